Background: an optimization exercise with open tools, aiming at small area, a short achievable clock period and few clock cycles. Do not read the settings as production practice. Where RTL was checked, it was by simulation tests only, not by an equivalence proof against the original. Order is by start time. A run may have started before the one above it ended, and the first run may already hold edits. Not every run is shown, and edits may drop behaviour that the tests do not exercise. No functional check of the RTL was part of runs 1 to 9, 18, 24 to 26 and 35.

`flow/design.v`:
```
module SORT_IP #(parameter IP_WIDTH = 8) (
    IN_character, IN_weight,
    OUT_character
);
input [IP_WIDTH*4-1:0]  IN_character;
input [IP_WIDTH*5-1:0]  IN_weight;
output [IP_WIDTH*4-1:0] OUT_character;
generate
    if(IP_WIDTH == 3) 
    begin
        wire [3:0] index[0:2];
        wire [4:0] weight[0:2];
        wire [4:0] w[0:5];
        wire [3:0] i[0:5];
        assign index[0] = IN_character[3:0];
        assign index[1] = IN_character[7:4];
        assign index[2] = IN_character[11:8];
        assign weight[0] = IN_weight[4:0];
        assign weight[1] = IN_weight[9:5];
        assign weight[2] = IN_weight[14:10];   
        compare c0(.index_1(index[0]) ,.index_2(index[2]),.weight_1(weight[0]),.weight_2(weight[2]),.index_b(i[0]),.index_s(i[1]),.weight_b(w[0]), .weight_s(w[1]));
        compare c1(.index_1(i[0]) ,.index_2(index[1]),.weight_1(w[0]),.weight_2(weight[1]),.index_b(i[2]),.index_s(i[3]),.weight_b(w[2]), .weight_s(w[3]));
        compare c2(.index_1(i[3]) ,.index_2(i[1]),.weight_1(w[3]),.weight_2(w[1]),.index_b(i[4]),.index_s(i[5]),.weight_b(w[4]), .weight_s(w[5]));
        assign OUT_character = {i[2],i[4],i[5]};
    end
    else if(IP_WIDTH == 4)
    begin
        wire [3:0] index[0:3];
        wire [4:0] weight[0:3];
        wire [3:0] i[0:9];
        wire [4:0] w[0:9];
        assign index[0] = IN_character[3:0];
        assign index[1] = IN_character[7:4];
        assign index[2] = IN_character[11:8];
        assign index[3] = IN_character[15:12];
        assign weight[0] = IN_weight[4:0];
        assign weight[1] = IN_weight[9:5];
        assign weight[2] = IN_weight[14:10];
        assign weight[3] = IN_weight[19:15];
        compare c0(.index_1(index[0]) ,.index_2(index[2]),.weight_1(weight[0]),.weight_2(weight[2]),.index_b(i[0]),.index_s(i[2]),.weight_b(w[0]), .weight_s(w[2]));
        compare c1(.index_1(index[1]) ,.index_2(index[3]),.weight_1(weight[1]),.weight_2(weight[3]),.index_b(i[1]),.index_s(i[3]),.weight_b(w[1]), .weight_s(w[3]));
        compare c2(.index_1(i[0]) ,.index_2(i[1]),.weight_1(w[0]),.weight_2(w[1]),.index_b(i[4]),.index_s(i[5]),.weight_b(w[4]), .weight_s(w[5]));
        compare c3(.index_1(i[2]) ,.index_2(i[3]),.weight_1(w[2]),.weight_2(w[3]),.index_b(i[6]),.index_s(i[7]),.weight_b(w[6]), .weight_s(w[7]));
        compare c4(.index_1(i[5]) ,.index_2(i[6]),.weight_1(w[5]),.weight_2(w[6]),.index_b(i[8]),.index_s(i[9]),.weight_b(w[8]), .weight_s(w[9]));
        assign OUT_character = {i[4],i[8],i[9],i[7]};
    end
    else if(IP_WIDTH == 5)
    begin
        wire [3:0] index[0:4];
        wire [4:0] weight[0:4];
        wire [3:0] i[0:17];
        wire [4:0] w[0:17];
        assign index[0] = IN_character[3:0];
        assign index[1] = IN_character[7:4];
        assign index[2] = IN_character[11:8];
        assign index[3] = IN_character[15:12];
        assign index[4] = IN_character[19:16];
        assign weight[0] = IN_weight[4:0];
        assign weight[1] = IN_weight[9:5];
        assign weight[2] = IN_weight[14:10];
        assign weight[3] = IN_weight[19:15];
        assign weight[4] = IN_weight[24:20];
        compare c0(.index_1(index[0]) ,.index_2(index[3]),.weight_1(weight[0]),.weight_2(weight[3]),.index_b(i[0]),.index_s(i[2]),.weight_b(w[0]), .weight_s(w[2]));
        compare c1(.index_1(index[1]) ,.index_2(index[4]),.weight_1(weight[1]),.weight_2(weight[4]),.index_b(i[1]),.index_s(i[3]),.weight_b(w[1]), .weight_s(w[3]));
        compare c2(.index_1(i[0]) ,.index_2(index[2]),.weight_1(w[0]),.weight_2(weight[2]),.index_b(i[4]),.index_s(i[6]),.weight_b(w[4]), .weight_s(w[6]));
        compare c3(.index_1(i[1]) ,.index_2(i[2]),.weight_1(w[1]),.weight_2(w[2]),.index_b(i[5]),.index_s(i[7]),.weight_b(w[5]), .weight_s(w[7]));
        compare c4(.index_1(i[4]) ,.index_2(i[5]),.weight_1(w[4]),.weight_2(w[5]),.index_b(i[8]),.index_s(i[9]),.weight_b(w[8]), .weight_s(w[9]));
        compare c5(.index_1(i[6]) ,.index_2(i[3]),.weight_1(w[6]),.weight_2(w[3]),.index_b(i[10]),.index_s(i[11]),.weight_b(w[10]), .weight_s(w[11])); 
        compare c6(.index_1(i[9]) ,.index_2(i[10]),.weight_1(w[9]),.weight_2(w[10]),.index_b(i[12]),.index_s(i[13]),.weight_b(w[12]), .weight_s(w[13]));
        compare c7(.index_1(i[7]) ,.index_2(i[11]),.weight_1(w[7]),.weight_2(w[11]),.index_b(i[14]),.index_s(i[15]),.weight_b(w[14]), .weight_s(w[15])); 
        compare c8(.index_1(i[13]) ,.index_2(i[14]),.weight_1(w[13]),.weight_2(w[14]),.index_b(i[16]),.index_s(i[17]),.weight_b(w[16]), .weight_s(w[17]));    
        assign OUT_character = {i[8],i[12],i[16],i[17],i[15]};       
    end
    else if(IP_WIDTH == 6)
    begin
        wire [3:0] index[0:5];
        wire [4:0] weight[0:5];
        wire [3:0] i[0:23];
        wire [4:0] w[0:23];
        assign index[0] = IN_character[3:0];
        assign index[1] = IN_character[7:4];
        assign index[2] = IN_character[11:8];
        assign index[3] = IN_character[15:12];
        assign index[4] = IN_character[19:16];
        assign index[5] = IN_character[23:20];
        assign weight[0] = IN_weight[4:0];
        assign weight[1] = IN_weight[9:5];
        assign weight[2] = IN_weight[14:10];
        assign weight[3] = IN_weight[19:15];
        assign weight[4] = IN_weight[24:20];
        assign weight[5] = IN_weight[29:25];
        compare c0(.index_1(index[0]) ,.index_2(index[5]),.weight_1(weight[0]),.weight_2(weight[5]),.index_b(i[0]),.index_s(i[5]),.weight_b(w[0]), .weight_s(w[5]));
        compare c1(.index_1(index[1]) ,.index_2(index[3]),.weight_1(weight[1]),.weight_2(weight[3]),.index_b(i[1]),.index_s(i[3]),.weight_b(w[1]), .weight_s(w[3]));
        compare c2(.index_1(index[2]) ,.index_2(index[4]),.weight_1(weight[2]),.weight_2(weight[4]),.index_b(i[2]),.index_s(i[4]),.weight_b(w[2]), .weight_s(w[4]));
        compare c3(.index_1(i[1]) ,.index_2(i[2]),.weight_1(w[1]),.weight_2(w[2]),.index_b(i[6]),.index_s(i[7]),.weight_b(w[6]), .weight_s(w[7]));
        compare c4(.index_1(i[3]) ,.index_2(i[4]),.weight_1(w[3]),.weight_2(w[4]),.index_b(i[8]),.index_s(i[9]),.weight_b(w[8]), .weight_s(w[9]));
        compare c5(.index_1(i[0]) ,.index_2(i[8]),.weight_1(w[0]),.weight_2(w[8]),.index_b(i[10]),.index_s(i[12]),.weight_b(w[10]), .weight_s(w[12]));
        compare c6(.index_1(i[7]) ,.index_2(i[5]),.weight_1(w[7]),.weight_2(w[5]),.index_b(i[11]),.index_s(i[13]),.weight_b(w[11]), .weight_s(w[13]));
        compare c7(.index_1(i[10]) ,.index_2(i[6]),.weight_1(w[10]),.weight_2(w[6]),.index_b(i[14]),.index_s(i[15]),.weight_b(w[14]), .weight_s(w[15]));
        compare c8(.index_1(i[11]) ,.index_2(i[12]),.weight_1(w[11]),.weight_2(w[12]),.index_b(i[16]),.index_s(i[17]),.weight_b(w[16]), .weight_s(w[17]));
        compare c9(.index_1(i[9]) ,.index_2(i[13]),.weight_1(w[9]),.weight_2(w[13]),.index_b(i[18]),.index_s(i[19]),.weight_b(w[18]), .weight_s(w[19]));
        compare c10(.index_1(i[15]) ,.index_2(i[16]),.weight_1(w[15]),.weight_2(w[16]),.index_b(i[20]),.index_s(i[21]),.weight_b(w[20]), .weight_s(w[21]));
        compare c11(.index_1(i[17]) ,.index_2(i[18]),.weight_1(w[17]),.weight_2(w[18]),.index_b(i[22]),.index_s(i[23]),.weight_b(w[22]), .weight_s(w[23]));
        assign OUT_character = {i[14],i[20],i[21],i[22],i[23],i[19]};
    end
    else if(IP_WIDTH == 7)
    begin
        wire [3:0] index[0:6];
        wire [4:0] weight[0:6];
        wire [3:0] i[0:31];
        wire [4:0] w[0:31];
        assign index[0] = IN_character[3:0];
        assign index[1] = IN_character[7:4];
        assign index[2] = IN_character[11:8];
        assign index[3] = IN_character[15:12];
        assign index[4] = IN_character[19:16];
        assign index[5] = IN_character[23:20];
        assign index[6] = IN_character[27:24];
        assign weight[0] = IN_weight[4:0];
        assign weight[1] = IN_weight[9:5];
        assign weight[2] = IN_weight[14:10];
        assign weight[3] = IN_weight[19:15];
        assign weight[4] = IN_weight[24:20];
        assign weight[5] = IN_weight[29:25];
        assign weight[6] = IN_weight[34:30];
        compare c0(.index_1(index[0]) ,.index_2(index[6]),.weight_1(weight[0]),.weight_2(weight[6]),.index_b(i[0]),.index_s(i[1]),.weight_b(w[0]), .weight_s(w[1]));
        compare c1(.index_1(index[2]) ,.index_2(index[3]),.weight_1(weight[2]),.weight_2(weight[3]),.index_b(i[2]),.index_s(i[3]),.weight_b(w[2]), .weight_s(w[3]));
        compare c2(.index_1(index[4]) ,.index_2(index[5]),.weight_1(weight[4]),.weight_2(weight[5]),.index_b(i[4]),.index_s(i[5]),.weight_b(w[4]), .weight_s(w[5]));
        compare c3(.index_1(index[1]) ,.index_2(i[4]),.weight_1(weight[1]),.weight_2(w[4]),.index_b(i[6]),.index_s(i[7]),.weight_b(w[6]), .weight_s(w[7]));
        compare c4(.index_1(i[0]) ,.index_2(i[2]),.weight_1(w[0]),.weight_2(w[2]),.index_b(i[8]),.index_s(i[9]),.weight_b(w[8]), .weight_s(w[9]));
        compare c5(.index_1(i[3]) ,.index_2(i[1]),.weight_1(w[3]),.weight_2(w[1]),.index_b(i[10]),.index_s(i[11]),.weight_b(w[10]), .weight_s(w[11]));
        compare c6(.index_1(i[8]) ,.index_2(i[6]),.weight_1(w[8]),.weight_2(w[6]),.index_b(i[12]),.index_s(i[13]),.weight_b(w[12]), .weight_s(w[13]));
        compare c7(.index_1(i[10]) ,.index_2(i[7]),.weight_1(w[10]),.weight_2(w[7]),.index_b(i[14]),.index_s(i[15]),.weight_b(w[14]), .weight_s(w[15]));
        compare c8(.index_1(i[9]) ,.index_2(i[5]),.weight_1(w[9]),.weight_2(w[5]),.index_b(i[16]),.index_s(i[17]),.weight_b(w[16]), .weight_s(w[17]));
        compare c9(.index_1(i[13]) ,.index_2(i[16]),.weight_1(w[13]),.weight_2(w[16]),.index_b(i[18]),.index_s(i[19]),.weight_b(w[18]), .weight_s(w[19]));
        compare c10(.index_1(i[15]) ,.index_2(i[11]),.weight_1(w[15]),.weight_2(w[11]),.index_b(i[20]),.index_s(i[21]),.weight_b(w[20]), .weight_s(w[21]));
        compare c11(.index_1(i[19]) ,.index_2(i[14]),.weight_1(w[19]),.weight_2(w[14]),.index_b(i[22]),.index_s(i[23]),.weight_b(w[22]), .weight_s(w[23]));
        compare c12(.index_1(i[20]) ,.index_2(i[17]),.weight_1(w[20]),.weight_2(w[17]),.index_b(i[24]),.index_s(i[25]),.weight_b(w[24]), .weight_s(w[25]));
        compare c13(.index_1(i[18]) ,.index_2(i[22]),.weight_1(w[18]),.weight_2(w[22]),.index_b(i[26]),.index_s(i[27]),.weight_b(w[26]), .weight_s(w[27]));
        compare c14(.index_1(i[23]) ,.index_2(i[24]),.weight_1(w[23]),.weight_2(w[24]),.index_b(i[28]),.index_s(i[29]),.weight_b(w[28]), .weight_s(w[29]));
        compare c15(.index_1(i[25]) ,.index_2(i[21]),.weight_1(w[25]),.weight_2(w[21]),.index_b(i[30]),.index_s(i[31]),.weight_b(w[30]), .weight_s(w[31]));
        assign OUT_character = {i[12],i[26],i[27],i[28],i[29],i[30],i[31]};
    end
    else if(IP_WIDTH == 8)
    begin
        wire [3:0] index[7:0];
        wire [4:0] weight[7:0];
        wire [3:0] i[0:37];
        wire [4:0] w[0:37];
        assign index[0] = IN_character[3:0];
        assign index[1] = IN_character[7:4];
        assign index[2] = IN_character[11:8];
        assign index[3] = IN_character[15:12];
        assign index[4] = IN_character[19:16];
        assign index[5] = IN_character[23:20];
        assign index[6] = IN_character[27:24];
        assign index[7] = IN_character[31:28];
        assign weight[0] = IN_weight[4:0];
        assign weight[1] = IN_weight[9:5];
        assign weight[2] = IN_weight[14:10];
        assign weight[3] = IN_weight[19:15];
        assign weight[4] = IN_weight[24:20];
        assign weight[5] = IN_weight[29:25];
        assign weight[6] = IN_weight[34:30];
        assign weight[7] = IN_weight[39:35];
        compare c0(.index_1(index[1]) ,.index_2(index[3]),.weight_1(weight[1]),.weight_2(weight[3]),.index_b(i[0]),.index_s(i[1]),.weight_b(w[0]), .weight_s(w[1]));
        compare c1(.index_1(index[4]) ,.index_2(index[6]),.weight_1(weight[4]),.weight_2(weight[6]),.index_b(i[2]),.index_s(i[3]),.weight_b(w[2]), .weight_s(w[3]));
        compare c2(.index_1(index[0]) ,.index_2(index[2]),.weight_1(weight[0]),.weight_2(weight[2]),.index_b(i[4]),.index_s(i[5]),.weight_b(w[4]), .weight_s(w[5]));
        compare c3(.index_1(index[5]) ,.index_2(index[7]),.weight_1(weight[5]),.weight_2(weight[7]),.index_b(i[6]),.index_s(i[7]),.weight_b(w[6]), .weight_s(w[7]));
        compare c4(.index_1(i[4]) ,.index_2(i[2]),.weight_1(w[4]),.weight_2(w[2]),.index_b(i[8]),.index_s(i[9]),.weight_b(w[8]), .weight_s(w[9]));
        compare c5(.index_1(i[0]) ,.index_2(i[6]),.weight_1(w[0]),.weight_2(w[6]),.index_b(i[10]),.index_s(i[11]),.weight_b(w[10]), .weight_s(w[11]));     
        compare c6(.index_1(i[5]) ,.index_2(i[3]),.weight_1(w[5]),.weight_2(w[3]),.index_b(i[12]),.index_s(i[13]),.weight_b(w[12]), .weight_s(w[13]));
        compare c7(.index_1(i[1]) ,.index_2(i[7]),.weight_1(w[1]),.weight_2(w[7]),.index_b(i[14]),.index_s(i[15]),.weight_b(w[14]), .weight_s(w[15]));
        compare c8(.index_1(i[8]) ,.index_2(i[10]),.weight_1(w[8]),.weight_2(w[10]),.index_b(i[16]),.index_s(i[17]),.weight_b(w[16]), .weight_s(w[17]));
        compare c9(.index_1(i[12]) ,.index_2(i[14]),.weight_1(w[12]),.weight_2(w[14]),.index_b(i[18]),.index_s(i[19]),.weight_b(w[18]), .weight_s(w[19]));
        compare c10(.index_1(i[9]) ,.index_2(i[11]),.weight_1(w[9]),.weight_2(w[11]),.index_b(i[20]),.index_s(i[21]),.weight_b(w[20]), .weight_s(w[21]));
        compare c11(.index_1(i[13]) ,.index_2(i[15]),.weight_1(w[13]),.weight_2(w[15]),.index_b(i[22]),.index_s(i[23]),.weight_b(w[22]), .weight_s(w[23]));
        compare c12(.index_1(i[18]) ,.index_2(i[20]),.weight_1(w[18]),.weight_2(w[20]),.index_b(i[24]),.index_s(i[25]),.weight_b(w[24]), .weight_s(w[25]));
        compare c13(.index_1(i[19]) ,.index_2(i[21]),.weight_1(w[19]),.weight_2(w[21]),.index_b(i[26]),.index_s(i[27]),.weight_b(w[26]), .weight_s(w[27]));
        compare c14(.index_1(i[17]) ,.index_2(i[25]),.weight_1(w[17]),.weight_2(w[25]),.index_b(i[28]),.index_s(i[29]),.weight_b(w[28]), .weight_s(w[29]));
        compare c15(.index_1(i[26]) ,.index_2(i[22]),.weight_1(w[26]),.weight_2(w[22]),.index_b(i[30]),.index_s(i[31]),.weight_b(w[30]), .weight_s(w[31]));
        compare c16(.index_1(i[28]) ,.index_2(i[24]),.weight_1(w[28]),.weight_2(w[24]),.index_b(i[32]),.index_s(i[33]),.weight_b(w[32]), .weight_s(w[33]));
        compare c17(.index_1(i[30]) ,.index_2(i[29]),.weight_1(w[30]),.weight_2(w[29]),.index_b(i[34]),.index_s(i[35]),.weight_b(w[34]), .weight_s(w[35]));
        compare c18(.index_1(i[27]) ,.index_2(i[31]),.weight_1(w[27]),.weight_2(w[31]),.index_b(i[36]),.index_s(i[37]),.weight_b(w[36]), .weight_s(w[37]));
        assign OUT_character = {i[16],i[32],i[33],i[34],i[35],i[36],i[37],i[23]};
    end
    else
    begin
        wire [3:0] index[0:2];
        wire [4:0] weight[0:2];
        wire [4:0] w[0:5];
        wire [3:0] i[0:5];
        assign index[0] = IN_character[3:0];
        assign index[1] = IN_character[7:4];
        assign index[2] = IN_character[11:8];
        assign weight[0] = IN_weight[4:0];
        assign weight[1] = IN_weight[9:5];
        assign weight[2] = IN_weight[14:10];   
        compare c0(.index_1(index[0]) ,.index_2(index[2]),.weight_1(weight[0]),.weight_2(weight[2]),.index_b(i[0]),.index_s(i[1]),.weight_b(w[0]), .weight_s(w[1]));
        compare c1(.index_1(i[0]) ,.index_2(index[1]),.weight_1(w[0]),.weight_2(weight[1]),.index_b(i[2]),.index_s(i[3]),.weight_b(w[2]), .weight_s(w[3]));
        compare c2(.index_1(i[3]) ,.index_2(i[1]),.weight_1(w[3]),.weight_2(w[1]),.index_b(i[4]),.index_s(i[5]),.weight_b(w[4]), .weight_s(w[5]));
        assign OUT_character = {i[2],i[4],i[5]};
    end
endgenerate
endmodule
module compare(
   index_1, 
   index_2,
   weight_1,
   weight_2,
   index_b,
   index_s,
   weight_b,
   weight_s
);
input [3:0] index_1;
input [3:0] index_2;
input [4:0] weight_1;
input [4:0] weight_2;
output reg [3:0] index_b;
output reg [3:0] index_s;
output reg [4:0] weight_b;
output reg [4:0] weight_s;
always @ (*)
begin
    if(weight_1 > weight_2 || (weight_1 == weight_2 && index_1 > index_2))
    begin
        index_b = index_1;
        index_s = index_2;
        weight_b = weight_1;
        weight_s = weight_2;
    end
    else
    begin
        index_b = index_2;
        index_s = index_1;
        weight_b = weight_2;
        weight_s = weight_1;
    end
end
endmodule
module HT_TOP(
    clk,
	rst_n,
	in_valid,
    in_weight, 
	out_mode,
    out_valid, 
	out_code
);
input clk, rst_n, in_valid, out_mode;
input [2:0] in_weight;
output reg out_valid, out_code;
reg [31:0] IN_character, OUT_character;
reg [39:0] IN_weight;
reg [4:0] weight_reg [0:15];
reg [3:0] current_state, next_state;
reg [3:0] input_cnt;
reg out_mode_reg;
reg mask_add[1:6][14:7];
reg [31:0] temp_out;
reg [2:0] build_cnt;
reg [2:0] out_len [14:7];
reg [6:0] huffman_out [14:7];
reg [2:0] out_cnt;
integer i;
integer j;
parameter IDLE = 0;
parameter INPUT = 1;
parameter BUILD = 2;
parameter A = 3;
parameter B = 4;
parameter C = 5;
parameter E = 6;
parameter I = 7;
parameter L = 8;
parameter O = 9;
parameter V = 10;
parameter shift = 11;
SORT_IP #(8) s0(.IN_character(IN_character),.IN_weight(IN_weight),.OUT_character(OUT_character));
always @ (*)
begin
    next_state = current_state;
    case(current_state)
        IDLE:
        begin
            if(in_valid == 1'b1) next_state = INPUT;
            else next_state = IDLE;
        end
        INPUT:
        begin
            if(input_cnt == 6) next_state = BUILD;
            else next_state = INPUT;
        end
        BUILD:
        begin
            if(build_cnt == 0) next_state = I;
            else next_state = BUILD;
        end
        I:
        begin
            if(out_cnt == out_len[10] - 1) 
            begin
                if(out_mode_reg == 1) next_state = C;
                else next_state = L;
            end
            else next_state = I;
        end
        C:
        begin
            if(out_cnt == out_len[12] - 1) next_state = L;
            else next_state = C;
        end
        L:
        begin
            if(out_cnt == out_len[9] - 1) 
            begin
                if(out_mode_reg == 1) next_state = A;
                else next_state = O;
            end
            else next_state = L;
        end
        A:
        begin
            if(out_cnt == out_len[14]-1) next_state = B;
            else next_state = A;
        end
        B:
        begin
            if(out_cnt == out_len[13]-1) next_state = IDLE;
            else next_state = B;
        end
        O:
        begin
            if(out_cnt == out_len[8]-1) next_state = V;
            else next_state = O;
        end
        V:
        begin
            if(out_cnt == out_len[7]-1) next_state = E;
            else next_state = V;
        end
        E:
        begin
            if(out_cnt == out_len[11]-1) next_state = IDLE;
            else next_state = E;
        end
    endcase
end
always @ (posedge clk or negedge rst_n)
begin
    if(!rst_n) out_code <= 0;
    else
    begin
        if(current_state == IDLE) out_code <= 0;
        else if(current_state == I) out_code <= huffman_out[10][out_cnt];
        else if(current_state == C) out_code <= huffman_out[12][out_cnt];
        else if(current_state == L) out_code <= huffman_out[9][out_cnt];
        else if(current_state == A) out_code <= huffman_out[14][out_cnt];
        else if(current_state == B) out_code <= huffman_out[13][out_cnt];
        else if(current_state == O) out_code <= huffman_out[8][out_cnt];
        else if(current_state == V) out_code <= huffman_out[7][out_cnt];
        else if(current_state == E) out_code <= huffman_out[11][out_cnt];
    end
end
always @ (posedge clk or negedge rst_n)
begin
    if(!rst_n) out_valid <= 0;
    else
    begin
        if(current_state == IDLE) out_valid <= 0;
        else if(current_state == I) out_valid <= 1;
    end
end
always @ (posedge clk or negedge rst_n)
begin
    if(!rst_n) out_cnt <= 0;
    else
    begin
        if(current_state == IDLE) out_cnt <= 0;
        else if(current_state == I)
        begin
         if(out_cnt ==  out_len[10] -1) out_cnt <= 0;
         else out_cnt <= out_cnt + 1;
        end
        else if(current_state == C)
        begin
         if(out_cnt ==  out_len[12] -1) out_cnt <= 0;
         else out_cnt <= out_cnt + 1;
        end
        else if(current_state == L)
        begin
         if(out_cnt ==  out_len[9] -1) out_cnt <= 0;
         else out_cnt <= out_cnt + 1;
        end
        else if(current_state == A)
        begin
         if(out_cnt ==  out_len[14] -1) out_cnt <= 0;
         else out_cnt <= out_cnt + 1;
        end
        else if(current_state == B)
        begin
         if(out_cnt ==  out_len[13] -1) out_cnt <= 0;
         else out_cnt <= out_cnt + 1;
        end
        else if(current_state == O)
        begin
         if(out_cnt ==  out_len[8] -1) out_cnt <= 0;
         else out_cnt <= out_cnt + 1;
        end
        else if(current_state == V)
        begin
         if(out_cnt ==  out_len[7] -1) out_cnt <= 0;
         else out_cnt <= out_cnt + 1;
        end
        else if(current_state == E)
        begin
         if(out_cnt ==  out_len[11] -1) out_cnt <= 0;
         else out_cnt <= out_cnt + 1;
        end
    end
end
always @ (*)
begin
    IN_weight = 0;
    if(build_cnt == 6) IN_weight = {weight_reg[14],weight_reg[13],weight_reg[12],weight_reg[11],weight_reg[10],weight_reg[9],weight_reg[8],weight_reg[7]};
    else IN_weight = {weight_reg[temp_out[31:28]],weight_reg[temp_out[27:24]], weight_reg[temp_out[23:20]], weight_reg[temp_out[19:16]], weight_reg[temp_out[15:12]], weight_reg[temp_out[11:8]], weight_reg[temp_out[7:4]], weight_reg[temp_out[3:0]]};
end
always @ (*)
begin
    IN_character = 0;
        case(build_cnt)
            6: IN_character = {4'd14,4'd13,4'd12,4'd11,4'd10,4'd9,4'd8,4'd7};
            5: IN_character = temp_out;
            4: IN_character = temp_out;
            3: IN_character = temp_out;
            2: IN_character = temp_out;
            1: IN_character = temp_out;
            0: IN_character = temp_out;  
        endcase 
end
always @ (posedge clk or negedge rst_n)
begin
    if(!rst_n) temp_out <= 0;
    else
    begin
        if(next_state == IDLE) temp_out <= 0;
        else if(next_state == BUILD || current_state == BUILD)
        begin
            case(build_cnt)
            6: temp_out <= {OUT_character[31:8],4'd6,4'd15};
            5: temp_out <= {OUT_character[27:8],4'd5,4'd15,4'd15};
            4: temp_out <= {OUT_character[23:8],4'd4,4'd15,4'd15,4'd15};
            3: temp_out <= {OUT_character[19:8],4'd3,4'd15,4'd15,4'd15,4'd15};
            2: temp_out <= {OUT_character[15:8],4'd2,4'd15,4'd15,4'd15,4'd15,4'd15};
            1: temp_out <= {OUT_character[11:8],4'd1,4'd15,4'd15,4'd15,4'd15,4'd15,4'd15};
            endcase
        end
    end
end
always @ (posedge clk or negedge rst_n)
begin
    if(!rst_n)
    begin
        for(i=0;i<7;i=i+1)
            for(j=7;j<15;j=j+1)
                mask_add[i][j] <= 0;
    end
    else
    begin
        if(next_state == IDLE)
        begin
            for(i=0;i<7;i=i+1)
                for(j=7;j<15;j=j+1)
                    mask_add[i][j] <= 0;
        end
        else if(next_state == BUILD || current_state == BUILD)
        begin
            if(build_cnt >= 1)
            begin
            if(OUT_character[3:0] >= 7 && OUT_character[7:4] >= 7)
            begin
                mask_add[build_cnt][OUT_character[3:0]] <= 1;
                mask_add[build_cnt][OUT_character[7:4]] <= 1; 
            end
            else if(OUT_character[3:0] < 7 && OUT_character[7:4] < 7)
            begin
                for(i=7;i<15;i=i+1)
                begin
                    mask_add[build_cnt][i] <= mask_add[OUT_character[3:0]][i] | mask_add[OUT_character[7:4]][i];
                end
            end
            else if(OUT_character[3:0] < 7 && OUT_character[7:4]>=7)
            begin
                case(OUT_character[7:4])
                    7:
                    begin
                        mask_add[build_cnt][7] <= 1;
                        mask_add[build_cnt][8] <= mask_add[OUT_character[3:0]][8];   
                        mask_add[build_cnt][9] <= mask_add[OUT_character[3:0]][9];    
                        mask_add[build_cnt][10] <= mask_add[OUT_character[3:0]][10]; 
                        mask_add[build_cnt][11] <= mask_add[OUT_character[3:0]][11];   
                        mask_add[build_cnt][12] <= mask_add[OUT_character[3:0]][12];    
                        mask_add[build_cnt][13] <= mask_add[OUT_character[3:0]][13];    
                        mask_add[build_cnt][14] <= mask_add[OUT_character[3:0]][14];                     
                    end
                    8:
                    begin
                        mask_add[build_cnt][8] <= 1;
                        mask_add[build_cnt][7] <= mask_add[OUT_character[3:0]][7];   
                        mask_add[build_cnt][9] <= mask_add[OUT_character[3:0]][9];    
                        mask_add[build_cnt][10] <= mask_add[OUT_character[3:0]][10]; 
                        mask_add[build_cnt][11] <= mask_add[OUT_character[3:0]][11];   
                        mask_add[build_cnt][12] <= mask_add[OUT_character[3:0]][12];    
                        mask_add[build_cnt][13] <= mask_add[OUT_character[3:0]][13];    
                        mask_add[build_cnt][14] <= mask_add[OUT_character[3:0]][14];   
                    end
                    9:
                    begin
                        mask_add[build_cnt][9] <= 1;
                        mask_add[build_cnt][7] <= mask_add[OUT_character[3:0]][7];   
                        mask_add[build_cnt][8] <= mask_add[OUT_character[3:0]][8];    
                        mask_add[build_cnt][10] <= mask_add[OUT_character[3:0]][10]; 
                        mask_add[build_cnt][11] <= mask_add[OUT_character[3:0]][11];   
                        mask_add[build_cnt][12] <= mask_add[OUT_character[3:0]][12];    
                        mask_add[build_cnt][13] <= mask_add[OUT_character[3:0]][13];    
                        mask_add[build_cnt][14] <= mask_add[OUT_character[3:0]][14];   
                    end
                    10:
                    begin
                        mask_add[build_cnt][10] <= 1;
                        mask_add[build_cnt][7] <= mask_add[OUT_character[3:0]][7];   
                        mask_add[build_cnt][8] <= mask_add[OUT_character[3:0]][8];    
                        mask_add[build_cnt][9] <= mask_add[OUT_character[3:0]][9]; 
                        mask_add[build_cnt][11] <= mask_add[OUT_character[3:0]][11];   
                        mask_add[build_cnt][12] <= mask_add[OUT_character[3:0]][12];    
                        mask_add[build_cnt][13] <= mask_add[OUT_character[3:0]][13];    
                        mask_add[build_cnt][14] <= mask_add[OUT_character[3:0]][14];   
                    end
                    11:
                    begin
                        mask_add[build_cnt][11] <= 1;
                        mask_add[build_cnt][7] <= mask_add[OUT_character[3:0]][7];   
                        mask_add[build_cnt][8] <= mask_add[OUT_character[3:0]][8];    
                        mask_add[build_cnt][9] <= mask_add[OUT_character[3:0]][9]; 
                        mask_add[build_cnt][10] <= mask_add[OUT_character[3:0]][10];   
                        mask_add[build_cnt][12] <= mask_add[OUT_character[3:0]][12];    
                        mask_add[build_cnt][13] <= mask_add[OUT_character[3:0]][13];    
                        mask_add[build_cnt][14] <= mask_add[OUT_character[3:0]][14];   
                    end
                    12:
                    begin
                        mask_add[build_cnt][12] <= 1;
                        mask_add[build_cnt][7] <= mask_add[OUT_character[3:0]][7];   
                        mask_add[build_cnt][8] <= mask_add[OUT_character[3:0]][8];    
                        mask_add[build_cnt][9] <= mask_add[OUT_character[3:0]][9]; 
                        mask_add[build_cnt][10] <= mask_add[OUT_character[3:0]][10];   
                        mask_add[build_cnt][11] <= mask_add[OUT_character[3:0]][11];    
                        mask_add[build_cnt][13] <= mask_add[OUT_character[3:0]][13];    
                        mask_add[build_cnt][14] <= mask_add[OUT_character[3:0]][14];   
                    end
                    13:
                    begin
                        mask_add[build_cnt][13] <= 1;
                        mask_add[build_cnt][7] <= mask_add[OUT_character[3:0]][7];   
                        mask_add[build_cnt][8] <= mask_add[OUT_character[3:0]][8];    
                        mask_add[build_cnt][9] <= mask_add[OUT_character[3:0]][9]; 
                        mask_add[build_cnt][10] <= mask_add[OUT_character[3:0]][10];   
                        mask_add[build_cnt][11] <= mask_add[OUT_character[3:0]][11];    
                        mask_add[build_cnt][12] <= mask_add[OUT_character[3:0]][12];    
                        mask_add[build_cnt][14] <= mask_add[OUT_character[3:0]][14];   
                    end
                    14:
                    begin
                        mask_add[build_cnt][14] <= 1;
                        mask_add[build_cnt][7] <= mask_add[OUT_character[3:0]][7];   
                        mask_add[build_cnt][8] <= mask_add[OUT_character[3:0]][8];    
                        mask_add[build_cnt][9] <= mask_add[OUT_character[3:0]][9]; 
                        mask_add[build_cnt][10] <= mask_add[OUT_character[3:0]][10];   
                        mask_add[build_cnt][11] <= mask_add[OUT_character[3:0]][11];    
                        mask_add[build_cnt][12] <= mask_add[OUT_character[3:0]][12];    
                        mask_add[build_cnt][13] <= mask_add[OUT_character[3:0]][13];   
                    end
                endcase 
            end
            else if(OUT_character[3:0] >= 7 && OUT_character[7:4]<7)
            begin
                case(OUT_character[3:0])
                    7:
                    begin
                        mask_add[build_cnt][7] <= 1;
                        mask_add[build_cnt][8] <= mask_add[OUT_character[7:4]][8];
                        mask_add[build_cnt][9] <= mask_add[OUT_character[7:4]][9];
                        mask_add[build_cnt][10] <= mask_add[OUT_character[7:4]][10];
                        mask_add[build_cnt][11] <= mask_add[OUT_character[7:4]][11];
                        mask_add[build_cnt][12] <= mask_add[OUT_character[7:4]][12];
                        mask_add[build_cnt][13] <= mask_add[OUT_character[7:4]][13];
                        mask_add[build_cnt][14] <= mask_add[OUT_character[7:4]][14];
                    end
                    8:
                    begin
                        mask_add[build_cnt][8] <= 1;
                        mask_add[build_cnt][7] <= mask_add[OUT_character[7:4]][7];
                        mask_add[build_cnt][9] <= mask_add[OUT_character[7:4]][9];
                        mask_add[build_cnt][10] <= mask_add[OUT_character[7:4]][10];
                        mask_add[build_cnt][11] <= mask_add[OUT_character[7:4]][11];
                        mask_add[build_cnt][12] <= mask_add[OUT_character[7:4]][12];
                        mask_add[build_cnt][13] <= mask_add[OUT_character[7:4]][13];
                        mask_add[build_cnt][14] <= mask_add[OUT_character[7:4]][14];
                    end
                    9:
                    begin
                        mask_add[build_cnt][9] <= 1;
                        mask_add[build_cnt][7] <= mask_add[OUT_character[7:4]][7];
                        mask_add[build_cnt][8] <= mask_add[OUT_character[7:4]][8];
                        mask_add[build_cnt][10] <= mask_add[OUT_character[7:4]][10];
                        mask_add[build_cnt][11] <= mask_add[OUT_character[7:4]][11];
                        mask_add[build_cnt][12] <= mask_add[OUT_character[7:4]][12];
                        mask_add[build_cnt][13] <= mask_add[OUT_character[7:4]][13];
                        mask_add[build_cnt][14] <= mask_add[OUT_character[7:4]][14];
                    end
                    10:
                    begin
                        mask_add[build_cnt][10] <= 1;
                        mask_add[build_cnt][7] <= mask_add[OUT_character[7:4]][7];
                        mask_add[build_cnt][8] <= mask_add[OUT_character[7:4]][8];
                        mask_add[build_cnt][9] <= mask_add[OUT_character[7:4]][9];
                        mask_add[build_cnt][11] <= mask_add[OUT_character[7:4]][11];
                        mask_add[build_cnt][12] <= mask_add[OUT_character[7:4]][12];
                        mask_add[build_cnt][13] <= mask_add[OUT_character[7:4]][13];
                        mask_add[build_cnt][14] <= mask_add[OUT_character[7:4]][14];
                    end
                    11:
                    begin
                        mask_add[build_cnt][11] <= 1;
                        mask_add[build_cnt][7] <= mask_add[OUT_character[7:4]][7];
                        mask_add[build_cnt][8] <= mask_add[OUT_character[7:4]][8];
                        mask_add[build_cnt][9] <= mask_add[OUT_character[7:4]][9];
                        mask_add[build_cnt][10] <= mask_add[OUT_character[7:4]][10];
                        mask_add[build_cnt][12] <= mask_add[OUT_character[7:4]][12];
                        mask_add[build_cnt][13] <= mask_add[OUT_character[7:4]][13];
                        mask_add[build_cnt][14] <= mask_add[OUT_character[7:4]][14];
                    end
                    12:
                    begin
                        mask_add[build_cnt][12] <= 1;
                        mask_add[build_cnt][7] <= mask_add[OUT_character[7:4]][7];
                        mask_add[build_cnt][8] <= mask_add[OUT_character[7:4]][8];
                        mask_add[build_cnt][9] <= mask_add[OUT_character[7:4]][9];
                        mask_add[build_cnt][10] <= mask_add[OUT_character[7:4]][10];
                        mask_add[build_cnt][11] <= mask_add[OUT_character[7:4]][11];
                        mask_add[build_cnt][13] <= mask_add[OUT_character[7:4]][13];
                        mask_add[build_cnt][14] <= mask_add[OUT_character[7:4]][14];
                    end
                    13:
                    begin
                        mask_add[build_cnt][13] <= 1;
                        mask_add[build_cnt][7] <= mask_add[OUT_character[7:4]][7];
                        mask_add[build_cnt][8] <= mask_add[OUT_character[7:4]][8];
                        mask_add[build_cnt][9] <= mask_add[OUT_character[7:4]][9];
                        mask_add[build_cnt][10] <= mask_add[OUT_character[7:4]][10];
                        mask_add[build_cnt][11] <= mask_add[OUT_character[7:4]][11];
                        mask_add[build_cnt][12] <= mask_add[OUT_character[7:4]][12];
                        mask_add[build_cnt][14] <= mask_add[OUT_character[7:4]][14];
                    end
                    14:
                    begin
                        mask_add[build_cnt][14] <= 1;
                        mask_add[build_cnt][7] <= mask_add[OUT_character[7:4]][7];
                        mask_add[build_cnt][8] <= mask_add[OUT_character[7:4]][8];
                        mask_add[build_cnt][9] <= mask_add[OUT_character[7:4]][9];
                        mask_add[build_cnt][10] <= mask_add[OUT_character[7:4]][10];
                        mask_add[build_cnt][11] <= mask_add[OUT_character[7:4]][11];
                        mask_add[build_cnt][12] <= mask_add[OUT_character[7:4]][12];
                        mask_add[build_cnt][13] <= mask_add[OUT_character[7:4]][13];
                    end
                endcase
            end
            end
        end
    end
end
always @ (posedge clk or negedge rst_n)
begin
    if(!rst_n)
    begin
        for(i=7;i<15;i=i+1)
            huffman_out[i] <= 0;
    end
    else
    begin
        if(current_state == IDLE) 
        begin
            for(i=7;i<15;i=i+1)
                huffman_out[i] <= 0;
        end
        else if (next_state == BUILD || current_state == BUILD)
        begin
            if(OUT_character[7:4] >= 7 && OUT_character[3:0] >= 7)
            begin
                huffman_out[OUT_character[7:4]] <= {huffman_out[OUT_character[7:4]][5:0],1'b0};
                huffman_out[OUT_character[3:0]] <= {huffman_out[OUT_character[3:0]][5:0],1'b1};
            end
            else if(OUT_character[7:4] >= 7 && OUT_character[3:0] < 7)
            begin
                if(OUT_character[7:4] == 7) huffman_out[7] <= {huffman_out[7][5:0],1'b0};
                else
                begin
                    if(mask_add[OUT_character[3:0]][7] == 1) huffman_out[7] <= {huffman_out[7][5:0] , 1'b1};
                end
                if(OUT_character[7:4] == 8) huffman_out[8] <= {huffman_out[8][5:0],1'b0};
                else
                begin
                    if(mask_add[OUT_character[3:0]][8] == 1) huffman_out[8] <= {huffman_out[8][5:0] , 1'b1};
                end
                if(OUT_character[7:4] == 9) huffman_out[9] <= {huffman_out[9][5:0],1'b0};
                else
                begin
                    if(mask_add[OUT_character[3:0]][9] == 1) huffman_out[9] <= {huffman_out[9][5:0] , 1'b1};
                end
                if(OUT_character[7:4] == 10) huffman_out[10] <= {huffman_out[10][5:0],1'b0};
                else
                begin
                    if(mask_add[OUT_character[3:0]][10] == 1) huffman_out[10] <= {huffman_out[10][5:0] , 1'b1};
                end
                if(OUT_character[7:4] == 11) huffman_out[11] <= {huffman_out[11][5:0],1'b0};
                else
                begin
                    if(mask_add[OUT_character[3:0]][11] == 1) huffman_out[11] <= {huffman_out[11][5:0] , 1'b1};
                end
                if(OUT_character[7:4] == 12) huffman_out[12] <= {huffman_out[12][5:0],1'b0};
                else
                begin
                    if(mask_add[OUT_character[3:0]][12] == 1) huffman_out[12] <= {huffman_out[12][5:0] , 1'b1};
                end
                if(OUT_character[7:4] == 13) huffman_out[13] <= {huffman_out[13][5:0],1'b0};
                else
                begin
                    if(mask_add[OUT_character[3:0]][13] == 1) huffman_out[13] <= {huffman_out[13][5:0] , 1'b1};
                end
                if(OUT_character[7:4] == 14) huffman_out[14] <= {huffman_out[14][5:0],1'b0};
                else
                begin
                    if(mask_add[OUT_character[3:0]][14] == 1) huffman_out[14] <= {huffman_out[14][5:0] , 1'b1};
                end
            end
            else if(OUT_character[7:4] <7 && OUT_character[3:0] >= 7)
            begin
                if(OUT_character[3:0] == 7) huffman_out[7] <= {huffman_out[7][5:0],1'b1};
                else
                begin
                    if(mask_add[OUT_character[7:4]][7] == 1) huffman_out[7] <= {huffman_out[7][5:0],1'b0}; 
                end
                if(OUT_character[3:0] == 8) huffman_out[8] <= {huffman_out[8][5:0],1'b1};
                else
                begin
                    if(mask_add[OUT_character[7:4]][8] == 1) huffman_out[8] <= {huffman_out[8][5:0],1'b0}; 
                end
                if(OUT_character[3:0] == 9) huffman_out[9] <= {huffman_out[9][5:0],1'b1};
                else
                begin
                    if(mask_add[OUT_character[7:4]][9] == 1) huffman_out[9] <= {huffman_out[9][5:0],1'b0}; 
                end
                if(OUT_character[3:0] == 10) huffman_out[10] <= {huffman_out[10][5:0],1'b1};
                else
                begin
                    if(mask_add[OUT_character[7:4]][10] == 1) huffman_out[10] <= {huffman_out[10][5:0],1'b0}; 
                end
                if(OUT_character[3:0] == 11) huffman_out[11] <= {huffman_out[11][5:0],1'b1};
                else
                begin
                    if(mask_add[OUT_character[7:4]][11] == 1) huffman_out[11] <= {huffman_out[11][5:0],1'b0}; 
                end
                if(OUT_character[3:0] == 12) huffman_out[12] <= {huffman_out[12][5:0],1'b1};
                else
                begin
                    if(mask_add[OUT_character[7:4]][12] == 1) huffman_out[12] <= {huffman_out[12][5:0],1'b0}; 
                end
                if(OUT_character[3:0] == 13) huffman_out[13] <= {huffman_out[13][5:0],1'b1};
                else
                begin
                    if(mask_add[OUT_character[7:4]][13] == 1) huffman_out[13] <= {huffman_out[13][5:0],1'b0}; 
                end
                if(OUT_character[3:0] == 14) huffman_out[14] <= {huffman_out[14][5:0],1'b1};
                else
                begin
                    if(mask_add[OUT_character[7:4]][14] == 1) huffman_out[14] <= {huffman_out[14][5:0],1'b0}; 
                end
            end
            else
            begin
                if(mask_add[OUT_character[7:4]][7] == 1 && mask_add[OUT_character[3:0]][7] == 0) huffman_out[7] <= {huffman_out[7][5:0],1'b0};
                else if(mask_add[OUT_character[7:4]][7] == 0 && mask_add[OUT_character[3:0]][7] == 1) huffman_out[7] <= {huffman_out[7][5:0],1'b1};
                if(mask_add[OUT_character[7:4]][8] == 1 && mask_add[OUT_character[3:0]][8] == 0) huffman_out[8] <= {huffman_out[8][5:0],1'b0};
                else if(mask_add[OUT_character[7:4]][8] == 0 && mask_add[OUT_character[3:0]][8] == 1) huffman_out[8] <= {huffman_out[8][5:0],1'b1};
                if(mask_add[OUT_character[7:4]][9] == 1 && mask_add[OUT_character[3:0]][9] == 0) huffman_out[9] <= {huffman_out[9][5:0],1'b0};
                else if(mask_add[OUT_character[7:4]][9] == 0 && mask_add[OUT_character[3:0]][9] == 1) huffman_out[9] <= {huffman_out[9][5:0],1'b1};
                if(mask_add[OUT_character[7:4]][10] == 1 && mask_add[OUT_character[3:0]][10] == 0) huffman_out[10] <= {huffman_out[10][5:0],1'b0};
                else if(mask_add[OUT_character[7:4]][10] == 0 && mask_add[OUT_character[3:0]][10] == 1) huffman_out[10] <= {huffman_out[10][5:0],1'b1};
                if(mask_add[OUT_character[7:4]][11] == 1 && mask_add[OUT_character[3:0]][11] == 0) huffman_out[11] <= {huffman_out[11][5:0],1'b0};
                else if(mask_add[OUT_character[7:4]][11] == 0 && mask_add[OUT_character[3:0]][11] == 1) huffman_out[11] <= {huffman_out[11][5:0],1'b1};
                if(mask_add[OUT_character[7:4]][12] == 1 && mask_add[OUT_character[3:0]][12] == 0) huffman_out[12] <= {huffman_out[12][5:0],1'b0};
                else if(mask_add[OUT_character[7:4]][12] == 0 && mask_add[OUT_character[3:0]][12] == 1) huffman_out[12] <= {huffman_out[12][5:0],1'b1};
                if(mask_add[OUT_character[7:4]][13] == 1 && mask_add[OUT_character[3:0]][13] == 0) huffman_out[13] <= {huffman_out[13][5:0],1'b0};
                else if(mask_add[OUT_character[7:4]][13] == 0 && mask_add[OUT_character[3:0]][13] == 1) huffman_out[13] <= {huffman_out[13][5:0],1'b1};
                if(mask_add[OUT_character[7:4]][14] == 1 && mask_add[OUT_character[3:0]][14] == 0) huffman_out[14] <= {huffman_out[14][5:0],1'b0};
                else if(mask_add[OUT_character[7:4]][14] == 0 && mask_add[OUT_character[3:0]][14] == 1) huffman_out[14] <= {huffman_out[14][5:0],1'b1};
            end
        end
    end
end
always @ (posedge clk or negedge rst_n)
begin
    if(!rst_n)
    begin
        for(i=7;i<15;i=i+1)
        begin
            out_len[i] <= 0;
        end
    end
    else
    begin
        if(current_state == IDLE)
        begin
            for(i=7; i<15;i=i+1)
                out_len[i] <= 0;
        end
        else if (next_state == BUILD || current_state == BUILD)
        begin
            if(OUT_character[7:4]>=7 && OUT_character[3:0] >= 7)
            begin
                out_len[OUT_character[7:4]] <= out_len[OUT_character[7:4]] + 1;
                out_len[OUT_character[3:0]] <= out_len[OUT_character[3:0]] + 1;
            end 
            else if(OUT_character[7:4] >= 7 && OUT_character[3:0] <7)
            begin
                if(OUT_character[7:4] == 7) out_len[7] <= out_len[7] + 1;
                else
                begin
                    if(mask_add[OUT_character[3:0]][7] == 1) out_len[7] <= out_len[7] + 1;
                end
                if(OUT_character[7:4] == 8) out_len[8] <= out_len[8] +1;
                else
                begin
                    if(mask_add[OUT_character[3:0]][8] == 1) out_len[8] <= out_len[8] + 1;
                end
                if(OUT_character[7:4] == 9) out_len[9] <= out_len[9] + 1;
                else
                begin
                    if(mask_add[OUT_character[3:0]][9] == 1) out_len[9] <= out_len[9] + 1;
                end
                if(OUT_character[7:4] == 10) out_len[10] <= out_len[10] + 1;
                else
                begin
                    if(mask_add[OUT_character[3:0]][10] == 1) out_len[10] <= out_len[10] + 1;
                end
                if(OUT_character[7:4] == 11) out_len[11] <= out_len[11] + 1;
                else
                begin
                    if(mask_add[OUT_character[3:0]][11] == 1) out_len[11] <= out_len[11] + 1;
                end
                if(OUT_character[7:4] == 12) out_len[12] <= out_len[12] + 1;
                else
                begin
                    if(mask_add[OUT_character[3:0]][12] == 1) out_len[12] <= out_len[12] + 1;
                end
                if(OUT_character[7:4] == 13) out_len[13] <= out_len[13] + 1;
                else
                begin
                    if(mask_add[OUT_character[3:0]][13] == 1) out_len[13] <= out_len[13] + 1;
                end
                if(OUT_character[7:4] == 14) out_len[14] <= out_len[14] + 1;
                else
                begin
                    if(mask_add[OUT_character[3:0]][14] == 1) out_len[14] <= out_len[14] + 1;
                end
            end
            else if(OUT_character[7:4] < 7 && OUT_character[3:0] >= 7)
            begin
                if(OUT_character[3:0] == 7) out_len[7] <= out_len[7] + 1;
                else
                begin
                    if(mask_add[OUT_character[7:4]][7] == 1) out_len[7] <= out_len[7] + 1;
                end
                if(OUT_character[3:0] == 8) out_len[8] <= out_len[8] + 1;
                else
                begin
                    if(mask_add[OUT_character[7:4]][8] == 1) out_len[8] <= out_len[8] + 1;
                end
                if(OUT_character[3:0] == 9) out_len[9] <= out_len[9] + 1;
                else
                begin
                    if(mask_add[OUT_character[7:4]][9] == 1) out_len[9] <= out_len[9] + 1;
                end
                if(OUT_character[3:0] == 10) out_len[10] <= out_len[10] + 1;
                else
                begin
                    if(mask_add[OUT_character[7:4]][10] == 1) out_len[10] <= out_len[10] + 1;
                end
                if(OUT_character[3:0] == 11) out_len[11] <= out_len[11] + 1;
                else
                begin
                    if(mask_add[OUT_character[7:4]][11] == 1) out_len[11] <= out_len[11] + 1;
                end
                if(OUT_character[3:0] == 12) out_len[12] <= out_len[12] + 1;
                else
                begin
                    if(mask_add[OUT_character[7:4]][12] == 1) out_len[12] <= out_len[12] + 1;
                end
                if(OUT_character[3:0] == 13) out_len[13] <= out_len[13] + 1;
                else
                begin
                    if(mask_add[OUT_character[7:4]][13] == 1) out_len[13] <= out_len[13] + 1;
                end
                if(OUT_character[3:0] == 14) out_len[14] <= out_len[14] + 1;
                else
                begin
                    if(mask_add[OUT_character[7:4]][14] == 1) out_len[14] <= out_len[14] + 1;
                end
            end
            else
            begin
                if(mask_add[OUT_character[3:0]][7] == 1) out_len[7] <= out_len[7] + 1;
                else
                begin
                    if(mask_add[OUT_character[7:4]][7] == 1) out_len[7] <= out_len[7] + 1;
                end   
                if(mask_add[OUT_character[3:0]][8] == 1) out_len[8] <= out_len[8] + 1;
                else
                begin
                    if(mask_add[OUT_character[7:4]][8] == 1) out_len[8] <= out_len[8] + 1;
                end    
                if(mask_add[OUT_character[3:0]][9] == 1) out_len[9] <= out_len[9] + 1;
                else
                begin
                    if(mask_add[OUT_character[7:4]][9] == 1) out_len[9] <= out_len[9] + 1;
                end       
                if(mask_add[OUT_character[3:0]][10] == 1) out_len[10] <= out_len[10] + 1;
                else
                begin
                    if(mask_add[OUT_character[7:4]][10] == 1) out_len[10] <= out_len[10] + 1;
                end               
                if(mask_add[OUT_character[3:0]][11] == 1) out_len[11] <= out_len[11] + 1;
                else
                begin
                    if(mask_add[OUT_character[7:4]][11] == 1) out_len[11] <= out_len[11] + 1;
                end    
                if(mask_add[OUT_character[3:0]][12] == 1) out_len[12] <= out_len[12] + 1;
                else
                begin
                    if(mask_add[OUT_character[7:4]][12] == 1) out_len[12] <= out_len[12] + 1;
                end     
                if(mask_add[OUT_character[3:0]][13] == 1) out_len[13] <= out_len[13] + 1;
                else
                begin
                    if(mask_add[OUT_character[7:4]][13] == 1) out_len[13] <= out_len[13] + 1;
                end   
                if(mask_add[OUT_character[3:0]][14] == 1) out_len[14] <= out_len[14] + 1;
                else
                begin
                    if(mask_add[OUT_character[7:4]][14] == 1) out_len[14] <= out_len[14] + 1;
                end        
            end
        end
    end
end
always @ (posedge clk or negedge rst_n)
begin
    if(!rst_n) build_cnt <= 6;
    else
    begin
        if(current_state == IDLE) build_cnt <= 6;
        else if(next_state == BUILD) 
        begin
            if(build_cnt == 0) build_cnt <= 0;
            else build_cnt <= build_cnt - 1;
        end
    end
end
always @ (posedge clk or negedge rst_n)
begin
    if(!rst_n)
    begin
        for(i=0;i<16;i=i+1)
        begin
            weight_reg[i] <= 0;
        end
    end
    else
    begin
        if(next_state == IDLE)
        begin
            for(i=0;i<15;i=i+1)
            begin
                weight_reg[i] <= 0;
            end
            weight_reg[15] <= 5'd31;
        end
        else if(next_state == INPUT)
        begin
            weight_reg[input_cnt] <= in_weight;
        end
        else if (next_state == BUILD || current_state == BUILD)
        begin
            weight_reg[build_cnt] <= weight_reg[OUT_character[7:4]] + weight_reg[OUT_character[3:0]];
        end
    end
end
always @ (posedge clk or negedge rst_n)
begin
    if(!rst_n) input_cnt <= 4'd14;
    else
    begin
        if(next_state == IDLE)
        begin
            input_cnt <= 4'd14;
        end
        else if(next_state == INPUT)
        begin
            input_cnt <= input_cnt - 1;
        end
    end
end
always @ (posedge clk or negedge rst_n)
begin
    if(!rst_n) out_mode_reg <= 0;
    else
    begin
        if(current_state == IDLE && next_state == INPUT)
        begin
            out_mode_reg <= out_mode;
        end
    end
end
always @ (posedge clk or negedge rst_n)
begin
    if(!rst_n) current_state <= IDLE;
    else current_state <= next_state;
end
endmodule
```
`flow/run.sh`:
```
#!/bin/bash
# synth_recipe.tcl (not shown) runs the flow's synth.tcl, then flattens the netlist and writes it again
# the make line also repeats each setting of config.mk as NAME=value (left out here)
make -C /OpenROAD-flow-scripts/flow DESIGN_CONFIG=/design/flow/config.mk WORK_HOME=/design/flow/orfs CLKGATE_MAP_FILE= SYNTH_SCRIPT=/design/flow/synth_recipe.tcl finish
```
`flow/config.mk`:
```
export PLATFORM = sky130hd
export DESIGN_NAME = HT_TOP
export DESIGN_NICKNAME = HT_TOP
export VERILOG_FILES = /design/flow/design.v
export SDC_FILE = /design/flow/constraint.sdc
export NUM_CORES = 4
export LEC_CHECK = 0
export CAP_MARGIN = 20
export CORE_MARGIN = 2
export CORE_UTILIZATION = 40
export SLEW_MARGIN = 20
```
`flow/constraint.sdc`:
```
create_clock -name core_clock -period 17.0 [get_ports {clk}]
set_input_delay 3.4000 -clock core_clock [delete_from_list [all_inputs] [get_ports {clk}]]
set_output_delay 3.4000 -clock core_clock [all_outputs]
set_load 0.01 [all_outputs]
```
==> run notes, run 1 <==
HP Class=reg -> reg; vias per inst=6.99; M1 wire length=70.2 mm; Mapped Area=0.0367 mm²; max-cap violation count=0; Cell Count, Final, Fillers Out=6,127; Tcrit/Tclk final=95.3%; leading cell type in the layout, fill and taps excluded=nand2_1; Initial Util=40.2%; num rows=111; worst hold slack=0.482 ns; core area=0.0912 mm²; Mapped Avg Cell Area=7.39 µm²; Die W=307 µm; CTS buffer count=39; crit path launch type=flip-flop; nets@finish=5,124; f_max=61.7 MHz; # fillers=9,334; routed via count=42,800; GRT overflow=0; die area=0.0942 mm²; synth-to-layout area growth=10.0%; Final WS setup=0.799 ns; clk slew on worst S/H paths=0.06 ns; largest net degree at the start of global routing=98; initial antenna violation count=5; # DRC=0; max reg flops=98; GPL Wtd Cong=1.08; FF+latch count, synth=299; Yosys top cell by area=dfrtp_1; Sink Count=299; share of cells above drive strength 1=12.8%; Top cell by count, worst path=ha_1; root buf cell=clkbuf_16; Setup violations, final=0; Synth top area share=15.7%; synth unique cells=125; io pins=9; kind of critical path=reg -> reg; CTS tree=yes; Routed Antenna Nets=0; Final Hold Vio Count=0; number of global-route vias before repair=39,600; relative max-transition margin=17.9%; CP endpoint kind=flip-flop; Area contributors post-synth=dfrtp_1 16%, ha_1 7.1%, a21oi_1 6.7%; Clock Latency Late Sink=0.61 ns; crit-path max FO=20; commonest non-fill, non-tap cells in the layout=564 x nand2_1, 484 x nor2_1, 477 x a21oi_1, 356 x o21ai_0, 241 x buf_4; Avg WL per Cell=31.0 µm; CP max-delay cell=dfrtp_1; Placed Cells=6,044; ys flop type=dfrtp_1; CP required=17.49 ns; clk_skew=0.0369 ns; register area share after synthesis=21.3%; Final Max Tran Viols=0; met3 wire length=25.6 mm; DR top layer=met5; post-layout minimum cycle time=16.20 ns; setup TNS=0 ns; Crit path largest cell delay=0.86 ns; die height=307 µm; Longest Clk Path Bufs=3; CP arrival=16.69 ns; 1st-pass router iterations=8; DP Worst Slack=-0.0329 ns; DP HPWL=139 mm; first-pass GRT wire length=273 mm; Async S/R FF share, synth=78.9%; H-tree Lvls=2; synth warn=7; count of flip-flops with a built-in enable after synthesis=63; worst slew pin tran=1.22 ns; met2 WL post-DR=78.5 mm; Total Wirelength=190 mm; gr usage total=38.8%; status=timing/DRC/antenna clean; cell count after synthesis=4,964; # port buffers=8; hold path depth=1; Detailed Route Iter0 Violations=7,213; R2R depth=61
worst max-delay path, delay by kind of cell (launching register included):
family          cells  cell delay, ns
buf+inv             5            0.80
flops               1            0.86
fa+ha+maj           8            2.26
xor+xnor            3            0.59
simple gates       16            3.98
compound gates     26            6.35
mux                 3            1.24
area by class of cell:
class                      instances  area [µm²]  share of cell area, %
inverter                         190         717                   1.78
sequential                       299        7830                   19.4
tap                             1186        1480                   3.67
clock buffer                      55        1130                   2.79
multi-input combinational       4124       27100                   67.0
antenna                            3        7.51                 0.0186
clock inverter                    17         186                  0.462
timing repair buffer             253        1960                   4.86
what timing repair did:
action,CTS,global route
resized for setup,2,85
setup endpoints to repair,7,223
hold buffers,0,0
buffers inserted,0,7
pin swaps,0,5
synth_stat cells (37+ instances only):
master	instances
a211oi_1	86
a21oi_1	489
a221oi_1	67
a22oi_1	86
a31oi_1	78
and2_1	38
buf_1	37
buf_2	62
clkbuf_1	291
dfrtp_1	231
edfxtp_1	63
ha_1	209
inv_1	183
mux2_2	84
mux2i_1	219
nand2_1	567
nand2b_1	37
nand3_1	167
nor2_1	492
nor2b_1	52
nor3_1	106
o211ai_1	61
o21ai_0	369
o21ai_1	59
o22ai_1	42
worst paths after layout:
| path | from | endpoint | slack [ns] |
|---|---|---|---|
| worst max-delay path | weight_reg[10][1] | mask_add[20] | 0.80 |
| worst min-delay path | out_valid | out_valid | 0.48 |
| worst max register to register | weight_reg[10][1] | mask_add[20] | 0.80 |
| worst min register to register | out_valid | out_valid | 0.48 |
| max in group asynchronous | rst_n | temp_out[28] | 12.04 |
| min in group asynchronous | rst_n | huffman_out[12][5] | 2.80 |
kinds of logic (layout without fill, tap and decap cells):
family,after synthesis,after routing,synth area share [%]
AND/OR/NAND/NOR,1688,1688,21.5
adder cells (fa/ha/maj),210,210,7.18
other,1,66,0.0102
flip-flops,299,299,21.3
AO/OA/AOI/OAI,1791,1791,32.4
multiplexers,331,331,10.1
XOR/XNOR,41,41,0.978
buffers and inverters,603,515,6.66
per-stage QoR:
stage,util (%),instance area [µm²]
5_1_grt,44.3,40400
3_5_place_dp,42.4,38700
4_1_cts,43.9,40000
6_report,44.3,40400
3_3_place_gp,42.4,38700
2_1_floorplan,-,36900
per-layer routing:
| metal | vias up | track usage [%] |
|---|---|---|
| met5 | - | 0 |
| met4 | 4 | 25.0 |
| met3 | 965 | 11.2 |
| met2 | 3314 | 57.7 |
| met1 | 20100 | 49.0 |
| li1 | 18400 | - |
Power of run 1 is left out: the tool's default activity adds up to more than one toggle a clock period on the data nets, which glitch-free logic cannot reach.
==> run 2, diff against run 1 <==
==> flow/design.v (replaced) <==
module SORT_IP #(parameter IP_WIDTH = 8) (
    IN_character, IN_weight,
    OUT_character
);
input [IP_WIDTH*4-1:0]  IN_character;
input [IP_WIDTH*5-1:0]  IN_weight;
output [IP_WIDTH*4-1:0] OUT_character;
generate
    if(IP_WIDTH == 3) 
    begin
        wire [3:0] index[0:2];
        wire [4:0] weight[0:2];
        wire [4:0] w[0:5];
        wire [3:0] i[0:5];
        assign index[0] = IN_character[3:0];
        assign index[1] = IN_character[7:4];
        assign index[2] = IN_character[11:8];
        assign weight[0] = IN_weight[4:0];
        assign weight[1] = IN_weight[9:5];
        assign weight[2] = IN_weight[14:10];   
        compare c0(.index_1(index[0]) ,.index_2(index[2]),.weight_1(weight[0]),.weight_2(weight[2]),.index_b(i[0]),.index_s(i[1]),.weight_b(w[0]), .weight_s(w[1]));
        compare c1(.index_1(i[0]) ,.index_2(index[1]),.weight_1(w[0]),.weight_2(weight[1]),.index_b(i[2]),.index_s(i[3]),.weight_b(w[2]), .weight_s(w[3]));
        compare c2(.index_1(i[3]) ,.index_2(i[1]),.weight_1(w[3]),.weight_2(w[1]),.index_b(i[4]),.index_s(i[5]),.weight_b(w[4]), .weight_s(w[5]));
        assign OUT_character = {i[2],i[4],i[5]};
    end
    else if(IP_WIDTH == 4)
    begin
        wire [3:0] index[0:3];
        wire [4:0] weight[0:3];
        wire [3:0] i[0:9];
        wire [4:0] w[0:9];
        assign index[0] = IN_character[3:0];
        assign index[1] = IN_character[7:4];
        assign index[2] = IN_character[11:8];
        assign index[3] = IN_character[15:12];
        assign weight[0] = IN_weight[4:0];
        assign weight[1] = IN_weight[9:5];
        assign weight[2] = IN_weight[14:10];
        assign weight[3] = IN_weight[19:15];
        compare c0(.index_1(index[0]) ,.index_2(index[2]),.weight_1(weight[0]),.weight_2(weight[2]),.index_b(i[0]),.index_s(i[2]),.weight_b(w[0]), .weight_s(w[2]));
        compare c1(.index_1(index[1]) ,.index_2(index[3]),.weight_1(weight[1]),.weight_2(weight[3]),.index_b(i[1]),.index_s(i[3]),.weight_b(w[1]), .weight_s(w[3]));
        compare c2(.index_1(i[0]) ,.index_2(i[1]),.weight_1(w[0]),.weight_2(w[1]),.index_b(i[4]),.index_s(i[5]),.weight_b(w[4]), .weight_s(w[5]));
        compare c3(.index_1(i[2]) ,.index_2(i[3]),.weight_1(w[2]),.weight_2(w[3]),.index_b(i[6]),.index_s(i[7]),.weight_b(w[6]), .weight_s(w[7]));
        compare c4(.index_1(i[5]) ,.index_2(i[6]),.weight_1(w[5]),.weight_2(w[6]),.index_b(i[8]),.index_s(i[9]),.weight_b(w[8]), .weight_s(w[9]));
        assign OUT_character = {i[4],i[8],i[9],i[7]};
    end
    else if(IP_WIDTH == 5)
    begin
        wire [3:0] index[0:4];
        wire [4:0] weight[0:4];
        wire [3:0] i[0:17];
        wire [4:0] w[0:17];
        assign index[0] = IN_character[3:0];
        assign index[1] = IN_character[7:4];
        assign index[2] = IN_character[11:8];
        assign index[3] = IN_character[15:12];
        assign index[4] = IN_character[19:16];
        assign weight[0] = IN_weight[4:0];
        assign weight[1] = IN_weight[9:5];
        assign weight[2] = IN_weight[14:10];
        assign weight[3] = IN_weight[19:15];
        assign weight[4] = IN_weight[24:20];
        compare c0(.index_1(index[0]) ,.index_2(index[3]),.weight_1(weight[0]),.weight_2(weight[3]),.index_b(i[0]),.index_s(i[2]),.weight_b(w[0]), .weight_s(w[2]));
        compare c1(.index_1(index[1]) ,.index_2(index[4]),.weight_1(weight[1]),.weight_2(weight[4]),.index_b(i[1]),.index_s(i[3]),.weight_b(w[1]), .weight_s(w[3]));
        compare c2(.index_1(i[0]) ,.index_2(index[2]),.weight_1(w[0]),.weight_2(weight[2]),.index_b(i[4]),.index_s(i[6]),.weight_b(w[4]), .weight_s(w[6]));
        compare c3(.index_1(i[1]) ,.index_2(i[2]),.weight_1(w[1]),.weight_2(w[2]),.index_b(i[5]),.index_s(i[7]),.weight_b(w[5]), .weight_s(w[7]));
        compare c4(.index_1(i[4]) ,.index_2(i[5]),.weight_1(w[4]),.weight_2(w[5]),.index_b(i[8]),.index_s(i[9]),.weight_b(w[8]), .weight_s(w[9]));
        compare c5(.index_1(i[6]) ,.index_2(i[3]),.weight_1(w[6]),.weight_2(w[3]),.index_b(i[10]),.index_s(i[11]),.weight_b(w[10]), .weight_s(w[11])); 
        compare c6(.index_1(i[9]) ,.index_2(i[10]),.weight_1(w[9]),.weight_2(w[10]),.index_b(i[12]),.index_s(i[13]),.weight_b(w[12]), .weight_s(w[13]));
        compare c7(.index_1(i[7]) ,.index_2(i[11]),.weight_1(w[7]),.weight_2(w[11]),.index_b(i[14]),.index_s(i[15]),.weight_b(w[14]), .weight_s(w[15])); 
        compare c8(.index_1(i[13]) ,.index_2(i[14]),.weight_1(w[13]),.weight_2(w[14]),.index_b(i[16]),.index_s(i[17]),.weight_b(w[16]), .weight_s(w[17]));    
        assign OUT_character = {i[8],i[12],i[16],i[17],i[15]};       
    end
    else if(IP_WIDTH == 6)
    begin
        wire [3:0] index[0:5];
        wire [4:0] weight[0:5];
        wire [3:0] i[0:23];
        wire [4:0] w[0:23];
        assign index[0] = IN_character[3:0];
        assign index[1] = IN_character[7:4];
        assign index[2] = IN_character[11:8];
        assign index[3] = IN_character[15:12];
        assign index[4] = IN_character[19:16];
        assign index[5] = IN_character[23:20];
        assign weight[0] = IN_weight[4:0];
        assign weight[1] = IN_weight[9:5];
        assign weight[2] = IN_weight[14:10];
        assign weight[3] = IN_weight[19:15];
        assign weight[4] = IN_weight[24:20];
        assign weight[5] = IN_weight[29:25];
        compare c0(.index_1(index[0]) ,.index_2(index[5]),.weight_1(weight[0]),.weight_2(weight[5]),.index_b(i[0]),.index_s(i[5]),.weight_b(w[0]), .weight_s(w[5]));
        compare c1(.index_1(index[1]) ,.index_2(index[3]),.weight_1(weight[1]),.weight_2(weight[3]),.index_b(i[1]),.index_s(i[3]),.weight_b(w[1]), .weight_s(w[3]));
        compare c2(.index_1(index[2]) ,.index_2(index[4]),.weight_1(weight[2]),.weight_2(weight[4]),.index_b(i[2]),.index_s(i[4]),.weight_b(w[2]), .weight_s(w[4]));
        compare c3(.index_1(i[1]) ,.index_2(i[2]),.weight_1(w[1]),.weight_2(w[2]),.index_b(i[6]),.index_s(i[7]),.weight_b(w[6]), .weight_s(w[7]));
        compare c4(.index_1(i[3]) ,.index_2(i[4]),.weight_1(w[3]),.weight_2(w[4]),.index_b(i[8]),.index_s(i[9]),.weight_b(w[8]), .weight_s(w[9]));
        compare c5(.index_1(i[0]) ,.index_2(i[8]),.weight_1(w[0]),.weight_2(w[8]),.index_b(i[10]),.index_s(i[12]),.weight_b(w[10]), .weight_s(w[12]));
        compare c6(.index_1(i[7]) ,.index_2(i[5]),.weight_1(w[7]),.weight_2(w[5]),.index_b(i[11]),.index_s(i[13]),.weight_b(w[11]), .weight_s(w[13]));
        compare c7(.index_1(i[10]) ,.index_2(i[6]),.weight_1(w[10]),.weight_2(w[6]),.index_b(i[14]),.index_s(i[15]),.weight_b(w[14]), .weight_s(w[15]));
        compare c8(.index_1(i[11]) ,.index_2(i[12]),.weight_1(w[11]),.weight_2(w[12]),.index_b(i[16]),.index_s(i[17]),.weight_b(w[16]), .weight_s(w[17]));
        compare c9(.index_1(i[9]) ,.index_2(i[13]),.weight_1(w[9]),.weight_2(w[13]),.index_b(i[18]),.index_s(i[19]),.weight_b(w[18]), .weight_s(w[19]));
        compare c10(.index_1(i[15]) ,.index_2(i[16]),.weight_1(w[15]),.weight_2(w[16]),.index_b(i[20]),.index_s(i[21]),.weight_b(w[20]), .weight_s(w[21]));
        compare c11(.index_1(i[17]) ,.index_2(i[18]),.weight_1(w[17]),.weight_2(w[18]),.index_b(i[22]),.index_s(i[23]),.weight_b(w[22]), .weight_s(w[23]));
        assign OUT_character = {i[14],i[20],i[21],i[22],i[23],i[19]};
    end
    else if(IP_WIDTH == 7)
    begin
        wire [3:0] index[0:6];
        wire [4:0] weight[0:6];
        wire [3:0] i[0:31];
        wire [4:0] w[0:31];
        assign index[0] = IN_character[3:0];
        assign index[1] = IN_character[7:4];
        assign index[2] = IN_character[11:8];
        assign index[3] = IN_character[15:12];
        assign index[4] = IN_character[19:16];
        assign index[5] = IN_character[23:20];
        assign index[6] = IN_character[27:24];
        assign weight[0] = IN_weight[4:0];
        assign weight[1] = IN_weight[9:5];
        assign weight[2] = IN_weight[14:10];
        assign weight[3] = IN_weight[19:15];
        assign weight[4] = IN_weight[24:20];
        assign weight[5] = IN_weight[29:25];
        assign weight[6] = IN_weight[34:30];
        compare c0(.index_1(index[0]) ,.index_2(index[6]),.weight_1(weight[0]),.weight_2(weight[6]),.index_b(i[0]),.index_s(i[1]),.weight_b(w[0]), .weight_s(w[1]));
        compare c1(.index_1(index[2]) ,.index_2(index[3]),.weight_1(weight[2]),.weight_2(weight[3]),.index_b(i[2]),.index_s(i[3]),.weight_b(w[2]), .weight_s(w[3]));
        compare c2(.index_1(index[4]) ,.index_2(index[5]),.weight_1(weight[4]),.weight_2(weight[5]),.index_b(i[4]),.index_s(i[5]),.weight_b(w[4]), .weight_s(w[5]));
        compare c3(.index_1(index[1]) ,.index_2(i[4]),.weight_1(weight[1]),.weight_2(w[4]),.index_b(i[6]),.index_s(i[7]),.weight_b(w[6]), .weight_s(w[7]));
        compare c4(.index_1(i[0]) ,.index_2(i[2]),.weight_1(w[0]),.weight_2(w[2]),.index_b(i[8]),.index_s(i[9]),.weight_b(w[8]), .weight_s(w[9]));
        compare c5(.index_1(i[3]) ,.index_2(i[1]),.weight_1(w[3]),.weight_2(w[1]),.index_b(i[10]),.index_s(i[11]),.weight_b(w[10]), .weight_s(w[11]));
        compare c6(.index_1(i[8]) ,.index_2(i[6]),.weight_1(w[8]),.weight_2(w[6]),.index_b(i[12]),.index_s(i[13]),.weight_b(w[12]), .weight_s(w[13]));
        compare c7(.index_1(i[10]) ,.index_2(i[7]),.weight_1(w[10]),.weight_2(w[7]),.index_b(i[14]),.index_s(i[15]),.weight_b(w[14]), .weight_s(w[15]));
        compare c8(.index_1(i[9]) ,.index_2(i[5]),.weight_1(w[9]),.weight_2(w[5]),.index_b(i[16]),.index_s(i[17]),.weight_b(w[16]), .weight_s(w[17]));
        compare c9(.index_1(i[13]) ,.index_2(i[16]),.weight_1(w[13]),.weight_2(w[16]),.index_b(i[18]),.index_s(i[19]),.weight_b(w[18]), .weight_s(w[19]));
        compare c10(.index_1(i[15]) ,.index_2(i[11]),.weight_1(w[15]),.weight_2(w[11]),.index_b(i[20]),.index_s(i[21]),.weight_b(w[20]), .weight_s(w[21]));
        compare c11(.index_1(i[19]) ,.index_2(i[14]),.weight_1(w[19]),.weight_2(w[14]),.index_b(i[22]),.index_s(i[23]),.weight_b(w[22]), .weight_s(w[23]));
        compare c12(.index_1(i[20]) ,.index_2(i[17]),.weight_1(w[20]),.weight_2(w[17]),.index_b(i[24]),.index_s(i[25]),.weight_b(w[24]), .weight_s(w[25]));
        compare c13(.index_1(i[18]) ,.index_2(i[22]),.weight_1(w[18]),.weight_2(w[22]),.index_b(i[26]),.index_s(i[27]),.weight_b(w[26]), .weight_s(w[27]));
        compare c14(.index_1(i[23]) ,.index_2(i[24]),.weight_1(w[23]),.weight_2(w[24]),.index_b(i[28]),.index_s(i[29]),.weight_b(w[28]), .weight_s(w[29]));
        compare c15(.index_1(i[25]) ,.index_2(i[21]),.weight_1(w[25]),.weight_2(w[21]),.index_b(i[30]),.index_s(i[31]),.weight_b(w[30]), .weight_s(w[31]));
        assign OUT_character = {i[12],i[26],i[27],i[28],i[29],i[30],i[31]};
    end
    else if(IP_WIDTH == 8)
    begin
        wire [3:0] index[7:0];
        wire [4:0] weight[7:0];
        wire [3:0] i[0:37];
        wire [4:0] w[0:37];
        assign index[0] = IN_character[3:0];
        assign index[1] = IN_character[7:4];
        assign index[2] = IN_character[11:8];
        assign index[3] = IN_character[15:12];
        assign index[4] = IN_character[19:16];
        assign index[5] = IN_character[23:20];
        assign index[6] = IN_character[27:24];
        assign index[7] = IN_character[31:28];
        assign weight[0] = IN_weight[4:0];
        assign weight[1] = IN_weight[9:5];
        assign weight[2] = IN_weight[14:10];
        assign weight[3] = IN_weight[19:15];
        assign weight[4] = IN_weight[24:20];
        assign weight[5] = IN_weight[29:25];
        assign weight[6] = IN_weight[34:30];
        assign weight[7] = IN_weight[39:35];
        compare c0(.index_1(index[1]) ,.index_2(index[3]),.weight_1(weight[1]),.weight_2(weight[3]),.index_b(i[0]),.index_s(i[1]),.weight_b(w[0]), .weight_s(w[1]));
        compare c1(.index_1(index[4]) ,.index_2(index[6]),.weight_1(weight[4]),.weight_2(weight[6]),.index_b(i[2]),.index_s(i[3]),.weight_b(w[2]), .weight_s(w[3]));
        compare c2(.index_1(index[0]) ,.index_2(index[2]),.weight_1(weight[0]),.weight_2(weight[2]),.index_b(i[4]),.index_s(i[5]),.weight_b(w[4]), .weight_s(w[5]));
        compare c3(.index_1(index[5]) ,.index_2(index[7]),.weight_1(weight[5]),.weight_2(weight[7]),.index_b(i[6]),.index_s(i[7]),.weight_b(w[6]), .weight_s(w[7]));
        compare c4(.index_1(i[4]) ,.index_2(i[2]),.weight_1(w[4]),.weight_2(w[2]),.index_b(i[8]),.index_s(i[9]),.weight_b(w[8]), .weight_s(w[9]));
        compare c5(.index_1(i[0]) ,.index_2(i[6]),.weight_1(w[0]),.weight_2(w[6]),.index_b(i[10]),.index_s(i[11]),.weight_b(w[10]), .weight_s(w[11]));     
        compare c6(.index_1(i[5]) ,.index_2(i[3]),.weight_1(w[5]),.weight_2(w[3]),.index_b(i[12]),.index_s(i[13]),.weight_b(w[12]), .weight_s(w[13]));
        compare c7(.index_1(i[1]) ,.index_2(i[7]),.weight_1(w[1]),.weight_2(w[7]),.index_b(i[14]),.index_s(i[15]),.weight_b(w[14]), .weight_s(w[15]));
        compare c8(.index_1(i[8]) ,.index_2(i[10]),.weight_1(w[8]),.weight_2(w[10]),.index_b(i[16]),.index_s(i[17]),.weight_b(w[16]), .weight_s(w[17]));
        compare c9(.index_1(i[12]) ,.index_2(i[14]),.weight_1(w[12]),.weight_2(w[14]),.index_b(i[18]),.index_s(i[19]),.weight_b(w[18]), .weight_s(w[19]));
        compare c10(.index_1(i[9]) ,.index_2(i[11]),.weight_1(w[9]),.weight_2(w[11]),.index_b(i[20]),.index_s(i[21]),.weight_b(w[20]), .weight_s(w[21]));
        compare c11(.index_1(i[13]) ,.index_2(i[15]),.weight_1(w[13]),.weight_2(w[15]),.index_b(i[22]),.index_s(i[23]),.weight_b(w[22]), .weight_s(w[23]));
        compare c12(.index_1(i[18]) ,.index_2(i[20]),.weight_1(w[18]),.weight_2(w[20]),.index_b(i[24]),.index_s(i[25]),.weight_b(w[24]), .weight_s(w[25]));
        compare c13(.index_1(i[19]) ,.index_2(i[21]),.weight_1(w[19]),.weight_2(w[21]),.index_b(i[26]),.index_s(i[27]),.weight_b(w[26]), .weight_s(w[27]));
        compare c14(.index_1(i[17]) ,.index_2(i[25]),.weight_1(w[17]),.weight_2(w[25]),.index_b(i[28]),.index_s(i[29]),.weight_b(w[28]), .weight_s(w[29]));
        compare c15(.index_1(i[26]) ,.index_2(i[22]),.weight_1(w[26]),.weight_2(w[22]),.index_b(i[30]),.index_s(i[31]),.weight_b(w[30]), .weight_s(w[31]));
        compare c16(.index_1(i[28]) ,.index_2(i[24]),.weight_1(w[28]),.weight_2(w[24]),.index_b(i[32]),.index_s(i[33]),.weight_b(w[32]), .weight_s(w[33]));
        compare c17(.index_1(i[30]) ,.index_2(i[29]),.weight_1(w[30]),.weight_2(w[29]),.index_b(i[34]),.index_s(i[35]),.weight_b(w[34]), .weight_s(w[35]));
        compare c18(.index_1(i[27]) ,.index_2(i[31]),.weight_1(w[27]),.weight_2(w[31]),.index_b(i[36]),.index_s(i[37]),.weight_b(w[36]), .weight_s(w[37]));
        assign OUT_character = {i[16],i[32],i[33],i[34],i[35],i[36],i[37],i[23]};
    end
    else
    begin
        wire [3:0] index[0:2];
        wire [4:0] weight[0:2];
        wire [4:0] w[0:5];
        wire [3:0] i[0:5];
        assign index[0] = IN_character[3:0];
        assign index[1] = IN_character[7:4];
        assign index[2] = IN_character[11:8];
        assign weight[0] = IN_weight[4:0];
        assign weight[1] = IN_weight[9:5];
        assign weight[2] = IN_weight[14:10];   
        compare c0(.index_1(index[0]) ,.index_2(index[2]),.weight_1(weight[0]),.weight_2(weight[2]),.index_b(i[0]),.index_s(i[1]),.weight_b(w[0]), .weight_s(w[1]));
        compare c1(.index_1(i[0]) ,.index_2(index[1]),.weight_1(w[0]),.weight_2(weight[1]),.index_b(i[2]),.index_s(i[3]),.weight_b(w[2]), .weight_s(w[3]));
        compare c2(.index_1(i[3]) ,.index_2(i[1]),.weight_1(w[3]),.weight_2(w[1]),.index_b(i[4]),.index_s(i[5]),.weight_b(w[4]), .weight_s(w[5]));
        assign OUT_character = {i[2],i[4],i[5]};
    end
endgenerate
endmodule
module compare(
   index_1, 
   index_2,
   weight_1,
   weight_2,
   index_b,
   index_s,
   weight_b,
   weight_s
);
input [3:0] index_1;
input [3:0] index_2;
input [4:0] weight_1;
input [4:0] weight_2;
output reg [3:0] index_b;
output reg [3:0] index_s;
output reg [4:0] weight_b;
output reg [4:0] weight_s;
always @ (*)
begin
    if(weight_1 > weight_2 || (weight_1 == weight_2 && index_1 > index_2))
    begin
        index_b = index_1;
        index_s = index_2;
        weight_b = weight_1;
        weight_s = weight_2;
    end
    else
    begin
        index_b = index_2;
        index_s = index_1;
        weight_b = weight_2;
        weight_s = weight_1;
    end
end
endmodule
module HT_TOP(
    clk,
    rst_n,
    in_valid,
    in_weight,
    out_mode,
    out_valid,
    out_code
);
input clk, rst_n, in_valid, out_mode;
input [2:0] in_weight;
output reg out_valid, out_code;
reg        merge, sending;
reg  [2:0] cnt;
reg  [2:0] cur;
reg        mode;
reg  [4:0] lw [0:7];
reg  [2:0] ptr [0:4];
reg  [7:0] code [0:4];
integer j, t;
wire       cur_mode = (cnt == 3'd0) ? out_mode : mode;
wire [4:0] sum = lw[0] + lw[1];
wire [4:0] val = merge ? sum : {2'b00, in_weight};
reg  [9:0] lt;
reg  [4:0] lwx [0:9];
always @(*) begin
    for (j = 0; j < 8; j = j + 1) lwx[j] = lw[j];
    lwx[8] = 5'd31;
    lwx[9] = 5'd31;
    lt[8] = 1'b0;
    lt[9] = 1'b0;
    for (j = 0; j < 8; j = j + 1)
        lt[j] = (lw[j] < val) | (!merge & (j + cnt < 8));
    if (merge) lt[1] = 1'b1;
end
reg [2:0] ins;
always @(*) begin
    ins = 3'd0;
    for (j = 0; j < 8; j = j + 1)
        if (merge) begin
            if (lt[j+1] & !lt[j+2]) ins = j;
        end else begin
            if (lt[j] & !lt[j+1]) ins = j;
        end
end
reg [2:0] leaf [0:4];
always @(*) begin
    leaf[0] = 3'd4;                        
    leaf[1] = cur_mode ? 3'd2 : 3'd5;      
    leaf[2] = cur_mode ? 3'd5 : 3'd6;      
    leaf[3] = cur_mode ? 3'd0 : 3'd7;      
    leaf[4] = cur_mode ? 3'd1 : 3'd3;      
end
wire root = merge & (cnt == 3'd6);
wire [7:0] code_cur = code[cur];
wire last_bit = (code_cur[7:1] == 7'd1);
always @(posedge clk) begin
    if (in_valid & (cnt == 3'd0)) mode <= out_mode;
    if (in_valid | (merge & !root)) begin
        for (j = 0; j < 8; j = j + 1)
            if (merge)
                lw[j] <= lt[j+2] ? lwx[j+2] : (lt[j+1] ? sum : lwx[j+1]);
            else
                lw[j] <= lt[j+1] ? lwx[j+1] : (lt[j] ? val : lwx[j]);
    end
    for (t = 0; t < 5; t = t + 1) begin
        if (in_valid) begin
            if (cnt == 3'd0) code[t] <= 8'd1;
            if (leaf[t] == cnt) ptr[t] <= ins;
            else if (lt[ptr[t]]) ptr[t] <= ptr[t] - 3'd1;
        end else if (merge) begin
            if (ptr[t][2:1] == 2'b00) begin
                ptr[t] <= ins;
                if (!(root && t == 0)) code[t] <= {code[t][6:0], ~ptr[t][0]};
            end else if (lt[ptr[t]]) ptr[t] <= ptr[t] - 3'd2;
            else ptr[t] <= ptr[t] - 3'd1;
        end else if (sending && cur == t) begin
            code[t] <= {1'b0, code[t][7:1]};
        end
    end
end
always @(posedge clk or negedge rst_n) begin
    if (!rst_n) begin
        merge <= 1'b0;
        sending <= 1'b0;
        cnt <= 3'd0;
        cur <= 3'd0;
        out_valid <= 1'b0;
        out_code <= 1'b0;
    end else begin
        if (in_valid) begin
            cnt <= cnt + 3'd1;
            if (cnt == 3'd7) merge <= 1'b1;
        end else if (merge) begin
            cnt <= cnt + 3'd1;
            if (root) begin
                merge <= 1'b0;
                sending <= 1'b1;
                out_valid <= 1'b1;
                out_code <= ~ptr[0][0];
                cur <= (code[0] == 8'd1) ? 3'd1 : 3'd0;
                cnt <= 3'd0;
            end
        end else if (sending) begin
            out_code <= code_cur[0];
            if (last_bit) begin
                cur <= cur + 3'd1;
                if (cur == 3'd4) begin
                    sending <= 1'b0;
                end
            end
        end else begin
            out_valid <= 1'b0;
            out_code <= 1'b0;
            cur <= 3'd0;
        end
    end
end
endmodule
==> run 2 against run 1 <==
  * Cell count shrank 81%
  * Worst hold slack gained 0.035 ns
  * Still clean on timing, DRC and antenna
  * Sequential share of layout area grew 16 points
  * Critical path depth shrank 50
  * Synthesized cell count shrank 82%
  * Non-clock buffer count shrank 231
  * Clock skew shrank 0.023 ns
  * Die area shrank 77%
  * Flip-flop and latch count shrank 193
  * Count of clock-buffer cells in the layout shrank 46
  * Largest cell class unchanged
  * Via count shrank 84%
  * Final area shrank 78%
==> run notes, run 2 <==
root buf cell=clkbuf_16 (unchanged); Initial Util=40.6% (was 40.2%); antenna cells=0 (was 3); register area share after synthesis=38.3% (was 21.3%); HP Class=reg -> reg (unchanged); commonest non-fill, non-tap cells in the layout=108 x nand2_1, 103 x nor2_1, 96 x edfxtp_1, 58 x a21oi_1, 57 x mux2i_1 (was 564 x nand2_1, 484 x nor2_1, 477 x a21oi_1, 356 x o21ai_0, 241 x buf_4); # fillers=1,982 (was 9,334); GPL Wtd Cong=0.815 (was 1.08); Longest Clk Path Bufs=2 (was 3); synth unique cells=83 (was 125); Yosys top cell by area=edfxtp_1 (was dfrtp_1); post-layout minimum cycle time=7.05 ns (was 16.20 ns); Avg WL per Cell=18.9 µm (was 31.0 µm); Multi-input gate area=0.00468 mm² (was 0.0271 mm²); share of cells above drive strength 1=7.46% (was 12.8%); f_max=142 MHz (was 61.7 MHz); Tcrit/Tclk final=41.5% (was 95.3%); CP endpoint kind=flip-flop (unchanged); clk_skew=0.0141 ns (was 0.0369 ns); relative max-transition margin=29.6% (was 17.9%); adder-cell area share of the yosys netlist=8.65% (was 7.18%); CTS buffer count=9 (was 39); setup TNS=0 ns (unchanged); num rows=52 (was 111); Clock Latency Late Sink=0.36 ns (was 0.61 ns); Die W=147 µm (was 307 µm); Reg-to-Reg Start=lw[1][0] (was weight_reg[10][1]); Sink Count=106 (was 299); Routed Antenna Nets=0 (unchanged); GRT overflow=0 (unchanged); FF+latch count, synth=106 (was 299); kind of critical path=in -> reg (was reg -> reg); synth warn=6 (was 7); top-count cell post-synth=nand2_1 (unchanged); Top cell by count, worst path=mux2i_1 (was ha_1); io pins=9 (unchanged); leading cell type in the layout, fill and taps excluded=nand2_1 (unchanged); Synth top area share=35.2% (was 15.7%); routed via count=6,782 (was 42,800); CTS tree=yes (unchanged); Total Wirelength=21.5 mm (was 190 mm); # port buffers=8 (unchanged); r2r setup slk=11.90 ns (was 0.80 ns); Area contributors post-synth=edfxtp_1 35%, ha_1 8.4%, mux2i_1 7.0% (was dfrtp_1 16%, ha_1 7.1%, a21oi_1 6.7%); synth-to-layout area growth=7.29% (was 10.0%); crit-path max FO=26 (was 20); CP max-delay cell=mux2i_1 (was dfrtp_1); first-pass GRT wire length=35.4 mm (was 273 mm); XOR/XNOR share of the synthesized area=1.07% (was 0.978%); Mapped Avg Cell Area=9.18 µm² (was 7.39 µm²); cell count after synthesis=892 (was 4,964); reg2reg end=ptr[0][2] (was mask_add[20]); hold path depth=2 (was 1); max-cap violation count=0 (unchanged); core area=0.0202 mm² (was 0.0912 mm²); largest family of logic cells by synthesized area=compound AO/OA/AOI/OAI gates (unchanged); H-tree Lvls=3 (was 2); worst slew pin tran=1.05 ns (was 1.22 ns); synth cell count leaders=108 x nand2_1, 103 x nor2_1, 96 x edfxtp_1 (was 567 x nand2_1, 492 x nor2_1, 489 x a21oi_1); Async S/R FF share, synth=9.43% (was 78.9%); top cell family by delay on the critical path=compound AO/OA/AOI/OAI gates (unchanged); ys flop type=edfxtp_1 (was dfrtp_1); Worst Hold Path EP=out_code (was out_valid); Compound-Gate Fraction of Synth Area=23.1% (was 32.4%); crit path launch type=input port (was flip-flop); Final Max Tran Viols=0 (unchanged); number of global-route vias before repair=6,616 (was 39,600); count of flip-flops with a built-in enable after synthesis=96 (was 63); Final Hold Vio Count=0 (unchanged); Setup violations, final=0 (unchanged); initial antenna violation count=0 (was 5); post_cts resized=0 (was 2); CP arrival=7.17 ns (was 16.69 ns); R2R depth=16 (was 61); Crit path largest cell delay=0.61 ns (was 0.86 ns); RSZ-0062 raised after global routing=false; FF+latch area=0.00314 mm² (was 0.00783 mm²); clk slew on worst S/H paths=0.08 ns (was 0.06 ns); Buf+Inv Stages, Crit Path=1 (was 5); Hold-fix buffers, CTS=0 (unchanged); Detailed Route Iter0 Violations=565 (was 7,213); gr usage total=20.3% (was 38.8%); CP required=17.12 ns (was 17.49 ns); die height=147 µm (was 307 µm); post-synthesis mux area share=9.35% (was 10.1%); Mapped Area=0.00819 mm² (was 0.0367 mm²); die area=0.0216 mm² (was 0.0942 mm²); nets@finish=929 (was 5,124); status=timing/DRC/antenna clean (unchanged); DP HPWL=15.4 mm (was 139 mm); CP Cell Sequence=clkdlybuf4s50_1 > mux2i_1 > ha_1 > a21o_1 > a211oi_1 > a21o_2 > nor2_1 > o32ai_1 > mux2i_1 > mux2_2 > a221o_1; 1st-pass router iterations=5 (was 8); largest net degree at the start of global routing=74 (was 98); hold_sp=out_code (was out_valid); post-CTS setup repair buffer count=0 (unchanged); Synth Area in Simple Gates=14.9% (was 21.5%); # DRC=0 (unchanged); vias per inst=5.94 (was 6.99)
run 2: changes by cell type after synthesis, sizes merged, moves of 106 or more:
cell and change:
nand3 -151, o21ai -370, nor3 -106, mux2i -162, nor2 -399, nand2 -464
dfrtp -221, a21oi -435, inv -152, ha -154, clkbuf -249
run 2: cell families (layout without fill, tap and decap cells):
kind of cell / after synthesis / in the layout
XOR/XNOR: 10 / 10
buffers and inverters: 96 / 75
flip-flops: 106 / 106
adder cells (fa/ha/maj): 56 / 56
AO/OA/AOI/OAI: 274 / 274
AND/OR/NAND/NOR: 282 / 282
multiplexers: 68 / 68
run 2: stage by stage:
stage	instances	hold WS, ns	cell area (µm²)	setup WS, ns	utilization, %
after CTS	1141	0.522	8790	9.96	43.6
after global routing	1141	0.581	8790	9.70	43.6
after global placement	1125	0.498	8470	9.65	42.0
final	1141	0.517	8790	9.95	43.6
after detailed placement	1125	0.503	8470	9.58	42.0
after floorplan	892	0.516	8190	10.61	-
run 2: how the worst max path moves through the flow:
stage	startpoint	slack [ns]	end	cells past startpoint
5_1_grt	in_weight[2]	9.70	ptr[0][1]	11
6_report	in_weight[2]	9.95	ptr[0][1]	11
4_1_cts	in_weight[2]	9.96	ptr[0][1]	11
2_1_floorplan	in_weight[1]	10.61	ptr[0][1]	11
3_5_place_dp	in_weight[2]	9.58	ptr[0][1]	11
3_3_place_gp	in_weight[2]	9.65	ptr[0][1]	11
run 2: worst register-to-register path: stages (launching register included):
cell and delay (ns):
edfxtp_1 0.41, ha_1 0.21, inv_1 0.06, fa_1 0.40, inv_1 0.07, a21o_1 0.10
a21oi_1 0.09, xnor2_1 0.66, or2_2 0.39, ha_1 0.29, nor2_1 0.18, a311o_1 0.70
mux2_2 0.31, o221ai_2 0.14, or2_1 0.41, o21a_1 0.22, a221o_1 0.25
run 2: layer usage:
| layer | track usage [%] | vias to the layer above | part of all wire (%) |
|---|---|---|---|
| met5 | 0 | - | 0 |
| li1 | - | 3295 | - |
| met1 | 28.5 | 3296 | 46 |
| met2 | 33.5 | 173 | 48 |
| met3 | 2.89 | 18 | 5.0 |
| met4 | 4.71 | 0 | 1.1 |
run 2: layout make-up:
type / instances / share of cell area [%]
multi-input cells: 690 / 53.2
flip-flops and latches: 106 / 35.7
well taps: 270 / 3.85
clock buffers: 9 / 2.56
repair buffers: 22 / 2.05
inverters: 37 / 1.58
clock inverters: 7 / 1.01
Power of run 2 is left out for the same reason.
==> run 3, diff against run 2 <==
--- a/flow/design.v
+++ b/flow/design.v
@@ -251,17 +251,28 @@
 input clk, rst_n, in_valid, out_mode;
 input [2:0] in_weight;
 output reg out_valid, out_code;
-reg        merge, sending;
+reg        vr, merge, sending;
 reg  [2:0] cnt;
 reg  [2:0] cur;
 reg        mode;
+reg  [2:0] xr;
 reg  [4:0] lw [0:7];
 reg  [2:0] ptr [0:4];
 reg  [7:0] code [0:4];
 integer j, t;
-wire       cur_mode = (cnt == 3'd0) ? out_mode : mode;
+function lt5;
+    input [4:0] a, b;
+    integer k;
+    reg c;
+    begin
+        c = 1'b0;
+        for (k = 0; k < 5; k = k + 1)
+            c = (~a[k] & b[k]) | (~a[k] & c) | (b[k] & c);
+        lt5 = c;
+    end
+endfunction
 wire [4:0] sum = lw[0] + lw[1];
-wire [4:0] val = merge ? sum : {2'b00, in_weight};
+wire [4:0] val = merge ? sum : {2'b00, xr};
 reg  [9:0] lt;
 reg  [4:0] lwx [0:9];
 always @(*) begin
@@ -271,7 +282,7 @@
     lt[8] = 1'b0;
     lt[9] = 1'b0;
     for (j = 0; j < 8; j = j + 1)
-        lt[j] = (lw[j] < val) | (!merge & (j + cnt < 8));
+        lt[j] = lt5(lw[j], val) | (!merge & (cnt < 8 - j));
     if (merge) lt[1] = 1'b1;
 end
 reg [2:0] ins;
@@ -286,42 +297,51 @@
 end
 reg [2:0] leaf [0:4];
 always @(*) begin
-    leaf[0] = 3'd4;                        
-    leaf[1] = cur_mode ? 3'd2 : 3'd5;      
-    leaf[2] = cur_mode ? 3'd5 : 3'd6;      
-    leaf[3] = cur_mode ? 3'd0 : 3'd7;      
-    leaf[4] = cur_mode ? 3'd1 : 3'd3;      
+    leaf[0] = 3'd4;                    
+    leaf[1] = mode ? 3'd2 : 3'd5;      
+    leaf[2] = mode ? 3'd5 : 3'd6;      
+    leaf[3] = mode ? 3'd0 : 3'd7;      
+    leaf[4] = mode ? 3'd1 : 3'd3;      
 end
 wire root = merge & (cnt == 3'd6);
-wire [7:0] code_cur = code[cur];
-wire last_bit = (code_cur[7:1] == 7'd1);
+wire empty = (code[0] == 8'd1);
+wire [7:0] src = empty ? code[1] : code[0];
+wire fin = (src[7:1] == 7'd1) & ((cur + {2'b00, empty}) == 3'd4);
 always @(posedge clk) begin
-    if (in_valid & (cnt == 3'd0)) mode <= out_mode;
-    if (in_valid | (merge & !root)) begin
-        for (j = 0; j < 8; j = j + 1)
-            if (merge)
-                lw[j] <= lt[j+2] ? lwx[j+2] : (lt[j+1] ? sum : lwx[j+1]);
-            else
-                lw[j] <= lt[j+1] ? lwx[j+1] : (lt[j] ? val : lwx[j]);
-    end
+    if (in_valid & !vr) mode <= out_mode;
+    xr <= in_weight;
+    for (j = 0; j < 8; j = j + 1)
+        if (merge)
+            lw[j] <= lt[j+2] ? lwx[j+2] : (lt[j+1] ? sum : lwx[j+1]);
+        else
+            lw[j] <= lt[j+1] ? lwx[j+1] : (lt[j] ? val : lwx[j]);
     for (t = 0; t < 5; t = t + 1) begin
-        if (in_valid) begin
-            if (cnt == 3'd0) code[t] <= 8'd1;
+        if (!merge) begin
             if (leaf[t] == cnt) ptr[t] <= ins;
             else if (lt[ptr[t]]) ptr[t] <= ptr[t] - 3'd1;
-        end else if (merge) begin
-            if (ptr[t][2:1] == 2'b00) begin
-                ptr[t] <= ins;
-                if (!(root && t == 0)) code[t] <= {code[t][6:0], ~ptr[t][0]};
-            end else if (lt[ptr[t]]) ptr[t] <= ptr[t] - 3'd2;
+        end else begin
+            if (ptr[t][2:1] == 2'b00) ptr[t] <= ins;
+            else if (lt[ptr[t]]) ptr[t] <= ptr[t] - 3'd2;
             else ptr[t] <= ptr[t] - 3'd1;
-        end else if (sending && cur == t) begin
-            code[t] <= {1'b0, code[t][7:1]};
+        end
+    end
+    for (t = 0; t < 5; t = t + 1)
+        if (vr)
+            code[t] <= {code[t][6:0], cnt == 3'd7};
+        else if (merge & (ptr[t][2:1] == 2'b00) & !(root & (t == 0)))
+            code[t] <= {code[t][6:0], ~ptr[t][0]};
+    if (sending) begin
+        code[0] <= {1'b0, src[7:1]};
+        if (empty) begin
+            code[1] <= code[2];
+            code[2] <= code[3];
+            code[3] <= code[4];
         end
     end
 end
 always @(posedge clk or negedge rst_n) begin
     if (!rst_n) begin
+        vr <= 1'b0;
         merge <= 1'b0;
         sending <= 1'b0;
         cnt <= 3'd0;
@@ -329,7 +349,8 @@
         out_valid <= 1'b0;
         out_code <= 1'b0;
     end else begin
-        if (in_valid) begin
+        vr <= in_valid;
+        if (vr) begin
             cnt <= cnt + 3'd1;
             if (cnt == 3'd7) merge <= 1'b1;
         end else if (merge) begin
@@ -339,21 +360,16 @@
                 sending <= 1'b1;
                 out_valid <= 1'b1;
                 out_code <= ~ptr[0][0];
-                cur <= (code[0] == 8'd1) ? 3'd1 : 3'd0;
+                cur <= 3'd0;
                 cnt <= 3'd0;
             end
         end else if (sending) begin
-            out_code <= code_cur[0];
-            if (last_bit) begin
-                cur <= cur + 3'd1;
-                if (cur == 3'd4) begin
-                    sending <= 1'b0;
-                end
-            end
+            out_code <= src[0];
+            cur <= cur + {2'b00, empty};
+            if (fin) sending <= 1'b0;
         end else begin
             out_valid <= 1'b0;
             out_code <= 1'b0;
-            cur <= 3'd0;
         end
     end
 end
==> flow/flow/run.sh (new file) <==
#!/bin/bash
set -euo pipefail
bash standard.sh SETUP_SLACK_MARGIN=12.5 finish > standard_flow.log 2>&1
==> flow/standard.sh (new file) <==
#!/bin/bash
# synth_recipe.tcl (not shown) runs the flow's synth.tcl, then flattens the netlist and writes it again
# the make line also repeats each setting of config.mk as NAME=value (left out here)
make -C /OpenROAD-flow-scripts/flow DESIGN_CONFIG=/design/flow/config.mk WORK_HOME=/design/flow/orfs CLKGATE_MAP_FILE= SYNTH_SCRIPT=/design/flow/synth_recipe.tcl "${@:-finish}"
removed: flow/run.sh
==> run 3 against run 2 <==
  * Count of clock-buffer cells in the layout is 2 higher
  * Clock skew hardly changed
  * Die area is 6.9% lower
  * Synthesized area is 7.0% lower
  * Setup slack better by 2.6 ns
  * Highest routed layer unchanged
  * Utilization is 0.14 points higher
  * Critical path depth is 10 lower
  * Critical path type is now reg -> out
  * Fmax is 58% higher
  * Wire length is 6.0% lower
  * Non-clock buffer count is 9 lower
  * Global-route usage is 0.051 points lower
  * Cell count is 3.5% lower
==> run notes, run 3 <==
status=timing/DRC/antenna clean (unchanged); Detailed Route Iter0 Violations=807 (was 565); synth-to-layout area growth=7.38% (was 7.29%); CP endpoint kind=primary output (was flip-flop); CTS tree=yes (unchanged); count of flip-flops with a built-in enable after synthesis=66 (was 96); largest family of logic cells by synthesized area=compound AO/OA/AOI/OAI gates (unchanged); root buf cell=clkbuf_16 (unchanged); Reg-to-Reg Start=merge (was lw[1][0]); Yosys top cell by area=edfxtp_1 (unchanged); Synth Area in Simple Gates=17.2% (was 14.9%); routed via count=6,678 (was 6,782); CP arrival=1.07 ns (was 7.17 ns); initial antenna violation count=0 (unchanged); H-tree Lvls=3 (unchanged); post-CTS setup repair buffer count=0 (unchanged); Tcrit/Tclk final=26.3% (was 41.5%); leading cell type in the layout, fill and taps excluded=nand2_1 (unchanged); core area=0.0187 mm² (was 0.0202 mm²); CP required=13.60 ns (was 17.12 ns); CP max-delay cell=dfrtp_1 (was mux2i_1); Mapped Area=0.00761 mm² (was 0.00819 mm²); GPL Wtd Cong=0.878 (was 0.815); synth cell count leaders=133 x nand2_1, 77 x o21ai_0, 75 x nor2_1 (was 108 x nand2_1, 103 x nor2_1, 96 x edfxtp_1); FF+latch count, synth=110 (was 106); crit path launch type=flip-flop (was input port); register area share after synthesis=38.3% (about the same); gr usage total=20.3% (about the same); Longest Clk Path Bufs=2 (unchanged); CTS buffer count=9 (unchanged); vias per inst=6.07 (was 5.94); post-layout minimum cycle time=4.47 ns (was 7.05 ns); Worst Hold Path EP=code[4][7] (was out_code); relative max-transition margin=44.0% (was 29.6%); Buf+Inv Stages, Crit Path=1 (unchanged); 1st-pass router iterations=7 (was 5); number of global-route vias before repair=5,972 (was 6,616); fin util=43.7% (was 43.6%); r2r setup slk=12.73 ns (was 11.90 ns); Total Wirelength=20.2 mm (was 21.5 mm); cell count after synthesis=885 (was 892); post-synthesis mux area share=7.22% (was 9.35%); RSZ-0062 raised after global routing=true (was false); share of cells above drive strength 1=7.96% (was 7.46%); Clock Latency Late Sink=0.37 ns (was 0.36 ns); GRT overflow=0 (unchanged); Compound-Gate Fraction of Synth Area=26.0% (was 23.1%); die height=142 µm (was 147 µm); XOR/XNOR share of the synthesized area=2.07% (was 1.07%); Crit path largest cell delay=0.41 ns (was 0.61 ns); max-cap violation count=0 (unchanged); Async S/R FF share, synth=10.0% (was 9.43%); synth warn=6 (unchanged); synth unique cells=88 (was 83); setup TNS=0 ns (unchanged); CP Cell Sequence=dlygate4sd2_1 (was clkdlybuf4s50_1 > mux2i_1 > ha_1 > a21o_1 > a211oi_1 > a21o_2 > nor2_1 > o32ai_1 > mux2i_1 > mux2_2 > a221o_1); f_max=224 MHz (was 142 MHz); Initial Util=40.7% (was 40.6%); Synth top area share=26.0% (was 35.2%); HP Class=reg -> reg (unchanged); clk_skew=0.0138 ns (was 0.0141 ns); reg2reg end=ptr[1][0] (was ptr[0][2]); kind of critical path=reg -> out (was in -> reg); largest net degree at the start of global routing=64 (was 74); antenna cells=0 (unchanged); Sink Count=110 (was 106); Final Max Tran Viols=0 (unchanged); commonest non-fill, non-tap cells in the layout=133 x nand2_1, 77 x o21ai_0, 73 x nor2_1, 66 x edfxtp_1, 58 x a21oi_1 (was 108 x nand2_1, 103 x nor2_1, 96 x edfxtp_1, 58 x a21oi_1, 57 x mux2i_1); Placed Cells=1,085 (was 1,125); crit-path max FO=2 (was 26); Routed Antenna Nets=0 (unchanged); DP HPWL=14.6 mm (was 15.4 mm); top cell family by delay on the critical path=flip-flops (was compound AO/OA/AOI/OAI gates); nets@finish=888 (was 929); io pins=9 (unchanged); adder-cell area share of the yosys netlist=4.50% (was 8.65%); Avg WL per Cell=18.4 µm (was 18.9 µm); die area=0.0201 mm² (was 0.0216 mm²); hold_sp=code[4][6] (was out_code); num rows=50 (was 52); top-count cell post-synth=nand2_1 (unchanged); hold path depth=0 (was 2); R2R depth=12 (was 16); worst hold slack=0.456 ns (was 0.517 ns); ys flop type=edfxtp_1 (unchanged); # DRC=0 (unchanged); clk slew on worst S/H paths=0.08 ns (about the same); worst slew pin tran=0.836 ns (was 1.05 ns); Setup violations, final=0 (unchanged); Final Hold Vio Count=0 (unchanged); # port buffers=8 (unchanged); first-pass GRT wire length=32.6 mm (was 35.4 mm); Die W=142 µm (was 147 µm); Mapped Avg Cell Area=8.60 µm² (was 9.18 µm²); Cell Count, Final, Fillers Out=1,101 (was 1,141); Area contributors post-synth=edfxtp_1 26%, dfxtp_1 8.7%, nand2_1 6.6% (was edfxtp_1 35%, ha_1 8.4%, mux2i_1 7.0%)
run 3: cell count changes in the layout (fill, tap and decap cells not counted), sizes merged, moves of 21 or more:
cell    previous run  this run
ha                55        19
dfxtp              0        33
edfxtp            96        66
nor2             103        75
nand2            108       133
o21ai             60        82
mux2i             59        38
run 3: logic make-up after synthesis:
family / count (synthesis)
AOI/OAI and AO/OA: 293
adders and majority gates: 29
and+or+nand+nor: 298
buffers and inverters: 89
xor gates and xnor gates: 15
muxes: 50
other: 1
DFF: 110
run 3: per-layer routing:
| metal | routed length [µm] | track usage [%] |
|---|---|---|
| met1 | 10100 | 31.6 |
| met3 | 1470 | 4.31 |
| met5 | 0 | 0 |
| met4 | 196 | 4.74 |
| met2 | 8410 | 28.4 |
run 3: stage by stage:
stage	setup WS [ns]	instance area [µm²]
6_report	12.53	8170
5_1_grt	12.45	8170
4_1_cts	12.52	8140
3_5_place_dp	11.82	7830
3_3_place_gp	11.87	7830
2_1_floorplan	13.19	7630
run 3: worst max-delay path by stage:
stage                     cells past startpoint         to  startpoint
after floorplan                               1       mode    in_valid
after global placement                       11  ptr[4][2]       merge
after detailed placement                     11  ptr[1][0]       merge
after CTS                                     1   out_code    out_code
after global routing                         11  ptr[3][2]       merge
final                                         1   out_code    out_code
run 3: area by class of cell:
| type | instances | area, µm² |
|---|---|---|
| Inverter | 38 | 143 |
| Sequential cell | 110 | 2920 |
| Timing Repair Buffer | 13 | 123 |
| Tap cell | 234 | 293 |
| Fill cell | 1834 | 10500 |
| Clock inverter | 5 | 43.8 |
| Multi-Input combinational cell | 690 | 4400 |
| Clock buffer | 11 | 254 |
run 3: what timing repair did:
action / in CTS / in global routing
hold endpoints to repair: 0 / 0
setup endpoints to repair: 39 / 21
hold buffers: 0 / 0
gates resized for setup: 8 / 9
Power of run 3 is not shown: the default activity estimate is doubtful for this run.
==> run 4, diff against run 3 <==
==> flow/run.sh (new file) <==
#!/bin/bash
# synth_recipe.tcl (not shown) runs the flow's synth.tcl, then flattens the netlist and writes it again
# the make line also repeats each setting of config.mk as NAME=value (left out here)
make -C /OpenROAD-flow-scripts/flow DESIGN_CONFIG=/design/flow/config.mk WORK_HOME=/design/flow/orfs CLKGATE_MAP_FILE= SYNTH_SCRIPT=/design/flow/synth_recipe.tcl finish
removed: flow/flow/run.sh
removed: flow/standard.sh
==> run 4 against run 3 <==
  * Wire length is essentially flat
  * Non-clock buffer count is the same
  * Utilization shrank 0.25 points
  * Worst hold slack lost 0.00081 ns
  * Synthesized area is the same
  * First-iteration DRC count shrank 6.7%
  * Critical path type is now reg -> reg
==> run notes, run 4 <==
crit path launch type=flip-flop (unchanged); synth cell count leaders=133 x nand2_1, 77 x o21ai_0, 75 x nor2_1 (unchanged); Avg WL per Cell=18.4 µm (about the same); Async S/R FF share, synth=10.0% (unchanged); Initial Util=40.7% (unchanged); cell count after synthesis=885 (unchanged); post-CTS setup repair buffer count=0 (unchanged); Area contributors post-synth=edfxtp_1 26%, dfxtp_1 8.7%, nand2_1 6.6% (unchanged); Clock Latency Late Sink=0.37 ns (about the same); Final Hold Vio Count=0 (unchanged); count of flip-flops with a built-in enable after synthesis=66 (unchanged); Tcrit/Tclk final=31.1% (was 26.3%); # DRC=0 (unchanged); die height=142 µm (unchanged); post_cts resized=0 (was 8); synth warn=6 (unchanged); post-layout minimum cycle time=5.29 ns (was 4.47 ns); Die W=142 µm (unchanged); CP required=17.13 ns (was 13.60 ns); Mapped Avg Cell Area=8.60 µm² (unchanged); routed via count=6,648 (was 6,678); CTS buffer count=9 (unchanged); Setup violations, final=0 (unchanged); vias per inst=6.04 (was 6.07); initial antenna violation count=0 (unchanged); FF+latch count, synth=110 (unchanged); relative max-transition margin=35.0% (was 44.0%); kind of critical path=reg -> reg (was reg -> out); 1st-pass router iterations=6 (was 7); status=timing/DRC/antenna clean (unchanged); clk slew on worst S/H paths=0.08 ns (about the same); largest net degree at the start of global routing=64 (unchanged); commonest non-fill, non-tap cells in the layout=133 x nand2_1, 77 x o21ai_0, 75 x nor2_1, 66 x edfxtp_1, 58 x a21oi_1 (was 133 x nand2_1, 77 x o21ai_0, 73 x nor2_1, 66 x edfxtp_1, 58 x a21oi_1); number of global-route vias before repair=5,956 (was 5,972); synth unique cells=88 (unchanged); ys flop type=edfxtp_1 (unchanged); CP endpoint kind=flip-flop (was primary output); io pins=9 (unchanged); top-count cell post-synth=nand2_1 (unchanged); die area=0.0201 mm² (unchanged); antenna cells=0 (unchanged); Sink Count=110 (unchanged); CTS tree=yes (unchanged); leading cell type in the layout, fill and taps excluded=nand2_1 (unchanged); f_max=189 MHz (was 224 MHz); share of cells above drive strength 1=6.92% (was 7.96%); Routed Antenna Nets=0 (unchanged); setup TNS=0 ns (unchanged); Longest Clk Path Bufs=2 (unchanged); # fillers=1,831 (was 1,834); HP Class=reg -> reg (unchanged); core area=0.0187 mm² (unchanged); num rows=50 (unchanged); first-pass GRT wire length=32.5 mm (was 32.6 mm); H-tree Lvls=3 (unchanged); Detailed Route Iter0 Violations=753 (was 807); Final Max Tran Viols=0 (unchanged); nets@finish=888 (unchanged); GRT overflow=0 (unchanged); Hold-fix buffers, CTS=0 (unchanged); CP arrival=5.42 ns (was 1.07 ns); register area share after synthesis=38.3% (unchanged); root buf cell=clkbuf_16 (unchanged); max-cap violation count=0 (unchanged); clk_skew=0.0134 ns (was 0.0138 ns); Total Wirelength=20.2 mm (about the same); gr usage total=20.3% (about the same); Yosys top cell by area=edfxtp_1 (unchanged); GPL Wtd Cong=0.878 (unchanged); Synth top area share=26.0% (unchanged); crit-path max FO=52 (was 2); synth-to-layout area growth=6.77% (was 7.38%); # port buffers=8 (unchanged); worst slew pin tran=0.972 ns (was 0.836 ns); RSZ-0062 raised after global routing=false (was true); DP HPWL=14.6 mm (unchanged); Mapped Area=0.00761 mm² (unchanged)
## run 4: through the flow
step                      utilization (%)  cells  setup WS [ns]  hold WS, ns  instance area, µm²
after floorplan                         -    889          13.19        0.418                7630
after global placement               41.9   1085          11.87        0.432                7830
after detailed placement             41.9   1085          11.82        0.435                7830
after CTS                            43.5   1101          11.81        0.460                8130
after global routing                 43.5   1101          11.24        0.470                8130
final                                43.5   1101          11.71        0.455                8130
## run 4: per-layer routing
layer	up-vias	part of all wire [%]	global-route usage, %
met1	3143	50	31.8
met5	-	0	0
met4	0	0.87	4.74
met2	235	41	28.4
li1	3257	-	-
met3	13	7.4	3.94
## run 4: logic make-up (layout without fill, tap and decap cells)
group                      count (synthesis)  after routing  share of synthesized area [%]
xor gates and xnor gates                  15             15                           2.07
adders and majority gates                 29             29                           4.50
other                                      1              5                         0.0493
and+or+nand+nor                          298            298                           17.2
AOI/OAI and AO/OA                        293            293                           26.0
DFF                                      110            110                           38.3
muxes                                     50             50                           7.22
buffers and inverters                     89             67                           4.62
## run 4: critical path, stage by stage (launching register included)
cell and delay, ns:
dfrtp_2 0.79, buf_4 0.58, mux2i_1 0.79, or2_2 0.23, maj3_1 0.16, maj3_1 0.19, a211oi_2 0.07, nor2_1 0.78
o31ai_1 0.26, a221oi_1 0.76, o221ai_1 0.20, a31o_2 0.24
## run 4: worst paths after layout
kind,from,end,slack (ns),depth (start not counted)
worst max-delay path,merge,ptr[1][0],11.71,11
worst max register to register,merge,ptr[1][0],11.71,11
worst min-delay path,code[4][6],code[4][7],0.46,0
max in group asynchronous,rst_n,merge,13.28,1
worst min register to register,code[4][6],code[4][7],0.46,0
min in group asynchronous,rst_n,vr,3.36,1
## run 4: final cells by class
class / instances / area, µm² / area share (%)
clock buffer: 11 / 254 / 3.13
clock inverter: 5 / 43.8 / 0.539
inverter: 38 / 143 / 1.75
multi-input combinational: 690 / 4360 / 53.6
sequential: 110 / 2920 / 35.9
tap: 234 / 293 / 3.60
timing repair buffer: 13 / 118 / 1.45
Power of run 4 is not shown: the default activity estimate is doubtful for this run.
==> run 5, diff against run 4 <==
--- a/flow/design.v
+++ b/flow/design.v
@@ -315,16 +315,11 @@
             lw[j] <= lt[j+2] ? lwx[j+2] : (lt[j+1] ? sum : lwx[j+1]);
         else
             lw[j] <= lt[j+1] ? lwx[j+1] : (lt[j] ? val : lwx[j]);
-    for (t = 0; t < 5; t = t + 1) begin
-        if (!merge) begin
-            if (leaf[t] == cnt) ptr[t] <= ins;
-            else if (lt[ptr[t]]) ptr[t] <= ptr[t] - 3'd1;
-        end else begin
-            if (ptr[t][2:1] == 2'b00) ptr[t] <= ins;
-            else if (lt[ptr[t]]) ptr[t] <= ptr[t] - 3'd2;
-            else ptr[t] <= ptr[t] - 3'd1;
-        end
-    end
+    for (t = 0; t < 5; t = t + 1)
+        if (merge ? (ptr[t][2:1] == 2'b00) : (leaf[t] == cnt))
+            ptr[t] <= ins;
+        else
+            ptr[t] <= ptr[t] - {1'b0, merge & lt[ptr[t]], merge ^ lt[ptr[t]]};
     for (t = 0; t < 5; t = t + 1)
         if (vr)
             code[t] <= {code[t][6:0], cnt == 3'd7};
==> flow/flow/run.sh (new file) <==
#!/bin/bash
set -euo pipefail
MARGIN=${MARGIN:-12.6}
HERE=$(pwd)
printf 'strash\ndch\nmap -a\nstrash\ndch\nmap -a\n' > "$HERE/area.abc"
cat > "$HERE/area_synth.tcl" <<'TCL'
proc abc {args} {
  set i [lsearch -exact $args -script]
  if {$i >= 0} {
    set args [lreplace $args [expr {$i + 1}] [expr {$i + 1}] $::env(AREA_ABC_SCRIPT)]
  }
  yosys abc {*}$args
}
TCL
cat synth_recipe.tcl >> "$HERE/area_synth.tcl"
export AREA_ABC_SCRIPT="$HERE/area.abc"
bash standard.sh SYNTH_SCRIPT="$HERE/area_synth.tcl" SETUP_SLACK_MARGIN="$MARGIN" finish > standard_flow.log 2>&1
==> flow/standard.sh (new file) <==
#!/bin/bash
# synth_recipe.tcl (not shown) runs the flow's synth.tcl, then flattens the netlist and writes it again
# the make line also repeats each setting of config.mk as NAME=value (left out here)
make -C /OpenROAD-flow-scripts/flow DESIGN_CONFIG=/design/flow/config.mk WORK_HOME=/design/flow/orfs CLKGATE_MAP_FILE= SYNTH_SCRIPT=/design/flow/synth_recipe.tcl "${@:-finish}"
removed: flow/run.sh
==> run 5 against run 4 <==
  * Clock skew shrank 0.0068 ns
  * Still clean on timing, DRC and antenna
  * Wire length shrank 6.2%
  * Critical endpoint is now out_valid
  * First-iteration DRC count shrank 8.2%
  * Fmax grew 22%
  * Die area shrank 17%
  * Flip-flop and latch count is the same
  * Sequential share of layout area grew 1.1 points
  * Synthesized cell count shrank 13%
==> run notes, run 5 <==
status=timing/DRC/antenna clean (unchanged); M1 wire length=7.77 mm (was 10.2 mm); met2 WL post-DR=9.26 mm (was 8.36 mm); CP Cell Sequence=buf_2 (was buf_4 > mux2i_1 > or2_2 > maj3_1 > maj3_1 > a211oi_2 > nor2_1 > o31ai_1 > a221oi_1 > o221ai_1 > a31o_2); clk slew on worst S/H paths=0.08 ns (about the same); nets@finish=858 (was 888); core area=0.0153 mm² (was 0.0187 mm²); top-count cell post-synth=o21ai_0 (was nand2_1); vias per inst=5.95 (was 6.04); FF+latch count, synth=110 (unchanged); largest net degree at the start of global routing=62 (was 64); top cell family by delay on the critical path=flip-flops (was compound AO/OA/AOI/OAI gates); gr usage total=23.2% (was 20.3%); worst slew pin tran=0.680 ns (was 0.972 ns); ys flop type=edfxtp_1 (unchanged); Clock Latency Late Sink=0.37 ns (about the same); commonest non-fill, non-tap cells in the layout=104 x o21ai_0, 103 x a21oi_1, 97 x nand2_1, 75 x clkinv_1, 64 x nor2_1 (was 133 x nand2_1, 77 x o21ai_0, 75 x nor2_1, 66 x edfxtp_1, 58 x a21oi_1); relative max-transition margin=54.5% (was 35.0%); die height=129 µm (was 142 µm); CP required=13.60 ns (was 17.13 ns); first-pass GRT wire length=30.3 mm (was 32.5 mm); synth unique cells=34 (was 88); Mapped Area=0.00626 mm² (was 0.00761 mm²); synth cell count leaders=114 x o21ai_0, 113 x a21oi_1, 101 x nand2_1 (was 133 x nand2_1, 77 x o21ai_0, 75 x nor2_1); die area=0.0167 mm² (was 0.0201 mm²); RSZ-0062 raised after global routing=true (was false); Buf+Inv Stages, Crit Path=1 (unchanged); # DRC=0 (unchanged); io pins=9 (unchanged); leading cell type in the layout, fill and taps excluded=o21ai_0 (was nand2_1); CP arrival=0.92 ns (was 5.42 ns); max-cap violation count=0 (unchanged); GPL Wtd Cong=0.910 (was 0.878); synth warn=6 (unchanged); HP Class=reg -> reg (unchanged); Async S/R FF share, synth=10.0% (unchanged); CP endpoint kind=primary output (was flip-flop); met3 wire length=1.13 mm (was 1.49 mm); clk_skew=0.00656 ns (was 0.0134 ns); GRT overflow=0 (unchanged); Placed Cells=999 (was 1,085); initial antenna violation count=0 (unchanged); crit-path max FO=2 (was 52); num rows=45 (was 50); # fillers=1,485 (was 1,831); Detailed Route Iter0 Violations=691 (was 753); Routed Antenna Nets=0 (unchanged); Final Max Tran Viols=0 (unchanged); Initial Util=41.1% (was 40.7%); synth-to-layout area growth=19.7% (was 6.77%); Yosys top cell by area=edfxtp_1 (unchanged); Mapped Avg Cell Area=8.11 µm² (was 8.60 µm²); CTS buffer count=9 (unchanged); CP max-delay cell=dfrtp_1 (was dfrtp_2); number of global-route vias before repair=5,968 (was 5,956); 1st-pass router iterations=5 (was 6); routed via count=6,203 (was 6,648); DR top layer=met4 (unchanged); antenna cells=0 (unchanged); setup TNS=0 ns (unchanged); register area share after synthesis=44.2% (was 38.3%); kind of critical path=reg -> out (was reg -> reg); Tcrit/Tclk final=25.4% (was 31.1%); Total Wirelength=19.0 mm (was 20.2 mm); post-layout minimum cycle time=4.32 ns (was 5.29 ns); Synth top area share=24.4% (was 26.0%); Avg WL per Cell=18.2 µm (was 18.4 µm); f_max=231 MHz (was 189 MHz); Longest Clk Path Bufs=2 (unchanged); count of flip-flops with a built-in enable after synthesis=51 (was 66); CTS tree=yes (unchanged); DP HPWL=12.9 mm (was 14.6 mm); Die W=129 µm (was 142 µm); Area contributors post-synth=edfxtp_1 24%, dfxtp_1 15%, o21ai_0 9.1% (was edfxtp_1 26%, dfxtp_1 8.7%, nand2_1 6.6%); root buf cell=clkbuf_16 (unchanged); Crit path largest cell delay=0.41 ns (was 0.79 ns); Cell Count, Final, Fillers Out=1,043 (was 1,101); # port buffers=8 (unchanged); Setup violations, final=0 (unchanged); crit path launch type=flip-flop (unchanged); cell count after synthesis=772 (was 885); Final Hold Vio Count=0 (unchanged); share of cells above drive strength 1=12.5% (was 6.92%); H-tree Lvls=3 (unchanged); Sink Count=110 (unchanged)
## run 5: cell types whose count changed after synthesis, moves of 10 or more
cell | previous run | this run
clkinv_1 | 1 | 85
a21oi_1 | 58 | 113
clkbuf_1 | 39 | 0
inv_1 | 37 | 0
o21ai_0 | 77 | 114
mux2i_1 | 38 | 6
nand2_1 | 133 | 101
o22ai_1 | 7 | 23
dfxtp_1 | 33 | 48
edfxtp_1 | 66 | 51
a22o_1 | 10 | 0
a31oi_1 | 21 | 11
## run 5: path summary, 6_finish.rpt
kind                                 start    endpoint  slack [ns]  cells after the start
max in group asynchronous            rst_n       merge       13.26                      1
min in group asynchronous            rst_n   out_valid        3.36                      1
worst max-delay path             out_valid   out_valid       12.68                      1
worst min-delay path            code[4][1]  code[4][2]        0.45                      0
worst min register to register  code[4][1]  code[4][2]        0.45                      0
worst max register to register    lw[0][0]   ptr[2][2]       12.77                     24
## run 5: layer usage
metal	up-vias	track usage, %
met3	80	4.34
met4	0	11.6
li1	2925	-
met2	268	38.9
met1	2930	28.5
met5	-	0
## run 5: logic make-up (layout without fill, tap and decap cells)
| kind of cell | after synthesis | after routing | share of synthesized area (%) |
|---|---|---|---|
| flip-flops | 110 | 110 | 44.2 |
| other | 1 | 5 | 0.0599 |
| buffers and inverters | 85 | 140 | 5.09 |
| XOR/XNOR | 7 | 7 | 0.979 |
| AND/OR/NAND/NOR | 221 | 222 | 14.3 |
| adder cells (fa/ha/maj) | 27 | 27 | 5.99 |
| multiplexers | 6 | 6 | 0.959 |
| AO/OA/AOI/OAI | 315 | 315 | 28.4 |
## run 5: what timing repair did
item,in CTS,in global routing
setup buffers,10,17
pin swaps,5,10
endpoints found under the setup margin,73,15
gates cloned,1,0
resized for setup,36,44
hold buffers,0,0
## run 5: stage by stage
stage | setup WS, ns | util, % | area, µm² | hold slack, ns
finish | 12.68 | 49.1 | 7500 | 0.454
floorplan | 12.61 | - | 6320 | 0.422
global route | 12.59 | 49.1 | 7500 | 0.475
detailed placement | 11.23 | 43.9 | 6690 | 0.444
global placement | 11.36 | 43.9 | 6690 | 0.439
CTS | 12.60 | 47.3 | 7220 | 0.456
## run 5: worst register-to-register path, cell delays in order, from the launching register on
cell and delay [ns]:
edfxtp_1 0.36, ha_2 0.19, clkinv_1 0.07, fa_2 0.36, nor2_2 0.13, or2_2 0.12, a21oi_1 0.07, or2_2 0.30
nand2_4 0.14, nor2_4 0.08, buf_4 0.16, o211ai_1 0.17, buf_4 0.16, nand2_4 0.06, buf_6 0.16, a21oi_1 0.18
o21ai_0 0.11, nand3_1 0.08, o31ai_1 0.07, ha_1 0.28, ha_1 0.19, fa_1 0.37, xor2_1 0.15, nand2_1 0.06
o21ai_0 0.08
## run 5: area by class of cell
cell class              instances  area [µm²]  share of cell area [%]
repair buffers                 39         345                    4.61
well taps                     211         264                    3.52
clock inverters                 7        91.3                    1.22
flip-flops and latches        110        2770                    37.0
inverters                      85         365                    4.87
clock buffers                   9         225                    3.00
multi-input cells             582        3430                    45.8
Power of run 5 is not shown: default switching activity piles up to over one toggle a cycle in this logic, so the estimate is an artifact.
==> run 6, diff against run 5 <==
--- a/flow/flow/run.sh
+++ b/flow/flow/run.sh
@@ -1,6 +1,6 @@
 #!/bin/bash
 set -euo pipefail
-MARGIN=${MARGIN:-12.6}
+MARGIN=${MARGIN:-12.85}
 HERE=$(pwd)
 printf 'strash\ndch\nmap -a\nstrash\ndch\nmap -a\n' > "$HERE/area.abc"
 cat > "$HERE/area_synth.tcl" <<'TCL'
==> run 6 against run 5 <==
  * Utilization is 2.4 points higher
  * Synthesized area stayed put
  * Largest cell class unchanged
  * Count of clock-buffer cells in the layout stayed put
==> run notes, run 6 <==
status=timing/DRC/antenna clean (unchanged); num rows=45 (unchanged); Final Max Tran Viols=0 (unchanged); Total Wirelength=18.9 mm (was 19.0 mm); Final Hold Vio Count=0 (unchanged); top cell family by delay on the critical path=flip-flops (unchanged); number of global-route vias before repair=6,030 (was 5,968); r2r setup slk=12.88 ns (was 12.77 ns); routed via count=6,211 (was 6,203); die area=0.0167 mm² (unchanged); die height=129 µm (unchanged); CP arrival=0.90 ns (was 0.92 ns); synth-to-layout area growth=25.4% (was 19.7%); synth unique cells=34 (unchanged); Worst path depth=1 (unchanged); leading cell type in the layout, fill and taps excluded=nand2_1 (was o21ai_0); CTS tree=yes (unchanged); share of cells above drive strength 1=18.9% (was 12.5%); Initial Util=41.1% (unchanged); Routed Antenna Nets=0 (unchanged); clk slew on worst S/H paths=0.08 ns (about the same); Die W=129 µm (unchanged); io pins=9 (unchanged); DP HPWL=12.6 mm (was 12.9 mm); FF+latch count, synth=110 (unchanged); CP Capture Point=out_code (was out_valid); Area contributors post-synth=edfxtp_1 24%, dfxtp_1 15%, o21ai_0 9.1% (unchanged); worst slew pin tran=0.725 ns (was 0.680 ns); Mapped Area=0.00626 mm² (unchanged); Buf+Inv Stages, Crit Path=1 (unchanged); largest net degree at the start of global routing=62 (unchanged); # port buffers=8 (unchanged); Sink Count=110 (unchanged); Synth top area share=24.4% (unchanged); Reg-to-Reg Start=lw[1][0] (was lw[0][0]); nets@finish=879 (was 858); met2 WL post-DR=9.50 mm (was 9.26 mm); commonest non-fill, non-tap cells in the layout=98 x nand2_1, 94 x a21oi_1, 79 x o21ai_0, 72 x clkinv_1, 62 x nor2_1 (was 104 x o21ai_0, 103 x a21oi_1, 97 x nand2_1, 75 x clkinv_1, 64 x nor2_1); register area share after synthesis=44.2% (unchanged); f_max=233 MHz (was 231 MHz); Longest Clk Path Bufs=2 (unchanged); worst hold slack=0.460 ns (was 0.454 ns); met3 wire length=909 µm (was 1.13 mm); reg2reg end=ptr[2][2] (unchanged); DR top layer=met4 (unchanged); synth cell count leaders=114 x o21ai_0, 113 x a21oi_1, 101 x nand2_1 (unchanged); GRT overflow=0 (unchanged); GPL Wtd Cong=0.899 (was 0.910); Avg WL per Cell=17.8 µm (was 18.2 µm); Yosys top cell by area=edfxtp_1 (unchanged); CP max-delay cell=dfrtp_1 (unchanged); crit path launch type=flip-flop (unchanged); Mapped Avg Cell Area=8.11 µm² (unchanged); Setup violations, final=0 (unchanged); crit-path max FO=2 (unchanged); Tcrit/Tclk final=25.3% (was 25.4%); R2R depth=24 (unchanged); H-tree Lvls=3 (unchanged); CP Cell Sequence=buf_2 (unchanged); vias per inst=5.84 (was 5.95); RSZ-0062 raised after global routing=true (unchanged); HP Class=reg -> reg (unchanged); core area=0.0153 mm² (unchanged); ys flop type=edfxtp_1 (unchanged); max-cap violation count=0 (unchanged); Detailed Route Iter0 Violations=501 (was 691); relative max-transition margin=51.5% (was 54.5%); CP required=13.60 ns (about the same); kind of critical path=reg -> out (unchanged); CP endpoint kind=primary output (unchanged); Crit. Startpoint=out_code (was out_valid); first-pass GRT wire length=30.0 mm (was 30.3 mm); setup TNS=0 ns (unchanged); initial antenna violation count=0 (unchanged); clk_skew=0.0102 ns (was 0.00656 ns); post-layout minimum cycle time=4.30 ns (was 4.32 ns); synth warn=6 (unchanged); M1 wire length=7.67 mm (was 7.77 mm); # DRC=0 (unchanged); Async S/R FF share, synth=10.0% (unchanged); gr usage total=22.9% (was 23.2%); antenna cells=0 (unchanged); CTS buffer count=9 (unchanged); Clock Latency Late Sink=0.37 ns (about the same); root buf cell=clkbuf_16 (unchanged); top-count cell post-synth=o21ai_0 (unchanged); count of flip-flops with a built-in enable after synthesis=51 (unchanged); Crit path largest cell delay=0.39 ns (was 0.41 ns); cell count after synthesis=772 (unchanged); 1st-pass router iterations=5 (unchanged)
==> run 6: worst min path at each step <==
stage	from	end	cells after the start
3_5_place_dp	code[4][3]	code[4][4]	0
5_1_grt	code[4][4]	code[4][5]	0
6_report	code[4][6]	code[4][7]	0
2_1_floorplan	code[4][7]	code[3][7]	2
4_1_cts	code[4][3]	code[4][4]	0
3_3_place_gp	code[4][4]	code[4][5]	0
==> run 6: cells by family (layout without fill, tap and decap cells) <==
family / Yosys count / in the layout / synth area share [%]
buffers and inverters: 85 / 161 / 5.09
DFF: 110 / 110 / 44.2
xor gates and xnor gates: 7 / 7 / 0.979
AOI/OAI and AO/OA: 315 / 315 / 28.4
other: 1 / 5 / 0.0599
muxes: 6 / 6 / 0.959
adders and majority gates: 27 / 27 / 5.99
and+or+nand+nor: 221 / 222 / 14.3
==> run 6: layer usage <==
metal	vias to the layer above	global-route usage, %
met5	-	0
met4	0	11.6
met3	67	5.33
met2	205	39.6
met1	2957	26.6
li1	2982	-
==> run 6: layout make-up <==
class | count | area [µm²]
Fill cell | 1367 | 7400
Multi-Input combinational cell | 582 | 3630
Sequential cell | 110 | 2770
Timing Repair Buffer | 59 | 527
Inverter | 85 | 379
Tap cell | 211 | 264
Clock buffer | 9 | 225
Clock inverter | 7 | 57.6
Timing Repair inverter | 1 | 6.26
==> run 6: timing repair <==
| action | CTS | global route |
|---|---|---|
| cloned | 2 | 0 |
| endpoints found under the setup margin | 78 | 17 |
| pin swaps | 19 | 34 |
| hold buffers | 0 | 0 |
| buffers inserted | 33 | 14 |
| gates resized for setup | 46 | 80 |
==> run 6: metrics by stage <==
stage | util [%] | worst slack (ns) | std cells | area, µm²
global route | 51.5 | 12.67 | 1064 | 7860
floorplan | - | 12.85 | 776 | 6390
global placement | 44.3 | 11.79 | 998 | 6760
CTS | 49.0 | 12.69 | 1050 | 7480
detailed placement | 44.4 | 11.61 | 999 | 6770
finish | 51.5 | 12.70 | 1064 | 7860
Power of run 6 is left out for the same reason.
==> run 7, diff against run 6 <==
--- a/flow/design.v
+++ b/flow/design.v
@@ -256,7 +256,9 @@
 reg  [2:0] cur;
 reg        mode;
 reg  [2:0] xr;
-reg  [4:0] lw [0:7];
+reg  [4:0] lw [0:6];
+reg  [2:0] lw7;       
+reg        fill7;     
 reg  [2:0] ptr [0:4];
 reg  [7:0] code [0:4];
 integer j, t;
@@ -276,13 +278,14 @@
 reg  [9:0] lt;
 reg  [4:0] lwx [0:9];
 always @(*) begin
-    for (j = 0; j < 8; j = j + 1) lwx[j] = lw[j];
+    for (j = 0; j < 7; j = j + 1) lwx[j] = lw[j];
+    lwx[7] = {fill7, fill7, lw7 | {3{fill7}}};
     lwx[8] = 5'd31;
     lwx[9] = 5'd31;
     lt[8] = 1'b0;
     lt[9] = 1'b0;
     for (j = 0; j < 8; j = j + 1)
-        lt[j] = lt5(lw[j], val) | (!merge & (cnt < 8 - j));
+        lt[j] = lt5(lwx[j], val) | (!merge & (cnt < 8 - j));
     if (merge) lt[1] = 1'b1;
 end
 reg [2:0] ins;
@@ -309,12 +312,16 @@
 wire fin = (src[7:1] == 7'd1) & ((cur + {2'b00, empty}) == 3'd4);
 always @(posedge clk) begin
     if (in_valid & !vr) mode <= out_mode;
+    if (root) cur <= 3'd0;
+    else if (sending) cur <= cur + {2'b00, empty};
     xr <= in_weight;
-    for (j = 0; j < 8; j = j + 1)
+    for (j = 0; j < 7; j = j + 1)
         if (merge)
             lw[j] <= lt[j+2] ? lwx[j+2] : (lt[j+1] ? sum : lwx[j+1]);
         else
             lw[j] <= lt[j+1] ? lwx[j+1] : (lt[j] ? val : lwx[j]);
+    fill7 <= merge;
+    if (!merge & lt[7]) lw7 <= xr;
     for (t = 0; t < 5; t = t + 1)
         if (merge ? (ptr[t][2:1] == 2'b00) : (leaf[t] == cnt))
             ptr[t] <= ins;
@@ -340,7 +347,6 @@
         merge <= 1'b0;
         sending <= 1'b0;
         cnt <= 3'd0;
-        cur <= 3'd0;
         out_valid <= 1'b0;
         out_code <= 1'b0;
     end else begin
@@ -355,12 +361,10 @@
                 sending <= 1'b1;
                 out_valid <= 1'b1;
                 out_code <= ~ptr[0][0];
-                cur <= 3'd0;
                 cnt <= 3'd0;
             end
         end else if (sending) begin
             out_code <= src[0];
-            cur <= cur + {2'b00, empty};
             if (fin) sending <= 1'b0;
         end else begin
             out_valid <= 1'b0;
--- a/flow/flow/run.sh
+++ b/flow/flow/run.sh
@@ -1,6 +1,6 @@
 #!/bin/bash
 set -euo pipefail
-MARGIN=${MARGIN:-12.85}
+MARGIN=${MARGIN:-12.6}
 HERE=$(pwd)
 printf 'strash\ndch\nmap -a\nstrash\ndch\nmap -a\n' > "$HERE/area.abc"
 cat > "$HERE/area_synth.tcl" <<'TCL'
==> run 7 against run 6 <==
  * Still clean
  * Register-to-register slack worse by 0.09 ns
  * Count of clock-buffer cells in the layout unchanged
  * Flip-flop and latch count down 1
  * Sequential share of layout area up 1.9 points
  * Critical endpoint unchanged
  * Largest cell class unchanged
==> run notes, run 7 <==
leading cell type in the layout, fill and taps excluded=a21oi_1 (was nand2_1); kind of critical path=reg -> out (unchanged); met3 usage=3.91% (was 5.33%); Synth top area share=26.1% (was 24.4%); core area=0.0152 mm² (was 0.0153 mm²); largest net degree at the start of global routing=55 (was 62); Routed Antenna Nets=0 (unchanged); num rows=45 (unchanged); routing usage on met1=32.2% (was 26.6%); clk_skew=0.00832 ns (was 0.0102 ns); Area contributors post-synth=edfxtp_1 26%, dfxtp_1 15%, o21ai_0 8.9% (was edfxtp_1 24%, dfxtp_1 15%, o21ai_0 9.1%); crit path launch type=flip-flop (unchanged); clk slew on worst S/H paths=0.08 ns (about the same); cell count after synthesis=763 (was 772); CP Cell Sequence=buf_2 (unchanged); max-cap violation count=0 (unchanged); CP endpoint kind=primary output (unchanged); r2r setup slk=12.79 ns (was 12.88 ns); Biggest register=code; Final Max Tran Viols=0 (unchanged); Buf+Inv Stages, Crit Path=1 (unchanged); HP Class=reg -> reg (unchanged); Tcrit/Tclk final=25.4% (was 25.3%); Mapped Avg Cell Area=8.13 µm² (was 8.11 µm²); grt peak-use layer=met1 (was met2); status=timing/DRC/antenna clean (unchanged); crit-path max FO=2 (unchanged); count of flip-flops with a built-in enable after synthesis=54 (was 51); max reg flops=40; # fillers=1,455 (was 1,367); gr usage total=21.4% (was 22.9%); nets@finish=863 (was 879); setup TNS=0 ns (unchanged); Mapped Area=0.00620 mm² (was 0.00626 mm²); Placed Cells=967 (was 999); GRT overflow=0 (unchanged); Longest Clk Path Bufs=2 (unchanged); first-pass GRT wire length=28.0 mm (was 30.0 mm); Detailed Route Iter0 Violations=699 (was 501); Setup violations, final=0 (unchanged); met2 GRT Util=32.1% (was 39.6%); Avg WL per Cell=17.7 µm (was 17.8 µm); Initial Util=40.8% (was 41.1%); Final Hold Vio Count=0 (unchanged); FF+latch count, synth=109 (was 110); root buf cell=clkbuf_16 (unchanged); CP required=13.60 ns (about the same); CTS buffer count=9 (unchanged); top cell family by delay on the critical path=flip-flops (unchanged); synth-to-layout area growth=20.1% (was 25.4%); commonest non-fill, non-tap cells in the layout=103 x a21oi_1, 100 x nand2_1, 97 x o21ai_0, 84 x nor2_1, 54 x edfxtp_1 (was 98 x nand2_1, 94 x a21oi_1, 79 x o21ai_0, 72 x clkinv_1, 62 x nor2_1); Yosys top cell by area=edfxtp_1 (unchanged); routed via count=6,102 (was 6,211); die area=0.0165 mm² (was 0.0167 mm²); top-count cell post-synth=o21ai_0 (unchanged); Sink Count=109 (was 110); f_max=232 MHz (was 233 MHz); relative max-transition margin=49.2% (was 51.5%); H-tree Lvls=3 (unchanged); DP HPWL=12.0 mm (was 12.6 mm); CTS tree=yes (unchanged); RSZ-0062 raised after global routing=true (unchanged); antenna cells=0 (unchanged); die height=129 µm (about the same); CP arrival=0.91 ns (was 0.90 ns); GPL Wtd Cong=0.888 (was 0.899); io pins=9 (unchanged); vias per inst=5.95 (was 5.84); # port buffers=8 (unchanged); Die W=129 µm (about the same); worst slew pin tran=0.763 ns (was 0.725 ns); share of cells above drive strength 1=13.3% (was 18.9%); initial antenna violation count=0 (unchanged); Crit path largest cell delay=0.40 ns (was 0.39 ns); synth warn=6 (unchanged); 1st-pass router iterations=5 (unchanged); Total Wirelength=18.1 mm (was 18.9 mm); synth unique cells=31 (was 34); synth cell count leaders=110 x o21ai_0, 108 x a21oi_1, 105 x nand2_1 (was 114 x o21ai_0, 113 x a21oi_1, 101 x nand2_1); # DRC=0 (unchanged); CP max-delay cell=dfrtp_1 (unchanged); Cell Count, Final, Fillers Out=1,025 (was 1,064); Async S/R FF share, synth=7.34% (was 10.0%); number of global-route vias before repair=5,280 (was 6,030); post-layout minimum cycle time=4.31 ns (was 4.30 ns); ys flop type=edfxtp_1 (unchanged); Clock Latency Late Sink=0.37 ns (about the same); register area share after synthesis=44.5% (was 44.2%)
run 7: layer usage:
metal	routed length, µm	vias to the layer above
li1	-	2933
met4	201	0
met3	1480	19
met5	0	-
met2	7830	283
met1	8590	2867
run 7: through the flow:
| step | utilization [%] | worst slack, ns | area [µm²] | hold slack, ns |
|---|---|---|---|---|
| 5_1_grt | 49.0 | 12.53 | 7450 | 0.481 |
| 3_5_place_dp | 43.6 | 11.55 | 6630 | 0.444 |
| 3_3_place_gp | 43.6 | 11.72 | 6630 | 0.434 |
| 2_1_floorplan | - | 12.53 | 6290 | 0.422 |
| 4_1_cts | 46.8 | 12.60 | 7120 | 0.464 |
| 6_report | 49.0 | 12.69 | 7450 | 0.464 |
run 7: final cells by class:
class / count / area [µm²] / area share (%)
clock buffer: 9 / 225 / 3.02
clock inverter: 7 / 78.8 / 1.06
inverter: 64 / 269 / 3.61
multi-input combinational: 597 / 3460 / 46.4
sequential: 109 / 2770 / 37.1
tap: 188 / 235 / 3.16
timing repair buffer: 50 / 409 / 5.49
timing repair inverter: 1 / 6.26 / 0.0840
run 7: worst paths after layout:
| kind | from | to | depth (start not counted) |
|---|---|---|---|
| setup / recovery | out_code | out_code | 1 |
| hold / removal | code[4][1] | code[4][2] | 0 |
| setup reg to reg | merge | ptr[0][2] | 19 |
| hold reg to reg | code[4][1] | code[4][2] | 0 |
| max in group asynchronous | rst_n | merge | 1 |
| min in group asynchronous | rst_n | vr | 1 |
run 7: what timing repair did:
action	4_1_cts	5_1_grt
pin swaps	2	9
cloned	1	3
setup endpoints to repair	74	17
buffers inserted	8	29
resized for setup	34	25
hold buffers	0	0
run 7: cells by family (layout without fill, tap and decap cells):
logic type	after synthesis	count (layout)	synth area share, %
xor gates and xnor gates	9	9	1.27
muxes	10	10	1.61
adders and majority gates	27	27	5.93
AOI/OAI and AO/OA	294	294	26.4
DFF	109	109	44.5
and+or+nand+nor	249	252	16.4
other	1	5	0.0605
buffers and inverters	64	131	3.87
Power of run 7 is left out for the same reason.
==> run 8, diff against run 7 <==
--- a/flow/config.mk
+++ b/flow/config.mk
@@ -7,5 +7,6 @@
 export LEC_CHECK = 0
 export CAP_MARGIN = 20
 export CORE_MARGIN = 2
-export CORE_UTILIZATION = 40
+export CORE_UTILIZATION = 65
+export CTS_BUF_LIST = sky130_fd_sc_hd__clkbuf_4 sky130_fd_sc_hd__clkbuf_8
 export SLEW_MARGIN = 20
==> run 8 against run 7 <==
  * Still clean on timing, DRC and antenna
  * Global-route usage is 13 points higher
  * Critical path depth stayed put
  * Sequential share of layout area is 0.72 points higher
  * Final area is 1.9% lower
  * Worst hold slack better by 0.0018 ns
  * Non-clock buffer count is 2 lower
  * Synthesized cell count stayed put
  * Die area is 37% lower
  * Register-to-register slack worse by 0.06 ns
  * Cell count is 6.0% lower
  * First-iteration DRC count is 29% higher
  * Setup slack worse by 0.0070 ns
  * Largest cell class unchanged
  * Highest routed layer unchanged
==> run notes, run 8 <==
status=timing/DRC/antenna clean (unchanged); 1st-pass router iterations=6 (was 5); antenna cells=0 (unchanged); Biggest register=code (unchanged); core area=0.00924 mm² (was 0.0152 mm²); synth-to-layout area growth=17.8% (was 20.1%); GPL Wtd Cong=0.948 (was 0.888); kind of critical path=reg -> out (unchanged); Longest Clk Path Bufs=2 (unchanged); Async S/R FF share, synth=7.34% (unchanged); synth cell count leaders=110 x o21ai_0, 108 x a21oi_1, 105 x nand2_1 (unchanged); # DRC=0 (unchanged); Crit path largest cell delay=0.40 ns (about the same); HP Class=reg -> reg (unchanged); synth unique cells=31 (unchanged); CP max-delay cell=dfrtp_1 (unchanged); worst hold slack=0.466 ns (was 0.464 ns); Area contributors post-synth=edfxtp_1 26%, dfxtp_1 15%, o21ai_0 8.9% (unchanged); Reg-to-Reg Start=lw[1][1] (was merge); vias per inst=6.56 (was 5.95); number of global-route vias before repair=5,597 (was 5,280); Buf+Inv Stages, Crit Path=1 (unchanged); post-layout minimum cycle time=4.32 ns (was 4.31 ns); Hold-fix buffers, CTS=0 (unchanged); # port buffers=8 (unchanged); leading cell type in the layout, fill and taps excluded=a21oi_1 (unchanged); GRT overflow=0 (unchanged); Die W=102 µm (was 129 µm); setup TNS=0 ns (unchanged); initial antenna violation count=0 (unchanged); Total Wirelength=17.9 mm (was 18.1 mm); Mapped Area=0.00620 mm² (unchanged); RSZ-0062 raised after global routing=true (unchanged); top-count cell post-synth=o21ai_0 (unchanged); register area share after synthesis=44.5% (unchanged); Initial Util=67.1% (was 40.8%); commonest non-fill, non-tap cells in the layout=104 x a21oi_1, 100 x nand2_1, 94 x o21ai_0, 85 x nor2_1, 54 x edfxtp_1 (was 103 x a21oi_1, 100 x nand2_1, 97 x o21ai_0, 84 x nor2_1, 54 x edfxtp_1); max-cap violation count=0 (unchanged); Synth Area in Simple Gates=16.4% (unchanged); CP arrival=0.92 ns (was 0.91 ns); largest net degree at the start of global routing=55 (unchanged); Synth top area share=26.1% (unchanged); XOR/XNOR share of the synthesized area=1.27% (unchanged); clk_skew=0.0142 ns (was 0.00832 ns); count of flip-flops with a built-in enable after synthesis=54 (unchanged); CP endpoint kind=primary output (unchanged); DP HPWL=11.6 mm (was 12.0 mm); Tcrit/Tclk final=25.4% (about the same); die area=0.0103 mm² (was 0.0165 mm²); root buf cell=clkbuf_8 (was clkbuf_16); CP Capture Point=out_code (unchanged); first-pass GRT wire length=27.8 mm (was 28.0 mm); ys flop type=edfxtp_1 (unchanged); adder-cell area share of the yosys netlist=5.93% (unchanged); post-synthesis mux area share=1.61% (unchanged); FF+latch count, synth=109 (unchanged); CTS buffer count=9 (unchanged); die height=102 µm (was 129 µm); CTS tree=yes (unchanged); synth warn=6 (unchanged); crit path launch type=flip-flop (unchanged); io pins=9 (unchanged); r2r setup slk=12.73 ns (was 12.79 ns); Clock Latency Late Sink=0.39 ns (was 0.37 ns); relative max-transition margin=28.7% (was 49.2%); R2R depth=18 (was 19); Sink Count=109 (unchanged); top cell family by delay on the critical path=flip-flops (unchanged); Avg WL per Cell=18.6 µm (was 17.7 µm); Final Hold Vio Count=0 (unchanged); CP required=13.60 ns (about the same); crit-path max FO=2 (unchanged); Mapped Avg Cell Area=8.13 µm² (unchanged); hold path depth=2 (was 0); Detailed Route Iter0 Violations=903 (was 699); share of cells above drive strength 1=13.2% (was 13.3%); routed via count=6,318 (was 6,102); worst slew pin tran=1.06 ns (was 0.763 ns); nets@finish=860 (was 863); Crit. Startpoint=out_code (unchanged); max reg flops=40 (unchanged); clk slew on worst S/H paths=0.10 ns (was 0.08 ns); largest family of logic cells by synthesized area=compound AO/OA/AOI/OAI gates (unchanged); f_max=232 MHz (about the same); Final Max Tran Viols=0 (unchanged); num rows=35 (was 45); Yosys top cell by area=edfxtp_1 (unchanged); Worst path depth=1 (unchanged); Compound-Gate Fraction of Synth Area=26.4% (unchanged); fin util=79.1% (was 49.0%); H-tree Lvls=3 (unchanged); # fillers=639 (was 1,455); cell count after synthesis=763 (unchanged); gr usage total=34.4% (was 21.4%); reg2reg end=ptr[2][1] (was ptr[0][2]); Setup violations, final=0 (unchanged); CP Cell Sequence=buf_2 (unchanged); Routed Antenna Nets=0 (unchanged)
run 8: changes by cell type in the layout (fill, tap and decap cells not counted), moves of 2 or more:
cell       delta
clkbuf_8     +10
buf_2         +2
o21ai_0       -3
inv_6         +3
o21ai_2       +2
clkinv_4      -3
clkbuf_16     -9
buf_4         -6
fa_2          +2
fa_1          -2
nand2_2       -2
run 8: how the worst min path moves through the flow:
stage          startpoint          to
2_1_floorplan  code[4][7]  code[3][7]
3_5_place_dp   code[4][5]  code[4][6]
4_1_cts        code[0][7]  code[0][7]
3_3_place_gp   code[4][1]  code[4][2]
5_1_grt        code[4][2]  code[4][3]
6_report       code[0][7]  code[0][7]
run 8: timing repair:
item | 4_1_cts | 5_1_grt
gates cloned | 1 | 3
setup endpoints to repair | 67 | 26
resized for setup | 36 | 33
pin swaps | 3 | 15
setup buffers | 7 | 28
run 8: layout make-up:
cell class | count | area, µm² | area share [%]
clock buffer | 10 | 138 | 1.88
clock inverter | 6 | 76.3 | 1.04
inverter | 64 | 289 | 3.95
multi-input combinational | 596 | 3460 | 47.3
sequential | 109 | 2770 | 37.9
tap | 129 | 161 | 2.21
timing repair buffer | 48 | 415 | 5.68
timing repair inverter | 1 | 5.00 | 0.0685
run 8: worst min-delay path: stages, from the launching register on:
cell	delay, ns
dfxtp_1	0.34
clkinv_1	0.04
a21oi_1	0.05
run 8: logic make-up (layout without fill, tap and decap cells):
family,count (synthesis),count (layout)
compound gates,294,295
mux,10,10
buf+inv,64,129
xor+xnor,9,9
flops,109,109
other cells,1,5
fa+ha+maj,27,27
simple gates,249,250
run 8: per-layer routing:
metal | wire length [µm] | track usage [%]
met5 | 0 | 0
met4 | 346 | 8.00
met3 | 2090 | 8.42
met2 | 7830 | 50.5
met1 | 7630 | 51.4
run 8: per-stage QoR:
step	setup WS, ns	area (µm²)	std cells
6_report	12.68	7310	963
5_1_grt	12.50	7310	963
4_1_cts	12.62	6940	931
3_5_place_dp	11.66	6550	907
3_3_place_gp	11.76	6550	907
2_1_floorplan	12.53	6290	767
Power of run 8 is left out for the same reason.
==> run 9, diff against run 8 <==
--- a/flow/design.v
+++ b/flow/design.v
@@ -251,11 +251,10 @@
 input clk, rst_n, in_valid, out_mode;
 input [2:0] in_weight;
 output reg out_valid, out_code;
-reg        vr, merge, sending;
+reg        merge, sending;
 reg  [2:0] cnt;
 reg  [2:0] cur;
 reg        mode;
-reg  [2:0] xr;
 reg  [4:0] lw [0:6];
 reg  [2:0] lw7;       
 reg        fill7;     
@@ -274,7 +273,7 @@
     end
 endfunction
 wire [4:0] sum = lw[0] + lw[1];
-wire [4:0] val = merge ? sum : {2'b00, xr};
+wire       cur_mode = (cnt == 3'd0) ? out_mode : mode;
 reg  [9:0] lt;
 reg  [4:0] lwx [0:9];
 always @(*) begin
@@ -285,7 +284,7 @@
     lt[8] = 1'b0;
     lt[9] = 1'b0;
     for (j = 0; j < 8; j = j + 1)
-        lt[j] = lt5(lwx[j], val) | (!merge & (cnt < 8 - j));
+        lt[j] = lt5(lwx[j], merge ? sum : {2'b00, in_weight}) | (!merge & (cnt < 8 - j));
     if (merge) lt[1] = 1'b1;
 end
 reg [2:0] ins;
@@ -301,34 +300,33 @@
 reg [2:0] leaf [0:4];
 always @(*) begin
     leaf[0] = 3'd4;                    
-    leaf[1] = mode ? 3'd2 : 3'd5;      
-    leaf[2] = mode ? 3'd5 : 3'd6;      
-    leaf[3] = mode ? 3'd0 : 3'd7;      
-    leaf[4] = mode ? 3'd1 : 3'd3;      
+    leaf[1] = cur_mode ? 3'd2 : 3'd5;      
+    leaf[2] = cur_mode ? 3'd5 : 3'd6;      
+    leaf[3] = cur_mode ? 3'd0 : 3'd7;      
+    leaf[4] = cur_mode ? 3'd1 : 3'd3;      
 end
 wire root = merge & (cnt == 3'd6);
 wire empty = (code[0] == 8'd1);
 wire [7:0] src = empty ? code[1] : code[0];
 wire fin = (src[7:1] == 7'd1) & ((cur + {2'b00, empty}) == 3'd4);
 always @(posedge clk) begin
-    if (in_valid & !vr) mode <= out_mode;
+    if (in_valid & (cnt == 3'd0)) mode <= out_mode;
     if (root) cur <= 3'd0;
     else if (sending) cur <= cur + {2'b00, empty};
-    xr <= in_weight;
     for (j = 0; j < 7; j = j + 1)
         if (merge)
             lw[j] <= lt[j+2] ? lwx[j+2] : (lt[j+1] ? sum : lwx[j+1]);
         else
-            lw[j] <= lt[j+1] ? lwx[j+1] : (lt[j] ? val : lwx[j]);
+            lw[j] <= lt[j+1] ? lwx[j+1] : (lt[j] ? {2'b00, in_weight} : lwx[j]);
     fill7 <= merge;
-    if (!merge & lt[7]) lw7 <= xr;
+    if (!merge & lt[7]) lw7 <= in_weight;
     for (t = 0; t < 5; t = t + 1)
         if (merge ? (ptr[t][2:1] == 2'b00) : (leaf[t] == cnt))
             ptr[t] <= ins;
         else
             ptr[t] <= ptr[t] - {1'b0, merge & lt[ptr[t]], merge ^ lt[ptr[t]]};
     for (t = 0; t < 5; t = t + 1)
-        if (vr)
+        if (in_valid)
             code[t] <= {code[t][6:0], cnt == 3'd7};
         else if (merge & (ptr[t][2:1] == 2'b00) & !(root & (t == 0)))
             code[t] <= {code[t][6:0], ~ptr[t][0]};
@@ -343,15 +341,13 @@
 end
 always @(posedge clk or negedge rst_n) begin
     if (!rst_n) begin
-        vr <= 1'b0;
         merge <= 1'b0;
         sending <= 1'b0;
         cnt <= 3'd0;
         out_valid <= 1'b0;
         out_code <= 1'b0;
     end else begin
-        vr <= in_valid;
-        if (vr) begin
+        if (in_valid) begin
             cnt <= cnt + 3'd1;
             if (cnt == 3'd7) merge <= 1'b1;
         end else if (merge) begin
--- a/flow/config.mk
+++ b/flow/config.mk
@@ -7,6 +7,5 @@
 export LEC_CHECK = 0
 export CAP_MARGIN = 20
 export CORE_MARGIN = 2
-export CORE_UTILIZATION = 65
-export CTS_BUF_LIST = sky130_fd_sc_hd__clkbuf_4 sky130_fd_sc_hd__clkbuf_8
+export CORE_UTILIZATION = 40
 export SLEW_MARGIN = 20
==> run 9 against run 8 <==
  * Still clean
  * Via count fell by 0.98%
  * Register-to-register slack got worse by 0.86 ns
  * Global-route usage fell by 11 points
  * Final area rose by 6.9%
  * Synthesized cell count rose by 1.6%
  * Clock skew fell by 0.0030 ns
  * Wire length rose by 7.2%
  * First-iteration DRC count fell by 31%
  * Non-clock buffer count rose by 16
  * Synthesized area fell by 0.22%
  * Setup slack got worse by 1.9 ns
  * Largest cell class unchanged
==> run notes, run 9 <==
RSZ-0062 raised after global routing=true (unchanged); Total Wirelength=19.2 mm (was 17.9 mm); Final Hold Vio Count=0 (unchanged); CTS tree=yes (unchanged); die height=128 µm (was 102 µm); Biggest register=code (unchanged); Initial Util=40.9% (was 67.1%); Detailed Route Iter0 Violations=622 (was 903); Tcrit/Tclk final=36.6% (was 25.4%); antenna cells=0 (unchanged); # DRC=0 (unchanged); max reg flops=40 (unchanged); relative max-transition margin=41.1% (was 28.7%); setup TNS=0 ns (unchanged); post-route cell area=0.00781 mm² (was 0.00731 mm²); status=timing/DRC/antenna clean (unchanged); core area=0.0151 mm² (was 0.00924 mm²); placed cell area=0.00674 mm² (was 0.00655 mm²); Final Max Tran Viols=0 (unchanged); first-pass GRT wire length=30.0 mm (was 27.8 mm); 1st-pass router iterations=6 (unchanged); GRT overflow=0 (unchanged); vias per inst=5.96 (was 6.56); root buf cell=clkbuf_16 (was clkbuf_8); Avg WL per Cell=18.3 µm (was 18.6 µm); gr usage total=23.5% (was 34.4%); worst hold slack=0.455 ns (was 0.466 ns); nets@finish=889 (was 860); CP required=17.23 ns (was 13.60 ns); io pins=9 (unchanged); Routed Antenna Nets=0 (unchanged); post-layout minimum cycle time=6.22 ns (was 4.32 ns); HP Class=reg -> reg (unchanged); crit path launch type=input port (was flip-flop); largest net degree at the start of global routing=61 (was 55); clk_skew=0.0112 ns (was 0.0142 ns); kind of critical path=in -> reg (was reg -> out); Async S/R FF share, synth=6.67% (was 7.34%); Longest Clk Path Bufs=2 (unchanged); hold_sp=code[4][2] (was code[0][7]); top-count cell post-synth=o21ai_0 (unchanged); FF+latch count, synth=105 (was 109); synth cell count leaders=113 x o21ai_0, 106 x nand2_1, 96 x nor2_1 (was 110 x o21ai_0, 108 x a21oi_1, 105 x nand2_1); leading cell type in the layout, fill and taps excluded=nand2_1 (was a21oi_1); H-tree Lvls=3 (unchanged); routed via count=6,256 (was 6,318); DP HPWL=12.8 mm (was 11.6 mm); crit-path max FO=6 (was 2); GPL Wtd Cong=0.910 (was 0.948); Synth top area share=26.2% (was 26.1%); Yosys top cell by area=edfxtp_1 (unchanged); synth unique cells=32 (was 31); Die W=128 µm (was 102 µm); Sink Count=105 (was 109); Crit. Startpoint=in_weight[1] (was out_code); Hold-fix buffers, CTS=0 (unchanged); commonest non-fill, non-tap cells in the layout=101 x nand2_1, 85 x a21oi_1, 81 x nor2_1, 80 x o21ai_0, 67 x clkinv_1 (was 104 x a21oi_1, 100 x nand2_1, 94 x o21ai_0, 85 x nor2_1, 54 x edfxtp_1); Mapped Area=0.00619 mm² (was 0.00620 mm²); Reg-to-Reg Start=lw[1][0] (was lw[1][1]); number of global-route vias before repair=5,666 (was 5,597); Setup violations, final=0 (unchanged); die area=0.0165 mm² (was 0.0103 mm²); Clock Latency Late Sink=0.36 ns (was 0.39 ns); share of cells above drive strength 1=18.7% (was 13.2%); f_max=161 MHz (was 232 MHz); cell count after synthesis=775 (was 763); worst slew pin tran=0.874 ns (was 1.06 ns); CP arrival=6.45 ns (was 0.92 ns); synth-to-layout area growth=26.2% (was 17.8%); initial antenna violation count=0 (unchanged); register area share after synthesis=43.3% (was 44.5%); ys flop type=edfxtp_1 (unchanged); num rows=45 (was 35); synth warn=6 (unchanged); # fillers=1,403 (was 639); Area contributors post-synth=edfxtp_1 26%, dfxtp_1 14%, o21ai_0 9.1% (was edfxtp_1 26%, dfxtp_1 15%, o21ai_0 8.9%); max-cap violation count=0 (unchanged); # port buffers=8 (unchanged); CTS buffer count=9 (unchanged); count of flip-flops with a built-in enable after synthesis=54 (unchanged); Mapped Avg Cell Area=7.99 µm² (was 8.13 µm²); CP endpoint kind=flip-flop (was primary output); clk slew on worst S/H paths=0.07 ns (was 0.10 ns)
## run 9: final cells by class
| class | instances | area, µm² | share of cell area, % |
|---|---|---|---|
| Timing Repair Buffer | 64 | 606 | 7.75 |
| Inverter | 81 | 394 | 5.05 |
| Clock buffer | 12 | 258 | 3.30 |
| Sequential cell | 105 | 2680 | 34.3 |
| Timing Repair inverter | 2 | 17.5 | 0.224 |
| Clock inverter | 4 | 32.5 | 0.417 |
| Tap cell | 188 | 235 | 3.01 |
| Multi-Input combinational cell | 594 | 3590 | 45.9 |
## run 9: per-layer routing
metal,share of wire (%),vias up,global-route usage [%]
met5,0,-,0
met1,44,2959,32.3
met3,7.8,43,4.53
li1,-,2977,-
met2,46,277,36.7
met4,2.6,0,9.18
## run 9: worst paths after layout
path | endpoint | slack, ns | cells after the start
worst max-delay path | ptr[2][1] | 10.78 | 18
worst min-delay path | code[4][3] | 0.46 | 0
worst max register to register | ptr[3][1] | 11.87 | 22
worst min register to register | code[4][3] | 0.46 | 0
max in group asynchronous | merge | 13.45 | 1
min in group asynchronous | out_valid | 3.29 | 1
## run 9: cells by family (layout without fill, tap and decap cells)
logic type / Yosys count / in the layout / synth area share [%]
xor+xnor: 9 / 9 / 1.27
mux: 11 / 11 / 1.80
compound gates: 286 / 286 / 25.8
fa+ha+maj: 28 / 28 / 6.27
flops: 105 / 105 / 43.3
simple gates: 254 / 255 / 16.7
buf+inv: 81 / 163 / 4.91
other cells: 1 / 5 / 0.0606
## run 9: what timing repair did
item,4_1_cts,5_1_grt
setup endpoints to repair,133,87
setup buffers,35,14
pin swaps,43,24
cloned,3,1
gates resized for setup,106,31
## run 9: worst max-delay path, stage by stage
cell and delay [ns]:
buf_12 0.09, clkinv_8 0.04, nor2_4 0.12, nor2_4 0.08, o22ai_1 0.29, o21ai_4 0.11
maj3_2 0.35, a21oi_2 0.14, a2bb2oi_2 0.22, nor2_4 0.06, buf_12 0.16, clkinv_4 0.06
a21oi_1 0.06, o31ai_1 0.22, ha_1 0.29, ha_4 0.17, fa_2 0.51, mux2i_1 0.06
## run 9: through the flow
| step | util [%] | cells | setup WS (ns) |
|---|---|---|---|
| finish | 51.6 | 1050 | 10.78 |
| global route | 51.6 | 1050 | 10.68 |
| CTS | 50.1 | 1035 | 10.89 |
| detailed placement | 44.5 | 981 | 9.31 |
| global placement | 44.5 | 981 | 9.43 |
| floorplan | - | 779 | 10.55 |
Power of run 9 is left out for the same reason.
==> run 10, diff against run 9 <==
--- a/flow/design.v
+++ b/flow/design.v
@@ -251,10 +251,11 @@
 input clk, rst_n, in_valid, out_mode;
 input [2:0] in_weight;
 output reg out_valid, out_code;
-reg        merge, sending;
+reg        vr, merge, sending;
 reg  [2:0] cnt;
 reg  [2:0] cur;
 reg        mode;
+reg  [2:0] xr;
 reg  [4:0] lw [0:6];
 reg  [2:0] lw7;       
 reg        fill7;     
@@ -273,7 +274,7 @@
     end
 endfunction
 wire [4:0] sum = lw[0] + lw[1];
-wire       cur_mode = (cnt == 3'd0) ? out_mode : mode;
+wire [4:0] val = merge ? sum : {2'b00, xr};
 reg  [9:0] lt;
 reg  [4:0] lwx [0:9];
 always @(*) begin
@@ -284,7 +285,7 @@
     lt[8] = 1'b0;
     lt[9] = 1'b0;
     for (j = 0; j < 8; j = j + 1)
-        lt[j] = lt5(lwx[j], merge ? sum : {2'b00, in_weight}) | (!merge & (cnt < 8 - j));
+        lt[j] = lt5(lwx[j], val) | (!merge & (cnt < 8 - j));
     if (merge) lt[1] = 1'b1;
 end
 reg [2:0] ins;
@@ -300,38 +301,41 @@
 reg [2:0] leaf [0:4];
 always @(*) begin
     leaf[0] = 3'd4;                    
-    leaf[1] = cur_mode ? 3'd2 : 3'd5;      
-    leaf[2] = cur_mode ? 3'd5 : 3'd6;      
-    leaf[3] = cur_mode ? 3'd0 : 3'd7;      
-    leaf[4] = cur_mode ? 3'd1 : 3'd3;      
+    leaf[1] = mode ? 3'd2 : 3'd5;      
+    leaf[2] = mode ? 3'd5 : 3'd6;      
+    leaf[3] = mode ? 3'd0 : 3'd7;      
+    leaf[4] = mode ? 3'd1 : 3'd3;      
 end
+wire first = merge & (cnt == 3'd5);    
 wire root = merge & (cnt == 3'd6);
 wire empty = (code[0] == 8'd1);
 wire [7:0] src = empty ? code[1] : code[0];
 wire fin = (src[7:1] == 7'd1) & ((cur + {2'b00, empty}) == 3'd4);
 always @(posedge clk) begin
-    if (in_valid & (cnt == 3'd0)) mode <= out_mode;
+    if (in_valid & !vr) mode <= out_mode;
     if (root) cur <= 3'd0;
     else if (sending) cur <= cur + {2'b00, empty};
+    xr <= in_weight;
     for (j = 0; j < 7; j = j + 1)
         if (merge)
             lw[j] <= lt[j+2] ? lwx[j+2] : (lt[j+1] ? sum : lwx[j+1]);
         else
-            lw[j] <= lt[j+1] ? lwx[j+1] : (lt[j] ? {2'b00, in_weight} : lwx[j]);
+            lw[j] <= lt[j+1] ? lwx[j+1] : (lt[j] ? val : lwx[j]);
     fill7 <= merge;
-    if (!merge & lt[7]) lw7 <= in_weight;
+    if (!merge & lt[7]) lw7 <= xr;
     for (t = 0; t < 5; t = t + 1)
         if (merge ? (ptr[t][2:1] == 2'b00) : (leaf[t] == cnt))
             ptr[t] <= ins;
         else
             ptr[t] <= ptr[t] - {1'b0, merge & lt[ptr[t]], merge ^ lt[ptr[t]]};
     for (t = 0; t < 5; t = t + 1)
-        if (in_valid)
+        if (vr)
             code[t] <= {code[t][6:0], cnt == 3'd7};
-        else if (merge & (ptr[t][2:1] == 2'b00) & !(root & (t == 0)))
+        else if (merge & (ptr[t][2:1] == 2'b00) & !(root & ((t == 0) | ((t == 1) & empty))))
             code[t] <= {code[t][6:0], ~ptr[t][0]};
-    if (sending) begin
+    if (sending | (root & !empty))
         code[0] <= {1'b0, src[7:1]};
+    if (sending) begin
         if (empty) begin
             code[1] <= code[2];
             code[2] <= code[3];
@@ -341,22 +345,27 @@
 end
 always @(posedge clk or negedge rst_n) begin
     if (!rst_n) begin
+        vr <= 1'b0;
         merge <= 1'b0;
         sending <= 1'b0;
         cnt <= 3'd0;
         out_valid <= 1'b0;
         out_code <= 1'b0;
     end else begin
-        if (in_valid) begin
+        vr <= in_valid;
+        if (vr) begin
             cnt <= cnt + 3'd1;
             if (cnt == 3'd7) merge <= 1'b1;
         end else if (merge) begin
             cnt <= cnt + 3'd1;
+            if (first) begin
+                out_valid <= 1'b1;
+                out_code <= lt[2] ^ (ptr[0][2:1] == 2'b00);
+            end
             if (root) begin
                 merge <= 1'b0;
                 sending <= 1'b1;
-                out_valid <= 1'b1;
-                out_code <= ~ptr[0][0];
+                out_code <= empty ? ~ptr[1][0] : code[0][0];
                 cnt <= 3'd0;
             end
         end else if (sending) begin
==> run 10 against run 9 <==
  * Still clean on timing, DRC and antenna
  * Synthesized cell count is 1.0% higher
  * Utilization is 2.3 points lower
  * Synthesized area up 1.2%
  * Final area is 3.8% lower
  * Critical path depth is 17 lower
  * Non-clock buffer count is 18 lower
  * Register-to-register slack better by 0.91 ns
  * Wire length down 5.6%
  * Fmax rose by 45%
==> run notes, run 10 <==
CTS buffer count=9 (unchanged); largest net degree at the start of global routing=58 (was 61); Crit. Startpoint=out_valid (was in_weight[1]); die height=129 µm (was 128 µm); Biggest register=code (unchanged); H-tree Lvls=3 (unchanged); setup TNS=0 ns (unchanged); CP endpoint kind=primary output (was flip-flop); Async S/R FF share, synth=7.34% (was 6.67%); FF+latch count, synth=109 (was 105); R2R depth=22 (unchanged); vias per inst=5.85 (was 5.96); commonest non-fill, non-tap cells in the layout=128 x a21oi_1, 96 x o21ai_0, 94 x nand2_1, 93 x nor2_1, 67 x clkinv_1 (was 101 x nand2_1, 85 x a21oi_1, 81 x nor2_1, 80 x o21ai_0, 67 x clkinv_1); Final Hold Vio Count=0 (unchanged); initial antenna violation count=0 (unchanged); placed cell area=0.00668 mm² (was 0.00674 mm²); first-pass GRT wire length=29.1 mm (was 30.0 mm); Clock Latency Late Sink=0.36 ns (about the same); Avg WL per Cell=17.0 µm (was 18.3 µm); Total Wirelength=18.1 mm (was 19.2 mm); GPL Wtd Cong=0.939 (was 0.910); io pins=9 (unchanged); Detailed Route Iter0 Violations=771 (was 622); r2r setup slk=12.78 ns (was 11.87 ns); CP arrival=0.88 ns (was 6.45 ns); ys flop type=edfxtp_1 (unchanged); count of flip-flops with a built-in enable after synthesis=54 (unchanged); die area=0.0167 mm² (was 0.0165 mm²); Yosys top cell by area=edfxtp_1 (unchanged); nets@finish=879 (was 889); number of global-route vias before repair=5,658 (was 5,666); root buf cell=clkbuf_16 (unchanged); synth-to-layout area growth=20.0% (was 26.2%); top-count cell post-synth=a21oi_1 (was o21ai_0); max-cap violation count=0 (unchanged); GRT overflow=0 (unchanged); # port buffers=8 (unchanged); DP HPWL=12.2 mm (was 12.8 mm); Mapped Area=0.00626 mm² (was 0.00619 mm²); Crit path largest cell delay=0.39 ns (was 0.51 ns); HP Class=reg -> reg (unchanged); CTS tree=yes (unchanged); Setup violations, final=0 (unchanged); RSZ-0062 raised after global routing=true (unchanged); routed via count=6,215 (was 6,256); Die W=129 µm (was 128 µm); DP Worst Slack=11.48 ns (was 9.31 ns); top cell family by delay on the critical path=flip-flops (was adder cells); leading cell type in the layout, fill and taps excluded=a21oi_1 (was nand2_1); hold_sp=code[4][1] (was code[4][2]); post-layout minimum cycle time=4.28 ns (was 6.22 ns); clk_skew=0.00496 ns (was 0.0112 ns); clk slew on worst S/H paths=0.08 ns (was 0.07 ns); cell count after synthesis=783 (was 775); # DRC=0 (unchanged); f_max=234 MHz (was 161 MHz); Mapped Avg Cell Area=8.00 µm² (was 7.99 µm²); fin util=49.3% (was 51.6%); reg2reg end=ptr[2][2] (was ptr[3][1]); gr usage total=22.2% (was 23.5%); share of cells above drive strength 1=12.7% (was 18.7%); num rows=45 (unchanged); Worst Hold Path EP=code[4][2] (was code[4][3]); core area=0.0153 mm² (was 0.0151 mm²); crit path launch type=flip-flop (was input port); max reg flops=40 (unchanged); synth warn=6 (unchanged); CP max-delay cell=dfrtp_1 (was fa_2); synth unique cells=30 (was 32); CP required=13.60 ns (was 17.23 ns); synth cell count leaders=135 x a21oi_1, 111 x o21ai_0, 100 x nor2_1 (was 113 x o21ai_0, 106 x nand2_1, 96 x nor2_1); worst slew pin tran=0.869 ns (was 0.874 ns); 1st-pass router iterations=5 (was 6); Reg-to-Reg Start=lw[1][1] (was lw[1][0]); Area contributors post-synth=edfxtp_1 26%, dfxtp_1 15%, a21oi_1 11% (was edfxtp_1 26%, dfxtp_1 14%, o21ai_0 9.1%); Tcrit/Tclk final=25.2% (was 36.6%); Routed Antenna Nets=0 (unchanged); Hold-fix buffers, CTS=0 (unchanged); crit-path max FO=2 (was 6); status=timing/DRC/antenna clean (unchanged); Initial Util=41.1% (was 40.9%); register area share after synthesis=44.1% (was 43.3%); kind of critical path=reg -> out (was in -> reg); Buf+Inv Stages, Crit Path=1 (was 4); Final Max Tran Viols=0 (unchanged); post-route cell area=0.00752 mm² (was 0.00781 mm²); Synth top area share=25.9% (was 26.2%); relative max-transition margin=41.9% (was 41.1%); antenna cells=0 (unchanged); hold path depth=0 (unchanged); Longest Clk Path Bufs=2 (unchanged); # fillers=1,474 (was 1,403); Final WS setup=12.72 ns (was 10.78 ns); Sink Count=109 (was 105); CP Cell Sequence=clkbuf_2 (was buf_12 > clkinv_8 > nor2_4 > nor2_4 > o22ai_1 > o21ai_4 > maj3_2 > a21oi_2 > a2bb2oi_2 > nor2_4 > buf_12 > clkinv_4 > a21oi_1 > o31ai_1 > ha_1 > ha_4 > fa_2 > mux2i_1)
[run 10: cell types whose count changed after synthesis, sizes merged, moves of 5 or more]
cell   previous run  this run
nor3             10        25
nand2           106        98
mux2i            10         5
a31oi            30         5
o22ai            12        17
a21oi            91       135
nand3            32        13
[run 10: cell families after synthesis]
logic type                 Yosys count  synth area share (%)
other                                1                0.0599
xor gates and xnor gates            10                  1.40
buffers and inverters               77                  4.61
adders and majority gates           29                  6.23
DFF                                109                  44.1
muxes                                5                 0.799
AOI/OAI and AO/OA                  310                  27.3
and+or+nand+nor                    242                  15.5
[run 10: metrics by stage]
stage,hold slack (ns),cells
finish,0.458,1063
global route,0.473,1063
CTS,0.459,1047
detailed placement,0.435,1010
global placement,0.431,1010
floorplan,0.422,787
[run 10: worst max-delay path by stage]
stage | cells past startpoint | slack (ns) | to
global route | 20 | 12.53 | ptr[2][2]
CTS | 1 | 12.61 | out_valid
floorplan | 18 | 12.57 | ptr[2][2]
finish | 1 | 12.72 | out_valid
detailed placement | 20 | 11.48 | ptr[1][2]
global placement | 19 | 11.69 | ptr[2][2]
[run 10: final cells by class]
| type | instances | area (µm²) | area share, % |
|---|---|---|---|
| inverters | 77 | 338 | 4.49 |
| repair inverters | 1 | 5.00 | 0.0666 |
| well taps | 211 | 264 | 3.51 |
| repair buffers | 46 | 368 | 4.89 |
| clock buffers | 10 | 229 | 3.05 |
| flip-flops and latches | 109 | 2760 | 36.8 |
| multi-input cells | 603 | 3470 | 46.1 |
| clock inverters | 6 | 81.3 | 1.08 |
[run 10: worst register-to-register path, cell delays in order (launching register included)]
cell      delay, ns
edfxtp_1       0.44
ha_4           0.30
a21oi_4        0.13
nor2_1         0.06
or2_2          0.29
nand2_1        0.08
inv_2          0.05
nor2_2         0.12
clkinv_2       0.13
nor2_4         0.22
clkinv_2       0.16
o22ai_1        0.14
o221ai_1       0.17
nand2_4        0.18
clkinv_4       0.14
o21ai_0        0.17
a32o_1         0.18
ha_1           0.24
ha_1           0.21
fa_1           0.37
xor2_1         0.16
nand2_1        0.07
o21ai_0        0.08
[run 10: metal layers]
metal,routed length (µm),share of wire (%),vias to the layer above,track usage [%]
li1,-,-,2971,-
met5,0,0,-,0
met4,356,2.0,0,8.12
met3,1560,8.6,34,3.30
met1,8330,46,2932,32.7
met2,7870,43,278,33.0
[run 10: timing repair]
item | 4_1_cts | 5_1_grt
setup endpoints to repair | 66 | 17
pin swaps | 5 | 8
gates cloned | 2 | 1
resized for setup | 41 | 45
buffers inserted | 19 | 15
Testbench counts for the RTL of run 10, summed over its fixed seeds: cycles 31,181.
Power of run 10 is not shown: the default activity estimate is doubtful for this run.
==> run 11, diff against run 10 <==
--- a/flow/config.mk
+++ b/flow/config.mk
@@ -7,5 +7,5 @@
 export LEC_CHECK = 0
 export CAP_MARGIN = 20
 export CORE_MARGIN = 2
-export CORE_UTILIZATION = 40
+export CORE_UTILIZATION = 60
 export SLEW_MARGIN = 20
==> run 11 against run 10 <==
  * Worst hold slack improved by 0.010 ns
  * Wire length fell by 2.8%
  * Register-to-register slack got worse by 0.05 ns
  * Global-route usage rose by 9.6 points
  * Still clean
  * Synthesized area did not move
  * Synthesized cell count did not move
  * Die area fell by 32%
  * Via count fell by 0.16%
  * Highest routed layer unchanged
  * Final area fell by 1.6%
  * Clock skew rose by 0.016 ns
==> run notes, run 11 <==
Mapped Area=0.00626 mm² (unchanged); largest net degree at the start of global routing=59 (was 58); die height=106 µm (was 129 µm); Synth top area share=25.9% (unchanged); top-count cell post-synth=a21oi_1 (unchanged); FF+latch area=0.00276 mm² (unchanged); crit-path max FO=2 (unchanged); DP HPWL=11.8 mm (was 12.2 mm); Setup violations, final=0 (unchanged); f_max=230 MHz (was 234 MHz); Clock Latency Late Sink=0.40 ns (was 0.36 ns); Yosys top cell by area=edfxtp_1 (unchanged); post-layout minimum cycle time=4.34 ns (was 4.28 ns); commonest non-fill, non-tap cells in the layout=128 x a21oi_1, 104 x o21ai_0, 93 x nand2_1, 91 x nor2_1, 66 x clkinv_1 (was 128 x a21oi_1, 96 x o21ai_0, 94 x nand2_1, 93 x nor2_1, 67 x clkinv_1); Buf+Inv Stages, Crit Path=1 (unchanged); cell count after synthesis=783 (unchanged); Detailed Route Iter0 Violations=637 (was 771); Longest Clk Path Bufs=2 (unchanged); Multi-input gate area=0.00353 mm² (was 0.00347 mm²); HP Class=reg -> reg (unchanged); Biggest register=code (unchanged); CP Cell Sequence=buf_2 (was clkbuf_2); clk slew on worst S/H paths=0.12 ns (was 0.08 ns); clk_skew=0.0210 ns (was 0.00496 ns); gr usage total=31.8% (was 22.2%); vias per inst=6.27 (was 5.85); hold path depth=0 (unchanged); FF+latch count, synth=109 (unchanged); GRT overflow=0 (unchanged); ys flop type=edfxtp_1 (unchanged); max reg flops=40 (unchanged); Total Wirelength=17.6 mm (was 18.1 mm); worst slew pin tran=0.823 ns (was 0.869 ns); initial antenna violation count=0 (unchanged); root buf cell=clkbuf_8 (was clkbuf_16); Hold-fix buffers, CTS=0 (unchanged); relative max-transition margin=45.0% (was 41.9%); number of global-route vias before repair=5,766 (was 5,658); die area=0.0113 mm² (was 0.0167 mm²); synth cell count leaders=135 x a21oi_1, 111 x o21ai_0, 100 x nor2_1 (unchanged); Async S/R FF share, synth=7.34% (unchanged); CP arrival=0.94 ns (was 0.88 ns); top cell family by delay on the critical path=flip-flops (unchanged); antenna cells=0 (unchanged); Avg WL per Cell=17.8 µm (was 17.0 µm); synth unique cells=30 (unchanged); Final Hold Vio Count=0 (unchanged); synth-to-layout area growth=18.1% (was 20.0%); register area share after synthesis=44.1% (unchanged); CTS buffer count=9 (unchanged); routed via count=6,205 (was 6,215); CP required=13.60 ns (about the same); Initial Util=61.2% (was 41.1%); Final WS setup=12.66 ns (was 12.72 ns); GPL Wtd Cong=0.922 (was 0.939); Tcrit/Tclk final=25.5% (was 25.2%); R2R depth=23 (was 22); reg2reg end=ptr[2][2] (unchanged); r2r setup slk=12.73 ns (was 12.78 ns); # port buffers=8 (unchanged); # DRC=0 (unchanged); count of flip-flops with a built-in enable after synthesis=54 (unchanged); Routed Antenna Nets=0 (unchanged); crit path launch type=flip-flop (unchanged); synth warn=6 (unchanged); CTS tree=yes (unchanged); nets@finish=881 (was 879); RSZ-0062 raised after global routing=false (was true); # fillers=825 (was 1,474); kind of critical path=reg -> out (unchanged); io pins=9 (unchanged); Crit path largest cell delay=0.40 ns (was 0.39 ns); CP max-delay cell=dfrtp_1 (unchanged); Reg-to-Reg Start=lw[0][2] (was lw[1][1]); first-pass GRT wire length=28.2 mm (was 29.1 mm); share of cells above drive strength 1=13.2% (was 12.7%); worst hold slack=0.468 ns (was 0.458 ns); 1st-pass router iterations=5 (unchanged); Sink Count=109 (unchanged); max-cap violation count=0 (unchanged); H-tree Lvls=3 (unchanged); Final Max Tran Viols=0 (unchanged); num rows=37 (was 45); status=timing/DRC/antenna clean (unchanged); DP Worst Slack=11.40 ns (was 11.48 ns); CP endpoint kind=primary output (unchanged); core area=0.0102 mm² (was 0.0153 mm²); leading cell type in the layout, fill and taps excluded=a21oi_1 (unchanged); Worst Hold Path EP=code[4][2] (unchanged); Area contributors post-synth=edfxtp_1 26%, dfxtp_1 15%, a21oi_1 11% (unchanged); Die W=106 µm (was 129 µm); setup TNS=0 ns (unchanged); Mapped Avg Cell Area=8.00 µm² (unchanged); hold_sp=code[4][1] (unchanged)
[run 11: worst max path at each step]
stage	start	to	slack [ns]	cells after the start
3_5_place_dp	lw[0][1]	ptr[2][2]	11.40	20
2_1_floorplan	merge	ptr[2][2]	12.57	18
4_1_cts	lw[1][1]	ptr[2][2]	12.60	23
6_report	out_valid	out_valid	12.66	1
3_3_place_gp	lw[0][1]	ptr[2][2]	11.54	20
5_1_grt	lw[1][1]	ptr[4][2]	12.54	23
[run 11: worst register-to-register path: cells and delay by family, from the launching register on]
family / cells / cell delay [ns]
AOI/OAI and AO/OA: 7 / 1.04
xor gates and xnor gates: 1 / 0.17
adders and majority gates: 5 / 1.41
buffers and inverters: 4 / 0.47
DFF: 1 / 0.44
and+or+nand+nor: 6 / 0.61
[run 11: logic make-up (layout without fill, tap and decap cells)]
family | after synthesis | after routing | synth area share [%]
muxes | 5 | 5 | 0.799
adders and majority gates | 29 | 29 | 6.23
and+or+nand+nor | 242 | 245 | 15.5
xor gates and xnor gates | 10 | 10 | 1.40
AOI/OAI and AO/OA | 310 | 310 | 27.3
buffers and inverters | 77 | 141 | 4.61
DFF | 109 | 109 | 44.1
other | 1 | 5 | 0.0599
[run 11: area by class of cell]
cell class	count	area share, %
flip-flops and latches	109	37.4
multi-input cells	604	47.7
clock buffers	10	2.01
repair buffers	47	5.30
inverters	77	4.42
clock inverters	6	0.829
well taps	136	2.30
repair inverters	1	0.0677
[run 11: what timing repair did]
action / in CTS / in global routing
gates cloned: 3 / 1
setup endpoints to repair: 70 / 15
setup buffers: 18 / 17
gates resized for setup: 52 / 35
pin swaps: 5 / 11
[run 11: layer usage]
layer	vias up	part of all wire (%)	global-route usage [%]	wire length, µm
li1	2971	-	-	-
met1	2900	45	47.3	7960
met2	301	44	46.2	7780
met3	33	8.7	5.76	1540
met4	0	1.8	11.7	317
met5	-	0	0	0
[run 11: per-stage QoR]
stage / cell area, µm² / std cells / utilization, %
after floorplan: 6300 / 787 / -
after global routing: 7400 / 990 / 72.3
after detailed placement: 6580 / 935 / 64.3
final: 7400 / 990 / 72.3
after CTS: 7110 / 972 / 69.5
after global placement: 6580 / 935 / 64.3
Power of run 11 is not shown: the default activity estimate is doubtful for this run.
==> run 12, diff against run 11 <==
--- a/flow/flow/run.sh
+++ b/flow/flow/run.sh
@@ -2,7 +2,7 @@
 set -euo pipefail
 MARGIN=${MARGIN:-12.6}
 HERE=$(pwd)
-printf 'strash\ndch\nmap -a\nstrash\ndch\nmap -a\n' > "$HERE/area.abc"
+printf 'strash\n&get -n\n&st\n&dch\n&nf\n&put\n' > "$HERE/area.abc"
 cat > "$HERE/area_synth.tcl" <<'TCL'
 proc abc {args} {
   set i [lsearch -exact $args -script]
--- a/flow/config.mk
+++ b/flow/config.mk
@@ -7,5 +7,5 @@
 export LEC_CHECK = 0
 export CAP_MARGIN = 20
 export CORE_MARGIN = 2
-export CORE_UTILIZATION = 60
+export CORE_UTILIZATION = 40
 export SLEW_MARGIN = 20
==> run 12 against run 11 <==
  * Synthesized area rose by 2.6%
  * Final area rose by 5.5%
  * Critical endpoint is now ptr[1][1]
  * Clock skew fell by 0.012 ns
  * First-iteration DRC count fell by 20%
  * Register-to-register slack got worse by 0.05 ns
  * Setup slack improved by 0.018 ns
  * Critical path type is now reg -> reg
  * Flip-flop and latch count did not move
  * Cell count fell by 1.1%
  * Via count fell by 7.0%
==> run notes, run 12 <==
commonest non-fill, non-tap cells in the layout=90 x o21ai_0, 79 x nand2_1, 65 x a21oi_1, 62 x nor2_1, 54 x edfxtp_1 (was 128 x a21oi_1, 104 x o21ai_0, 93 x nand2_1, 91 x nor2_1, 66 x clkinv_1); # port buffers=8 (unchanged); status=timing/DRC/antenna clean (unchanged); FF+latch area=0.00277 mm² (was 0.00276 mm²); Mapped Avg Cell Area=9.25 µm² (was 8.00 µm²); clk slew on worst S/H paths=0.08 ns (was 0.12 ns); Setup violations, final=0 (unchanged); register area share after synthesis=43.0% (was 44.1%); largest net degree at the start of global routing=45 (was 59); gr usage total=20.4% (was 31.8%); CP endpoint kind=flip-flop (was primary output); max-cap violation count=0 (unchanged); Synth top area share=25.2% (was 25.9%); CP arrival=4.54 ns (was 0.94 ns); Buf+Inv Stages, Crit Path=1 (unchanged); Hold-fix buffers, CTS=0 (unchanged); num rows=46 (was 37); Final Hold Vio Count=0 (unchanged); Biggest register=code (unchanged); share of cells above drive strength 1=14.5% (was 13.2%); vias per inst=5.89 (was 6.27); RSZ-0062 raised after global routing=false (unchanged); root buf cell=clkbuf_16 (was clkbuf_8); Clock Latency Late Sink=0.36 ns (was 0.40 ns); top-count cell post-synth=o21ai_0 (was a21oi_1); Avg WL per Cell=17.4 µm (was 17.8 µm); io pins=9 (unchanged); max reg flops=40 (unchanged); die height=131 µm (was 106 µm); GPL Wtd Cong=0.841 (was 0.922); crit-path max FO=8 (was 2); clk_skew=0.00862 ns (was 0.0210 ns); # DRC=0 (unchanged); CTS buffer count=9 (unchanged); Sink Count=109 (unchanged); Routed Antenna Nets=0 (unchanged); leading cell type in the layout, fill and taps excluded=o21ai_0 (was a21oi_1); cell count after synthesis=695 (was 783); synth unique cells=55 (was 30); Die W=131 µm (was 106 µm); GRT overflow=0 (unchanged); core area=0.0158 mm² (was 0.0102 mm²); Final Max Tran Viols=0 (unchanged); Top cell by count, worst path=a21oi_4; Detailed Route Iter0 Violations=512 (was 637); DP HPWL=11.3 mm (was 11.8 mm); FF+latch count, synth=109 (unchanged); Multi-input gate area=0.00400 mm² (was 0.00353 mm²); H-tree Lvls=3 (unchanged); Mapped Area=0.00643 mm² (was 0.00626 mm²); synth-to-layout area growth=21.5% (was 18.1%); Async S/R FF share, synth=7.34% (unchanged); CP max-delay cell=a2111oi_4 (was dfrtp_1); crit path launch type=flip-flop (unchanged); count of flip-flops with a built-in enable after synthesis=54 (unchanged); Initial Util=40.7% (was 61.2%); synth warn=6 (unchanged); CTS tree=yes (unchanged); first-pass GRT wire length=27.5 mm (was 28.2 mm); 1st-pass router iterations=7 (was 5); die area=0.0171 mm² (was 0.0113 mm²); Longest Clk Path Bufs=2 (unchanged); top cell family by delay on the critical path=adder cells (was flip-flops); # fillers=1,515 (was 825); number of global-route vias before repair=5,459 (was 5,766); Tcrit/Tclk final=25.4% (was 25.5%); Crit path largest cell delay=0.53 ns (was 0.40 ns); f_max=231 MHz (was 230 MHz); nets@finish=790 (was 881); routed via count=5,770 (was 6,205); Yosys top cell by area=edfxtp_1 (unchanged); CP required=17.21 ns (was 13.60 ns); kind of critical path=reg -> reg (was reg -> out); initial antenna violation count=0 (unchanged); antenna cells=0 (unchanged); post-layout minimum cycle time=4.32 ns (was 4.34 ns); Final WS setup=12.68 ns (was 12.66 ns); DP Worst Slack=11.53 ns (was 11.40 ns); setup TNS=0 ns (unchanged); ys flop type=edfxtp_1 (unchanged); relative max-transition margin=37.7% (was 45.0%); CP Cell Sequence=ha_4 > a21oi_4 > buf_12 > xor2_4 > a21oi_4 > a2111oi_4 > o31ai_4 > or3_4 > mux4_2 > nand2_1 > o31ai_1 > ha_1 > ha_2 > fa_2 > mux2i_1 (was buf_2); Total Wirelength=17.0 mm (was 17.6 mm); HP Class=reg -> reg (unchanged); worst slew pin tran=0.927 ns (was 0.823 ns); synth cell count leaders=97 x o21ai_0, 81 x nand2_1, 70 x a21oi_1 (was 135 x a21oi_1, 111 x o21ai_0, 100 x nor2_1); Area contributors post-synth=edfxtp_1 25%, dfxtp_1 15%, o21ai_0 7.6% (was edfxtp_1 26%, dfxtp_1 15%, a21oi_1 11%)
-- run 12: layout make-up --
type	count	share of cell area, %
clock inverters	7	0.689
multi-input cells	573	51.3
inverters	20	0.994
flip-flops and latches	109	35.4
clock buffers	9	2.89
repair buffers	45	5.24
well taps	216	3.46
-- run 12: path summary, 6_finish.rpt --
check	from	end	slack, ns	depth (start not counted)
max	lw[1][1]	ptr[1][1]	12.68	15
min	code[4][4]	code[4][5]	0.45	0
max reg2reg	lw[1][1]	ptr[1][1]	12.68	15
min reg2reg	code[4][4]	code[4][5]	0.45	0
max in group asynchronous	rst_n	merge	13.36	1
min in group asynchronous	rst_n	sending	3.33	1
-- run 12: per-stage QoR --
stage          hold slack, ns  util [%]  area, µm²  cells
6_report                0.454      49.5       7810    979
2_1_floorplan           0.418         -       6520    699
3_5_place_dp            0.435      43.8       6910    928
4_1_cts                 0.455      47.5       7500    955
5_1_grt                 0.467      49.5       7810    979
3_3_place_gp            0.432      43.8       6910    928
-- run 12: layer usage --
metal  vias to the layer above  global-route usage (%)  wire length, µm
met4                         0                    6.32              307
met3                        30                    3.50              866
met1                      2780                    27.8             7910
met5                         -                       0                0
met2                       170                    33.4             7910
li1                       2790                       -                -
-- run 12: timing repair --
item                                   4_1_cts  5_1_grt
setup endpoints to repair                   49       12
pin swaps                                    7       20
gates resized for setup                     36       26
endpoints found under the hold margin        0        0
gates cloned                                 4        0
setup buffers                                7       24
-- run 12: worst reg2reg max path: stages (launching register included) --
cell       delay [ns]
edfxtp_1         0.46
ha_4             0.32
a21oi_4          0.15
buf_12           0.14
xor2_4           0.22
a21oi_4          0.11
a2111oi_4        0.53
o31ai_4          0.12
or3_4            0.44
mux4_2           0.46
nand2_1          0.08
o31ai_1          0.07
ha_1             0.30
ha_2             0.19
fa_2             0.52
mux2i_1          0.07
-- run 12: cells by family (layout without fill, tap and decap cells) --
group | after synthesis | in the layout | share of synthesized area (%)
adders and majority gates | 33 | 33 | 6.70
muxes | 49 | 50 | 8.61
buffers and inverters | 20 | 81 | 1.17
AOI/OAI and AO/OA | 255 | 256 | 23.6
DFF | 109 | 109 | 43.0
xor gates and xnor gates | 16 | 16 | 2.18
other | 1 | 5 | 0.0584
and+or+nand+nor | 212 | 213 | 14.7
Power of run 12 is not shown: the default activity estimate is doubtful for this run.
==> run 13, diff against run 12 <==
--- a/flow/design.v
+++ b/flow/design.v
@@ -317,17 +317,17 @@
     else if (sending) cur <= cur + {2'b00, empty};
     xr <= in_weight;
     for (j = 0; j < 7; j = j + 1)
-        if (merge)
-            lw[j] <= lt[j+2] ? lwx[j+2] : (lt[j+1] ? sum : lwx[j+1]);
-        else
-            lw[j] <= lt[j+1] ? lwx[j+1] : (lt[j] ? val : lwx[j]);
+        if (merge | lt[j])
+            lw[j] <= ({5{merge & lt[j+2]}} & lwx[j+2])
+                   | ({5{merge ? (lt[j+1] & ~lt[j+2]) : (lt[j] & ~lt[j+1])}} & val)
+                   | ({5{merge ^ lt[j+1]}} & lwx[j+1]);
     fill7 <= merge;
     if (!merge & lt[7]) lw7 <= xr;
     for (t = 0; t < 5; t = t + 1)
         if (merge ? (ptr[t][2:1] == 2'b00) : (leaf[t] == cnt))
             ptr[t] <= ins;
         else
-            ptr[t] <= ptr[t] - {1'b0, merge & lt[ptr[t]], merge ^ lt[ptr[t]]};
+            ptr[t] <= lt[ptr[t]] ? (ptr[t] - {merge, !merge}) : (ptr[t] - {2'b00, merge});
     for (t = 0; t < 5; t = t + 1)
         if (vr)
             code[t] <= {code[t][6:0], cnt == 3'd7};
--- a/flow/flow/run.sh
+++ b/flow/flow/run.sh
@@ -2,7 +2,7 @@
 set -euo pipefail
 MARGIN=${MARGIN:-12.6}
 HERE=$(pwd)
-printf 'strash\n&get -n\n&st\n&dch\n&nf\n&put\n' > "$HERE/area.abc"
+printf 'strash\ndch\nmap -a\nstrash\ndch\nmap -a\n' > "$HERE/area.abc"
 cat > "$HERE/area_synth.tcl" <<'TCL'
 proc abc {args} {
   set i [lsearch -exact $args -script]
--- a/flow/config.mk
+++ b/flow/config.mk
@@ -8,4 +8,6 @@
 export CAP_MARGIN = 20
 export CORE_MARGIN = 2
 export CORE_UTILIZATION = 40
+export CTS_CLUSTER_DIAMETER = 200
+export CTS_CLUSTER_SIZE = 40
 export SLEW_MARGIN = 20
==> run 13 against run 12 <==
  * Still clean
  * Utilization shrank 2.5 points
  * Non-clock buffer count shrank 14
  * Setup slack lost 0.048 ns
  * Clock skew grew 0.00097 ns
  * Critical path type is now reg -> out
==> run notes, run 13 <==
largest net degree at the start of global routing=34 (was 45); top-count cell post-synth=clkinv_1 (was o21ai_0); relative max-transition margin=34.3% (was 37.7%); Initial Util=40.5% (was 40.7%); die area=0.0162 mm² (was 0.0171 mm²); CP Cell Sequence=clkdlybuf4s15_1 (was ha_4 > a21oi_4 > buf_12 > xor2_4 > a21oi_4 > a2111oi_4 > o31ai_4 > or3_4 > mux4_2 > nand2_1 > o31ai_1 > ha_1 > ha_2 > fa_2 > mux2i_1); Final Hold Vio Count=0 (unchanged); Sink Count=109 (unchanged); Hold-fix buffers, CTS=0 (unchanged); Die W=127 µm (was 131 µm); GPL Wtd Cong=0.929 (was 0.841); RSZ-0062 raised after global routing=true (was false); register area share after synthesis=45.3% (was 43.0%); DP HPWL=11.2 mm (was 11.3 mm); max reg flops=40 (unchanged); CP max-delay cell=dfrtp_1 (was a2111oi_4); Mapped Avg Cell Area=8.52 µm² (was 9.25 µm²); ys flop type=edfxtp_1 (unchanged); CP endpoint kind=primary output (was flip-flop); core area=0.0150 mm² (was 0.0158 mm²); Routed Antenna Nets=0 (unchanged); synth cell count leaders=111 x clkinv_1, 105 x o21ai_0, 104 x nand2_1 (was 97 x o21ai_0, 81 x nand2_1, 70 x a21oi_1); clk_skew=0.00960 ns (was 0.00862 ns); synth unique cells=31 (was 55); die height=127 µm (was 131 µm); CTS buffer count=9 (unchanged); GRT overflow=0 (unchanged); HP Class=reg -> reg (unchanged); synth warn=6 (unchanged); Tcrit/Tclk final=25.7% (was 25.4%); clk slew on worst S/H paths=0.08 ns (about the same); num rows=45 (was 46); Multi-input gate area=0.00305 mm² (was 0.00400 mm²); post-layout minimum cycle time=4.37 ns (was 4.32 ns); Final Max Tran Viols=0 (unchanged); status=timing/DRC/antenna clean (unchanged); nets@finish=806 (was 790); worst slew pin tran=0.973 ns (was 0.927 ns); synth-to-layout area growth=15.9% (was 21.5%); CP arrival=0.97 ns (was 4.54 ns); Detailed Route Iter0 Violations=462 (was 512); # DRC=0 (unchanged); root buf cell=clkbuf_16 (unchanged); crit-path max FO=2 (was 8); kind of critical path=reg -> out (was reg -> reg); CP required=13.60 ns (was 17.21 ns); Yosys top cell by area=edfxtp_1 (unchanged); Area contributors post-synth=edfxtp_1 27%, dfxtp_1 15%, o21ai_0 8.6% (was edfxtp_1 25%, dfxtp_1 15%, o21ai_0 7.6%); H-tree Lvls=3 (unchanged); Clock Latency Late Sink=0.37 ns (was 0.36 ns); io pins=9 (unchanged); max-cap violation count=0 (unchanged); antenna cells=0 (unchanged); # fillers=1,417 (was 1,515); initial antenna violation count=0 (unchanged); first-pass GRT wire length=24.8 mm (was 27.5 mm); count of flip-flops with a built-in enable after synthesis=54 (unchanged); number of global-route vias before repair=4,909 (was 5,459); # port buffers=8 (unchanged); Mapped Area=0.00609 mm² (was 0.00643 mm²); commonest non-fill, non-tap cells in the layout=101 x clkinv_1, 101 x nand2_1, 89 x o21ai_0, 62 x a21oi_1, 54 x edfxtp_1 (was 90 x o21ai_0, 79 x nand2_1, 65 x a21oi_1, 62 x nor2_1, 54 x edfxtp_1); share of cells above drive strength 1=10.6% (was 14.5%); setup TNS=0 ns (unchanged); Synth top area share=26.6% (was 25.2%); FF+latch count, synth=109 (unchanged); Biggest register=code (unchanged); Setup violations, final=0 (unchanged); crit path launch type=flip-flop (unchanged); routed via count=5,400 (was 5,770); Crit path largest cell delay=0.38 ns (was 0.53 ns); Avg WL per Cell=16.5 µm (was 17.4 µm); cell count after synthesis=715 (was 695); FF+latch area=0.00276 mm² (was 0.00277 mm²); r2r setup slk=12.79 ns (was 12.68 ns); Longest Clk Path Bufs=2 (unchanged); Async S/R FF share, synth=7.34% (unchanged); f_max=229 MHz (was 231 MHz); 1st-pass router iterations=5 (was 7); CTS tree=yes (unchanged); Buf+Inv Stages, Crit Path=1 (unchanged); vias per inst=5.65 (was 5.89); gr usage total=19.1% (was 20.4%); top cell family by delay on the critical path=flip-flops (was adder cells); Total Wirelength=15.8 mm (was 17.0 mm)
run 13: cell count changes after synthesis, moves of 13 or more:
cell,change
nor3_1,-13
mux2i_1,-34
o22ai_1,+15
clkinv_1,+91
nand2_1,+23
o221ai_1,+19
run 13: what timing repair did:
action / in CTS / in global routing
hold endpoints to repair: 0 / 0
endpoints found under the setup margin: 27 / 12
pin swaps: 3 / 13
resized for setup: 18 / 52
cloned: 0 / 2
setup buffers: 8 / 11
run 13: cell families after synthesis:
| group | share of synthesized area (%) |
|---|---|
| xor+xnor | 1.01 |
| fa+ha+maj | 8.67 |
| simple gates | 12.4 |
| compound gates | 24.1 |
| buf+inv | 6.84 |
| mux | 1.64 |
| flops | 45.3 |
| other cells | 0.0616 |
run 13: cell type report:
class	instances	area share [%]
Clock buffer	9	3.19
Clock inverter	7	1.10
Inverter	111	6.24
Multi-Input combinational cell	499	43.1
Sequential cell	109	39.1
Tap cell	188	3.33
Timing Repair Buffer	31	3.83
Timing Repair inverter	1	0.0709
run 13: final timing paths:
kind                              end  cells past startpoint  startpoint
hold reg to reg            code[3][7]                      2  code[4][7]
hold / removal             code[3][7]                      2  code[4][7]
setup / recovery             out_code                      1    out_code
min in group asynchronous          vr                      1       rst_n
setup reg to reg            ptr[3][1]                     21    lw[1][0]
max in group asynchronous       merge                      1       rst_n
run 13: per-layer routing:
| layer | up-vias | part of all wire (%) | track usage (%) |
|---|---|---|---|
| li1 | 2661 | - | - |
| met1 | 2572 | 49 | 27.1 |
| met2 | 143 | 45 | 29.7 |
| met3 | 24 | 4.4 | 2.60 |
| met4 | 0 | 1.9 | 7.43 |
| met5 | - | 0 | 0 |
run 13: stage by stage:
stage / area [µm²] / utilization [%] / std cells / worst slack, ns / hold slack [ns]
floorplan: 6110 / - / 719 / 12.62 / 0.400
global placement: 6450 / 42.9 / 918 / 12.16 / 0.421
detailed placement: 6450 / 42.9 / 918 / 11.91 / 0.422
CTS: 6850 / 45.6 / 942 / 12.59 / 0.448
global route: 7060 / 47.0 / 955 / 12.58 / 0.464
finish: 7060 / 47.0 / 955 / 12.63 / 0.457
Testbench counts for the RTL of run 13, summed over its fixed seeds: cycles 31,181.
Power of run 13 is not shown: the default activity estimate is doubtful for this run.
==> run 14, diff against run 13 <==
--- a/flow/flow/run.sh
+++ b/flow/flow/run.sh
@@ -1,6 +1,6 @@
 #!/bin/bash
 set -euo pipefail
-MARGIN=${MARGIN:-12.6}
+MARGIN=${MARGIN:-12.72}
 HERE=$(pwd)
 printf 'strash\ndch\nmap -a\nstrash\ndch\nmap -a\n' > "$HERE/area.abc"
 cat > "$HERE/area_synth.tcl" <<'TCL'
--- a/flow/config.mk
+++ b/flow/config.mk
@@ -8,6 +8,4 @@
 export CAP_MARGIN = 20
 export CORE_MARGIN = 2
 export CORE_UTILIZATION = 40
-export CTS_CLUSTER_DIAMETER = 200
-export CTS_CLUSTER_SIZE = 40
 export SLEW_MARGIN = 20
==> run 14 against run 13 <==
  * Still clean
  * Count of clock-buffer cells in the layout unchanged
  * Non-clock buffer count increased by 16
  * Synthesized cell count unchanged
  * Utilization rose by 1.0 points
  * Final area grew 2.2%
  * Setup slack better by 0.084 ns
  * Fmax is 2.0% higher
  * Wire length rose by 0.12%
  * Worst hold slack worse by 0.0080 ns
  * Critical path type unchanged
  * Highest routed layer unchanged
==> run notes, run 14 <==
register area share after synthesis=45.3% (unchanged); fin util=48.0% (was 47.0%); cell count after synthesis=715 (unchanged); GRT overflow=0 (unchanged); Die W=127 µm (unchanged); DP HPWL=11.4 mm (was 11.2 mm); synth-to-layout area growth=18.4% (was 15.9%); # fillers=1,380 (was 1,417); CP max-delay cell=dfrtp_1 (unchanged); commonest non-fill, non-tap cells in the layout=102 x nand2_1, 101 x clkinv_1, 86 x o21ai_0, 61 x a21oi_1, 54 x edfxtp_1 (was 101 x clkinv_1, 101 x nand2_1, 89 x o21ai_0, 62 x a21oi_1, 54 x edfxtp_1); first-pass GRT wire length=25.7 mm (was 24.8 mm); vias per inst=5.64 (was 5.65); Buf+Inv Stages, Crit Path=1 (unchanged); Hold-fix buffers, CTS=0 (unchanged); worst hold slack=0.449 ns (was 0.457 ns); Yosys top cell by area=edfxtp_1 (unchanged); synth unique cells=31 (unchanged); status=timing/DRC/antenna clean (unchanged); CP Cell Sequence=buf_2 (was clkdlybuf4s15_1); Mapped Avg Cell Area=8.52 µm² (unchanged); f_max=233 MHz (was 229 MHz); HP Class=reg -> reg (unchanged); Sink Count=109 (unchanged); # port buffers=8 (unchanged); setup TNS=0 ns (unchanged); Final Hold Vio Count=0 (unchanged); Area contributors post-synth=edfxtp_1 27%, dfxtp_1 15%, o21ai_0 8.6% (unchanged); Initial Util=40.5% (unchanged); top cell family by delay on the critical path=flip-flops (unchanged); post-route cell area=0.00722 mm² (was 0.00706 mm²); CP arrival=0.89 ns (was 0.97 ns); max reg flops=40 (unchanged); placed cell area=0.00645 mm² (about the same); Tcrit/Tclk final=25.2% (was 25.7%); Routed Antenna Nets=0 (unchanged); root buf cell=clkbuf_16 (unchanged); CTS tree=yes (unchanged); RSZ-0062 raised after global routing=true (unchanged); Multi-input gate area=0.00307 mm² (was 0.00305 mm²); Async S/R FF share, synth=7.34% (unchanged); crit path launch type=flip-flop (unchanged); H-tree Lvls=3 (unchanged); CTS buffer count=9 (unchanged); FF+latch area=0.00276 mm² (unchanged); GPL Wtd Cong=0.904 (was 0.929); Avg WL per Cell=16.3 µm (was 16.5 µm); Detailed Route Iter0 Violations=419 (was 462); worst slew pin tran=0.940 ns (was 0.973 ns); nets@finish=821 (was 806); ys flop type=edfxtp_1 (unchanged); relative max-transition margin=36.5% (was 34.3%); top-count cell post-synth=clkinv_1 (unchanged); Final Max Tran Viols=0 (unchanged); synth cell count leaders=111 x clkinv_1, 105 x o21ai_0, 104 x nand2_1 (unchanged); synth warn=6 (unchanged); CP endpoint kind=primary output (unchanged); initial antenna violation count=0 (unchanged); Total Wirelength=15.8 mm (about the same); CP required=13.60 ns (about the same); clk_skew=0.00815 ns (was 0.00960 ns); Longest Clk Path Bufs=2 (unchanged); post-layout minimum cycle time=4.29 ns (was 4.37 ns); crit-path max FO=2 (unchanged); Crit path largest cell delay=0.39 ns (was 0.38 ns); gr usage total=19.7% (was 19.1%); FF+latch count, synth=109 (unchanged); Setup violations, final=0 (unchanged); Mapped Area=0.00609 mm² (unchanged); number of global-route vias before repair=5,146 (was 4,909); count of flip-flops with a built-in enable after synthesis=54 (unchanged); Clock Latency Late Sink=0.36 ns (was 0.37 ns); routed via count=5,469 (was 5,400); share of cells above drive strength 1=13.0% (was 10.6%); largest net degree at the start of global routing=34 (unchanged); die area=0.0162 mm² (unchanged); # DRC=0 (unchanged); antenna cells=0 (unchanged); io pins=9 (unchanged); num rows=45 (unchanged); leading cell type in the layout, fill and taps excluded=nand2_1; die height=127 µm (unchanged); clk slew on worst S/H paths=0.07 ns (was 0.08 ns); max-cap violation count=0 (unchanged); Synth top area share=26.6% (unchanged); core area=0.0150 mm² (unchanged); Biggest register=code (unchanged); kind of critical path=reg -> out (unchanged); 1st-pass router iterations=5 (unchanged); r2r setup slk=12.84 ns (was 12.79 ns)
-- run 14: cells by family (layout without fill, tap and decap cells) --
logic type	after synthesis	in the layout	share of synthesized area (%)
DFF	109	109	45.3
and+or+nand+nor	188	188	12.4
muxes	10	10	1.64
xor gates and xnor gates	7	7	1.01
adders and majority gates	39	39	8.67
other	1	5	0.0616
buffers and inverters	111	174	6.84
AOI/OAI and AO/OA	250	250	24.1
-- run 14: through the flow --
stage,cells,setup slack (ns)
2_1_floorplan,719,12.77
3_3_place_gp,918,12.00
3_5_place_dp,918,11.91
4_1_cts,956,12.71
5_1_grt,970,12.62
6_report,970,12.71
-- run 14: path summary, 6_finish.rpt --
kind | start | endpoint | cells past startpoint
setup reg to reg | lw[1][0] | ptr[0][2] | 24
min in group asynchronous | rst_n | out_code | 1
hold / removal | xr[0] | lw7[0] | 0
hold reg to reg | xr[0] | lw7[0] | 0
setup / recovery | out_code | out_code | 1
max in group asynchronous | rst_n | merge | 1
-- run 14: per-layer routing --
metal / global-route usage, % / wire length, µm
met1: 27.5 / 7500
met4: 5.88 / 308
met5: 0 / 0
met2: 31.6 / 7230
met3: 3.31 / 736
-- run 14: final cells by class --
class / count / share of cell area (%)
clock inverter: 7 / 1.16
inverter: 111 / 6.45
timing repair buffer: 47 / 5.24
multi-input combinational: 499 / 42.5
sequential: 109 / 38.3
tap: 188 / 3.26
clock buffer: 9 / 3.12
-- run 14: timing repair --
action,4_1_cts,5_1_grt
resized for setup,24,54
setup endpoints to repair,31,18
pin swaps,2,23
buffers inserted,22,14
endpoints found under the hold margin,0,0
Power of run 14 is not shown: the default activity estimate is doubtful for this run.
==> run 15, diff against run 14 <==
--- a/flow/flow/run.sh
+++ b/flow/flow/run.sh
@@ -1,6 +1,6 @@
 #!/bin/bash
 set -euo pipefail
-MARGIN=${MARGIN:-12.72}
+MARGIN=${MARGIN:-12.6}
 HERE=$(pwd)
 printf 'strash\ndch\nmap -a\nstrash\ndch\nmap -a\n' > "$HERE/area.abc"
 cat > "$HERE/area_synth.tcl" <<'TCL'
==> run 15 against run 14 <==
  * Sequential share of layout area grew 0.83 points
  * Non-clock buffer count down 16
  * Global-route usage decreased by 0.59 points
  * Worst hold slack improved by 0.0080 ns
  * Fmax down 1.9%
  * Synthesized cell count did not move
  * Critical endpoint unchanged
  * Clock skew up 0.0014 ns
  * Still clean
  * Via count is 1.3% lower
==> run notes, run 15 <==
status=timing/DRC/antenna clean (unchanged); DP Worst Slack=11.91 ns (about the same); CTS tree=yes (unchanged); vias per inst=5.65 (was 5.64); Biggest register=code (unchanged); crit-path max FO=2 (unchanged); synth unique cells=31 (unchanged); # DRC=0 (unchanged); Final Max Tran Viols=0 (unchanged); first-pass GRT wire length=24.8 mm (was 25.7 mm); relative max-transition margin=34.3% (was 36.5%); Async S/R FF share, synth=7.34% (unchanged); count of flip-flops with a built-in enable after synthesis=54 (unchanged); Yosys top cell by area=edfxtp_1 (unchanged); Die W=127 µm (unchanged); Buf+Inv Stages, Crit Path=1 (unchanged); GPL Wtd Cong=0.929 (was 0.904); number of global-route vias before repair=4,909 (was 5,146); Final WS setup=12.63 ns (was 12.71 ns); Longest Clk Path Bufs=2 (unchanged); Setup violations, final=0 (unchanged); FF+latch count, synth=109 (unchanged); Initial Util=40.5% (unchanged); core area=0.0150 mm² (unchanged); crit path launch type=flip-flop (unchanged); Crit path largest cell delay=0.38 ns (was 0.39 ns); post-layout minimum cycle time=4.37 ns (was 4.29 ns); routed via count=5,400 (was 5,469); Worst Hold Path EP=code[3][7] (was lw7[0]); top cell family by delay on the critical path=flip-flops (unchanged); nets@finish=806 (was 821); register area share after synthesis=45.3% (unchanged); hold_sp=code[4][7] (was xr[0]); # fillers=1,417 (was 1,380); largest net degree at the start of global routing=34 (unchanged); num rows=45 (unchanged); die height=127 µm (unchanged); Clock Latency Late Sink=0.37 ns (was 0.36 ns); top-count cell post-synth=clkinv_1 (unchanged); Sink Count=109 (unchanged); GRT overflow=0 (unchanged); CP max-delay cell=dfrtp_1 (unchanged); setup TNS=0 ns (unchanged); commonest non-fill, non-tap cells in the layout=101 x clkinv_1, 101 x nand2_1, 89 x o21ai_0, 62 x a21oi_1, 54 x edfxtp_1 (was 102 x nand2_1, 101 x clkinv_1, 86 x o21ai_0, 61 x a21oi_1, 54 x edfxtp_1); synth cell count leaders=111 x clkinv_1, 105 x o21ai_0, 104 x nand2_1 (unchanged); R2R depth=21 (was 24); hold path depth=2 (was 0); clk slew on worst S/H paths=0.08 ns (was 0.07 ns); Synth top area share=26.6% (unchanged); max reg flops=40 (unchanged); Final Hold Vio Count=0 (unchanged); CTS buffer count=9 (unchanged); ys flop type=edfxtp_1 (unchanged); Mapped Area=0.00609 mm² (unchanged); io pins=9 (unchanged); gr usage total=19.1% (was 19.7%); Tcrit/Tclk final=25.7% (was 25.2%); Mapped Avg Cell Area=8.52 µm² (unchanged); root buf cell=clkbuf_16 (unchanged); synth-to-layout area growth=15.9% (was 18.4%); Avg WL per Cell=16.5 µm (was 16.3 µm); die area=0.0162 mm² (unchanged); r2r setup slk=12.79 ns (was 12.84 ns); synth warn=6 (unchanged); CP Cell Sequence=clkdlybuf4s15_1 (was buf_2); clk_skew=0.00960 ns (was 0.00815 ns); RSZ-0062 raised after global routing=true (unchanged); # port buffers=8 (unchanged); Detailed Route Iter0 Violations=462 (was 419); Routed Antenna Nets=0 (unchanged); Total Wirelength=15.8 mm (about the same); f_max=229 MHz (was 233 MHz); reg2reg end=ptr[3][1] (was ptr[0][2]); Reg-to-Reg Start=lw[1][0] (unchanged); DP HPWL=11.2 mm (was 11.4 mm); CP arrival=0.97 ns (was 0.89 ns); kind of critical path=reg -> out (unchanged); Area contributors post-synth=edfxtp_1 27%, dfxtp_1 15%, o21ai_0 8.6% (unchanged); antenna cells=0 (unchanged); CP endpoint kind=primary output (unchanged); cell count after synthesis=715 (unchanged); H-tree Lvls=3 (unchanged); max-cap violation count=0 (unchanged); HP Class=reg -> reg (unchanged); 1st-pass router iterations=5 (unchanged); initial antenna violation count=0 (unchanged); CP required=13.60 ns (about the same); share of cells above drive strength 1=10.6% (was 13.0%); Hold-fix buffers, CTS=0 (unchanged); worst slew pin tran=0.973 ns (was 0.940 ns)
## run 15: cell count changes in the layout (fill, tap and decap cells not counted), moves of 3 or more
cell     delta
o21ai_0     +3
inv_8       +3
buf_4      -16
o21ai_1     -3
## run 15: how the worst max path moves through the flow
stage	startpoint	to	slack (ns)	depth (start not counted)
6_report	out_code	out_code	12.63	1
5_1_grt	lw[0][0]	ptr[3][1]	12.58	22
4_1_cts	lw[1][0]	ptr[0][2]	12.59	21
3_5_place_dp	lw[1][0]	ptr[0][2]	11.91	22
3_3_place_gp	lw[1][0]	ptr[0][2]	12.16	19
2_1_floorplan	merge	ptr[0][2]	12.62	17
## run 15: stage by stage
stage | instances | utilization (%) | hold WS (ns) | area (µm²)
floorplan | 719 | - | 0.400 | 6110
global placement | 918 | 42.9 | 0.421 | 6450
detailed placement | 918 | 42.9 | 0.422 | 6450
CTS | 942 | 45.6 | 0.448 | 6850
global route | 955 | 47.0 | 0.464 | 7060
finish | 955 | 47.0 | 0.457 | 7060
## run 15: routing by layer
| layer | share of wire [%] | global-route usage [%] | vias up |
|---|---|---|---|
| li1 | - | - | 2661 |
| met1 | 49 | 27.1 | 2572 |
| met2 | 45 | 29.7 | 143 |
| met3 | 4.4 | 2.60 | 24 |
| met4 | 1.9 | 7.43 | 0 |
| met5 | 0 | 0 | - |
## run 15: final cells by class
type	instances	area, µm²	area share [%]
multi-input combinational	499	3050	43.1
sequential	109	2760	39.1
inverter	111	440	6.24
timing repair buffer	31	270	3.83
tap	188	235	3.33
clock buffer	9	225	3.19
clock inverter	7	77.6	1.10
timing repair inverter	1	5.00	0.0709
## run 15: cell families (layout without fill, tap and decap cells)
kind of cell             Yosys count  in the layout  share of synthesized area, %
adder cells (fa/ha/maj)           39             39                          8.67
multiplexers                      10             10                          1.64
flip-flops                       109            109                          45.3
other                              1              5                        0.0616
AO/OA/AOI/OAI                    250            250                          24.1
buffers and inverters            111            159                          6.84
XOR/XNOR                           7              7                          1.01
AND/OR/NAND/NOR                  188            188                          12.4
## run 15: timing repair
item | CTS | global route
setup buffers | 8 | 11
gates cloned | 0 | 2
pin swaps | 3 | 13
resized for setup | 18 | 52
setup endpoints to repair | 27 | 12
Power of run 15 is not shown: the default activity estimate is doubtful for this run.
==> run 16, diff against run 15 <==
--- a/flow/config.mk
+++ b/flow/config.mk
@@ -8,4 +8,5 @@
 export CAP_MARGIN = 20
 export CORE_MARGIN = 2
 export CORE_UTILIZATION = 40
+export CTS_BUF_LIST = sky130_fd_sc_hd__clkbuf_8
 export SLEW_MARGIN = 20
==> run 16 against run 15 <==
  * Still clean
  * Clock skew rose by 0.0043 ns
  * Setup slack worse by 0.0049 ns
  * Die area is the same
  * Cell count grew 0.21%
  * Fmax fell by 0.11%
  * Count of clock-buffer cells in the layout unchanged
  * Via count down 1.6%
  * Utilization is 0.89 points lower
  * Synthesized area unchanged
  * First-iteration DRC count is 12% lower
  * Critical path type unchanged
==> run notes, run 16 <==
status=timing/DRC/antenna clean (unchanged); core area=0.0150 mm² (unchanged); Avg WL per Cell=16.3 µm (was 16.5 µm); Detailed Route Iter0 Violations=406 (was 462); post-synthesis mux area share=1.64% (unchanged); register area share after synthesis=45.3% (unchanged); num rows=45 (unchanged); max reg flops=40 (unchanged); Tcrit/Tclk final=25.7% (about the same); 1st-pass router iterations=5 (unchanged); relative max-transition margin=36.0% (was 34.3%); synth unique cells=31 (unchanged); CP required=13.60 ns (about the same); number of global-route vias before repair=4,902 (was 4,909); Synth Area in Simple Gates=12.4% (unchanged); # port buffers=8 (unchanged); root buf cell=clkbuf_8 (was clkbuf_16); crit path launch type=flip-flop (unchanged); Routed Antenna Nets=0 (unchanged); GPL Wtd Cong=0.929 (unchanged); antenna cells=0 (unchanged); worst slew pin tran=0.960 ns (was 0.973 ns); Final Max Tran Viols=0 (unchanged); commonest non-fill, non-tap cells in the layout=101 x clkinv_1, 101 x nand2_1, 93 x o21ai_0, 62 x a21oi_1, 54 x edfxtp_1 (was 101 x clkinv_1, 101 x nand2_1, 89 x o21ai_0, 62 x a21oi_1, 54 x edfxtp_1); synth warn=6 (unchanged); reg2reg end=ptr[1][2] (was ptr[3][1]); r2r setup slk=12.77 ns (was 12.79 ns); fin util=46.1% (was 47.0%); first-pass GRT wire length=24.6 mm (was 24.8 mm); RSZ-0062 raised after global routing=true (unchanged); R2R depth=20 (was 21); routed via count=5,313 (was 5,400); clk_skew=0.0139 ns (was 0.00960 ns); crit-path max FO=2 (unchanged); Compound-Gate Fraction of Synth Area=24.1% (unchanged); Initial Util=40.5% (unchanged); hold_sp=code[4][7] (unchanged); CTS buffer count=9 (unchanged); clk slew on worst S/H paths=0.12 ns (was 0.08 ns); Mapped Area=0.00609 mm² (unchanged); Synth top area share=26.6% (unchanged); CP arrival=0.98 ns (was 0.97 ns); cell count after synthesis=715 (unchanged); Die W=127 µm (unchanged); hold path depth=2 (unchanged); gr usage total=19.0% (was 19.1%); Total Wirelength=15.6 mm (was 15.8 mm); XOR/XNOR share of the synthesized area=1.01% (unchanged); CP endpoint kind=primary output (unchanged); Clock Latency Late Sink=0.42 ns (was 0.37 ns); Mapped Avg Cell Area=8.52 µm² (unchanged); worst hold slack=0.465 ns (was 0.457 ns); synth cell count leaders=111 x clkinv_1, 105 x o21ai_0, 104 x nand2_1 (unchanged); adder-cell area share of the yosys netlist=8.67% (unchanged); top-count cell post-synth=clkinv_1 (unchanged); top cell family by delay on the critical path=flip-flops (unchanged); vias per inst=5.55 (was 5.65); Worst Hold Path EP=code[3][7] (unchanged); max-cap violation count=0 (unchanged); synth-to-layout area growth=13.7% (was 15.9%); # fillers=1,432 (was 1,417); CTS tree=yes (unchanged); Crit path largest cell delay=0.43 ns (was 0.38 ns); io pins=9 (unchanged); f_max=228 MHz (was 229 MHz); share of cells above drive strength 1=10.0% (was 10.6%); ys flop type=edfxtp_1 (unchanged); nets@finish=808 (was 806); Setup violations, final=0 (unchanged); die area=0.0162 mm² (unchanged); largest family of logic cells by synthesized area=compound AO/OA/AOI/OAI gates (unchanged); GRT overflow=0 (unchanged); Area contributors post-synth=edfxtp_1 27%, dfxtp_1 15%, o21ai_0 8.6% (unchanged); count of flip-flops with a built-in enable after synthesis=54 (unchanged); kind of critical path=reg -> out (unchanged); CP Cell Sequence=buf_6 (was clkdlybuf4s15_1); HP Class=reg -> reg (unchanged); DP HPWL=11.2 mm (unchanged); setup TNS=0 ns (unchanged); initial antenna violation count=0 (unchanged); CP max-delay cell=dfrtp_1 (unchanged); Yosys top cell by area=edfxtp_1 (unchanged); Final WS setup=12.62 ns (was 12.63 ns); Biggest register=code (unchanged); Final Hold Vio Count=0 (unchanged); largest net degree at the start of global routing=34 (unchanged); Longest Clk Path Bufs=2 (unchanged); die height=127 µm (unchanged); post-layout minimum cycle time=4.38 ns (was 4.37 ns); Sink Count=109 (unchanged); # DRC=0 (unchanged); Async S/R FF share, synth=7.34% (unchanged); FF+latch count, synth=109 (unchanged); Buf+Inv Stages, Crit Path=1 (unchanged); H-tree Lvls=3 (unchanged); Reg-to-Reg Start=lw[0][0] (was lw[1][0]); DP Worst Slack=11.91 ns (unchanged)
## run 16: how the worst max path moves through the flow
stage                     startpoint        end  cells after the start  slack (ns)
after floorplan                merge  ptr[0][2]                     17       12.62
after global placement      lw[1][0]  ptr[0][2]                     19       12.16
after detailed placement    lw[1][0]  ptr[0][2]                     22       11.91
after CTS                   lw[0][2]  ptr[0][2]                     22       12.55
after global routing        lw[0][0]  ptr[1][2]                     20       12.56
final                      out_valid  out_valid                      1       12.62
## run 16: area by class of cell
class / count / area [µm²] / area share (%)
multi-input combinational: 499 / 3010 / 43.4
sequential: 109 / 2760 / 39.9
inverter: 111 / 447 / 6.45
timing repair buffer: 33 / 272 / 3.92
tap: 188 / 235 / 3.39
clock buffer: 9 / 124 / 1.79
clock inverter: 7 / 77.6 / 1.12
timing repair inverter: 1 / 5.00 / 0.0722
## run 16: kinds of logic after synthesis
group / after synthesis
AO/OA/AOI/OAI: 250
XOR/XNOR: 7
adder cells (fa/ha/maj): 39
buffers and inverters: 111
flip-flops: 109
multiplexers: 10
other: 1
AND/OR/NAND/NOR: 188
## run 16: stage by stage
step	cells	instance area, µm²
finish	957	6930
CTS	941	6730
floorplan	719	6110
global route	957	6930
detailed placement	918	6450
global placement	918	6450
## run 16: tightest hold or removal path: cells and delay by family (launching register included)
kind | cells | cell delay [ns]
and+or+nand+nor | 1 | 0.05
AOI/OAI and AO/OA | 1 | 0.05
DFF | 1 | 0.34
## run 16: what timing repair did
item,in CTS,in global routing
gates cloned,0,2
hold buffers,0,0
pin swaps,2,6
setup buffers,7,14
gates resized for setup,21,36
endpoints found under the setup margin,27,13
## run 16: metal layers
metal,global-route usage [%],wire length (µm)
met1,26.7,7620
met2,29.6,7050
met3,2.47,582
met4,8.14,324
met5,0,0
Power of run 16 is not shown: the default activity estimate is doubtful for this run.
==> run 17, diff against run 16 <==
--- a/flow/design.v
+++ b/flow/design.v
@@ -263,14 +263,14 @@
 reg  [7:0] code [0:4];
 integer j, t;
 function lt5;
-    input [4:0] a, b;
+    input [4:0] a, nb;
     integer k;
     reg c;
     begin
-        c = 1'b0;
+        c = 1'b1;
         for (k = 0; k < 5; k = k + 1)
-            c = (~a[k] & b[k]) | (~a[k] & c) | (b[k] & c);
-        lt5 = c;
+            c = (a[k] & nb[k]) | (a[k] & c) | (nb[k] & c);
+        lt5 = ~c;
     end
 endfunction
 wire [4:0] sum = lw[0] + lw[1];
@@ -285,7 +285,7 @@
     lt[8] = 1'b0;
     lt[9] = 1'b0;
     for (j = 0; j < 8; j = j + 1)
-        lt[j] = lt5(lwx[j], val) | (!merge & (cnt < 8 - j));
+        lt[j] = lt5(lwx[j], ~val) | (!merge & (cnt < 8 - j));
     if (merge) lt[1] = 1'b1;
 end
 reg [2:0] ins;
==> run 17 against run 16 <==
  * Synthesized area is 0.72% lower
  * Via count up 1.2%
  * Setup slack gained 0.063 ns
  * Sequential share of layout area up 0.17 points
  * Largest cell class unchanged
  * Fmax grew 1.5%
  * Utilization up 1.1 points
  * Final area shrank 0.29%
  * Die area shrank 0.70%
  * Critical endpoint is now out_code
==> run notes, run 17 <==
crit path launch type=flip-flop (unchanged); hold path depth=0 (was 2); FF+latch count, synth=109 (unchanged); setup TNS=0 ns (unchanged); kind of critical path=reg -> out (unchanged); cell count after synthesis=716 (was 715); Final Max Tran Viols=0 (unchanged); f_max=232 MHz (was 228 MHz); Initial Util=41.3% (was 40.5%); leading cell type in the layout, fill and taps excluded=o21ai_0; 1st-pass router iterations=5 (unchanged); GRT overflow=0 (unchanged); hold_sp=code[4][2] (was code[4][7]); Buf+Inv Stages, Crit Path=1 (unchanged); first-pass GRT wire length=25.3 mm (was 24.6 mm); Detailed Route Iter0 Violations=414 (was 406); Mapped Avg Cell Area=8.45 µm² (was 8.52 µm²); CP required=13.60 ns (about the same); synth cell count leaders=116 x o21ai_0, 104 x clkinv_1, 84 x nand2_1 (was 111 x clkinv_1, 105 x o21ai_0, 104 x nand2_1); Clock Latency Late Sink=0.38 ns (was 0.42 ns); antenna cells=0 (unchanged); Final Hold Vio Count=0 (unchanged); top cell family by delay on the critical path=flip-flops (unchanged); Mapped Area=0.00605 mm² (was 0.00609 mm²); Synth top area share=26.8% (was 26.6%); synth warn=6 (unchanged); relative max-transition margin=45.5% (was 36.0%); worst slew pin tran=0.814 ns (was 0.960 ns); H-tree Lvls=3 (unchanged); CTS buffer count=9 (unchanged); io pins=9 (unchanged); # DRC=0 (unchanged); synth unique cells=33 (was 31); Tcrit/Tclk final=25.4% (was 25.7%); fin util=47.2% (was 46.1%); CTS tree=yes (unchanged); nets@finish=809 (was 808); GPL Wtd Cong=0.908 (was 0.929); die height=127 µm (about the same); commonest non-fill, non-tap cells in the layout=100 x o21ai_0, 97 x clkinv_1, 79 x nand2_1, 69 x nor2_1, 67 x a21oi_1 (was 101 x clkinv_1, 101 x nand2_1, 93 x o21ai_0, 62 x a21oi_1, 54 x edfxtp_1); Biggest register=code (unchanged); CP arrival=0.91 ns (was 0.98 ns); core area=0.0146 mm² (was 0.0150 mm²); Async S/R FF share, synth=7.34% (unchanged); Longest Clk Path Bufs=2 (unchanged); CP max-delay cell=dfrtp_1 (unchanged); post-layout minimum cycle time=4.31 ns (was 4.38 ns); num rows=44 (was 45); Reg-to-Reg Start=lw[1][0] (was lw[0][0]); top-count cell post-synth=o21ai_0 (was clkinv_1); die area=0.0161 mm² (was 0.0162 mm²); routed via count=5,379 (was 5,313); max-cap violation count=0 (unchanged); initial antenna violation count=0 (unchanged); DP HPWL=11.5 mm (was 11.2 mm); synth-to-layout area growth=14.2% (was 13.7%); reg2reg end=ptr[0][2] (was ptr[1][2]); R2R depth=21 (was 20); r2r setup slk=12.73 ns (was 12.77 ns); Area contributors post-synth=edfxtp_1 27%, dfxtp_1 16%, o21ai_0 9.6% (was edfxtp_1 27%, dfxtp_1 15%, o21ai_0 8.6%); Sink Count=109 (unchanged); clk_skew=0.00947 ns (was 0.0139 ns); clk slew on worst S/H paths=0.10 ns (was 0.12 ns); count of flip-flops with a built-in enable after synthesis=54 (unchanged); crit-path max FO=2 (unchanged); HP Class=reg -> reg (unchanged); status=timing/DRC/antenna clean (unchanged); Crit path largest cell delay=0.39 ns (was 0.43 ns); gr usage total=19.6% (was 19.0%); Die W=127 µm (about the same); register area share after synthesis=45.7% (was 45.3%); RSZ-0062 raised after global routing=false (was true); max reg flops=40 (unchanged); CP endpoint kind=primary output (unchanged); Avg WL per Cell=16.5 µm (was 16.3 µm); Yosys top cell by area=edfxtp_1 (unchanged); number of global-route vias before repair=4,953 (was 4,902); share of cells above drive strength 1=10.4% (was 10.0%); ys flop type=edfxtp_1 (unchanged); # port buffers=8 (unchanged); worst hold slack=0.460 ns (was 0.465 ns); largest net degree at the start of global routing=32 (was 34); root buf cell=clkbuf_8 (unchanged); Setup violations, final=0 (unchanged); Total Wirelength=15.7 mm (was 15.6 mm); Worst Hold Path EP=code[4][3] (was code[3][7]); CP Cell Sequence=buf_2 (was buf_6); Routed Antenna Nets=0 (unchanged); vias per inst=5.64 (was 5.55)
-- run 17: cell count changes after synthesis, sizes merged, moves of 3 or more --
cell	delta
xor2	+4
xnor2	-3
o21ai	+11
mux2i	-10
o221ai	-6
nor3	-3
a21oi	+6
o22ai	+5
nand2	-20
clkinv	-7
nor2	+16
a31oi	-4
a211oi	+4
nand3	+8
-- run 17: layer usage --
metal	GRT usage (%)	part of all wire [%]	routed length, µm	up-vias
met3	3.42	4.7	731	22
met4	5.75	1.8	289	0
met5	0	0	0	-
met1	27.5	47	7410	2545
met2	31.3	46	7290	150
li1	-	-	-	2662
-- run 17: how the worst max path moves through the flow --
| stage | cells past startpoint | slack, ns | to | start |
|---|---|---|---|---|
| after CTS | 22 | 12.61 | ptr[1][2] | lw[0][0] |
| after floorplan | 20 | 12.67 | ptr[2][2] | lw[1][0] |
| final | 1 | 12.69 | out_code | out_code |
| after global placement | 20 | 12.16 | ptr[2][2] | merge |
| after global routing | 21 | 12.57 | ptr[0][2] | lw[1][0] |
| after detailed placement | 20 | 11.96 | ptr[1][2] | merge |
-- run 17: timing repair --
item | CTS | global route
pin swaps | 1 | 17
hold buffers | 0 | 0
cloned | 0 | 1
setup buffers | 3 | 19
gates resized for setup | 24 | 45
setup endpoints to repair | 24 | 15
-- run 17: kinds of logic after synthesis --
group                      share of synthesized area (%)
DFF                                                 45.7
and+or+nand+nor                                     12.7
xor gates and xnor gates                            1.16
other                                             0.0620
buffers and inverters                               6.45
AOI/OAI and AO/OA                                   25.0
adders and majority gates                           8.90
-- run 17: cell type report --
| class | instances | area (µm²) |
|---|---|---|
| fill | 1427 | 7730 |
| inverter | 104 | 423 |
| multi-input combinational | 507 | 3030 |
| tap | 184 | 230 |
| sequential | 109 | 2770 |
| timing repair inverter | 1 | 8.76 |
| clock buffer | 10 | 138 |
| clock inverter | 6 | 30.0 |
| timing repair buffer | 33 | 282 |
-- run 17: metrics by stage --
stage	worst slack, ns	instance area, µm²	cells
2_1_floorplan	12.67	6070	720
6_report	12.69	6910	954
3_3_place_gp	12.16	6400	915
4_1_cts	12.61	6630	934
3_5_place_dp	11.96	6400	915
5_1_grt	12.57	6910	954
Testbench counts for the RTL of run 17, summed over its fixed seeds: cycles 31,181.
Power of run 17 is not shown: the default activity estimate is doubtful for this run.
==> run 18, diff against run 17 <==
--- a/flow/design.v
+++ b/flow/design.v
@@ -253,15 +253,18 @@
 output reg out_valid, out_code;
 reg        vr, merge, sending;
 reg  [2:0] cnt;
-reg  [2:0] cur;
+reg  [2:0] cur;       
+reg  [2:0] stp;       
 reg        mode;
 reg  [2:0] xr;
 reg  [4:0] lw [0:6];
 reg  [2:0] lw7;       
 reg        fill7;     
-reg  [2:0] ptr [0:4];
-reg  [7:0] code [0:4];
-integer j, t;
+reg  [2:0] p0 [0:4];
+reg  [2:0] q1, q2, q3;
+reg  [1:0] q4, q5;
+reg        q6;
+integer j, t, i;
 function lt5;
     input [4:0] a, nb;
     integer k;
@@ -273,6 +276,17 @@
         lt5 = ~c;
     end
 endfunction
+function lt3;
+    input [2:0] a, b;
+    integer k;
+    reg c;
+    begin
+        c = 1'b0;
+        for (k = 0; k < 3; k = k + 1)
+            c = (~a[k] & b[k]) | (~a[k] & c) | (b[k] & c);
+        lt3 = c;
+    end
+endfunction
 wire [4:0] sum = lw[0] + lw[1];
 wire [4:0] val = merge ? sum : {2'b00, xr};
 reg  [9:0] lt;
@@ -306,15 +320,48 @@
     leaf[3] = mode ? 3'd0 : 3'd7;      
     leaf[4] = mode ? 3'd1 : 3'd3;      
 end
-wire first = merge & (cnt == 3'd5);    
-wire root = merge & (cnt == 3'd6);
-wire empty = (code[0] == 8'd1);
-wire [7:0] src = empty ? code[1] : code[0];
-wire fin = (src[7:1] == 7'd1) & ((cur + {2'b00, empty}) == 3'd4);
+reg [2:0] p, qi, pos5, pm1, pm2;
+reg [1:0] u1;
+reg [7:1] inv, bv;
+always @(*) begin
+    p = p0[cur];
+    pos5 = 3'd0;
+    for (i = 1; i < 7; i = i + 1) begin
+        case (i)
+            1: qi = q1;
+            2: qi = q2;
+            3: qi = q3;
+            4: qi = {1'b0, q4};
+            5: qi = {1'b0, q5};
+            default: qi = {2'b00, q6};
+        endcase
+        if (i == 6) pos5 = p;
+        inv[i] = (p[2:1] == 2'b00);
+        bv[i] = (p == 3'd0);
+        u1 = {p[2] & p[1], ~p[1]};
+        pm2 = {u1, p[0]};
+        pm1 = p[0] ? {p[2:1], 1'b0} : {u1, 1'b1};
+        if (inv[i]) p = qi;
+        else if (lt3(pm2, qi)) p = pm2;
+        else p = pm1;
+    end
+    inv[7] = 1'b1;
+    bv[7] = (p == 3'd0);
+end
+reg [2:0] nxt;
+reg       more;
+always @(*) begin
+    nxt = 3'd0;
+    more = 1'b0;
+    for (i = 1; i < 7; i = i + 1)
+        if (inv[i] && (i < stp)) begin
+            nxt = i;
+            more = 1'b1;
+        end
+end
+wire last_merge = merge & (cnt == 3'd5);    
 always @(posedge clk) begin
     if (in_valid & !vr) mode <= out_mode;
-    if (root) cur <= 3'd0;
-    else if (sending) cur <= cur + {2'b00, empty};
     xr <= in_weight;
     for (j = 0; j < 7; j = j + 1)
         if (merge | lt[j])
@@ -323,23 +370,28 @@
                    | ({5{merge ^ lt[j+1]}} & lwx[j+1]);
     fill7 <= merge;
     if (!merge & lt[7]) lw7 <= xr;
-    for (t = 0; t < 5; t = t + 1)
-        if (merge ? (ptr[t][2:1] == 2'b00) : (leaf[t] == cnt))
-            ptr[t] <= ins;
-        else
-            ptr[t] <= lt[ptr[t]] ? (ptr[t] - {merge, !merge}) : (ptr[t] - {2'b00, merge});
-    for (t = 0; t < 5; t = t + 1)
-        if (vr)
-            code[t] <= {code[t][6:0], cnt == 3'd7};
-        else if (merge & (ptr[t][2:1] == 2'b00) & !(root & ((t == 0) | ((t == 1) & empty))))
-            code[t] <= {code[t][6:0], ~ptr[t][0]};
-    if (sending | (root & !empty))
-        code[0] <= {1'b0, src[7:1]};
-    if (sending) begin
-        if (empty) begin
-            code[1] <= code[2];
-            code[2] <= code[3];
-            code[3] <= code[4];
+    if (vr)
+        for (t = 0; t < 5; t = t + 1)
+            if (leaf[t] == cnt) p0[t] <= ins;
+            else if (lt[p0[t]]) p0[t] <= p0[t] - 3'd1;
+    if (merge)
+        case (cnt)
+            3'd0: q1 <= ins;
+            3'd1: q2 <= ins;
+            3'd2: q3 <= ins;
+            3'd3: q4 <= ins[1:0];
+            3'd4: q5 <= ins[1:0];
+            3'd5: q6 <= ins[0];
+            default: ;
+        endcase
+    if (merge & (cnt != 3'd5)) begin
+        cur <= 3'd0;
+        stp <= 3'd7;
+    end else if (last_merge | sending) begin
+        if (more) stp <= nxt;
+        else begin
+            stp <= 3'd7;
+            cur <= cur + 3'd1;
         end
     end
 end
@@ -358,19 +410,16 @@
             if (cnt == 3'd7) merge <= 1'b1;
         end else if (merge) begin
             cnt <= cnt + 3'd1;
-            if (first) begin
-                out_valid <= 1'b1;
-                out_code <= lt[2] ^ (ptr[0][2:1] == 2'b00);
-            end
-            if (root) begin
+            if (last_merge) begin
                 merge <= 1'b0;
                 sending <= 1'b1;
-                out_code <= empty ? ~ptr[1][0] : code[0][0];
+                out_valid <= 1'b1;
+                out_code <= lt[2] ^ (pos5[2:1] == 2'b00);
                 cnt <= 3'd0;
             end
         end else if (sending) begin
-            out_code <= src[0];
-            if (fin) sending <= 1'b0;
+            out_code <= bv[stp];
+            if (!more & (cur == 3'd4)) sending <= 1'b0;
         end else begin
             out_valid <= 1'b0;
             out_code <= 1'b0;
==> run 18 against run 17 <==
  * Synthesized cell count is 3.5% higher
  * Worst hold slack better by 0.052 ns
  * Sequential share of layout area is 6.5 points lower
  * Wire length is 5.6% higher
  * Die area is 2.4% lower
  * Utilization is 3.4 points higher
  * Non-clock buffer count is 19 higher
  * Cell count is 4.5% higher
  * Clock skew is 0.0038 ns higher
  * Global-route usage is 1.7 points higher
==> run notes, run 18 <==
CP endpoint kind=flip-flop (was primary output); Clock Latency Late Sink=0.38 ns (about the same); Top cell by count, worst path=o21ai_2; Routed Antenna Nets=0 (unchanged); gr usage total=21.4% (was 19.6%); synth warn=5 (was 6); vias per inst=5.54 (was 5.64); io pins=9 (unchanged); Avg WL per Cell=16.6 µm (was 16.5 µm); Longest Clk Path Bufs=2 (unchanged); GRT overflow=0 (unchanged); Final Hold Vio Count=0 (unchanged); Final Max Tran Viols=0 (unchanged); number of global-route vias before repair=5,440 (was 4,953); DP HPWL=12.1 mm (was 11.5 mm); CP arrival=6.65 ns (was 0.91 ns); 1st-pass router iterations=5 (unchanged); Total Wirelength=16.6 mm (was 15.7 mm); # fillers=1,361 (was 1,427); worst slew pin tran=0.852 ns (was 0.814 ns); num rows=44 (unchanged); nets@finish=853 (was 809); Mapped Area=0.00590 mm² (was 0.00605 mm²); relative max-transition margin=43.2% (was 45.5%); H-tree Lvls=3 (unchanged); Multi-input gate area=0.00342 mm² (was 0.00303 mm²); antenna cells=0 (unchanged); crit-path max FO=4 (was 2); synth cell count leaders=139 x clkinv_1, 101 x nand2_1, 90 x o21ai_0 (was 116 x o21ai_0, 104 x clkinv_1, 84 x nand2_1); status=timing/DRC/antenna clean (unchanged); Mapped Avg Cell Area=7.96 µm² (was 8.45 µm²); register area share after synthesis=41.4% (was 45.7%); HP Class=reg -> reg (unchanged); cell count after synthesis=741 (was 716); max reg flops=35 (was 40); commonest non-fill, non-tap cells in the layout=104 x clkinv_1, 90 x nand2_1, 73 x o21ai_0, 68 x edfxtp_1, 67 x nor2_1 (was 100 x o21ai_0, 97 x clkinv_1, 79 x nand2_1, 69 x nor2_1, 67 x a21oi_1); Area contributors post-synth=edfxtp_1 35%, clkinv_1 8.8%, ha_1 7.9% (was edfxtp_1 27%, dfxtp_1 16%, o21ai_0 9.6%); top cell family by delay on the critical path=compound AO/OA/AOI/OAI gates (was flip-flops); Crit path largest cell delay=0.38 ns (was 0.39 ns); CP required=17.31 ns (was 13.60 ns); clk slew on worst S/H paths=0.09 ns (was 0.10 ns); Yosys top cell by area=edfxtp_1 (unchanged); initial antenna violation count=1 (was 0); Cell Count, Final, Fillers Out=997 (was 954); largest net degree at the start of global routing=30 (was 32); Detailed Route Iter0 Violations=420 (was 414); Initial Util=40.7% (was 41.3%); setup TNS=0 ns (unchanged); CTS buffer count=9 (unchanged); core area=0.0145 mm² (was 0.0146 mm²); max-cap violation count=0 (unchanged); post-layout minimum cycle time=6.34 ns (was 4.31 ns); GPL Wtd Cong=0.819 (was 0.908); FF+latch count, synth=86 (was 109); Buf+Inv Stages, Crit Path=9 (was 1); Synth top area share=34.6% (was 26.8%); count of flip-flops with a built-in enable after synthesis=68 (was 54); Setup violations, final=0 (unchanged); synth-to-layout area growth=24.2% (was 14.2%); root buf cell=clkbuf_8 (unchanged); Async S/R FF share, synth=9.30% (was 7.34%); kind of critical path=reg -> reg (was reg -> out); RSZ-0062 raised after global routing=true (was false); CTS tree=yes (unchanged); # DRC=0 (unchanged); f_max=158 MHz (was 232 MHz); # port buffers=8 (unchanged); FF+latch area=0.00246 mm² (was 0.00277 mm²); Biggest register=lw (was code); die height=125 µm (was 127 µm); synth unique cells=30 (was 33); Tcrit/Tclk final=37.3% (was 25.4%); first-pass GRT wire length=27.1 mm (was 25.3 mm); clk_skew=0.0133 ns (was 0.00947 ns); Placed Cells=938 (was 915); share of cells above drive strength 1=21.8% (was 10.4%); Sink Count=86 (was 109); leading cell type in the layout, fill and taps excluded=clkinv_1 (was o21ai_0); die area=0.0157 mm² (was 0.0161 mm²); CP max-delay cell=dfxtp_4 (was dfrtp_1); ys flop type=edfxtp_1 (unchanged); Die W=125 µm (was 127 µm); routed via count=5,528 (was 5,379); crit path launch type=flip-flop (unchanged); post-route cell area=0.00732 mm² (was 0.00691 mm²); top-count cell post-synth=clkinv_1 (was o21ai_0); Hold-fix buffers, CTS=0 (unchanged); placed cell area=0.00640 mm² (unchanged); fin util=50.6% (was 47.2%)
## run 18: cell types whose count changed in the layout (fill, tap and decap cells not counted), moves of 8 or more
cell / previous run / this run
dfxtp_1: 47 / 7
o21ai_0: 100 / 73
buf_4: 21 / 40
a21oi_1: 67 / 53
edfxtp_1: 54 / 68
o211ai_1: 4 / 16
o21ai_1: 15 / 3
nand2_1: 79 / 90
inv_2: 1 / 10
o21ai_2: 1 / 9
o22ai_1: 22 / 14
## run 18: logic make-up after synthesis
group / after synthesis / share of synthesized area [%]
compound gates: 242 / 24.5
simple gates: 225 / 15.4
buf+inv: 139 / 8.85
flops: 86 / 41.4
fa+ha+maj: 43 / 9.04
xor+xnor: 5 / 0.743
other cells: 1 / 0.0636
## run 18: cell type report
cell class | count | share of cell area, %
inverters | 139 | 8.00
repair buffers | 52 | 5.68
clock buffers | 9 | 1.69
multi-input cells | 520 | 46.7
flip-flops and latches | 86 | 33.6
well taps | 184 | 3.15
clock inverters | 7 | 1.25
## run 18: metal layers
metal,wire (µm),track usage [%],vias to the layer above
met2,7870,35.4,96
li1,-,-,2759
met3,539,3.51,35
met4,545,8.43,0
met5,0,0,-
met1,7640,28.1,2638
## run 18: path summary, 6_finish.rpt
check / start / endpoint / slack [ns] / depth (start not counted)
max: cur[0] / cur[2] / 10.66 / 45
min: xr[0] / lw7[0] / 0.51 / 0
max reg2reg: cur[0] / cur[2] / 10.66 / 45
min reg2reg: xr[0] / lw7[0] / 0.51 / 0
max in group asynchronous: rst_n / merge / 13.39 / 1
min in group asynchronous: rst_n / out_code / 3.30 / 1
## run 18: timing repair
action / in CTS / in global routing
pin swaps: 28 / 28
setup endpoints to repair: 94 / 58
gates resized for setup: 57 / 66
buffers inserted: 27 / 16
## run 18: worst register-to-register path: cells and delay by family (launching register included)
kind,cells,cell delay [ns]
compound gates,22,3.51
simple gates,12,1.10
buf+inv,9,0.95
flops,1,0.38
fa+ha+maj,2,0.33
## run 18: stage by stage
step	worst slack, ns	hold WS, ns
floorplan	11.04	0.403
global placement	10.59	0.480
detailed placement	10.23	0.496
CTS	10.71	0.518
global route	10.23	0.534
finish	10.66	0.512
Power of run 18 is left out: the tool's default activity adds up to more than one toggle a clock period on the data nets, which glitch-free logic cannot reach.
==> run 19, diff against run 18 <==
==> flow/design.v: back to that of run 17 <==
--- a/flow/flow/run.sh
+++ b/flow/flow/run.sh
@@ -1,6 +1,6 @@
 #!/bin/bash
 set -euo pipefail
-MARGIN=${MARGIN:-12.6}
+MARGIN=${MARGIN:-12.66}
 HERE=$(pwd)
 printf 'strash\ndch\nmap -a\nstrash\ndch\nmap -a\n' > "$HERE/area.abc"
 cat > "$HERE/area_synth.tcl" <<'TCL'
==> run 19 against run 18 <==
  * Clock skew down 0.0035 ns
  * Count of clock-buffer cells in the layout rose by 1
  * Register-to-register slack better by 2.1 ns
  * Via count decreased by 2.6%
  * Sequential share of layout area rose by 6.3 points
  * Global-route usage down 1.6 points
  * Die area up 2.5%
  * Final area is 5.3% lower
  * Wire length down 4.8%
  * Synthesized cell count down 3.4%
==> run notes, run 19 <==
number of global-route vias before repair=4,960 (was 5,440); RSZ-0062 raised after global routing=true (unchanged); setup TNS=0 ns (unchanged); adder-cell area share of the yosys netlist=8.90% (was 9.04%); crit-path max FO=2 (was 4); Biggest register=code (was lw); Routed Antenna Nets=0 (unchanged); num rows=44 (unchanged); # fillers=1,426 (was 1,361); 1st-pass router iterations=5 (unchanged); CP required=13.60 ns (was 17.31 ns); Die W=127 µm (was 125 µm); top-count cell post-synth=o21ai_0 (was clkinv_1); Longest Clk Path Bufs=2 (unchanged); kind of critical path=reg -> out (was reg -> reg); CTS tree=yes (unchanged); Detailed Route Iter0 Violations=452 (was 420); top cell family by delay on the critical path=flip-flops (was compound AO/OA/AOI/OAI gates); Hold-fix buffers, CTS=0 (unchanged); Mapped Avg Cell Area=8.45 µm² (was 7.96 µm²); gr usage total=19.8% (was 21.4%); routing usage on met1=27.8% (was 28.1%); max-cap violation count=0 (unchanged); core area=0.0146 mm² (was 0.0145 mm²); XOR/XNOR share of the synthesized area=1.16% (was 0.743%); Initial Util=41.3% (was 40.7%); Crit path largest cell delay=0.39 ns (was 0.38 ns); clk_skew=0.00981 ns (was 0.0133 ns); CP endpoint kind=primary output (was flip-flop); count of flip-flops with a built-in enable after synthesis=54 (was 68); Async S/R FF share, synth=7.34% (was 9.30%); synth cell count leaders=116 x o21ai_0, 104 x clkinv_1, 84 x nand2_1 (was 139 x clkinv_1, 101 x nand2_1, 90 x o21ai_0); initial antenna violation count=0 (was 1); synth unique cells=33 (was 30); Sink Count=109 (was 86); vias per inst=5.62 (was 5.54); Buf+Inv Stages, Crit Path=1 (was 9); Avg WL per Cell=16.5 µm (was 16.6 µm); grt peak-use layer=met2 (unchanged); die height=127 µm (was 125 µm); fin util=47.3% (was 50.6%); Total Wirelength=15.8 mm (was 16.6 mm); Synth top area share=26.8% (was 34.6%); crit path launch type=flip-flop (unchanged); Clock Latency Late Sink=0.38 ns (about the same); met3 usage=3.42% (was 3.51%); Tcrit/Tclk final=25.4% (was 37.3%); Synth Area in Simple Gates=12.7% (was 15.4%); post-layout minimum cycle time=4.31 ns (was 6.34 ns); Cell Count, Final, Fillers Out=959 (was 997); hold path depth=0 (unchanged); Area contributors post-synth=edfxtp_1 27%, dfxtp_1 16%, o21ai_0 9.6% (was edfxtp_1 35%, clkinv_1 8.8%, ha_1 7.9%); nets@finish=814 (was 853); synth-to-layout area growth=14.6% (was 24.2%); Multi-input gate area=0.00303 mm² (was 0.00342 mm²); root buf cell=clkbuf_8 (unchanged); post-synthesis mux area share=0% (unchanged); clk slew on worst S/H paths=0.10 ns (was 0.09 ns); largest family of logic cells by synthesized area=compound AO/OA/AOI/OAI gates (unchanged); io pins=9 (unchanged); Mapped Area=0.00605 mm² (was 0.00590 mm²); FF+latch count, synth=109 (was 86); CTS buffer count=9 (unchanged); Yosys top cell by area=edfxtp_1 (unchanged); f_max=232 MHz (was 158 MHz); met2 GRT Util=31.4% (was 35.4%); cell count after synthesis=716 (was 741); routed via count=5,386 (was 5,528); R2R depth=22 (was 45); worst slew pin tran=0.814 ns (was 0.852 ns); HP Class=reg -> reg (unchanged); Worst path depth=1 (was 45); status=timing/DRC/antenna clean (unchanged); antenna cells=0 (unchanged); worst hold slack=0.460 ns (was 0.512 ns); synth warn=6 (was 5); largest net degree at the start of global routing=32 (was 30); register area share after synthesis=45.7% (was 41.4%); Final Max Tran Viols=0 (unchanged); CP max-delay cell=dfrtp_1 (was dfxtp_4); CP Cell Sequence=buf_2; H-tree Lvls=3 (unchanged); relative max-transition margin=45.5% (was 43.2%); # DRC=0 (unchanged); GPL Wtd Cong=0.908 (was 0.819); Placed Cells=915 (was 938); first-pass GRT wire length=25.4 mm (was 27.1 mm); GRT overflow=0 (unchanged); CP arrival=0.91 ns (was 6.65 ns); DP HPWL=11.5 mm (was 12.1 mm); Compound-Gate Fraction of Synth Area=25.0% (was 24.5%); max reg flops=40 (was 35); commonest non-fill, non-tap cells in the layout=97 x o21ai_0, 97 x clkinv_1, 79 x nand2_1, 68 x nor2_1, 66 x a21oi_1 (was 104 x clkinv_1, 90 x nand2_1, 73 x o21ai_0, 68 x edfxtp_1, 67 x nor2_1); die area=0.0161 mm² (was 0.0157 mm²); # port buffers=8 (unchanged); FF+latch area=0.00277 mm² (was 0.00246 mm²); ys flop type=edfxtp_1 (unchanged); Final Hold Vio Count=0 (unchanged); share of cells above drive strength 1=11.4% (was 21.8%); Setup violations, final=0 (unchanged)
[run 19: logic make-up after synthesis]
kind of cell    after synthesis
flops                       109
simple gates                190
xor+xnor                      8
fa+ha+maj                    40
other cells                   1
compound gates              264
buf+inv                     104
[run 19: worst paths after layout]
path                                   end  slack, ns        from
min in group asynchronous         out_code       3.30       rst_n
max in group asynchronous            merge      13.39       rst_n
worst max-delay path              out_code      12.69    out_code
worst min-delay path            code[4][3]       0.46  code[4][2]
worst min register to register  code[4][3]       0.46  code[4][2]
worst max register to register   ptr[0][2]      12.79    lw[0][0]
[run 19: layer usage]
| metal | up-vias | routed length [µm] |
|---|---|---|
| met2 | 152 | 7410 |
| met3 | 22 | 770 |
| li1 | 2672 | - |
| met5 | - | 0 |
| met1 | 2540 | 7330 |
| met4 | 0 | 277 |
[run 19: final cells by class]
| cell class | count | share of cell area [%] |
|---|---|---|
| Timing Repair inverter | 1 | 0.126 |
| Sequential cell | 109 | 39.9 |
| Timing Repair Buffer | 38 | 4.39 |
| Inverter | 104 | 6.12 |
| Clock inverter | 6 | 0.433 |
| Multi-Input combinational cell | 507 | 43.7 |
| Clock buffer | 10 | 1.99 |
| Tap cell | 184 | 3.32 |
[run 19: metrics by stage]
step | setup slack [ns] | instance area [µm²]
after floorplan | 12.67 | 6070
after global placement | 12.16 | 6400
after detailed placement | 11.96 | 6400
after CTS | 12.63 | 6700
after global routing | 12.63 | 6930
final | 12.69 | 6930
[run 19: repair_timing]
| item | in CTS | in global routing |
|---|---|---|
| endpoints found under the setup margin | 29 | 24 |
| cloned | 1 | 0 |
| pin swaps | 4 | 19 |
| resized for setup | 32 | 44 |
| setup buffers | 10 | 17 |
Testbench counts for the RTL of run 19, summed over its fixed seeds: cycles 31,181.
Power of run 19 is not shown: the default activity estimate is doubtful for this run.
==> run 20, diff against run 19 <==
--- a/flow/flow/run.sh
+++ b/flow/flow/run.sh
@@ -1,6 +1,6 @@
 #!/bin/bash
 set -euo pipefail
-MARGIN=${MARGIN:-12.66}
+MARGIN=${MARGIN:-12.72}
 HERE=$(pwd)
 printf 'strash\ndch\nmap -a\nstrash\ndch\nmap -a\n' > "$HERE/area.abc"
 cat > "$HERE/area_synth.tcl" <<'TCL'
==> run 20 against run 19 <==
  * Synthesized cell count is the same
  * Still clean on timing, DRC and antenna
  * Global-route usage grew 0.68 points
  * Non-clock buffer count shrank 7
  * Cell count shrank 0.73%
  * Utilization grew 0.50 points
  * Largest cell class unchanged
  * Worst hold slack is essentially flat
  * Fmax shrank 0.68%
  * Die area is the same
  * Critical path depth is the same
  * Highest routed layer unchanged
  * Count of clock-buffer cells in the layout shrank 1
  * Wire length grew 2.6%
  * Synthesized area is the same
==> run notes, run 20 <==
H-tree Lvls=3 (unchanged); CTS buffer count=9 (unchanged); Total Wirelength=16.2 mm (was 15.8 mm); CP arrival=0.94 ns (was 0.91 ns); synth unique cells=33 (unchanged); CP max-delay cell=dfrtp_1 (unchanged); first-pass GRT wire length=26.2 mm (was 25.4 mm); Mapped Avg Cell Area=8.45 µm² (unchanged); grt peak-use layer=met2 (unchanged); met3 usage=4.64% (was 3.42%); Crit path largest cell delay=0.40 ns (was 0.39 ns); # port buffers=8 (unchanged); status=timing/DRC/antenna clean (unchanged); crit-path max FO=2 (unchanged); synth-to-layout area growth=15.8% (was 14.6%); Reg-to-Reg Start=lw[0][0] (unchanged); GRT overflow=0 (unchanged); io pins=9 (unchanged); core area=0.0146 mm² (unchanged); Final WS setup=12.66 ns (was 12.69 ns); f_max=230 MHz (was 232 MHz); Area contributors post-synth=edfxtp_1 27%, dfxtp_1 16%, o21ai_0 9.6% (unchanged); RSZ-0062 raised after global routing=true (unchanged); Mapped Area=0.00605 mm² (unchanged); CP Cell Sequence=buf_2 (unchanged); largest family of logic cells by synthesized area=compound AO/OA/AOI/OAI gates (unchanged); share of cells above drive strength 1=11.7% (was 11.4%); kind of critical path=reg -> out (unchanged); register area share after synthesis=45.7% (unchanged); CTS tree=yes (unchanged); GPL Wtd Cong=0.896 (was 0.908); R2R depth=21 (was 22); antenna cells=0 (unchanged); die height=127 µm (unchanged); Routed Antenna Nets=0 (unchanged); worst slew pin tran=0.816 ns (was 0.814 ns); hold_sp=code[3][6] (was code[4][2]); setup TNS=0 ns (unchanged); Hold-fix buffers, CTS=0 (unchanged); commonest non-fill, non-tap cells in the layout=94 x o21ai_0, 94 x clkinv_1, 79 x nand2_1, 70 x nor2_1, 66 x a21oi_1 (was 97 x o21ai_0, 97 x clkinv_1, 79 x nand2_1, 68 x nor2_1, 66 x a21oi_1); Avg WL per Cell=17.0 µm (was 16.5 µm); root buf cell=clkbuf_8 (unchanged); post-synthesis mux area share=0% (unchanged); Biggest register=code (unchanged); Final Hold Vio Count=0 (unchanged); nets@finish=807 (was 814); placed cell area=0.00639 mm² (was 0.00640 mm²); 1st-pass router iterations=5 (unchanged); Clock Latency Late Sink=0.40 ns (was 0.38 ns); Tcrit/Tclk final=25.5% (was 25.4%); Yosys top cell by area=edfxtp_1 (unchanged); CP endpoint kind=primary output (unchanged); post-layout minimum cycle time=4.34 ns (was 4.31 ns); Initial Util=41.3% (unchanged); top-count cell post-synth=o21ai_0 (unchanged); Detailed Route Iter0 Violations=476 (was 452); Crit. Startpoint=out_valid (was out_code); cell count after synthesis=716 (unchanged); num rows=44 (unchanged); Die W=127 µm (unchanged); DP HPWL=11.6 mm (was 11.5 mm); DP Worst Slack=11.61 ns (was 11.96 ns); initial antenna violation count=0 (unchanged); relative max-transition margin=45.4% (was 45.5%); Synth Area in Simple Gates=12.7% (unchanged); adder-cell area share of the yosys netlist=8.90% (unchanged); max reg flops=40 (unchanged); # DRC=0 (unchanged); CP Capture Point=out_valid (was out_code); HP Class=reg -> reg (unchanged); synth cell count leaders=116 x o21ai_0, 104 x clkinv_1, 84 x nand2_1 (unchanged); CP required=13.60 ns (about the same); Async S/R FF share, synth=7.34% (unchanged); Longest Clk Path Bufs=2 (unchanged); met2 GRT Util=33.7% (was 31.4%); Worst path depth=1 (unchanged); count of flip-flops with a built-in enable after synthesis=54 (unchanged); Compound-Gate Fraction of Synth Area=25.0% (unchanged); Final Max Tran Viols=0 (unchanged); clk slew on worst S/H paths=0.11 ns (was 0.10 ns); XOR/XNOR share of the synthesized area=1.16% (unchanged); clk_skew=0.0152 ns (was 0.00981 ns); FF+latch count, synth=109 (unchanged); ys flop type=edfxtp_1 (unchanged); Synth top area share=26.8% (unchanged); top cell family by delay on the critical path=flip-flops (unchanged); routed via count=5,471 (was 5,386); synth warn=6 (unchanged); crit path launch type=flip-flop (unchanged); gr usage total=20.4% (was 19.8%); max-cap violation count=0 (unchanged); Sink Count=109 (unchanged); routing usage on met1=26.5% (was 27.8%); r2r setup slk=12.74 ns (was 12.79 ns); Setup violations, final=0 (unchanged); vias per inst=5.75 (was 5.62); post-route cell area=0.00701 mm² (was 0.00693 mm²); largest net degree at the start of global routing=32 (unchanged); reg2reg end=ptr[2][2] (was ptr[0][2]); Buf+Inv Stages, Crit Path=1 (unchanged); die area=0.0161 mm² (unchanged); number of global-route vias before repair=5,192 (was 4,960)
run 20: cell counts after synthesis:
Identical to the previous run, type by type.
run 20: area by class of cell:
type                       instances  area (µm²)
fill                            1414        7640
tap                              184         230
timing repair inverter             1        6.26
clock inverter                     7        96.3
multi-input combinational        507        3090
clock buffer                       9         124
sequential                       109        2770
inverter                         104         427
timing repair buffer              31         270
run 20: through the flow:
step / hold WS (ns) / std cells / utilization, %
3_5_place_dp: 0.435 / 914 / 43.7
4_1_cts: 0.463 / 942 / 46.2
2_1_floorplan: 0.409 / 720 / -
3_3_place_gp: 0.432 / 914 / 43.7
6_report: 0.459 / 952 / 47.8
5_1_grt: 0.472 / 952 / 47.8
run 20: how the worst min path moves through the flow:
stage                            end  slack, ns  cells past startpoint
after detailed placement  code[4][1]       0.43                      0
final                     code[2][6]       0.46                      2
after floorplan               lw7[0]       0.41                      0
after global placement    code[4][6]       0.43                      0
after CTS                 code[4][1]       0.46                      0
after global routing      code[4][1]       0.47                      0
run 20: layer usage:
| metal | share of wire [%] | wire length [µm] | up-vias |
|---|---|---|---|
| li1 | - | - | 2658 |
| met1 | 43 | 7040 | 2565 |
| met2 | 48 | 7840 | 218 |
| met3 | 6.3 | 1020 | 30 |
| met4 | 1.8 | 298 | 0 |
| met5 | 0 | 0 | - |
run 20: cells by family (layout without fill, tap and decap cells):
kind of cell,after synthesis,after routing
XOR/XNOR,8,8
adder cells (fa/ha/maj),40,40
buffers and inverters,104,152
other,1,5
AND/OR/NAND/NOR,190,190
flip-flops,109,109
AO/OA/AOI/OAI,264,264
run 20: repair_timing:
item	CTS	global route
endpoints found under the setup margin	72	21
setup buffers	11	10
gates resized for setup	33	56
pin swaps	4	20
gates cloned	1	0
Power of run 20 is not shown: the default activity estimate is doubtful for this run.
==> run 21, diff against run 20 <==
==> flow/flow/run.sh (replaced) <==
#!/bin/bash
set -euo pipefail
MARGIN=${MARGIN:-12.6}
HERE=$(pwd)
printf 'strash\ndch\nmap -a\nstrash\ndch\nmap -a\n' > "$HERE/area.abc"
cat > "$HERE/area_synth.tcl" <<'TCL'
proc abc {args} {
  set i [lsearch -exact $args -script]
  if {$i >= 0} {
    set args [lreplace $args [expr {$i + 1}] [expr {$i + 1}] $::env(AREA_ABC_SCRIPT)]
  }
  yosys abc {*}$args
}
TCL
cat synth_recipe.tcl >> "$HERE/area_synth.tcl"
export AREA_ABC_SCRIPT="$HERE/area.abc"
bash standard.sh SYNTH_SCRIPT="$HERE/area_synth.tcl" SETUP_SLACK_MARGIN="$MARGIN" BUFFER_PORTS_ARGS="-buffer_cell sky130_fd_sc_hd__buf_1" finish > standard_flow.log 2>&1
==> run 21 against run 20 <==
  * Non-clock buffer count down 6
  * Critical endpoint unchanged
  * Final area down 2.1%
  * Sequential share of layout area up 0.86 points
  * Worst hold slack worse by 0.0020 ns
  * First-iteration DRC count up 9.5%
  * Clock skew down 0.0039 ns
  * Synthesized area unchanged
  * Utilization down 1.0 points
==> run notes, run 21 <==
status=timing/DRC/antenna clean (unchanged); first-pass GRT wire length=25.4 mm (was 26.2 mm); top cell family by delay on the critical path=flip-flops (unchanged); commonest non-fill, non-tap cells in the layout=96 x clkinv_1, 95 x o21ai_0, 80 x nand2_1, 70 x nor2_1, 66 x a21oi_1 (was 94 x o21ai_0, 94 x clkinv_1, 79 x nand2_1, 70 x nor2_1, 66 x a21oi_1); largest net degree at the start of global routing=32 (unchanged); clk_skew=0.0113 ns (was 0.0152 ns); CTS buffer count=9 (unchanged); RSZ-0062 raised after global routing=true (unchanged); ys flop type=edfxtp_1 (unchanged); Routed Antenna Nets=0 (unchanged); CP endpoint kind=primary output (unchanged); share of cells above drive strength 1=9.72% (was 11.7%); die area=0.0161 mm² (unchanged); synth warn=6 (unchanged); Synth top area share=26.8% (unchanged); FF+latch count, synth=109 (unchanged); Die W=127 µm (unchanged); top-count cell post-synth=o21ai_0 (unchanged); clk slew on worst S/H paths=0.10 ns (was 0.11 ns); 1st-pass router iterations=5 (unchanged); Final Max Tran Viols=0 (unchanged); Yosys top cell by area=edfxtp_1 (unchanged); Longest Clk Path Bufs=2 (unchanged); vias per inst=5.70 (was 5.75); # port buffers=8 (unchanged); f_max=232 MHz (was 230 MHz); count of flip-flops with a built-in enable after synthesis=54 (unchanged); setup TNS=0 ns (unchanged); core area=0.0146 mm² (unchanged); Tcrit/Tclk final=25.3% (was 25.5%); CP max-delay cell=dfrtp_1 (unchanged); worst slew pin tran=0.775 ns (was 0.816 ns); Total Wirelength=15.7 mm (was 16.2 mm); antenna cells=0 (unchanged); Detailed Route Iter0 Violations=521 (was 476); number of global-route vias before repair=5,005 (was 5,192); routed via count=5,384 (was 5,471); Sink Count=109 (unchanged); Final Hold Vio Count=0 (unchanged); initial antenna violation count=0 (unchanged); GPL Wtd Cong=0.901 (was 0.896); cell count after synthesis=716 (unchanged); Buf+Inv Stages, Crit Path=1 (unchanged); Async S/R FF share, synth=7.34% (unchanged); Avg WL per Cell=16.6 µm (was 17.0 µm); Area contributors post-synth=edfxtp_1 27%, dfxtp_1 16%, o21ai_0 9.6% (unchanged); register area share after synthesis=45.7% (unchanged); CP arrival=0.91 ns (was 0.94 ns); Biggest register=code (unchanged); DP HPWL=11.6 mm (about the same); Crit path largest cell delay=0.39 ns (was 0.40 ns); max-cap violation count=0 (unchanged); leading cell type in the layout, fill and taps excluded=clkinv_1; crit-path max FO=2 (unchanged); # DRC=0 (unchanged); Clock Latency Late Sink=0.39 ns (was 0.40 ns); CTS tree=yes (unchanged); nets@finish=800 (was 807); CP Cell Sequence=buf_1 (was buf_2); Mapped Area=0.00605 mm² (unchanged); kind of critical path=reg -> out (unchanged); die height=127 µm (unchanged); max reg flops=40 (unchanged); post-layout minimum cycle time=4.31 ns (was 4.34 ns); io pins=9 (unchanged); synth cell count leaders=116 x o21ai_0, 104 x clkinv_1, 84 x nand2_1 (unchanged); root buf cell=clkbuf_8 (unchanged); Initial Util=41.3% (unchanged); GRT overflow=0 (unchanged); synth-to-layout area growth=13.4% (was 15.8%); num rows=44 (unchanged); HP Class=reg -> reg (unchanged); Mapped Avg Cell Area=8.45 µm² (unchanged); Setup violations, final=0 (unchanged); synth unique cells=33 (unchanged); H-tree Lvls=3 (unchanged); gr usage total=19.9% (was 20.4%); relative max-transition margin=48.2% (was 45.4%); CP required=13.60 ns (about the same); crit path launch type=flip-flop (unchanged)
-- run 21: changes by cell type in the layout (fill, tap and decap cells not counted), moves of 2 or more --
| cell | previous run | this run |
|---|---|---|
| buf_1 | 0 | 8 |
| buf_2 | 2 | 0 |
| buf_4 | 18 | 14 |
| clkdlybuf4s50_1 | 6 | 0 |
| clkinv_1 | 94 | 96 |
| clkinv_4 | 2 | 0 |
| inv_4 | 6 | 4 |
| o21ai_1 | 16 | 19 |
| o21ai_2 | 5 | 2 |
-- run 21: layout make-up --
| type | instances | area [µm²] |
|---|---|---|
| Multi-Input combinational cell | 507 | 3030 |
| Tap cell | 184 | 230 |
| Clock buffer | 10 | 138 |
| Clock inverter | 6 | 108 |
| Timing Repair Buffer | 25 | 169 |
| Fill cell | 1407 | 7790 |
| Sequential cell | 109 | 2770 |
| Inverter | 104 | 418 |
-- run 21: metal layers --
metal / routed length (µm) / part of all wire [%] / GRT usage [%] / vias up
li1: - / - / - / 2634
met1: 7280 / 46 / 26.7 / 2569
met2: 7420 / 47 / 31.8 / 159
met3: 703 / 4.5 / 4.34 / 22
met4: 319 / 2.0 / 6.85 / 0
met5: 0 / 0 / 0 / -
-- run 21: final timing paths --
| check | from | endpoint | slack [ns] | cells past startpoint |
|---|---|---|---|---|
| min in group asynchronous | rst_n | out_code | 2.91 | 1 |
| max reg2reg | lw[1][0] | ptr[4][2] | 12.73 | 23 |
| min | code[4][1] | code[4][2] | 0.46 | 0 |
| max | out_valid | out_valid | 12.69 | 1 |
| max in group asynchronous | rst_n | merge | 13.74 | 1 |
| min reg2reg | code[4][1] | code[4][2] | 0.46 | 0 |
-- run 21: logic make-up (layout without fill, tap and decap cells) --
logic type / after synthesis / after routing / share of synthesized area (%)
simple gates: 190 / 190 / 12.7
flops: 109 / 109 / 45.7
xor+xnor: 8 / 8 / 1.16
fa+ha+maj: 40 / 40 / 8.90
buf+inv: 104 / 145 / 6.45
other cells: 1 / 5 / 0.0620
compound gates: 264 / 264 / 25.0
-- run 21: what timing repair did --
item,CTS,global route
cloned,0,0
hold buffers,0,0
gates resized for setup,17,51
pin swaps,1,22
endpoints found under the hold margin,0,0
setup endpoints to repair,26,15
setup buffers,4,10
-- run 21: stage by stage --
step | worst slack, ns | hold WS, ns | util, % | area [µm²] | cells
global route | 12.56 | 0.472 | 46.8 | 6860 | 945
detailed placement | 11.97 | 0.433 | 43.4 | 6350 | 915
floorplan | 12.67 | 0.403 | - | 6070 | 720
global placement | 12.14 | 0.434 | 43.4 | 6350 | 915
CTS | 12.61 | 0.457 | 45.5 | 6670 | 935
finish | 12.69 | 0.457 | 46.8 | 6860 | 945
Power of run 21 is not shown: the default activity estimate is doubtful for this run.
==> run 22, diff against run 21 <==
--- a/flow/flow/run.sh
+++ b/flow/flow/run.sh
@@ -14,4 +14,4 @@
 TCL
 cat synth_recipe.tcl >> "$HERE/area_synth.tcl"
 export AREA_ABC_SCRIPT="$HERE/area.abc"
-bash standard.sh SYNTH_SCRIPT="$HERE/area_synth.tcl" SETUP_SLACK_MARGIN="$MARGIN" BUFFER_PORTS_ARGS="-buffer_cell sky130_fd_sc_hd__buf_1" finish > standard_flow.log 2>&1
+bash standard.sh SYNTH_SCRIPT="$HERE/area_synth.tcl" SETUP_SLACK_MARGIN="$MARGIN" finish > standard_flow.log 2>&1
--- a/flow/config.mk
+++ b/flow/config.mk
@@ -7,6 +7,6 @@
 export LEC_CHECK = 0
 export CAP_MARGIN = 20
 export CORE_MARGIN = 2
-export CORE_UTILIZATION = 40
+export CORE_UTILIZATION = 65
 export CTS_BUF_LIST = sky130_fd_sc_hd__clkbuf_8
 export SLEW_MARGIN = 20
==> run 22 against run 21 <==
  * Still clean on timing, DRC and antenna
  * Synthesized cell count stayed put
  * Worst hold slack lost 0.0047 ns
  * Sequential share of layout area increased by 0.059 points
  * Global-route usage up 11 points
  * Highest routed layer unchanged
==> run notes, run 22 <==
RSZ-0062 raised after global routing=true (unchanged); ys flop type=edfxtp_1 (unchanged); # port buffers=8 (unchanged); Mapped Area=0.00605 mm² (unchanged); routed via count=5,572 (was 5,384); die height=100 µm (was 127 µm); setup TNS=0 ns (unchanged); reg2reg end=ptr[0][2] (was ptr[4][2]); root buf cell=clkbuf_8 (unchanged); Sink Count=109 (unchanged); register area share after synthesis=45.7% (unchanged); max reg flops=40 (unchanged); core area=0.00915 mm² (was 0.0146 mm²); Worst path depth=1 (unchanged); worst slew pin tran=0.775 ns (about the same); Crit. Startpoint=out_valid (unchanged); CP required=13.60 ns (about the same); vias per inst=6.36 (was 5.70); num rows=35 (was 44); top cell family by delay on the critical path=flip-flops (unchanged); CTS buffer count=9 (unchanged); largest net degree at the start of global routing=32 (unchanged); Final Max Tran Viols=0 (unchanged); Final Hold Vio Count=0 (unchanged); Mapped Avg Cell Area=8.45 µm² (unchanged); GRT overflow=0 (unchanged); synth unique cells=33 (unchanged); Clock Latency Late Sink=0.38 ns (was 0.39 ns); clk slew on worst S/H paths=0.11 ns (was 0.10 ns); GPL Wtd Cong=0.851 (was 0.901); die area=0.0101 mm² (was 0.0161 mm²); commonest non-fill, non-tap cells in the layout=96 x clkinv_1, 85 x o21ai_0, 79 x nand2_1, 68 x nor2_1, 64 x a21oi_1 (was 96 x clkinv_1, 95 x o21ai_0, 80 x nand2_1, 70 x nor2_1, 66 x a21oi_1); # DRC=0 (unchanged); Async S/R FF share, synth=7.34% (unchanged); crit-path max FO=2 (unchanged); crit path launch type=flip-flop (unchanged); Routed Antenna Nets=0 (unchanged); leading cell type in the layout, fill and taps excluded=clkinv_1 (unchanged); Longest Clk Path Bufs=2 (unchanged); relative max-transition margin=48.1% (was 48.2%); synth warn=6 (unchanged); Yosys top cell by area=edfxtp_1 (unchanged); synth cell count leaders=116 x o21ai_0, 104 x clkinv_1, 84 x nand2_1 (unchanged); f_max=232 MHz (about the same); Die W=100 µm (was 127 µm); CTS tree=yes (unchanged); kind of critical path=reg -> out (unchanged); CP arrival=0.90 ns (was 0.91 ns); count of flip-flops with a built-in enable after synthesis=54 (unchanged); share of cells above drive strength 1=11.9% (was 9.72%); synth-to-layout area growth=13.2% (was 13.4%); cell count after synthesis=716 (unchanged); Reg-to-Reg Start=lw[0][0] (was lw[1][0]); post-layout minimum cycle time=4.30 ns (was 4.31 ns); Setup violations, final=0 (unchanged); HP Class=reg -> reg (unchanged); Detailed Route Iter0 Violations=482 (was 521); Avg WL per Cell=17.5 µm (was 16.6 µm); Hold-fix buffers, CTS=0 (unchanged); nets@finish=804 (was 800); Crit path largest cell delay=0.40 ns (was 0.39 ns); gr usage total=31.2% (was 19.9%); top-count cell post-synth=o21ai_0 (unchanged); initial antenna violation count=0 (unchanged); Tcrit/Tclk final=25.3% (about the same); max-cap violation count=0 (unchanged); CP Capture Point=out_valid (unchanged); Biggest register=code (unchanged); status=timing/DRC/antenna clean (unchanged); number of global-route vias before repair=5,188 (was 5,005); R2R depth=20 (was 23); DP HPWL=11.0 mm (was 11.6 mm); CP Cell Sequence=buf_2 (was buf_1); H-tree Lvls=3 (unchanged); FF+latch count, synth=109 (unchanged); 1st-pass router iterations=7 (was 5); Initial Util=66.1% (was 41.3%); Area contributors post-synth=edfxtp_1 27%, dfxtp_1 16%, o21ai_0 9.6% (unchanged); Buf+Inv Stages, Crit Path=1 (unchanged); r2r setup slk=12.76 ns (was 12.73 ns); CP endpoint kind=primary output (unchanged); clk_skew=0.0146 ns (was 0.0113 ns); first-pass GRT wire length=24.9 mm (was 25.4 mm); io pins=9 (unchanged); CP max-delay cell=dfrtp_1 (unchanged); antenna cells=0 (unchanged); Synth top area share=26.8% (unchanged); Total Wirelength=15.3 mm (was 15.7 mm)
-- run 22: kinds of logic (layout without fill, tap and decap cells) --
logic type                 after synthesis  in the layout  share of synthesized area [%]
and+or+nand+nor                        190            190                           12.7
AOI/OAI and AO/OA                      264            264                           25.0
adders and majority gates               40             40                           8.90
xor gates and xnor gates                 8              8                           1.16
other                                    1              5                         0.0620
buffers and inverters                  104            149                           6.45
DFF                                    109            109                           45.7
-- run 22: per-layer routing --
metal,vias to the layer above,global-route usage (%),share of wire (%)
li1,2652,-,-
met1,2638,42.7,43
met4,0,8.43,1.5
met5,-,0,0
met3,33,6.10,7.8
met2,249,51.2,48
-- run 22: cell type report --
class                           count  area [µm²]
Multi-Input combinational cell    507        3090
Sequential cell                   109        2770
Fill cell                         718        2310
Inverter                          104         413
Timing Repair Buffer               29         246
Tap cell                          111         139
Clock buffer                       10         138
Clock inverter                      6        57.6
-- run 22: worst min-delay path by stage --
stage               startpoint         end  slack [ns]  cells after the start
finish              code[4][3]  code[4][4]        0.45                      0
global route        code[4][2]  code[4][3]        0.46                      0
CTS                 code[4][0]  code[4][1]        0.45                      0
detailed placement  code[4][3]  code[4][4]        0.43                      0
global placement    code[4][5]  code[4][6]        0.43                      0
floorplan                xr[1]      lw7[1]        0.40                      0
-- run 22: worst register-to-register path: cells and delay by family (launching register included) --
kind	cells	cell delay (ns)
flops	1	0.42
buf+inv	2	0.20
xor+xnor	1	0.18
fa+ha+maj	6	1.89
simple gates	4	0.79
compound gates	7	0.66
-- run 22: timing repair --
action / in CTS / in global routing
setup endpoints to repair: 36 / 20
hold endpoints to repair: 0 / 0
cloned: 0 / 0
pin swaps: 2 / 26
gates resized for setup: 24 / 76
buffers inserted: 6 / 13
-- run 22: metrics by stage --
step	setup slack, ns	cells	instance area (µm²)	hold slack, ns	utilization [%]
after detailed placement	11.79	841	6300	0.432	68.8
after floorplan	12.67	720	6070	0.403	-
after global placement	11.91	841	6300	0.433	68.8
final	12.70	876	6850	0.453	74.8
after CTS	12.59	863	6590	0.449	71.9
after global routing	12.56	876	6850	0.464	74.8
Power of run 22 is not shown: the default activity estimate is doubtful for this run.
==> run 23, diff against run 22 <==
--- a/flow/design.v
+++ b/flow/design.v
@@ -308,8 +308,8 @@
 end
 wire first = merge & (cnt == 3'd5);    
 wire root = merge & (cnt == 3'd6);
-wire empty = (code[0] == 8'd1);
-wire [7:0] src = empty ? code[1] : code[0];
+wire empty = (code[0][6:0] == 7'd1);
+wire [7:0] src = empty ? code[1] : {1'b0, code[0][6:0]};
 wire fin = (src[7:1] == 7'd1) & ((cur + {2'b00, empty}) == 3'd4);
 always @(posedge clk) begin
     if (in_valid & !vr) mode <= out_mode;
--- a/flow/config.mk
+++ b/flow/config.mk
@@ -7,6 +7,6 @@
 export LEC_CHECK = 0
 export CAP_MARGIN = 20
 export CORE_MARGIN = 2
-export CORE_UTILIZATION = 65
+export CORE_UTILIZATION = 40
 export CTS_BUF_LIST = sky130_fd_sc_hd__clkbuf_8
 export SLEW_MARGIN = 20
==> run 23 against run 22 <==
  * Setup slack got worse by 0.031 ns
  * Cell count rose by 7.6%
  * Synthesized area fell by 0.46%
  * Global-route usage fell by 11 points
  * Flip-flop and latch count fell by 1
  * Synthesized cell count fell by 1.4%
  * Critical path depth did not move
  * Sequential share of layout area fell by 0.55 points
  * Highest routed layer unchanged
  * Non-clock buffer count rose by 2
  * Still clean on timing, DRC and antenna
  * Register-to-register slack improved by 0.02 ns
==> run notes, run 23 <==
CP required=13.60 ns (about the same); die area=0.0160 mm² (was 0.0101 mm²); setup TNS=0 ns (unchanged); relative max-transition margin=36.1% (was 48.1%); adder-cell area share of the yosys netlist=8.94% (was 8.90%); root buf cell=clkbuf_8 (unchanged); Placed Cells=903 (was 841); post-layout minimum cycle time=4.33 ns (was 4.30 ns); DP HPWL=11.3 mm (was 11.0 mm); clk_skew=0.0119 ns (was 0.0146 ns); Compound-Gate Fraction of Synth Area=24.0% (was 25.0%); initial antenna violation count=0 (unchanged); ys flop type=edfxtp_1 (unchanged); post-route cell area=0.00689 mm² (was 0.00685 mm²); Cell Count, Final, Fillers Out=943 (was 876); Final Max Tran Viols=0 (unchanged); Setup violations, final=0 (unchanged); synth unique cells=29 (was 33); HP Class=reg -> reg (unchanged); Die W=127 µm (was 100 µm); clk slew on worst S/H paths=0.11 ns (about the same); largest family of logic cells by synthesized area=compound AO/OA/AOI/OAI gates (unchanged); Biggest register=code (unchanged); leading cell type in the layout, fill and taps excluded=nand2_1 (was clkinv_1); top cell family by delay on the critical path=flip-flops (unchanged); Initial Util=41.1% (was 66.1%); crit-path max FO=2 (unchanged); post-synthesis mux area share=1.66% (was 0%); Detailed Route Iter0 Violations=549 (was 482); Final Hold Vio Count=0 (unchanged); Mapped Area=0.00602 mm² (was 0.00605 mm²); Synth Area in Simple Gates=12.3% (was 12.7%); crit path launch type=flip-flop (unchanged); FF+latch count, synth=108 (was 109); max-cap violation count=0 (unchanged); hold_sp=code[4][7] (was code[4][3]); synth warn=6 (unchanged); Longest Clk Path Bufs=2 (unchanged); number of global-route vias before repair=4,916 (was 5,188); Routed Antenna Nets=0 (unchanged); kind of critical path=reg -> out (unchanged); worst slew pin tran=0.959 ns (was 0.775 ns); H-tree Lvls=3 (unchanged); Tcrit/Tclk final=25.5% (was 25.3%); Total Wirelength=15.6 mm (was 15.3 mm); cell count after synthesis=706 (was 716); max reg flops=39 (was 40); largest net degree at the start of global routing=28 (was 32); Async S/R FF share, synth=7.41% (was 7.34%); GRT overflow=0 (unchanged); 1st-pass router iterations=5 (was 7); CP endpoint kind=primary output (unchanged); Multi-input gate area=0.00302 mm² (was 0.00309 mm²); commonest non-fill, non-tap cells in the layout=109 x nand2_1, 99 x o21ai_0, 91 x clkinv_1, 58 x a21oi_1, 54 x edfxtp_1 (was 96 x clkinv_1, 85 x o21ai_0, 79 x nand2_1, 68 x nor2_1, 64 x a21oi_1); Area contributors post-synth=edfxtp_1 27%, dfxtp_1 15%, o21ai_0 9.4% (was edfxtp_1 27%, dfxtp_1 16%, o21ai_0 9.6%); io pins=9 (unchanged); Hold-fix buffers, CTS=0 (unchanged); die height=127 µm (was 100 µm); Clock Latency Late Sink=0.40 ns (was 0.38 ns); # port buffers=8 (unchanged); Crit. Startpoint=out_valid (unchanged); f_max=231 MHz (was 232 MHz); num rows=44 (was 35); FF+latch area=0.00275 mm² (was 0.00277 mm²); Mapped Avg Cell Area=8.53 µm² (was 8.45 µm²); CP Cell Sequence=buf_2 (unchanged); Yosys top cell by area=edfxtp_1 (unchanged); placed cell area=0.00636 mm² (was 0.00630 mm²); synth-to-layout area growth=14.4% (was 13.2%); routed via count=5,328 (was 5,572); Synth top area share=26.9% (was 26.8%); register area share after synthesis=45.6% (was 45.7%); count of flip-flops with a built-in enable after synthesis=54 (unchanged); CP max-delay cell=dfrtp_1 (unchanged); share of cells above drive strength 1=10.0% (was 11.9%); Crit path largest cell delay=0.39 ns (was 0.40 ns); CP arrival=0.93 ns (was 0.90 ns); status=timing/DRC/antenna clean (unchanged); worst hold slack=0.460 ns (was 0.453 ns); Reg-to-Reg Start=lw[1][0] (was lw[0][0]); RSZ-0062 raised after global routing=true (unchanged); first-pass GRT wire length=25.4 mm (was 24.9 mm); CTS buffer count=9 (unchanged); Buf+Inv Stages, Crit Path=1 (unchanged); synth cell count leaders=113 x nand2_1, 113 x o21ai_0, 101 x clkinv_1 (was 116 x o21ai_0, 104 x clkinv_1, 84 x nand2_1); vias per inst=5.65 (was 6.36); GPL Wtd Cong=0.871 (was 0.851); core area=0.0146 mm² (was 0.00915 mm²); nets@finish=798 (was 804); # DRC=0 (unchanged); Sink Count=108 (was 109); CTS tree=yes (unchanged); XOR/XNOR share of the synthesized area=1.16% (about the same); Avg WL per Cell=16.6 µm (was 17.5 µm); antenna cells=0 (unchanged); # fillers=1,423 (was 718); gr usage total=19.9% (was 31.2%)
-- run 23: cell count changes after synthesis, moves of 4 or more --
cell / change
mux2i_1: +10
nand3_1: -9
o211ai_1: +4
nand2_1: +29
a211oi_1: -7
a21oi_1: -10
nor2_1: -19
-- run 23: layout make-up --
class,instances,share of cell area (%)
repair buffers,31,3.78
flip-flops and latches,108,39.9
repair inverters,1,0.0908
clock inverters,7,1.34
clock buffers,9,1.80
inverters,101,6.03
well taps,184,3.34
multi-input cells,502,43.8
-- run 23: cells by family after synthesis --
kind of cell	count (synthesis)
simple gates	188
xor+xnor	8
mux	10
flops	108
compound gates	250
fa+ha+maj	40
other cells	1
buf+inv	101
-- run 23: path summary, 6_finish.rpt --
| kind | slack (ns) | endpoint | depth (start not counted) |
|---|---|---|---|
| worst max-delay path | 12.67 | out_valid | 1 |
| worst min-delay path | 0.46 | code[3][7] | 2 |
| worst max register to register | 12.78 | ptr[4][2] | 22 |
| worst min register to register | 0.46 | code[3][7] | 2 |
| max in group asynchronous | 13.42 | merge | 1 |
| min in group asynchronous | 3.28 | merge | 1 |
-- run 23: through the flow --
stage	worst slack [ns]	util [%]
after global routing	12.54	47.1
after detailed placement	11.69	43.5
final	12.67	47.1
after global placement	11.73	43.5
after CTS	12.62	45.6
after floorplan	12.73	-
-- run 23: per-layer routing --
layer  GRT usage (%)  vias to the layer above  routed length, µm
met5               0                        -                  0
met4            7.11                        0                208
met3            2.53                       12                590
met2            29.8                      132               6810
met1            29.6                     2565               8000
li1                -                     2619                  -
-- run 23: repair_timing --
action / CTS / global route
setup endpoints to repair: 43 / 15
setup buffers: 6 / 16
cloned: 0 / 2
pin swaps: 2 / 6
gates resized for setup: 27 / 31
Testbench counts for the RTL of run 23, summed over its fixed seeds: cycles 31,181.
Power of run 23 is not shown: the default activity estimate is doubtful for this run.
==> run 24, diff against run 23 <==
--- a/flow/design.v
+++ b/flow/design.v
@@ -258,10 +258,10 @@
 reg  [2:0] xr;
 reg  [4:0] lw [0:6];
 reg  [2:0] lw7;       
-reg        fill7;     
 reg  [2:0] ptr [0:4];
 reg  [7:0] code [0:4];
 integer j, t;
+wire fill7 = merge & (cnt != 3'd0);
 function lt5;
     input [4:0] a, nb;
     integer k;
@@ -279,7 +279,7 @@
 reg  [4:0] lwx [0:9];
 always @(*) begin
     for (j = 0; j < 7; j = j + 1) lwx[j] = lw[j];
-    lwx[7] = {fill7, fill7, lw7 | {3{fill7}}};
+    lwx[7] = {fill7, fill7, lw7 | {3{fill7}}};    
     lwx[8] = 5'd31;
     lwx[9] = 5'd31;
     lt[8] = 1'b0;
@@ -321,7 +321,6 @@
             lw[j] <= ({5{merge & lt[j+2]}} & lwx[j+2])
                    | ({5{merge ? (lt[j+1] & ~lt[j+2]) : (lt[j] & ~lt[j+1])}} & val)
                    | ({5{merge ^ lt[j+1]}} & lwx[j+1]);
-    fill7 <= merge;
     if (!merge & lt[7]) lw7 <= xr;
     for (t = 0; t < 5; t = t + 1)
         if (merge ? (ptr[t][2:1] == 2'b00) : (leaf[t] == cnt))
==> run 24 against run 23 <==
  * Sequential share of layout area fell by 0.77 points
  * Largest cell class unchanged
  * Setup slack improved by 0.011 ns
  * Non-clock buffer count grew 8
  * Critical path type unchanged
  * First-iteration DRC count grew 12%
  * Die area decreased by 0.65%
  * Highest routed layer unchanged
  * Flip-flop and latch count decreased by 1
  * Global-route usage down 0.36 points
  * Critical path depth stayed put
==> run notes, run 24 <==
DP HPWL=10.9 mm (was 11.3 mm); RSZ-0062 raised after global routing=false (was true); H-tree Lvls=3 (unchanged); 1st-pass router iterations=5 (unchanged); synth-to-layout area growth=16.6% (was 14.4%); synth unique cells=32 (was 29); Longest Clk Path Bufs=2 (unchanged); Crit path largest cell delay=0.38 ns (was 0.39 ns); Total Wirelength=15.7 mm (was 15.6 mm); Routed Antenna Nets=0 (unchanged); commonest non-fill, non-tap cells in the layout=118 x nand2_1, 102 x o21ai_0, 87 x clkinv_1, 54 x edfxtp_1, 53 x a21oi_1 (was 109 x nand2_1, 99 x o21ai_0, 91 x clkinv_1, 58 x a21oi_1, 54 x edfxtp_1); count of flip-flops with a built-in enable after synthesis=54 (unchanged); Detailed Route Iter0 Violations=616 (was 549); CP arrival=0.92 ns (was 0.93 ns); Clock Latency Late Sink=0.40 ns (about the same); number of global-route vias before repair=4,852 (was 4,916); GPL Wtd Cong=0.932 (was 0.871); Buf+Inv Stages, Crit Path=1 (unchanged); routing usage on met1=29.3% (was 29.6%); initial antenna violation count=0 (unchanged); die area=0.0159 mm² (was 0.0160 mm²); crit-path max FO=2 (unchanged); clk slew on worst S/H paths=0.10 ns (was 0.11 ns); grt peak-use layer=met1 (was met2); CP Cell Sequence=buf_2 (unchanged); GRT overflow=0 (unchanged); kind of critical path=reg -> out (unchanged); max-cap violation count=0 (unchanged); Synth Area in Simple Gates=13.3% (was 12.3%); top-count cell post-synth=nand2_1; Hold-fix buffers, CTS=0 (unchanged); share of cells above drive strength 1=11.6% (was 10.0%); Setup violations, final=0 (unchanged); # port buffers=8 (unchanged); cell count after synthesis=706 (unchanged); Avg WL per Cell=16.5 µm (was 16.6 µm); worst slew pin tran=0.789 ns (was 0.959 ns); vias per inst=5.64 (was 5.65); largest net degree at the start of global routing=30 (was 28); worst hold slack=0.456 ns (was 0.460 ns); relative max-transition margin=47.2% (was 36.1%); clk_skew=0.00803 ns (was 0.0119 ns); Mapped Avg Cell Area=8.47 µm² (was 8.53 µm²); f_max=231 MHz (about the same); # fillers=1,417 (was 1,423); CTS buffer count=9 (unchanged); adder-cell area share of the yosys netlist=9.54% (was 8.94%); Mapped Area=0.00598 mm² (was 0.00602 mm²); synth cell count leaders=121 x nand2_1, 111 x o21ai_0, 99 x clkinv_1 (was 113 x nand2_1, 113 x o21ai_0, 101 x clkinv_1); Compound-Gate Fraction of Synth Area=24.4% (was 24.0%); ys flop type=edfxtp_1 (unchanged); r2r setup slk=12.75 ns (was 12.78 ns); CP max-delay cell=dfrtp_1 (unchanged); HP Class=reg -> reg (unchanged); Final Hold Vio Count=0 (unchanged); routed via count=5,361 (was 5,328); post-layout minimum cycle time=4.32 ns (was 4.33 ns); num rows=44 (unchanged); # DRC=0 (unchanged); Area contributors post-synth=edfxtp_1 27%, dfxtp_1 15%, o21ai_0 9.3% (was edfxtp_1 27%, dfxtp_1 15%, o21ai_0 9.4%); CP endpoint kind=primary output (unchanged); Die W=126 µm (was 127 µm); top cell family by delay on the critical path=flip-flops (unchanged); die height=126 µm (was 127 µm); XOR/XNOR share of the synthesized area=1.03% (was 1.16%); met2 GRT Util=28.6% (was 29.8%); max reg flops=39 (unchanged); Initial Util=41.0% (was 41.1%); crit path launch type=flip-flop (unchanged); Sink Count=107 (was 108); CP required=13.60 ns (about the same); Final Max Tran Viols=0 (unchanged); Async S/R FF share, synth=7.48% (was 7.41%); largest family of logic cells by synthesized area=compound AO/OA/AOI/OAI gates (unchanged); root buf cell=clkbuf_8 (unchanged); core area=0.0146 mm² (about the same); Yosys top cell by area=edfxtp_1 (unchanged); first-pass GRT wire length=24.9 mm (was 25.4 mm); register area share after synthesis=45.5% (was 45.6%); antenna cells=0 (unchanged); Tcrit/Tclk final=25.4% (was 25.5%); Biggest register=code (unchanged); status=timing/DRC/antenna clean (unchanged); Synth top area share=27.1% (was 26.9%); CTS tree=yes (unchanged); nets@finish=806 (was 798); leading cell type in the layout, fill and taps excluded=nand2_1 (unchanged); met3 usage=3.23% (was 2.53%); FF+latch count, synth=107 (was 108); synth warn=6 (unchanged); post-synthesis mux area share=0% (was 1.66%); io pins=9 (unchanged); setup TNS=0 ns (unchanged); gr usage total=19.5% (was 19.9%)
[run 24: worst paths after layout]
path / startpoint / end / cells past startpoint
worst min-delay path: code[4][7] / code[3][7] / 2
worst min register to register: code[4][7] / code[3][7] / 2
max in group asynchronous: rst_n / merge / 1
worst max register to register: lw[1][0] / ptr[4][2] / 20
min in group asynchronous: rst_n / cnt[2] / 1
worst max-delay path: out_code / out_code / 1
[run 24: stage by stage]
stage          cell area [µm²]  std cells  utilization (%)  worst slack, ns
2_1_floorplan             6010        710                -            12.60
3_3_place_gp              6330        903             43.4            11.77
3_5_place_dp              6330        903             43.4            11.53
4_1_cts                   6680        927             45.8            12.58
5_1_grt                   6970        950             47.8            12.54
6_report                  6970        950             47.8            12.68
[run 24: worst reg2reg max path: cells and delay by family (launching register included)]
family / cells / cell delay (ns)
xor gates and xnor gates: 1 / 0.15
AOI/OAI and AO/OA: 8 / 0.87
buffers and inverters: 1 / 0.17
and+or+nand+nor: 5 / 0.98
DFF: 1 / 0.48
adders and majority gates: 5 / 1.49
[run 24: area by class of cell]
cell class | count | area [µm²] | area share [%]
Clock buffer | 10 | 138 | 1.97
Multi-Input combinational cell | 505 | 3070 | 44.0
Inverter | 99 | 417 | 5.97
Clock inverter | 6 | 86.3 | 1.24
Sequential cell | 107 | 2730 | 39.1
Tap cell | 184 | 230 | 3.30
Timing Repair Buffer | 39 | 310 | 4.45
[run 24: kinds of logic (layout without fill, tap and decap cells)]
family,Yosys count,count (layout)
and+or+nand+nor,199,199
AOI/OAI and AO/OA,250,251
DFF,107,107
adders and majority gates,43,43
buffers and inverters,99,154
other,1,5
xor gates and xnor gates,7,7
[run 24: per-layer routing]
layer / wire length [µm] / vias up
li1: - / 2626
met1: 7680 / 2563
met2: 6990 / 155
met3: 836 / 17
met4: 167 / 0
met5: 0 / -
[run 24: repair_timing]
item / CTS / global route
endpoints found under the hold margin: 0 / 0
cloned: 0 / 1
pin swaps: 2 / 7
endpoints found under the setup margin: 45 / 15
buffers inserted: 8 / 22
resized for setup: 27 / 34
Power of run 24 is not shown: the default activity estimate is doubtful for this run.
==> run 25, diff against run 24 <==
--- a/flow/design.v
+++ b/flow/design.v
@@ -251,17 +251,16 @@
 input clk, rst_n, in_valid, out_mode;
 input [2:0] in_weight;
 output reg out_valid, out_code;
-reg        vr, merge, sending;
+reg        merge, sending;
 reg  [2:0] cnt;
 reg  [2:0] cur;
 reg        mode;
-reg  [2:0] xr;
 reg  [4:0] lw [0:6];
 reg  [2:0] lw7;       
+reg        fill7;     
 reg  [2:0] ptr [0:4];
 reg  [7:0] code [0:4];
 integer j, t;
-wire fill7 = merge & (cnt != 3'd0);
 function lt5;
     input [4:0] a, nb;
     integer k;
@@ -274,18 +273,24 @@
     end
 endfunction
 wire [4:0] sum = lw[0] + lw[1];
-wire [4:0] val = merge ? sum : {2'b00, xr};
+wire [4:0] val = merge ? sum : {2'b00, in_weight};
+wire [7:0] gt;
+genvar v;
+generate for (v = 0; v < 8; v = v + 1) begin : G
+    assign gt[v] = (in_weight > v);
+end endgenerate
+wire cur_mode = (cnt == 3'd0) ? out_mode : mode;
 reg  [9:0] lt;
 reg  [4:0] lwx [0:9];
 always @(*) begin
     for (j = 0; j < 7; j = j + 1) lwx[j] = lw[j];
-    lwx[7] = {fill7, fill7, lw7 | {3{fill7}}};    
+    lwx[7] = {fill7, fill7, lw7 | {3{fill7}}};
     lwx[8] = 5'd31;
     lwx[9] = 5'd31;
     lt[8] = 1'b0;
     lt[9] = 1'b0;
     for (j = 0; j < 8; j = j + 1)
-        lt[j] = lt5(lwx[j], ~val) | (!merge & (cnt < 8 - j));
+        lt[j] = merge ? lt5(lwx[j], ~sum) : (gt[lwx[j][2:0]] | (cnt < 8 - j));
     if (merge) lt[1] = 1'b1;
 end
 reg [2:0] ins;
@@ -301,10 +306,10 @@
 reg [2:0] leaf [0:4];
 always @(*) begin
     leaf[0] = 3'd4;                    
-    leaf[1] = mode ? 3'd2 : 3'd5;      
-    leaf[2] = mode ? 3'd5 : 3'd6;      
-    leaf[3] = mode ? 3'd0 : 3'd7;      
-    leaf[4] = mode ? 3'd1 : 3'd3;      
+    leaf[1] = cur_mode ? 3'd2 : 3'd5;      
+    leaf[2] = cur_mode ? 3'd5 : 3'd6;      
+    leaf[3] = cur_mode ? 3'd0 : 3'd7;      
+    leaf[4] = cur_mode ? 3'd1 : 3'd3;      
 end
 wire first = merge & (cnt == 3'd5);    
 wire root = merge & (cnt == 3'd6);
@@ -312,23 +317,23 @@
 wire [7:0] src = empty ? code[1] : {1'b0, code[0][6:0]};
 wire fin = (src[7:1] == 7'd1) & ((cur + {2'b00, empty}) == 3'd4);
 always @(posedge clk) begin
-    if (in_valid & !vr) mode <= out_mode;
+    if (in_valid & (cnt == 3'd0)) mode <= out_mode;
     if (root) cur <= 3'd0;
     else if (sending) cur <= cur + {2'b00, empty};
-    xr <= in_weight;
     for (j = 0; j < 7; j = j + 1)
         if (merge | lt[j])
             lw[j] <= ({5{merge & lt[j+2]}} & lwx[j+2])
                    | ({5{merge ? (lt[j+1] & ~lt[j+2]) : (lt[j] & ~lt[j+1])}} & val)
                    | ({5{merge ^ lt[j+1]}} & lwx[j+1]);
-    if (!merge & lt[7]) lw7 <= xr;
+    fill7 <= merge;
+    if (!merge & lt[7]) lw7 <= in_weight;
     for (t = 0; t < 5; t = t + 1)
         if (merge ? (ptr[t][2:1] == 2'b00) : (leaf[t] == cnt))
             ptr[t] <= ins;
         else
             ptr[t] <= lt[ptr[t]] ? (ptr[t] - {merge, !merge}) : (ptr[t] - {2'b00, merge});
     for (t = 0; t < 5; t = t + 1)
-        if (vr)
+        if (in_valid)
             code[t] <= {code[t][6:0], cnt == 3'd7};
         else if (merge & (ptr[t][2:1] == 2'b00) & !(root & ((t == 0) | ((t == 1) & empty))))
             code[t] <= {code[t][6:0], ~ptr[t][0]};
@@ -344,15 +349,13 @@
 end
 always @(posedge clk or negedge rst_n) begin
     if (!rst_n) begin
-        vr <= 1'b0;
         merge <= 1'b0;
         sending <= 1'b0;
         cnt <= 3'd0;
         out_valid <= 1'b0;
         out_code <= 1'b0;
     end else begin
-        vr <= in_valid;
-        if (vr) begin
+        if (in_valid) begin
             cnt <= cnt + 3'd1;
             if (cnt == 3'd7) merge <= 1'b1;
         end else if (merge) begin
==> run 25 against run 24 <==
  * Still clean on timing, DRC and antenna
  * Utilization rose by 3.5 points
  * Critical path depth up 15
  * Synthesized area is 2.3% higher
  * Via count grew 10%
  * Global-route usage up 2.8 points
  * Fmax is 25% lower
  * Highest routed layer unchanged
==> run notes, run 25 <==
DR top layer=met4 (unchanged); FF+latch count, synth=104 (was 107); setup TNS=0 ns (unchanged); # port buffers=8 (unchanged); routed via count=5,907 (was 5,361); max-cap violation count=0 (unchanged); clk_skew=0.0107 ns (was 0.00803 ns); relative max-transition margin=27.8% (was 47.2%); Final Max Tran Viols=0 (unchanged); share of cells above drive strength 1=22.1% (was 11.6%); largest net degree at the start of global routing=31 (was 30); synth unique cells=34 (was 32); first-pass GRT wire length=28.7 mm (was 24.9 mm); Die W=128 µm (was 126 µm); Hold-fix buffers, CTS=0 (unchanged); DP HPWL=12.9 mm (was 10.9 mm); status=timing/DRC/antenna clean (unchanged); Synth top area share=26.5% (was 27.1%); die area=0.0163 mm² (was 0.0159 mm²); Sink Count=104 (was 107); die height=128 µm (was 126 µm); core area=0.0151 mm² (was 0.0146 mm²); Area contributors post-synth=edfxtp_1 26%, dfxtp_1 14%, o21ai_0 8.9% (was edfxtp_1 27%, dfxtp_1 15%, o21ai_0 9.3%); met3 wire length=1.00 mm (was 836 µm); initial antenna violation count=0 (unchanged); post-layout minimum cycle time=5.74 ns (was 4.32 ns); number of global-route vias before repair=5,586 (was 4,852); synth cell count leaders=120 x nand2_1, 114 x clkinv_1, 109 x o21ai_0 (was 121 x nand2_1, 111 x o21ai_0, 99 x clkinv_1); H-tree Lvls=3 (unchanged); Routed Antenna Nets=0 (unchanged); max reg flops=39 (unchanged); fin util=51.3% (was 47.8%); Total Wirelength=18.0 mm (was 15.7 mm); CTS buffer count=9 (unchanged); ys flop type=edfxtp_1 (unchanged); Initial Util=40.6% (was 41.0%); top-count cell post-synth=nand2_1 (unchanged); # DRC=0 (unchanged); antenna cells=0 (unchanged); GPL Wtd Cong=0.939 (was 0.932); RSZ-0062 raised after global routing=true (was false); Biggest register=code (unchanged); M1 wire length=8.01 mm (was 7.68 mm); Yosys top cell by area=edfxtp_1 (unchanged); count of flip-flops with a built-in enable after synthesis=54 (unchanged); CP arrival=6.01 ns (was 0.92 ns); crit-path max FO=4 (was 2); CP endpoint kind=flip-flop (was primary output); Clock Latency Late Sink=0.41 ns (was 0.40 ns); GRT overflow=0 (unchanged); Avg WL per Cell=17.6 µm (was 16.5 µm); post-route cell area=0.00774 mm² (was 0.00697 mm²); met2 WL post-DR=8.62 mm (was 6.99 mm); nets@finish=862 (was 806); CP required=17.27 ns (was 13.60 ns); io pins=9 (unchanged); register area share after synthesis=43.4% (was 45.5%); crit path launch type=input port (was flip-flop); worst hold slack=0.453 ns (was 0.456 ns); synth-to-layout area growth=26.5% (was 16.6%); worst slew pin tran=1.07 ns (was 0.789 ns); root buf cell=clkbuf_8 (unchanged); Final Hold Vio Count=0 (unchanged); kind of critical path=in -> reg (was reg -> out); leading cell type in the layout, fill and taps excluded=nand2_1 (unchanged); f_max=174 MHz (was 231 MHz); Longest Clk Path Bufs=2 (unchanged); HP Class=reg -> reg (unchanged); clk slew on worst S/H paths=0.11 ns (was 0.10 ns); num rows=45 (was 44); Detailed Route Iter0 Violations=640 (was 616); placed cell area=0.00662 mm² (was 0.00633 mm²); 1st-pass router iterations=5 (unchanged); CTS tree=yes (unchanged); cell count after synthesis=754 (was 706); Mapped Area=0.00612 mm² (was 0.00598 mm²); gr usage total=22.3% (was 19.5%); Async S/R FF share, synth=6.73% (was 7.48%); Setup violations, final=0 (unchanged); vias per inst=5.79 (was 5.64); Tcrit/Tclk final=33.7% (was 25.4%); Mapped Avg Cell Area=8.12 µm² (was 8.47 µm²); commonest non-fill, non-tap cells in the layout=106 x nand2_1, 101 x clkinv_1, 83 x o21ai_0, 55 x nor2_1 (was 118 x nand2_1, 102 x o21ai_0, 87 x clkinv_1, 54 x edfxtp_1, 53 x a21oi_1); synth warn=6 (unchanged)
-- run 25: cell types whose count changed after synthesis, moves of 3 or more --
cell and delta:
a21oi_1 +6, a22oi_1 -12, clkinv_1 +15, ha_1 -11, mux2i_1 +12, nand3_1 +7
nor2_1 +18, nor3_1 +4, o211ai_1 +3, o221ai_1 +5, o31ai_1 +3, o32ai_1 +3
xnor2_1 -3, xor2_1 +4
-- run 25: layout make-up --
| class | count | area [µm²] |
|---|---|---|
| fillers | 1397 | 7350 |
| multi-input cells | 540 | 3580 |
| flip-flops and latches | 104 | 2660 |
| repair buffers | 59 | 553 |
| inverters | 114 | 522 |
| well taps | 188 | 235 |
| clock buffers | 9 | 124 |
| clock inverters | 7 | 66.3 |
-- run 25: metal layers --
metal  vias up  global-route usage, %
met3        30                   4.51
met4         0                   6.59
li1       2843                      -
met1      2830                   30.2
met2       204                   36.4
met5         -                      0
-- run 25: kinds of logic after synthesis --
family                   share of synthesized area (%)
flip-flops                                        43.4
AND/OR/NAND/NOR                                   15.2
other                                           0.0613
AO/OA/AOI/OAI                                     24.1
multiplexers                                      1.96
adder cells (fa/ha/maj)                           7.07
buffers and inverters                             6.99
XOR/XNOR                                          1.15
-- run 25: timing repair --
item / in CTS / in global routing
cloned: 0 / 0
endpoints found under the setup margin: 127 / 82
pin swaps: 23 / 27
setup buffers: 24 / 25
resized for setup: 113 / 71
-- run 25: final timing paths --
check,startpoint,end,slack [ns],cells after the start
setup / recovery,in_weight[0],ptr[1][1],11.26,16
hold / removal,code[4][7],code[3][7],0.45,2
setup reg to reg,lw[1][0],ptr[1][1],11.94,22
hold reg to reg,code[4][7],code[3][7],0.45,2
max in group asynchronous,rst_n,cnt[1],13.46,1
min in group asynchronous,rst_n,out_valid,3.27,1
-- run 25: through the flow --
stage               std cells  setup WS [ns]
finish                   1021          11.26
global route             1021          11.17
CTS                       996          11.38
detailed placement        956           9.58
global placement          956           9.64
floorplan                 758          11.19
-- run 25: critical path, cell delays in order --
cell      delay (ns)
buf_12          0.12
buf_4           0.13
nor2_4          0.17
o221ai_4        0.13
a31oi_4         0.25
nor2_4          0.06
nor2_4          0.15
inv_4           0.07
a21oi_2         0.13
o21ai_1         0.09
nand3_1         0.11
o31ai_2         0.07
ha_1            0.32
ha_2            0.20
fa_2            0.52
mux2i_1         0.06
Power of run 25 is not shown: the default activity estimate is doubtful for this run.
==> run 26, diff against run 25 <==
--- a/flow/design.v
+++ b/flow/design.v
@@ -251,16 +251,17 @@
 input clk, rst_n, in_valid, out_mode;
 input [2:0] in_weight;
 output reg out_valid, out_code;
-reg        merge, sending;
+reg        vr, merge, sending;
 reg  [2:0] cnt;
 reg  [2:0] cur;
 reg        mode;
+reg  [2:0] xr;
 reg  [4:0] lw [0:6];
 reg  [2:0] lw7;       
-reg        fill7;     
 reg  [2:0] ptr [0:4];
 reg  [7:0] code [0:4];
 integer j, t;
+wire fill7 = merge & (cnt != 3'd0);
 function lt5;
     input [4:0] a, nb;
     integer k;
@@ -273,24 +274,18 @@
     end
 endfunction
 wire [4:0] sum = lw[0] + lw[1];
-wire [4:0] val = merge ? sum : {2'b00, in_weight};
-wire [7:0] gt;
-genvar v;
-generate for (v = 0; v < 8; v = v + 1) begin : G
-    assign gt[v] = (in_weight > v);
-end endgenerate
-wire cur_mode = (cnt == 3'd0) ? out_mode : mode;
+wire [4:0] val = merge ? sum : {2'b00, xr};
 reg  [9:0] lt;
 reg  [4:0] lwx [0:9];
 always @(*) begin
     for (j = 0; j < 7; j = j + 1) lwx[j] = lw[j];
-    lwx[7] = {fill7, fill7, lw7 | {3{fill7}}};
+    lwx[7] = {fill7, fill7, lw7 | {3{fill7}}};    
     lwx[8] = 5'd31;
     lwx[9] = 5'd31;
     lt[8] = 1'b0;
     lt[9] = 1'b0;
     for (j = 0; j < 8; j = j + 1)
-        lt[j] = merge ? lt5(lwx[j], ~sum) : (gt[lwx[j][2:0]] | (cnt < 8 - j));
+        lt[j] = lt5(lwx[j], ~val) | (!merge & (cnt < 8 - j));
     if (merge) lt[1] = 1'b1;
 end
 reg [2:0] ins;
@@ -306,56 +301,59 @@
 reg [2:0] leaf [0:4];
 always @(*) begin
     leaf[0] = 3'd4;                    
-    leaf[1] = cur_mode ? 3'd2 : 3'd5;      
-    leaf[2] = cur_mode ? 3'd5 : 3'd6;      
-    leaf[3] = cur_mode ? 3'd0 : 3'd7;      
-    leaf[4] = cur_mode ? 3'd1 : 3'd3;      
+    leaf[1] = mode ? 3'd2 : 3'd5;      
+    leaf[2] = mode ? 3'd5 : 3'd6;      
+    leaf[3] = mode ? 3'd0 : 3'd7;      
+    leaf[4] = mode ? 3'd1 : 3'd3;      
 end
 wire first = merge & (cnt == 3'd5);    
 wire root = merge & (cnt == 3'd6);
 wire empty = (code[0][6:0] == 7'd1);
-wire [7:0] src = empty ? code[1] : {1'b0, code[0][6:0]};
+reg  [7:0] nextcode;
+always @(*)
+    case (cur[1:0])
+        2'd0: nextcode = code[1];
+        2'd1: nextcode = code[2];
+        2'd2: nextcode = code[3];
+        default: nextcode = code[4];
+    endcase
+wire [7:0] src = empty ? nextcode : {1'b0, code[0][6:0]};
 wire fin = (src[7:1] == 7'd1) & ((cur + {2'b00, empty}) == 3'd4);
 always @(posedge clk) begin
-    if (in_valid & (cnt == 3'd0)) mode <= out_mode;
+    if (in_valid & !vr) mode <= out_mode;
     if (root) cur <= 3'd0;
     else if (sending) cur <= cur + {2'b00, empty};
+    xr <= in_weight;
     for (j = 0; j < 7; j = j + 1)
         if (merge | lt[j])
             lw[j] <= ({5{merge & lt[j+2]}} & lwx[j+2])
                    | ({5{merge ? (lt[j+1] & ~lt[j+2]) : (lt[j] & ~lt[j+1])}} & val)
                    | ({5{merge ^ lt[j+1]}} & lwx[j+1]);
-    fill7 <= merge;
-    if (!merge & lt[7]) lw7 <= in_weight;
+    if (!merge & lt[7]) lw7 <= xr;
     for (t = 0; t < 5; t = t + 1)
         if (merge ? (ptr[t][2:1] == 2'b00) : (leaf[t] == cnt))
             ptr[t] <= ins;
         else
             ptr[t] <= lt[ptr[t]] ? (ptr[t] - {merge, !merge}) : (ptr[t] - {2'b00, merge});
     for (t = 0; t < 5; t = t + 1)
-        if (in_valid)
+        if (vr)
             code[t] <= {code[t][6:0], cnt == 3'd7};
         else if (merge & (ptr[t][2:1] == 2'b00) & !(root & ((t == 0) | ((t == 1) & empty))))
             code[t] <= {code[t][6:0], ~ptr[t][0]};
     if (sending | (root & !empty))
         code[0] <= {1'b0, src[7:1]};
-    if (sending) begin
-        if (empty) begin
-            code[1] <= code[2];
-            code[2] <= code[3];
-            code[3] <= code[4];
-        end
-    end
 end
 always @(posedge clk or negedge rst_n) begin
     if (!rst_n) begin
+        vr <= 1'b0;
         merge <= 1'b0;
         sending <= 1'b0;
         cnt <= 3'd0;
         out_valid <= 1'b0;
         out_code <= 1'b0;
     end else begin
-        if (in_valid) begin
+        vr <= in_valid;
+        if (vr) begin
             cnt <= cnt + 3'd1;
             if (cnt == 3'd7) merge <= 1'b1;
         end else if (merge) begin
==> run 26 against run 25 <==
  * Still clean
  * Clock skew up 0.0052 ns
  * Register-to-register slack better by 0.72 ns
  * Setup slack better by 1.4 ns
  * Via count down 13%
  * Wire length down 13%
  * Count of clock-buffer cells in the layout unchanged
  * Worst hold slack worse by 0.0039 ns
  * Cell count down 13%
  * Flip-flop and latch count up 3
  * Non-clock buffer count down 10
  * Global-route usage down 2.6 points
  * Die area down 1.9%
  * Largest cell class is now flip-flops and latches
==> run notes, run 26 <==
Yosys top cell by area=edfxtp_1 (unchanged); Die W=126 µm (was 128 µm); routed via count=5,135 (was 5,907); Synth top area share=39.0% (was 26.5%); leading cell type in the layout, fill and taps excluded=nand2_1 (unchanged); setup TNS=0 ns (unchanged); CP arrival=4.60 ns (was 6.01 ns); synth unique cells=34 (unchanged); GRT overflow=0 (unchanged); Area contributors post-synth=edfxtp_1 39%, dfxtp_1 7.0%, ha_1 6.7% (was edfxtp_1 26%, dfxtp_1 14%, o21ai_0 8.9%); Final WS setup=12.66 ns (was 11.26 ns); RSZ-0062 raised after global routing=true (unchanged); io pins=9 (unchanged); core area=0.0146 mm² (was 0.0151 mm²); cell count after synthesis=639 (was 754); Final Hold Vio Count=0 (unchanged); synth warn=6 (unchanged); synth-to-layout area growth=17.0% (was 26.5%); Top cell by count, worst path=o21ai_0 (was nor2_4); crit path launch type=flip-flop (was input port); synth cell count leaders=92 x clkinv_1, 87 x nand2_1, 78 x edfxtp_1 (was 120 x nand2_1, 114 x clkinv_1, 109 x o21ai_0); top-count cell post-synth=clkinv_1 (was nand2_1); CP Cell Sequence=ha_2 > fa_1 > or2_4 > o21ai_4 > buf_4 > inv_2 > o221ai_1 > o21ai_0 > nor2_2 > clkinv_2 > a21oi_1 > o21ai_0 > nand3_1 > o21ai_0 > ha_1 > ha_1 > fa_1 > xor2_1 > nand2_1 > o21ai_0 (was buf_12 > buf_4 > nor2_4 > o221ai_4 > a31oi_4 > nor2_4 > nor2_4 > inv_4 > a21oi_2 > o21ai_1 > nand3_1 > o31ai_2 > ha_1 > ha_2 > fa_2 > mux2i_1); Buf+Inv Stages, Crit Path=3 (unchanged); DP Worst Slack=11.64 ns (was 9.58 ns); clk slew on worst S/H paths=0.11 ns (about the same); fin util=48.1% (was 51.3%); share of cells above drive strength 1=13.8% (was 22.1%); Total Wirelength=15.6 mm (was 18.0 mm); clk_skew=0.0159 ns (was 0.0107 ns); count of flip-flops with a built-in enable after synthesis=78 (was 54); gr usage total=19.7% (was 22.3%); max-cap violation count=0 (unchanged); vias per inst=5.75 (was 5.79); f_max=230 MHz (was 174 MHz); 1st-pass router iterations=6 (was 5); post-layout minimum cycle time=4.34 ns (was 5.74 ns); GPL Wtd Cong=0.960 (was 0.939); CP required=17.26 ns (was 17.27 ns); Mapped Area=0.00600 mm² (was 0.00612 mm²); H-tree Lvls=3 (unchanged); Tcrit/Tclk final=25.5% (was 33.7%); root buf cell=clkbuf_8 (unchanged); initial antenna violation count=0 (unchanged); Crit path largest cell delay=0.47 ns (was 0.52 ns); die area=0.0160 mm² (was 0.0163 mm²); HP Class=reg -> reg (unchanged); max reg flops=39 (unchanged); Setup violations, final=0 (unchanged); nets@finish=749 (was 862); Biggest register=code (unchanged); number of global-route vias before repair=5,070 (was 5,586); worst hold slack=0.449 ns (was 0.453 ns); Async S/R FF share, synth=7.48% (was 6.73%); Clock Latency Late Sink=0.40 ns (was 0.41 ns); register area share after synthesis=49.4% (was 43.4%); CTS tree=yes (unchanged); DP HPWL=11.2 mm (was 12.9 mm); die height=126 µm (was 128 µm); Final Max Tran Viols=0 (unchanged); CP endpoint kind=flip-flop (unchanged); FF+latch count, synth=107 (was 104); CTS buffer count=9 (unchanged); Mapped Avg Cell Area=9.39 µm² (was 8.12 µm²); crit-path max FO=8 (was 4); Avg WL per Cell=17.5 µm (was 17.6 µm); num rows=44 (was 45); Routed Antenna Nets=0 (unchanged); # port buffers=8 (unchanged); Sink Count=107 (was 104); largest net degree at the start of global routing=30 (was 31); kind of critical path=reg -> reg (was in -> reg); antenna cells=0 (unchanged); Hold-fix buffers, CTS=0 (unchanged); Longest Clk Path Bufs=2 (unchanged); Detailed Route Iter0 Violations=536 (was 640); ys flop type=edfxtp_1 (unchanged); status=timing/DRC/antenna clean (unchanged); Initial Util=41.1% (was 40.6%); top cell family by delay on the critical path=adder cells (unchanged); first-pass GRT wire length=25.4 mm (was 28.7 mm); CP max-delay cell=fa_1 (was fa_2); worst slew pin tran=0.647 ns (was 1.07 ns); # DRC=0 (unchanged); relative max-transition margin=56.6% (was 27.8%); commonest non-fill, non-tap cells in the layout=85 x nand2_1, 81 x clkinv_1, 78 x edfxtp_1, 63 x o21ai_0, 55 x nor2_1 (was 106 x nand2_1, 101 x clkinv_1, 83 x o21ai_0, 55 x nor2_1)
run 26: layer usage:
layer | vias up | global-route usage (%) | routed length, µm
met2 | 164 | 32.7 | 7700
met5 | - | 0 | 0
met4 | 0 | 6.46 | 318
met1 | 2490 | 26.2 | 6840
met3 | 28 | 3.58 | 777
li1 | 2453 | - | -
run 26: path summary, 6_finish.rpt:
kind,slack (ns),depth (start not counted),from,end
max,12.66,20,lw[0][0],ptr[4][2]
min,0.45,0,code[3][5],code[3][6]
max reg2reg,12.66,20,lw[0][0],ptr[4][2]
min reg2reg,0.45,0,code[3][5],code[3][6]
max in group asynchronous,13.43,1,rst_n,merge
min in group asynchronous,3.27,1,rst_n,out_code
run 26: area by class of cell:
cell class                      instances  area (µm²)
Sequential cell                       107        2970
Clock inverter                          7        67.6
Timing Repair inverter                  1        3.75
Inverter                               92         370
Clock buffer                            9         124
Multi-Input combinational cell        444        2850
Tap cell                              184         230
Timing Repair Buffer                   49         414
Fill cell                            1337        7560
run 26: logic make-up after synthesis:
| logic type | after synthesis | share of synthesized area, % |
|---|---|---|
| compound gates | 211 | 21.5 |
| simple gates | 169 | 11.3 |
| flops | 107 | 49.4 |
| buf+inv | 92 | 5.75 |
| fa+ha+maj | 42 | 9.34 |
| mux | 10 | 1.67 |
| xor+xnor | 7 | 1.02 |
| other cells | 1 | 0.0625 |
run 26: repair_timing:
item / 4_1_cts / 5_1_grt
endpoints found under the setup margin: 40 / 10
buffers inserted: 17 / 24
cloned: 1 / 0
pin swaps: 3 / 10
gates resized for setup: 29 / 31
run 26: through the flow:
step,area (µm²),cells
floorplan,6050,643
global placement,6360,835
detailed placement,6360,835
CTS,6750,869
global route,7020,893
finish,7020,893
Power of run 26 is not shown: the default activity estimate is doubtful for this run.
==> run 27, diff against run 26 <==
--- a/flow/design.v
+++ b/flow/design.v
@@ -258,10 +258,10 @@
 reg  [2:0] xr;
 reg  [4:0] lw [0:6];
 reg  [2:0] lw7;       
+reg        fill7;     
 reg  [2:0] ptr [0:4];
 reg  [7:0] code [0:4];
 integer j, t;
-wire fill7 = merge & (cnt != 3'd0);
 function lt5;
     input [4:0] a, nb;
     integer k;
@@ -279,7 +279,7 @@
 reg  [4:0] lwx [0:9];
 always @(*) begin
     for (j = 0; j < 7; j = j + 1) lwx[j] = lw[j];
-    lwx[7] = {fill7, fill7, lw7 | {3{fill7}}};    
+    lwx[7] = {fill7, fill7, lw7 | {3{fill7}}};
     lwx[8] = 5'd31;
     lwx[9] = 5'd31;
     lt[8] = 1'b0;
@@ -329,6 +329,7 @@
             lw[j] <= ({5{merge & lt[j+2]}} & lwx[j+2])
                    | ({5{merge ? (lt[j+1] & ~lt[j+2]) : (lt[j] & ~lt[j+1])}} & val)
                    | ({5{merge ^ lt[j+1]}} & lwx[j+1]);
+    fill7 <= merge;
     if (!merge & lt[7]) lw7 <= xr;
     for (t = 0; t < 5; t = t + 1)
         if (merge ? (ptr[t][2:1] == 2'b00) : (leaf[t] == cnt))
==> run 27 against run 26 <==
  * Sequential share of layout area is 1.3 points higher
  * Critical path depth down 19
  * Synthesized cell count grew 0.63%
  * Clock skew is 0.0014 ns lower
  * First-iteration DRC count decreased by 23%
  * Flip-flop and latch count increased by 1
==> run notes, run 27 <==
Synth top area share=39.1% (was 39.0%); Clock Latency Late Sink=0.39 ns (was 0.40 ns); root buf cell=clkbuf_8 (unchanged); Async S/R FF share, synth=7.41% (was 7.48%); core area=0.0146 mm² (unchanged); leading cell type in the layout, fill and taps excluded=nand2_1 (unchanged); top cell family by delay on the critical path=flip-flops (was adder cells); CP required=13.60 ns (was 17.26 ns); num rows=44 (unchanged); Area contributors post-synth=edfxtp_1 39%, o21ai_0 7.6%, dfxtp_1 7.3% (was edfxtp_1 39%, dfxtp_1 7.0%, ha_1 6.7%); Multi-input gate area=0.00285 mm² (unchanged); FF+latch count, synth=108 (was 107); Avg WL per Cell=17.2 µm (was 17.5 µm); top-count cell post-synth=nand2_1 (was clkinv_1); synth warn=6 (unchanged); Yosys top cell by area=edfxtp_1 (unchanged); HP Class=reg -> reg (unchanged); FF+latch area=0.00299 mm² (was 0.00297 mm²); Total Wirelength=15.0 mm (was 15.6 mm); XOR/XNOR share of the synthesized area=1.17% (was 1.02%); CTS buffer count=9 (unchanged); Mapped Avg Cell Area=9.32 µm² (was 9.39 µm²); nets@finish=730 (was 749); CP Cell Sequence=buf_2 (was ha_2 > fa_1 > or2_4 > o21ai_4 > buf_4 > inv_2 > o221ai_1 > o21ai_0 > nor2_2 > clkinv_2 > a21oi_1 > o21ai_0 > nand3_1 > o21ai_0 > ha_1 > ha_1 > fa_1 > xor2_1 > nand2_1 > o21ai_0); io pins=9 (unchanged); Final Max Tran Viols=0 (unchanged); r2r setup slk=12.75 ns (was 12.66 ns); register area share after synthesis=49.7% (was 49.4%); commonest non-fill, non-tap cells in the layout=97 x nand2_1, 80 x clkinv_1, 79 x o21ai_0, 78 x edfxtp_1 (was 85 x nand2_1, 81 x clkinv_1, 78 x edfxtp_1, 63 x o21ai_0, 55 x nor2_1); die height=126 µm (about the same); synth-to-layout area growth=14.3% (was 17.0%); Setup violations, final=0 (unchanged); Die W=126 µm (about the same); synth cell count leaders=99 x nand2_1, 91 x o21ai_0, 86 x clkinv_1 (was 92 x clkinv_1, 87 x nand2_1, 78 x edfxtp_1); Final Hold Vio Count=0 (unchanged); CP max-delay cell=dfrtp_1 (was fa_1); initial antenna violation count=0 (unchanged); max reg flops=39 (unchanged); reg2reg end=ptr[0][2] (was ptr[4][2]); Biggest register=code (unchanged); CTS tree=yes (unchanged); DP HPWL=10.9 mm (was 11.2 mm); Worst Hold Path EP=code[4][2] (was code[3][6]); post-layout minimum cycle time=4.32 ns (was 4.34 ns); first-pass GRT wire length=25.0 mm (was 25.4 mm); GPL Wtd Cong=0.911 (was 0.960); Synth Area in Simple Gates=12.1% (was 11.3%); post-synthesis mux area share=0.835% (was 1.67%); Detailed Route Iter0 Violations=415 (was 536); Routed Antenna Nets=0 (unchanged); # fillers=1,339 (was 1,337); Hold-fix buffers, CTS=0 (unchanged); routed via count=4,981 (was 5,135); max-cap violation count=0 (unchanged); Compound-Gate Fraction of Synth Area=21.9% (was 21.5%); gr usage total=19.5% (was 19.7%); H-tree Lvls=3 (unchanged); vias per inst=5.69 (was 5.75); largest net degree at the start of global routing=22 (was 30); count of flip-flops with a built-in enable after synthesis=78 (unchanged); die area=0.0160 mm² (about the same); Longest Clk Path Bufs=2 (unchanged); relative max-transition margin=36.7% (was 56.6%); antenna cells=0 (unchanged); crit path launch type=flip-flop (unchanged); ys flop type=edfxtp_1 (unchanged); synth unique cells=34 (unchanged); Buf+Inv Stages, Crit Path=1 (was 3); 1st-pass router iterations=6 (unchanged); # DRC=0 (unchanged); clk slew on worst S/H paths=0.11 ns (about the same); Sink Count=108 (was 107); Initial Util=41.1% (about the same); R2R depth=21 (was 20); Crit path largest cell delay=0.39 ns (was 0.47 ns); status=timing/DRC/antenna clean (unchanged); Mapped Area=0.00600 mm² (about the same); kind of critical path=reg -> out (was reg -> reg); RSZ-0062 raised after global routing=true (unchanged); largest family of logic cells by synthesized area=compound AO/OA/AOI/OAI gates (unchanged); CP endpoint kind=primary output (was flip-flop); number of global-route vias before repair=4,921 (was 5,070); setup TNS=0 ns (unchanged); cell count after synthesis=643 (was 639); Tcrit/Tclk final=25.4% (was 25.5%); adder-cell area share of the yosys netlist=8.81% (was 9.34%); hold_sp=code[4][1] (was code[3][5]); share of cells above drive strength 1=10.7% (was 13.8%); crit-path max FO=2 (was 8); Reg-to-Reg Start=lw[0][0] (unchanged); worst slew pin tran=0.943 ns (was 0.647 ns); f_max=231 MHz (was 230 MHz); hold path depth=0 (unchanged); clk_skew=0.0146 ns (was 0.0159 ns); GRT overflow=0 (unchanged); # port buffers=8 (unchanged); CP arrival=0.92 ns (was 4.60 ns)
## run 27: changes by cell type in the layout (fill, tap and decap cells not counted), moves of 6 or more
| cell | delta |
|---|---|
| buf_4 | -19 |
| o21ai_0 | +16 |
| nor2_1 | -13 |
| nand2_1 | +12 |
| nand3_1 | +8 |
| a21oi_1 | -6 |
## run 27: how the worst max path moves through the flow
stage,start,to,cells past startpoint
final,out_valid,out_valid,1
after CTS,lw[1][0],ptr[0][2],21
after global routing,lw[1][0],ptr[4][2],21
after floorplan,lw[1][0],ptr[0][2],20
after global placement,merge,ptr[1][0],15
after detailed placement,lw[1][0],ptr[0][0],14
## run 27: stage by stage
| step | cells | util [%] | area, µm² | setup WS (ns) | hold WS [ns] |
|---|---|---|---|---|---|
| global placement | 840 | 43.4 | 6330 | 11.80 | 0.431 |
| finish | 875 | 47.0 | 6850 | 12.68 | 0.462 |
| detailed placement | 840 | 43.4 | 6330 | 11.64 | 0.432 |
| floorplan | 647 | - | 6010 | 12.63 | 0.403 |
| global route | 875 | 47.0 | 6850 | 12.56 | 0.471 |
| CTS | 866 | 46.0 | 6710 | 12.61 | 0.459 |
## run 27: area by class of cell
class | instances | share of cell area (%)
Inverter | 86 | 5.04
Multi-Input combinational cell | 453 | 41.6
Clock buffer | 10 | 2.01
Timing Repair Buffer | 28 | 3.43
Tap cell | 184 | 3.36
Clock inverter | 6 | 1.02
Sequential cell | 108 | 43.6
## run 27: logic make-up after synthesis
logic type,count (synthesis)
and+or+nand+nor,177
xor gates and xnor gates,8
other,1
DFF,108
buffers and inverters,86
muxes,5
AOI/OAI and AO/OA,219
adders and majority gates,39
## run 27: metal layers
layer	part of all wire, %	vias up	global-route usage, %
li1	-	2432	-
met1	45	2370	26.3
met2	48	158	32.6
met3	5.4	21	3.46
met4	1.6	0	5.37
met5	0	-	0
## run 27: repair_timing
action,in CTS,in global routing
buffers inserted,10,9
pin swaps,5,9
gates resized for setup,34,26
endpoints found under the hold margin,0,0
setup endpoints to repair,69,20
Testbench counts for the RTL of run 27, summed over its fixed seeds: cycles 31,181.
Power of run 27 is not shown: the default activity estimate is doubtful for this run.
==> run 28, diff against run 27 <==
--- a/flow/flow/run.sh
+++ b/flow/flow/run.sh
@@ -14,4 +14,4 @@
 TCL
 cat synth_recipe.tcl >> "$HERE/area_synth.tcl"
 export AREA_ABC_SCRIPT="$HERE/area.abc"
-bash standard.sh SYNTH_SCRIPT="$HERE/area_synth.tcl" SETUP_SLACK_MARGIN="$MARGIN" finish > standard_flow.log 2>&1
+bash standard.sh SYNTH_SCRIPT="$HERE/area_synth.tcl" SETUP_SLACK_MARGIN="$MARGIN" SETUP_MOVE_SEQUENCE="unbuffer,sizeup,swap" finish > standard_flow.log 2>&1
==> run 28 against run 27 <==
  * Critical path depth stayed put
  * Sequential share of layout area up 0.70 points
  * Register-to-register slack hardly changed
  * Clock skew about the same
  * Non-clock buffer count fell by 19
  * Worst hold slack about the same
  * Utilization fell by 0.75 points
  * Synthesized cell count unchanged
  * Critical path type unchanged
  * Cell count shrank 2.2%
  * Die area did not move
  * Still clean on timing, DRC and antenna
  * Global-route usage is 0.19 points lower
  * Count of clock-buffer cells in the layout stayed put
==> run notes, run 28 <==
max-cap violation count=0 (unchanged); cell count after synthesis=643 (unchanged); Crit path largest cell delay=0.41 ns (was 0.39 ns); synth-to-layout area growth=12.5% (was 14.3%); root buf cell=clkbuf_8 (unchanged); synth warn=6 (unchanged); largest net degree at the start of global routing=41 (was 22); Async S/R FF share, synth=7.41% (unchanged); Tcrit/Tclk final=25.6% (was 25.4%); Initial Util=41.1% (unchanged); Detailed Route Iter0 Violations=353 (was 415); Hold-fix buffers, CTS=0 (unchanged); relative max-transition margin=42.3% (was 36.7%); Synth top area share=39.1% (unchanged); synth unique cells=34 (unchanged); Final WS setup=12.66 ns (was 12.68 ns); crit path launch type=flip-flop (unchanged); initial antenna violation count=0 (unchanged); Yosys top cell by area=edfxtp_1 (unchanged); DP Worst Slack=11.64 ns (unchanged); RSZ-0062 raised after global routing=true (unchanged); GPL Wtd Cong=0.911 (unchanged); post-layout minimum cycle time=4.34 ns (was 4.32 ns); largest family of logic cells by synthesized area=compound AO/OA/AOI/OAI gates (unchanged); H-tree Lvls=3 (unchanged); top-count cell post-synth=nand2_1 (unchanged); XOR/XNOR share of the synthesized area=1.17% (unchanged); CP Cell Sequence=buf_2 (unchanged); Avg WL per Cell=17.2 µm (about the same); Final Hold Vio Count=0 (unchanged); 1st-pass router iterations=5 (was 6); CP required=13.60 ns (about the same); status=timing/DRC/antenna clean (unchanged); Sink Count=108 (unchanged); vias per inst=5.79 (was 5.69); r2r setup slk=12.74 ns (was 12.75 ns); clk slew on worst S/H paths=0.11 ns (about the same); max reg flops=39 (unchanged); Reg-to-Reg Start=lw[1][0] (was lw[0][0]); CP endpoint kind=primary output (unchanged); Compound-Gate Fraction of Synth Area=21.9% (unchanged); Longest Clk Path Bufs=2 (unchanged); register area share after synthesis=49.7% (unchanged); number of global-route vias before repair=4,881 (was 4,921); Biggest register=code (unchanged); post-synthesis mux area share=0.835% (unchanged); setup TNS=0 ns (unchanged); HP Class=reg -> reg (unchanged); ys flop type=edfxtp_1 (unchanged); top cell family by delay on the critical path=flip-flops (unchanged); CP max-delay cell=dfrtp_1 (unchanged); adder-cell area share of the yosys netlist=8.81% (unchanged); Die W=126 µm (unchanged); Routed Antenna Nets=0 (unchanged); Final Max Tran Viols=0 (unchanged); Buf+Inv Stages, Crit Path=1 (unchanged); CP Capture Point=out_code (was out_valid); # DRC=0 (unchanged); clk_skew=0.0144 ns (was 0.0146 ns); first-pass GRT wire length=24.8 mm (was 25.0 mm); nets@finish=711 (was 730); GRT overflow=0 (unchanged); leading cell type in the layout, fill and taps excluded=nand2_1 (unchanged); Mapped Area=0.00600 mm² (unchanged); synth cell count leaders=99 x nand2_1, 91 x o21ai_0, 86 x clkinv_1 (unchanged); FF+latch count, synth=108 (unchanged); CP arrival=0.94 ns (was 0.92 ns); core area=0.0146 mm² (unchanged); # port buffers=8 (unchanged); R2R depth=21 (unchanged); kind of critical path=reg -> out (unchanged); count of flip-flops with a built-in enable after synthesis=78 (unchanged); Worst path depth=1 (unchanged); Crit. Startpoint=out_code (was out_valid); routed via count=4,953 (was 4,981); share of cells above drive strength 1=9.67% (was 10.7%); Setup violations, final=0 (unchanged); die height=126 µm (unchanged); worst slew pin tran=0.866 ns (was 0.943 ns); reg2reg end=ptr[0][2] (unchanged); gr usage total=19.3% (was 19.5%); Synth Area in Simple Gates=12.1% (unchanged); io pins=9 (unchanged); Area contributors post-synth=edfxtp_1 39%, o21ai_0 7.6%, dfxtp_1 7.3% (unchanged); antenna cells=0 (unchanged); f_max=230 MHz (was 231 MHz); CTS tree=yes (unchanged); Mapped Avg Cell Area=9.32 µm² (unchanged); worst hold slack=0.462 ns (about the same); crit-path max FO=2 (unchanged); Clock Latency Late Sink=0.39 ns (about the same); CTS buffer count=9 (unchanged); die area=0.0160 mm² (unchanged); commonest non-fill, non-tap cells in the layout=97 x nand2_1, 78 x clkinv_1, 78 x edfxtp_1, 68 x o21ai_0 (was 97 x nand2_1, 80 x clkinv_1, 79 x o21ai_0, 78 x edfxtp_1); DP HPWL=10.9 mm (unchanged); Total Wirelength=14.7 mm (was 15.0 mm); num rows=44 (unchanged)
## run 28: worst min path at each step
stage                     cells after the start    endpoint       start
after floorplan                               0      lw7[1]       xr[1]
after CTS                                     0  code[4][2]  code[4][1]
after global placement                        0  code[4][2]  code[4][1]
after global routing                          0  code[4][2]  code[4][1]
after detailed placement                      0  code[4][2]  code[4][1]
final                                         0  code[4][2]  code[4][1]
## run 28: final cells by class
| type | instances | area, µm² |
|---|---|---|
| Clock buffer | 10 | 138 |
| Clock inverter | 6 | 70.1 |
| Fill cell | 1347 | 7850 |
| Inverter | 86 | 353 |
| Multi-Input combinational cell | 453 | 2890 |
| Sequential cell | 108 | 2990 |
| Tap cell | 184 | 230 |
| Timing Repair Buffer | 9 | 81.3 |
## run 28: per-layer routing
| metal | global-route usage (%) | share of wire (%) | routed length [µm] |
|---|---|---|---|
| met2 | 32.2 | 48 | 7130 |
| met3 | 3.50 | 4.4 | 643 |
| met1 | 26.0 | 46 | 6710 |
| met4 | 5.37 | 1.5 | 220 |
| met5 | 0 | 0 | 0 |
## run 28: through the flow
step	util [%]	std cells	area, µm²
after floorplan	-	647	6010
after global placement	43.4	840	6330
after detailed placement	43.4	840	6330
after CTS	45.4	856	6620
after global routing	46.2	856	6740
final	46.2	856	6740
## run 28: repair_timing
item                                    in CTS  in global routing
endpoints found under the setup margin      69                 16
gates resized for setup                     38                 45
buffers inserted                             0                  0
pin swaps                                    5                 19
## run 28: cells by family (layout without fill, tap and decap cells)
group           count (synthesis)  in the layout
mux                             5              5
xor+xnor                        8              8
fa+ha+maj                      39             39
buf+inv                        86            111
compound gates                219            219
flops                         108            108
other cells                     1              5
simple gates                  177            177
Power of run 28 is not shown: the default activity estimate is doubtful for this run.
==> run 29, diff against run 28 <==
--- a/flow/flow/run.sh
+++ b/flow/flow/run.sh
@@ -1,6 +1,6 @@
 #!/bin/bash
 set -euo pipefail
-MARGIN=${MARGIN:-12.6}
+MARGIN=${MARGIN:-12.7}
 HERE=$(pwd)
 printf 'strash\ndch\nmap -a\nstrash\ndch\nmap -a\n' > "$HERE/area.abc"
 cat > "$HERE/area_synth.tcl" <<'TCL'
==> run 29 against run 28 <==
  * First-iteration DRC count rose by 16%
  * Wire length down 1.3%
  * Clock skew up 0.00091 ns
  * Synthesized cell count did not move
  * Count of clock-buffer cells in the layout decreased by 1
  * Non-clock buffer count decreased by 1
  * Final area is the same
  * Flip-flop and latch count unchanged
  * Worst hold slack improved by 0.0033 ns
  * Setup slack better by 0.011 ns
  * Fmax rose by 0.25%
  * Largest cell class unchanged
==> run notes, run 29 <==
DP HPWL=10.9 mm (about the same); vias per inst=5.68 (was 5.79); die height=126 µm (unchanged); hold path depth=0 (unchanged); clk slew on worst S/H paths=0.12 ns (was 0.11 ns); Tcrit/Tclk final=25.5% (was 25.6%); r2r setup slk=12.78 ns (was 12.74 ns); # DRC=0 (unchanged); reg2reg end=ptr[1][2] (was ptr[0][2]); Cell Count, Final, Fillers Out=855 (was 856); max-cap violation count=0 (unchanged); first-pass GRT wire length=23.6 mm (was 24.8 mm); crit-path max FO=2 (unchanged); setup TNS=0 ns (unchanged); Worst Hold Path EP=code[4][2] (unchanged); core area=0.0146 mm² (unchanged); Detailed Route Iter0 Violations=411 (was 353); initial antenna violation count=0 (unchanged); Buf+Inv Stages, Crit Path=1 (unchanged); number of global-route vias before repair=4,734 (was 4,881); synth unique cells=34 (unchanged); Synth top area share=39.1% (unchanged); antenna cells=0 (unchanged); Hold-fix buffers, CTS=0 (unchanged); Biggest register=code (unchanged); CP required=13.60 ns (about the same); max reg flops=39 (unchanged); Die W=126 µm (unchanged); largest net degree at the start of global routing=41 (unchanged); FF+latch area=0.00299 mm² (unchanged); Crit path largest cell delay=0.41 ns (about the same); post-CTS setup repair buffer count=0 (unchanged); leading cell type in the layout, fill and taps excluded=nand2_1 (unchanged); RSZ-0062 raised after global routing=true (unchanged); CP Cell Sequence=buf_2 (unchanged); CTS buffer count=9 (unchanged); # fillers=1,393 (was 1,347); cell count after synthesis=643 (unchanged); relative max-transition margin=41.2% (was 42.3%); die area=0.0160 mm² (unchanged); status=timing/DRC/antenna clean (unchanged); CP arrival=0.93 ns (was 0.94 ns); hold_sp=code[4][1] (unchanged); share of cells above drive strength 1=10.1% (was 9.67%); Mapped Avg Cell Area=9.32 µm² (unchanged); register area share after synthesis=49.7% (unchanged); top cell family by delay on the critical path=flip-flops (unchanged); Mapped Area=0.00600 mm² (unchanged); worst slew pin tran=0.883 ns (was 0.866 ns); Final Max Tran Viols=0 (unchanged); top-count cell post-synth=nand2_1 (unchanged); # port buffers=8 (unchanged); Yosys top cell by area=edfxtp_1 (unchanged); num rows=44 (unchanged); Final Hold Vio Count=0 (unchanged); clk_skew=0.0153 ns (was 0.0144 ns); routed via count=4,858 (was 4,953); kind of critical path=reg -> out (unchanged); Placed Cells=839 (was 840); Initial Util=41.1% (unchanged); 1st-pass router iterations=5 (unchanged); ys flop type=edfxtp_1 (unchanged); nets@finish=710 (was 711); GPL Wtd Cong=0.837 (was 0.911); crit path launch type=flip-flop (unchanged); CP max-delay cell=dfrtp_1 (unchanged); GRT overflow=0 (unchanged); synth cell count leaders=99 x nand2_1, 91 x o21ai_0, 86 x clkinv_1 (unchanged); HP Class=reg -> reg (unchanged); Total Wirelength=14.5 mm (was 14.7 mm); CP endpoint kind=primary output (unchanged); Area contributors post-synth=edfxtp_1 39%, o21ai_0 7.6%, dfxtp_1 7.3% (unchanged); synth-to-layout area growth=12.5% (unchanged); Reg-to-Reg Start=merge (was lw[1][0]); Longest Clk Path Bufs=2 (unchanged); count of flip-flops with a built-in enable after synthesis=78 (unchanged); R2R depth=18 (was 21); commonest non-fill, non-tap cells in the layout=97 x nand2_1, 79 x clkinv_1, 78 x edfxtp_1, 67 x o21ai_0, 42 x nor2_1 (was 97 x nand2_1, 78 x clkinv_1, 78 x edfxtp_1, 68 x o21ai_0); Avg WL per Cell=17.0 µm (was 17.2 µm); Clock Latency Late Sink=0.39 ns (about the same); io pins=9 (unchanged); synth warn=6 (unchanged); worst hold slack=0.465 ns (was 0.462 ns); Multi-input gate area=0.00291 mm² (was 0.00289 mm²); gr usage total=18.5% (was 19.3%); Setup violations, final=0 (unchanged); Sink Count=108 (unchanged); FF+latch count, synth=108 (unchanged); CTS tree=yes (unchanged); root buf cell=clkbuf_8 (unchanged); f_max=231 MHz (was 230 MHz); Routed Antenna Nets=0 (unchanged); post-layout minimum cycle time=4.33 ns (was 4.34 ns); Async S/R FF share, synth=7.41% (unchanged); H-tree Lvls=3 (unchanged)
==> run 29: stage by stage <==
stage | worst slack, ns | cell area (µm²) | utilization (%)
2_1_floorplan | 12.76 | 6020 | -
3_3_place_gp | 11.84 | 6330 | 43.4
3_5_place_dp | 11.73 | 6330 | 43.4
4_1_cts | 12.63 | 6630 | 45.4
5_1_grt | 12.51 | 6740 | 46.2
6_report | 12.67 | 6740 | 46.2
==> run 29: routing by layer <==
metal	vias up	GRT usage, %	wire, µm
met5	-	0	0
met4	0	5.43	225
met3	17	3.29	536
met2	112	30.8	7050
met1	2339	24.7	6690
li1	2390	-	-
==> run 29: final cells by class <==
type / count / share of cell area (%)
flip-flops and latches: 108 / 44.3
clock inverters: 7 / 1.15
repair buffers: 8 / 1.04
well taps: 184 / 3.41
inverters: 86 / 5.18
clock buffers: 9 / 1.84
multi-input cells: 453 / 43.1
==> run 29: how the worst max path moves through the flow <==
stage	from	to	slack, ns	cells after the start
2_1_floorplan	lw[1][0]	ptr[0][2]	12.76	19
3_3_place_gp	merge	ptr[0][2]	11.84	19
3_5_place_dp	merge	ptr[4][2]	11.73	19
4_1_cts	out_code	out_code	12.63	1
5_1_grt	merge	ptr[1][2]	12.51	19
6_report	out_code	out_code	12.67	1
==> run 29: cell families (layout without fill, tap and decap cells) <==
logic type | after synthesis | count (layout) | share of synthesized area [%]
AND/OR/NAND/NOR | 177 | 177 | 12.1
buffers and inverters | 86 | 110 | 5.38
adder cells (fa/ha/maj) | 39 | 39 | 8.81
AO/OA/AOI/OAI | 219 | 219 | 21.9
flip-flops | 108 | 108 | 49.7
multiplexers | 5 | 5 | 0.835
other | 1 | 5 | 0.0625
XOR/XNOR | 8 | 8 | 1.17
==> run 29: repair_timing <==
| item | CTS | global route |
|---|---|---|
| hold endpoints to repair | 0 | 0 |
| gates resized for setup | 38 | 45 |
| pin swaps | 7 | 21 |
| endpoints found under the setup margin | 57 | 17 |
Power of run 29 is not shown: the default activity estimate is doubtful for this run.
==> run 30, diff against run 29 <==
==> flow/flow/run.sh (replaced) <==
#!/bin/bash
set -euo pipefail
MARGIN=${MARGIN:-12.6}
HERE=$(pwd)
printf 'strash\ndch\nmap -a\nstrash\ndch\nmap -a\n' > "$HERE/area.abc"
cat > "$HERE/area_synth.tcl" <<'TCL'
proc abc {args} {
  set i [lsearch -exact $args -script]
  if {$i >= 0} {
    set args [lreplace $args [expr {$i + 1}] [expr {$i + 1}] $::env(AREA_ABC_SCRIPT)]
  }
  yosys abc {*}$args
}
TCL
cat synth_recipe.tcl >> "$HERE/area_synth.tcl"
export AREA_ABC_SCRIPT="$HERE/area.abc"
bash standard.sh SYNTH_SCRIPT="$HERE/area_synth.tcl" SETUP_SLACK_MARGIN="$MARGIN" SETUP_MOVE_SEQUENCE="sizeup,swap" finish > standard_flow.log 2>&1
==> run 30 against run 29 <==
  * Clock skew fell by 0.00091 ns
  * Setup slack worse by 0.011 ns
  * Via count rose by 2.0%
  * Flip-flop and latch count is the same
  * Global-route usage increased by 0.89 points
  * Synthesized cell count unchanged
  * Final area unchanged
  * Synthesized area did not move
  * Sequential share of layout area unchanged
==> run notes, run 30 <==
GPL Wtd Cong=0.911 (was 0.837); status=timing/DRC/antenna clean (unchanged); Total Wirelength=14.7 mm (was 14.5 mm); Final Max Tran Viols=0 (unchanged); routing usage on met1=26.0% (was 24.7%); r2r setup slk=12.74 ns (was 12.78 ns); Mapped Avg Cell Area=9.32 µm² (unchanged); relative max-transition margin=42.3% (was 41.2%); ys flop type=edfxtp_1 (unchanged); cell count after synthesis=643 (unchanged); core area=0.0146 mm² (unchanged); DP HPWL=10.9 mm (about the same); synth warn=6 (unchanged); HP Class=reg -> reg (unchanged); Hold-fix buffers, CTS=0 (unchanged); number of global-route vias before repair=4,881 (was 4,734); hold_sp=code[4][1] (unchanged); Reg-to-Reg Start=lw[1][0] (was merge); top-count cell post-synth=nand2_1 (unchanged); met3 usage=3.50% (was 3.29%); met2 GRT Util=32.2% (was 30.8%); # DRC=0 (unchanged); register area share after synthesis=49.7% (unchanged); commonest non-fill, non-tap cells in the layout=97 x nand2_1, 78 x clkinv_1, 78 x edfxtp_1, 68 x o21ai_0 (was 97 x nand2_1, 79 x clkinv_1, 78 x edfxtp_1, 67 x o21ai_0, 42 x nor2_1); max-cap violation count=0 (unchanged); Biggest register=code (unchanged); gr usage total=19.3% (was 18.5%); initial antenna violation count=0 (unchanged); Mapped Area=0.00600 mm² (unchanged); CTS buffer count=9 (unchanged); antenna cells=0 (unchanged); CP endpoint kind=primary output (unchanged); synth unique cells=34 (unchanged); placed cell area=0.00633 mm² (about the same); CP max-delay cell=dfrtp_1 (unchanged); Initial Util=41.1% (unchanged); vias per inst=5.79 (was 5.68); nets@finish=711 (was 710); FF+latch count, synth=108 (unchanged); Yosys top cell by area=edfxtp_1 (unchanged); worst hold slack=0.462 ns (was 0.465 ns); Clock Latency Late Sink=0.39 ns (about the same); Area contributors post-synth=edfxtp_1 39%, o21ai_0 7.6%, dfxtp_1 7.3% (unchanged); H-tree Lvls=3 (unchanged); largest net degree at the start of global routing=41 (unchanged); Longest Clk Path Bufs=2 (unchanged); top cell family by delay on the critical path=flip-flops (unchanged); # port buffers=8 (unchanged); Async S/R FF share, synth=7.41% (unchanged); worst slew pin tran=0.866 ns (was 0.883 ns); post-layout minimum cycle time=4.34 ns (was 4.33 ns); io pins=9 (unchanged); 1st-pass router iterations=5 (unchanged); Tcrit/Tclk final=25.6% (was 25.5%); CP arrival=0.94 ns (was 0.93 ns); Final Hold Vio Count=0 (unchanged); setup TNS=0 ns (unchanged); Detailed Route Iter0 Violations=353 (was 411); share of cells above drive strength 1=9.67% (was 10.1%); Routed Antenna Nets=0 (unchanged); die area=0.0160 mm² (unchanged); CP Cell Sequence=buf_2 (unchanged); routed via count=4,953 (was 4,858); crit-path max FO=2 (unchanged); # fillers=1,347 (was 1,393); Synth top area share=39.1% (unchanged); die height=126 µm (unchanged); count of flip-flops with a built-in enable after synthesis=78 (unchanged); max reg flops=39 (unchanged); Setup violations, final=0 (unchanged); Avg WL per Cell=17.2 µm (was 17.0 µm); synth cell count leaders=99 x nand2_1, 91 x o21ai_0, 86 x clkinv_1 (unchanged); num rows=44 (unchanged); GRT overflow=0 (unchanged); fin util=46.2% (unchanged); post-route cell area=0.00674 mm² (unchanged); clk_skew=0.0144 ns (was 0.0153 ns); RSZ-0062 raised after global routing=true (unchanged); CTS tree=yes (unchanged); kind of critical path=reg -> out (unchanged); root buf cell=clkbuf_8 (unchanged); Crit. Startpoint=out_code (unchanged); clk slew on worst S/H paths=0.11 ns (was 0.12 ns); crit path launch type=flip-flop (unchanged); f_max=230 MHz (was 231 MHz); Sink Count=108 (unchanged); post-CTS setup repair buffer count=0 (unchanged); Die W=126 µm (unchanged); Crit path largest cell delay=0.41 ns (about the same); Buf+Inv Stages, Crit Path=1 (unchanged); synth-to-layout area growth=12.5% (unchanged); CP required=13.60 ns (about the same); first-pass GRT wire length=24.8 mm (was 23.6 mm); leading cell type in the layout, fill and taps excluded=nand2_1 (unchanged); grt peak-use layer=met2 (unchanged)
-- run 30: cell counts after synthesis --
No cell type changed its count.
-- run 30: through the flow --
step | setup WS [ns] | cells
2_1_floorplan | 12.63 | 647
3_3_place_gp | 11.80 | 840
3_5_place_dp | 11.64 | 840
4_1_cts | 12.57 | 856
5_1_grt | 12.50 | 856
6_report | 12.66 | 856
-- run 30: logic make-up (layout without fill, tap and decap cells) --
group | Yosys count | in the layout | synth area share (%)
compound gates | 219 | 219 | 21.9
xor+xnor | 8 | 8 | 1.17
fa+ha+maj | 39 | 39 | 8.81
buf+inv | 86 | 111 | 5.38
flops | 108 | 108 | 49.7
mux | 5 | 5 | 0.835
other cells | 1 | 5 | 0.0625
simple gates | 177 | 177 | 12.1
-- run 30: timing repair --
item | in CTS | in global routing
pin swaps | 5 | 19
setup endpoints to repair | 69 | 16
resized for setup | 38 | 45
-- run 30: worst paths after layout --
check	endpoint	cells after the start
worst max-delay path	out_code	1
worst min-delay path	code[4][2]	0
worst max register to register	ptr[0][2]	21
worst min register to register	code[4][2]	0
max in group asynchronous	merge	1
min in group asynchronous	merge	1
-- run 30: layout make-up --
cell class | instances | area, µm² | share of cell area [%]
Clock buffer | 10 | 138 | 2.04
Clock inverter | 6 | 70.1 | 1.04
Inverter | 86 | 353 | 5.23
Multi-Input combinational cell | 453 | 2890 | 42.8
Sequential cell | 108 | 2990 | 44.3
Tap cell | 184 | 230 | 3.41
Timing Repair Buffer | 9 | 81.3 | 1.21
-- run 30: routing by layer --
metal | vias up | share of wire (%)
met4 | 0 | 1.5
li1 | 2399 | -
met2 | 143 | 48
met3 | 21 | 4.4
met1 | 2390 | 46
met5 | - | 0
Power of run 30 is not shown: the default activity estimate is doubtful for this run.
==> run 31, diff against run 30 <==
--- a/flow/flow/run.sh
+++ b/flow/flow/run.sh
@@ -14,4 +14,4 @@
 TCL
 cat synth_recipe.tcl >> "$HERE/area_synth.tcl"
 export AREA_ABC_SCRIPT="$HERE/area.abc"
-bash standard.sh SYNTH_SCRIPT="$HERE/area_synth.tcl" SETUP_SLACK_MARGIN="$MARGIN" SETUP_MOVE_SEQUENCE="sizeup,swap" finish > standard_flow.log 2>&1
+bash standard.sh SYNTH_SCRIPT="$HERE/area_synth.tcl" SETUP_SLACK_MARGIN="$MARGIN" SETUP_MOVE_SEQUENCE="unbuffer,sizeup,swap" finish > standard_flow.log 2>&1
--- a/flow/config.mk
+++ b/flow/config.mk
@@ -7,6 +7,6 @@
 export LEC_CHECK = 0
 export CAP_MARGIN = 20
 export CORE_MARGIN = 2
-export CORE_UTILIZATION = 40
+export CORE_UTILIZATION = 55
 export CTS_BUF_LIST = sky130_fd_sc_hd__clkbuf_8
 export SLEW_MARGIN = 20
==> run 31 against run 30 <==
  * Still clean on timing, DRC and antenna
  * Setup slack better by 0.020 ns
  * Sequential share of layout area is 0.086 points higher
  * Highest routed layer unchanged
  * Register-to-register slack worse by 0.06 ns
  * Count of clock-buffer cells in the layout is 1 lower
  * Synthesized area stayed put
  * Largest cell class unchanged
  * Final area is 0.28% lower
  * First-iteration DRC count is 16% higher
  * Via count is 1.6% lower
  * Utilization is 16 points higher
  * Global-route usage is 6.3 points higher
  * Flip-flop and latch count stayed put
==> run notes, run 31 <==
status=timing/DRC/antenna clean (unchanged); core area=0.0107 mm² (was 0.0146 mm²); Initial Util=55.8% (was 41.1%); commonest non-fill, non-tap cells in the layout=97 x nand2_1, 78 x clkinv_1, 78 x edfxtp_1, 65 x o21ai_0, 41 x nor2_1 (was 97 x nand2_1, 78 x clkinv_1, 78 x edfxtp_1, 68 x o21ai_0); root buf cell=clkbuf_8 (unchanged); Tcrit/Tclk final=25.4% (was 25.6%); relative max-transition margin=40.1% (was 42.3%); share of cells above drive strength 1=11.3% (was 9.67%); max-cap violation count=0 (unchanged); register area share after synthesis=49.7% (unchanged); # fillers=937 (was 1,347); CP required=17.25 ns (was 13.60 ns); top cell family by delay on the critical path=adder cells (was flip-flops); Sink Count=108 (unchanged); vias per inst=6.00 (was 5.79); Async S/R FF share, synth=7.41% (unchanged); Multi-input gate area=0.00292 mm² (was 0.00289 mm²); CP max-delay cell=fa_1 (was dfrtp_1); Mapped Avg Cell Area=9.32 µm² (unchanged); FF+latch area=0.00298 mm² (was 0.00299 mm²); fin util=62.6% (was 46.2%); CP arrival=4.58 ns (was 0.94 ns); largest net degree at the start of global routing=41 (unchanged); nets@finish=712 (was 711); count of flip-flops with a built-in enable after synthesis=78 (unchanged); CP endpoint kind=flip-flop (was primary output); io pins=9 (unchanged); Clock Latency Late Sink=0.38 ns (was 0.39 ns); clk slew on worst S/H paths=0.11 ns (about the same); leading cell type in the layout, fill and taps excluded=nand2_1 (unchanged); CTS buffer count=9 (unchanged); antenna cells=0 (unchanged); die area=0.0118 mm² (was 0.0160 mm²); f_max=231 MHz (was 230 MHz); Detailed Route Iter0 Violations=410 (was 353); Routed Antenna Nets=0 (unchanged); synth-to-layout area growth=12.2% (was 12.5%); Total Wirelength=14.4 mm (was 14.7 mm); initial antenna violation count=0 (unchanged); DP HPWL=10.7 mm (was 10.9 mm); Avg WL per Cell=17.8 µm (was 17.2 µm); synth warn=6 (unchanged); top-count cell post-synth=nand2_1 (unchanged); first-pass GRT wire length=23.2 mm (was 24.8 mm); crit-path max FO=12 (was 2); GPL Wtd Cong=0.886 (was 0.911); Top cell by count, worst path=o21ai_2; ys flop type=edfxtp_1 (unchanged); cell count after synthesis=643 (unchanged); Longest Clk Path Bufs=2 (unchanged); RSZ-0062 raised after global routing=true (unchanged); kind of critical path=reg -> reg (was reg -> out); H-tree Lvls=3 (unchanged); setup TNS=0 ns (unchanged); routed via count=4,875 (was 4,953); Final Hold Vio Count=0 (unchanged); HP Class=reg -> reg (unchanged); Hold-fix buffers, CTS=0 (unchanged); CP Cell Sequence=ha_2 > fa_1 > or2_4 > o21ai_2 > buf_6 > clkinv_8 > o21ai_2 > maj3_2 > o21ai_2 > o221ai_2 > o211ai_1 > nor2_4 > o21ai_2 > nand2_1 > o21ai_2 > ha_1 > ha_2 > fa_2 > xor2_1 > nand2_1 > o21ai_1 (was buf_2); Biggest register=code (unchanged); Mapped Area=0.00600 mm² (unchanged); synth cell count leaders=99 x nand2_1, 91 x o21ai_0, 86 x clkinv_1 (unchanged); # port buffers=8 (unchanged); worst hold slack=0.442 ns (was 0.462 ns); Final Max Tran Viols=0 (unchanged); worst slew pin tran=0.898 ns (was 0.866 ns); Crit path largest cell delay=0.52 ns (was 0.41 ns); post-CTS setup repair buffer count=0 (unchanged); num rows=38 (was 44); Buf+Inv Stages, Crit Path=2 (was 1); Area contributors post-synth=edfxtp_1 39%, o21ai_0 7.6%, dfxtp_1 7.3% (unchanged); gr usage total=25.7% (was 19.3%); CTS tree=yes (unchanged); # DRC=0 (unchanged); Yosys top cell by area=edfxtp_1 (unchanged); post-layout minimum cycle time=4.32 ns (was 4.34 ns); 1st-pass router iterations=5 (unchanged); Die W=108 µm (was 126 µm); number of global-route vias before repair=4,612 (was 4,881); Synth top area share=39.1% (unchanged); crit path launch type=flip-flop (unchanged); synth unique cells=34 (unchanged); clk_skew=0.0168 ns (was 0.0144 ns); FF+latch count, synth=108 (unchanged); die height=108 µm (was 126 µm); GRT overflow=0 (unchanged); max reg flops=39 (unchanged); Setup violations, final=0 (unchanged)
run 31: area by class of cell:
cell class,count,share of cell area (%)
inverters,86,5.17
clock buffers,9,1.84
clock inverters,7,1.19
well taps,140,2.60
repair buffers,10,1.38
multi-input cells,453,43.4
flip-flops and latches,108,44.4
run 31: timing repair:
item                                    4_1_cts  5_1_grt
gates resized for setup                      31       65
pin swaps                                     4       19
endpoints found under the setup margin       62       19
gates cloned                                  0        0
run 31: final timing paths:
check                             end        from  slack, ns  cells after the start
min in group asynchronous     sending       rst_n       3.28                      1
max in group asynchronous       merge       rst_n      13.44                      1
min reg2reg                code[1][1]  code[1][0]       0.44                      0
max                         ptr[0][2]    lw[1][0]      12.68                     21
min                        code[1][1]  code[1][0]       0.44                      0
max reg2reg                 ptr[0][2]    lw[1][0]      12.68                     21
run 31: per-stage QoR:
stage	area (µm²)	instances	setup WS [ns]
2_1_floorplan	6010	647	12.63
3_3_place_gp	6280	797	11.85
3_5_place_dp	6280	797	11.65
4_1_cts	6560	813	12.61
5_1_grt	6730	813	12.49
6_report	6730	813	12.68
run 31: logic make-up (layout without fill, tap and decap cells):
| group | Yosys count | after routing | synth area share, % |
|---|---|---|---|
| AOI/OAI and AO/OA | 219 | 219 | 21.9 |
| and+or+nand+nor | 177 | 177 | 12.1 |
| DFF | 108 | 108 | 49.7 |
| buffers and inverters | 86 | 112 | 5.38 |
| adders and majority gates | 39 | 39 | 8.81 |
| xor gates and xnor gates | 8 | 8 | 1.17 |
| muxes | 5 | 5 | 0.835 |
| other | 1 | 5 | 0.0625 |
run 31: routing by layer:
metal	routed length, µm	global-route usage, %
met5	0	0
met4	161	8.42
met3	578	4.64
met2	6610	38.8
met1	7090	37.4
Power of run 31 is not shown: the default activity estimate is doubtful for this run.
==> run 32, diff against run 31 <==
--- a/flow/config.mk
+++ b/flow/config.mk
@@ -7,6 +7,6 @@
 export LEC_CHECK = 0
 export CAP_MARGIN = 20
 export CORE_MARGIN = 2
-export CORE_UTILIZATION = 55
+export CORE_UTILIZATION = 70
 export CTS_BUF_LIST = sky130_fd_sc_hd__clkbuf_8
 export SLEW_MARGIN = 20
==> run 32 against run 31 <==
  * Final area is 0.78% lower
  * Synthesized area stayed put
  * Critical endpoint is now out_valid
  * Largest cell class unchanged
  * Count of clock-buffer cells in the layout stayed put
  * Synthesized cell count stayed put
==> run notes, run 32 <==
worst slew pin tran=0.894 ns (was 0.898 ns); crit path launch type=flip-flop (unchanged); count of flip-flops with a built-in enable after synthesis=78 (unchanged); cell count after synthesis=643 (unchanged); Yosys top cell by area=edfxtp_1 (unchanged); CP arrival=0.95 ns (was 4.58 ns); max-cap violation count=0 (unchanged); largest net degree at the start of global routing=41 (unchanged); Setup violations, final=0 (unchanged); status=timing/DRC/antenna clean (unchanged); core area=0.00826 mm² (was 0.0107 mm²); num rows=33 (was 38); Initial Util=72.6% (was 55.8%); H-tree Lvls=3 (unchanged); register area share after synthesis=49.7% (unchanged); io pins=9 (unchanged); clk_skew=0.0223 ns (was 0.0168 ns); CP max-delay cell=dfrtp_1 (was fa_1); synth warn=6 (unchanged); nets@finish=712 (unchanged); FF+latch count, synth=108 (unchanged); Sink Count=108 (unchanged); number of global-route vias before repair=4,864 (was 4,612); Avg WL per Cell=19.6 µm (was 17.8 µm); routed via count=5,222 (was 4,875); share of cells above drive strength 1=9.66% (was 11.3%); initial antenna violation count=0 (unchanged); vias per inst=6.71 (was 6.00); ys flop type=edfxtp_1 (unchanged); first-pass GRT wire length=24.1 mm (was 23.2 mm); # port buffers=8 (unchanged); top cell family by delay on the critical path=flip-flops (was adder cells); post-CTS setup repair buffer count=0 (unchanged); Async S/R FF share, synth=7.41% (unchanged); synth unique cells=34 (unchanged); Area contributors post-synth=edfxtp_1 39%, o21ai_0 7.6%, dfxtp_1 7.3% (unchanged); # DRC=0 (unchanged); Die W=96.6 µm (was 108 µm); Clock Latency Late Sink=0.38 ns (about the same); Final Max Tran Viols=0 (unchanged); Longest Clk Path Bufs=2 (unchanged); Tcrit/Tclk final=25.6% (was 25.4%); Mapped Avg Cell Area=9.32 µm² (unchanged); Detailed Route Iter0 Violations=507 (was 410); commonest non-fill, non-tap cells in the layout=98 x nand2_1, 79 x clkinv_1, 78 x edfxtp_1, 72 x o21ai_0 (was 97 x nand2_1, 78 x clkinv_1, 78 x edfxtp_1, 65 x o21ai_0, 41 x nor2_1); Synth top area share=39.1% (unchanged); GPL Wtd Cong=0.952 (was 0.886); CP required=13.60 ns (was 17.25 ns); root buf cell=clkbuf_8 (unchanged); kind of critical path=reg -> out (was reg -> reg); top-count cell post-synth=nand2_1 (unchanged); GRT overflow=0 (unchanged); CTS tree=yes (unchanged); leading cell type in the layout, fill and taps excluded=nand2_1 (unchanged); Final Hold Vio Count=0 (unchanged); max reg flops=39 (unchanged); 1st-pass router iterations=5 (unchanged); die height=96.6 µm (was 108 µm); CTS buffer count=9 (unchanged); RSZ-0062 raised after global routing=true (unchanged); synth-to-layout area growth=11.3% (was 12.2%); crit-path max FO=2 (was 12); Crit path largest cell delay=0.42 ns (was 0.52 ns); DP HPWL=11.1 mm (was 10.7 mm); Mapped Area=0.00600 mm² (unchanged); CP Cell Sequence=buf_2 (was ha_2 > fa_1 > or2_4 > o21ai_2 > buf_6 > clkinv_8 > o21ai_2 > maj3_2 > o21ai_2 > o221ai_2 > o211ai_1 > nor2_4 > o21ai_2 > nand2_1 > o21ai_2 > ha_1 > ha_2 > fa_2 > xor2_1 > nand2_1 > o21ai_1); synth cell count leaders=99 x nand2_1, 91 x o21ai_0, 86 x clkinv_1 (unchanged); antenna cells=0 (unchanged); setup TNS=0 ns (unchanged); Total Wirelength=15.2 mm (was 14.4 mm); Buf+Inv Stages, Crit Path=1 (was 2); relative max-transition margin=40.4% (was 40.1%); gr usage total=34.0% (was 25.7%); HP Class=reg -> reg (unchanged); CP endpoint kind=primary output (was flip-flop); f_max=230 MHz (was 231 MHz); Biggest register=code (unchanged); post-layout minimum cycle time=4.35 ns (was 4.32 ns); Routed Antenna Nets=0 (unchanged); clk slew on worst S/H paths=0.12 ns (was 0.11 ns); die area=0.00932 mm² (was 0.0118 mm²)
run 32: cell counts after synthesis:
No cell type changed its count.
run 32: kinds of logic after synthesis:
family,after synthesis,synth area share (%)
adders and majority gates,39,8.81
buffers and inverters,86,5.38
other,1,0.0625
xor gates and xnor gates,8,1.17
AOI/OAI and AO/OA,219,21.9
and+or+nand+nor,177,12.1
muxes,5,0.835
DFF,108,49.7
run 32: metrics by stage:
| stage | area (µm²) | setup slack (ns) | std cells | hold WS [ns] | util [%] |
|---|---|---|---|---|---|
| after floorplan | 6010 | 12.63 | 647 | 0.403 | - |
| after global placement | 6240 | 11.95 | 762 | 0.413 | 75.6 |
| after detailed placement | 6240 | 11.72 | 762 | 0.434 | 75.6 |
| after CTS | 6530 | 12.61 | 778 | 0.460 | 79.0 |
| after global routing | 6670 | 12.55 | 778 | 0.478 | 80.8 |
| final | 6670 | 12.65 | 778 | 0.463 | 80.8 |
run 32: path summary, 6_finish.rpt:
check	from	to	slack (ns)	cells after the start
min	code[3][6]	code[3][7]	0.46	0
max in group asynchronous	rst_n	merge	13.40	1
max	out_valid	out_valid	12.65	1
min in group asynchronous	rst_n	cnt[2]	3.29	1
min reg2reg	code[3][6]	code[3][7]	0.46	0
max reg2reg	lw[1][0]	ptr[4][2]	12.72	21
run 32: layout make-up:
| cell class | count | area [µm²] |
|---|---|---|
| Tap cell | 105 | 131 |
| Sequential cell | 108 | 2980 |
| Inverter | 86 | 345 |
| Clock buffer | 9 | 124 |
| Fill cell | 521 | 1590 |
| Multi-Input combinational cell | 453 | 2880 |
| Timing Repair Buffer | 10 | 92.6 |
| Clock inverter | 7 | 116 |
run 32: what timing repair did:
action	4_1_cts	5_1_grt
setup endpoints to repair	47	20
endpoints found under the hold margin	0	0
cloned	0	0
pin swaps	1	8
resized for setup	28	48
hold buffers	0	0
run 32: metal layers:
metal | track usage, % | wire length (µm) | vias up
li1 | - | - | 2388
met1 | 47.4 | 6280 | 2481
met2 | 54.7 | 7330 | 315
met3 | 6.05 | 1320 | 38
met4 | 11.0 | 312 | 0
met5 | 0 | 0 | -
Power of run 32 is not shown: the default activity estimate is doubtful for this run.
==> run 33, diff against run 32 <==
--- a/flow/flow/run.sh
+++ b/flow/flow/run.sh
@@ -1,4 +1,8 @@
 #!/bin/bash
+# Layout with ORFS's own scripts. Changes from the standard layout:
+#  - synthesis is the standard one except that ABC maps the logic for area
+#    (flip-flops are mapped before ABC, so registers are unchanged);
+#  - the port buffers start as buf_1 cells (resized as timing needs).
 set -euo pipefail
 MARGIN=${MARGIN:-12.6}
 HERE=$(pwd)
@@ -14,4 +18,4 @@
 TCL
 cat synth_recipe.tcl >> "$HERE/area_synth.tcl"
 export AREA_ABC_SCRIPT="$HERE/area.abc"
-bash standard.sh SYNTH_SCRIPT="$HERE/area_synth.tcl" SETUP_SLACK_MARGIN="$MARGIN" SETUP_MOVE_SEQUENCE="unbuffer,sizeup,swap" finish > standard_flow.log 2>&1
+bash standard.sh SYNTH_SCRIPT="$HERE/area_synth.tcl" SETUP_SLACK_MARGIN="$MARGIN" SETUP_MOVE_SEQUENCE="unbuffer,sizeup,swap" BUFFER_PORTS_ARGS="-buffer_cell sky130_fd_sc_hd__buf_1" finish > standard_flow.log 2>&1
--- a/flow/config.mk
+++ b/flow/config.mk
@@ -7,6 +7,6 @@
 export LEC_CHECK = 0
 export CAP_MARGIN = 20
 export CORE_MARGIN = 2
-export CORE_UTILIZATION = 70
+export CORE_UTILIZATION = 40
 export CTS_BUF_LIST = sky130_fd_sc_hd__clkbuf_8
 export SLEW_MARGIN = 20
==> run 33 against run 32 <==
  * Cell count is 10% higher
  * Via count decreased by 7.7%
  * Register-to-register slack improved by 0.06 ns
  * Fmax grew 0.31%
  * Flip-flop and latch count did not move
  * Worst hold slack is essentially flat
  * Synthesized area did not move
  * Critical path depth did not move
  * Sequential share of layout area down 0.57 points
  * Non-clock buffer count decreased by 1
  * Wire length decreased by 3.5%
  * Highest routed layer unchanged
==> run notes, run 33 <==
register area share after synthesis=49.7% (unchanged); Hold-fix buffers, CTS=0 (unchanged); antenna cells=0 (unchanged); largest net degree at the start of global routing=41 (unchanged); Placed Cells=840 (was 762); gr usage total=18.8% (was 34.0%); Cell Count, Final, Fillers Out=856 (was 778); GPL Wtd Cong=0.859 (was 0.952); worst slew pin tran=0.916 ns (was 0.894 ns); root buf cell=clkbuf_8 (unchanged); # fillers=1,343 (was 521); Initial Util=41.1% (was 72.6%); top cell family by delay on the critical path=flip-flops (unchanged); io pins=9 (unchanged); f_max=231 MHz (was 230 MHz); nets@finish=711 (was 712); core area=0.0146 mm² (was 0.00826 mm²); leading cell type in the layout, fill and taps excluded=nand2_1 (unchanged); Routed Antenna Nets=0 (unchanged); largest family of logic cells by synthesized area=compound AO/OA/AOI/OAI gates (unchanged); Clock Latency Late Sink=0.39 ns (was 0.38 ns); 1st-pass router iterations=5 (unchanged); HP Class=reg -> reg (unchanged); max-cap violation count=0 (unchanged); Total Wirelength=14.7 mm (was 15.2 mm); relative max-transition margin=38.9% (was 40.4%); # DRC=0 (unchanged); adder-cell area share of the yosys netlist=8.81% (unchanged); Setup violations, final=0 (unchanged); placed cell area=0.00628 mm² (was 0.00624 mm²); number of global-route vias before repair=4,752 (was 4,864); CP arrival=0.93 ns (was 0.95 ns); CP Cell Sequence=clkbuf_2 (was buf_2); GRT overflow=0 (unchanged); Area contributors post-synth=edfxtp_1 39%, o21ai_0 7.6%, dfxtp_1 7.3% (unchanged); Async S/R FF share, synth=7.41% (unchanged); met2 GRT Util=31.0% (was 54.7%); count of flip-flops with a built-in enable after synthesis=78 (unchanged); die area=0.0160 mm² (was 0.00932 mm²); max reg flops=39 (unchanged); setup TNS=0 ns (unchanged); Biggest register=code (unchanged); CP max-delay cell=dfrtp_1 (unchanged); synth warn=6 (unchanged); post-route cell area=0.00676 mm² (was 0.00667 mm²); synth cell count leaders=99 x nand2_1, 91 x o21ai_0, 86 x clkinv_1 (unchanged); num rows=44 (was 33); DP HPWL=10.9 mm (was 11.1 mm); Buf+Inv Stages, Crit Path=1 (unchanged); Final Hold Vio Count=0 (unchanged); ys flop type=edfxtp_1 (unchanged); Yosys top cell by area=edfxtp_1 (unchanged); synth unique cells=34 (unchanged); top-count cell post-synth=nand2_1 (unchanged); Mapped Avg Cell Area=9.32 µm² (unchanged); XOR/XNOR share of the synthesized area=1.17% (unchanged); Detailed Route Iter0 Violations=368 (was 507); FF+latch count, synth=108 (unchanged); RSZ-0062 raised after global routing=false (was true); share of cells above drive strength 1=11.0% (was 9.66%); crit-path max FO=2 (unchanged); cell count after synthesis=643 (unchanged); H-tree Lvls=3 (unchanged); vias per inst=5.63 (was 6.71); Longest Clk Path Bufs=2 (unchanged); CTS buffer count=9 (unchanged); Tcrit/Tclk final=25.5% (was 25.6%); synth-to-layout area growth=12.8% (was 11.3%); Die W=126 µm (was 96.6 µm); Synth Area in Simple Gates=12.1% (unchanged); post-CTS setup repair buffer count=0 (unchanged); Synth top area share=39.1% (unchanged); crit path launch type=flip-flop (unchanged); grt peak-use layer=met2 (unchanged); status=timing/DRC/antenna clean (unchanged); routed via count=4,820 (was 5,222); Final Max Tran Viols=0 (unchanged); CP endpoint kind=primary output (unchanged); clk slew on worst S/H paths=0.11 ns (was 0.12 ns); CP required=13.60 ns (about the same); Mapped Area=0.00600 mm² (unchanged); first-pass GRT wire length=24.1 mm (about the same); die height=126 µm (was 96.6 µm); post-layout minimum cycle time=4.33 ns (was 4.35 ns); kind of critical path=reg -> out (unchanged); routing usage on met1=25.2% (was 47.4%); post-synthesis mux area share=0.835% (unchanged); Compound-Gate Fraction of Synth Area=21.9% (unchanged); Sink Count=108 (unchanged); # port buffers=8 (unchanged); commonest non-fill, non-tap cells in the layout=97 x nand2_1, 78 x clkinv_1, 78 x edfxtp_1, 67 x o21ai_0, 40 x nor2_1 (was 98 x nand2_1, 79 x clkinv_1, 78 x edfxtp_1, 72 x o21ai_0); CTS tree=yes (unchanged); initial antenna violation count=0 (unchanged); clk_skew=0.0131 ns (was 0.0223 ns); met3 usage=3.84% (was 6.05%); Avg WL per Cell=17.2 µm (was 19.6 µm); Crit path largest cell delay=0.41 ns (was 0.42 ns)
## run 33: cell count changes in the layout (fill, tap and decap cells not counted), sizes merged
cell / change
clkinvlp: -1
clkbuf: +2
bufinv: -1
inv: +1
clkdlybuf4s50: -6
buf: +4
## run 33: area by class of cell
type	count	area [µm²]	area share, %
sequential	108	2990	44.2
multi-input combinational	453	2940	43.5
inverter	86	353	5.22
tap	184	230	3.40
clock buffer	10	138	2.03
clock inverter	6	76.3	1.13
timing repair buffer	9	38.8	0.573
## run 33: per-stage QoR
step | util, % | setup slack (ns) | hold slack (ns)
after floorplan | - | 12.63 | 0.403
after global placement | 43.1 | 11.81 | 0.432
after detailed placement | 43.1 | 11.69 | 0.436
after CTS | 45.1 | 12.62 | 0.464
after global routing | 46.4 | 12.60 | 0.469
final | 46.4 | 12.67 | 0.463
## run 33: worst paths after layout
check	startpoint	end	slack, ns	cells past startpoint
min in group asynchronous	rst_n	sending	2.90	1
max in group asynchronous	rst_n	merge	13.76	1
hold reg to reg	code[2][4]	code[2][5]	0.46	0
setup / recovery	out_code	out_code	12.67	1
setup reg to reg	merge	ptr[1][2]	12.78	19
hold / removal	code[2][4]	code[2][5]	0.46	0
## run 33: logic make-up after synthesis
logic type	Yosys count
xor+xnor	8
other cells	1
buf+inv	86
mux	5
fa+ha+maj	39
compound gates	219
simple gates	177
flops	108
## run 33: what timing repair did
action                                  CTS  global route
resized for setup                        26            62
hold endpoints to repair                  0             0
pin swaps                                 3            14
endpoints found under the setup margin   55            11
## run 33: routing by layer
layer / routed length [µm] / up-vias
li1: - / 2387
met1: 6900 / 2296
met2: 6970 / 117
met3: 600 / 20
met4: 240 / 0
met5: 0 / -
Power of run 33 is not shown: the default activity estimate is doubtful for this run.
==> run 34, diff against run 33 <==
==> flow/flow/run.sh (replaced) <==
#!/bin/bash
# Layout with ORFS's own scripts. Changes from the standard layout:
#  - synthesis is the standard one except that ABC maps the logic for area
#    (flip-flops are mapped before ABC, so registers are unchanged);
set -euo pipefail
MARGIN=${MARGIN:-12.6}
HERE=$(pwd)
printf 'strash\ndch\nmap -a\nstrash\ndch\nmap -a\n' > "$HERE/area.abc"
cat > "$HERE/area_synth.tcl" <<'TCL'
proc abc {args} {
  set i [lsearch -exact $args -script]
  if {$i >= 0} {
    set args [lreplace $args [expr {$i + 1}] [expr {$i + 1}] $::env(AREA_ABC_SCRIPT)]
  }
  yosys abc {*}$args
}
TCL
cat synth_recipe.tcl >> "$HERE/area_synth.tcl"
export AREA_ABC_SCRIPT="$HERE/area.abc"
bash standard.sh SYNTH_SCRIPT="$HERE/area_synth.tcl" SETUP_SLACK_MARGIN="$MARGIN" SETUP_MOVE_SEQUENCE="unbuffer,sizeup,swap" finish > standard_flow.log 2>&1
==> run 34 against run 33 <==
  * Largest cell class unchanged
  * Utilization fell by 0.14 points
  * Clock skew rose by 0.0012 ns
  * Final area fell by 0.30%
  * Highest routed layer unchanged
  * Wire length barely moved
  * Register-to-register slack got worse by 0.04 ns
  * Critical path type unchanged
  * Still clean
==> run notes, run 34 <==
Biggest register=code (unchanged); Initial Util=41.1% (unchanged); H-tree Lvls=3 (unchanged); Yosys top cell by area=edfxtp_1 (unchanged); clk slew on worst S/H paths=0.11 ns (about the same); initial antenna violation count=0 (unchanged); Crit path largest cell delay=0.41 ns (about the same); CP endpoint kind=primary output (unchanged); max reg flops=39 (unchanged); top-count cell post-synth=nand2_1 (unchanged); commonest non-fill, non-tap cells in the layout=97 x nand2_1, 78 x clkinv_1, 78 x edfxtp_1, 68 x o21ai_0 (was 97 x nand2_1, 78 x clkinv_1, 78 x edfxtp_1, 67 x o21ai_0, 40 x nor2_1); synth unique cells=34 (unchanged); gr usage total=19.3% (was 18.8%); Area contributors post-synth=edfxtp_1 39%, o21ai_0 7.6%, dfxtp_1 7.3% (unchanged); XOR/XNOR share of the synthesized area=1.17% (unchanged); GPL Wtd Cong=0.911 (was 0.859); Die W=126 µm (unchanged); Compound-Gate Fraction of Synth Area=21.9% (unchanged); CTS buffer count=9 (unchanged); die height=126 µm (unchanged); f_max=230 MHz (was 231 MHz); setup TNS=0 ns (unchanged); crit-path max FO=2 (unchanged); io pins=9 (unchanged); CP required=13.60 ns (about the same); Avg WL per Cell=17.2 µm (about the same); Sink Count=108 (unchanged); vias per inst=5.79 (was 5.63); HP Class=reg -> reg (unchanged); clk_skew=0.0144 ns (was 0.0131 ns); share of cells above drive strength 1=9.67% (was 11.0%); largest family of logic cells by synthesized area=compound AO/OA/AOI/OAI gates (unchanged); # port buffers=8 (unchanged); synth cell count leaders=99 x nand2_1, 91 x o21ai_0, 86 x clkinv_1 (unchanged); number of global-route vias before repair=4,881 (was 4,752); post-layout minimum cycle time=4.34 ns (was 4.33 ns); Synth top area share=39.1% (unchanged); met3 usage=3.50% (was 3.84%); largest net degree at the start of global routing=41 (unchanged); CP max-delay cell=dfrtp_1 (unchanged); Hold-fix buffers, CTS=0 (unchanged); Final Max Tran Viols=0 (unchanged); status=timing/DRC/antenna clean (unchanged); nets@finish=711 (unchanged); r2r setup slk=12.74 ns (was 12.78 ns); Async S/R FF share, synth=7.41% (unchanged); RSZ-0062 raised after global routing=true (was false); routing usage on met1=26.0% (was 25.2%); root buf cell=clkbuf_8 (unchanged); GRT overflow=0 (unchanged); Final Hold Vio Count=0 (unchanged); register area share after synthesis=49.7% (unchanged); Clock Latency Late Sink=0.39 ns (about the same); CP arrival=0.94 ns (was 0.93 ns); first-pass GRT wire length=24.8 mm (was 24.1 mm); synth warn=6 (unchanged); Longest Clk Path Bufs=2 (unchanged); core area=0.0146 mm² (unchanged); routed via count=4,953 (was 4,820); Tcrit/Tclk final=25.6% (was 25.5%); Synth Area in Simple Gates=12.1% (unchanged); Mapped Area=0.00600 mm² (unchanged); CP Cell Sequence=buf_2 (was clkbuf_2); Routed Antenna Nets=0 (unchanged); DP HPWL=10.9 mm (about the same); worst slew pin tran=0.866 ns (was 0.916 ns); count of flip-flops with a built-in enable after synthesis=78 (unchanged); num rows=44 (unchanged); cell count after synthesis=643 (unchanged); antenna cells=0 (unchanged); Total Wirelength=14.7 mm (about the same); top cell family by delay on the critical path=flip-flops (unchanged); Detailed Route Iter0 Violations=353 (was 368); kind of critical path=reg -> out (unchanged); die area=0.0160 mm² (unchanged); max-cap violation count=0 (unchanged); grt peak-use layer=met2 (unchanged); ys flop type=edfxtp_1 (unchanged); adder-cell area share of the yosys netlist=8.81% (unchanged); fin util=46.2% (was 46.4%); met2 GRT Util=32.2% (was 31.0%); relative max-transition margin=42.3% (was 38.9%); leading cell type in the layout, fill and taps excluded=nand2_1 (unchanged); Setup violations, final=0 (unchanged); Mapped Avg Cell Area=9.32 µm² (unchanged); post-synthesis mux area share=0.835% (unchanged); crit path launch type=flip-flop (unchanged); # DRC=0 (unchanged); CTS tree=yes (unchanged); Buf+Inv Stages, Crit Path=1 (unchanged); 1st-pass router iterations=5 (unchanged); FF+latch count, synth=108 (unchanged); synth-to-layout area growth=12.5% (was 12.8%); post-CTS setup repair buffer count=0 (unchanged)
==> run 34: cell families (layout without fill, tap and decap cells) <==
| family | after synthesis | count (layout) |
|---|---|---|
| compound gates | 219 | 219 |
| xor+xnor | 8 | 8 |
| fa+ha+maj | 39 | 39 |
| buf+inv | 86 | 111 |
| flops | 108 | 108 |
| mux | 5 | 5 |
| other cells | 1 | 5 |
| simple gates | 177 | 177 |
==> run 34: stage by stage <==
| stage | cells | instance area (µm²) | hold WS (ns) | worst slack [ns] |
|---|---|---|---|---|
| 3_5_place_dp | 840 | 6330 | 0.432 | 11.64 |
| 4_1_cts | 856 | 6620 | 0.459 | 12.57 |
| 5_1_grt | 856 | 6740 | 0.471 | 12.50 |
| 2_1_floorplan | 647 | 6010 | 0.403 | 12.63 |
| 3_3_place_gp | 840 | 6330 | 0.431 | 11.80 |
| 6_report | 856 | 6740 | 0.462 | 12.66 |
==> run 34: repair_timing <==
| action | in CTS | in global routing |
|---|---|---|
| resized for setup | 38 | 45 |
| pin swaps | 5 | 19 |
| endpoints found under the setup margin | 69 | 16 |
==> run 34: worst paths after layout <==
kind                       startpoint         end  cells past startpoint
max                          out_code    out_code                      1
min                        code[4][1]  code[4][2]                      0
max reg2reg                  lw[1][0]   ptr[0][2]                     21
min reg2reg                code[4][1]  code[4][2]                      0
max in group asynchronous       rst_n       merge                      1
min in group asynchronous       rst_n       merge                      1
==> run 34: layout make-up <==
class,count,area (µm²)
Fill cell,1347,7850
Sequential cell,108,2990
Multi-Input combinational cell,453,2890
Inverter,86,353
Tap cell,184,230
Clock buffer,10,138
Timing Repair Buffer,9,81.3
Clock inverter,6,70.1
==> run 34: routing by layer <==
layer,routed length [µm],up-vias
met5,0,-
met4,220,0
met3,643,21
met2,7130,143
met1,6710,2390
li1,-,2399
Power of run 34 is not shown: the default activity estimate is doubtful for this run.
==> run 35, diff against run 34 <==
--- a/flow/design.v
+++ b/flow/design.v
@@ -288,16 +288,10 @@
         lt[j] = lt5(lwx[j], ~val) | (!merge & (cnt < 8 - j));
     if (merge) lt[1] = 1'b1;
 end
-reg [2:0] ins;
-always @(*) begin
-    ins = 3'd0;
-    for (j = 0; j < 8; j = j + 1)
-        if (merge) begin
-            if (lt[j+1] & !lt[j+2]) ins = j;
-        end else begin
-            if (lt[j] & !lt[j+1]) ins = j;
-        end
-end
+wire [7:0] th = merge ? lt[8:1] : lt[7:0];
+wire [2:0] ins = {th[4],
+                  (th[2] & ~th[4]) | th[6],
+                  (th[1] & ~th[2]) | (th[3] & ~th[4]) | (th[5] & ~th[6]) | th[7]};
 reg [2:0] leaf [0:4];
 always @(*) begin
     leaf[0] = 3'd4;                    
==> run 35 against run 34 <==
  * Die area down 0.87%
  * Wire length down 1.8%
  * Cell count is 3.5% lower
  * Still clean on timing, DRC and antenna
  * Synthesized area shrank 0.90%
  * Global-route usage shrank 0.65 points
  * Setup slack got worse by 0.048 ns
  * Count of clock-buffer cells in the layout decreased by 1
  * Clock skew up 0.0061 ns
  * Register-to-register slack is essentially flat
  * Flip-flop and latch count is the same
==> run notes, run 35 <==
number of global-route vias before repair=4,765 (was 4,881); FF+latch count, synth=108 (unchanged); post-CTS setup repair buffer count=0 (unchanged); top cell family by delay on the critical path=flip-flops (unchanged); crit path launch type=flip-flop (unchanged); relative max-transition margin=42.8% (was 42.3%); io pins=9 (unchanged); 1st-pass router iterations=5 (unchanged); share of cells above drive strength 1=11.2% (was 9.67%); Longest Clk Path Bufs=2 (unchanged); synth warn=6 (unchanged); CP max-delay cell=dfrtp_1 (unchanged); max-cap violation count=0 (unchanged); Detailed Route Iter0 Violations=376 (was 353); synth-to-layout area growth=12.8% (was 12.5%); cell count after synthesis=613 (was 643); Initial Util=40.9% (was 41.1%); Die W=126 µm (about the same); Tcrit/Tclk final=25.8% (was 25.6%); Setup violations, final=0 (unchanged); antenna cells=0 (unchanged); die area=0.0158 mm² (was 0.0160 mm²); ys flop type=edfxtp_1 (unchanged); # DRC=0 (unchanged); CP arrival=0.99 ns (was 0.94 ns); RSZ-0062 raised after global routing=true (unchanged); H-tree Lvls=3 (unchanged); GRT overflow=0 (unchanged); Clock Latency Late Sink=0.40 ns (was 0.39 ns); status=timing/DRC/antenna clean (unchanged); GPL Wtd Cong=0.925 (was 0.911); # fillers=1,388 (was 1,347); Synth top area share=39.4% (was 39.1%); Routed Antenna Nets=0 (unchanged); clk_skew=0.0205 ns (was 0.0144 ns); Yosys top cell by area=edfxtp_1 (unchanged); HP Class=reg -> reg (unchanged); root buf cell=clkbuf_8 (unchanged); max reg flops=39 (unchanged); first-pass GRT wire length=23.9 mm (was 24.8 mm); Async S/R FF share, synth=7.41% (unchanged); DP HPWL=10.7 mm (was 10.9 mm); CTS buffer count=9 (unchanged); initial antenna violation count=0 (unchanged); largest net degree at the start of global routing=40 (was 41); Buf+Inv Stages, Crit Path=1 (unchanged); num rows=44 (unchanged); top-count cell post-synth=o21ai_0 (was nand2_1); routed via count=4,803 (was 4,953); Mapped Avg Cell Area=9.69 µm² (was 9.32 µm²); count of flip-flops with a built-in enable after synthesis=78 (unchanged); leading cell type in the layout, fill and taps excluded=nand2_1 (unchanged); CP Cell Sequence=buf_6 (was buf_2); register area share after synthesis=50.2% (was 49.7%); post-layout minimum cycle time=4.39 ns (was 4.34 ns); worst slew pin tran=0.858 ns (was 0.866 ns); Biggest register=code (unchanged); CTS tree=yes (unchanged); commonest non-fill, non-tap cells in the layout=80 x nand2_1, 78 x edfxtp_1, 69 x clkinv_1, 66 x o21ai_0, 45 x a21oi_1 (was 97 x nand2_1, 78 x clkinv_1, 78 x edfxtp_1, 68 x o21ai_0); Total Wirelength=14.4 mm (was 14.7 mm); kind of critical path=reg -> out (unchanged); synth unique cells=35 (was 34); Final Hold Vio Count=0 (unchanged); setup TNS=0 ns (unchanged); gr usage total=18.7% (was 19.3%); Crit path largest cell delay=0.45 ns (was 0.41 ns); Avg WL per Cell=17.5 µm (was 17.2 µm); CP required=13.60 ns (about the same); vias per inst=5.81 (was 5.79); synth cell count leaders=91 x o21ai_0, 87 x nand2_1, 78 x clkinv_1, 78 x edfxtp_1, 47 x a21oi_1 (was 99 x nand2_1, 91 x o21ai_0, 86 x clkinv_1); clk slew on worst S/H paths=0.12 ns (was 0.11 ns); Mapped Area=0.00594 mm² (was 0.00600 mm²); f_max=228 MHz (was 230 MHz); die height=126 µm (about the same); crit-path max FO=2 (unchanged); nets@finish=682 (was 711); CP endpoint kind=primary output (unchanged); Sink Count=108 (unchanged); Final Max Tran Viols=0 (unchanged); # port buffers=8 (unchanged); core area=0.0145 mm² (was 0.0146 mm²); Area contributors post-synth=edfxtp_1 39%, o21ai_0 7.7%, dfxtp_1 7.4% (was edfxtp_1 39%, o21ai_0 7.6%, dfxtp_1 7.3%)
run 35: cell types whose count changed in the layout (fill, tap and decap cells not counted), sizes merged, moves of 2 or more:
| cell | previous run | this run |
|---|---|---|
| nor2 | 45 | 29 |
| xor2 | 5 | 8 |
| clkinv | 85 | 75 |
| nand4 | 3 | 1 |
| nand3 | 16 | 6 |
| a31oi | 3 | 5 |
| xnor2 | 3 | 0 |
| o211ai | 5 | 3 |
| maj3 | 2 | 5 |
| clkinvlp | 0 | 2 |
| mux2i | 5 | 10 |
| nand2 | 99 | 87 |
| a21oi | 45 | 47 |
| nor3 | 4 | 10 |
run 35: worst register-to-register path, cell delays in order (launching register included):
cell and delay (ns):
edfxtp_1 0.44, ha_2 0.24, fa_2 0.59, or2_4 0.12
o21ai_2 0.05, buf_6 0.18, o22ai_1 0.14, o21ai_2 0.07
maj3_1 0.32, o21ai_0 0.11, nand2_1 0.09, o211ai_1 0.18
nor2_4 0.14, o21ai_0 0.21, nand2_1 0.09, o21ai_1 0.14
ha_1 0.25, ha_2 0.18, fa_2 0.33, xor2_1 0.15
nand2_1 0.06, o21ai_0 0.08
run 35: final timing paths:
kind,start,cells after the start,slack [ns],end
max,out_code,1,12.61,out_code
min,code[3][3],0,0.46,code[3][4]
max reg2reg,lw[1][0],21,12.74,ptr[1][2]
min reg2reg,code[3][3],0,0.46,code[3][4]
max in group asynchronous,rst_n,1,13.46,merge
min in group asynchronous,rst_n,1,3.25,sending
run 35: layer usage:
layer	wire length, µm	track usage (%)
met1	6600	24.4
met2	6900	30.6
met3	606	3.27
met4	347	8.14
met5	0	0
run 35: cells by family after synthesis:
kind of cell	count (synthesis)	synth area share [%]
AND/OR/NAND/NOR	141	9.67
AO/OA/AOI/OAI	224	22.7
adder cells (fa/ha/maj)	43	9.60
XOR/XNOR	8	1.18
buffers and inverters	78	4.93
other	1	0.0631
multiplexers	10	1.68
flip-flops	108	50.2
run 35: timing repair:
action,CTS,global route
pin swaps,1,15
hold buffers,0,0
endpoints found under the setup margin,33,16
resized for setup,30,62
endpoints found under the hold margin,0,0
run 35: final cells by class:
| class | count | area (µm²) | share of cell area [%] |
|---|---|---|---|
| clock buffers | 9 | 124 | 1.85 |
| multi-input cells | 431 | 2840 | 42.4 |
| flip-flops and latches | 108 | 2990 | 44.6 |
| inverters | 78 | 340 | 5.08 |
| well taps | 184 | 230 | 3.43 |
| repair buffers | 9 | 87.6 | 1.31 |
| clock inverters | 7 | 91.3 | 1.36 |
run 35: stage by stage:
step | utilization [%] | hold WS, ns | worst slack (ns) | std cells | cell area [µm²]
floorplan | - | 0.403 | 12.65 | 617 | 5960
global placement | 43.2 | 0.429 | 11.88 | 810 | 6280
detailed placement | 43.2 | 0.437 | 11.67 | 810 | 6280
CTS | 45.2 | 0.465 | 12.60 | 826 | 6570
global route | 46.1 | 0.476 | 12.55 | 826 | 6700
finish | 46.1 | 0.463 | 12.61 | 826 | 6700
Power of run 35 is not shown: the default activity estimate is doubtful for this run.
==> run 36, diff against run 35 <==
--- a/flow/design.v
+++ b/flow/design.v
@@ -288,10 +288,16 @@
         lt[j] = lt5(lwx[j], ~val) | (!merge & (cnt < 8 - j));
     if (merge) lt[1] = 1'b1;
 end
-wire [7:0] th = merge ? lt[8:1] : lt[7:0];
-wire [2:0] ins = {th[4],
-                  (th[2] & ~th[4]) | th[6],
-                  (th[1] & ~th[2]) | (th[3] & ~th[4]) | (th[5] & ~th[6]) | th[7]};
+reg [2:0] ins;
+always @(*) begin
+    ins = 3'd0;
+    for (j = 0; j < 8; j = j + 1)
+        if (merge) begin
+            if (lt[j+1] & !lt[j+2]) ins = j;
+        end else begin
+            if (lt[j] & !lt[j+1]) ins = j;
+        end
+end
 reg [2:0] leaf [0:4];
 always @(*) begin
     leaf[0] = 3'd4;                    
--- a/flow/config.mk
+++ b/flow/config.mk
@@ -8,5 +8,5 @@
 export CAP_MARGIN = 20
 export CORE_MARGIN = 2
 export CORE_UTILIZATION = 40
-export CTS_BUF_LIST = sky130_fd_sc_hd__clkbuf_8
+export CTS_BUF_LIST = sky130_fd_sc_hd__clkbuf_4 sky130_fd_sc_hd__clkbuf_8
 export SLEW_MARGIN = 20
==> run 36 against run 35 <==
  * Synthesized area rose by 0.91%
  * Count of clock-buffer cells in the layout rose by 1
  * Synthesized cell count rose by 4.9%
  * Critical path type unchanged
==> run notes, run 36 <==
status=timing/DRC/antenna clean (unchanged); relative max-transition margin=42.3% (was 42.8%); count of flip-flops with a built-in enable after synthesis=78 (unchanged); register area share after synthesis=49.7% (was 50.2%); max reg flops=39 (unchanged); commonest non-fill, non-tap cells in the layout=97 x nand2_1, 78 x clkinv_1, 78 x edfxtp_1, 68 x o21ai_0 (was 80 x nand2_1, 78 x edfxtp_1, 69 x clkinv_1, 66 x o21ai_0, 45 x a21oi_1); CP max-delay cell=dfrtp_1 (unchanged); H-tree Lvls=3 (unchanged); Mapped Avg Cell Area=9.32 µm² (was 9.69 µm²); post-layout minimum cycle time=4.34 ns (was 4.39 ns); die area=0.0160 mm² (was 0.0158 mm²); top cell family by delay on the critical path=flip-flops (unchanged); # port buffers=8 (unchanged); synth-to-layout area growth=12.5% (was 12.8%); 1st-pass router iterations=5 (unchanged); synth warn=6 (unchanged); Worst Hold Path EP=code[4][2] (was code[3][4]); vias per inst=5.79 (was 5.81); gr usage total=19.3% (was 18.7%); Initial Util=41.1% (was 40.9%); Setup violations, final=0 (unchanged); crit path launch type=flip-flop (unchanged); Final Hold Vio Count=0 (unchanged); GPL Wtd Cong=0.911 (was 0.925); Clock Latency Late Sink=0.39 ns (was 0.40 ns); Hold-fix buffers, CTS=0 (unchanged); hold_sp=code[4][1] (was code[3][3]); hold path depth=0 (unchanged); io pins=9 (unchanged); core area=0.0146 mm² (was 0.0145 mm²); first-pass GRT wire length=24.8 mm (was 23.9 mm); CP Cell Sequence=buf_2 (was buf_6); Final Max Tran Viols=0 (unchanged); clk_skew=0.0144 ns (was 0.0205 ns); DP HPWL=10.9 mm (was 10.7 mm); synth cell count leaders=99 x nand2_1, 91 x o21ai_0, 86 x clkinv_1 (was 91 x o21ai_0, 87 x nand2_1, 78 x clkinv_1, 78 x edfxtp_1, 47 x a21oi_1); Tcrit/Tclk final=25.6% (was 25.8%); cell count after synthesis=643 (was 613); ys flop type=edfxtp_1 (unchanged); Crit path largest cell delay=0.41 ns (was 0.45 ns); root buf cell=clkbuf_8 (unchanged); Reg-to-Reg Start=lw[1][0] (unchanged); Yosys top cell by area=edfxtp_1 (unchanged); leading cell type in the layout, fill and taps excluded=nand2_1 (unchanged); CTS tree=yes (unchanged); Area contributors post-synth=edfxtp_1 39%, o21ai_0 7.6%, dfxtp_1 7.3% (was edfxtp_1 39%, o21ai_0 7.7%, dfxtp_1 7.4%); f_max=230 MHz (was 228 MHz); setup TNS=0 ns (unchanged); HP Class=reg -> reg (unchanged); kind of critical path=reg -> out (unchanged); clk slew on worst S/H paths=0.11 ns (was 0.12 ns); crit-path max FO=2 (unchanged); nets@finish=711 (was 682); Biggest register=code (unchanged); CP required=13.60 ns (about the same); FF+latch count, synth=108 (unchanged); Sink Count=108 (unchanged); RSZ-0062 raised after global routing=true (unchanged); antenna cells=0 (unchanged); number of global-route vias before repair=4,881 (was 4,765); initial antenna violation count=0 (unchanged); worst slew pin tran=0.866 ns (was 0.858 ns); Async S/R FF share, synth=7.41% (unchanged); Buf+Inv Stages, Crit Path=1 (unchanged); CP arrival=0.94 ns (was 0.99 ns); die height=126 µm (about the same); share of cells above drive strength 1=9.67% (was 11.2%); CP endpoint kind=primary output (unchanged); Longest Clk Path Bufs=2 (unchanged); Total Wirelength=14.7 mm (was 14.4 mm); Mapped Area=0.00600 mm² (was 0.00594 mm²); max-cap violation count=0 (unchanged); routed via count=4,953 (was 4,803); r2r setup slk=12.74 ns (about the same); largest net degree at the start of global routing=41 (was 40); Avg WL per Cell=17.2 µm (was 17.5 µm); top-count cell post-synth=nand2_1 (was o21ai_0); synth unique cells=34 (was 35); num rows=44 (unchanged); Synth top area share=39.1% (was 39.4%); Routed Antenna Nets=0 (unchanged); reg2reg end=ptr[0][2] (was ptr[1][2]); Detailed Route Iter0 Violations=353 (was 376); # DRC=0 (unchanged); Die W=126 µm (about the same); CTS buffer count=9 (unchanged); R2R depth=21 (unchanged); GRT overflow=0 (unchanged)
==> run 36: how the worst max path moves through the flow <==
stage,startpoint,endpoint,slack (ns),depth (start not counted)
after floorplan,lw[1][0],ptr[0][2],12.63,20
after global placement,merge,ptr[1][0],11.80,15
after detailed placement,lw[1][0],ptr[0][0],11.64,14
after CTS,lw[1][0],ptr[0][0],12.57,16
after global routing,merge,ptr[4][2],12.50,19
final,out_code,out_code,12.66,1
==> run 36: through the flow <==
step	area, µm²	std cells	utilization (%)	hold WS [ns]	setup slack [ns]
final	6740	856	46.2	0.462	12.66
after global placement	6330	840	43.4	0.431	11.80
after detailed placement	6330	840	43.4	0.432	11.64
after CTS	6620	856	45.4	0.459	12.57
after floorplan	6010	647	-	0.403	12.63
after global routing	6740	856	46.2	0.471	12.50
==> run 36: kinds of logic (layout without fill, tap and decap cells) <==
family          Yosys count  count (layout)  share of synthesized area, %
fa+ha+maj                39              39                          8.81
compound gates          219             219                          21.9
buf+inv                  86             111                          5.38
flops                   108             108                          49.7
mux                       5               5                         0.835
xor+xnor                  8               8                          1.17
other cells               1               5                        0.0625
simple gates            177             177                          12.1
==> run 36: per-layer routing <==
metal / GRT usage [%] / share of wire (%) / vias to the layer above
li1: - / - / 2399
met1: 26.0 / 46 / 2390
met2: 32.2 / 48 / 143
met3: 3.50 / 4.4 / 21
met4: 5.37 / 1.5 / 0
met5: 0 / 0 / -
==> run 36: timing repair <==
action | 4_1_cts | 5_1_grt
resized for setup | 38 | 45
setup buffers | 0 | 0
pin swaps | 5 | 19
setup endpoints to repair | 69 | 16
==> run 36: final cells by class <==
cell class	instances	area (µm²)
fill	1347	7850
sequential	108	2990
multi-input combinational	453	2890
inverter	86	353
tap	184	230
clock buffer	10	138
timing repair buffer	9	81.3
clock inverter	6	70.1
Testbench counts for the RTL of run 36, summed over its fixed seeds: cycles 31,181.
Power of run 36 is not shown: the default activity estimate is doubtful for this run.

[separate check: timing with driven ports]
No port has a modelled driver above. Below, the same layouts with a new extraction and two added sets of constraints. Step 1 (the two cells are an assumption about what drives the block):
set clk [get_ports {clk}]
set_driving_cell -lib_cell sky130_fd_sc_hd__clkbuf_16 $clk
set_driving_cell -lib_cell sky130_fd_sc_hd__buf_2 [delete_from_list [all_inputs] $clk]
Step 2 adds t to the input delays and takes it off the output delays; t is the mean of the earliest and latest rising clock arrival at the registers after step 1. Input paths then give back, and output paths get back, about the clock's delay inside the block. Three values: ideal ports, drivers, drivers and shift; two values: the first two.
run	t (ns)	setup WS [ns]	slew at the worst register clock pin (ns)	worst data-port slew with drivers (ns)
run 1	0.667	0.799 / 0.799 / 0.799	0.07 / 0.07	0.06
run 2	0.399	9.949 / 9.972 / 9.573	0.09 / 0.09	0.04
run 3	0.406	12.532 / 12.488 / 12.651	0.08 / 0.08	0.03
run 4	0.405	11.710 / 11.710 / 11.710	0.08 / 0.08	0.03
run 5	0.408	12.678 / 12.637 / 12.650	0.08 / 0.08	0.04
run 6	0.406	12.704 / 12.659 / 12.657	0.08 / 0.08	0.04
run 7	0.407	12.689 / 12.644 / 12.651	0.08 / 0.08	0.03
run 8	0.414	12.682 / 12.647 / 12.651	0.11 / 0.11	0.03
run 9	0.403	10.778 / 10.761 / 10.357	0.08 / 0.08	0.06
run 10	0.401	12.723 / 12.680 / 12.587	0.08 / 0.08	0.03
run 11	0.427	12.658 / 12.622 / 12.646	0.12 / 0.12	0.03
run 12	0.395	12.676 / 12.676 / 12.636	0.08 / 0.08	0.03
run 13	0.402	12.628 / 12.588 / 12.625	0.08 / 0.08	0.03
run 14	0.394	12.712 / 12.674 / 12.634	0.08 / 0.08	0.03
run 15	0.402	12.628 / 12.588 / 12.625	0.08 / 0.08	0.03
run 16	0.444	12.623 / 12.587 / 12.637	0.12 / 0.12	0.03
run 17	0.416	12.686 / 12.650 / 12.666	0.10 / 0.10	0.03
run 18	0.412	10.660 / 10.660 / 10.660	0.09 / 0.09	0.03
run 19	0.415	12.688 / 12.652 / 12.664	0.10 / 0.10	0.03
run 20	0.427	12.658 / 12.620 / 12.666	0.11 / 0.11	0.03
run 21	0.423	12.692 / 12.653 / 12.731	0.11 / 0.11	0.03
run 22	0.402	12.698 / 12.664 / 12.638	0.11 / 0.11	0.03
run 23	0.437	12.666 / 12.627 / 12.612	0.11 / 0.11	0.03
run 24	0.438	12.678 / 12.641 / 12.617	0.10 / 0.10	0.04
run 25	0.438	11.264 / 11.236 / 10.799	0.12 / 0.12	0.08
run 26	0.427	12.659 / 12.637 / 12.659	0.11 / 0.11	0.04
run 27	0.421	12.677 / 12.641 / 12.672	0.11 / 0.11	0.03
run 28	0.421	12.656 / 12.620 / 12.674	0.11 / 0.11	0.03
run 29	0.419	12.667 / 12.630 / 12.672	0.12 / 0.12	0.03
run 30	0.421	12.656 / 12.620 / 12.674	0.11 / 0.11	0.03
run 31	0.410	12.676 / 12.642 / 12.647	0.11 / 0.11	0.03
run 32	0.403	12.655 / 12.624 / 12.549	0.12 / 0.12	0.04
run 33	0.422	12.668 / 12.631 / 12.784	0.11 / 0.11	0.03
run 34	0.421	12.656 / 12.620 / 12.674	0.11 / 0.11	0.03
run 35	0.423	12.608 / 12.573 / 12.681	0.12 / 0.12	0.03
run 36	0.421	12.656 / 12.620 / 12.674	0.11 / 0.11	0.03
After both steps setup and hold are still met in every run listed. For run 25, which loses most, drivers alone change the setup slack by -0.028 ns; drivers and shift together by -0.465 ns.
